Source: an optimization exercise on an open RTL-to-GDS flow (aim: small area, a short achievable clock period and few clock cycles). Production flows keep margins and buffers that such runs may drop.
At most, simulation tests tie the RTL to the original design; equivalence was not proved.
The runs stand in the order in which they began. Some may have run side by side, so a run need not build on the results above it, and the first need not be the original design.
Some runs may be left out. An edit can pass the tests and still lose a function that they never use.
No functional check of the RTL was part of runs 3 to 8, 10 to 18, 20 to 28, 32, 33, 55 and 57.

===== design/flow/run.sh =====
#!/bin/bash
# synth_recipe.tcl (not shown) runs the flow's synth.tcl, then flattens the netlist and writes it again
# the make line also repeats each setting of config.mk as NAME=value (left out here)
make -C /OpenROAD-flow-scripts/flow DESIGN_CONFIG=/design/flow/config.mk WORK_HOME=/design/flow/orfs CLKGATE_MAP_FILE= SYNTH_SCRIPT=/design/flow/synth_recipe.tcl finish

===== design/flow/config.mk =====
export PLATFORM = sky130hd
export DESIGN_NAME = Top_lvl
export DESIGN_NICKNAME = Top_lvl
export VERILOG_FILES = /design/flow/design.v
export SDC_FILE = /design/flow/constraint.sdc
export NUM_CORES = 4
export LEC_CHECK = 0
export CAP_MARGIN = 20
export CORE_MARGIN = 2
export CORE_UTILIZATION = 40
export SLEW_MARGIN = 20

===== design/flow/constraint.sdc =====
create_clock -name core_clock -period 7.5 [get_ports {clk}]
set_input_delay 1.5000 -clock core_clock [delete_from_list [all_inputs] [get_ports {clk}]]
set_output_delay 1.5000 -clock core_clock [all_outputs]
set_load 0.01 [all_outputs]

===== design/flow/design.v =====
module FSM (clk,start,SNumel,kone,nc0,nc2,nc3,nc4,wg,
            ST_ENTERLOOP,ST_DECREMENTK,ST_GETIX,ST_GETSTACKIX,ST_GETnc,
            ST_GETWEIGHTW,ST_CHILD1,ST_CHILD2,ST_CHILD3,ST_CHILD4,ST_DONESTAGE);
input clk,start,SNumel,kone,nc0,nc2,nc3,nc4,wg;
output ST_ENTERLOOP,ST_DECREMENTK,ST_GETIX,ST_GETSTACKIX,ST_GETnc,
       ST_GETWEIGHTW,ST_CHILD1,ST_CHILD2,ST_CHILD3,ST_CHILD4,ST_DONESTAGE;
parameter START     = 12'b000000000001,
          ENTERLOOP = 12'b000000000010,
          DECREMENTK= 12'b000000000100,
          GETIX     = 12'b000000001000,
          GETSTACKIX= 12'b000000010000,
          GETnc     = 12'b000000100000,
          GETWEIGHTW= 12'b000001000000,
          CHILD1    = 12'b000010000000,
          CHILD2    = 12'b000100000000,
          CHILD3    = 12'b001000000000,
          CHILD4    = 12'b010000000000,
          DONESTAGE = 12'b100000000000;
reg [11:0] state,nstate;
always @(posedge clk)
if(start) state<=ENTERLOOP;
else state<=nstate;
assign ST_ENTERLOOP = (state==ENTERLOOP);
assign ST_DECREMENTK= (state==DECREMENTK);
assign ST_GETIX     = (state==GETIX);
assign ST_GETSTACKIX= (state==GETSTACKIX);
assign ST_GETnc     = (state==GETnc);
assign ST_GETWEIGHTW= (state==GETWEIGHTW);
assign ST_CHILD1    = (state==CHILD1);
assign ST_CHILD2    = (state==CHILD2);
assign ST_CHILD3    = (state==CHILD3);
assign ST_CHILD4    = (state==CHILD4);
assign ST_DONESTAGE = (state==DONESTAGE);
always @(*)
begin
nstate=START;
case(state)
START:      nstate=START;
ENTERLOOP:  if(SNumel) nstate=DECREMENTK; else nstate=GETIX;
DECREMENTK: if(kone) nstate=DONESTAGE; else nstate=ENTERLOOP;
GETIX:      nstate=GETSTACKIX;
GETSTACKIX: nstate=GETnc;
GETnc:      nstate=GETWEIGHTW;
GETWEIGHTW: nstate=CHILD1;
CHILD1:     if(wg || nc0 || !nc2) nstate=ENTERLOOP; else nstate=CHILD2;
CHILD2:     if(nc3) nstate=CHILD3; else nstate=ENTERLOOP;
CHILD3:     if(nc4) nstate=CHILD4; else nstate=ENTERLOOP;
CHILD4:     nstate=ENTERLOOP;
DONESTAGE:  nstate=DONESTAGE;
default:    nstate=START;
endcase
end
endmodule
module Datapath #(parameter C = 4,D=8)(clk,start,data,
            ST_ENTERLOOP,ST_DECREMENTK,ST_GETIX,ST_GETSTACKIX,ST_GETnc,
            ST_GETWEIGHTW,ST_CHILD1,ST_CHILD2,ST_CHILD3,ST_CHILD4,ST_DONESTAGE,
            SNumel,kone,nc0,nc2,nc3,nc4,wg,addres,wpathmin,pathm);
input clk,start;
input [17:0] data;
input ST_ENTERLOOP,ST_DECREMENTK,ST_GETIX,ST_GETSTACKIX,ST_GETnc,
      ST_GETWEIGHTW,ST_CHILD1,ST_CHILD2,ST_CHILD3,ST_CHILD4,ST_DONESTAGE;
output SNumel,kone,nc0,nc2,nc3,nc4,wg;
output reg [17:0] addres;
output reg [14:0] wpathmin;
output [17:0] pathm;
reg [3:0] k;
reg [3:0] nextk;                   
reg [2:0] STACK_IX [1:D];          
reg [2:0] STACK_NUMEL [1:D];       
reg [17:0] STACK_ADRS [0:D*C-1];   
reg [14:0] wpath [1:D];            
reg [17:0] path [1:D];             
reg [17:0] pathmin [1:D];          
reg [3:0] minnodes;                
reg [2:0] nc;
reg [11:0] w;
reg [17:0] adrs;
reg [3:0] outk;                    
integer i;
wire [2:0] ixk = STACK_IX[k];
wire [4:0] rdix = {k[2:0]-3'd1, ixk[1:0]-2'd1};
wire [4:0] wrbase = {k[2:0], 2'b00};    
assign SNumel = (STACK_NUMEL[nextk]==0);
assign kone   = (k==1);
assign nc0    = (nc==0);
assign nc2    = (nc>=2);
assign nc3    = (nc>=3);
assign nc4    = (nc>=4);
assign wg     = (wpath[k]>wpathmin);
assign pathm  = (outk<=minnodes) ? pathmin[outk] : 18'h3FFFF;
always @(posedge clk) begin
if(start) begin
    nextk<=1;
    wpathmin<=15'h7FFF;
    minnodes<=0;
    addres<=0;
    for(i=1;i<=D;i=i+1) begin STACK_IX[i]<=1; STACK_NUMEL[i]<=1; end
    for(i=0;i<D*C;i=i+1) STACK_ADRS[i]<=0;
end
else begin
    if(ST_ENTERLOOP) k<=nextk;
    if(ST_DECREMENTK) begin
        nextk<=k-1;
        outk<=1;
    end
    if(ST_GETIX) begin
        adrs<=STACK_ADRS[rdix];
        addres<=STACK_ADRS[rdix];
        path[k]<=STACK_ADRS[rdix];
        STACK_IX[k]<=STACK_IX[k]+1;
        STACK_NUMEL[k]<=STACK_NUMEL[k]-1;
    end
    if(ST_GETSTACKIX) addres<=adrs+2;
    if(ST_GETnc) begin
        w<=data[11:0];
        addres<=adrs+3;
    end
    if(ST_GETWEIGHTW) begin
        nc<=data[2:0];
        if(k==1) wpath[k]<={3'b000,w};
        else wpath[k]<=wpath[k-1]+{3'b000,w};
        addres<=adrs+4;
    end
    if(ST_CHILD1) begin
        addres<=adrs+5;
        if(!wg) begin
            if(nc==0) begin
                if(wpath[k]<wpathmin) begin
                    wpathmin<=wpath[k];
                    minnodes<=k;
                    for(i=1;i<=D;i=i+1) pathmin[i]<=path[i];
                end
            end
            else begin
                nextk<=k+1;
                STACK_IX[k+1]<=1;
                STACK_NUMEL[k+1]<=nc;
                STACK_ADRS[wrbase]<=data;
            end
        end
    end
    if(ST_CHILD2) begin
        addres<=adrs+6;
        STACK_ADRS[wrbase+1]<=data;
    end
    if(ST_CHILD3) STACK_ADRS[wrbase+2]<=data;
    if(ST_CHILD4) STACK_ADRS[wrbase+3]<=data;
    if(ST_DONESTAGE) if(outk<=D) outk<=outk+1;
end
end
endmodule  
module Top_lvl (clk,start,mem_addr,mem_data,MIN_WEIGHT,MIN_PATH_NODES,donee);
input clk,start;
output [17:0] mem_addr;
input [17:0] mem_data;
output reg [14:0] MIN_WEIGHT;
output reg [17:0] MIN_PATH_NODES;  
output reg donee;
wire ST_ENTERLOOP,ST_DECREMENTK,ST_GETIX,ST_GETSTACKIX,ST_GETnc,
     ST_GETWEIGHTW,ST_CHILD1,ST_CHILD2,ST_CHILD3,ST_CHILD4,ST_DONESTAGE;
wire SNumel,kone,nc0,nc2,nc3,nc4,wg;
wire [17:0] pathm;
wire [14:0] wpathmin;
Datapath d(.clk(clk),.start(start),.data(mem_data),
  .ST_ENTERLOOP(ST_ENTERLOOP),.ST_DECREMENTK(ST_DECREMENTK),.ST_GETIX(ST_GETIX),
  .ST_GETSTACKIX(ST_GETSTACKIX),.ST_GETnc(ST_GETnc),.ST_GETWEIGHTW(ST_GETWEIGHTW),
  .ST_CHILD1(ST_CHILD1),.ST_CHILD2(ST_CHILD2),.ST_CHILD3(ST_CHILD3),.ST_CHILD4(ST_CHILD4),
  .ST_DONESTAGE(ST_DONESTAGE),
  .SNumel(SNumel),.kone(kone),.nc0(nc0),.nc2(nc2),.nc3(nc3),.nc4(nc4),.wg(wg),
  .addres(mem_addr),.wpathmin(wpathmin),.pathm(pathm));
FSM f(.clk(clk),.start(start),.SNumel(SNumel),.kone(kone),.nc0(nc0),.nc2(nc2),.nc3(nc3),.nc4(nc4),.wg(wg),
  .ST_ENTERLOOP(ST_ENTERLOOP),.ST_DECREMENTK(ST_DECREMENTK),.ST_GETIX(ST_GETIX),
  .ST_GETSTACKIX(ST_GETSTACKIX),.ST_GETnc(ST_GETnc),.ST_GETWEIGHTW(ST_GETWEIGHTW),
  .ST_CHILD1(ST_CHILD1),.ST_CHILD2(ST_CHILD2),.ST_CHILD3(ST_CHILD3),.ST_CHILD4(ST_CHILD4),
  .ST_DONESTAGE(ST_DONESTAGE));
always @(posedge clk) begin
if(start) donee<=0;
else begin
  donee<=ST_DONESTAGE;
  if(ST_DONESTAGE) begin
    MIN_PATH_NODES<=pathm;
    MIN_WEIGHT<=wpathmin;
  end
end
end
endmodule  

==> results of run 1 <==
worst max path at each step:
stage | slack [ns] | from | end
floorplan | 0.63 | flip-flop | d.pathmin[1][0]
global placement | 1.60 | flip-flop | d.STACK_NUMEL[7][1]
detailed placement | 1.54 | flip-flop | d.STACK_NUMEL[4][0]
CTS | 1.51 | flip-flop | d.STACK_NUMEL[6][0]
global route | 1.16 | flip-flop | d.STACK_NUMEL[7][1]
finish | 1.48 | flip-flop | d.STACK_NUMEL[6][0]
cells in the final DEF, fill, tap and decap left out, drive strengths merged, types with 23 or more instances in the layout:
cell and instances:
a21oi 157, a22oi 59, a311oi 32, a31oi 42, and2 571, and3 69
buf 137, clkbuf 155, clkdlybuf4s50 69, clkinv 57, dfxtp 58, edfxtp 1138
ha 49, inv 60, mux2 27, mux2i 47, mux4 86, nand2 625
nand3 168, nand4 23, nor2 212, nor3 48, o21ai 109, xnor2 31
xor2 27
registers in the layout (all words and copies together) (netlist names), 18 cells and up, named ones only:
| name | count |
|---|---|
| d.STACK_ADRS | 576 |
| d.path | 144 |
| d.STACK_IX | 32 |
| MIN_PATH_NODES | 18 |
| d.adrs | 18 |
| d.pathmin | 144 |
| d.wpath | 120 |
| d.STACK_NUMEL | 48 |
| d.addres | 18 |
worst register-to-register path, cell delays in order, from the launching register on:
cell and delay (ns):
dfxtp_4 0.75, mux4_2 0.61, mux2_2 0.29, ha_1 0.30, and4_1 0.18, and4_1 0.22, nand3_1 0.10, o21bai_2 0.22
a31oi_2 0.52, or4_2 1.00, o31ai_1 0.17, a222oi_1 0.90, or2_1 0.26, nand2_1 0.17
cells by family after synthesis:
family	Yosys count
flip-flops	1196
AND/OR/NAND/NOR	1799
adder cells (fa/ha/maj)	50
XOR/XNOR	58
multiplexers	160
AO/OA/AOI/OAI	610
buffers and inverters	354
metrics by stage:
step,setup slack (ns),hold WS [ns],cell area [um^2],instances
after floorplan,0.633,0.400,53800,4227
after global placement,1.60,0.400,56700,5894
after detailed placement,1.54,0.405,56700,5895
after CTS,1.51,0.394,60900,6130
after global routing,1.16,0.402,61000,6133
final,1.48,0.395,61000,6134
per-layer routing:
metal	wire (um)	vias up	track usage (%)
li1	-	15616	-
met1	64400	17598	31.2
met2	71000	1623	34.9
met3	13100	295	3.75
met4	5690	0	8.69
met5	0	-	0
area by class of cell:
| type | count | area (um^2) | area share, % |
|---|---|---|---|
| diodes | 1 | 2.50 | 0.00410 |
| clock buffers | 155 | 3380 | 5.54 |
| well taps | 1768 | 2210 | 3.63 |
| multi-input cells | 2677 | 17300 | 28.3 |
| repair buffers | 206 | 1840 | 3.01 |
| inverters | 51 | 193 | 0.316 |
| flip-flops and latches | 1196 | 35300 | 57.9 |
| clock inverters | 80 | 763 | 1.25 |
==> flow_metrics.tcl, run 1 <==
set metrics [dict create \
    area_growth_pct 13.3 \
    timing.final.hold_violations 0 \
    synthSimpleGateAreaFrac_pct 16.6 \
    ant_nets 0 \
    drv_cap 0 \
    synth_fa_ha_area_share_pct 1.18 \
    synth_compound_area_share_pct 7.71 \
    finish.utilization_pct 45.7 \
    place_hpwl_mm 94.3 \
    clkSinkCount 1196 \
    synth_ff_type "edfxtp_1" \
    rsz0062_at_grt "false" \
    post-cts-setup-buffers 0 \
    period_share_pct 80.2 \
    first_global_vias 33906 \
    slew_headroom_pct 21.2 \
    hold_depth 0 \
    routed_wl_mm 154 \
    synth.most_common_cell "edfxtp_1" \
    crit_chain "mux4_2 -> mux2_2 -> ha_1 -> and4_1 -> and4_1 -> nand3_1 -> o21bai_2 -> a31oi_2 -> or4_2 -> o31ai_1 -> a222oi_1 -> or2_1 -> nand2_1" \
    syn_avg_cell_area_um2 12.7 \
    via_per_inst 5.73 \
    synth_top_family_by_area "simple AND/OR/NAND/NOR gates" \
    reg2regPathDepth 13 \
    clock_latency_ns 0.76 \
    muxShareOfSynthArea_pct 5.04 \
    hp-start "d.path[8][6]" \
    ctsLongestPathBuffers 3 \
    synth-seq-cells 1196 \
    synth_top_cell_area_share_pct 63.5 \
    synth_enable_flop_cells 1138 \
    portBuffers 71 \
    die_area_um2 138000 \
    required_ns 7.91 \
    hold_path_class "flip-flop to flip-flop" \
    die_h_um 371 \
    start_util_pct 40.3 \
    gp_congestion 0.915 \
    critPathBufInv 0 \
    setup_tns_ns 0 \
    critical_path.most_common_cell "and4_1" \
    finalClockSkew_ns 0.0280 \
    grt_max_degree 82 \
    synth.distinct_cells 85 \
    seq_area_frac_synth_pct 65.6 \
    fmax_mhz 166 \
    cts_root_buf "clkbuf_16" \
    nets 4332 \
    wire_per_inst_um 25.1 \
    path_clk_slew_ns 0.06 \
    worst_pin_slew_ns 1.18 \
    critPathTopFamily "simple AND/OR/NAND/NOR gates" \
    ios 72 \
    synth_commonest_cells "1138 x edfxtp_1, 625 x nand2_1, 570 x and2_1" \
    slowest_delay_ns 0.99 \
    critical_path_class "flip-flop to flip-flop" \
    vias 35132 \
    synth_xor_area_share_pct 0.944 \
    grt_pass1_wl_mm 227 \
    syn_nets 4297 \
    grt-ovfl-total 0 \
    period_needed_ns 6.02 \
    track_usage_pct 22.4 \
    rows 134 \
    cts_buffers 130 \
    fp.dieW_um 371 \
    crit_path_max_fanout 33 \
    drv_slew 0 \
    htreeDepth 4 \
    synth-async-reset-ratio_pct 0 \
    antenna_found_initial 10 \
    coreArea_um2 133000 \
    cp-end-kind "flip-flop" \
    yosys-top-cells-area "edfxtp_1 63%, and2_1 6.6%, nand2_1 4.4%" \
    postCtsResizedCells 0 \
    drt-pass1-iter-count 6 \
    n_fill_cell 11967 \
    r2r_slack_ns 1.48 \
    critPathArrivalTime_ns 6.42 \
    hold_end "d.pathmin[8][6]" \
    syn_inst 4227 \
    setup_viol 0 \
    yosys.area.top_type "edfxtp_1" \
    yosysWarningCount 22 \
    drt_iter0_markers 4269 \
    reg2reg_to "d.STACK_NUMEL[6][0]" \
    synth_area_um2 53800 \
    final_layout_size_suffix_gt1_share_pct 11.8 \
    critPathLaunchType "flip-flop" \
    status "no timing/DRC/antenna violations" \
    cts_tree "built" \
    worst-path-stages 13 \
    postCtsHoldBufs 0 \
    drc 0 \
    cp_slowest_cell "or4_2" \
]
Testbench counts, summed over its fixed seeds: cycles 40,905.
Power of run 1 is not shown: the default activity estimate is doubtful for this run.
==> run 2: changes to the inputs <==
==> design/flow/design.v (replaced) <==
module Top_lvl (clk,start,mem_addr,mem_data,MIN_WEIGHT,MIN_PATH_NODES,donee);
input clk,start;
output [17:0] mem_addr;
input [17:0] mem_data;
output [14:0] MIN_WEIGHT;
output [17:0] MIN_PATH_NODES;  
output reg donee;
localparam V0=3'd0, V1=3'd1, V2=3'd2, FIN=3'd3, WK=3'd4, WK2=3'd5, DONE=3'd6;
reg [2:0] st;
reg [3:0] d;             
reg [17:0] x;            
reg [14:0] wcur;         
reg [14:0] bud;          
reg [14:0] wx;           
reg [14:0] wmin;         
reg [17:0] best;         
reg [3:0] bd;            
reg [3:0] oc;            
reg [17:0] S [1:7];      
reg [1:0]  R [1:7];      
reg [14:0] W [1:7];      
reg tv;
reg [2:0] T;
integer l;
always @* begin
  tv = 1'b0; T = 3'd1;
  for (l = 1; l <= 7; l = l + 1)
    if (l < d && R[l] != 2'd0) begin tv = 1'b1; T = l; end
end
wire [2:0] bdm1 = bd[2:0] - 3'd1;    
wire [2:0] ridx = (st == DONE) ? oc[2:0] - 3'd1 : T;
wire [17:0] sT = S[ridx];
wire [14:0] WT = W[T];
wire [11:0] w = mem_data[11:0];
wire [2:0] nc = mem_data[2:0];
wire prune = ({3'b000, w} >= bud);
wire [14:0] wsum = wcur + {3'b000, w};
wire leaf1 = !prune && d[3];             
wire end1 = prune || d[3];
wire end2 = (nc == 3'd0);
reg [17:0] addr;
always @* begin
  case (st)
    V0:  addr = mem_data;
    V1:  addr = end1 ? sT : x + 18'd2;
    V2:  addr = end2 ? sT : x + 18'd3;
    FIN: addr = best + 18'd1;
    WK2: addr = x;
    default: addr = sT;
  endcase
end
assign mem_addr = start ? 18'd0 : addr;
assign MIN_WEIGHT = wmin;
assign MIN_PATH_NODES = (oc == 4'd1) ? 18'd0 : (oc > bd) ? 18'h3FFFF : sT;
always @(posedge clk) begin
  if (start) begin
    st <= V1; d <= 4'd1; x <= 18'd0; wcur <= 15'd0;
    bud <= 15'h7FFF; wmin <= 15'h7FFF; donee <= 1'b0;
  end else begin
    case (st)
      V0: begin
        x <= mem_data;
        bud <= wmin - wcur;
        st <= V1;
      end
      V1: begin
        wx <= wsum;
        if (leaf1) begin wmin <= wsum; best <= x; bd <= d; end
        if (!end1) st <= V2;
      end
      V2: begin
        if (end2) begin
          wmin <= wx; best <= x; bd <= d;
        end else begin
          S[d[2:0]] <= x + 18'd4;
          R[d[2:0]] <= nc - 3'd1;
          W[d[2:0]] <= wx;
          wcur <= wx;
          d <= d + 4'd1;
          st <= V0;
        end
      end
      FIN: begin
        if (bd >= 4'd2) S[bdm1] <= best;
        if (bd >= 4'd3) begin d <= bd - 4'd1; st <= WK; end
        else begin st <= DONE; donee <= 1'b1; oc <= 4'd1; end
      end
      WK: begin
        S[d[2:0] - 3'd1] <= mem_data;
        if (d == 4'd2) begin st <= DONE; donee <= 1'b1; oc <= 4'd1; end
        else begin x <= mem_data + 18'd1; d <= d - 4'd1; st <= WK2; end
      end
      WK2: st <= WK;
      default: if (oc <= 4'd8) oc <= oc + 4'd1;
    endcase
    if ((st == V1 && end1) || (st == V2 && end2)) begin
      if (tv) begin
        S[T] <= sT + 18'd1;
        R[T] <= R[T] - 2'd1;
        W[T] <= WT;
        d <= {1'b0, T} + 4'd1;
        wcur <= WT;
        st <= V0;
      end else st <= FIN;
    end
  end
end
endmodule  
==> flow_metrics.tcl, run 2 <==
set metrics [dict create \
    drc 0 \
    critPathBufInv 2 \
    gp_congestion 0.985 \
    clkSinkCount 359 \
    clock_latency_ns 0.57 \
    postCtsHoldBufs 0 \
    synth-seq-cells 359 \
    n_fill_cell 4659 \
    grt_pass1_wl_mm 95.1 \
    synth_ff_type "edfxtp_1" \
    hold_ws_ns 0.479 \
    start_util_pct 40.6 \
    drv_cap 0 \
    slowest_delay_ns 0.62 \
    drt_iter0_markers 1412 \
    synth_commonest_cells "303 x nand2_1, 288 x edfxtp_1, 191 x nor2_1" \
    fin_area_um2 22900 \
    crit_path_max_fanout 15 \
    syn_nets 2120 \
    syn_avg_cell_area_um2 9.80 \
    critPathTopFamily "compound AO/OA/AOI/OAI gates" \
    ctsLongestPathBuffers 3 \
    first_global_vias 15507 \
    cp_slowest_cell "clkdlybuf4s50_1" \
    routed_wl_mm 62.3 \
    die_area_um2 51600 \
    setup_tns_ns 0 \
    num_antenna_cells 0 \
    cts_tree "built" \
    nets 2166 \
    drv_slew 0 \
    finalClockSkew_ns 0.0252 \
    timing.final.hold_violations 0 \
    yosys-top-cells-area "edfxtp_1 43%, dfxtp_1 7.1%, nand2_1 5.7%" \
    via_per_inst 5.84 \
    track_usage_pct 24.3 \
    ant_nets 0 \
    crit_chain "ha_1 -> o32ai_1 -> nand2_1 -> a311oi_1 -> nor2_1 -> buf_4 -> a311oi_1 -> or3_1 -> a221oi_1 -> a221oi_1 -> clkdlybuf4s50_1" \
    cts_root_buf "clkbuf_16" \
    status "no timing/DRC/antenna violations" \
    area_growth_pct 14.6 \
    fmax_mhz 150 \
    critPathLaunchType "flip-flop" \
    postPlaceCellArea_um2 21500 \
    slew_headroom_pct 30.6 \
    largest_register_ffs 126 \
    regMostFlops "S" \
    path_clk_slew_ns 0.06 \
    seq_area_frac_synth_pct 50.5 \
    coreArea_um2 49100 \
    worst_pin_slew_ns 1.03 \
    critPathArrivalTime_ns 5.18 \
    yosys.area.top_type "edfxtp_1" \
    cts_buffers 41 \
    place_hpwl_mm 42.6 \
    grt_max_degree 52 \
    post-cts-setup-buffers 0 \
    fp.dieW_um 227 \
    rsz0062_at_grt "false" \
    syn_inst 2035 \
    hold_path_class "flip-flop to flip-flop" \
    place_ws_ns 0.990 \
    required_ns 6.00 \
    final_layout_size_suffix_gt1_share_pct 9.04 \
    grt-ovfl-total 0 \
    htreeDepth 2 \
    vias 16201 \
    drt-pass1-iter-count 5 \
    synth.most_common_cell "nand2_1" \
    portBuffers 71 \
    critical_path_class "flip-flop to output port" \
    synth-async-reset-ratio_pct 0 \
    setup_viol 0 \
    period_share_pct 89.0 \
    postCtsResizedCells 0 \
    die_h_um 227 \
    yosysWarningCount 1 \
    cp-end-kind "output port" \
    period_needed_ns 6.68 \
    synth.distinct_cells 82 \
    synth_enable_flop_cells 288 \
    antenna_found_initial 0 \
    synth_top_cell_area_share_pct 43.4 \
    ios 72 \
    mostFrequentLayoutCells "303 x nand2_1, 288 x edfxtp_1, 184 x nor2_1" \
    finalWorstSetupSlack_ns 0.822 \
    rows 81 \
    synth_area_um2 19900 \
    final_common_cell "nand2_1" \
    wire_per_inst_um 22.4 \
]
[run 2: cell count changes after synthesis, sizes merged, moves of 79 or more]
cell / delta
edfxtp: -850
and2: -556
nand2: -322
nand3: -87
mux4: -86
buf: -85
clkbuf: -79
[run 2: layer usage]
layer | track usage (%) | vias up | part of all wire [%]
li1 | - | 7579 | -
met1 | 33.0 | 7913 | 43
met4 | 8.81 | 0 | 3.5
met2 | 39.2 | 583 | 46
met3 | 3.82 | 126 | 6.8
met5 | 0 | - | 0
[run 2: worst min-delay path: stages, from the launching register on]
cell and delay [ns]:
dfxtp_1 0.33, a21oi_1 0.06, o31ai_1 0.06
[run 2: metrics by stage]
| stage | util [%] | cells |
|---|---|---|
| after detailed placement | 43.8 | 2701 |
| after floorplan | - | 2035 |
| after global placement | 43.8 | 2701 |
| after CTS | 46.6 | 2775 |
| final | 46.6 | 2776 |
| after global routing | 46.6 | 2776 |
[run 2: final cells by class]
class	instances	area (um^2)	area share, %
flip-flops and latches	359	10100	44.1
multi-input cells	1468	9110	39.9
repair buffers	142	1240	5.41
clock buffers	55	1150	5.03
well taps	664	831	3.64
inverters	69	259	1.13
clock inverters	19	196	0.860
[run 2: path summary, 6_finish.rpt]
| path | from | end | slack, ns | cells after the start |
|---|---|---|---|---|
| worst max register to register | d[0] | S[6][16] | 2.11 | 15 |
| worst min register to register | bud[5] | bud[5] | 0.48 | 2 |
| worst max-delay path | d[0] | mem_addr[2] | 0.82 | 11 |
| worst min-delay path | bud[5] | bud[5] | 0.48 | 2 |
[run 2: cell families after synthesis]
kind of cell    share of synthesized area (%)
mux                                      2.63
simple gates                             16.2
fa+ha+maj                                4.16
flops                                    50.5
xor+xnor                                 4.96
buf+inv                                  4.21
compound gates                           17.3
Testbench counts for the RTL of run 2, summed over its fixed seeds: cycles 14,360.
Power of run 2 is not shown: the default activity estimate is doubtful for this run.
==> run 3: changes to the inputs <==
==> design/flow/design.v (replaced) <==
module Top_lvl (clk,start,mem_addr,mem_data,MIN_WEIGHT,MIN_PATH_NODES,donee);
input clk,start;
output [17:0] mem_addr;
input [17:0] mem_data;
output [14:0] MIN_WEIGHT;
output [17:0] MIN_PATH_NODES;  
output reg donee;
localparam V0=3'd0, V1=3'd1, V2=3'd2, WK=3'd3, DN=3'd4;
reg [2:0] st;
reg [3:0] d;             
reg [17:0] x;            
reg [14:0] wcur;         
reg [14:0] wmin;         
reg [17:0] best;         
reg [3:0] bd;            
reg [3:0] oc;            
reg [17:0] nx;           
reg [2:0] T;             
reg tv;                  
reg [17:0] S [1:7];      
reg [1:0]  R [1:7];      
reg [14:0] W [1:7];      
reg tv2;
reg [2:0] T2;
integer l;
always @* begin
  tv2 = 1'b0; T2 = 3'd1;
  for (l = 1; l <= 7; l = l + 1)
    if (l < T && R[l] != 2'd0) begin tv2 = 1'b1; T2 = l; end
end
wire [2:0] ridx = donee ? oc[2:0] - 3'd1 : T2;
wire [17:0] sr = S[ridx];
wire [1:0] RT = R[T];
wire [11:0] w = mem_data[11:0];
wire [2:0] nc = mem_data[2:0];
wire [14:0] bud = wmin - wcur;
wire prune = ({3'b000, w} >= bud);
wire [14:0] wsum = wcur + {3'b000, w};
wire leaf1 = !prune && d[3];             
wire end1 = prune || d[3];
wire end2 = (nc == 3'd0);
wire fin = (st == V1 && end1) || (st == V2 && end2);    
wire leaf = (st == V1) ? leaf1 : 1'b1;   
wire [17:0] bst = leaf ? x : best;
wire [3:0] bdn = leaf ? d : bd;
reg [17:0] addr;
always @* begin
  case (st)
    V0:  addr = mem_data;
    V1:  addr = end1 ? (tv ? nx : bst + 18'd1) : x + 18'd2;
    V2:  addr = end2 ? (tv ? nx : bst + 18'd1) : x + 18'd3;
    WK:  addr = mem_data + 18'd1;
    default: addr = nx;
  endcase
end
assign mem_addr = start ? 18'd0 : addr;
assign MIN_WEIGHT = wmin;
assign MIN_PATH_NODES = (oc == 4'd1) ? 18'd0 : (oc > bd) ? 18'h3FFFF : sr;
reg sw, rw, ww;
reg [2:0] si;
reg [17:0] sd;
reg [1:0] rd;
always @* begin
  sw = 1'b0; rw = 1'b0; ww = 1'b0; si = d[2:0]; sd = x + 18'd4; rd = nc[1:0] - 2'd1;
  if (st == V2 && !end2) begin sw = 1'b1; rw = 1'b1; ww = 1'b1; end
  if (fin && tv) begin sw = 1'b1; rw = 1'b1; si = T; sd = nx + 18'd1; rd = RT - 2'd1; end
  if (fin && !tv) begin sw = (bdn >= 4'd2); si = bdn[2:0] - 3'd1; sd = bst; end
  if (st == WK) begin sw = 1'b1; si = d[2:0] - 3'd1; sd = mem_data; end
end
always @(posedge clk) begin
  if (sw) S[si] <= sd;
  if (rw) R[si] <= rd;
  if (ww) W[si] <= wcur;
end
always @(posedge clk) begin
  if (start) begin
    st <= V1; d <= 4'd1; x <= 18'd0; wcur <= 15'd0;
    wmin <= 15'h7FFF; donee <= 1'b0; tv <= 1'b0;
  end else begin
    case (st)
      V0: begin
        x <= mem_data;
        st <= V1;
      end
      V1: begin
        wcur <= wsum;
        if (!end1) st <= V2;
      end
      V2: if (!end2) begin
        d <= d + 4'd1;
        st <= V0;
        if (nc[2:1] != 2'b00) begin nx <= x + 18'd4; T <= d[2:0]; tv <= 1'b1; end
      end
      WK: begin
        d <= d - 4'd1;
        if (d == 4'd3) begin donee <= 1'b1; oc <= 4'd1; end
        if (d == 4'd2) begin st <= DN; oc <= 4'd2; end
      end
      default: if (oc <= 4'd8) oc <= oc + 4'd1;
    endcase
    if (fin) begin
      if (leaf) begin wmin <= (st == V1) ? wsum : wcur; best <= x; bd <= d; end
      if (tv) begin
        d <= {1'b0, T} + 4'd1;
        wcur <= W[T];
        st <= V0;
        if (RT == 2'd1) begin nx <= sr; T <= T2; tv <= tv2; end
        else nx <= nx + 18'd1;
      end else begin
        d <= bdn - 4'd1;
        if (bdn >= 4'd3) begin
          st <= WK;
          if (bdn == 4'd3) begin donee <= 1'b1; oc <= 4'd1; end
        end else begin
          st <= DN; donee <= 1'b1; oc <= 4'd1;
        end
      end
    end
  end
end
endmodule  
--- a/design/flow/config.mk
+++ b/design/flow/config.mk
@@ -5,7 +5,9 @@
 export SDC_FILE = /design/flow/constraint.sdc
 export NUM_CORES = 4
 export LEC_CHECK = 0
+export ABC_CLOCK_PERIOD_IN_PS = 4500
 export CAP_MARGIN = 20
 export CORE_MARGIN = 2
 export CORE_UTILIZATION = 40
+export SETUP_SLACK_MARGIN = 2.5
 export SLEW_MARGIN = 20
==> flow_metrics.tcl, run 3 <==
set metrics [dict create \
    hold_depth 1 \
    required_ns 6.00 \
    grt_pass1_wl_mm 106 \
    yosys.area.top_type "edfxtp_1" \
    area_growth_pct 31.2 \
    crit_path_max_fanout 6 \
    fp.dieW_um 228 \
    coreArea_um2 49200 \
    track_usage_pct 26.8 \
    reg2regPathDepth 34 \
    status "no timing/DRC/antenna violations" \
    critical_path_class "flip-flop to output port" \
    mostFrequentLayoutCells "294 x edfxtp_1, 261 x nand2_1, 142 x buf_4" \
    ios 72 \
    setup_viol 0 \
    drt-pass1-iter-count 7 \
    grt-ovfl-total 0 \
    final_layout_size_suffix_gt1_share_pct 25.3 \
    nets 2276 \
    portBuffers 71 \
    reg2reg_to "S[2][8]" \
    postCtsHoldBufs 0 \
    place_hpwl_mm 45.2 \
    n_fill_cell 4225 \
    clock_latency_ns 0.59 \
    critPathLaunchType "flip-flop" \
    r2r-start "wcur[1]" \
    grt_max_degree 50 \
    vias 17593 \
    drt_iter0_markers 1891 \
    drv_cap 0 \
    final_common_cell "edfxtp_1" \
    via_per_inst 6.10 \
    worstSetupEndpoint "mem_addr[10]" \
    slew_headroom_pct 29.6 \
    routed_wl_mm 74.1 \
    ctsLongestPathBuffers 3 \
    cp_slowest_cell "dfxtp_1" \
    synth-seq-cells 354 \
    hold_ws_ns 0.528 \
    cts_buffers 39 \
    period_share_pct 90.3 \
    finalClockSkew_ns 0.0375 \
    worst_pin_slew_ns 1.06 \
    drc 0 \
    synth_area_um2 20000 \
    period_needed_ns 6.77 \
    yosysWarningCount 1 \
    cts_root_buf "clkbuf_16" \
    rsz0062_at_grt "true" \
    syn_avg_cell_area_um2 10.1 \
    synth_commonest_cells "294 x edfxtp_1, 270 x nand2_1, 147 x nor2_1" \
    cp-startpoint "wcur[7]" \
    synth_ff_type "edfxtp_1" \
    synth.most_common_cell "edfxtp_1" \
    path_clk_slew_ns 0.06 \
    gp_congestion 0.958 \
    critical_path.most_common_cell "a21oi_2" \
    seq_area_frac_synth_pct 50.1 \
    antenna_found_initial 2 \
    syn_inst 1987 \
    wire_per_inst_um 25.7 \
    final_cell_count_no_fill 2885 \
    critPathArrivalTime_ns 5.27 \
    dp_cells 2662 \
    clkSinkCount 354 \
    synth-async-reset-ratio_pct 0 \
    cp-end-kind "output port" \
    cts_tree "built" \
    regMostFlops "S" \
    drv_slew 0 \
    synth_top_cell_area_share_pct 44.1 \
    synth.distinct_cells 83 \
    die_area_um2 51900 \
    ant_nets 0 \
    syn_nets 2073 \
    timing.final.hold_violations 0 \
    htreeDepth 2 \
    slowest_delay_ns 0.43 \
    start_util_pct 40.7 \
    largest_register_ffs 126 \
    fmax_mhz 148 \
    setup_tns_ns 0 \
    first_global_vias 16266 \
    yosys-top-cells-area "edfxtp_1 44%, dfxtp_1 6.0%, nand2_1 5.1%" \
    synth_enable_flop_cells 294 \
    r2r_slack_ns 1.61 \
    hold_path_class "flip-flop to flip-flop" \
    die_h_um 228 \
    rows 81 \
]
-- run 3: how the worst min path moves through the flow --
stage / startpoint / to / slack (ns)
2_1_floorplan: wmin[0] / wmin[0] / 0.48
3_3_place_gp: wmin[0] / wmin[0] / 0.46
3_5_place_dp: wmin[0] / wmin[0] / 0.46
4_1_cts: wmin[11] / wmin[11] / 0.53
5_1_grt: wmin[11] / wmin[11] / 0.56
6_report: wmin[11] / wmin[11] / 0.53
-- run 3: worst max-delay path: cells and delay by family (launching register included) --
kind / cells / cell delay, ns
AO/OA/AOI/OAI: 11 / 1.87
buffers and inverters: 3 / 0.39
adder cells (fa/ha/maj): 3 / 0.81
flip-flops: 1 / 0.43
AND/OR/NAND/NOR: 6 / 0.83
XOR/XNOR: 2 / 0.36
-- run 3: cells by family after synthesis --
group	synth area share, %
fa+ha+maj	4.24
simple gates	15.4
mux	5.39
xor+xnor	4.36
compound gates	16.9
flops	50.1
buf+inv	3.67
-- run 3: area by class of cell --
type | count | area, um^2 | share of cell area [%]
inverter | 57 | 220 | 0.838
antenna | 1 | 2.50 | 0.00952
clock buffer | 50 | 1030 | 3.91
clock inverter | 21 | 226 | 0.862
multi-input combinational | 1446 | 10700 | 40.8
timing repair buffer | 292 | 3190 | 12.1
tap | 664 | 831 | 3.16
sequential | 354 | 10000 | 38.2
-- run 3: per-stage QoR --
stage	instance area (um^2)	setup WS (ns)	util [%]
final	26300	0.728	53.5
after global routing	26300	0.504	53.5
after global placement	22100	0.580	45.0
after detailed placement	22100	0.580	45.0
after CTS	25200	0.772	51.2
after floorplan	20500	1.63	-
-- run 3: routing by layer --
metal | share of wire, % | global-route usage [%]
met4 | 3.3 | 8.33
met3 | 10 | 6.96
met5 | 0 | 0
met1 | 42 | 38.1
met2 | 45 | 40.1
-- run 3: what timing repair did --
| item | CTS | global route |
|---|---|---|
| gates resized for setup | 232 | 122 |
| gates cloned | 18 | 7 |
| setup endpoints to repair | 409 | 414 |
| hold endpoints to repair | 0 | 0 |
| pin swaps | 60 | 46 |
| buffers inserted | 74 | 50 |
Power of run 3 is not shown: the default activity estimate is doubtful for this run.
==> run 4: changes to the inputs <==
==> design/flow/config.mk (replaced) <==
export PLATFORM = sky130hd
export DESIGN_NAME = Top_lvl
export DESIGN_NICKNAME = Top_lvl
export VERILOG_FILES = /design/flow/design.v
export SDC_FILE = /design/flow/constraint.sdc
export NUM_CORES = 4
export LEC_CHECK = 0
export CAP_MARGIN = 20
export CORE_MARGIN = 2
export CORE_UTILIZATION = 40
export SLEW_MARGIN = 20
==> flow_metrics.tcl, run 4 <==
set metrics [dict create \
    rsz0062_at_grt "true" \
    required_ns 6.00 \
    clkSinkCount 354 \
    synth.most_common_cell "edfxtp_1" \
    synth_commonest_cells "294 x edfxtp_1, 270 x nand2_1, 147 x nor2_1" \
    yosysWarningCount 1 \
    wl_met3_mm 5.70 \
    slew_headroom_pct 24.6 \
    rows 81 \
    seq_area_frac_synth_pct 50.1 \
    timing.final.hold_violations 0 \
    synth-async-reset-ratio_pct 0 \
    routed_wl_mm 65.5 \
    area_growth_pct 16.2 \
    grt_max_degree 68 \
    period_share_pct 96.4 \
    cts_root_buf "clkbuf_16" \
    drv_slew 0 \
    coreArea_um2 49200 \
    worst_pin_slew_ns 1.13 \
    path_clk_slew_ns 0.06 \
    fin_area_um2 23300 \
    wl_met2_mm 28.7 \
    routed.top_layer "met4" \
    antenna_found_initial 0 \
    status "no timing/DRC/antenna violations" \
    cts_buffers 40 \
    synth.distinct_cells 83 \
    hold_ws_ns 0.490 \
    drt-pass1-iter-count 6 \
    drc 0 \
    via_per_inst 6.02 \
    ant_nets 0 \
    start_util_pct 40.7 \
    clock_latency_ns 0.60 \
    vias 16488 \
    finalClockSkew_ns 0.0447 \
    synth_ff_type "edfxtp_1" \
    cp-end-kind "output port" \
    synth_top_cell_area_share_pct 44.1 \
    regMostFlops "S" \
    die_h_um 228 \
    syn_inst 1987 \
    synth-seq-cells 354 \
    die_area_um2 51900 \
    synth_area_um2 20000 \
    final_common_cell "edfxtp_1" \
    top_usage_layer "met1" \
    use_met2_pct 37.1 \
    hold_depth 1 \
    grt_pass1_wl_mm 98.2 \
    yosys-top-cells-area "edfxtp_1 44%, dfxtp_1 6.0%, nand2_1 5.1%" \
    hold_path_class "flip-flop to flip-flop" \
    setup_viol 0 \
    crit_path_max_fanout 18 \
    mostFrequentLayoutCells "294 x edfxtp_1, 268 x nand2_1, 146 x nor2_1" \
    period_needed_ns 7.23 \
    finish.utilization_pct 47.3 \
    yosys.area.top_type "edfxtp_1" \
    ios 72 \
    postCtsHoldBufs 0 \
    wire_per_inst_um 23.9 \
    ctsLongestPathBuffers 3 \
    wl_met1_mm 30.2 \
    dp_cells 2661 \
    postPlaceCellArea_um2 21700 \
    first_global_vias 15279 \
    num_antenna_cells 0 \
    place_hpwl_mm 44.4 \
    use_met1_pct 37.2 \
    portBuffers 71 \
    nets 2130 \
    track_usage_pct 24.7 \
    htreeDepth 2 \
    cts_tree "built" \
    critical_path_class "flip-flop to output port" \
    largest_register_ffs 126 \
    fmax_mhz 138 \
    critPathArrivalTime_ns 5.73 \
    met3_usage_pct 4.51 \
    reg2regPathDepth 27 \
    drv_cap 0 \
    critPathLaunchType "flip-flop" \
    r2r_slack_ns 0.86 \
    fp.dieW_um 228 \
    synth_enable_flop_cells 294 \
    syn_avg_cell_area_um2 10.1 \
    final_layout_size_suffix_gt1_share_pct 12.7 \
    final_cell_count_no_fill 2739 \
    gp_congestion 0.946 \
    grt-ovfl-total 0 \
    syn_nets 2073 \
    drt_iter0_markers 1710 \
]
run 4: cell counts after synthesis:
No cell type changed its count.
run 4: cell type report:
| class | count | area (um^2) |
|---|---|---|
| well taps | 664 | 831 |
| repair buffers | 152 | 1360 |
| clock buffers | 50 | 1090 |
| fillers | 4582 | 25900 |
| flip-flops and latches | 354 | 10000 |
| clock inverters | 23 | 239 |
| inverters | 57 | 214 |
| multi-input cells | 1439 | 9510 |
run 4: path summary, 6_finish.rpt:
| kind | from | to |
|---|---|---|
| setup / recovery | wcur[0] | mem_addr[4] |
| hold / removal | wmin[0] | wmin[0] |
| setup reg to reg | wcur[0] | S[3][12] |
| hold reg to reg | wmin[0] | wmin[0] |
run 4: worst max-delay path, stage by stage (launching register included):
cell and delay [ns]:
dfxtp_2 0.38, ha_1 0.24, fa_1 0.40, nand2b_1 0.21, a21oi_2 0.21, nor2b_1 0.10, o21bai_1 0.13, a21oi_1 0.09
xor2_1 0.16, ha_1 0.30, a21oi_1 0.06, o21ai_0 0.21, o21ai_0 0.15, a21oi_2 0.24, o22a_2 0.26, buf_4 0.14
nand4_4 0.27, a21oi_4 0.25, buf_6 0.22, o21a_1 0.15, a21oi_1 0.04, o22ai_1 0.33, clkdlybuf4s50_1 0.61
run 4: stage by stage:
step / worst slack [ns] / setup TNS (ns)
final: 0.273 / 0
after global routing: -0.0238 / -0.0443
after CTS: 0.0134 / 0
after detailed placement: 0.157 / 0
after global placement: 0.278 / 0
after floorplan: 0.890 / 0
run 4: logic make-up after synthesis:
group | after synthesis | share of synthesized area [%]
AO/OA/AOI/OAI | 516 | 16.9
multiplexers | 81 | 5.39
flip-flops | 354 | 50.1
adder cells (fa/ha/maj) | 66 | 4.24
XOR/XNOR | 97 | 4.36
buffers and inverters | 194 | 3.67
AND/OR/NAND/NOR | 679 | 15.4
run 4: timing repair:
item                       4_1_cts  5_1_grt
buffers inserted                 0        5
pin swaps                        0        6
gates cloned                     0        0
setup endpoints to repair        5       18
gates resized for setup          8       37
Power of run 4 is not shown: the default activity estimate is doubtful for this run.
==> run 5: changes to the inputs <==
==> design/flow/design.v (replaced) <==
module Top_lvl (clk,start,mem_addr,mem_data,MIN_WEIGHT,MIN_PATH_NODES,donee);
input clk,start;
output [17:0] mem_addr;
input [17:0] mem_data;
output [14:0] MIN_WEIGHT;
output [17:0] MIN_PATH_NODES;  
output reg donee;
localparam V0=3'd0, V1=3'd1, V2=3'd2, WK=3'd3, DN=3'd4, FIN=3'd5;
reg [2:0] st;
reg [3:0] d;             
reg [17:0] x;            
reg [14:0] wcur;         
reg [14:0] bud;          
reg [14:0] wmin;         
reg [17:0] best;         
reg [3:0] bd;            
reg [3:0] oc;            
reg [17:0] nx;           
reg [2:0] T;             
reg tv;                  
reg [17:0] S [1:7];      
reg [1:0]  R [1:7];      
reg [14:0] W [1:7];      
reg tv2;
reg [2:0] T2;
integer l;
always @* begin
  tv2 = 1'b0; T2 = 3'd1;
  for (l = 1; l <= 7; l = l + 1)
    if (l < T && R[l] != 2'd0) begin tv2 = 1'b1; T2 = l; end
end
wire [2:0] bdm1 = bd[2:0] - 3'd1;       
wire [2:0] ridx = donee ? oc[2:0] - 3'd1 : T2;
wire [17:0] sr = S[ridx];
wire [1:0] RT = R[T];
wire [17:0] nx1 = nx + 18'd1;           
wire [17:0] xk = x + {16'd0, 1'b1, st == V2};    
wire [17:0] best1 = best + 18'd1;       
wire [11:0] w = mem_data[11:0];
wire [2:0] nc = mem_data[2:0];
wire prune = (bud[14:12] == 3'd0) && (w >= bud[11:0]);
wire [14:0] wsum = wcur + {3'b000, w};
wire end1 = prune || d[3];              
wire end2 = (nc == 3'd0);
wire v1 = (st == V1), v2 = (st == V2);
wire fin = (v1 && end1) || (v2 && end2);    
wire leaf = fin && !(v1 && prune);          
wire over = (fin && !tv && !leaf) || (st == FIN);    
reg [17:0] addr;
always @* begin
  if (st == V0) addr = mem_data;
  else if (st == WK) addr = mem_data + 18'd1;
  else if (!(v1 || v2) || fin) addr = tv ? nx1 : best1;
  else addr = xk;
end
assign mem_addr = start ? 18'd0 : addr;
assign MIN_WEIGHT = wmin;
assign MIN_PATH_NODES = (oc == 4'd1) ? 18'd0 : (oc > bd) ? 18'h3FFFF : sr;
reg sw, rw, ww;
reg [2:0] si;
reg [17:0] sd;
reg [1:0] rd;
always @* begin
  sw = 1'b0; rw = 1'b0; ww = 1'b0; si = d[2:0]; sd = xk; rd = nc[1:0] - 2'd1;
  if (v2 && !end2) begin sw = 1'b1; rw = 1'b1; ww = 1'b1; end
  if (fin && tv) begin sw = 1'b1; rw = 1'b1; si = T; sd = nx1; rd = RT - 2'd1; end
  if (over) begin sw = (bd >= 4'd2); si = bdm1; sd = best; end
  if (st == WK) begin sw = 1'b1; si = d[2:0] - 3'd1; sd = mem_data; end
end
always @(posedge clk) begin
  if (sw) S[si] <= sd;
  if (rw) R[si] <= rd;
  if (ww) W[si] <= wcur;
end
always @(posedge clk) begin
  if (start) begin
    st <= V1; d <= 4'd1; x <= 18'd0; wcur <= 15'd0;
    bud <= 15'h7FFF; wmin <= 15'h7FFF; donee <= 1'b0; tv <= 1'b0;
  end else begin
    case (st)
      V0: begin
        x <= mem_data;
        bud <= wmin - wcur;
        st <= V1;
      end
      V1: begin
        wcur <= wsum;
        if (!end1) st <= V2;
      end
      V2: if (!end2) begin
        d <= d + 4'd1;
        st <= V0;
        if (nc[2:1] != 2'b00) begin nx <= xk; T <= d[2:0]; tv <= 1'b1; end
      end
      WK: begin
        d <= d - 4'd1;
        if (d == 4'd3) begin donee <= 1'b1; oc <= 4'd1; end
        if (d == 4'd2) begin st <= DN; oc <= 4'd2; end
      end
      DN: if (oc <= 4'd8) oc <= oc + 4'd1;
      default: ;
    endcase
    if (leaf) begin wmin <= v1 ? wsum : wcur; best <= x; bd <= d; end
    if (fin) begin
      if (tv) begin
        d <= {1'b0, T} + 4'd1;
        wcur <= W[T];
        st <= V0;
        if (RT == 2'd1) begin nx <= sr; T <= T2; tv <= tv2; end
        else nx <= nx1;
      end else if (leaf) st <= FIN;
    end
    if (over) begin
      d <= bd - 4'd1;
      if (bd >= 4'd3) begin
        st <= WK;
        if (bd == 4'd3) begin donee <= 1'b1; oc <= 4'd1; end
      end else begin
        st <= DN; donee <= 1'b1; oc <= 4'd1;
      end
    end
  end
end
endmodule  
--- a/design/flow/config.mk
+++ b/design/flow/config.mk
@@ -8,4 +8,5 @@
 export CAP_MARGIN = 20
 export CORE_MARGIN = 2
 export CORE_UTILIZATION = 40
+export SETUP_SLACK_MARGIN = 3.0
 export SLEW_MARGIN = 20
==> flow_metrics.tcl, run 5 <==
set metrics [dict create \
    routed_wl_mm 60.6 \
    hold_ws_ns 0.475 \
    required_ns 6.00 \
    setup_viol 0 \
    synth_area_um2 19400 \
    status "no timing/DRC/antenna violations" \
    drv_slew 0 \
    yosys-top-cells-area "edfxtp_1 46%, dfxtp_1 7.7%, mux4_2 4.3%" \
    syn_inst 1800 \
    synth_enable_flop_cells 294 \
    synth.most_common_cell "edfxtp_1" \
    timing.final.hold_violations 0 \
    period_share_pct 71.5 \
    final_common_cell "edfxtp_1" \
    cts_buffers 40 \
    drt_iter0_markers 1518 \
    grt-ovfl-total 0 \
    coreArea_um2 47800 \
    first_global_vias 14901 \
    nets 2046 \
    path_clk_slew_ns 0.06 \
    finalClockSkew_ns 0.0356 \
    synth_top_cell_area_share_pct 45.5 \
    grt_pass1_wl_mm 91.7 \
    syn_nets 1881 \
    fp.dieW_um 224 \
    area_growth_pct 23.6 \
    worst_pin_slew_ns 1.06 \
    antenna_found_initial 1 \
    ctsLongestPathBuffers 3 \
    ios 72 \
    synth-seq-cells 369 \
    postPlaceCellArea_um2 21100 \
    track_usage_pct 24.0 \
    ant_nets 0 \
    rsz0062_at_grt "true" \
    regMostFlops "S" \
    syn_avg_cell_area_um2 10.8 \
    period_needed_ns 5.36 \
    fin_area_um2 24000 \
    seq_area_frac_synth_pct 53.3 \
    slew_headroom_pct 28.7 \
    critical_path_class "primary input to output port" \
    largest_register_ffs 126 \
    cp-end-kind "output port" \
    synth_commonest_cells "294 x edfxtp_1, 192 x nand2_1, 174 x nor2_1" \
    portBuffers 71 \
    clkSinkCount 369 \
    cts_root_buf "clkbuf_16" \
    synth_ff_type "edfxtp_1" \
    place_hpwl_mm 38.3 \
    num_antenna_cells 0 \
    wire_per_inst_um 23.2 \
    crit_path_max_fanout 3 \
    r2r_slack_ns 3.74 \
    drt-pass1-iter-count 6 \
    vias 15663 \
    clock_latency_ns 0.58 \
    yosysWarningCount 1 \
    rows 80 \
    mostFrequentLayoutCells "294 x edfxtp_1, 184 x nand2_1, 155 x nor2_1" \
    hold_path_class "flip-flop to flip-flop" \
    via_per_inst 6.00 \
    fmax_mhz 187 \
    die_h_um 224 \
    drv_cap 0 \
    yosys.area.top_type "edfxtp_1" \
    start_util_pct 40.5 \
    critPathArrivalTime_ns 3.86 \
    grt_max_degree 65 \
    synth.distinct_cells 79 \
    drc 0 \
    synth-async-reset-ratio_pct 0 \
    htreeDepth 2 \
    gp_congestion 0.929 \
    die_area_um2 50300 \
    cts_tree "built" \
    final_layout_size_suffix_gt1_share_pct 23.5 \
    setup_tns_ns 0 \
    critPathLaunchType "primary input" \
]
run 5: cell count changes in the layout (fill, tap and decap cells not counted), sizes merged, moves of 14 or more:
cell           change
buf              +118
nand2             -78
clkdlybuf4s50     -40
a21oi             -30
nor2              +26
nand3             -25
a211oi            +23
xnor2             -22
a311oi            -20
mux2              -18
mux4              +18
dfxtp             +15
nor3              -14
run 5: cells by family (layout without fill, tap and decap cells):
family / after synthesis / count (layout) / share of synthesized area [%]
AOI/OAI and AO/OA: 468 / 472 / 15.8
xor gates and xnor gates: 73 / 73 / 3.30
and+or+nand+nor: 592 / 593 / 14.0
buffers and inverters: 165 / 357 / 3.52
adders and majority gates: 61 / 61 / 4.01
DFF: 369 / 369 / 53.3
muxes: 72 / 72 / 6.16
run 5: final timing paths:
path	start	endpoint	depth (start not counted)
max reg2reg	bud[2]	S[7][0]	13
max	mem_data[10]	mem_addr[0]	14
min	bud[14]	bud[14]	2
min reg2reg	bud[14]	bud[14]	2
run 5: critical path, cell delays in order:
cell and delay, ns:
buf_6 0.09, buf_6 0.12, ha_4 0.26, and4_4 0.27, a21oi_4 0.07, a21oi_4 0.20, a211oi_4 0.07, buf_6 0.14
a21oi_4 0.23, buf_12 0.14, mux2_4 0.30, a211oi_2 0.20, a211oi_2 0.07, buf_2 0.18
run 5: through the flow:
step                std cells  utilization, %  worst slack, ns
global placement         2425            44.1             1.03
finish                   2612            50.1             2.14
global route             2612            50.1             2.08
floorplan                1800               -             2.52
CTS                      2597            49.6             2.15
detailed placement       2425            44.1            0.977
run 5: final cells by class:
class,count,area (um^2)
clock buffer,52,1060
clock inverter,22,228
fill,4265,23900
inverter,61,231
multi-input combinational,1271,9510
sequential,369,10300
tap,615,769
timing repair buffer,222,1850
run 5: what timing repair did:
item	4_1_cts	5_1_grt
resized for setup	330	31
endpoints found under the setup margin	433	170
setup buffers	93	15
pin swaps	74	32
cloned	5	0
endpoints found under the hold margin	0	0
hold buffers	0	0
run 5: routing by layer:
layer	routed length, um	global-route usage, %
met2	26600	36.1
met1	27000	35.4
met4	1680	7.22
met3	5340	3.93
met5	0	0
Power of run 5 is not shown: the default activity estimate is doubtful for this run.
==> run 6: changes to the inputs <==
--- a/design/flow/config.mk
+++ b/design/flow/config.mk
@@ -8,5 +8,4 @@
 export CAP_MARGIN = 20
 export CORE_MARGIN = 2
 export CORE_UTILIZATION = 40
-export SETUP_SLACK_MARGIN = 3.0
 export SLEW_MARGIN = 20
==> flow_metrics.tcl, run 6 <==
set metrics [dict create \
    reg2regPathDepth 12 \
    timing.final.hold_violations 0 \
    area_growth_pct 15.3 \
    postCtsResizedCells 0 \
    synth_top_cell_area_share_pct 45.5 \
    seq_area_frac_synth_pct 53.3 \
    path_clk_slew_ns 0.06 \
    clock_latency_ns 0.58 \
    ctsLongestPathBuffers 3 \
    cp-startpoint "mem_data[11]" \
    synth.most_common_cell "edfxtp_1" \
    syn_nets 1881 \
    ios 72 \
    drt-pass1-iter-count 5 \
    postPlaceCellArea_um2 20900 \
    r2r_slack_ns 3.20 \
    vias 14925 \
    critical_path_class "primary input to output port" \
    status "no timing/DRC/antenna violations" \
    finalWorstSetupSlack_ns 0.730 \
    start_util_pct 40.5 \
    gp_congestion 0.976 \
    grt-ovfl-total 0 \
    hold_end "bud[13]" \
    yosysWarningCount 1 \
    die_h_um 224 \
    hp-start "bud[13]" \
    critPathLaunchType "primary input" \
    period_share_pct 90.3 \
    yosys.area.top_type "edfxtp_1" \
    largest_register_ffs 126 \
    fmax_mhz 148 \
    final_layout_size_suffix_gt1_share_pct 11.2 \
    via_per_inst 5.95 \
    drt_iter0_markers 1520 \
    mostFrequentLayoutCells "294 x edfxtp_1, 191 x nand2_1, 172 x nor2_1" \
    die_area_um2 50300 \
    finalClockSkew_ns 0.0238 \
    rsz0062_at_grt "false" \
    top_usage_layer "met2" \
    coreArea_um2 47800 \
    slew_headroom_pct 27.8 \
    setup_viol 0 \
    fp.dieW_um 224 \
    regMostFlops "S" \
    grt_max_degree 60 \
    cts_root_buf "clkbuf_16" \
    drc 0 \
    portBuffers 71 \
    r2r-start "st[1]" \
    wire_per_inst_um 22.8 \
    met3_usage_pct 5.78 \
    postCtsHoldBufs 0 \
    synth_ff_type "edfxtp_1" \
    rows 80 \
    reg2reg_to "S[3][14]" \
    first_global_vias 14285 \
    n_fill_cell 4340 \
    track_usage_pct 22.8 \
    post-cts-setup-buffers 0 \
    hold_path_class "flip-flop to flip-flop" \
    worst_pin_slew_ns 1.08 \
    ant_nets 0 \
    antenna_found_initial 3 \
    syn_inst 1800 \
    synth-async-reset-ratio_pct 0 \
    grt_pass1_wl_mm 87.5 \
    clkSinkCount 369 \
    use_met1_pct 33.2 \
    layout.area.seq_um2 10300 \
    fin_area_um2 22400 \
    htreeDepth 2 \
    hold_depth 2 \
    final_common_cell "edfxtp_1" \
    critPathArrivalTime_ns 5.27 \
    use_met2_pct 33.3 \
    multiInputGateArea_um2 8500 \
    cts_buffers 40 \
    nets 1943 \
    period_needed_ns 6.77 \
    synth-seq-cells 369 \
    place_ws_ns 0.773 \
    synth_enable_flop_cells 294 \
    synth_area_um2 19400 \
    cp-end-kind "output port" \
    synth_commonest_cells "294 x edfxtp_1, 192 x nand2_1, 174 x nor2_1" \
    drv_cap 0 \
    crit_path_max_fanout 11 \
    required_ns 6.00 \
    place_hpwl_mm 39.4 \
    drv_slew 0 \
    syn_avg_cell_area_um2 10.8 \
    setup_tns_ns 0 \
    synth.distinct_cells 79 \
    routed_wl_mm 57.3 \
    cts_tree "built" \
    yosys-top-cells-area "edfxtp_1 46%, dfxtp_1 7.7%, mux4_2 4.3%" \
]
## run 6: logic make-up after synthesis
group / Yosys count / share of synthesized area (%)
AO/OA/AOI/OAI: 468 / 15.8
XOR/XNOR: 73 / 3.30
adder cells (fa/ha/maj): 61 / 4.01
buffers and inverters: 165 / 3.52
flip-flops: 369 / 53.3
multiplexers: 72 / 6.16
AND/OR/NAND/NOR: 592 / 14.0
## run 6: worst max-delay path by stage
| stage | endpoint | depth (start not counted) |
|---|---|---|
| finish | mem_addr[8] | 11 |
| global route | mem_addr[0] | 12 |
| CTS | mem_addr[0] | 11 |
| detailed placement | mem_addr[0] | 11 |
| global placement | mem_addr[0] | 11 |
| floorplan | S[5][0] | 10 |
## run 6: worst max-delay path: stages
cell and delay [ns]:
clkdlybuf4s50_1 0.53, ha_1 0.36, and4_1 0.19, a21oi_1 0.19, a21oi_1 0.16, a211oi_2 0.59, a21oi_2 0.36, nor2_1 0.17
o31ai_1 0.09, a211oi_1 0.46, clkdlybuf4s50_1 0.64
## run 6: final cells by class
type                            count  area share, %
Sequential cell                   369           46.2
Multi-Input combinational cell   1266           38.0
Timing Repair Buffer              124           4.94
Clock buffer                       46           4.62
Tap cell                          615           3.44
Clock inverter                     28           1.73
Inverter                           61           1.02
Antenna cell                        1         0.0112
## run 6: metrics by stage
stage | hold WS (ns) | utilization, % | cells
3_5_place_dp | 0.455 | 43.7 | 2435
4_1_cts | 0.467 | 46.7 | 2509
6_report | 0.464 | 46.7 | 2510
5_1_grt | 0.483 | 46.7 | 2509
3_3_place_gp | 0.443 | 43.7 | 2435
2_1_floorplan | 0.406 | - | 1800
## run 6: layer usage
| layer | up-vias | wire length (um) | part of all wire, % |
|---|---|---|---|
| met1 | 7298 | 25500 | 45 |
| li1 | 6891 | - | - |
| met2 | 628 | 24500 | 43 |
| met3 | 106 | 5410 | 9.4 |
| met4 | 2 | 1830 | 3.2 |
| met5 | - | 8 | 0.014 |
Power of run 6 is not shown: the default activity estimate is doubtful for this run.
==> run 7: changes to the inputs <==
--- a/design/flow/design.v
+++ b/design/flow/design.v
@@ -15,7 +15,6 @@
 reg [17:0] best;         
 reg [3:0] bd;            
 reg [3:0] oc;            
-reg [17:0] nx;           
 reg [2:0] T;             
 reg tv;                  
 reg [17:0] S [1:7];      
@@ -30,10 +29,10 @@
     if (l < T && R[l] != 2'd0) begin tv2 = 1'b1; T2 = l; end
 end
 wire [2:0] bdm1 = bd[2:0] - 3'd1;       
-wire [2:0] ridx = donee ? oc[2:0] - 3'd1 : T2;
+wire [2:0] ridx = donee ? oc[2:0] - 3'd1 : T;
 wire [17:0] sr = S[ridx];
 wire [1:0] RT = R[T];
-wire [17:0] nx1 = nx + 18'd1;           
+wire [17:0] nx1 = sr + 18'd1;           
 wire [17:0] xk = x + {16'd0, 1'b1, st == V2};    
 wire [17:0] best1 = best + 18'd1;       
 wire [11:0] w = mem_data[11:0];
@@ -90,7 +89,7 @@
       V2: if (!end2) begin
         d <= d + 4'd1;
         st <= V0;
-        if (nc[2:1] != 2'b00) begin nx <= xk; T <= d[2:0]; tv <= 1'b1; end
+        if (nc[2:1] != 2'b00) begin T <= d[2:0]; tv <= 1'b1; end
       end
       WK: begin
         d <= d - 4'd1;
@@ -106,8 +105,7 @@
         d <= {1'b0, T} + 4'd1;
         wcur <= W[T];
         st <= V0;
-        if (RT == 2'd1) begin nx <= sr; T <= T2; tv <= tv2; end
-        else nx <= nx1;
+        if (RT == 2'd1) begin T <= T2; tv <= tv2; end
       end else if (leaf) st <= FIN;
     end
     if (over) begin
--- a/design/flow/config.mk
+++ b/design/flow/config.mk
@@ -8,4 +8,5 @@
 export CAP_MARGIN = 20
 export CORE_MARGIN = 2
 export CORE_UTILIZATION = 40
+export SETUP_SLACK_MARGIN = 3.0
 export SLEW_MARGIN = 20
==> flow_metrics.tcl, run 7 <==
set metrics [dict create \
    vias 14775 \
    synth.distinct_cells 74 \
    die_area_um2 47200 \
    drc 0 \
    start_util_pct 40.3 \
    slew_headroom_pct 24.6 \
    yosysWarningCount 1 \
    reg2reg_to "S[1][10]" \
    hp-start "bud[4]" \
    worst_pin_slew_ns 1.13 \
    period_share_pct 73.1 \
    status "no timing/DRC/antenna violations" \
    ios 72 \
    wl_met2_mm 25.8 \
    finalWorstSetupSlack_ns 2.02 \
    reg2regPathDepth 8 \
    synth_commonest_cells "276 x edfxtp_1, 174 x nand2_1, 154 x nor2_1" \
    synth_ff_type "edfxtp_1" \
    critPathLaunchType "flip-flop" \
    drv_cap 0 \
    drv_slew 0 \
    mostFrequentLayoutCells "276 x edfxtp_1, 170 x nand2_1, 134 x nor2_1" \
    gp_congestion 0.866 \
    required_ns 6.00 \
    grt_max_degree 50 \
    final_common_cell "edfxtp_1" \
    synth_area_um2 18200 \
    cts_tree "built" \
    cp_slowest_cell "edfxtp_1" \
    synth_top_cell_area_share_pct 45.5 \
    wire_per_inst_um 22.6 \
    drt-pass1-iter-count 6 \
    place_hpwl_mm 35.6 \
    hold_end "bud[4]" \
    area_growth_pct 26.6 \
    cp-startpoint "oc[0]" \
    synth-async-reset-ratio_pct 0 \
    cts_root_buf "clkbuf_16" \
    syn_avg_cell_area_um2 10.5 \
    fp.dieW_um 217 \
    via_per_inst 5.91 \
    setup_tns_ns 0 \
    ctsLongestPathBuffers 3 \
    path_clk_slew_ns 0.06 \
    cp-end-kind "output port" \
    routed.top_layer "met5" \
    antenna_found_initial 2 \
    rows 78 \
    synth-seq-cells 351 \
    cts_buffers 40 \
    synth.most_common_cell "edfxtp_1" \
    worst-path-stages 15 \
    seq_area_frac_synth_pct 53.8 \
    yosys.area.top_type "edfxtp_1" \
    track_usage_pct 23.9 \
    regMostFlops "S" \
    syn_inst 1727 \
    largest_register_ffs 126 \
    nets 1951 \
    final_layout_size_suffix_gt1_share_pct 22.9 \
    critPathArrivalTime_ns 3.98 \
    rsz0062_at_grt "true" \
    portBuffers 71 \
    wl_met1_mm 24.9 \
    grt_pass1_wl_mm 86.6 \
    routed_wl_mm 56.6 \
    clkSinkCount 351 \
    clock_latency_ns 0.57 \
    crit_path_max_fanout 13 \
    yosys-top-cells-area "edfxtp_1 46%, dfxtp_1 8.2%, ha_1 4.1%" \
    hold_depth 2 \
    critical_path_class "flip-flop to output port" \
    num_antenna_cells 0 \
    syn_nets 1808 \
    setup_viol 0 \
    timing.final.hold_violations 0 \
    die_h_um 217 \
    place_ws_ns 0.834 \
    htreeDepth 2 \
    fmax_mhz 182 \
    first_global_vias 14188 \
    grt-ovfl-total 0 \
    drt_iter0_markers 1385 \
    hold_ws_ns 0.468 \
    wl_met3_mm 4.70 \
    finish.utilization_pct 51.0 \
    crit_chain "inv_2 -> ha_4 -> and2_4 -> nor2_4 -> buf_12 -> a311oi_2 -> a31oi_1 -> buf_4 -> or3_4 -> nand4bb_4 -> nor3_4 -> xor2_2 -> a211o_1 -> a31oi_2 -> buf_2" \
    r2r-start "tv" \
    postCtsHoldBufs 0 \
    ant_nets 0 \
    synth_enable_flop_cells 276 \
    slowest_delay_ns 0.42 \
    critPathBufInv 4 \
    r2r_slack_ns 2.92 \
    critPathTopFamily "simple AND/OR/NAND/NOR gates" \
    coreArea_um2 45200 \
    period_needed_ns 5.48 \
    hold_path_class "flip-flop to flip-flop" \
    n_fill_cell 3976 \
    finalClockSkew_ns 0.0274 \
]
run 7: worst max path at each step:
| stage | endpoint | slack (ns) |
|---|---|---|
| finish | mem_addr[17] | 2.02 |
| global route | mem_addr[17] | 1.87 |
| global placement | mem_addr[17] | 0.87 |
| CTS | mem_addr[12] | 2.04 |
| floorplan | mem_addr[17] | 2.71 |
| detailed placement | mem_addr[0] | 0.83 |
run 7: cell type report:
class / instances / area, um^2 / area share (%)
Clock inverter: 26 / 298 / 1.29
Sequential cell: 351 / 9800 / 42.5
Multi-Input combinational cell: 1212 / 8940 / 38.8
Tap cell: 600 / 751 / 3.26
Clock buffer: 48 / 1050 / 4.56
Inverter: 57 / 218 / 0.945
Timing Repair Buffer: 208 / 1990 / 8.64
run 7: metal layers:
layer	global-route usage (%)	vias to the layer above
met2	37.0	633
met3	4.37	98
met4	6.35	4
met1	34.3	7290
li1	-	6750
met5	0	-
run 7: repair_timing:
item / CTS / global route
resized for setup: 287 / 64
endpoints found under the setup margin: 411 / 260
gates cloned: 7 / 0
buffers inserted: 72 / 22
pin swaps: 41 / 24
run 7: kinds of logic (layout without fill, tap and decap cells):
kind of cell	after synthesis	after routing	share of synthesized area [%]
flops	351	351	53.8
simple gates	566	567	14.4
mux	57	57	4.56
fa+ha+maj	61	61	4.28
buf+inv	166	339	3.73
xor+xnor	74	74	3.60
compound gates	452	453	15.7
run 7: per-stage QoR:
step	instance area (um^2)	cells
after floorplan	18500	1727
after global placement	19800	2327
after detailed placement	19800	2327
after CTS	22600	2480
after global routing	23000	2502
final	23000	2502
run 7: worst register-to-register path, delay by kind of cell, from the launching register on:
| kind | cells | cell delay (ns) |
|---|---|---|
| and+or+nand+nor | 4 | 1.28 |
| DFF | 1 | 1.06 |
| buffers and inverters | 2 | 1.00 |
| AOI/OAI and AO/OA | 2 | 0.90 |
Power of run 7 is not shown: the default activity estimate is doubtful for this run.
==> run 8: changes to the inputs <==
--- a/design/flow/config.mk
+++ b/design/flow/config.mk
@@ -5,6 +5,7 @@
 export SDC_FILE = /design/flow/constraint.sdc
 export NUM_CORES = 4
 export LEC_CHECK = 0
+export ABC_CLOCK_PERIOD_IN_PS = 2500
 export CAP_MARGIN = 20
 export CORE_MARGIN = 2
 export CORE_UTILIZATION = 40
==> flow_metrics.tcl, run 8 <==
set metrics [dict create \
    rsz0062_at_grt "true" \
    regMostFlops "S" \
    synth-async-reset-ratio_pct 0 \
    portBuffers 71 \
    place_hpwl_mm 35.6 \
    seq_area_frac_synth_pct 53.8 \
    grt_pass1_wl_mm 86.6 \
    num_antenna_cells 0 \
    fmax_mhz 182 \
    syn_avg_cell_area_um2 10.5 \
    ctsLongestPathBuffers 3 \
    wl_met3_mm 4.70 \
    postCtsHoldBufs 0 \
    drv_slew 0 \
    drt_iter0_markers 1385 \
    die_area_um2 47200 \
    grt-ovfl-total 0 \
    area_growth_pct 26.6 \
    synth_commonest_cells "276 x edfxtp_1, 174 x nand2_1, 154 x nor2_1" \
    required_ns 6.00 \
    critPathLaunchType "flip-flop" \
    critPathArrivalTime_ns 3.98 \
    n_fill_cell 3976 \
    gp_congestion 0.866 \
    use_met2_pct 37.0 \
    period_needed_ns 5.48 \
    ios 72 \
    finalClockSkew_ns 0.0274 \
    first_global_vias 14188 \
    ant_nets 0 \
    antenna_found_initial 2 \
    die_h_um 217 \
    rows 78 \
    wl_met2_mm 25.8 \
    clkSinkCount 351 \
    synth_enable_flop_cells 276 \
    htreeDepth 2 \
    status "no timing/DRC/antenna violations" \
    grt_max_degree 50 \
    cts_root_buf "clkbuf_16" \
    worst_pin_slew_ns 1.13 \
    vias 14775 \
    final_layout_size_suffix_gt1_share_pct 22.9 \
    syn_nets 1808 \
    routed_wl_mm 56.6 \
    slew_headroom_pct 24.6 \
    mostFrequentLayoutCells "276 x edfxtp_1, 170 x nand2_1, 134 x nor2_1" \
    coreArea_um2 45200 \
    yosys.area.top_type "edfxtp_1" \
    nets 1951 \
    routed.top_layer "met5" \
    drc 0 \
    use_met1_pct 34.3 \
    timing.final.hold_violations 0 \
    synth-seq-cells 351 \
    fp.dieW_um 217 \
    cts_tree "built" \
    crit_path_max_fanout 13 \
    top_usage_layer "met2" \
    setup_tns_ns 0 \
    yosysWarningCount 1 \
    wire_per_inst_um 22.6 \
    wl_met1_mm 24.9 \
    cp-end-kind "output port" \
    critical_path_class "flip-flop to output port" \
    yosys-top-cells-area "edfxtp_1 46%, dfxtp_1 8.2%, ha_1 4.1%" \
    cts_buffers 40 \
    path_clk_slew_ns 0.06 \
    hold_path_class "flip-flop to flip-flop" \
    track_usage_pct 23.9 \
    synth_area_um2 18200 \
    syn_inst 1727 \
    met3_usage_pct 4.37 \
    drt-pass1-iter-count 6 \
    start_util_pct 40.3 \
    clock_latency_ns 0.57 \
    setup_viol 0 \
    final_common_cell "edfxtp_1" \
    via_per_inst 5.91 \
    largest_register_ffs 126 \
    period_share_pct 73.1 \
    synth.most_common_cell "edfxtp_1" \
    synth.distinct_cells 74 \
    drv_cap 0 \
    synth_ff_type "edfxtp_1" \
    synth_top_cell_area_share_pct 45.5 \
]
run 8: cell type report:
class,count,area (um^2),share of cell area [%]
Tap cell,600,751,3.26
Clock buffer,48,1050,4.56
Timing Repair Buffer,208,1990,8.64
Inverter,57,218,0.945
Clock inverter,26,298,1.29
Sequential cell,351,9800,42.5
Multi-Input combinational cell,1212,8940,38.8
run 8: metrics by stage:
| step | utilization, % | hold slack, ns | area (um^2) | cells | worst slack, ns |
|---|---|---|---|---|---|
| floorplan | - | 0.435 | 18500 | 1727 | 2.71 |
| global placement | 43.8 | 0.453 | 19800 | 2327 | 0.869 |
| detailed placement | 43.8 | 0.454 | 19800 | 2327 | 0.834 |
| CTS | 49.9 | 0.468 | 22600 | 2480 | 2.04 |
| global route | 51.0 | 0.494 | 23000 | 2502 | 1.87 |
| finish | 51.0 | 0.468 | 23000 | 2502 | 2.02 |
run 8: timing repair:
action,CTS,global route
resized for setup,287,64
setup buffers,72,22
setup endpoints to repair,411,260
pin swaps,41,24
cloned,7,0
run 8: kinds of logic (layout without fill, tap and decap cells):
logic type / after synthesis / in the layout / synth area share [%]
simple gates: 566 / 567 / 14.4
compound gates: 452 / 453 / 15.7
flops: 351 / 351 / 53.8
buf+inv: 166 / 339 / 3.73
xor+xnor: 74 / 74 / 3.60
fa+ha+maj: 61 / 61 / 4.28
mux: 57 / 57 / 4.56
run 8: worst paths after layout:
path	start	to	slack, ns	cells past startpoint
max reg2reg	tv	S[1][10]	2.92	8
max	oc[0]	mem_addr[17]	2.02	15
min reg2reg	bud[4]	bud[4]	0.47	2
min	bud[4]	bud[4]	0.47	2
run 8: worst max-delay path, stage by stage (launching register included):
cell and delay [ns]:
edfxtp_1 0.42, inv_2 0.08, ha_4 0.30, and2_4 0.19
nor2_4 0.06, buf_12 0.16, a311oi_2 0.23, a31oi_1 0.07
buf_4 0.18, or3_4 0.41, nand4bb_4 0.28, nor3_4 0.23
xor2_2 0.12, a211o_1 0.31, a31oi_2 0.20, buf_2 0.16
Power of run 8 is not shown: the default activity estimate is doubtful for this run.
==> run 9: changes to the inputs <==
--- a/design/flow/design.v
+++ b/design/flow/design.v
@@ -14,7 +14,6 @@
 reg [14:0] wmin;         
 reg [17:0] best;         
 reg [3:0] bd;            
-reg [3:0] oc;            
 reg [2:0] T;             
 reg tv;                  
 reg [17:0] S [1:7];      
@@ -29,8 +28,7 @@
     if (l < T && R[l] != 2'd0) begin tv2 = 1'b1; T2 = l; end
 end
 wire [2:0] bdm1 = bd[2:0] - 3'd1;       
-wire [2:0] ridx = donee ? oc[2:0] - 3'd1 : T;
-wire [17:0] sr = S[ridx];
+wire [17:0] sr = S[T];
 wire [1:0] RT = R[T];
 wire [17:0] nx1 = sr + 18'd1;           
 wire [17:0] xk = x + {16'd0, 1'b1, st == V2};    
@@ -54,7 +52,7 @@
 end
 assign mem_addr = start ? 18'd0 : addr;
 assign MIN_WEIGHT = wmin;
-assign MIN_PATH_NODES = (oc == 4'd1) ? 18'd0 : (oc > bd) ? 18'h3FFFF : sr;
+assign MIN_PATH_NODES = (st != DN || d == 4'd1) ? 18'd0 : (d > bd) ? 18'h3FFFF : sr;
 reg sw, rw, ww;
 reg [2:0] si;
 reg [17:0] sd;
@@ -93,10 +91,13 @@
       end
       WK: begin
         d <= d - 4'd1;
-        if (d == 4'd3) begin donee <= 1'b1; oc <= 4'd1; end
-        if (d == 4'd2) begin st <= DN; oc <= 4'd2; end
+        if (d == 4'd3) donee <= 1'b1;
+        if (d == 4'd2) begin st <= DN; d <= 4'd2; T <= 3'd1; end
       end
-      DN: if (oc <= 4'd8) oc <= oc + 4'd1;
+      DN: begin
+        if (d <= 4'd8) d <= d + 4'd1;
+        T <= T + 3'd1;
+      end
       default: ;
     endcase
     if (leaf) begin wmin <= v1 ? wsum : wcur; best <= x; bd <= d; end
@@ -112,9 +113,9 @@
       d <= bd - 4'd1;
       if (bd >= 4'd3) begin
         st <= WK;
-        if (bd == 4'd3) begin donee <= 1'b1; oc <= 4'd1; end
+        if (bd == 4'd3) donee <= 1'b1;
       end else begin
-        st <= DN; donee <= 1'b1; oc <= 4'd1;
+        st <= DN; donee <= 1'b1; d <= 4'd1; T <= 3'd0;
       end
     end
   end
==> design/flow/config.mk (replaced) <==
export PLATFORM = sky130hd
export DESIGN_NAME = Top_lvl
export DESIGN_NICKNAME = Top_lvl
export VERILOG_FILES = /design/flow/design.v
export SDC_FILE = /design/flow/constraint.sdc
export NUM_CORES = 4
export LEC_CHECK = 0
export CAP_MARGIN = 20
export CORE_MARGIN = 2
export CORE_UTILIZATION = 40
export SETUP_SLACK_MARGIN = 4.0
export SLEW_MARGIN = 20
==> flow_metrics.tcl, run 9 <==
set metrics [dict create \
    status "no timing/DRC/antenna violations" \
    nets 1932 \
    rows 77 \
    final_cell_count_no_fill 2476 \
    fin_area_um2 24800 \
    gp_congestion 0.879 \
    yosys.area.top_type "edfxtp_1" \
    slew_headroom_pct 37.7 \
    timing.final.hold_violations 0 \
    synth_ff_type "edfxtp_1" \
    mostFrequentLayoutCells "272 x edfxtp_1, 134 x nand2_1, 104 x nor2_1" \
    n_fill_cell 3603 \
    synth-async-reset-ratio_pct 0 \
    htreeDepth 2 \
    synth_top_cell_area_share_pct 45.1 \
    grt-ovfl-total 0 \
    synth.distinct_cells 88 \
    place_ws_ns 1.06 \
    setup_viol 0 \
    largest_register_ffs 126 \
    hp-start "bud[13]" \
    grt_pass1_wl_mm 89.1 \
    cp-startpoint "mem_data[11]" \
    num_antenna_cells 0 \
    final_common_cell "edfxtp_1" \
    worst_pin_slew_ns 0.934 \
    critPathArrivalTime_ns 3.85 \
    path_clk_slew_ns 0.05 \
    ios 72 \
    fmax_mhz 187 \
    syn_inst 1602 \
    synth_xor_area_share_pct 3.39 \
    syn_avg_cell_area_um2 11.3 \
    dp_cells 2204 \
    ctsLongestPathBuffers 3 \
    finalWorstSetupSlack_ns 2.15 \
    wire_per_inst_um 24.6 \
    crit_path_max_fanout 4 \
    synth_top_family_by_area "compound AO/OA/AOI/OAI gates" \
    drc 0 \
    synth-seq-cells 347 \
    synth_commonest_cells "272 x edfxtp_1, 143 x nand2_1, 123 x nor2_1" \
    synth_fa_ha_area_share_pct 4.16 \
    clkSinkCount 347 \
    postPlaceCellArea_um2 20100 \
    regMostFlops "S" \
    synth_compound_area_share_pct 15.1 \
    via_per_inst 5.95 \
    track_usage_pct 25.2 \
    drt-pass1-iter-count 5 \
    die_area_um2 47000 \
    final_layout_size_suffix_gt1_share_pct 34.1 \
    period_needed_ns 5.35 \
    start_util_pct 40.8 \
    place_hpwl_mm 36.0 \
    area_growth_pct 37.2 \
    r2r-start "st[0]" \
    syn_nets 1681 \
    yosysWarningCount 1 \
    seq_area_frac_synth_pct 53.4 \
    clock_latency_ns 0.57 \
    ant_nets 0 \
    die_h_um 217 \
    drv_cap 0 \
    postCtsHoldBufs 0 \
    finalClockSkew_ns 0.0288 \
    period_share_pct 71.3 \
    critPathLaunchType "primary input" \
    finish.utilization_pct 55.9 \
    antenna_found_initial 2 \
    cts_tree "built" \
    synthSimpleGateAreaFrac_pct 12.4 \
    synth.most_common_cell "edfxtp_1" \
    first_global_vias 14314 \
    synth_area_um2 18100 \
    coreArea_um2 44400 \
    cts_root_buf "clkbuf_16" \
    required_ns 6.00 \
    drt_iter0_markers 1327 \
    muxShareOfSynthArea_pct 8.20 \
    grt_max_degree 69 \
    rsz0062_at_grt "true" \
    synth_enable_flop_cells 272 \
    hold_ws_ns 0.473 \
    cts_buffers 39 \
    critical_path_class "primary input to output port" \
    drv_slew 0 \
    hold_path_class "flip-flop to flip-flop" \
    portBuffers 71 \
    fp.dieW_um 217 \
    yosys-top-cells-area "edfxtp_1 45%, dfxtp_1 8.3%, ha_1 3.9%" \
    setup_tns_ns 0 \
    routed_wl_mm 60.9 \
    vias 14720 \
    cp-end-kind "output port" \
]
==> run 9: cell count changes in the layout (fill, tap and decap cells not counted), moves of 18 or more <==
cell     before  now
buf_6        22   84
nand3_1      94   32
nand2_1     170  134
o21ai_0      78   47
buf_2        18   36
nor2_1      134  104
a21oi_1     121   69
==> run 9: worst max-delay path: stages <==
cell	delay (ns)
buf_6	0.09
buf_6	0.12
ha_4	0.29
nand2_4	0.06
o21ai_4	0.23
o21ai_4	0.10
a21oi_4	0.22
o31a_1	0.21
buf_4	0.14
mux2_4	0.33
a211oi_4	0.24
nor3_4	0.10
buf_2	0.20
==> run 9: area by class of cell <==
type | count | area, um^2 | area share (%)
clock inverter | 20 | 169 | 0.680
clock buffer | 52 | 1070 | 4.29
inverter | 53 | 214 | 0.861
sequential | 347 | 9700 | 39.0
multi-input combinational | 1112 | 9630 | 38.8
tap | 592 | 741 | 2.98
timing repair buffer | 300 | 3320 | 13.4
==> run 9: metal layers <==
layer  track usage (%)  part of all wire, %
met1              32.1                   39
met2              41.2                   47
met3              5.62                  8.4
met4              11.4                  4.7
met5                 0                0.039
==> run 9: cells by family (layout without fill, tap and decap cells) <==
| kind of cell | after synthesis | after routing |
|---|---|---|
| simple gates | 468 | 469 |
| compound gates | 406 | 409 |
| flops | 347 | 347 |
| buf+inv | 147 | 425 |
| mux | 105 | 105 |
| xor+xnor | 70 | 70 |
| fa+ha+maj | 59 | 59 |
==> run 9: worst paths after layout <==
kind         slack, ns          end  cells past startpoint
max               2.15  mem_addr[0]                     13
min               0.47      bud[13]                      2
max reg2reg       3.58      S[1][6]                     12
min reg2reg       0.47      bud[13]                      2
==> run 9: what timing repair did <==
action                                 4_1_cts  5_1_grt
endpoints found under the hold margin        0        0
setup buffers                              143       37
setup endpoints to repair                  492      474
pin swaps                                   80       60
resized for setup                          464      103
gates cloned                                16        4
Testbench counts for the RTL of run 9, summed over its fixed seeds: cycles 13,924.
Power of run 9 is not shown: the default activity estimate is doubtful for this run.
==> run 10: changes to the inputs <==
--- a/design/flow/design.v
+++ b/design/flow/design.v
@@ -9,7 +9,6 @@
 reg [2:0] st;
 reg [3:0] d;             
 reg [17:0] x;            
-reg [14:0] wcur;         
 reg [14:0] bud;          
 reg [14:0] wmin;         
 reg [17:0] best;         
@@ -36,10 +35,12 @@
 wire [11:0] w = mem_data[11:0];
 wire [2:0] nc = mem_data[2:0];
 wire prune = (bud[14:12] == 3'd0) && (w >= bud[11:0]);
-wire [14:0] wsum = wcur + {3'b000, w};
 wire end1 = prune || d[3];              
 wire end2 = (nc == 3'd0);
 wire v1 = (st == V1), v2 = (st == V2);
+wire [14:0] bw = bud - {3'b000, w};     
+wire [2:0] dm1 = d[2:0] - 3'd1;         
+wire [14:0] wp = wmin - ((st == V0) ? W[dm1] : v1 ? bw : bud);
 wire fin = (v1 && end1) || (v2 && end2);    
 wire leaf = fin && !(v1 && prune);          
 wire over = (fin && !tv && !leaf) || (st == FIN);    
@@ -62,26 +63,26 @@
   if (v2 && !end2) begin sw = 1'b1; rw = 1'b1; ww = 1'b1; end
   if (fin && tv) begin sw = 1'b1; rw = 1'b1; si = T; sd = nx1; rd = RT - 2'd1; end
   if (over) begin sw = (bd >= 4'd2); si = bdm1; sd = best; end
-  if (st == WK) begin sw = 1'b1; si = d[2:0] - 3'd1; sd = mem_data; end
+  if (st == WK) begin sw = 1'b1; si = dm1; sd = mem_data; end
 end
 always @(posedge clk) begin
   if (sw) S[si] <= sd;
   if (rw) R[si] <= rd;
-  if (ww) W[si] <= wcur;
+  if (ww) W[si] <= wp;
 end
 always @(posedge clk) begin
   if (start) begin
-    st <= V1; d <= 4'd1; x <= 18'd0; wcur <= 15'd0;
+    st <= V1; d <= 4'd1; x <= 18'd0;
     bud <= 15'h7FFF; wmin <= 15'h7FFF; donee <= 1'b0; tv <= 1'b0;
   end else begin
     case (st)
       V0: begin
         x <= mem_data;
-        bud <= wmin - wcur;
+        bud <= wp;
         st <= V1;
       end
       V1: begin
-        wcur <= wsum;
+        bud <= bw;
         if (!end1) st <= V2;
       end
       V2: if (!end2) begin
@@ -100,11 +101,10 @@
       end
       default: ;
     endcase
-    if (leaf) begin wmin <= v1 ? wsum : wcur; best <= x; bd <= d; end
+    if (leaf) begin wmin <= wp; best <= x; bd <= d; end
     if (fin) begin
       if (tv) begin
         d <= {1'b0, T} + 4'd1;
-        wcur <= W[T];
         st <= V0;
         if (RT == 2'd1) begin T <= T2; tv <= tv2; end
       end else if (leaf) st <= FIN;
--- a/design/flow/config.mk
+++ b/design/flow/config.mk
@@ -8,5 +8,6 @@
 export CAP_MARGIN = 20
 export CORE_MARGIN = 2
 export CORE_UTILIZATION = 40
-export SETUP_SLACK_MARGIN = 4.0
+export CTS_BUF_LIST = sky130_fd_sc_hd__clkbuf_4 sky130_fd_sc_hd__clkbuf_8
+export SETUP_SLACK_MARGIN = 3.0
 export SLEW_MARGIN = 20
==> flow_metrics.tcl, run 10 <==
set metrics [dict create \
    rows 77 \
    synth_compound_area_share_pct 15.0 \
    regMostFlops "S" \
    timing.final.hold_violations 0 \
    syn_nets 1737 \
    synth_xor_area_share_pct 3.45 \
    critPathArrivalTime_ns 3.82 \
    portBuffers 71 \
    yosysWarningCount 1 \
    final_layout_size_suffix_gt1_share_pct 30.6 \
    cts_tree "built" \
    drv_cap 0 \
    synth.most_common_cell "edfxtp_1" \
    synth-seq-cells 332 \
    ios 72 \
    ctsLongestPathBuffers 3 \
    cp-startpoint "mem_data[9]" \
    status "no timing/DRC/antenna violations" \
    synth_enable_flop_cells 272 \
    worstSetupEndpoint "mem_addr[0]" \
    cts_root_buf "clkbuf_8" \
    synth_ff_type "edfxtp_1" \
    yosys.area.top_type "edfxtp_1" \
    synth-async-reset-ratio_pct 0 \
    vias 14540 \
    synth_area_um2 18000 \
    antenna_found_initial 3 \
    period_needed_ns 5.32 \
    setup_tns_ns 0 \
    cp-end-kind "output port" \
    finalClockSkew_ns 0.0466 \
    critical_path_class "primary input to output port" \
    seq_area_frac_synth_pct 52.0 \
    fmax_mhz 188 \
    path_clk_slew_ns 0.06 \
    drv_slew 0 \
    final_common_cell "edfxtp_1" \
    synth_commonest_cells "272 x edfxtp_1, 171 x nand2_1, 148 x a21oi_1" \
    place_hpwl_mm 37.0 \
    use_met2_pct 38.2 \
    met3_usage_pct 6.12 \
    r2r-start "d[1]" \
    clkSinkCount 332 \
    via_per_inst 5.83 \
    reg2reg_to "W[5][14]" \
    hold_path_class "flip-flop to flip-flop" \
    required_ns 6.00 \
    grt-ovfl-total 0 \
    yosys-top-cells-area "edfxtp_1 45%, dfxtp_1 6.7%, mux4_2 4.1%" \
    critPathLaunchType "primary input" \
    use_met1_pct 31.4 \
    muxShareOfSynthArea_pct 9.23 \
    top_usage_layer "met2" \
    gp_congestion 0.953 \
    track_usage_pct 23.8 \
    hold_depth 2 \
    grt_pass1_wl_mm 84.1 \
    nets 1933 \
    start_util_pct 40.6 \
    ant_nets 0 \
    r2r_slack_ns 2.98 \
    wire_per_inst_um 23.1 \
    grt_max_degree 42 \
    crit_path_max_fanout 6 \
    area_growth_pct 30.0 \
    setup_viol 0 \
    coreArea_um2 44300 \
    rsz0062_at_grt "true" \
    synth.distinct_cells 78 \
    reg2regPathDepth 20 \
    postCtsHoldBufs 0 \
    htreeDepth 2 \
    clock_latency_ns 0.66 \
    routed_wl_mm 57.5 \
    drc 0 \
    synth_fa_ha_area_share_pct 4.18 \
    mostFrequentLayoutCells "272 x edfxtp_1, 160 x nand2_1, 118 x a21oi_1" \
    syn_avg_cell_area_um2 10.9 \
    syn_inst 1658 \
    synthSimpleGateAreaFrac_pct 12.5 \
    largest_register_ffs 126 \
    synth_top_cell_area_share_pct 45.4 \
    fp.dieW_um 216 \
    period_share_pct 70.9 \
    slew_headroom_pct 17.4 \
    cts_buffers 56 \
    die_h_um 216 \
    first_global_vias 14001 \
    worst_pin_slew_ns 1.23 \
    num_antenna_cells 0 \
    drt_iter0_markers 1350 \
    drt-pass1-iter-count 7 \
    synth_top_family_by_area "compound AO/OA/AOI/OAI gates" \
    die_area_um2 46700 \
]
## run 10: how the worst min path moves through the flow
| stage | from | to |
|---|---|---|
| 5_1_grt | x[0] | best[0] |
| 3_3_place_gp | x[0] | best[0] |
| 2_1_floorplan | x[0] | best[0] |
| 3_5_place_dp | x[0] | best[0] |
| 4_1_cts | x[0] | best[0] |
| 6_report | x[17] | x[17] |
## run 10: cells by family after synthesis
logic type                 count (synthesis)
and+or+nand+nor                          486
AOI/OAI and AO/OA                        425
DFF                                      332
buffers and inverters                    163
muxes                                    122
xor gates and xnor gates                  71
adders and majority gates                 59
## run 10: critical path, cell delays in order
cell and delay (ns):
buf_12 0.10, inv_12 0.03, ha_4 0.25, nand4_1 0.12
or4_4 0.43, o31a_1 0.35, buf_6 0.15, nand2_8 0.11
mux2_4 0.34, a211oi_4 0.21, a211oi_2 0.06, buf_2 0.16
## run 10: what timing repair did
| item | CTS | global route |
|---|---|---|
| pin swaps | 51 | 65 |
| resized for setup | 303 | 150 |
| cloned | 3 | 2 |
| endpoints found under the setup margin | 536 | 376 |
| setup buffers | 87 | 30 |
## run 10: layout make-up
| class | count | area, um^2 |
|---|---|---|
| Inverter | 66 | 308 |
| Clock inverter | 36 | 299 |
| Tap cell | 592 | 741 |
| Timing Repair Buffer | 232 | 2210 |
| Clock buffer | 70 | 882 |
| Fill cell | 3850 | 20900 |
| Sequential cell | 332 | 9390 |
| Multi-Input combinational cell | 1166 | 9590 |
## run 10: metal layers
layer / wire length [um] / share of wire (%)
met1: 23900 / 42
met2: 26800 / 47
met3: 5130 / 8.9
met4: 1700 / 3.0
met5: 13 / 0.023
## run 10: stage by stage
stage                     area [um^2]  util [%]  setup slack [ns]  std cells  hold WS (ns)
after global routing            23400      52.8              2.10       2494         0.511
final                           23400      52.8              2.18       2494         0.495
after CTS                       22500      50.8              2.21       2462         0.485
after floorplan                 18600         -              2.31       1658         0.437
after global placement          20000      45.0             0.654       2266         0.451
after detailed placement        20000      45.0             0.561       2266         0.468
Power of run 10 is not shown: the default activity estimate is doubtful for this run.
==> run 11: changes to the inputs <==
--- a/design/flow/design.v
+++ b/design/flow/design.v
@@ -1,3 +1,15 @@
+module Next_addr (md, bud, a, b, start, sv0, swk, sv1, sv2, d8, prune, addr);
+input [17:0] md;
+input [14:0] bud;
+input [17:0] a, b;
+input start, sv0, swk, sv1, sv2, d8;
+output prune;
+output [17:0] addr;
+assign prune = (bud[14:12] == 3'd0) && (md[11:0] >= bud[11:0]);
+wire e = (sv1 && (prune || d8)) || (sv2 && md[2:0] == 3'd0) || !(sv1 || sv2);
+wire [17:0] m = sv0 ? md : swk ? md + 18'd1 : e ? a : b;
+assign addr = start ? 18'd0 : m;
+endmodule
 module Top_lvl (clk,start,mem_addr,mem_data,MIN_WEIGHT,MIN_PATH_NODES,donee);
 input clk,start;
 output [17:0] mem_addr;
@@ -34,7 +46,7 @@
 wire [17:0] best1 = best + 18'd1;       
 wire [11:0] w = mem_data[11:0];
 wire [2:0] nc = mem_data[2:0];
-wire prune = (bud[14:12] == 3'd0) && (w >= bud[11:0]);
+wire prune;
 wire end1 = prune || d[3];              
 wire end2 = (nc == 3'd0);
 wire v1 = (st == V1), v2 = (st == V2);
@@ -44,14 +56,8 @@
 wire fin = (v1 && end1) || (v2 && end2);    
 wire leaf = fin && !(v1 && prune);          
 wire over = (fin && !tv && !leaf) || (st == FIN);    
-reg [17:0] addr;
-always @* begin
-  if (st == V0) addr = mem_data;
-  else if (st == WK) addr = mem_data + 18'd1;
-  else if (!(v1 || v2) || fin) addr = tv ? nx1 : best1;
-  else addr = xk;
-end
-assign mem_addr = start ? 18'd0 : addr;
+Next_addr na (.md(mem_data), .bud(bud), .a(tv ? nx1 : best1), .b(xk), .start(start),
+  .sv0(st == V0), .swk(st == WK), .sv1(v1), .sv2(v2), .d8(d[3]), .prune(prune), .addr(mem_addr));
 assign MIN_WEIGHT = wmin;
 assign MIN_PATH_NODES = (st != DN || d == 4'd1) ? 18'd0 : (d > bd) ? 18'h3FFFF : sr;
 reg sw, rw, ww;
--- a/design/flow/config.mk
+++ b/design/flow/config.mk
@@ -8,6 +8,7 @@
 export CAP_MARGIN = 20
 export CORE_MARGIN = 2
 export CORE_UTILIZATION = 40
-export CTS_BUF_LIST = sky130_fd_sc_hd__clkbuf_4 sky130_fd_sc_hd__clkbuf_8
 export SETUP_SLACK_MARGIN = 3.0
 export SLEW_MARGIN = 20
+export SYNTH_HIERARCHICAL = 1
+export SYNTH_MINIMUM_KEEP_SIZE = 0
==> flow_metrics.tcl, run 11 <==
set metrics [dict create \
    status "no timing/DRC/antenna violations" \
    drc 0 \
    largest_register_ffs 126 \
    rows 77 \
    drt_iter0_markers 1497 \
    cts_tree "built" \
    setup_tns_ns 0 \
    finalClockSkew_ns 0.0344 \
    seq_area_frac_synth_pct 51.8 \
    worst_pin_slew_ns 1.10 \
    ios 72 \
    timing.final.hold_violations 0 \
    mostFrequentLayoutCells "272 x edfxtp_1, 159 x nand2_1, 117 x a21oi_1" \
    area_growth_pct 30.4 \
    grt_pass1_wl_mm 82.9 \
    synth.distinct_cells 94 \
    postCtsResizedCells 281 \
    period_needed_ns 5.11 \
    cts_buffers 37 \
    place_hpwl_mm 36.6 \
    fin_area_um2 23600 \
    final_common_cell "edfxtp_1" \
    clkSinkCount 332 \
    synth_enable_flop_cells 272 \
    critical_path_class "primary input to output port" \
    synth_area_um2 18100 \
    ctsLongestPathBuffers 3 \
    postPlaceCellArea_um2 19700 \
    rsz0062_at_grt "true" \
    cp-end-kind "output port" \
    reg2reg_to "W[2][13]" \
    first_global_vias 13575 \
    n_fill_cell 3743 \
    cp-startpoint "mem_data[1]" \
    hold_path_class "flip-flop to flip-flop" \
    drv_slew 0 \
    slowest_delay_ns 0.34 \
    fp.dieW_um 217 \
    antenna_found_initial 0 \
    grt_max_degree 47 \
    nets 1912 \
    cts_root_buf "clkbuf_16" \
    grt-ovfl-total 0 \
    synth-async-reset-ratio_pct 0 \
    synth-seq-cells 332 \
    yosys.area.top_type "edfxtp_1" \
    place_ws_ns 1.06 \
    reg2regPathDepth 18 \
    final_layout_size_suffix_gt1_share_pct 28.0 \
    regMostFlops "S" \
    synth_ff_type "edfxtp_1" \
    clock_latency_ns 0.56 \
    htreeDepth 2 \
    syn_avg_cell_area_um2 11.1 \
    slew_headroom_pct 26.9 \
    post-cts-setup-buffers 71 \
    path_clk_slew_ns 0.06 \
    start_util_pct 40.7 \
    hold_end "best[0]" \
    fmax_mhz 196 \
    synth_top_cell_area_share_pct 45.1 \
    postCtsHoldBufs 0 \
    drv_cap 0 \
    critPathArrivalTime_ns 3.61 \
    die_area_um2 46900 \
    setup_viol 0 \
    synth.most_common_cell "edfxtp_1" \
    period_share_pct 68.1 \
    critPathLaunchType "primary input" \
    cp_slowest_cell "a211o_1" \
    crit_path_max_fanout 5 \
    die_h_um 217 \
    syn_nets 1715 \
    required_ns 6.00 \
    r2r_slack_ns 3.00 \
    drt-pass1-iter-count 6 \
    num_antenna_cells 0 \
    hp-start "x[0]" \
    r2r-start "d[1]" \
    routed_wl_mm 57.3 \
    crit_chain "buf_12 -> inv_2 -> ha_4 -> nor2b_4 -> a211o_1 -> nor3_4 -> a21oi_4 -> buf_12 -> buf_6 -> buf_8 -> and4b_1 -> a211o_1 -> buf_2" \
    yosys-top-cells-area "edfxtp_1 45%, dfxtp_1 6.6%, a21oi_1 4.1%" \
    yosysWarningCount 7 \
    vias 14486 \
    wire_per_inst_um 23.4 \
    hold_depth 0 \
    finalWorstSetupSlack_ns 2.39 \
    portBuffers 71 \
    synth_commonest_cells "272 x edfxtp_1, 164 x nand2_1, 147 x a21oi_1" \
    gp_congestion 0.944 \
    via_per_inst 5.91 \
    coreArea_um2 44400 \
    syn_inst 1635 \
    ant_nets 0 \
    track_usage_pct 23.1 \
]
[run 11: cell count changes after synthesis, moves of 8 or more]
cell	before	now
mux2_2	22	13
mux2i_1	67	50
nor2_1	118	134
or3_1	5	13
nor4_1	16	3
and3_1	17	9
clkbuf_1	65	54
mux4_1	0	11
nor3_1	50	31
o21ai_0	95	76
xor2_1	30	21
[run 11: Yosys stat by module, one instance, submodules excluded]
module     cells inside  flip-flops and latches  times used
Top_lvl            1417                     332           1
Next_addr           218                       0           1
[run 11: metrics by stage]
stage / hold WS, ns / cells / utilization (%)
finish: 0.479 / 2452 / 53.1
global route: 0.495 / 2452 / 53.1
CTS: 0.472 / 2387 / 50.0
detailed placement: 0.455 / 2246 / 44.3
global placement: 0.456 / 2245 / 44.3
floorplan: 0.430 / 1635 / -
[run 11: cell families after synthesis]
kind of cell / after synthesis / share of synthesized area, %
xor gates and xnor gates: 69 / 3.34
muxes: 100 / 8.41
DFF: 332 / 51.8
buffers and inverters: 154 / 3.85
AOI/OAI and AO/OA: 423 / 14.9
and+or+nand+nor: 497 / 13.4
adders and majority gates: 60 / 4.23
[run 11: metal layers]
layer / track usage (%) / part of all wire (%) / vias to the layer above
li1: - / - / 6570
met1: 32.0 / 42 / 7164
met2: 37.8 / 47 / 630
met3: 3.92 / 8.0 / 122
met4: 5.87 / 2.8 / 0
met5: 0 / 0 / -
[run 11: how the worst max path moves through the flow]
stage,end,cells after the start,slack (ns)
2_1_floorplan,W[1][14],16,2.75
3_3_place_gp,mem_addr[13],11,1.09
3_5_place_dp,mem_addr[13],11,1.06
4_1_cts,mem_addr[2],13,2.42
5_1_grt,mem_addr[13],13,2.29
6_report,mem_addr[2],13,2.39
[run 11: final cells by class]
class	instances	area, um^2	share of cell area [%]
inverter	67	274	1.16
multi-input combinational	1150	9510	40.3
tap	592	741	3.14
timing repair buffer	244	2570	10.9
clock buffer	52	1010	4.29
clock inverter	15	109	0.461
sequential	332	9380	39.8
[run 11: critical path, delay by kind of cell]
family / cells / cell delay (ns)
fa+ha+maj: 1 / 0.14
buf+inv: 6 / 0.72
compound gates: 3 / 0.69
simple gates: 3 / 0.55
Power of run 11 is not shown: the default activity estimate is doubtful for this run.
==> run 12: changes to the inputs <==
--- a/design/flow/design.v
+++ b/design/flow/design.v
@@ -1,15 +1,3 @@
-module Next_addr (md, bud, a, b, start, sv0, swk, sv1, sv2, d8, prune, addr);
-input [17:0] md;
-input [14:0] bud;
-input [17:0] a, b;
-input start, sv0, swk, sv1, sv2, d8;
-output prune;
-output [17:0] addr;
-assign prune = (bud[14:12] == 3'd0) && (md[11:0] >= bud[11:0]);
-wire e = (sv1 && (prune || d8)) || (sv2 && md[2:0] == 3'd0) || !(sv1 || sv2);
-wire [17:0] m = sv0 ? md : swk ? md + 18'd1 : e ? a : b;
-assign addr = start ? 18'd0 : m;
-endmodule
 module Top_lvl (clk,start,mem_addr,mem_data,MIN_WEIGHT,MIN_PATH_NODES,donee);
 input clk,start;
 output [17:0] mem_addr;
@@ -17,11 +5,12 @@
 output [14:0] MIN_WEIGHT;
 output [17:0] MIN_PATH_NODES;  
 output reg donee;
-localparam V0=3'd0, V1=3'd1, V2=3'd2, WK=3'd3, DN=3'd4, FIN=3'd5;
+localparam V0=3'd0, V1=3'd1, V2=3'd2, WK=3'd3, DN=3'd4, FIN=3'd5, V1B=3'd6;
 reg [2:0] st;
 reg [3:0] d;             
 reg [17:0] x;            
 reg [14:0] bud;          
+reg pr;                  
 reg [14:0] wmin;         
 reg [17:0] best;         
 reg [3:0] bd;            
@@ -39,25 +28,34 @@
     if (l < T && R[l] != 2'd0) begin tv2 = 1'b1; T2 = l; end
 end
 wire [2:0] bdm1 = bd[2:0] - 3'd1;       
+wire [2:0] dm1 = d[2:0] - 3'd1;         
 wire [17:0] sr = S[T];
 wire [1:0] RT = R[T];
 wire [17:0] nx1 = sr + 18'd1;           
 wire [17:0] xk = x + {16'd0, 1'b1, st == V2};    
 wire [17:0] best1 = best + 18'd1;       
+wire [17:0] na = tv ? nx1 : best1;      
+wire v1 = (st == V1), v2 = (st == V2);
 wire [11:0] w = mem_data[11:0];
 wire [2:0] nc = mem_data[2:0];
-wire prune;
-wire end1 = prune || d[3];              
-wire end2 = (nc == 3'd0);
-wire v1 = (st == V1), v2 = (st == V2);
+wire prune = (bud[14:12] == 3'd0) && (w >= bud[11:0]);
+wire guess = (bud[14:11] == 4'd0);      
+wire d8 = d[3];                         
+wire nc0 = (nc == 3'd0);
 wire [14:0] bw = bud - {3'b000, w};     
-wire [2:0] dm1 = d[2:0] - 3'd1;         
 wire [14:0] wp = wmin - ((st == V0) ? W[dm1] : v1 ? bw : bud);
-wire fin = (v1 && end1) || (v2 && end2);    
-wire leaf = fin && !(v1 && prune);          
+wire fin = (v1 && (d8 || (guess && prune))) || (v2 && (pr || nc0));    
+wire leaf = (v1 && d8 && !prune) || (v2 && !pr && nc0);              
 wire over = (fin && !tv && !leaf) || (st == FIN);    
-Next_addr na (.md(mem_data), .bud(bud), .a(tv ? nx1 : best1), .b(xk), .start(start),
-  .sv0(st == V0), .swk(st == WK), .sv1(v1), .sv2(v2), .d8(d[3]), .prune(prune), .addr(mem_addr));
+wire push = v2 && !pr && !nc0;
+reg [17:0] addr;
+always @* begin
+  if (st == V0) addr = mem_data;
+  else if (st == WK) addr = mem_data + 18'd1;
+  else if (st == V1B || (v1 && !(guess || d8)) || push) addr = xk;
+  else addr = na;
+end
+assign mem_addr = start ? 18'd0 : addr;
 assign MIN_WEIGHT = wmin;
 assign MIN_PATH_NODES = (st != DN || d == 4'd1) ? 18'd0 : (d > bd) ? 18'h3FFFF : sr;
 reg sw, rw, ww;
@@ -66,7 +64,7 @@
 reg [1:0] rd;
 always @* begin
   sw = 1'b0; rw = 1'b0; ww = 1'b0; si = d[2:0]; sd = xk; rd = nc[1:0] - 2'd1;
-  if (v2 && !end2) begin sw = 1'b1; rw = 1'b1; ww = 1'b1; end
+  if (push) begin sw = 1'b1; rw = 1'b1; ww = 1'b1; end
   if (fin && tv) begin sw = 1'b1; rw = 1'b1; si = T; sd = nx1; rd = RT - 2'd1; end
   if (over) begin sw = (bd >= 4'd2); si = bdm1; sd = best; end
   if (st == WK) begin sw = 1'b1; si = dm1; sd = mem_data; end
@@ -89,9 +87,14 @@
       end
       V1: begin
         bud <= bw;
-        if (!end1) st <= V2;
+        pr <= prune;
+        st <= (guess && !prune) ? V1B : V2;
       end
-      V2: if (!end2) begin
+      V1B: begin
+        pr <= 1'b0;
+        st <= V2;
+      end
+      V2: if (push) begin
         d <= d + 4'd1;
         st <= V0;
         if (nc[2:1] != 2'b00) begin T <= d[2:0]; tv <= 1'b1; end
--- a/design/flow/config.mk
+++ b/design/flow/config.mk
@@ -10,5 +10,3 @@
 export CORE_UTILIZATION = 40
 export SETUP_SLACK_MARGIN = 3.0
 export SLEW_MARGIN = 20
-export SYNTH_HIERARCHICAL = 1
-export SYNTH_MINIMUM_KEEP_SIZE = 0
==> flow_metrics.tcl, run 12 <==
set metrics [dict create \
    status "no timing/DRC/antenna violations" \
    cp_slowest_cell "nor4_4" \
    regMostFlops "S" \
    wl_met2_mm 26.9 \
    crit_path_max_fanout 6 \
    synth-seq-cells 333 \
    r2r_slack_ns 2.91 \
    wl_met1_mm 25.4 \
    gp_congestion 0.918 \
    cp-end-kind "output port" \
    hold_ws_ns 0.498 \
    track_usage_pct 24.1 \
    syn_nets 1727 \
    synth-async-reset-ratio_pct 0 \
    yosys-top-cells-area "edfxtp_1 45%, dfxtp_1 6.7%, mux4_2 4.1%" \
    final_layout_size_suffix_gt1_share_pct 30.5 \
    portBuffers 71 \
    required_ns 6.00 \
    synth.most_common_cell "edfxtp_1" \
    finalClockSkew_ns 0.0394 \
    critical_path_class "primary input to output port" \
    setup_tns_ns 0 \
    slew_headroom_pct 29.6 \
    cp-startpoint "mem_data[6]" \
    critPathArrivalTime_ns 3.42 \
    num_antenna_cells 0 \
    r2r-start "d[0]" \
    hold_depth 0 \
    hold_path_class "flip-flop to flip-flop" \
    yosysWarningCount 1 \
    cts_buffers 38 \
    synth_ff_type "edfxtp_1" \
    htreeDepth 2 \
    ant_nets 0 \
    period_share_pct 65.7 \
    slowest_delay_ns 0.34 \
    critPathLaunchType "primary input" \
    wire_per_inst_um 23.8 \
    n_fill_cell 3794 \
    yosys.area.top_type "edfxtp_1" \
    via_per_inst 5.95 \
    grt_max_degree 42 \
    rsz0062_at_grt "true" \
    critPathBufInv 3 \
    drv_slew 0 \
    drc 0 \
    final_cell_count_no_fill 2447 \
    die_area_um2 46900 \
    drv_cap 0 \
    largest_register_ffs 126 \
    synth_enable_flop_cells 273 \
    drt-pass1-iter-count 7 \
    routed.top_layer "met5" \
    cts_tree "built" \
    dp_cells 2248 \
    worst-path-stages 10 \
    period_needed_ns 4.92 \
    setup_viol 0 \
    synth.distinct_cells 84 \
    first_global_vias 14022 \
    rows 77 \
    critPathTopFamily "simple AND/OR/NAND/NOR gates" \
    area_growth_pct 30.5 \
    synth_commonest_cells "273 x edfxtp_1, 152 x nor2_1, 143 x nand2_1" \
    die_h_um 216 \
    mostFrequentLayoutCells "273 x edfxtp_1, 136 x nor2_1, 130 x nand2_1" \
    synth_area_um2 18100 \
    place_hpwl_mm 37.2 \
    final_common_cell "edfxtp_1" \
    clkSinkCount 333 \
    multiInputGateArea_um2 9760 \
    routed_wl_mm 58.3 \
    vias 14570 \
    syn_avg_cell_area_um2 11.0 \
    fmax_mhz 203 \
    wl_met3_mm 4.25 \
    timing.final.hold_violations 0 \
    coreArea_um2 44400 \
    antenna_found_initial 1 \
    drt_iter0_markers 1317 \
    cts_root_buf "clkbuf_16" \
    ctsLongestPathBuffers 3 \
    grt_pass1_wl_mm 86.0 \
    ios 72 \
    worst_pin_slew_ns 1.04 \
    nets 1907 \
    crit_chain "buf_4 -> inv_2 -> nor4_4 -> and4_4 -> and3_4 -> nand3_2 -> a21oi_1 -> nor2_1 -> a2111oi_4 -> buf_2" \
    seq_area_frac_synth_pct 52.1 \
    layout.area.seq_um2 9430 \
    reg2reg_to "bud[14]" \
    grt-ovfl-total 0 \
    path_clk_slew_ns 0.06 \
    fp.dieW_um 216 \
    worstSetupEndpoint "mem_addr[17]" \
    start_util_pct 40.7 \
    syn_inst 1648 \
    reg2regPathDepth 17 \
    synth_top_cell_area_share_pct 45.4 \
    finish.utilization_pct 53.1 \
    clock_latency_ns 0.58 \
]
[run 12: changes by cell type in the layout (fill, tap and decap cells not counted), sizes merged, moves of 9 or more]
cell	before	now
xor2	21	37
clkdlybuf4s50	36	27
xnor2	49	33
o21ai	82	102
nor4	4	17
mux2	13	23
nor2	134	153
a21oi	151	134
nand2	164	143
dlymetal6s2s	1	11
[run 12: layout make-up]
class,instances,area share [%]
clock inverter,13,0.499
multi-input combinational,1160,41.4
tap,592,3.14
sequential,333,40.0
inverter,58,1.01
timing repair buffer,237,9.38
clock buffer,54,4.55
[run 12: how the worst min path moves through the flow]
stage          start       to  slack, ns
2_1_floorplan   d[2]    bd[2]       0.43
3_3_place_gp    x[0]  best[0]       0.45
3_5_place_dp    x[0]  best[0]       0.46
4_1_cts         x[0]  best[0]       0.48
5_1_grt         x[0]  best[0]       0.50
6_report        x[0]  best[0]       0.50
[run 12: kinds of logic (layout without fill, tap and decap cells)]
group / Yosys count / count (layout) / share of synthesized area, %
flip-flops: 333 / 333 / 52.1
AO/OA/AOI/OAI: 427 / 429 / 14.9
adder cells (fa/ha/maj): 59 / 59 / 4.17
XOR/XNOR: 68 / 70 / 3.30
AND/OR/NAND/NOR: 490 / 490 / 13.0
buffers and inverters: 159 / 362 / 3.85
multiplexers: 112 / 112 / 8.65
[run 12: repair_timing]
action / 4_1_cts / 5_1_grt
pin swaps: 84 / 65
hold buffers: 0 / 0
resized for setup: 360 / 103
endpoints found under the hold margin: 0 / 0
buffers inserted: 91 / 34
cloned: 4 / 3
setup endpoints to repair: 536 / 394
[run 12: per-layer routing]
layer / track usage, % / vias up
met5: 0 / -
met4: 7.95 / 2
met3: 4.84 / 104
met2: 37.6 / 563
met1: 33.7 / 7321
li1: - / 6580
[run 12: per-stage QoR]
stage                     setup slack (ns)  area, um^2
after floorplan                       2.54       18600
after global placement                1.03       19800
after detailed placement              1.10       19800
after CTS                             2.60       22800
after global routing                  2.49       23600
final                                 2.58       23600
Power of run 12 is not shown: the default activity estimate is doubtful for this run.
==> run 13: changes to the inputs <==
--- a/design/flow/config.mk
+++ b/design/flow/config.mk
@@ -8,5 +8,7 @@
 export CAP_MARGIN = 20
 export CORE_MARGIN = 2
 export CORE_UTILIZATION = 40
+export CTS_CLUSTER_DIAMETER = 100
+export CTS_CLUSTER_SIZE = 30
 export SETUP_SLACK_MARGIN = 3.0
 export SLEW_MARGIN = 20
==> flow_metrics.tcl, run 13 <==
set metrics [dict create \
    die_h_um 216 \
    critical_path_class "flip-flop to output port" \
    postPlaceCellArea_um2 19800 \
    routed_wl_mm 57.2 \
    yosys.area.top_type "edfxtp_1" \
    ctsLongestPathBuffers 3 \
    reg2reg_to "bud[13]" \
    start_util_pct 40.7 \
    path_clk_slew_ns 0.11 \
    critPathLaunchType "flip-flop" \
    clkSinkCount 333 \
    hp-start "x[0]" \
    synth.most_common_cell "edfxtp_1" \
    fp.dieW_um 216 \
    status "no timing/DRC/antenna violations" \
    synth_commonest_cells "273 x edfxtp_1, 152 x nor2_1, 143 x nand2_1" \
    synth.distinct_cells 84 \
    timing.final.hold_violations 0 \
    cts_tree "built" \
    cp_slowest_cell "mux4_2" \
    syn_avg_cell_area_um2 11.0 \
    syn_inst 1648 \
    setup_viol 0 \
    cp-end-kind "output port" \
    finish.utilization_pct 51.8 \
    synth_top_family_by_area "compound AO/OA/AOI/OAI gates" \
    synth_top_cell_area_share_pct 45.4 \
    ant_nets 0 \
    synth_area_um2 18100 \
    wire_per_inst_um 23.7 \
    crit_chain "buf_8 -> buf_6 -> mux2_4 -> mux4_2 -> o211ai_1 -> buf_4 -> buf_4 -> nor4_1 -> xnor2_1 -> buf_4 -> a21oi_4 -> a41oi_2 -> buf_2" \
    synth_ff_type "edfxtp_1" \
    crit_path_max_fanout 5 \
    area_growth_pct 27.4 \
    drt-pass1-iter-count 7 \
    setup_tns_ns 0 \
    required_ns 6.00 \
    synth_compound_area_share_pct 14.9 \
    drv_slew 0 \
    finalClockSkew_ns 0.0239 \
    grt_max_degree 42 \
    htreeDepth 1 \
    synthSimpleGateAreaFrac_pct 13.0 \
    nets 1891 \
    hold_path_class "flip-flop to flip-flop" \
    reg2regPathDepth 17 \
    num_antenna_cells 0 \
    grt_pass1_wl_mm 84.8 \
    first_global_vias 13729 \
    seq_area_frac_synth_pct 52.1 \
    cts_buffers 16 \
    gp_congestion 0.918 \
    final_common_cell "edfxtp_1" \
    ios 72 \
    r2r_slack_ns 3.08 \
    rsz0062_at_grt "true" \
    slew_headroom_pct 30.2 \
    die_area_um2 46900 \
    hold_depth 2 \
    regMostFlops "S" \
    synth_xor_area_share_pct 3.30 \
    period_share_pct 65.5 \
    coreArea_um2 44400 \
    yosys-top-cells-area "edfxtp_1 45%, dfxtp_1 6.7%, mux4_2 4.1%" \
    critical_path.most_common_cell "buf_4" \
    hold_ws_ns 0.508 \
    fmax_mhz 203 \
    place_hpwl_mm 37.2 \
    worst_pin_slew_ns 1.04 \
    track_usage_pct 23.6 \
    drv_cap 0 \
    via_per_inst 5.94 \
    portBuffers 71 \
    critPathBufInv 6 \
    synth-async-reset-ratio_pct 0 \
    synth_fa_ha_area_share_pct 4.17 \
    clock_latency_ns 0.55 \
    syn_nets 1727 \
    muxShareOfSynthArea_pct 8.65 \
    critPathArrivalTime_ns 3.41 \
    synth_enable_flop_cells 273 \
    rows 77 \
    final_layout_size_suffix_gt1_share_pct 30.0 \
    postCtsHoldBufs 0 \
    drt_iter0_markers 1493 \
    mostFrequentLayoutCells "273 x edfxtp_1, 134 x nor2_1, 131 x nand2_1" \
    fin_area_um2 23000 \
    cts_root_buf "clkbuf_16" \
    slowest_delay_ns 0.53 \
    synth-seq-cells 333 \
    antenna_found_initial 0 \
    yosysWarningCount 1 \
    drc 0 \
    r2r-start "d[0]" \
    vias 14345 \
    grt-ovfl-total 0 \
    hold_end "x[0]" \
    critPathTopFamily "buffers and inverters" \
    period_needed_ns 4.91 \
    largest_register_ffs 126 \
]
-- run 13: cell counts after synthesis --
Identical to the previous run, type by type.
-- run 13: cells by family (layout without fill, tap and decap cells) --
| kind of cell | after synthesis | count (layout) |
|---|---|---|
| muxes | 112 | 112 |
| adders and majority gates | 59 | 59 |
| buffers and inverters | 159 | 330 |
| and+or+nand+nor | 490 | 490 |
| AOI/OAI and AO/OA | 427 | 428 |
| DFF | 333 | 333 |
| xor gates and xnor gates | 68 | 70 |
-- run 13: what timing repair did --
action	4_1_cts	5_1_grt
buffers inserted	93	41
resized for setup	352	126
setup endpoints to repair	537	411
gates cloned	2	2
pin swaps	104	60
-- run 13: through the flow --
step | setup slack (ns) | instances
2_1_floorplan | 2.54 | 1648
3_5_place_dp | 1.10 | 2248
4_1_cts | 2.54 | 2371
3_3_place_gp | 1.03 | 2248
5_1_grt | 2.45 | 2414
6_report | 2.59 | 2414
-- run 13: worst min-delay path, cell delays in order, from the launching register on --
cell	delay (ns)
dfxtp_1	0.35
nand2_1	0.06
a21oi_1	0.06
-- run 13: final cells by class --
type | instances | area [um^2]
timing repair buffer | 244 | 2310
inverter | 58 | 256
multi-input combinational | 1159 | 9740
clock buffer | 23 | 448
tap | 592 | 741
clock inverter | 5 | 68.8
sequential | 333 | 9430
fill | 3873 | 21400
-- run 13: worst max-delay path by stage --
stage / depth (start not counted) / startpoint / to / slack [ns]
global route: 15 / flip-flop / mem_addr[17] / 2.45
finish: 13 / flip-flop / mem_addr[10] / 2.59
global placement: 11 / mem_data[0] / mem_addr[0] / 1.03
CTS: 12 / flip-flop / mem_addr[5] / 2.54
detailed placement: 11 / mem_data[0] / mem_addr[1] / 1.10
floorplan: 11 / mem_data[0] / S[3][0] / 2.54
-- run 13: layer usage --
metal / up-vias / part of all wire, % / GRT usage [%]
li1: 6522 / - / -
met1: 7234 / 45 / 33.9
met2: 518 / 47 / 37.8
met3: 71 / 6.2 / 3.24
met4: 0 / 2.4 / 5.87
met5: - / 0 / 0
Power of run 13 is not shown: the default activity estimate is doubtful for this run.
==> run 14: changes to the inputs <==
--- a/design/flow/design.v
+++ b/design/flow/design.v
@@ -5,7 +5,7 @@
 output [14:0] MIN_WEIGHT;
 output [17:0] MIN_PATH_NODES;  
 output reg donee;
-localparam V0=3'd0, V1=3'd1, V2=3'd2, WK=3'd3, DN=3'd4, FIN=3'd5, V1B=3'd6;
+localparam V0=3'd0, V1=3'd1, V2=3'd2, WK=3'd3, DN=3'd4, FIN=3'd5, V1B=3'd6, WK2=3'd7;
 reg [2:0] st;
 reg [3:0] d;             
 reg [17:0] x;            
@@ -32,7 +32,7 @@
 wire [17:0] sr = S[T];
 wire [1:0] RT = R[T];
 wire [17:0] nx1 = sr + 18'd1;           
-wire [17:0] xk = x + {16'd0, 1'b1, st == V2};    
+wire [17:0] xk = x + {16'd0, st != WK2, st == V2 || st == WK2};    
 wire [17:0] best1 = best + 18'd1;       
 wire [17:0] na = tv ? nx1 : best1;      
 wire v1 = (st == V1), v2 = (st == V2);
@@ -48,13 +48,9 @@
 wire leaf = (v1 && d8 && !prune) || (v2 && !pr && nc0);              
 wire over = (fin && !tv && !leaf) || (st == FIN);    
 wire push = v2 && !pr && !nc0;
-reg [17:0] addr;
-always @* begin
-  if (st == V0) addr = mem_data;
-  else if (st == WK) addr = mem_data + 18'd1;
-  else if (st == V1B || (v1 && !(guess || d8)) || push) addr = xk;
-  else addr = na;
-end
+wire rx = (st == V1B) || (st == WK2) || (v1 && !(guess || d8));
+wire [17:0] ra = rx ? xk : na;
+wire [17:0] addr = (st == V0) ? mem_data : (push ? xk : ra);
 assign mem_addr = start ? 18'd0 : addr;
 assign MIN_WEIGHT = wmin;
 assign MIN_PATH_NODES = (st != DN || d == 4'd1) ? 18'd0 : (d > bd) ? 18'h3FFFF : sr;
@@ -100,9 +96,14 @@
         if (nc[2:1] != 2'b00) begin T <= d[2:0]; tv <= 1'b1; end
       end
       WK: begin
+        x <= mem_data;
         d <= d - 4'd1;
-        if (d == 4'd3) donee <= 1'b1;
+        st <= WK2;
         if (d == 4'd2) begin st <= DN; d <= 4'd2; T <= 3'd1; end
+      end
+      WK2: begin
+        st <= WK;
+        if (d == 4'd2) donee <= 1'b1;
       end
       DN: begin
         if (d <= 4'd8) d <= d + 4'd1;
--- a/design/flow/config.mk
+++ b/design/flow/config.mk
@@ -8,7 +8,5 @@
 export CAP_MARGIN = 20
 export CORE_MARGIN = 2
 export CORE_UTILIZATION = 40
-export CTS_CLUSTER_DIAMETER = 100
-export CTS_CLUSTER_SIZE = 30
 export SETUP_SLACK_MARGIN = 3.0
 export SLEW_MARGIN = 20
==> flow_metrics.tcl, run 14 <==
set metrics [dict create \
    required_ns 7.76 \
    clkSinkCount 333 \
    synth_ff_type "edfxtp_1" \
    critPathBufInv 4 \
    critPathTopFamily "compound AO/OA/AOI/OAI gates" \
    setup_tns_ns 0 \
    cp_slowest_cell "o41a_1" \
    met3_usage_pct 4.16 \
    final_layout_size_suffix_gt1_share_pct 31.3 \
    drt_iter0_markers 1692 \
    die_h_um 213 \
    coreArea_um2 43100 \
    synth_enable_flop_cells 273 \
    status "no timing/DRC/antenna violations" \
    slowest_delay_ns 0.45 \
    wl_met2_mm 26.6 \
    yosys.area.top_type "edfxtp_1" \
    finalClockSkew_ns 0.0340 \
    worst_pin_slew_ns 1.20 \
    timing.final.hold_violations 0 \
    vias 14366 \
    synth-async-reset-ratio_pct 0 \
    ctsLongestPathBuffers 3 \
    use_met2_pct 39.6 \
    fp.dieW_um 213 \
    routed_wl_mm 58.8 \
    setup_viol 0 \
    synth.distinct_cells 76 \
    area_growth_pct 33.9 \
    grt_pass1_wl_mm 85.9 \
    wl_met1_mm 25.1 \
    path_clk_slew_ns 0.06 \
    hold_ws_ns 0.485 \
    cts_buffers 37 \
    final_common_cell "edfxtp_1" \
    critical_path_class "primary input to flip-flop" \
    syn_inst 1571 \
    wl_met3_mm 5.08 \
    first_global_vias 13627 \
    critPathArrivalTime_ns 5.27 \
    regMostFlops "S" \
    yosysWarningCount 1 \
    routed.top_layer "met4" \
    track_usage_pct 25.5 \
    drv_slew 0 \
    hold_path_class "flip-flop to flip-flop" \
    die_area_um2 45400 \
    postCtsHoldBufs 0 \
    drc 0 \
    mostFrequentLayoutCells "273 x edfxtp_1, 140 x nand2_1, 137 x buf_4" \
    yosys-top-cells-area "edfxtp_1 47%, dfxtp_1 6.9%, a21oi_1 4.4%" \
    wire_per_inst_um 24.4 \
    rsz0062_at_grt "true" \
    use_met1_pct 36.6 \
    clock_latency_ns 0.57 \
    syn_nets 1650 \
    period_needed_ns 5.01 \
    synth-seq-cells 333 \
    via_per_inst 5.96 \
    num_antenna_cells 0 \
    synth_top_cell_area_share_pct 46.9 \
    ios 72 \
    rows 76 \
    crit_path_max_fanout 5 \
    cp-end-kind "flip-flop" \
    drt-pass1-iter-count 6 \
    largest_register_ffs 126 \
    period_share_pct 66.8 \
    cts_root_buf "clkbuf_16" \
    drv_cap 0 \
    critPathLaunchType "primary input" \
    slew_headroom_pct 19.7 \
    place_hpwl_mm 36.8 \
    cts_tree "built" \
    portBuffers 71 \
    syn_avg_cell_area_um2 11.1 \
    start_util_pct 40.6 \
    antenna_found_initial 0 \
    synth.most_common_cell "edfxtp_1" \
    ant_nets 0 \
    synth_commonest_cells "273 x edfxtp_1, 153 x a21oi_1, 146 x nand2_1" \
    fmax_mhz 200 \
    crit_chain "buf_12 -> ha_4 -> inv_2 -> fa_2 -> buf_4 -> xnor2_2 -> o22ai_2 -> a21oi_2 -> ha_1 -> nor2b_1 -> o31a_1 -> o41ai_2 -> o21ai_1 -> o41a_1 -> a21o_1 -> a21oi_4 -> buf_6 -> xnor2_2" \
    htreeDepth 2 \
    grt_max_degree 46 \
    synth_area_um2 17500 \
    critical_path.most_common_cell "xnor2_2" \
    grt-ovfl-total 0 \
    top_usage_layer "met2" \
    r2r_slack_ns 2.58 \
    seq_area_frac_synth_pct 53.8 \
    nets 1875 \
    gp_congestion 0.920 \
]
-- run 14: final timing paths --
path | from | to | cells past startpoint
max | mem_data[0] | W[6][14] | 18
min | x[17] | best[17] | 0
max reg2reg | d[1] | W[6][14] | 18
min reg2reg | x[17] | best[17] | 0
-- run 14: what timing repair did --
item / CTS / global route
gates cloned: 6 / 6
setup buffers: 103 / 49
gates resized for setup: 321 / 109
pin swaps: 75 / 79
endpoints found under the setup margin: 511 / 372
-- run 14: logic make-up (layout without fill, tap and decap cells) --
| family | Yosys count | in the layout | synth area share, % |
|---|---|---|---|
| adders and majority gates | 59 | 59 | 4.35 |
| AOI/OAI and AO/OA | 411 | 411 | 14.8 |
| muxes | 87 | 87 | 7.85 |
| DFF | 333 | 333 | 53.8 |
| xor gates and xnor gates | 67 | 69 | 3.36 |
| and+or+nand+nor | 466 | 468 | 12.1 |
| buffers and inverters | 148 | 398 | 3.76 |
-- run 14: cell type report --
type | instances | area, um^2
clock inverters | 16 | 310
repair buffers | 274 | 2620
repair inverters | 1 | 5.00
flip-flops and latches | 333 | 9420
inverters | 55 | 219
multi-input cells | 1094 | 9090
clock buffers | 52 | 1000
well taps | 585 | 732
fillers | 3572 | 19700
-- run 14: through the flow --
| stage | setup slack, ns | instance area [um^2] | instances | util, % |
|---|---|---|---|---|
| after global placement | 1.22 | 19200 | 2177 | 44.5 |
| final | 2.49 | 23400 | 2410 | 54.3 |
| after floorplan | 2.63 | 17900 | 1571 | - |
| after detailed placement | 1.12 | 19200 | 2177 | 44.5 |
| after global routing | 2.36 | 23400 | 2410 | 54.3 |
| after CTS | 2.53 | 22400 | 2354 | 52.1 |
-- run 14: worst reg2reg max path: stages, from the launching register on --
cell and delay (ns):
dfxtp_2 0.37, inv_1 0.23, ha_2 0.28, xor2_2 0.17, buf_8 0.27, mux4_2 0.34, mux2_2 0.33, o211a_1 0.25
a21oi_4 0.17, ha_4 0.23, o21a_1 0.16, o31a_1 0.13, o41ai_2 0.38, o21ai_1 0.17, o41a_1 0.45, a21o_1 0.21
a21oi_4 0.24, buf_6 0.14, xnor2_2 0.09
Power of run 14 is not shown: the default activity estimate is doubtful for this run.
==> run 15: changes to the inputs <==
--- a/design/flow/design.v
+++ b/design/flow/design.v
@@ -16,6 +16,7 @@
 reg [3:0] bd;            
 reg [2:0] T;             
 reg tv;                  
+reg [17:0] na;           
 reg [17:0] S [1:7];      
 reg [1:0]  R [1:7];      
 reg [14:0] W [1:7];      
@@ -32,9 +33,9 @@
 wire [17:0] sr = S[T];
 wire [1:0] RT = R[T];
 wire [17:0] nx1 = sr + 18'd1;           
-wire [17:0] xk = x + {16'd0, st != WK2, st == V2 || st == WK2};    
+wire k1 = (st == WK2) || (st == FIN);
+wire [17:0] xk = x + {16'd0, !k1, (st == V2) || k1};    
 wire [17:0] best1 = best + 18'd1;       
-wire [17:0] na = tv ? nx1 : best1;      
 wire v1 = (st == V1), v2 = (st == V2);
 wire [11:0] w = mem_data[11:0];
 wire [2:0] nc = mem_data[2:0];
@@ -43,12 +44,13 @@
 wire d8 = d[3];                         
 wire nc0 = (nc == 3'd0);
 wire [14:0] bw = bud - {3'b000, w};     
-wire [14:0] wp = wmin - ((st == V0) ? W[dm1] : v1 ? bw : bud);
+wire [14:0] wq = wmin - ((st == V0) ? W[dm1] : bud);
+wire [14:0] wx = wq + {3'b000, w};      
 wire fin = (v1 && (d8 || (guess && prune))) || (v2 && (pr || nc0));    
 wire leaf = (v1 && d8 && !prune) || (v2 && !pr && nc0);              
 wire over = (fin && !tv && !leaf) || (st == FIN);    
 wire push = v2 && !pr && !nc0;
-wire rx = (st == V1B) || (st == WK2) || (v1 && !(guess || d8));
+wire rx = (st == V1B) || k1 || (v1 && !(guess || d8));
 wire [17:0] ra = rx ? xk : na;
 wire [17:0] addr = (st == V0) ? mem_data : (push ? xk : ra);
 assign mem_addr = start ? 18'd0 : addr;
@@ -68,7 +70,7 @@
 always @(posedge clk) begin
   if (sw) S[si] <= sd;
   if (rw) R[si] <= rd;
-  if (ww) W[si] <= wp;
+  if (ww) W[si] <= wq;
 end
 always @(posedge clk) begin
   if (start) begin
@@ -78,7 +80,8 @@
     case (st)
       V0: begin
         x <= mem_data;
-        bud <= wp;
+        na <= tv ? nx1 : best1;
+        bud <= wq;
         st <= V1;
       end
       V1: begin
@@ -111,7 +114,7 @@
       end
       default: ;
     endcase
-    if (leaf) begin wmin <= wp; best <= x; bd <= d; end
+    if (leaf) begin wmin <= v1 ? wx : wq; best <= x; bd <= d; end
     if (fin) begin
       if (tv) begin
         d <= {1'b0, T} + 4'd1;
==> flow_metrics.tcl, run 15 <==
set metrics [dict create \
    largest_register_ffs 126 \
    via_per_inst 5.97 \
    hp-start "x[17]" \
    drt-pass1-iter-count 6 \
    hold_path_class "flip-flop to flip-flop" \
    synth-async-reset-ratio_pct 0 \
    routed_wl_mm 63.2 \
    clkSinkCount 351 \
    timing.final.hold_violations 0 \
    required_ns 6.00 \
    n_fill_cell 3892 \
    drc 0 \
    syn_inst 1688 \
    wire_per_inst_um 24.6 \
    nets 2022 \
    worst_pin_slew_ns 1.08 \
    postCtsResizedCells 332 \
    finalClockSkew_ns 0.0200 \
    fp.dieW_um 221 \
    htreeDepth 2 \
    setup_tns_ns 0 \
    critPathLaunchType "primary input" \
    synth_commonest_cells "291 x edfxtp_1, 175 x nand2_1, 147 x nor2_1" \
    mostFrequentLayoutCells "291 x edfxtp_1, 161 x nand2_1, 134 x nor2_1" \
    final_layout_size_suffix_gt1_share_pct 30.4 \
    synth_ff_type "edfxtp_1" \
    seq_area_frac_synth_pct 52.8 \
    clock_latency_ns 0.58 \
    synth.distinct_cells 86 \
    place_ws_ns 1.23 \
    synth_area_um2 18800 \
    r2r-start "d[0]" \
    num_antenna_cells 0 \
    first_global_vias 14822 \
    vias 15312 \
    die_h_um 221 \
    track_usage_pct 24.9 \
    die_area_um2 48800 \
    period_share_pct 62.4 \
    coreArea_um2 46500 \
    finish.utilization_pct 54.4 \
    drt_iter0_markers 1602 \
    grt_max_degree 48 \
    cts_tree "built" \
    cp-end-kind "output port" \
    post-cts-setup-buffers 130 \
    grt_pass1_wl_mm 92.9 \
    finalWorstSetupSlack_ns 2.82 \
    path_clk_slew_ns 0.06 \
    place_hpwl_mm 39.3 \
    critical_path_class "primary input to output port" \
    status "no timing/DRC/antenna violations" \
    syn_avg_cell_area_um2 11.1 \
    synth.most_common_cell "edfxtp_1" \
    final_common_cell "edfxtp_1" \
    period_needed_ns 4.68 \
    area_growth_pct 34.4 \
    crit_path_max_fanout 6 \
    drv_slew 0 \
    ios 72 \
    ant_nets 0 \
    portBuffers 71 \
    cp-startpoint "mem_data[0]" \
    fmax_mhz 214 \
    cts_root_buf "clkbuf_16" \
    yosysWarningCount 1 \
    drv_cap 0 \
    antenna_found_initial 0 \
    regMostFlops "S" \
    slew_headroom_pct 28.0 \
    ctsLongestPathBuffers 3 \
    synth_enable_flop_cells 291 \
    grt-ovfl-total 0 \
    rows 79 \
    yosys.area.top_type "edfxtp_1" \
    start_util_pct 40.5 \
    rsz0062_at_grt "true" \
    yosys-top-cells-area "edfxtp_1 46%, dfxtp_1 6.4%, ha_1 4.7%" \
    setup_viol 0 \
    synth-seq-cells 351 \
    cts_buffers 40 \
    syn_nets 1782 \
    gp_congestion 0.875 \
    critPathArrivalTime_ns 3.18 \
    postCtsHoldBufs 0 \
    synth_top_cell_area_share_pct 46.4 \
]
[run 15: changes by cell type after synthesis, sizes merged, moves of 10 or more]
cell and delta:
mux2i +22, a211oi +17, a31oi +13, nand2 +30, nand3 -12, ha +14, xor2 +10, o211ai +18
a21oi -18, edfxtp +18
[run 15: final timing paths]
kind / to / slack (ns) / cells past startpoint
min: x[17] / 0.50 / 2
max reg2reg: wmin[9] / 2.92 / 22
min reg2reg: x[17] / 0.50 / 2
max: mem_addr[4] / 2.82 / 14
[run 15: cell type report]
cell class / instances / area, um^2 / share of cell area, %
flip-flops and latches: 351 / 9970 / 39.4
multi-input cells: 1187 / 9860 / 39.0
repair buffers: 297 / 3060 / 12.1
clock buffers: 50 / 1100 / 4.35
well taps: 607 / 759 / 3.00
clock inverters: 23 / 282 / 1.11
inverters: 51 / 258 / 1.02
[run 15: worst max-delay path, stage by stage]
cell      delay [ns]
buf_12          0.11
inv_12          0.05
ha_4            0.11
nor2b_4         0.17
nor2_4          0.05
nand2_2         0.09
o21ai_4         0.10
buf_6           0.16
buf_16          0.13
buf_6           0.11
nand2_2         0.05
o211ai_1        0.17
a21oi_2         0.20
buf_2           0.17
[run 15: kinds of logic (layout without fill, tap and decap cells)]
kind of cell,after synthesis,after routing,synth area share (%)
and+or+nand+nor,512,512,12.8
AOI/OAI and AO/OA,421,421,14.6
DFF,351,351,52.8
buffers and inverters,151,421,3.61
muxes,100,100,7.43
xor gates and xnor gates,79,80,3.68
adders and majority gates,74,74,5.08
[run 15: per-layer routing]
| layer | global-route usage [%] | vias to the layer above | part of all wire, % |
|---|---|---|---|
| met2 | 39.4 | 723 | 46 |
| met1 | 33.7 | 7577 | 41 |
| li1 | - | 6824 | - |
| met3 | 4.40 | 188 | 7.9 |
| met5 | 0 | - | 0 |
| met4 | 10.8 | 0 | 5.0 |
[run 15: stage by stage]
stage	cells	area [um^2]	hold WS [ns]
after floorplan	1688	19500	0.432
after global placement	2313	20800	0.452
after detailed placement	2315	20800	0.462
after CTS	2532	24500	0.502
after global routing	2566	25300	0.530
final	2566	25300	0.502
Power of run 15 is not shown: the default activity estimate is doubtful for this run.
==> run 16: changes to the inputs <==
--- a/design/flow/design.v
+++ b/design/flow/design.v
@@ -16,7 +16,6 @@
 reg [3:0] bd;            
 reg [2:0] T;             
 reg tv;                  
-reg [17:0] na;           
 reg [17:0] S [1:7];      
 reg [1:0]  R [1:7];      
 reg [14:0] W [1:7];      
@@ -33,9 +32,9 @@
 wire [17:0] sr = S[T];
 wire [1:0] RT = R[T];
 wire [17:0] nx1 = sr + 18'd1;           
-wire k1 = (st == WK2) || (st == FIN);
-wire [17:0] xk = x + {16'd0, !k1, (st == V2) || k1};    
+wire [17:0] xk = x + {16'd0, st != WK2, st == V2 || st == WK2};    
 wire [17:0] best1 = best + 18'd1;       
+wire [17:0] na = tv ? nx1 : best1;      
 wire v1 = (st == V1), v2 = (st == V2);
 wire [11:0] w = mem_data[11:0];
 wire [2:0] nc = mem_data[2:0];
@@ -50,7 +49,7 @@
 wire leaf = (v1 && d8 && !prune) || (v2 && !pr && nc0);              
 wire over = (fin && !tv && !leaf) || (st == FIN);    
 wire push = v2 && !pr && !nc0;
-wire rx = (st == V1B) || k1 || (v1 && !(guess || d8));
+wire rx = (st == V1B) || (st == WK2) || (v1 && !(guess || d8));
 wire [17:0] ra = rx ? xk : na;
 wire [17:0] addr = (st == V0) ? mem_data : (push ? xk : ra);
 assign mem_addr = start ? 18'd0 : addr;
@@ -80,7 +79,6 @@
     case (st)
       V0: begin
         x <= mem_data;
-        na <= tv ? nx1 : best1;
         bud <= wq;
         st <= V1;
       end
==> flow_metrics.tcl, run 16 <==
set metrics [dict create \
    drc 0 \
    num_antenna_cells 0 \
    path_clk_slew_ns 0.06 \
    cts_buffers 38 \
    fin_area_um2 24400 \
    seq_area_frac_synth_pct 52.1 \
    fmax_mhz 201 \
    ios 72 \
    synth-seq-cells 333 \
    final_layout_size_suffix_gt1_share_pct 31.8 \
    coreArea_um2 44400 \
    r2r_slack_ns 2.74 \
    synth_enable_flop_cells 273 \
    yosys-top-cells-area "edfxtp_1 45%, dfxtp_1 6.7%, ha_1 4.9%" \
    syn_nets 1744 \
    synth-async-reset-ratio_pct 0 \
    slew_headroom_pct 37.2 \
    antenna_found_initial 0 \
    r2r-start "d[0]" \
    worst_pin_slew_ns 0.935 \
    synth_ff_type "edfxtp_1" \
    critPathBufInv 6 \
    yosysWarningCount 1 \
    cts_root_buf "clkbuf_16" \
    reg2regPathDepth 22 \
    rsz0062_at_grt "true" \
    routed_wl_mm 61.2 \
    gp_congestion 0.916 \
    period_share_pct 66.5 \
    finish.utilization_pct 55.0 \
    cp-startpoint "mem_data[1]" \
    cp-end-kind "output port" \
    track_usage_pct 24.9 \
    grt-ovfl-total 0 \
    portBuffers 71 \
    synth_top_cell_area_share_pct 45.4 \
    hold_path_class "flip-flop to flip-flop" \
    critPathLaunchType "primary input" \
    drv_cap 0 \
    routed.top_layer "met4" \
    cts_tree "built" \
    wl_met2_mm 28.8 \
    regMostFlops "S" \
    die_h_um 216 \
    crit_path_max_fanout 4 \
    synth_area_um2 18000 \
    mostFrequentLayoutCells "273 x edfxtp_1, 154 x nand2_1, 138 x buf_4" \
    timing.final.hold_violations 0 \
    drt-pass1-iter-count 6 \
    area_growth_pct 35.5 \
    vias 15094 \
    critPathTopFamily "compound AO/OA/AOI/OAI gates" \
    cp_slowest_cell "a21boi_4" \
    critical_path.most_common_cell "buf_6" \
    use_met1_pct 32.7 \
    wl_met3_mm 4.87 \
    ant_nets 0 \
    rows 77 \
    setup_tns_ns 0 \
    critPathArrivalTime_ns 3.49 \
    syn_avg_cell_area_um2 10.9 \
    drt_iter0_markers 1587 \
    worst-path-stages 15 \
    drv_slew 0 \
    htreeDepth 2 \
    slowest_delay_ns 0.25 \
    clock_latency_ns 0.58 \
    final_common_cell "edfxtp_1" \
    met3_usage_pct 4.73 \
    nets 1983 \
    critical_path_class "primary input to output port" \
    clkSinkCount 333 \
    start_util_pct 40.6 \
    postPlaceCellArea_um2 19900 \
    yosys.area.top_type "edfxtp_1" \
    synth.most_common_cell "edfxtp_1" \
    use_met2_pct 40.3 \
    grt_max_degree 41 \
    wire_per_inst_um 24.4 \
    syn_inst 1650 \
    ctsLongestPathBuffers 3 \
    wl_met1_mm 24.6 \
    finalClockSkew_ns 0.0367 \
    synth.distinct_cells 83 \
    via_per_inst 6.02 \
    fp.dieW_um 216 \
    largest_register_ffs 126 \
    worstSetupEndpoint "mem_addr[14]" \
    period_needed_ns 4.99 \
    status "no timing/DRC/antenna violations" \
    first_global_vias 14540 \
    synth_commonest_cells "273 x edfxtp_1, 163 x nand2_1, 149 x nor2_1" \
    top_usage_layer "met2" \
    required_ns 6.00 \
    grt_pass1_wl_mm 88.5 \
    crit_chain "buf_6 -> buf_6 -> inv_4 -> ha_4 -> nor2b_4 -> nor3_4 -> o21ai_2 -> buf_6 -> a21boi_4 -> buf_6 -> o211ai_1 -> a21oi_2 -> a221oi_2 -> nor2_2 -> buf_6" \
    place_hpwl_mm 36.9 \
    setup_viol 0 \
    die_area_um2 46800 \
    reg2reg_to "wmin[14]" \
]
run 16: cell count changes after synthesis, moves of 7 or more:
cell,before,now
a21oi_1,134,148
o21ai_0,72,79
nor4_1,15,3
a22oi_1,0,17
a221oi_1,3,12
nor4b_1,7,0
edfxtp_1,291,273
nand2_1,175,163
o211ai_1,37,46
a31oi_1,19,7
run 16: cell type report:
cell class	instances	area, um^2
fillers	3679	20000
multi-input cells	1174	9870
repair buffers	289	2980
inverters	53	230
well taps	592	741
clock buffers	46	1000
flip-flops and latches	333	9420
clock inverters	21	200
run 16: worst min-delay path by stage:
stage	cells past startpoint	to	slack (ns)	startpoint
2_1_floorplan	0	bd[3]	0.43	d[3]
3_3_place_gp	0	best[17]	0.46	x[17]
3_5_place_dp	0	best[0]	0.47	x[0]
4_1_cts	0	best[17]	0.48	x[17]
5_1_grt	0	best[17]	0.49	x[17]
6_report	0	best[17]	0.48	x[17]
run 16: kinds of logic (layout without fill, tap and decap cells):
| logic type | Yosys count | in the layout | share of synthesized area, % |
|---|---|---|---|
| and+or+nand+nor | 471 | 472 | 11.8 |
| AOI/OAI and AO/OA | 442 | 445 | 15.7 |
| DFF | 333 | 333 | 52.1 |
| buffers and inverters | 147 | 409 | 3.45 |
| muxes | 100 | 100 | 7.62 |
| xor gates and xnor gates | 83 | 83 | 4.03 |
| adders and majority gates | 74 | 74 | 5.30 |
run 16: metrics by stage:
step / cells / hold slack, ns / worst slack (ns)
after floorplan: 1650 / 0.432 / 2.72
after global routing: 2508 / 0.493 / 2.48
after detailed placement: 2267 / 0.470 / 1.04
after CTS: 2460 / 0.477 / 2.57
final: 2508 / 0.476 / 2.51
after global placement: 2267 / 0.462 / 1.08
run 16: timing repair:
| action | 4_1_cts | 5_1_grt |
|---|---|---|
| gates cloned | 12 | 6 |
| hold buffers | 0 | 0 |
| pin swaps | 65 | 81 |
| setup endpoints to repair | 497 | 430 |
| resized for setup | 349 | 172 |
| buffers inserted | 114 | 42 |
Power of run 16 is not shown: the default activity estimate is doubtful for this run.
==> run 17: changes to the inputs <==
--- a/design/flow/design.v
+++ b/design/flow/design.v
@@ -1,3 +1,11 @@
+module Next_addr (md, a, b, start, sv0, sv2, sb, addr);
+input [17:0] md, a, b;
+input start, sv0, sv2, sb;
+output [17:0] addr;
+wire useb = sb || (sv2 && md[2:0] != 3'd0);
+wire [17:0] m = sv0 ? md : useb ? b : a;
+assign addr = start ? 18'd0 : m;
+endmodule
 module Top_lvl (clk,start,mem_addr,mem_data,MIN_WEIGHT,MIN_PATH_NODES,donee);
 input clk,start;
 output [17:0] mem_addr;
@@ -16,6 +24,7 @@
 reg [3:0] bd;            
 reg [2:0] T;             
 reg tv;                  
+reg [17:0] na;           
 reg [17:0] S [1:7];      
 reg [1:0]  R [1:7];      
 reg [14:0] W [1:7];      
@@ -32,9 +41,9 @@
 wire [17:0] sr = S[T];
 wire [1:0] RT = R[T];
 wire [17:0] nx1 = sr + 18'd1;           
-wire [17:0] xk = x + {16'd0, st != WK2, st == V2 || st == WK2};    
+wire k1 = (st == WK2) || (st == FIN);
+wire [17:0] xk = x + {16'd0, !k1, (st == V2) || k1};    
 wire [17:0] best1 = best + 18'd1;       
-wire [17:0] na = tv ? nx1 : best1;      
 wire v1 = (st == V1), v2 = (st == V2);
 wire [11:0] w = mem_data[11:0];
 wire [2:0] nc = mem_data[2:0];
@@ -49,10 +58,9 @@
 wire leaf = (v1 && d8 && !prune) || (v2 && !pr && nc0);              
 wire over = (fin && !tv && !leaf) || (st == FIN);    
 wire push = v2 && !pr && !nc0;
-wire rx = (st == V1B) || (st == WK2) || (v1 && !(guess || d8));
-wire [17:0] ra = rx ? xk : na;
-wire [17:0] addr = (st == V0) ? mem_data : (push ? xk : ra);
-assign mem_addr = start ? 18'd0 : addr;
+wire rx = (st == V1B) || k1 || (v1 && !(guess || d8));
+Next_addr nad (.md(mem_data), .a(na), .b(xk), .start(start), .sv0(st == V0),
+  .sv2(v2 && !pr), .sb(rx), .addr(mem_addr));
 assign MIN_WEIGHT = wmin;
 assign MIN_PATH_NODES = (st != DN || d == 4'd1) ? 18'd0 : (d > bd) ? 18'h3FFFF : sr;
 reg sw, rw, ww;
@@ -79,6 +87,7 @@
     case (st)
       V0: begin
         x <= mem_data;
+        na <= tv ? nx1 : best1;
         bud <= wq;
         st <= V1;
       end
--- a/design/flow/config.mk
+++ b/design/flow/config.mk
@@ -8,5 +8,7 @@
 export CAP_MARGIN = 20
 export CORE_MARGIN = 2
 export CORE_UTILIZATION = 40
-export SETUP_SLACK_MARGIN = 3.0
+export SETUP_SLACK_MARGIN = 2.5
 export SLEW_MARGIN = 20
+export SYNTH_HIERARCHICAL = 1
+export SYNTH_MINIMUM_KEEP_SIZE = 0
==> flow_metrics.tcl, run 17 <==
set metrics [dict create \
    worst_pin_slew_ns 1.11 \
    fmax_mhz 200 \
    synth_top_cell_area_share_pct 46.0 \
    synth-async-reset-ratio_pct 0 \
    slew_headroom_pct 25.2 \
    required_ns 7.74 \
    hold_path_class "flip-flop to flip-flop" \
    yosys.area.top_type "edfxtp_1" \
    drt_iter0_markers 1548 \
    critPathLaunchType "primary input" \
    synth-seq-cells 351 \
    htreeDepth 2 \
    finish.utilization_pct 48.8 \
    drv_slew 0 \
    area_growth_pct 20.1 \
    r2r_slack_ns 2.71 \
    final_layout_size_suffix_gt1_share_pct 19.9 \
    portBuffers 71 \
    track_usage_pct 23.3 \
    synth_ff_type "edfxtp_1" \
    critPathArrivalTime_ns 5.24 \
    period_needed_ns 5.00 \
    syn_inst 1682 \
    via_per_inst 5.91 \
    yosys-top-cells-area "edfxtp_1 46%, dfxtp_1 6.3%, ha_1 4.6%" \
    cp-end-kind "flip-flop" \
    clkSinkCount 351 \
    crit_path_max_fanout 7 \
    rsz0062_at_grt "true" \
    hold_ws_ns 0.485 \
    place_hpwl_mm 39.9 \
    ant_nets 0 \
    slowest_delay_ns 0.49 \
    post-cts-setup-buffers 31 \
    gp_congestion 0.937 \
    synth_enable_flop_cells 291 \
    cts_root_buf "clkbuf_16" \
    clock_latency_ns 0.59 \
    setup_tns_ns 0 \
    grt_pass1_wl_mm 87.1 \
    critPathTopFamily "compound AO/OA/AOI/OAI gates" \
    fp.dieW_um 222 \
    synth.distinct_cells 93 \
    period_share_pct 66.7 \
    critPathBufInv 4 \
    drt-pass1-iter-count 9 \
    die_h_um 222 \
    mostFrequentLayoutCells "291 x edfxtp_1, 137 x nor2_1, 120 x nand2_1" \
    postCtsHoldBufs 0 \
    grt-ovfl-total 0 \
    syn_avg_cell_area_um2 11.3 \
    path_clk_slew_ns 0.06 \
    synth_area_um2 19000 \
    nets 1914 \
    drv_cap 0 \
    antenna_found_initial 0 \
    drc 0 \
    final_common_cell "edfxtp_1" \
    finalClockSkew_ns 0.0428 \
    vias 14516 \
    ctsLongestPathBuffers 3 \
    yosysWarningCount 7 \
    routed_wl_mm 58.9 \
    regMostFlops "S" \
    die_area_um2 49200 \
    cts_tree "built" \
    synth_commonest_cells "291 x edfxtp_1, 150 x nor2_1, 129 x nand2_1" \
    start_util_pct 40.6 \
    coreArea_um2 46800 \
    cts_buffers 38 \
    setup_viol 0 \
    timing.final.hold_violations 0 \
    synth.most_common_cell "edfxtp_1" \
    seq_area_frac_synth_pct 52.3 \
    grt_max_degree 52 \
    ios 72 \
    crit_chain "clkdlybuf4s50_1 -> buf_4 -> inv_1 -> ha_1 -> nand2b_1 -> a2111o_1 -> a311oi_4 -> a21o_1 -> o32ai_1 -> o41ai_2 -> nand2_2 -> nor3_4 -> buf_2" \
    first_global_vias 13853 \
    critical_path_class "primary input to flip-flop" \
    status "no timing/DRC/antenna violations" \
    largest_register_ffs 126 \
    cp_slowest_cell "o41ai_2" \
    postCtsResizedCells 99 \
    num_antenna_cells 0 \
    wire_per_inst_um 24.0 \
    syn_nets 1776 \
    rows 79 \
]
run 17: cell types whose count changed in the layout (fill, tap and decap cells not counted), sizes merged, moves of 15 or more:
cell	before	now
a31oi	7	26
o211ai	47	32
a21oi	148	119
o21ai	85	108
nand2	164	130
buf	234	120
clkdlybuf4s50	30	49
edfxtp	273	291
inv	55	86
run 17: metrics by stage:
| step | cells | cell area (um^2) | setup slack, ns |
|---|---|---|---|
| after floorplan | 1682 | 19000 | 2.04 |
| after global placement | 2321 | 20500 | 1.21 |
| after detailed placement | 2321 | 20500 | 1.14 |
| after CTS | 2423 | 22300 | 2.32 |
| after global routing | 2456 | 22800 | 2.41 |
| final | 2456 | 22800 | 2.50 |
run 17: path summary, 6_finish.rpt:
check	from	end	cells after the start
worst max-delay path	mem_data[0]	W[1][12]	13
worst min-delay path	x[17]	best[17]	0
worst min register to register	x[17]	best[17]	0
worst max register to register	d[0]	wmin[14]	23
run 17: cells by family after synthesis:
group	share of synthesized area (%)
AO/OA/AOI/OAI	15.9
flip-flops	52.3
XOR/XNOR	3.69
multiplexers	8.51
buffers and inverters	4.06
AND/OR/NAND/NOR	10.5
adder cells (fa/ha/maj)	5.03
run 17: modules after synthesis, one instance, submodules excluded:
module     cells inside  flip-flops and latches  cell area (um^2)  copies in the design
Next_addr            86                       0               588                     1
Top_lvl            1596                     351             18400                     1
run 17: layout make-up:
| type | instances | area, um^2 |
|---|---|---|
| clock buffer | 46 | 991 |
| timing repair buffer | 189 | 1710 |
| inverter | 88 | 343 |
| timing repair inverter | 1 | 6.26 |
| multi-input combinational | 1151 | 8820 |
| clock inverter | 23 | 210 |
| tap | 607 | 759 |
| fill | 4187 | 23900 |
| sequential | 351 | 9970 |
run 17: per-layer routing:
metal	up-vias	share of wire [%]	track usage, %
met5	-	0	0
met2	666	45	36.3
li1	6600	-	-
met4	0	2.6	6.52
met1	7140	44	33.3
met3	110	8.4	4.39
Power of run 17 is not shown: the default activity estimate is doubtful for this run.
==> run 18: changes to the inputs <==
--- a/design/flow/config.mk
+++ b/design/flow/config.mk
@@ -8,7 +8,7 @@
 export CAP_MARGIN = 20
 export CORE_MARGIN = 2
 export CORE_UTILIZATION = 40
-export SETUP_SLACK_MARGIN = 2.5
+export SETUP_SLACK_MARGIN = 3.0
 export SLEW_MARGIN = 20
 export SYNTH_HIERARCHICAL = 1
 export SYNTH_MINIMUM_KEEP_SIZE = 0
==> flow_metrics.tcl, run 18 <==
set metrics [dict create \
    drc 0 \
    final_common_cell "edfxtp_1" \
    syn_nets 1776 \
    timing.final.hold_violations 0 \
    synth_area_um2 19000 \
    period_share_pct 65.3 \
    synth_xor_area_share_pct 3.69 \
    clock_latency_ns 0.58 \
    routed_wl_mm 61.2 \
    hold_ws_ns 0.521 \
    drv_slew 0 \
    fmax_mhz 204 \
    cts_root_buf "clkbuf_16" \
    cts_buffers 39 \
    regMostFlops "S" \
    place_ws_ns 1.22 \
    track_usage_pct 24.3 \
    synth_enable_flop_cells 291 \
    die_h_um 222 \
    mostFrequentLayoutCells "291 x edfxtp_1, 174 x buf_4, 129 x nor2_1" \
    fp.dieW_um 222 \
    synth-async-reset-ratio_pct 0 \
    gp_congestion 0.918 \
    num_antenna_cells 0 \
    cp-end-kind "output port" \
    critical_path_class "flip-flop to output port" \
    vias 15363 \
    dp_cells 2299 \
    syn_inst 1682 \
    synth.most_common_cell "edfxtp_1" \
    path_clk_slew_ns 0.06 \
    drt_iter0_markers 1749 \
    die_area_um2 49200 \
    ctsLongestPathBuffers 3 \
    rows 79 \
    synth_fa_ha_area_share_pct 5.03 \
    area_growth_pct 29.5 \
    ant_nets 0 \
    muxShareOfSynthArea_pct 8.51 \
    largest_register_ffs 126 \
    htreeDepth 2 \
    setup_viol 0 \
    period_needed_ns 4.90 \
    finalClockSkew_ns 0.0325 \
    postPlaceCellArea_um2 20600 \
    place_hpwl_mm 39.7 \
    yosys.area.top_type "edfxtp_1" \
    nets 2011 \
    coreArea_um2 46800 \
    synth_top_family_by_area "compound AO/OA/AOI/OAI gates" \
    worst_pin_slew_ns 1.03 \
    first_global_vias 14861 \
    finish.utilization_pct 52.6 \
    synth-seq-cells 351 \
    final_layout_size_suffix_gt1_share_pct 29.0 \
    portBuffers 71 \
    synth_top_cell_area_share_pct 46.0 \
    synth_commonest_cells "291 x edfxtp_1, 150 x nor2_1, 129 x nand2_1" \
    start_util_pct 40.6 \
    yosysWarningCount 7 \
    fin_area_um2 24600 \
    finalWorstSetupSlack_ns 2.60 \
    cts_tree "built" \
    clkSinkCount 351 \
    yosys-top-cells-area "edfxtp_1 46%, dfxtp_1 6.3%, ha_1 4.6%" \
    slew_headroom_pct 31.3 \
    synth_compound_area_share_pct 15.9 \
    drt-pass1-iter-count 8 \
    final_cell_count_no_fill 2555 \
    grt_pass1_wl_mm 91.3 \
    synthSimpleGateAreaFrac_pct 10.5 \
    seq_area_frac_synth_pct 52.3 \
    status "no timing/DRC/antenna violations" \
    critPathLaunchType "flip-flop" \
    crit_path_max_fanout 5 \
    grt_max_degree 53 \
    via_per_inst 6.01 \
    grt-ovfl-total 0 \
    critPathArrivalTime_ns 3.40 \
    hold_path_class "flip-flop to flip-flop" \
    rsz0062_at_grt "true" \
    synth_ff_type "edfxtp_1" \
    drv_cap 0 \
    synth.distinct_cells 93 \
    syn_avg_cell_area_um2 11.3 \
    antenna_found_initial 0 \
    required_ns 6.00 \
    wire_per_inst_um 24.0 \
    setup_tns_ns 0 \
    ios 72 \
]
## run 18: cell counts after synthesis
Identical to the previous run, type by type.
## run 18: per-layer routing
layer | part of all wire (%) | vias up | GRT usage (%) | wire length (um)
li1 | - | 6801 | - | -
met3 | 9.6 | 166 | 4.27 | 5910
met4 | 4.1 | 0 | 9.63 | 2510
met1 | 42 | 7566 | 34.3 | 25500
met2 | 45 | 830 | 37.4 | 27300
met5 | 0 | - | 0 | 0
## run 18: cells by family after synthesis
kind of cell | after synthesis
and+or+nand+nor | 437
xor gates and xnor gates | 80
adders and majority gates | 74
AOI/OAI and AO/OA | 447
muxes | 112
buffers and inverters | 181
DFF | 351
## run 18: cell type report
| class | count | area [um^2] |
|---|---|---|
| clock buffer | 49 | 1030 |
| tap | 607 | 759 |
| multi-input combinational | 1151 | 9490 |
| sequential | 351 | 9970 |
| clock inverter | 23 | 367 |
| fill | 3939 | 22200 |
| timing repair buffer | 286 | 2630 |
| inverter | 88 | 352 |
## run 18: modules after synthesis, one instance, submodules excluded
module / cells inside / area, um^2 / copies in the design / flops+latches
Top_lvl: 1596 / 18400 / 1 / 351
Next_addr: 86 / 588 / 1 / 0
## run 18: path summary, 6_finish.rpt
path         slack (ns)           end  depth (start not counted)     from
max                2.60  mem_addr[10]                         12    st[1]
min                0.52       wmin[4]                          1  wmin[4]
max reg2reg        2.63      wmin[14]                         24     d[0]
min reg2reg        0.52       wmin[4]                          1  wmin[4]
## run 18: repair_timing
| item | CTS | global route |
|---|---|---|
| cloned | 4 | 1 |
| pin swaps | 62 | 77 |
| hold buffers | 0 | 0 |
| gates resized for setup | 209 | 137 |
| buffers inserted | 133 | 45 |
| setup endpoints to repair | 455 | 376 |
## run 18: critical path, stage by stage (launching register included)
cell	delay [ns]
dfxtp_4	0.38
or3b_4	0.40
nand2_4	0.08
ha_4	0.14
inv_2	0.04
fa_2	0.38
nor2_4	0.16
nand3_4	0.14
nor3_2	0.15
xor2_1	0.28
o21ai_1	0.16
a221oi_2	0.31
buf_2	0.20
Power of run 18 is not shown: the default activity estimate is doubtful for this run.
==> run 19: changes to the inputs <==
==> design/flow/design.v: back to that of run 9 <==
--- a/design/flow/config.mk
+++ b/design/flow/config.mk
@@ -10,5 +10,3 @@
 export CORE_UTILIZATION = 40
 export SETUP_SLACK_MARGIN = 3.0
 export SLEW_MARGIN = 20
-export SYNTH_HIERARCHICAL = 1
-export SYNTH_MINIMUM_KEEP_SIZE = 0
==> flow_metrics.tcl, run 19 <==
set metrics [dict create \
    place_hpwl_mm 36.4 \
    setup_tns_ns 0 \
    grt-ovfl-total 0 \
    mostFrequentLayoutCells "272 x edfxtp_1, 137 x nand2_1, 112 x nor2_1" \
    yosys-top-cells-area "edfxtp_1 45%, dfxtp_1 8.3%, ha_1 3.9%" \
    track_usage_pct 23.1 \
    period_needed_ns 5.28 \
    drc 0 \
    htreeDepth 2 \
    ctsLongestPathBuffers 3 \
    num_antenna_cells 0 \
    hold_depth 0 \
    die_area_um2 47000 \
    synth.distinct_cells 88 \
    syn_nets 1681 \
    critical_path_class "primary input to output port" \
    grt_max_degree 50 \
    yosys.area.top_type "edfxtp_1" \
    sh_seq_area_pct 43.6 \
    wire_per_inst_um 23.9 \
    reg2regPathDepth 9 \
    cts_root_buf "clkbuf_16" \
    syn_inst 1602 \
    cp-end-kind "output port" \
    synth_top_cell_area_share_pct 45.1 \
    fmax_mhz 189 \
    first_global_vias 13349 \
    hold_ws_ns 0.473 \
    regMostFlops "S" \
    fin_area_um2 22200 \
    drv_slew 0 \
    nets 1796 \
    coreArea_um2 44400 \
    n_all_buffers 164 \
    period_share_pct 70.4 \
    cts_buffers 40 \
    reg2reg_to "S[7][14]" \
    synth_enable_flop_cells 272 \
    setup_viol 0 \
    path_clk_slew_ns 0.06 \
    rows 77 \
    rsz0062_at_grt "true" \
    syn_avg_cell_area_um2 11.3 \
    inverters 53 \
    area_growth_pct 22.8 \
    clkSinkCount 347 \
    ant_nets 0 \
    finalClockSkew_ns 0.0206 \
    hp-start "x[0]" \
    layout.area.seq_um2 9690 \
    drv_cap 0 \
    synth-async-reset-ratio_pct 0 \
    vias 14000 \
    final_common_cell "edfxtp_1" \
    crit_path_max_fanout 4 \
    via_per_inst 5.98 \
    buf_share_pct 6.81 \
    drt_iter0_markers 1366 \
    postCtsHoldBufs 0 \
    final_layout_size_suffix_gt1_share_pct 21.7 \
    largest_register_ffs 126 \
    hold_end "best[0]" \
    multiInputGateArea_um2 8720 \
    cts_tree "built" \
    synth_commonest_cells "272 x edfxtp_1, 143 x nand2_1, 123 x nor2_1" \
    area_dominant_class "registers" \
    ios 72 \
    r2r_slack_ns 3.62 \
    tap_cells 592 \
    num-multi-input-gates 1111 \
    die_h_um 217 \
    drt-pass1-iter-count 7 \
    r2r-start "st[0]" \
    critPathLaunchType "primary input" \
    postPlaceCellArea_um2 19900 \
    yosysWarningCount 1 \
    area_share_clock_buf_inv_pct 6.11 \
    status "no timing/DRC/antenna violations" \
    synth_area_um2 18100 \
    synth.most_common_cell "edfxtp_1" \
    portBuffers 71 \
    multi_input_area_share_pct 39.2 \
    finalWorstSetupSlack_ns 2.22 \
    start_util_pct 40.8 \
    synth_ff_type "edfxtp_1" \
    gp_congestion 0.914 \
    clkbuf_count 51 \
    timing.final.hold_violations 0 \
    place_ws_ns 0.797 \
    seq_area_frac_synth_pct 53.4 \
    antenna_found_initial 5 \
    fp.dieW_um 217 \
    hold_path_class "flip-flop to flip-flop" \
    worst_pin_slew_ns 1.16 \
    grt_pass1_wl_mm 82.1 \
    n_fill_cell 3882 \
    synth-seq-cells 347 \
    clock_latency_ns 0.57 \
    slew_headroom_pct 22.2 \
    required_ns 6.00 \
    seq_cells 347 \
    routed_wl_mm 55.9 \
    critPathArrivalTime_ns 3.78 \
]
run 19: cell types whose count changed after synthesis, moves of 13 or more:
cell / delta
nor2_1: -27
and3_1: +15
a211oi_1: +38
nand2_1: +14
mux2i_1: -18
dfxtp_1: +15
ha_1: -13
o21ai_0: -43
inv_1: -33
edfxtp_1: -19
run 19: cell families (layout without fill, tap and decap cells):
kind of cell               Yosys count  after routing  share of synthesized area [%]
buffers and inverters              147            290                           3.39
adders and majority gates           59             59                           4.16
muxes                              105            105                           8.20
and+or+nand+nor                    468            468                           12.4
DFF                                347            347                           53.4
AOI/OAI and AO/OA                  406            409                           15.1
xor gates and xnor gates            70             70                           3.39
run 19: worst max-delay path by stage:
stage,startpoint,endpoint,slack (ns),cells past startpoint
final,mem_data[11],mem_addr[1],2.22,15
after global routing,mem_data[11],mem_addr[1],2.12,15
after CTS,mem_data[11],mem_addr[0],2.24,12
after detailed placement,mem_data[0],mem_addr[16],0.80,11
after global placement,mem_data[0],mem_addr[16],0.84,11
after floorplan,mem_data[8],W[4][0],2.55,11
run 19: what timing repair did:
| item | CTS | global route |
|---|---|---|
| cloned | 1 | 4 |
| resized for setup | 204 | 66 |
| setup endpoints to repair | 382 | 305 |
| pin swaps | 31 | 23 |
| setup buffers | 22 | 28 |
run 19: through the flow:
stage	cells	util [%]
finish	2340	50.0
global route	2340	50.0
CTS	2308	48.8
detailed placement	2212	44.7
global placement	2212	44.7
floorplan	1602	-
run 19: worst max-delay path, cell delays in order:
cell      delay [ns]
buf_6           0.09
buf_6           0.12
ha_4            0.29
nand2_4         0.05
o21ai_4         0.23
o21ai_4         0.09
a21oi_4         0.20
buf_6           0.13
o31ai_4         0.05
buf_6           0.16
buf_6           0.12
nand2_2         0.06
nand3_2         0.09
a221oi_4        0.38
buf_2           0.20
run 19: layer usage:
metal	GRT usage, %	vias to the layer above	part of all wire (%)
met2	37.3	642	47
met5	0	-	0.091
met4	8.58	8	3.6
met3	4.44	128	8.1
li1	-	6341	-
met1	30.8	6881	42
Testbench counts for the RTL of run 19, summed over its fixed seeds: cycles 13,924.
Power of run 19 is not shown: the default activity estimate is doubtful for this run.
==> run 20: changes to the inputs <==
==> design/flow/design.v (replaced) <==
module Next_addr (md, a, b, start, sv0, sv2, sb, addr);
input [17:0] md, a, b;
input start, sv0, sv2, sb;
output [17:0] addr;
wire useb = sb || (sv2 && md[2:0] != 3'd0);
wire [17:0] m = sv0 ? md : useb ? b : a;
assign addr = start ? 18'd0 : m;
endmodule
module Top_lvl (clk,start,mem_addr,mem_data,MIN_WEIGHT,MIN_PATH_NODES,donee);
input clk,start;
output [17:0] mem_addr;
input [17:0] mem_data;
output [14:0] MIN_WEIGHT;
output [17:0] MIN_PATH_NODES;  
output reg donee;
localparam V0=3'd0, V1=3'd1, V2=3'd2, WK=3'd3, DN=3'd4, FIN=3'd5, V1B=3'd6, WK2=3'd7;
reg [2:0] st;
reg [3:0] d;             
reg [17:0] x;            
reg [14:0] bud;          
reg pr;                  
reg [14:0] wmin;         
reg [17:0] best;         
reg [3:0] bd;            
reg [2:0] T;             
reg tv;                  
reg [17:0] na;           
reg [17:0] S [1:7];      
reg [1:0]  R [1:7];      
reg [14:0] W [1:7];      
reg tv2;
reg [2:0] T2;
integer l;
always @* begin
  tv2 = 1'b0; T2 = 3'd1;
  for (l = 1; l <= 7; l = l + 1)
    if (l < T && R[l] != 2'd0) begin tv2 = 1'b1; T2 = l; end
end
wire [2:0] bdm1 = bd[2:0] - 3'd1;       
wire [2:0] dm1 = d[2:0] - 3'd1;         
wire [17:0] sr = S[T];
wire [1:0] RT = R[T];
wire [17:0] nx1 = sr + 18'd1;           
wire k1 = (st == WK2) || (st == FIN);
wire [17:0] xk = x + {16'd0, !k1, (st == V2) || k1};    
wire [17:0] best1 = best + 18'd1;       
wire v1 = (st == V1), v2 = (st == V2);
wire [11:0] w = mem_data[11:0];
wire [2:0] nc = mem_data[2:0];
wire prune = (bud[14:12] == 3'd0) && (w >= bud[11:0]);
wire guess = (bud[14:11] == 4'd0);      
wire d8 = d[3];                         
wire nc0 = (nc == 3'd0);
wire [14:0] bw = bud - {3'b000, w};     
wire [14:0] wq = wmin - ((st == V0) ? W[dm1] : bud);
wire [14:0] wx = wq + {3'b000, w};      
wire fin = (v1 && (d8 || (guess && prune))) || (v2 && (pr || nc0));    
wire leaf = (v1 && d8 && !prune) || (v2 && !pr && nc0);              
wire over = (fin && !tv && !leaf) || (st == FIN);    
wire push = v2 && !pr && !nc0;
wire rx = (st == V1B) || k1 || (v1 && !(guess || d8));
Next_addr nad (.md(mem_data), .a(na), .b(xk), .start(start), .sv0(st == V0),
  .sv2(v2 && !pr), .sb(rx), .addr(mem_addr));
assign MIN_WEIGHT = wmin;
assign MIN_PATH_NODES = (st != DN || d == 4'd1) ? 18'd0 : (d > bd) ? 18'h3FFFF : sr;
reg sw, rw, ww;
reg [2:0] si;
reg [17:0] sd;
reg [1:0] rd;
always @* begin
  sw = 1'b0; rw = 1'b0; ww = 1'b0; si = d[2:0]; sd = xk; rd = nc[1:0] - 2'd1;
  if (push) begin sw = 1'b1; rw = 1'b1; ww = 1'b1; end
  if (fin && tv) begin sw = 1'b1; rw = 1'b1; si = T; sd = nx1; rd = RT - 2'd1; end
  if (over) begin sw = (bd >= 4'd2); si = bdm1; sd = best; end
  if (st == WK) begin sw = 1'b1; si = dm1; sd = mem_data; end
end
always @(posedge clk) begin
  if (sw) S[si] <= sd;
  if (rw) R[si] <= rd;
  if (ww) W[d[2:0]] <= wq;    
end
always @(posedge clk) begin
  if (start) begin
    st <= V1; d <= 4'd1; x <= 18'd0;
    bud <= 15'h7FFF; wmin <= 15'h7FFF; donee <= 1'b0; tv <= 1'b0;
  end else begin
    case (st)
      V0: begin
        x <= mem_data;
        na <= tv ? nx1 : best1;
        bud <= wq;
        st <= V1;
      end
      V1: begin
        bud <= bw;
        pr <= prune;
        st <= (guess && !prune) ? V1B : V2;
      end
      V1B: begin
        pr <= 1'b0;
        st <= V2;
      end
      V2: if (push) begin
        d <= d + 4'd1;
        st <= V0;
        if (nc[2:1] != 2'b00) begin T <= d[2:0]; tv <= 1'b1; end
      end
      WK: begin
        x <= mem_data;
        d <= d - 4'd1;
        st <= WK2;
        if (d == 4'd2) begin st <= DN; d <= 4'd2; T <= 3'd1; end
      end
      WK2: begin
        st <= WK;
        if (d == 4'd2) donee <= 1'b1;
      end
      DN: begin
        if (d <= 4'd8) d <= d + 4'd1;
        T <= T + 3'd1;
      end
      default: ;
    endcase
    if (leaf) begin wmin <= v1 ? wx : wq; best <= x; bd <= d; end
    if (fin) begin
      if (tv) begin
        d <= {1'b0, T} + 4'd1;
        st <= V0;
        if (RT == 2'd1) begin T <= T2; tv <= tv2; end
      end else if (leaf) st <= FIN;
    end
    if (over) begin
      d <= bd - 4'd1;
      if (bd >= 4'd3) begin
        st <= WK;
        if (bd == 4'd3) donee <= 1'b1;
      end else begin
        st <= DN; donee <= 1'b1; d <= 4'd1; T <= 3'd0;
      end
    end
  end
end
endmodule  
--- a/design/flow/config.mk
+++ b/design/flow/config.mk
@@ -8,5 +8,7 @@
 export CAP_MARGIN = 20
 export CORE_MARGIN = 2
 export CORE_UTILIZATION = 40
-export SETUP_SLACK_MARGIN = 3.0
+export SETUP_SLACK_MARGIN = 2.5
 export SLEW_MARGIN = 20
+export SYNTH_HIERARCHICAL = 1
+export SYNTH_MINIMUM_KEEP_SIZE = 0
==> flow_metrics.tcl, run 20 <==
set metrics [dict create \
    status "no timing/DRC/antenna violations" \
    synthSimpleGateAreaFrac_pct 10.7 \
    coreArea_um2 46400 \
    postPlaceCellArea_um2 20300 \
    cts_tree "built" \
    regMostFlops "S" \
    grt-ovfl-total 0 \
    mostFrequentLayoutCells "291 x edfxtp_1, 160 x nor2_1, 123 x a21oi_1" \
    ios 72 \
    via_per_inst 5.86 \
    antenna_found_initial 0 \
    post-cts-setup-buffers 12 \
    postCtsResizedCells 89 \
    synth.most_common_cell "edfxtp_1" \
    start_util_pct 40.4 \
    hold_ws_ns 0.498 \
    synth_commonest_cells "291 x edfxtp_1, 172 x nor2_1, 131 x a21oi_1" \
    die_h_um 220 \
    syn_avg_cell_area_um2 11.3 \
    synth_compound_area_share_pct 15.2 \
    wire_per_inst_um 23.0 \
    drt_iter0_markers 1292 \
    yosys-top-cells-area "edfxtp_1 47%, dfxtp_1 6.4%, ha_1 4.7%" \
    largest_register_ffs 126 \
    required_ns 6.00 \
    drc 0 \
    period_needed_ns 4.97 \
    die_area_um2 48600 \
    seq_area_frac_synth_pct 53.1 \
    routed_wl_mm 55.0 \
    syn_nets 1755 \
    final_common_cell "edfxtp_1" \
    htreeDepth 2 \
    cts_root_buf "clkbuf_16" \
    synth_xor_area_share_pct 3.88 \
    syn_inst 1660 \
    drv_slew 0 \
    drt-pass1-iter-count 5 \
    synth_top_cell_area_share_pct 46.6 \
    portBuffers 71 \
    drv_cap 0 \
    ctsLongestPathBuffers 3 \
    postCtsHoldBufs 0 \
    critical_path_class "flip-flop to output port" \
    period_share_pct 66.3 \
    hold_path_class "flip-flop to flip-flop" \
    critPathLaunchType "flip-flop" \
    cp_slowest_cell "fa_2" \
    final_cell_count_no_fill 2395 \
    gp_congestion 0.892 \
    synth_enable_flop_cells 291 \
    track_usage_pct 22.8 \
    rows 79 \
    yosysWarningCount 7 \
    cp-end-kind "output port" \
    crit_chain "clkinvlp_4 -> nor2_4 -> inv_1 -> o21ai_1 -> ha_2 -> inv_1 -> fa_2 -> nor4_4 -> buf_4 -> nor2b_4 -> nand2_1 -> xnor2_2 -> o21ai_0 -> a221oi_2 -> clkbuf_2" \
    fin_area_um2 22300 \
    ant_nets 0 \
    first_global_vias 13439 \
    synth_area_um2 18700 \
    finalWorstSetupSlack_ns 2.53 \
    setup_viol 0 \
    synth-async-reset-ratio_pct 0 \
    nets 1851 \
    synth.distinct_cells 80 \
    place_hpwl_mm 37.5 \
    slowest_delay_ns 0.39 \
    finish.utilization_pct 48.0 \
    place_ws_ns 1.29 \
    synth_top_family_by_area "compound AO/OA/AOI/OAI gates" \
    path_clk_slew_ns 0.06 \
    worst_pin_slew_ns 1.10 \
    cts_buffers 40 \
    synth-seq-cells 351 \
    synth_fa_ha_area_share_pct 5.17 \
    fp.dieW_um 220 \
    rsz0062_at_grt "true" \
    grt_pass1_wl_mm 83.0 \
    final_layout_size_suffix_gt1_share_pct 16.9 \
    timing.final.hold_violations 0 \
    slew_headroom_pct 26.0 \
    area_growth_pct 18.8 \
    dp_cells 2296 \
    yosys.area.top_type "edfxtp_1" \
    clkSinkCount 351 \
    critPathArrivalTime_ns 3.47 \
    grt_max_degree 55 \
    clock_latency_ns 0.59 \
    muxShareOfSynthArea_pct 8.19 \
    setup_tns_ns 0 \
    synth_ff_type "edfxtp_1" \
    finalClockSkew_ns 0.0430 \
    vias 14028 \
    crit_path_max_fanout 3 \
    critical_path.most_common_cell "inv_1" \
    fmax_mhz 201 \
]
==> run 20: changes by cell type after synthesis, sizes merged, moves of 16 or more <==
| cell | delta |
|---|---|
| a221oi | +20 |
| a211oi | -36 |
| inv | +17 |
| nand2 | -27 |
| edfxtp | +19 |
| a21oi | +20 |
| nor2 | +47 |
| mux2 | -22 |
| nand3 | -16 |
| o21ai | +45 |
==> run 20: logic make-up after synthesis <==
logic type / Yosys count
AO/OA/AOI/OAI: 442
AND/OR/NAND/NOR: 440
flip-flops: 351
buffers and inverters: 166
multiplexers: 103
XOR/XNOR: 83
adder cells (fa/ha/maj): 75
==> run 20: worst max-delay path: cells and delay by family (launching register included) <==
kind / cells / cell delay (ns)
simple gates: 4 / 0.71
xor+xnor: 1 / 0.16
buf+inv: 5 / 0.58
flops: 1 / 0.35
compound gates: 3 / 0.48
fa+ha+maj: 2 / 0.59
==> run 20: final cells by class <==
| class | count | area (um^2) |
|---|---|---|
| fill | 4157 | 24100 |
| sequential | 351 | 9950 |
| multi-input combinational | 1143 | 8620 |
| timing repair buffer | 148 | 1310 |
| clock buffer | 44 | 1030 |
| tap | 607 | 759 |
| clock inverter | 29 | 304 |
| inverter | 72 | 283 |
| antenna | 1 | 2.50 |
==> run 20: path summary, 6_finish.rpt <==
check | cells past startpoint | slack [ns] | start | endpoint
worst max-delay path | 15 | 2.53 | st[0] | mem_addr[16]
worst min-delay path | 0 | 0.50 | x[0] | best[0]
worst max register to register | 21 | 2.67 | d[0] | wmin[14]
worst min register to register | 0 | 0.50 | x[0] | best[0]
==> run 20: modules after synthesis, one instance, submodules excluded <==
module / flip-flops and latches / area [um^2] / cells inside / times used
Next_addr: 0 / 588 / 86 / 1
Top_lvl: 351 / 18100 / 1574 / 1
==> run 20: routing by layer <==
layer  vias up  GRT usage (%)  wire length (um)  part of all wire [%]
met5         -              0                 0                     0
met4         0           6.17              1270                   2.3
met3        82           3.42              3550                   6.5
met2       507           36.2             25400                    46
met1      6997           32.5             24800                    45
li1       6442              -                 -                     -
Power of run 20 is not shown: the default activity estimate is doubtful for this run.
==> run 21: changes to the inputs <==
==> design/flow/design.v (replaced) <==
module Next_addr (md, a, b, start, sv0, sv2, sb, addr);
input [17:0] md, a, b;
input start, sv0, sv2, sb;
output [17:0] addr;
wire useb = sb || (sv2 && md[2:0] != 3'd0);
wire [17:0] m = sv0 ? md : useb ? b : a;
assign addr = start ? 18'd0 : m;
endmodule
module Stack (clk, sen, ren, wen, sd, rd, wd, si, ri, wi, so, ro, wo, rnz);
input clk;
input [7:1] sen, ren, wen;      
input [17:0] sd;
input [1:0] rd;
input [14:0] wd;
input [2:0] si, ri, wi;         
output reg [17:0] so;
output reg [1:0] ro;
output reg [14:0] wo;
output [7:1] rnz;               
reg [18*7-1:0] S;
reg [2*7-1:0] R;
reg [15*7-1:0] W;
integer l;
always @(posedge clk)
  for (l = 1; l <= 7; l = l + 1) begin
    if (sen[l]) S[18*(l-1) +: 18] <= sd;
    if (ren[l]) R[2*(l-1) +: 2] <= rd;
    if (wen[l]) W[15*(l-1) +: 15] <= wd;
  end
always @* begin
  case (si)
    3'd2: so = S[18*1 +: 18];
    3'd3: so = S[18*2 +: 18];
    3'd4: so = S[18*3 +: 18];
    3'd5: so = S[18*4 +: 18];
    3'd6: so = S[18*5 +: 18];
    3'd7: so = S[18*6 +: 18];
    default: so = S[17:0];
  endcase
  case (ri)
    3'd2: ro = R[2*1 +: 2];
    3'd3: ro = R[2*2 +: 2];
    3'd4: ro = R[2*3 +: 2];
    3'd5: ro = R[2*4 +: 2];
    3'd6: ro = R[2*5 +: 2];
    3'd7: ro = R[2*6 +: 2];
    default: ro = R[1:0];
  endcase
  case (wi)
    3'd2: wo = W[15*1 +: 15];
    3'd3: wo = W[15*2 +: 15];
    3'd4: wo = W[15*3 +: 15];
    3'd5: wo = W[15*4 +: 15];
    3'd6: wo = W[15*5 +: 15];
    3'd7: wo = W[15*6 +: 15];
    default: wo = W[14:0];
  endcase
end
genvar g;
generate for (g = 1; g <= 7; g = g + 1) begin : nz
  assign rnz[g] = (R[2*(g-1) +: 2] != 2'd0);
end endgenerate
endmodule
module Top_lvl (clk,start,mem_addr,mem_data,MIN_WEIGHT,MIN_PATH_NODES,donee);
input clk,start;
output [17:0] mem_addr;
input [17:0] mem_data;
output [14:0] MIN_WEIGHT;
output [17:0] MIN_PATH_NODES;  
output reg donee;
localparam V0=3'd0, V1=3'd1, V2=3'd2, WK=3'd3, DN=3'd4, FIN=3'd5, V1B=3'd6, WK2=3'd7;
reg [2:0] st;
reg [3:0] d;             
reg [17:0] x;            
reg [17:0] xa;           
reg [14:0] bud;          
reg pr;                  
reg [14:0] wmin;         
reg [17:0] best;         
reg [3:0] bd;            
reg [2:0] T;             
reg tv;                  
reg [17:0] na;           
wire v1 = (st == V1), v2 = (st == V2), wk = (st == WK);
wire [11:0] w = mem_data[11:0];
wire [2:0] nc = mem_data[2:0];
wire prune = (bud[14:12] == 3'd0) && (w >= bud[11:0]);
wire guess = (bud[14:11] == 4'd0);      
wire d8 = d[3];                         
wire nc0 = (nc == 3'd0);
wire fin = (v1 && (d8 || (guess && prune))) || (v2 && (pr || nc0));    
wire leaf = (v1 && d8 && !prune) || (v2 && !pr && nc0);              
wire over = (fin && !tv && !leaf) || (st == FIN);    
wire push = v2 && !pr && !nc0;
wire adv = fin && tv;                   
wire [2:0] bdm1 = bd[2:0] - 3'd1;       
wire [2:0] dm1 = d[2:0] - 3'd1;         
wire [17:0] sr;
wire [1:0] RT;
wire [14:0] Wp;
wire [7:1] rnz;
wire [17:0] nx1 = sr + 18'd1;           
wire [14:0] wq = wmin - ((st == V0) ? Wp : bud);    
wire [14:0] wx = wq + {3'b000, w};      
wire [17:0] sd = wk ? mem_data : push ? xa : tv ? nx1 : best;
wire [1:0] rd = push ? nc[1:0] - 2'd1 : RT - 2'd1;
reg [7:1] sen, ren, wen;
integer l;
always @* begin
  for (l = 1; l <= 7; l = l + 1) begin
    wen[l] = push && d[2:0] == l;
    ren[l] = wen[l] || (adv && T == l);
    sen[l] = ren[l] || (over && bd >= 4'd2 && bdm1 == l) || (wk && dm1 == l);
  end
end
Stack stk (.clk(clk), .sen(sen), .ren(ren), .wen(wen), .sd(sd), .rd(rd), .wd(wq),
  .si(T), .ri(T), .wi(dm1), .so(sr), .ro(RT), .wo(Wp), .rnz(rnz));
reg tv2;
reg [2:0] T2;
always @* begin
  tv2 = 1'b0; T2 = 3'd1;
  for (l = 1; l <= 7; l = l + 1)
    if (l < T && rnz[l]) begin tv2 = 1'b1; T2 = l; end
end
wire rx = (st == V1B) || (st == WK2) || (v1 && !(guess || d8));
Next_addr nad (.md(mem_data), .a((st == FIN) ? best + 18'd1 : na), .b(xa), .start(start),
  .sv0(st == V0), .sv2(v2 && !pr), .sb(rx), .addr(mem_addr));
assign MIN_WEIGHT = wmin;
assign MIN_PATH_NODES = (st != DN || d == 4'd1) ? 18'd0 : (d > bd) ? 18'h3FFFF : sr;
always @(posedge clk) begin
  if (start) begin
    st <= V1; d <= 4'd1; x <= 18'd0; xa <= 18'd2;
    bud <= 15'h7FFF; wmin <= 15'h7FFF; donee <= 1'b0; tv <= 1'b0;
  end else begin
    case (st)
      V0: begin
        x <= mem_data;
        na <= tv ? nx1 : best + 18'd1;
        bud <= wq;
        st <= V1;
      end
      V1: begin
        bud <= bud - {3'b000, w};
        pr <= prune;
        st <= (guess && !prune) ? V1B : V2;
      end
      V1B: begin
        pr <= 1'b0;
        st <= V2;
      end
      V2: if (push) begin
        d <= d + 4'd1;
        st <= V0;
        if (nc[2:1] != 2'b00) begin T <= d[2:0]; tv <= 1'b1; end
      end
      WK: begin
        d <= d - 4'd1;
        st <= WK2;
        if (d == 4'd2) begin st <= DN; d <= 4'd2; T <= 3'd1; end
      end
      WK2: begin
        st <= WK;
        if (d == 4'd2) donee <= 1'b1;
      end
      DN: begin
        if (d <= 4'd8) d <= d + 4'd1;
        T <= T + 3'd1;
      end
      default: ;
    endcase
    if (st == V0 || wk) xa <= mem_data + {16'd0, st == V0, wk};
    else if (rx) xa <= xa + 18'd1;
    if (leaf) begin wmin <= v1 ? wx : wq; best <= x; bd <= d; end
    if (fin) begin
      if (tv) begin
        d <= {1'b0, T} + 4'd1;
        st <= V0;
        if (RT == 2'd1) begin T <= T2; tv <= tv2; end
      end else if (leaf) st <= FIN;
    end
    if (over) begin
      d <= bd - 4'd1;
      if (bd >= 4'd3) begin
        st <= WK;
        if (bd == 4'd3) donee <= 1'b1;
      end else begin
        st <= DN; donee <= 1'b1; d <= 4'd1; T <= 3'd0;
      end
    end
  end
end
endmodule  
--- a/design/flow/config.mk
+++ b/design/flow/config.mk
@@ -10,5 +10,3 @@
 export CORE_UTILIZATION = 40
 export SETUP_SLACK_MARGIN = 2.5
 export SLEW_MARGIN = 20
-export SYNTH_HIERARCHICAL = 1
-export SYNTH_MINIMUM_KEEP_SIZE = 0
==> flow_metrics.tcl, run 21 <==
set metrics [dict create \
    required_ns 6.00 \
    synth-async-reset-ratio_pct 0 \
    hold_depth 0 \
    synth_ff_type "edfxtp_1" \
    yosysWarningCount 2 \
    drv_cap 0 \
    final_layout_size_suffix_gt1_share_pct 18.3 \
    setup_tns_ns 0 \
    final_cell_count_no_fill 2611 \
    syn_avg_cell_area_um2 10.7 \
    gp_congestion 0.903 \
    setup_viol 0 \
    finish.utilization_pct 49.0 \
    portBuffers 71 \
    grt_pass1_wl_mm 96.3 \
    cts_buffers 41 \
    drt-pass1-iter-count 9 \
    mostFrequentLayoutCells "289 x edfxtp_1, 144 x nand2_1, 143 x nor2_1" \
    place_ws_ns 0.960 \
    via_per_inst 6.15 \
    htreeDepth 2 \
    drc 0 \
    finalClockSkew_ns 0.0279 \
    cts_tree "built" \
    slowest_delay_ns 0.44 \
    multiInputGateArea_um2 9440 \
    grt-ovfl-total 0 \
    syn_inst 1832 \
    synth-seq-cells 364 \
    layout.area.seq_um2 10200 \
    synth_enable_flop_cells 289 \
    ctsLongestPathBuffers 3 \
    die_area_um2 50600 \
    routed_wl_mm 65.2 \
    cp-end-kind "output port" \
    hold_path_class "flip-flop to flip-flop" \
    crit_chain "buf_6 -> buf_6 -> inv_2 -> buf_6 -> ha_4 -> nor2b_4 -> or4_4 -> nand2b_4 -> buf_12 -> buf_12 -> buf_16 -> a211oi_4 -> a211oi_2 -> buf_2" \
    synth.distinct_cells 78 \
    cp_slowest_cell "or4_4" \
    synth_top_cell_area_share_pct 44.4 \
    synth_commonest_cells "289 x edfxtp_1, 148 x nor2_1, 147 x nand2_1" \
    drt_iter0_markers 1660 \
    first_global_vias 15301 \
    track_usage_pct 25.2 \
    nets 2066 \
    status "no timing/DRC/antenna violations" \
    final_common_cell "edfxtp_1" \
    die_h_um 225 \
    clock_latency_ns 0.59 \
    start_util_pct 40.3 \
    critPathLaunchType "primary input" \
    num_antenna_cells 0 \
    area_growth_pct 21.8 \
    cts_root_buf "clkbuf_16" \
    slew_headroom_pct 24.6 \
    fmax_mhz 199 \
    vias 16055 \
    regMostFlops "stk.S" \
    path_clk_slew_ns 0.06 \
    ant_nets 0 \
    dp_cells 2467 \
    n_fill_cell 4337 \
    fp.dieW_um 225 \
    critical_path.most_common_cell "buf_6" \
    wire_per_inst_um 25.0 \
    period_share_pct 67.0 \
    worst_pin_slew_ns 1.13 \
    critPathArrivalTime_ns 3.53 \
    finalWorstSetupSlack_ns 2.47 \
    crit_path_max_fanout 4 \
    ios 72 \
    clkSinkCount 364 \
    timing.final.hold_violations 0 \
    coreArea_um2 48500 \
    largest_register_ffs 126 \
    drv_slew 0 \
    syn_nets 1941 \
    synth.most_common_cell "edfxtp_1" \
    antenna_found_initial 0 \
    period_needed_ns 5.03 \
    critical_path_class "primary input to output port" \
    synth_area_um2 19500 \
    yosys-top-cells-area "edfxtp_1 44%, dfxtp_1 7.7%, ha_1 5.4%" \
    place_hpwl_mm 42.2 \
    grt_max_degree 61 \
    rows 81 \
    reg2regPathDepth 21 \
    seq_area_frac_synth_pct 52.1 \
    rsz0062_at_grt "true" \
    yosys.area.top_type "edfxtp_1" \
]
run 21: final cells by class:
type	instances	area share (%)
multi-input combinational	1285	39.7
timing repair buffer	194	7.44
inverter	71	1.15
clock buffer	49	4.44
tap	622	3.27
clock inverter	26	1.23
sequential	364	42.8
run 21: logic make-up (layout without fill, tap and decap cells):
| kind of cell | Yosys count | after routing | synth area share, % |
|---|---|---|---|
| xor+xnor | 90 | 90 | 4.03 |
| buf+inv | 183 | 340 | 3.80 |
| compound gates | 577 | 577 | 20.2 |
| simple gates | 495 | 495 | 12.2 |
| mux | 34 | 34 | 1.86 |
| flops | 364 | 364 | 52.1 |
| fa+ha+maj | 89 | 89 | 5.85 |
run 21: stage by stage:
| stage | hold slack (ns) | area, um^2 |
|---|---|---|
| finish | 0.430 | 23800 |
| global route | 0.439 | 23800 |
| CTS | 0.431 | 23400 |
| detailed placement | 0.416 | 21100 |
| global placement | 0.411 | 21100 |
| floorplan | 0.408 | 19700 |
run 21: final timing paths:
kind                             startpoint           end  slack [ns]
worst max-delay path            mem_data[1]  mem_addr[11]        2.47
worst min-delay path                   x[9]       best[9]        0.43
worst max register to register         d[0]      wmin[14]        2.65
worst min register to register         x[9]       best[9]        0.43
run 21: routing by layer:
metal	up-vias	GRT usage, %	wire, um
met2	754	39.9	29700
met4	0	8.22	2150
met1	7946	35.6	28300
met3	140	3.81	5040
li1	7215	-	-
met5	-	0	0
run 21: worst max-delay path: cells and delay by family:
family          cells  cell delay (ns)
fa+ha+maj           1             0.14
simple gates        3             0.69
compound gates      2             0.35
buf+inv             8             0.84
run 21: what timing repair did:
item	in CTS	in global routing
setup buffers	52	10
resized for setup	214	63
hold buffers	0	0
pin swaps	38	37
gates cloned	5	1
endpoints found under the setup margin	276	114
Power of run 21 is not shown: the default activity estimate is doubtful for this run.
==> run 22: changes to the inputs <==
--- a/design/flow/config.mk
+++ b/design/flow/config.mk
@@ -10,3 +10,5 @@
 export CORE_UTILIZATION = 40
 export SETUP_SLACK_MARGIN = 2.5
 export SLEW_MARGIN = 20
+export SYNTH_HIERARCHICAL = 1
+export SYNTH_MINIMUM_KEEP_SIZE = 0
==> flow_metrics.tcl, run 22 <==
set metrics [dict create \
    status "no timing/DRC/antenna violations" \
    syn_avg_cell_area_um2 10.9 \
    hold_path_class "flip-flop to flip-flop" \
    drv_cap 0 \
    clkSinkCount 364 \
    critPathTopFamily "compound AO/OA/AOI/OAI gates" \
    path_clk_slew_ns 0.07 \
    num_antenna_cells 0 \
    largest_register_ffs 126 \
    yosysWarningCount 8 \
    grt_pass1_wl_mm 90.2 \
    period_share_pct 66.4 \
    place_hpwl_mm 40.5 \
    drt_iter0_markers 1458 \
    area_growth_pct 17.9 \
    timing.final.hold_violations 0 \
    critPathLaunchType "flip-flop" \
    slew_headroom_pct 31.8 \
    n_fill_cell 4552 \
    worst_pin_slew_ns 1.02 \
    die_area_um2 52200 \
    clock_latency_ns 0.59 \
    fmax_mhz 201 \
    worstSetupEndpoint "wmin[13]" \
    critical_path_class "flip-flop to flip-flop" \
    worst-path-stages 24 \
    postCtsHoldBufs 0 \
    critPathBufInv 4 \
    r2r-start "d[1]" \
    via_per_inst 5.89 \
    syn_inst 1855 \
    ios 72 \
    crit_path_max_fanout 5 \
    final_cell_count_no_fill 2648 \
    setup_tns_ns 0 \
    coreArea_um2 50000 \
    wl_met2_mm 26.9 \
    rows 82 \
    routed.top_layer "met4" \
    fin_area_um2 23700 \
    postPlaceCellArea_um2 21500 \
    mostFrequentLayoutCells "289 x edfxtp_1, 142 x nand2_1, 129 x a21oi_1" \
    wl_met3_mm 4.80 \
    regMostFlops "stk.S" \
    r2r_slack_ns 2.52 \
    dp_cells 2530 \
    gp_congestion 0.877 \
    drc 0 \
    ant_nets 0 \
    synth_area_um2 20100 \
    slowest_delay_ns 0.37 \
    period_needed_ns 4.98 \
    cp-end-kind "flip-flop" \
    required_ns 7.94 \
    wire_per_inst_um 22.7 \
    fp.dieW_um 228 \
    finalClockSkew_ns 0.0402 \
    syn_nets 1963 \
    drt-pass1-iter-count 5 \
    cts_tree "built" \
    grt-ovfl-total 0 \
    final_layout_size_suffix_gt1_share_pct 14.8 \
    ctsLongestPathBuffers 3 \
    reg2regPathDepth 24 \
    track_usage_pct 22.5 \
    finalWorstSetupSlack_ns 2.52 \
    critPathArrivalTime_ns 5.42 \
    routed_wl_mm 60.2 \
    drv_slew 0 \
    nets 2056 \
    cts_root_buf "clkbuf_16" \
    crit_chain "clkinvlp_4 -> ha_4 -> clkinvlp_4 -> buf_12 -> and2_4 -> a32o_1 -> o32a_1 -> mux2i_1 -> ha_1 -> buf_6 -> o21a_1 -> o31a_1 -> nor2_2 -> nor2_2 -> a21oi_4 -> xnor2_4 -> ha_4 -> and2_4 -> a311oi_4 -> a21oi_2 -> a211o_1 -> nand3_2 -> xor2_1 -> o211ai_1" \
    cp_slowest_cell "dfxtp_4" \
    wl_met1_mm 26.5 \
    vias 15600 \
    reg2reg_to "wmin[13]" \
    cp-startpoint "d[1]" \
    place_ws_ns 1.22 \
    die_h_um 228 \
    htreeDepth 2 \
    grt_max_degree 61 \
    final_common_cell "edfxtp_1" \
    rsz0062_at_grt "true" \
    portBuffers 71 \
    antenna_found_initial 0 \
    first_global_vias 14731 \
    cts_buffers 40 \
    start_util_pct 40.3 \
    setup_viol 0 \
]
## run 22: worst min path at each step
stage	startpoint	to	slack, ns	cells after the start
detailed placement	x[10]	best[10]	0.41	0
floorplan	x[0]	best[0]	0.41	0
finish	x[3]	best[3]	0.43	0
global placement	x[11]	best[11]	0.41	0
CTS	x[4]	best[4]	0.43	0
global route	x[2]	best[2]	0.44	0
## run 22: layer usage
metal / GRT usage, % / up-vias
met2: 34.4 / 650
met1: 32.1 / 7644
met5: 0 / -
met4: 7.99 / 0
li1: - / 7203
met3: 3.83 / 103
## run 22: area by class of cell
cell class                      instances  area [um^2]  area share [%]
Timing Repair Buffer                  159         1450            6.11
Inverter                               81          329            1.39
Multi-Input combinational cell       1302         9620            40.5
Sequential cell                       364        10200            42.9
Clock inverter                         24          290            1.22
Clock buffer                           46         1020            4.31
Tap cell                              672          841            3.54
## run 22: stage by stage
step                hold slack, ns  utilization [%]
floorplan                    0.408                -
global placement             0.413             43.0
detailed placement           0.414             43.0
CTS                          0.428             46.7
global route                 0.440             47.5
finish                       0.426             47.5
## run 22: repair_timing
action                     in CTS  in global routing
pin swaps                      24                 37
setup endpoints to repair     136                142
resized for setup              69                 65
buffers inserted               33                 14
cloned                          1                  0
Power of run 22 is not shown: the default activity estimate is doubtful for this run.
==> run 23: changes to the inputs <==
==> design/flow/design.v: back to that of run 10 <==
--- a/design/flow/config.mk
+++ b/design/flow/config.mk
@@ -10,5 +10,3 @@
 export CORE_UTILIZATION = 40
 export SETUP_SLACK_MARGIN = 2.5
 export SLEW_MARGIN = 20
-export SYNTH_HIERARCHICAL = 1
-export SYNTH_MINIMUM_KEEP_SIZE = 0
==> flow_metrics.tcl, run 23 <==
set metrics [dict create \
    rows 77 \
    synth_ff_type "edfxtp_1" \
    drc 0 \
    antenna_found_initial 1 \
    routed_wl_mm 55.4 \
    grt_max_degree 42 \
    mostFrequentLayoutCells "272 x edfxtp_1, 164 x nand2_1, 130 x a21oi_1" \
    critPathLaunchType "primary input" \
    synth.distinct_cells 78 \
    cp_slowest_cell "or4_4" \
    fin_area_um2 22300 \
    drt-pass1-iter-count 7 \
    critPathArrivalTime_ns 3.80 \
    gp_congestion 0.933 \
    synth_area_um2 18000 \
    synth_commonest_cells "272 x edfxtp_1, 171 x nand2_1, 148 x a21oi_1" \
    hp-start "x[0]" \
    largest_register_ffs 126 \
    setup_tns_ns 0 \
    final_layout_size_suffix_gt1_share_pct 23.5 \
    rsz0062_at_grt "true" \
    period_share_pct 70.7 \
    hold_depth 0 \
    slowest_delay_ns 0.45 \
    path_clk_slew_ns 0.06 \
    via_per_inst 5.86 \
    drv_slew 0 \
    n_fill_cell 3952 \
    cts_root_buf "clkbuf_16" \
    period_needed_ns 5.30 \
    timing.final.hold_violations 0 \
    fmax_mhz 189 \
    syn_avg_cell_area_um2 10.9 \
    synth_fa_ha_area_share_pct 4.18 \
    fp.dieW_um 216 \
    cts_tree "built" \
    crit_chain "buf_12 -> inv_6 -> ha_4 -> nand4_1 -> or4_4 -> o31a_4 -> and2_4 -> buf_6 -> nand2_2 -> nand3_2 -> a221oi_4 -> buf_2" \
    required_ns 6.00 \
    seq_area_frac_synth_pct 52.0 \
    portBuffers 71 \
    wire_per_inst_um 23.1 \
    ctsLongestPathBuffers 3 \
    synth_compound_area_share_pct 15.0 \
    place_hpwl_mm 37.3 \
    drv_cap 0 \
    die_h_um 216 \
    synth_xor_area_share_pct 3.45 \
    synthSimpleGateAreaFrac_pct 12.5 \
    syn_inst 1658 \
    r2r-start "d[1]" \
    yosysWarningCount 1 \
    area_growth_pct 23.7 \
    start_util_pct 40.6 \
    coreArea_um2 44300 \
    slew_headroom_pct 28.8 \
    track_usage_pct 23.5 \
    critical_path_class "primary input to output port" \
    drt_iter0_markers 1353 \
    synth_enable_flop_cells 272 \
    hold_end "best[0]" \
    hold_path_class "flip-flop to flip-flop" \
    clock_latency_ns 0.56 \
    num_antenna_cells 0 \
    crit_path_max_fanout 5 \
    synth-seq-cells 332 \
    grt_pass1_wl_mm 83.3 \
    muxShareOfSynthArea_pct 9.23 \
    regMostFlops "S" \
    setup_viol 0 \
    finalClockSkew_ns 0.0220 \
    grt-ovfl-total 0 \
    synth-async-reset-ratio_pct 0 \
    cts_buffers 38 \
    vias 14086 \
    synth_top_family_by_area "compound AO/OA/AOI/OAI gates" \
    htreeDepth 2 \
    reg2reg_to "W[1][14]" \
    first_global_vias 13520 \
    final_common_cell "edfxtp_1" \
    cp-end-kind "output port" \
    ant_nets 0 \
    reg2regPathDepth 18 \
    die_area_um2 46700 \
    synth.most_common_cell "edfxtp_1" \
    clkSinkCount 332 \
    nets 1861 \
    syn_nets 1737 \
    yosys-top-cells-area "edfxtp_1 45%, dfxtp_1 6.7%, mux4_2 4.1%" \
    worst_pin_slew_ns 1.06 \
    r2r_slack_ns 2.68 \
    yosys.area.top_type "edfxtp_1" \
    status "no timing/DRC/antenna violations" \
    ios 72 \
    dp_cells 2266 \
    synth_top_cell_area_share_pct 45.4 \
    final_cell_count_no_fill 2403 \
    postPlaceCellArea_um2 19900 \
]
[run 23: metrics by stage]
stage	hold slack [ns]	setup slack [ns]	utilization [%]
2_1_floorplan	0.437	2.07	-
3_3_place_gp	0.446	0.672	44.8
3_5_place_dp	0.470	0.564	44.8
4_1_cts	0.472	2.23	49.4
5_1_grt	0.491	2.16	50.3
6_report	0.488	2.20	50.3
[run 23: area by class of cell]
type | count | area, um^2 | area share, %
inverter | 66 | 283 | 1.27
sequential | 332 | 9380 | 42.1
clock inverter | 24 | 164 | 0.736
clock buffer | 45 | 997 | 4.48
multi-input combinational | 1166 | 9150 | 41.0
tap | 592 | 741 | 3.32
timing repair buffer | 178 | 1570 | 7.03
[run 23: worst max-delay path by stage]
stage,depth (start not counted),endpoint,slack [ns],startpoint
finish,12,mem_addr[1],2.20,mem_data[11]
global route,13,mem_addr[1],2.16,mem_data[7]
detailed placement,12,mem_addr[5],0.56,mem_data[7]
floorplan,10,S[2][0],2.07,mem_data[9]
global placement,12,mem_addr[5],0.67,mem_data[7]
CTS,10,mem_addr[13],2.23,flip-flop
[run 23: worst max-delay path: cells and delay by family]
kind / cells / cell delay (ns)
AND/OR/NAND/NOR: 5 / 0.94
AO/OA/AOI/OAI: 2 / 0.66
buffers and inverters: 4 / 0.43
adder cells (fa/ha/maj): 1 / 0.26
[run 23: per-layer routing]
metal / up-vias / track usage [%] / wire [um]
met5: - / 0 / 0
met4: 0 / 6.85 / 1460
met3: 101 / 3.94 / 4180
met2: 548 / 37.2 / 25800
met1: 6961 / 33.1 / 24000
li1: 6476 / - / -
[run 23: kinds of logic (layout without fill, tap and decap cells)]
kind of cell,Yosys count,after routing
AO/OA/AOI/OAI,425,425
XOR/XNOR,71,71
adder cells (fa/ha/maj),59,59
buffers and inverters,163,313
flip-flops,332,332
multiplexers,122,122
AND/OR/NAND/NOR,486,489
[run 23: timing repair]
item | 4_1_cts | 5_1_grt
pin swaps | 44 | 31
hold buffers | 0 | 0
resized for setup | 265 | 53
setup buffers | 51 | 14
setup endpoints to repair | 417 | 139
gates cloned | 2 | 1
Power of run 23 is not shown: the default activity estimate is doubtful for this run.
==> run 24: changes to the inputs <==
--- a/design/flow/config.mk
+++ b/design/flow/config.mk
@@ -8,5 +8,5 @@
 export CAP_MARGIN = 20
 export CORE_MARGIN = 2
 export CORE_UTILIZATION = 40
-export SETUP_SLACK_MARGIN = 2.5
+export SETUP_SLACK_MARGIN = 2.0
 export SLEW_MARGIN = 20
==> flow_metrics.tcl, run 24 <==
set metrics [dict create \
    yosys-top-cells-area "edfxtp_1 45%, dfxtp_1 6.7%, mux4_2 4.1%" \
    yosysWarningCount 1 \
    finalWorstSetupSlack_ns 2.06 \
    path_clk_slew_ns 0.06 \
    via_per_inst 5.90 \
    period_needed_ns 5.44 \
    syn_inst 1658 \
    die_h_um 216 \
    cp-end-kind "output port" \
    yosys.area.top_type "edfxtp_1" \
    synth_area_um2 18000 \
    routed_wl_mm 53.7 \
    final_layout_size_suffix_gt1_share_pct 17.6 \
    place_ws_ns 0.550 \
    worst_pin_slew_ns 1.15 \
    timing.final.hold_violations 0 \
    coreArea_um2 44300 \
    setup_tns_ns 0 \
    seq_area_frac_synth_pct 52.0 \
    portBuffers 71 \
    critPathArrivalTime_ns 3.94 \
    crit_path_max_fanout 7 \
    fin_area_um2 21400 \
    grt_pass1_wl_mm 80.6 \
    drv_cap 0 \
    cp_slowest_cell "o31a_1" \
    setup_viol 0 \
    final_common_cell "edfxtp_1" \
    critical_path_class "primary input to output port" \
    gp_congestion 0.951 \
    rsz0062_at_grt "true" \
    htreeDepth 2 \
    drt_iter0_markers 1402 \
    crit_chain "buf_2 -> inv_1 -> ha_4 -> nand2_1 -> nor3_2 -> a21oi_2 -> o31a_1 -> nand2_4 -> clkbuf_16 -> o21ai_0 -> and3_1 -> nor4_2 -> clkdlybuf4s15_2" \
    die_area_um2 46700 \
    largest_register_ffs 126 \
    rows 77 \
    ctsLongestPathBuffers 3 \
    postCtsHoldBufs 0 \
    syn_avg_cell_area_um2 10.9 \
    syn_nets 1737 \
    cts_buffers 38 \
    synth_top_cell_area_share_pct 45.4 \
    grt_max_degree 51 \
    synth.most_common_cell "edfxtp_1" \
    antenna_found_initial 2 \
    status "no timing/DRC/antenna violations" \
    critPathTopFamily "simple AND/OR/NAND/NOR gates" \
    critPathLaunchType "primary input" \
    first_global_vias 13349 \
    ant_nets 0 \
    clkSinkCount 332 \
    r2r_slack_ns 2.41 \
    postPlaceCellArea_um2 19600 \
    drc 0 \
    required_ns 6.00 \
    synth_ff_type "edfxtp_1" \
    finalClockSkew_ns 0.0186 \
    vias 13941 \
    synth-async-reset-ratio_pct 0 \
    slew_headroom_pct 23.2 \
    slowest_delay_ns 0.35 \
    regMostFlops "S" \
    ios 72 \
    grt-ovfl-total 0 \
    period_share_pct 72.5 \
    fp.dieW_um 216 \
    start_util_pct 40.6 \
    nets 1820 \
    cts_tree "built" \
    clock_latency_ns 0.56 \
    synth.distinct_cells 78 \
    area_growth_pct 18.7 \
    synth_commonest_cells "272 x edfxtp_1, 171 x nand2_1, 148 x a21oi_1" \
    drt-pass1-iter-count 6 \
    fmax_mhz 184 \
    mostFrequentLayoutCells "272 x edfxtp_1, 169 x nand2_1, 144 x a21oi_1" \
    drv_slew 0 \
    wire_per_inst_um 22.7 \
    synth-seq-cells 332 \
    track_usage_pct 22.5 \
    cts_root_buf "clkbuf_16" \
    synth_enable_flop_cells 272 \
    critPathBufInv 4 \
    place_hpwl_mm 36.8 \
    hold_path_class "flip-flop to flip-flop" \
    num_antenna_cells 0 \
]
-- run 24: changes by cell type in the layout (fill, tap and decap cells not counted), moves of 8 or more --
cell / delta
a21oi_1: +14
buf_6: -17
a21oi_2: -11
buf_4: -29
clkbuf_1: +8
nor4_4: -9
nor4_2: +8
clkinv_1: -9
-- run 24: kinds of logic (layout without fill, tap and decap cells) --
kind of cell / after synthesis / count (layout) / share of synthesized area [%]
AND/OR/NAND/NOR: 486 / 486 / 12.5
AO/OA/AOI/OAI: 425 / 425 / 15.0
flip-flops: 332 / 332 / 52.0
buffers and inverters: 163 / 275 / 3.59
multiplexers: 122 / 122 / 9.23
XOR/XNOR: 71 / 71 / 3.45
adder cells (fa/ha/maj): 59 / 59 / 4.18
-- run 24: area by class of cell --
class / instances / area, um^2
multi-input cells: 1163 / 8480
clock inverters: 14 / 209
inverters: 66 / 263
fillers: 4006 / 22900
flip-flops and latches: 332 / 9380
well taps: 592 / 741
clock buffers: 55 / 1050
repair buffers: 140 / 1250
-- run 24: worst paths after layout --
path | startpoint | endpoint | cells after the start
worst max-delay path | mem_data[6] | mem_addr[15] | 13
worst min register to register | x[17] | best[17] | 0
worst min-delay path | x[17] | best[17] | 0
worst max register to register | d[1] | W[4][14] | 19
-- run 24: repair_timing --
item	CTS	global route
pin swaps	18	14
resized for setup	167	55
endpoints found under the setup margin	253	52
cloned	1	1
buffers inserted	15	7
-- run 24: metal layers --
metal | global-route usage (%) | vias up | wire length (um)
met3 | 3.40 | 97 | 3870
met2 | 36.0 | 539 | 24700
met4 | 6.69 | 0 | 1370
li1 | - | 6387 | -
met5 | 0 | - | 0
met1 | 31.7 | 6918 | 23700
-- run 24: per-stage QoR --
stage / hold slack (ns) / utilization (%) / instances
finish: 0.483 / 48.2 / 2362
global route: 0.506 / 48.2 / 2362
CTS: 0.479 / 47.8 / 2354
detailed placement: 0.465 / 44.1 / 2269
global placement: 0.472 / 44.1 / 2269
floorplan: 0.437 / - / 1658
Power of run 24 is not shown: the default activity estimate is doubtful for this run.
==> run 25: changes to the inputs <==
==> design/flow/design.v (replaced) <==
module Next_addr (md, bud, a, b, start, sv0, sv1, sv2, d8, sb, addr);
input [17:0] md, a, b;
input [6:0] bud;                
input start, sv0, sv1, sv2, d8, sb;
output [17:0] addr;
wire gone = (bud[6:4] == 3'd0) && (md[11:8] > bud[3:0]);
wire useb = sb || (sv1 && !gone && !d8) || (sv2 && md[2:0] != 3'd0);
wire [17:0] m = sv0 ? md : useb ? b : a;
assign addr = start ? 18'd0 : m;
endmodule
module Top_lvl (clk,start,mem_addr,mem_data,MIN_WEIGHT,MIN_PATH_NODES,donee);
input clk,start;
output [17:0] mem_addr;
input [17:0] mem_data;
output [14:0] MIN_WEIGHT;
output [17:0] MIN_PATH_NODES;  
output reg donee;
localparam V0=3'd0, V1=3'd1, V2=3'd2, WK=3'd3, DN=3'd4, FIN=3'd5, WK2=3'd7;
reg [2:0] st;
reg [3:0] d;             
reg [17:0] x;            
reg [14:0] bud;          
reg pr;                  
reg [14:0] wmin;         
reg [17:0] best;         
reg [3:0] bd;            
reg [2:0] T;             
reg tv;                  
reg [17:0] na;           
reg [17:0] S [1:7];      
reg [1:0]  R [1:7];      
reg [14:0] W [1:7];      
reg tv2;
reg [2:0] T2;
integer l;
always @* begin
  tv2 = 1'b0; T2 = 3'd1;
  for (l = 1; l <= 7; l = l + 1)
    if (l < T && R[l] != 2'd0) begin tv2 = 1'b1; T2 = l; end
end
wire [2:0] bdm1 = bd[2:0] - 3'd1;       
wire [2:0] dm1 = d[2:0] - 3'd1;         
wire [17:0] sr = S[T];
wire [1:0] RT = R[T];
wire [17:0] nx1 = sr + 18'd1;           
wire k1 = (st == WK2) || (st == FIN);
wire [17:0] xk = x + {16'd0, !k1, (st == V2) || k1};    
wire [17:0] best1 = best + 18'd1;       
wire v1 = (st == V1), v2 = (st == V2);
wire [11:0] w = mem_data[11:0];
wire [2:0] nc = mem_data[2:0];
wire prune = (bud[14:12] == 3'd0) && (w >= bud[11:0]);
wire gone = (bud[14:12] == 3'd0) && (w[11:8] > bud[11:8]);    
wire d8 = d[3];                         
wire nc0 = (nc == 3'd0);
wire [14:0] bw = bud - {3'b000, w};     
wire [14:0] wq = wmin - ((st == V0) ? W[dm1] : bud);
wire [14:0] wx = wq + {3'b000, w};      
wire fin = (v1 && (d8 || gone)) || (v2 && (pr || nc0));    
wire leaf = (v1 && d8 && !prune) || (v2 && !pr && nc0);              
wire over = (fin && !tv && !leaf) || (st == FIN);    
wire push = v2 && !pr && !nc0;
Next_addr nad (.md(mem_data), .bud(bud[14:8]), .a(na), .b(xk), .start(start), .sv0(st == V0),
  .sv1(v1), .sv2(v2 && !pr), .d8(d8), .sb(k1), .addr(mem_addr));
assign MIN_WEIGHT = wmin;
assign MIN_PATH_NODES = (st != DN || d == 4'd1) ? 18'd0 : (d > bd) ? 18'h3FFFF : sr;
reg sw, rw, ww;
reg [2:0] si;
reg [17:0] sd;
reg [1:0] rd;
always @* begin
  sw = 1'b0; rw = 1'b0; ww = 1'b0; si = d[2:0]; sd = xk; rd = nc[1:0] - 2'd1;
  if (push) begin sw = 1'b1; rw = 1'b1; ww = 1'b1; end
  if (fin && tv) begin sw = 1'b1; rw = 1'b1; si = T; sd = nx1; rd = RT - 2'd1; end
  if (over) begin sw = (bd >= 4'd2); si = bdm1; sd = best; end
  if (st == WK) begin sw = 1'b1; si = dm1; sd = mem_data; end
end
always @(posedge clk) begin
  if (sw) S[si] <= sd;
  if (rw) R[si] <= rd;
  if (ww) W[d[2:0]] <= wq;    
end
always @(posedge clk) begin
  if (start) begin
    st <= V1; d <= 4'd1; x <= 18'd0;
    bud <= 15'h7FFF; wmin <= 15'h7FFF; donee <= 1'b0; tv <= 1'b0;
  end else begin
    case (st)
      V0: begin
        x <= mem_data;
        na <= tv ? nx1 : best1;
        bud <= wq;
        st <= V1;
      end
      V1: begin
        bud <= bw;
        pr <= prune;
        st <= V2;
      end
      V2: if (push) begin
        d <= d + 4'd1;
        st <= V0;
        if (nc[2:1] != 2'b00) begin T <= d[2:0]; tv <= 1'b1; end
      end
      WK: begin
        x <= mem_data;
        d <= d - 4'd1;
        st <= WK2;
        if (d == 4'd2) begin st <= DN; d <= 4'd2; T <= 3'd1; end
      end
      WK2: begin
        st <= WK;
        if (d == 4'd2) donee <= 1'b1;
      end
      DN: begin
        if (d <= 4'd8) d <= d + 4'd1;
        T <= T + 3'd1;
      end
      default: ;
    endcase
    if (leaf) begin wmin <= v1 ? wx : wq; best <= x; bd <= d; end
    if (fin) begin
      if (tv) begin
        d <= {1'b0, T} + 4'd1;
        st <= V0;
        if (RT == 2'd1) begin T <= T2; tv <= tv2; end
      end else if (leaf) st <= FIN;
    end
    if (over) begin
      d <= bd - 4'd1;
      if (bd >= 4'd3) begin
        st <= WK;
        if (bd == 4'd3) donee <= 1'b1;
      end else begin
        st <= DN; donee <= 1'b1; d <= 4'd1; T <= 3'd0;
      end
    end
  end
end
endmodule  
--- a/design/flow/config.mk
+++ b/design/flow/config.mk
@@ -10,3 +10,5 @@
 export CORE_UTILIZATION = 40
 export SETUP_SLACK_MARGIN = 2.0
 export SLEW_MARGIN = 20
+export SYNTH_HIERARCHICAL = 1
+export SYNTH_MINIMUM_KEEP_SIZE = 0
==> flow_metrics.tcl, run 25 <==
set metrics [dict create \
    cts_root_buf "clkbuf_16" \
    place_hpwl_mm 41.4 \
    syn_avg_cell_area_um2 11.1 \
    critPathLaunchType "primary input" \
    cp_slowest_cell "clkdlybuf4s50_1" \
    fmax_mhz 183 \
    period_needed_ns 5.48 \
    drt_iter0_markers 1105 \
    cts_tree "built" \
    hold_path_class "flip-flop to flip-flop" \
    synth_ff_type "edfxtp_1" \
    nets 1912 \
    finalClockSkew_ns 0.0202 \
    slew_headroom_pct 24.0 \
    ant_nets 0 \
    critPathArrivalTime_ns 3.98 \
    path_clk_slew_ns 0.06 \
    drv_cap 0 \
    synth-async-reset-ratio_pct 0 \
    first_global_vias 14102 \
    syn_inst 1729 \
    ios 72 \
    grt-ovfl-total 0 \
    antenna_found_initial 0 \
    clkSinkCount 351 \
    synth-seq-cells 351 \
    crit_chain "clkdlybuf4s50_1 -> buf_4 -> o31ai_2 -> nand2b_2 -> buf_4 -> a2111oi_0 -> a211oi_1 -> clkdlybuf4s50_1" \
    die_area_um2 49900 \
    postCtsHoldBufs 0 \
    r2r-start "d[0]" \
    crit_path_max_fanout 18 \
    setup_tns_ns 0 \
    seq_area_frac_synth_pct 51.6 \
    status "no timing/DRC/antenna violations" \
    reg2reg_to "wmin[11]" \
    via_per_inst 5.83 \
    fp.dieW_um 223 \
    cp-startpoint "mem_data[1]" \
    wire_per_inst_um 23.6 \
    mostFrequentLayoutCells "291 x edfxtp_1, 166 x nor2_1, 141 x nand2_1" \
    critPathTopFamily "buffers and inverters" \
    drc 0 \
    start_util_pct 40.4 \
    n_fill_cell 4373 \
    drt-pass1-iter-count 5 \
    worst-path-stages 8 \
    htreeDepth 2 \
    synth_area_um2 19300 \
    setup_viol 0 \
    area_growth_pct 15.8 \
    track_usage_pct 23.0 \
    synth_commonest_cells "291 x edfxtp_1, 168 x nor2_1, 143 x nand2_1" \
    routed_wl_mm 58.0 \
    critical_path_class "primary input to output port" \
    syn_nets 1829 \
    reg2regPathDepth 20 \
    worstSetupEndpoint "mem_addr[0]" \
    gp_congestion 0.898 \
    num_antenna_cells 0 \
    worst_pin_slew_ns 1.13 \
    cp-end-kind "output port" \
    grt_max_degree 56 \
    regMostFlops "S" \
    drv_slew 0 \
    vias 14332 \
    slowest_delay_ns 0.53 \
    rsz0062_at_grt "true" \
    grt_pass1_wl_mm 86.1 \
    largest_register_ffs 126 \
    final_common_cell "edfxtp_1" \
    critPathBufInv 4 \
    timing.final.hold_violations 0 \
    portBuffers 71 \
    final_layout_size_suffix_gt1_share_pct 13.7 \
    synth_enable_flop_cells 291 \
    synth_top_cell_area_share_pct 45.4 \
    r2r_slack_ns 2.23 \
    required_ns 6.00 \
    clock_latency_ns 0.57 \
    synth.most_common_cell "edfxtp_1" \
    coreArea_um2 47600 \
    cts_buffers 39 \
    yosysWarningCount 7 \
    ctsLongestPathBuffers 3 \
    period_share_pct 73.0 \
    die_h_um 223 \
    synth.distinct_cells 91 \
    rows 80 \
    yosys.area.top_type "edfxtp_1" \
    yosys-top-cells-area "edfxtp_1 45%, dfxtp_1 6.2%, ha_1 4.9%" \
]
==> run 25: per-module statistics from Yosys, one instance, submodules excluded <==
module | times used | area [um^2] | flops+latches | cells
Top_lvl | 1 | 18400 | 351 | 1590
Next_addr | 1 | 893 | 0 | 139
==> run 25: through the flow <==
stage | cell area [um^2] | utilization (%) | hold WS [ns] | cells | worst slack (ns)
6_report | 22300 | 46.8 | 0.481 | 2457 | 2.02
3_5_place_dp | 20700 | 43.5 | 0.471 | 2371 | 1.20
4_1_cts | 22100 | 46.4 | 0.474 | 2447 | 2.02
3_3_place_gp | 20700 | 43.5 | 0.451 | 2371 | 1.30
2_1_floorplan | 19300 | - | 0.437 | 1729 | 2.02
5_1_grt | 22300 | 46.8 | 0.478 | 2457 | 1.99
==> run 25: worst min-delay path by stage <==
stage / startpoint / end / depth (start not counted)
after CTS: x[0] / best[0] / 0
final: x[0] / best[0] / 0
after detailed placement: x[0] / best[0] / 0
after global routing: x[0] / best[0] / 0
after floorplan: x[0] / best[0] / 0
after global placement: x[0] / best[0] / 0
==> run 25: timing repair <==
item | in CTS | in global routing
endpoints found under the hold margin | 0 | 0
buffers inserted | 5 | 9
gates resized for setup | 42 | 25
pin swaps | 4 | 8
setup endpoints to repair | 31 | 82
==> run 25: cell type report <==
cell class / count / area [um^2] / share of cell area (%)
Sequential cell: 351 / 9960 / 44.6
Multi-Input combinational cell: 1209 / 8840 / 39.6
Timing Repair Buffer: 135 / 1220 / 5.47
Clock buffer: 48 / 1020 / 4.57
Tap cell: 615 / 769 / 3.45
Inverter: 76 / 290 / 1.30
Clock inverter: 23 / 204 / 0.914
==> run 25: routing by layer <==
metal / wire, um / vias up / track usage [%]
met5: 0 / - / 0
met4: 2160 / 0 / 9.61
met3: 3300 / 106 / 3.87
met2: 27800 / 482 / 38.1
met1: 24700 / 7126 / 29.8
li1: - / 6618 / -
==> run 25: kinds of logic after synthesis <==
group | synth area share (%)
buf+inv | 3.69
mux | 7.95
xor+xnor | 3.91
compound gates | 14.7
fa+ha+maj | 5.35
flops | 51.6
simple gates | 12.9
Power of run 25 is not shown: the default activity estimate is doubtful for this run.
==> run 26: changes to the inputs <==
--- a/design/flow/config.mk
+++ b/design/flow/config.mk
@@ -8,7 +8,7 @@
 export CAP_MARGIN = 20
 export CORE_MARGIN = 2
 export CORE_UTILIZATION = 40
-export SETUP_SLACK_MARGIN = 2.0
+export SETUP_SLACK_MARGIN = 2.5
 export SLEW_MARGIN = 20
 export SYNTH_HIERARCHICAL = 1
 export SYNTH_MINIMUM_KEEP_SIZE = 0
==> flow_metrics.tcl, run 26 <==
set metrics [dict create \
    status "no timing/DRC/antenna violations" \
    nets 1955 \
    postPlaceCellArea_um2 20800 \
    largest_register_ffs 126 \
    setup_tns_ns 0 \
    vias 14697 \
    synth_commonest_cells "291 x edfxtp_1, 168 x nor2_1, 143 x nand2_1" \
    yosys-top-cells-area "edfxtp_1 45%, dfxtp_1 6.2%, ha_1 4.9%" \
    fp.dieW_um 223 \
    antenna_found_initial 1 \
    cts_tree "built" \
    synth_area_um2 19300 \
    rows 80 \
    r2r_slack_ns 2.63 \
    critPathArrivalTime_ns 3.56 \
    postCtsHoldBufs 0 \
    syn_avg_cell_area_um2 11.1 \
    final_layout_size_suffix_gt1_share_pct 20.8 \
    r2r-start "d[0]" \
    hold_end "x[1]" \
    rsz0062_at_grt "true" \
    cp-startpoint "st[2]" \
    period_share_pct 67.4 \
    reg2reg_to "wmin[12]" \
    slew_headroom_pct 25.7 \
    synth.distinct_cells 91 \
    worst_pin_slew_ns 1.11 \
    gp_congestion 0.917 \
    synth_top_cell_area_share_pct 45.4 \
    die_area_um2 49900 \
    via_per_inst 5.88 \
    clkSinkCount 351 \
    critical_path_class "flip-flop to output port" \
    hold_path_class "flip-flop to flip-flop" \
    final_common_cell "edfxtp_1" \
    area_growth_pct 21.0 \
    hp-start "x[1]" \
    cp_slowest_cell "or3b_4" \
    drv_slew 0 \
    portBuffers 71 \
    timing.final.hold_violations 0 \
    grt_max_degree 74 \
    critPathLaunchType "flip-flop" \
    routed_wl_mm 58.4 \
    slowest_delay_ns 0.43 \
    syn_inst 1729 \
    synth.most_common_cell "edfxtp_1" \
    coreArea_um2 47600 \
    required_ns 6.00 \
    worstSetupEndpoint "mem_addr[16]" \
    critical_path.most_common_cell "inv_2" \
    grt_pass1_wl_mm 87.5 \
    drt-pass1-iter-count 7 \
    yosysWarningCount 7 \
    period_needed_ns 5.06 \
    grt-ovfl-total 0 \
    ios 72 \
    fin_area_um2 23300 \
    num_antenna_cells 0 \
    setup_viol 0 \
    clock_latency_ns 0.57 \
    first_global_vias 14355 \
    crit_path_max_fanout 4 \
    finalClockSkew_ns 0.0310 \
    syn_nets 1829 \
    wire_per_inst_um 23.4 \
    synth_ff_type "edfxtp_1" \
    die_h_um 223 \
    mostFrequentLayoutCells "291 x edfxtp_1, 162 x nor2_1, 137 x nand2_1" \
    path_clk_slew_ns 0.06 \
    hold_depth 2 \
    synth-seq-cells 351 \
    cp-end-kind "output port" \
    ctsLongestPathBuffers 3 \
    yosys.area.top_type "edfxtp_1" \
    ant_nets 0 \
    cts_root_buf "clkbuf_16" \
    synth-async-reset-ratio_pct 0 \
    drv_cap 0 \
    track_usage_pct 23.1 \
    cts_buffers 39 \
    start_util_pct 40.4 \
    reg2regPathDepth 20 \
    drc 0 \
    seq_area_frac_synth_pct 51.6 \
    place_hpwl_mm 38.8 \
    fmax_mhz 198 \
    drt_iter0_markers 1388 \
    regMostFlops "S" \
    crit_chain "or3b_4 -> nand2_4 -> ha_4 -> inv_2 -> fa_2 -> nor3b_2 -> nand4_1 -> inv_2 -> and3_4 -> xor2_2 -> nor2_2 -> a211oi_4 -> buf_2" \
    htreeDepth 2 \
    synth_enable_flop_cells 291 \
]
run 26: per-module statistics from Yosys (local to each module, per instance):
module     copies in the design  flops+latches
Next_addr                     1              0
Top_lvl                       1            351
run 26: cell families after synthesis:
| kind of cell | Yosys count | synth area share, % |
|---|---|---|
| buffers and inverters | 169 | 3.69 |
| AO/OA/AOI/OAI | 420 | 14.7 |
| flip-flops | 351 | 51.6 |
| AND/OR/NAND/NOR | 519 | 12.9 |
| XOR/XNOR | 86 | 3.91 |
| multiplexers | 104 | 7.95 |
| adder cells (fa/ha/maj) | 80 | 5.35 |
run 26: worst max-delay path: cells and delay by family, from the launching register on:
| kind | cells | cell delay, ns |
|---|---|---|
| flip-flops | 1 | 0.35 |
| XOR/XNOR | 1 | 0.20 |
| AO/OA/AOI/OAI | 1 | 0.29 |
| adder cells (fa/ha/maj) | 2 | 0.49 |
| AND/OR/NAND/NOR | 6 | 1.23 |
| buffers and inverters | 3 | 0.40 |
run 26: metal layers:
metal / part of all wire [%] / vias up / global-route usage, %
li1: - / 6709 / -
met1: 42 / 7309 / 30.5
met2: 47 / 544 / 37.9
met3: 7.1 / 133 / 4.29
met4: 3.4 / 2 / 8.56
met5: 0.012 / - / 0
run 26: per-stage QoR:
step | hold WS (ns) | setup slack (ns) | utilization, % | cells
finish | 0.485 | 2.44 | 48.9 | 2500
global route | 0.509 | 2.40 | 48.9 | 2500
CTS | 0.488 | 2.33 | 48.0 | 2481
detailed placement | 0.447 | 1.17 | 43.6 | 2371
global placement | 0.448 | 1.29 | 43.6 | 2371
floorplan | 0.437 | 2.03 | - | 1729
run 26: timing repair:
action                                  4_1_cts  5_1_grt
setup buffers                                33       16
gates cloned                                  6        3
endpoints found under the setup margin      281      198
pin swaps                                    28       26
gates resized for setup                     206       84
run 26: final cells by class:
type / instances / area (um^2)
clock buffers: 49 / 1040
clock inverters: 22 / 200
fillers: 4295 / 24300
inverters: 76 / 294
multi-input cells: 1212 / 9480
flip-flops and latches: 351 / 9960
well taps: 615 / 769
repair buffers: 174 / 1550
repair inverters: 1 / 7.51
Power of run 26 is not shown: the default activity estimate is doubtful for this run.
==> run 27: changes to the inputs <==
==> design/flow/design.v: back to that of run 10 <==
--- a/design/flow/config.mk
+++ b/design/flow/config.mk
@@ -8,7 +8,7 @@
 export CAP_MARGIN = 20
 export CORE_MARGIN = 2
 export CORE_UTILIZATION = 40
-export SETUP_SLACK_MARGIN = 2.5
+export CTS_CLUSTER_DIAMETER = 60
+export CTS_CLUSTER_SIZE = 24
+export SETUP_SLACK_MARGIN = 2.0
 export SLEW_MARGIN = 20
-export SYNTH_HIERARCHICAL = 1
-export SYNTH_MINIMUM_KEEP_SIZE = 0
==> flow_metrics.tcl, run 27 <==
set metrics [dict create \
    period_share_pct 72.5 \
    final_layout_size_suffix_gt1_share_pct 17.5 \
    grt_pass1_wl_mm 79.6 \
    drv_cap 0 \
    ios 72 \
    synth-async-reset-ratio_pct 0 \
    crit_path_max_fanout 6 \
    postCtsHoldBufs 0 \
    period_needed_ns 5.43 \
    cts_buffers 28 \
    synth_fa_ha_area_share_pct 4.18 \
    place_ws_ns 0.550 \
    worst_pin_slew_ns 1.16 \
    drc 0 \
    r2r_slack_ns 2.38 \
    yosysWarningCount 1 \
    grt_max_degree 51 \
    track_usage_pct 22.1 \
    synth_top_family_by_area "compound AO/OA/AOI/OAI gates" \
    finalClockSkew_ns 0.0150 \
    die_h_um 216 \
    syn_inst 1658 \
    syn_avg_cell_area_um2 10.9 \
    critPathLaunchType "primary input" \
    synth_top_cell_area_share_pct 45.4 \
    grt-ovfl-total 0 \
    critical_path_class "primary input to output port" \
    setup_tns_ns 0 \
    final_common_cell "edfxtp_1" \
    synthSimpleGateAreaFrac_pct 12.5 \
    finalWorstSetupSlack_ns 2.07 \
    synth_commonest_cells "272 x edfxtp_1, 171 x nand2_1, 148 x a21oi_1" \
    synth.most_common_cell "edfxtp_1" \
    path_clk_slew_ns 0.08 \
    hold_path_class "flip-flop to flip-flop" \
    r2r-start "d[1]" \
    htreeDepth 1 \
    antenna_found_initial 1 \
    synth_enable_flop_cells 272 \
    reg2regPathDepth 19 \
    drv_slew 0 \
    via_per_inst 5.86 \
    fp.dieW_um 216 \
    yosys.area.top_type "edfxtp_1" \
    status "no timing/DRC/antenna violations" \
    clock_latency_ns 0.58 \
    ctsLongestPathBuffers 3 \
    cts_tree "built" \
    ant_nets 0 \
    yosys-top-cells-area "edfxtp_1 45%, dfxtp_1 6.7%, mux4_2 4.1%" \
    largest_register_ffs 126 \
    clkSinkCount 332 \
    seq_area_frac_synth_pct 52.0 \
    synth.distinct_cells 78 \
    drt_iter0_markers 1302 \
    reg2reg_to "W[3][14]" \
    hold_depth 0 \
    place_hpwl_mm 36.8 \
    num_antenna_cells 0 \
    gp_congestion 0.951 \
    hp-start "x[17]" \
    synth_area_um2 18000 \
    rsz0062_at_grt "false" \
    hold_end "best[17]" \
    cts_root_buf "clkbuf_16" \
    critPathArrivalTime_ns 3.93 \
    mostFrequentLayoutCells "272 x edfxtp_1, 169 x nand2_1, 144 x a21oi_1" \
    nets 1811 \
    portBuffers 71 \
    drt-pass1-iter-count 6 \
    synth_ff_type "edfxtp_1" \
    timing.final.hold_violations 0 \
    die_area_um2 46700 \
    slew_headroom_pct 22.6 \
    cp-end-kind "output port" \
    muxShareOfSynthArea_pct 9.23 \
    vias 13739 \
    synth-seq-cells 332 \
    synth_compound_area_share_pct 15.0 \
    rows 77 \
    synth_xor_area_share_pct 3.45 \
    regMostFlops "S" \
    setup_viol 0 \
    coreArea_um2 44300 \
    fmax_mhz 184 \
    required_ns 6.00 \
    wire_per_inst_um 22.6 \
    routed_wl_mm 53.1 \
    syn_nets 1737 \
    area_growth_pct 17.6 \
    first_global_vias 13178 \
    start_util_pct 40.6 \
]
## run 27: cells by family (layout without fill, tap and decap cells)
kind of cell,count (synthesis),count (layout)
and+or+nand+nor,486,486
AOI/OAI and AO/OA,425,425
DFF,332,332
buffers and inverters,163,259
muxes,122,122
xor gates and xnor gates,71,71
adders and majority gates,59,59
## run 27: worst max path at each step
stage	startpoint	to	slack [ns]	cells past startpoint
after global routing	d[1]	W[3][14]	1.98	19
after floorplan	mem_data[2]	S[1][0]	1.45	12
after global placement	mem_data[10]	mem_addr[15]	0.65	12
after CTS	mem_data[1]	mem_addr[14]	1.97	11
after detailed placement	mem_data[10]	mem_addr[15]	0.55	12
final	mem_data[9]	mem_addr[15]	2.07	13
## run 27: metal layers
metal	up-vias	share of wire (%)	global-route usage, %
met2	522	46	35.6
li1	6370	-	-
met3	87	7.5	3.21
met5	-	0	0
met4	0	2.4	5.50
met1	6760	44	31.6
## run 27: final cells by class
type,count,area [um^2]
Clock buffer,28,701
Clock inverter,24,334
Fill cell,4038,23100
Inverter,66,263
Multi-Input combinational cell,1163,8490
Sequential cell,332,9380
Tap cell,592,741
Timing Repair Buffer,141,1270
## run 27: stage by stage
stage / util [%] / hold WS (ns) / instances / instance area, um^2
after floorplan: - / 0.437 / 1658 / 18100
after global placement: 44.1 / 0.472 / 2269 / 19600
after detailed placement: 44.1 / 0.465 / 2269 / 19600
after CTS: 47.3 / 0.486 / 2337 / 21000
after global routing: 47.8 / 0.513 / 2346 / 21200
final: 47.8 / 0.486 / 2346 / 21200
## run 27: what timing repair did
item	CTS	global route
setup buffers	15	6
setup endpoints to repair	249	47
gates resized for setup	171	53
cloned	1	1
pin swaps	19	13
## run 27: critical path: stages
cell	delay, ns
buf_8	0.09
inv_4	0.05
ha_4	0.26
nand4_1	0.15
or4_4	0.46
o31a_1	0.32
nand2_4	0.16
buf_12	0.12
clkbuf_16	0.13
o21ai_0	0.06
and3_1	0.23
nor4_2	0.23
buf_2	0.17
Power of run 27 is not shown: the default activity estimate is doubtful for this run.
==> run 28: changes to the inputs <==
==> design/flow/design.v (replaced) <==
module Next_addr (md, bud, a, b, start, sv0, sv1, sv2, d8, sb, addr);
input [17:0] md, a, b;
input [6:0] bud;                
input start, sv0, sv1, sv2, d8, sb;
output [17:0] addr;
wire gone = (bud[6:4] == 3'd0) && (md[11:8] > bud[3:0]);
wire useb = sb || (sv1 && !gone && !d8) || (sv2 && md[2:0] != 3'd0);
wire [17:0] m = sv0 ? md : useb ? b : a;
assign addr = start ? 18'd0 : m;
endmodule
module Top_lvl (clk,start,mem_addr,mem_data,MIN_WEIGHT,MIN_PATH_NODES,donee);
input clk,start;
output [17:0] mem_addr;
input [17:0] mem_data;
output [14:0] MIN_WEIGHT;
output [17:0] MIN_PATH_NODES;  
output reg donee;
localparam V0=3'd0, V1=3'd1, V2=3'd2, WK=3'd3, DN=3'd4, FIN=3'd5, WK2=3'd7;
reg [2:0] st;
reg [3:0] d;             
reg [17:0] x;            
reg [14:0] bud;          
reg pr;                  
reg [14:0] wmin;         
reg [17:0] best;         
reg [3:0] bd;            
reg [2:0] T;             
reg tv;                  
reg [17:0] na;           
reg [17:0] S [1:7];      
reg [1:0]  R [1:7];      
reg [14:0] W [1:7];      
reg tv2;
reg [2:0] T2;
integer l;
always @* begin
  tv2 = 1'b0; T2 = 3'd1;
  for (l = 1; l <= 7; l = l + 1)
    if (l < T && R[l] != 2'd0) begin tv2 = 1'b1; T2 = l; end
end
wire [2:0] bdm1 = bd[2:0] - 3'd1;       
wire [2:0] dm1 = d[2:0] - 3'd1;         
wire [17:0] sr = S[T];
wire [1:0] RT = R[T];
wire [17:0] nx1 = sr + 18'd1;           
wire [17:0] x1 = x + 18'd1;             
wire [17:0] xk = v2 ? x1 : x;           
wire [17:0] best1 = best + 18'd1;       
wire v1 = (st == V1), v2 = (st == V2);
wire [11:0] w = mem_data[11:0];
wire [2:0] nc = mem_data[2:0];
wire prune = (bud[14:12] == 3'd0) && (w >= bud[11:0]);
wire gone = (bud[14:12] == 3'd0) && (w[11:8] > bud[11:8]);    
wire d8 = d[3];                         
wire nc0 = (nc == 3'd0);
wire [14:0] bw = bud - {3'b000, w};     
wire [14:0] wq = wmin - ((st == V0) ? W[dm1] : bud);
wire [14:0] wx = wq + {3'b000, w};      
wire fin = (v1 && (d8 || gone)) || (v2 && (pr || nc0));    
wire leaf = (v1 && d8 && !prune) || (v2 && !pr && nc0);              
wire over = (fin && !tv && !leaf) || (st == FIN);    
wire push = v2 && !pr && !nc0;
Next_addr nad (.md(mem_data), .bud(bud[14:8]), .a((st == FIN) ? best1 : na), .b(xk), .start(start),
  .sv0(st == V0), .sv1(v1), .sv2(v2 && !pr), .d8(d8), .sb(st == WK2), .addr(mem_addr));
assign MIN_WEIGHT = wmin;
assign MIN_PATH_NODES = (st != DN || d == 4'd1) ? 18'd0 : (d > bd) ? 18'h3FFFF : sr;
reg sw, rw, ww;
reg [2:0] si;
reg [17:0] sd;
reg [1:0] rd;
always @* begin
  sw = 1'b0; rw = 1'b0; ww = 1'b0; si = d[2:0]; sd = xk; rd = nc[1:0] - 2'd1;
  if (push) begin sw = 1'b1; rw = 1'b1; ww = 1'b1; end
  if (fin && tv) begin sw = 1'b1; rw = 1'b1; si = T; sd = nx1; rd = RT - 2'd1; end
  if (over) begin sw = (bd >= 4'd2); si = bdm1; sd = best; end
  if (st == WK) begin sw = 1'b1; si = dm1; sd = mem_data; end
end
always @(posedge clk) begin
  if (sw) S[si] <= sd;
  if (rw) R[si] <= rd;
  if (ww) W[d[2:0]] <= wq;    
end
always @(posedge clk) begin
  if (start) begin
    st <= V1; d <= 4'd1; x <= 18'd2;
    bud <= 15'h7FFF; wmin <= 15'h7FFF; donee <= 1'b0; tv <= 1'b0;
  end else begin
    case (st)
      V0: begin
        x <= mem_data + 18'd2;
        na <= tv ? nx1 : best1;
        bud <= wq;
        st <= V1;
      end
      V1: begin
        bud <= bw;
        pr <= prune;
        st <= V2;
      end
      V2: if (push) begin
        d <= d + 4'd1;
        st <= V0;
        if (nc[2:1] != 2'b00) begin T <= d[2:0]; tv <= 1'b1; end
      end
      WK: begin
        x <= mem_data + 18'd1;
        d <= d - 4'd1;
        st <= WK2;
        if (d == 4'd2) begin st <= DN; d <= 4'd2; T <= 3'd1; end
      end
      WK2: begin
        st <= WK;
        if (d == 4'd2) donee <= 1'b1;
      end
      DN: begin
        if (d <= 4'd8) d <= d + 4'd1;
        T <= T + 3'd1;
      end
      default: ;
    endcase
    if (leaf) begin wmin <= v1 ? wx : wq; best <= x - 18'd2; bd <= d; end
    if (fin) begin
      if (tv) begin
        d <= {1'b0, T} + 4'd1;
        st <= V0;
        if (RT == 2'd1) begin T <= T2; tv <= tv2; end
      end else if (leaf) st <= FIN;
    end
    if (over) begin
      d <= bd - 4'd1;
      if (bd >= 4'd3) begin
        st <= WK;
        if (bd == 4'd3) donee <= 1'b1;
      end else begin
        st <= DN; donee <= 1'b1; d <= 4'd1; T <= 3'd0;
      end
    end
  end
end
endmodule  
--- a/design/flow/config.mk
+++ b/design/flow/config.mk
@@ -8,7 +8,7 @@
 export CAP_MARGIN = 20
 export CORE_MARGIN = 2
 export CORE_UTILIZATION = 40
-export CTS_CLUSTER_DIAMETER = 60
-export CTS_CLUSTER_SIZE = 24
-export SETUP_SLACK_MARGIN = 2.0
+export SETUP_SLACK_MARGIN = 2.5
 export SLEW_MARGIN = 20
+export SYNTH_HIERARCHICAL = 1
+export SYNTH_MINIMUM_KEEP_SIZE = 0
==> flow_metrics.tcl, run 28 <==
set metrics [dict create \
    synth_area_um2 19900 \
    met3_usage_pct 3.74 \
    status "no timing/DRC/antenna violations" \
    rows 81 \
    rsz0062_at_grt "true" \
    gp_congestion 0.938 \
    synth_xor_area_share_pct 4.71 \
    n_fill_cell 4431 \
    top_usage_layer "met2" \
    syn_inst 1824 \
    ios 72 \
    synth_ff_type "edfxtp_1" \
    required_ns 6.00 \
    synthSimpleGateAreaFrac_pct 12.7 \
    synth_top_family_by_area "compound AO/OA/AOI/OAI gates" \
    largest_register_ffs 126 \
    drc 0 \
    drt_iter0_markers 1329 \
    drv_cap 0 \
    grt_pass1_wl_mm 89.5 \
    synth_commonest_cells "291 x edfxtp_1, 195 x nor2_1, 129 x nand2_1" \
    clock_latency_ns 0.58 \
    yosys-top-cells-area "edfxtp_1 44%, dfxtp_1 6.0%, ha_1 5.0%" \
    seq_area_frac_synth_pct 49.9 \
    postCtsHoldBufs 0 \
    muxShareOfSynthArea_pct 7.76 \
    worst_pin_slew_ns 1.02 \
    vias 15302 \
    syn_avg_cell_area_um2 10.9 \
    portBuffers 71 \
    critPathArrivalTime_ns 3.43 \
    grt_max_degree 59 \
    fmax_mhz 203 \
    cts_root_buf "clkbuf_16" \
    use_met1_pct 32.3 \
    ant_nets 0 \
    period_share_pct 65.8 \
    use_met2_pct 36.6 \
    clkSinkCount 351 \
    antenna_found_initial 1 \
    cp-end-kind "output port" \
    mostFrequentLayoutCells "291 x edfxtp_1, 189 x nor2_1, 129 x nand2_1" \
    area_growth_pct 20.8 \
    slew_headroom_pct 32.0 \
    ctsLongestPathBuffers 3 \
    drv_slew 0 \
    final_common_cell "edfxtp_1" \
    yosys.area.top_type "edfxtp_1" \
    start_util_pct 40.6 \
    syn_nets 1927 \
    wl_met3_mm 3.64 \
    critPathLaunchType "primary input" \
    synth-seq-cells 351 \
    setup_tns_ns 0 \
    yosysWarningCount 7 \
    wl_met2_mm 27.7 \
    synth.most_common_cell "edfxtp_1" \
    htreeDepth 2 \
    coreArea_um2 49100 \
    synth_compound_area_share_pct 15.7 \
    cts_buffers 40 \
    period_needed_ns 4.93 \
    cts_tree "built" \
    die_area_um2 51600 \
    nets 2044 \
    final_layout_size_suffix_gt1_share_pct 19.5 \
    fp.dieW_um 227 \
    synth-async-reset-ratio_pct 0 \
    regMostFlops "S" \
    critical_path_class "primary input to output port" \
    routed.top_layer "met4" \
    finalClockSkew_ns 0.0353 \
    drt-pass1-iter-count 8 \
    via_per_inst 5.80 \
    place_hpwl_mm 42.1 \
    timing.final.hold_violations 0 \
    synth_enable_flop_cells 291 \
    synth_fa_ha_area_share_pct 5.33 \
    hold_path_class "flip-flop to flip-flop" \
    crit_path_max_fanout 7 \
    synth_top_cell_area_share_pct 43.9 \
    path_clk_slew_ns 0.06 \
    wl_met1_mm 27.1 \
    die_h_um 227 \
    track_usage_pct 23.0 \
    routed_wl_mm 59.9 \
    first_global_vias 14538 \
    setup_viol 0 \
    wire_per_inst_um 22.7 \
    synth.distinct_cells 88 \
    grt-ovfl-total 0 \
]
[run 28: per-module statistics from Yosys, one instance, submodules excluded]
module / area [um^2] / copies in the design / cells inside
Top_lvl: 19000 / 1 / 1685
Next_addr: 893 / 1 / 139
[run 28: cells by family after synthesis]
group | Yosys count
flip-flops | 351
AO/OA/AOI/OAI | 463
XOR/XNOR | 107
AND/OR/NAND/NOR | 538
multiplexers | 103
buffers and inverters | 179
adder cells (fa/ha/maj) | 83
[run 28: final timing paths]
kind | startpoint | to | slack [ns] | cells past startpoint
worst min-delay path | bud[2] | bud[2] | 0.53 | 2
worst max register to register | d[0] | wmin[13] | 2.68 | 21
worst min register to register | bud[2] | bud[2] | 0.53 | 2
worst max-delay path | mem_data[9] | mem_addr[0] | 2.57 | 9
[run 28: worst max-delay path, stage by stage]
cell,delay [ns]
buf_2,0.17
ha_4,0.28
nor2b_1,0.12
o211ai_1,0.13
buf_6,0.17
a211o_4,0.37
buf_4,0.16
a211oi_4,0.33
buf_2,0.20
[run 28: final cells by class]
type,count,area [um^2],area share (%)
multi-input combinational,1295,10100,42.1
sequential,351,9950,41.4
antenna,1,2.50,0.0104
clock inverter,22,238,0.989
inverter,73,284,1.18
clock buffer,51,1060,4.42
tap,664,831,3.46
timing repair buffer,180,1550,6.43
[run 28: timing repair]
action / 4_1_cts / 5_1_grt
resized for setup: 181 / 69
setup endpoints to repair: 281 / 227
gates cloned: 2 / 2
pin swaps: 10 / 19
setup buffers: 21 / 27
[run 28: per-stage QoR]
| step | hold slack (ns) | setup slack (ns) | instances | utilization (%) | area [um^2] |
|---|---|---|---|---|---|
| after global placement | 0.527 | 1.06 | 2511 | 43.9 | 21600 |
| final | 0.533 | 2.57 | 2637 | 49.0 | 24000 |
| after global routing | 0.552 | 2.43 | 2636 | 49.0 | 24000 |
| after detailed placement | 0.525 | 1.04 | 2511 | 43.9 | 21600 |
| after floorplan | 0.486 | 2.25 | 1824 | - | 20000 |
| after CTS | 0.535 | 2.32 | 2607 | 48.0 | 23600 |
Power of run 28 is not shown: the default activity estimate is doubtful for this run.
==> run 29: changes to the inputs <==
==> design/flow/design.v (replaced) <==
module Top_lvl (clk,start,mem_addr,mem_data,MIN_WEIGHT,MIN_PATH_NODES,donee);
input clk,start;
output [17:0] mem_addr;
input [17:0] mem_data;
output [14:0] MIN_WEIGHT;
output [17:0] MIN_PATH_NODES;  
output reg donee;
localparam V0=3'd0, V1=3'd1, V2=3'd2, WK=3'd3, DN=3'd4, FIN=3'd5;
reg [2:0] st;
reg [3:0] d;             
reg [17:0] x;            
reg [14:0] bud;          
reg pr;                  
reg [14:0] wmin;         
reg [17:0] best;         
reg [3:0] bd;            
reg [2:0] T;             
reg tv;                  
reg [17:0] S [1:7];      
reg [1:0]  R [1:7];      
reg [14:0] W [1:7];      
reg tv2;
reg [2:0] T2;
integer l;
always @* begin
  tv2 = 1'b0; T2 = 3'd1;
  for (l = 1; l <= 7; l = l + 1)
    if (l < T && R[l] != 2'd0) begin tv2 = 1'b1; T2 = l; end
end
wire [2:0] bdm1 = bd[2:0] - 3'd1;       
wire [17:0] sr = S[T];
wire [1:0] RT = R[T];
wire [17:0] nx1 = sr + 18'd1;           
wire [17:0] xk = x + {16'd0, 1'b1, st == V2};    
wire [17:0] best1 = best + 18'd1;       
wire [11:0] w = mem_data[11:0];
wire [2:0] nc = mem_data[2:0];
wire prune = (bud[14:12] == 3'd0) && (w >= bud[11:0]);
wire gone = (bud[14:12] == 3'd0) && (w[11:8] > bud[11:8]);    
wire end1 = gone || d[3];               
wire end2 = pr || (nc == 3'd0);
wire v1 = (st == V1), v2 = (st == V2);
wire [14:0] bw = bud - {3'b000, w};     
wire [2:0] dm1 = d[2:0] - 3'd1;         
wire [14:0] wp = wmin - ((st == V0) ? W[dm1] : v1 ? bw : bud);
wire fin = (v1 && end1) || (v2 && end2);    
wire leaf = fin && !(v1 ? prune : pr);      
wire over = (fin && !tv && !leaf) || (st == FIN);    
reg [17:0] addr;
always @* begin
  if (st == V0) addr = mem_data;
  else if (st == WK) addr = mem_data + 18'd1;
  else if (!(v1 || v2) || fin) addr = tv ? nx1 : best1;
  else addr = xk;
end
assign mem_addr = start ? 18'd0 : addr;
assign MIN_WEIGHT = wmin;
assign MIN_PATH_NODES = (st != DN || d == 4'd1) ? 18'd0 : (d > bd) ? 18'h3FFFF : sr;
reg sw, rw, ww;
reg [2:0] si;
reg [17:0] sd;
reg [1:0] rd;
always @* begin
  sw = 1'b0; rw = 1'b0; ww = 1'b0; si = d[2:0]; sd = xk; rd = nc[1:0] - 2'd1;
  if (v2 && !end2) begin sw = 1'b1; rw = 1'b1; ww = 1'b1; end
  if (fin && tv) begin sw = 1'b1; rw = 1'b1; si = T; sd = nx1; rd = RT - 2'd1; end
  if (over) begin sw = (bd >= 4'd2); si = bdm1; sd = best; end
  if (st == WK) begin sw = 1'b1; si = dm1; sd = mem_data; end
end
always @(posedge clk) begin
  if (sw) S[si] <= sd;
  if (rw) R[si] <= rd;
  if (ww) W[si] <= wp;
end
always @(posedge clk) begin
  if (start) begin
    st <= V1; d <= 4'd1; x <= 18'd0;
    bud <= 15'h7FFF; wmin <= 15'h7FFF; donee <= 1'b0; tv <= 1'b0;
  end else begin
    case (st)
      V0: begin
        x <= mem_data;
        bud <= wp;
        st <= V1;
      end
      V1: begin
        bud <= bw;
        pr <= prune;
        if (!end1) st <= V2;
      end
      V2: if (!end2) begin
        d <= d + 4'd1;
        st <= V0;
        if (nc[2:1] != 2'b00) begin T <= d[2:0]; tv <= 1'b1; end
      end
      WK: begin
        d <= d - 4'd1;
        if (d == 4'd3) donee <= 1'b1;
        if (d == 4'd2) begin st <= DN; d <= 4'd2; T <= 3'd1; end
      end
      DN: begin
        if (d <= 4'd8) d <= d + 4'd1;
        T <= T + 3'd1;
      end
      default: ;
    endcase
    if (leaf) begin wmin <= wp; best <= x; bd <= d; end
    if (fin) begin
      if (tv) begin
        d <= {1'b0, T} + 4'd1;
        st <= V0;
        if (RT == 2'd1) begin T <= T2; tv <= tv2; end
      end else if (leaf) st <= FIN;
    end
    if (over) begin
      d <= bd - 4'd1;
      if (bd >= 4'd3) begin
        st <= WK;
        if (bd == 4'd3) donee <= 1'b1;
      end else begin
        st <= DN; donee <= 1'b1; d <= 4'd1; T <= 3'd0;
      end
    end
  end
end
endmodule  
--- a/design/flow/config.mk
+++ b/design/flow/config.mk
@@ -8,7 +8,7 @@
 export CAP_MARGIN = 20
 export CORE_MARGIN = 2
 export CORE_UTILIZATION = 40
+export CTS_CLUSTER_DIAMETER = 60
+export CTS_CLUSTER_SIZE = 24
 export SETUP_SLACK_MARGIN = 2.5
 export SLEW_MARGIN = 20
-export SYNTH_HIERARCHICAL = 1
-export SYNTH_MINIMUM_KEEP_SIZE = 0
==> flow_metrics.tcl, run 29 <==
set metrics [dict create \
    rows 77 \
    synth_enable_flop_cells 273 \
    coreArea_um2 44200 \
    clkSinkCount 333 \
    timing.final.hold_violations 0 \
    period_share_pct 69.4 \
    path_clk_slew_ns 0.08 \
    ctsLongestPathBuffers 3 \
    final_common_cell "edfxtp_1" \
    first_global_vias 13546 \
    synth_top_cell_area_share_pct 45.8 \
    yosysWarningCount 1 \
    rsz0062_at_grt "true" \
    cp-end-kind "output port" \
    synth_commonest_cells "273 x edfxtp_1, 147 x a21oi_1, 147 x nand2_1" \
    synth_top_family_by_area "compound AO/OA/AOI/OAI gates" \
    status "no timing/DRC/antenna violations" \
    nets 1809 \
    synth_ff_type "edfxtp_1" \
    place_hpwl_mm 35.6 \
    cts_root_buf "clkbuf_16" \
    routed_wl_mm 54.1 \
    hold_path_class "flip-flop to flip-flop" \
    grt_max_degree 48 \
    syn_inst 1599 \
    drt_iter0_markers 1447 \
    track_usage_pct 22.9 \
    syn_nets 1680 \
    synth.distinct_cells 76 \
    clock_latency_ns 0.63 \
    drt-pass1-iter-count 6 \
    synth_area_um2 17900 \
    antenna_found_initial 1 \
    cts_tree "built" \
    setup_tns_ns 0 \
    synth.most_common_cell "edfxtp_1" \
    synth_compound_area_share_pct 15.0 \
    crit_path_max_fanout 12 \
    regMostFlops "S" \
    start_util_pct 40.5 \
    drc 0 \
    synth-seq-cells 333 \
    gp_congestion 0.961 \
    htreeDepth 1 \
    finalClockSkew_ns 0.0500 \
    slew_headroom_pct 17.6 \
    worst_pin_slew_ns 1.23 \
    critPathTopFamily "compound AO/OA/AOI/OAI gates" \
    seq_area_frac_synth_pct 52.5 \
    critPathBufInv 5 \
    num_antenna_cells 0 \
    critPathArrivalTime_ns 3.71 \
    die_area_um2 46400 \
    drv_slew 0 \
    ios 72 \
    yosys-top-cells-area "edfxtp_1 46%, dfxtp_1 6.7%, ha_1 4.1%" \
    fmax_mhz 192 \
    yosys.area.top_type "edfxtp_1" \
    final_layout_size_suffix_gt1_share_pct 23.6 \
    largest_register_ffs 126 \
    period_needed_ns 5.21 \
    area_growth_pct 22.6 \
    fp.dieW_um 216 \
    vias 13882 \
    finish.utilization_pct 49.6 \
    synth-async-reset-ratio_pct 0 \
    cts_buffers 30 \
    wire_per_inst_um 23.1 \
    syn_avg_cell_area_um2 11.2 \
    die_h_um 216 \
    portBuffers 71 \
    via_per_inst 5.92 \
    grt-ovfl-total 0 \
    required_ns 6.00 \
    muxShareOfSynthArea_pct 8.99 \
    cp_slowest_cell "dlygate4sd2_1" \
    crit_chain "buf_12 -> inv_6 -> ha_4 -> nor2b_4 -> o21bai_4 -> a21oi_4 -> nor3_4 -> o21ai_2 -> buf_4 -> buf_6 -> mux2i_1 -> a211oi_1 -> dlygate4sd2_1" \
    critPathLaunchType "primary input" \
    grt_pass1_wl_mm 81.9 \
    slowest_delay_ns 0.30 \
    mostFrequentLayoutCells "273 x edfxtp_1, 143 x nand2_1, 131 x a21oi_1" \
    synth_xor_area_share_pct 3.48 \
    ant_nets 0 \
    setup_viol 0 \
    drv_cap 0 \
    synthSimpleGateAreaFrac_pct 11.5 \
    critical_path_class "primary input to output port" \
    synth_fa_ha_area_share_pct 4.35 \
]
==> run 29: cell types whose count changed in the layout (fill, tap and decap cells not counted), sizes merged, moves of 17 or more <==
cell / before / now
nor3: 35 / 52
a211oi: 62 / 27
nor2: 196 / 123
ha: 80 / 59
xor2: 52 / 33
or2: 22 / 2
buf: 120 / 145
clkbuf: 56 / 34
o211ai: 39 / 16
edfxtp: 291 / 273
nand2: 129 / 147
a21oi: 114 / 147
==> run 29: final cells by class <==
cell class | count | area (um^2)
clock buffers | 31 | 754
clock inverters | 24 | 380
fillers | 3895 | 22300
inverters | 56 | 238
multi-input cells | 1112 | 8660
flip-flops and latches | 333 | 9420
well taps | 592 | 741
repair buffers | 195 | 1760
==> run 29: timing repair <==
item	in CTS	in global routing
gates cloned	2	0
pin swaps	44	39
setup endpoints to repair	346	224
setup buffers	59	24
resized for setup	244	79
hold buffers	0	0
==> run 29: worst paths after layout <==
kind                   to  slack (ns)   startpoint  cells after the start
max          mem_addr[16]        2.29  mem_data[9]                     13
min               best[0]        0.45         x[0]                      0
max reg2reg       W[3][8]        2.75         d[1]                     14
min reg2reg       best[0]        0.45         x[0]                      0
==> run 29: routing by layer <==
layer / GRT usage [%] / up-vias / routed length [um]
li1: - / 6300 / -
met1: 31.7 / 6849 / 22900
met2: 37.3 / 628 / 25200
met3: 3.47 / 103 / 4330
met4: 6.83 / 2 / 1610
met5: 0 / - / 11
==> run 29: through the flow <==
| stage | instances | hold WS (ns) | instance area [um^2] | setup WS, ns |
|---|---|---|---|---|
| 2_1_floorplan | 1599 | 0.435 | 18000 | 2.01 |
| 3_3_place_gp | 2202 | 0.466 | 19300 | 0.927 |
| 3_5_place_dp | 2203 | 0.466 | 19300 | 0.838 |
| 4_1_cts | 2319 | 0.443 | 21500 | 2.24 |
| 5_1_grt | 2343 | 0.471 | 21900 | 2.17 |
| 6_report | 2343 | 0.446 | 21900 | 2.29 |
Testbench counts for the RTL of run 29, summed over its fixed seeds: cycles 14,033.
Power of run 29 is not shown: the default activity estimate is doubtful for this run.
==> run 30: changes to the inputs <==
--- a/design/flow/config.mk
+++ b/design/flow/config.mk
@@ -10,5 +10,5 @@
 export CORE_UTILIZATION = 40
 export CTS_CLUSTER_DIAMETER = 60
 export CTS_CLUSTER_SIZE = 24
-export SETUP_SLACK_MARGIN = 2.5
+export SETUP_SLACK_MARGIN = 3.0
 export SLEW_MARGIN = 20
==> flow_metrics.tcl, run 30 <==
set metrics [dict create \
    via_per_inst 5.90 \
    grt_pass1_wl_mm 81.7 \
    worst_pin_slew_ns 1.04 \
    synth_area_um2 17900 \
    status "no timing/DRC/antenna violations" \
    coreArea_um2 44200 \
    path_clk_slew_ns 0.07 \
    portBuffers 71 \
    critPathLaunchType "primary input" \
    wl_met3_mm 3.78 \
    first_global_vias 13454 \
    syn_inst 1599 \
    synth_top_cell_area_share_pct 45.8 \
    syn_nets 1680 \
    antenna_found_initial 0 \
    required_ns 6.00 \
    setup_viol 0 \
    die_area_um2 46400 \
    gp_congestion 0.936 \
    start_util_pct 40.5 \
    wire_per_inst_um 23.4 \
    hold_path_class "flip-flop to flip-flop" \
    crit_chain "buf_12 -> inv_12 -> ha_4 -> nand2_4 -> o21bai_4 -> a21oi_4 -> nor3_4 -> o21a_2 -> buf_6 -> buf_12 -> a211oi_4 -> a211oi_4 -> a211oi_2 -> a211oi_2 -> buf_2" \
    n_fill_cell 3796 \
    clkSinkCount 333 \
    die_h_um 216 \
    vias 13956 \
    final_layout_size_suffix_gt1_share_pct 27.9 \
    slowest_delay_ns 0.29 \
    fp.dieW_um 216 \
    yosys.area.top_type "edfxtp_1" \
    ios 72 \
    met3_usage_pct 3.10 \
    drt-pass1-iter-count 5 \
    yosysWarningCount 1 \
    drc 0 \
    synth.most_common_cell "edfxtp_1" \
    cp_slowest_cell "ha_4" \
    synth_commonest_cells "273 x edfxtp_1, 147 x a21oi_1, 147 x nand2_1" \
    area_growth_pct 27.4 \
    routed_wl_mm 55.3 \
    final_common_cell "edfxtp_1" \
    use_met2_pct 37.5 \
    crit_path_max_fanout 5 \
    regMostFlops "S" \
    routed.top_layer "met4" \
    drv_slew 0 \
    yosys-top-cells-area "edfxtp_1 46%, dfxtp_1 6.7%, ha_1 4.1%" \
    synth_ff_type "edfxtp_1" \
    setup_tns_ns 0 \
    period_share_pct 69.4 \
    ctsLongestPathBuffers 3 \
    critPathBufInv 5 \
    critPathArrivalTime_ns 3.71 \
    cts_buffers 28 \
    slew_headroom_pct 28.9 \
    cts_tree "built" \
    postCtsHoldBufs 0 \
    grt_max_degree 43 \
    mostFrequentLayoutCells "273 x edfxtp_1, 135 x nand2_1, 123 x a21oi_1" \
    finalClockSkew_ns 0.0393 \
    place_hpwl_mm 35.6 \
    timing.final.hold_violations 0 \
    htreeDepth 1 \
    use_met1_pct 31.7 \
    syn_avg_cell_area_um2 11.2 \
    rsz0062_at_grt "true" \
    wl_met2_mm 26.2 \
    drv_cap 0 \
    num_antenna_cells 0 \
    largest_register_ffs 126 \
    clock_latency_ns 0.60 \
    top_usage_layer "met2" \
    ant_nets 0 \
    grt-ovfl-total 0 \
    wl_met1_mm 23.5 \
    critical_path_class "primary input to output port" \
    rows 77 \
    period_needed_ns 5.21 \
    critPathTopFamily "compound AO/OA/AOI/OAI gates" \
    synth_enable_flop_cells 273 \
    synth.distinct_cells 76 \
    seq_area_frac_synth_pct 52.5 \
    drt_iter0_markers 1270 \
    synth-async-reset-ratio_pct 0 \
    track_usage_pct 22.9 \
    cp-end-kind "output port" \
    synth-seq-cells 333 \
    cts_root_buf "clkbuf_16" \
    nets 1831 \
    fmax_mhz 192 \
]
[run 30: changes by cell type in the layout (fill, tap and decap cells not counted), sizes merged]
| cell | previous run | this run |
|---|---|---|
| dlymetal6s2s | 1 | 17 |
| clkdlybuf4s15 | 2 | 1 |
| bufbuf | 1 | 0 |
| clkdlybuf4s50 | 40 | 23 |
| a41o | 1 | 2 |
| dlygate4sd2 | 3 | 1 |
| clkinvlp | 1 | 2 |
| clkdlybuf4s18 | 0 | 1 |
| buf | 145 | 172 |
| xor2 | 33 | 32 |
| clkinv | 9 | 5 |
| bufinv | 2 | 3 |
[run 30: final timing paths]
check	slack, ns	startpoint	depth (start not counted)	to
hold / removal	0.48	x[0]	0	best[0]
hold reg to reg	0.48	x[0]	0	best[0]
setup reg to reg	2.92	d[1]	18	bud[13]
setup / recovery	2.29	mem_data[11]	15	mem_addr[1]
[run 30: kinds of logic after synthesis]
group	after synthesis	share of synthesized area (%)
adders and majority gates	61	4.35
xor gates and xnor gates	71	3.48
and+or+nand+nor	450	11.5
muxes	108	8.99
DFF	333	52.5
AOI/OAI and AO/OA	421	15.0
buffers and inverters	155	4.07
[run 30: area by class of cell]
| type | instances | area (um^2) | share of cell area [%] |
|---|---|---|---|
| timing repair buffer | 219 | 2100 | 9.23 |
| tap | 592 | 741 | 3.25 |
| inverter | 56 | 270 | 1.19 |
| sequential | 333 | 9410 | 41.3 |
| clock inverter | 22 | 335 | 1.47 |
| clock buffer | 30 | 729 | 3.20 |
| multi-input combinational | 1112 | 9200 | 40.4 |
[run 30: per-stage QoR]
stage               std cells  setup slack (ns)  hold slack (ns)  area (um^2)  util (%)
floorplan                1599              2.74            0.435        18500         -
global placement         2207              1.00            0.469        19700      44.6
detailed placement       2207             0.953            0.465        19700      44.6
CTS                      2334              2.24            0.485        22100      50.1
global route             2364              2.21            0.491        22800      51.5
finish                   2364              2.29            0.485        22800      51.5
[run 30: what timing repair did]
item / CTS / global route
hold endpoints to repair: 0 / 0
pin swaps: 51 / 43
resized for setup: 300 / 115
cloned: 2 / 2
setup buffers: 73 / 28
endpoints found under the setup margin: 509 / 301
Power of run 30 is not shown: the default activity estimate is doubtful for this run.
==> run 31: changes to the inputs <==
==> design/flow/config.mk (replaced) <==
export PLATFORM = sky130hd
export DESIGN_NAME = Top_lvl
export DESIGN_NICKNAME = Top_lvl
export VERILOG_FILES = /design/flow/design.v
export SDC_FILE = /design/flow/constraint.sdc
export NUM_CORES = 4
export LEC_CHECK = 0
export CAP_MARGIN = 0
export CORE_MARGIN = 2
export CORE_UTILIZATION = 40
export CTS_CLUSTER_DIAMETER = 60
export CTS_CLUSTER_SIZE = 24
export SETUP_SLACK_MARGIN = 2.0
export SLEW_MARGIN = 0
==> flow_metrics.tcl, run 31 <==
set metrics [dict create \
    synth_commonest_cells "273 x edfxtp_1, 147 x a21oi_1, 147 x nand2_1" \
    final_common_cell "edfxtp_1" \
    period_share_pct 72.0 \
    reg2regPathDepth 18 \
    wire_per_inst_um 22.8 \
    period_needed_ns 5.40 \
    critPathArrivalTime_ns 3.90 \
    routed.top_layer "met4" \
    num_antenna_cells 0 \
    synth.most_common_cell "edfxtp_1" \
    drt_iter0_markers 1425 \
    yosysWarningCount 1 \
    hold_depth 0 \
    synth_enable_flop_cells 273 \
    grt_pass1_wl_mm 78.0 \
    n_fill_cell 3994 \
    crit_path_max_fanout 7 \
    met3_usage_pct 3.68 \
    drv_cap 0 \
    start_util_pct 40.5 \
    rows 77 \
    path_clk_slew_ns 0.08 \
    postCtsHoldBufs 0 \
    hold_ws_ns 0.478 \
    track_usage_pct 21.9 \
    syn_nets 1680 \
    fmax_mhz 185 \
    critPathLaunchType "primary input" \
    drv_slew 0 \
    slew_headroom_pct 24.2 \
    die_h_um 216 \
    die_area_um2 46400 \
    finalClockSkew_ns 0.0349 \
    seq_area_frac_synth_pct 52.5 \
    use_met2_pct 34.4 \
    htreeDepth 1 \
    nets 1762 \
    rsz0062_at_grt "true" \
    synth-seq-cells 333 \
    synth_top_cell_area_share_pct 45.8 \
    timing.final.hold_violations 0 \
    drc 0 \
    largest_register_ffs 126 \
    cts_tree "built" \
    first_global_vias 12622 \
    clkSinkCount 333 \
    gp_congestion 0.944 \
    hold_path_class "flip-flop to flip-flop" \
    fp.dieW_um 216 \
    yosys-top-cells-area "edfxtp_1 46%, dfxtp_1 6.7%, ha_1 4.1%" \
    status "no timing/DRC/antenna violations" \
    synth-async-reset-ratio_pct 0 \
    portBuffers 71 \
    drt-pass1-iter-count 5 \
    regMostFlops "S" \
    ios 72 \
    mostFrequentLayoutCells "273 x edfxtp_1, 146 x nand2_1, 142 x a21oi_1" \
    via_per_inst 5.85 \
    wl_met2_mm 24.0 \
    wl_met1_mm 23.2 \
    ctsLongestPathBuffers 3 \
    cp-end-kind "output port" \
    synth_ff_type "edfxtp_1" \
    coreArea_um2 44200 \
    finish.utilization_pct 47.6 \
    top_usage_layer "met2" \
    critical_path_class "primary input to output port" \
    yosys.area.top_type "edfxtp_1" \
    cts_buffers 28 \
    vias 13425 \
    final_layout_size_suffix_gt1_share_pct 17.1 \
    grt-ovfl-total 0 \
    synth_area_um2 17900 \
    syn_inst 1599 \
    setup_viol 0 \
    synth.distinct_cells 76 \
    worst_pin_slew_ns 1.13 \
    wl_met3_mm 3.85 \
    antenna_found_initial 0 \
    routed_wl_mm 52.4 \
    place_hpwl_mm 35.6 \
    area_growth_pct 17.7 \
    clock_latency_ns 0.60 \
    setup_tns_ns 0 \
    required_ns 6.00 \
    syn_avg_cell_area_um2 11.2 \
    grt_max_degree 44 \
    use_met1_pct 31.6 \
    ant_nets 0 \
    cts_root_buf "clkbuf_16" \
]
==> run 31: worst paths after layout <==
kind | start | endpoint | slack (ns)
max | mem_data[9] | mem_addr[3] | 2.10
min | x[0] | best[0] | 0.48
max reg2reg | d[1] | W[4][14] | 2.26
min reg2reg | x[0] | best[0] | 0.48
==> run 31: what timing repair did <==
action | CTS | global route
setup endpoints to repair | 53 | 59
buffers inserted | 18 | 19
pin swaps | 9 | 20
cloned | 2 | 1
gates resized for setup | 100 | 51
==> run 31: worst max-delay path, cell delays in order <==
cell	delay, ns
buf_2	0.17
inv_2	0.09
ha_4	0.31
nor2b_1	0.14
o21bai_1	0.09
a21oi_2	0.19
nor3_2	0.07
o21a_2	0.29
a211oi_2	0.24
a21oi_1	0.09
a221oi_2	0.38
dlygate4sd2_1	0.33
==> run 31: through the flow <==
| step | cell area (um^2) | setup slack [ns] | std cells |
|---|---|---|---|
| final | 21100 | 2.10 | 2295 |
| after global routing | 21100 | 1.93 | 2295 |
| after detailed placement | 19200 | 0.879 | 2203 |
| after global placement | 19200 | 0.973 | 2203 |
| after CTS | 20800 | 1.93 | 2275 |
| after floorplan | 17900 | 1.98 | 1599 |
==> run 31: area by class of cell <==
cell class,count,area (um^2),share of cell area (%)
Tap cell,592,741,3.52
Inverter,56,215,1.02
Timing Repair Buffer,150,1350,6.41
Sequential cell,333,9410,44.7
Clock buffer,31,733,3.48
Clock inverter,21,350,1.66
Multi-Input combinational cell,1112,8260,39.2
==> run 31: logic make-up (layout without fill, tap and decap cells) <==
logic type | Yosys count | in the layout | synth area share [%]
buffers and inverters | 155 | 258 | 4.07
adder cells (fa/ha/maj) | 61 | 61 | 4.35
multiplexers | 108 | 108 | 8.99
flip-flops | 333 | 333 | 52.5
AO/OA/AOI/OAI | 421 | 421 | 15.0
XOR/XNOR | 71 | 72 | 3.48
AND/OR/NAND/NOR | 450 | 450 | 11.5
Power of run 31 is not shown: the default activity estimate is doubtful for this run.
==> run 32: changes to the inputs <==
--- a/design/flow/design.v
+++ b/design/flow/design.v
@@ -1,3 +1,15 @@
+module Next_addr #(parameter N = 6) (md, w4, n3, bud, a, b, start, sv0, sv1, sv2, d8, sb, addr);
+input [N-1:0] md, a, b;
+input [3:0] w4;                 
+input [2:0] n3;                 
+input [6:0] bud;                
+input start, sv0, sv1, sv2, d8, sb;
+output [N-1:0] addr;
+wire gone = (bud[6:4] == 3'd0) && (w4 > bud[3:0]);
+wire useb = sb || (sv1 && !gone && !d8) || (sv2 && n3 != 3'd0);
+wire [N-1:0] m = sv0 ? md : useb ? b : a;
+assign addr = start ? {N{1'b0}} : m;
+endmodule
 module Top_lvl (clk,start,mem_addr,mem_data,MIN_WEIGHT,MIN_PATH_NODES,donee);
 input clk,start;
 output [17:0] mem_addr;
@@ -5,7 +17,7 @@
 output [14:0] MIN_WEIGHT;
 output [17:0] MIN_PATH_NODES;  
 output reg donee;
-localparam V0=3'd0, V1=3'd1, V2=3'd2, WK=3'd3, DN=3'd4, FIN=3'd5;
+localparam V0=3'd0, V1=3'd1, V2=3'd2, WK=3'd3, DN=3'd4, FIN=3'd5, WK2=3'd6;
 reg [2:0] st;
 reg [3:0] d;             
 reg [17:0] x;            
@@ -31,7 +43,7 @@
 wire [17:0] sr = S[T];
 wire [1:0] RT = R[T];
 wire [17:0] nx1 = sr + 18'd1;           
-wire [17:0] xk = x + {16'd0, 1'b1, st == V2};    
+wire [17:0] xk = (st == V2) ? x + 18'd1 : x;    
 wire [17:0] best1 = best + 18'd1;       
 wire [11:0] w = mem_data[11:0];
 wire [2:0] nc = mem_data[2:0];
@@ -46,14 +58,13 @@
 wire fin = (v1 && end1) || (v2 && end2);    
 wire leaf = fin && !(v1 ? prune : pr);      
 wire over = (fin && !tv && !leaf) || (st == FIN);    
-reg [17:0] addr;
-always @* begin
-  if (st == V0) addr = mem_data;
-  else if (st == WK) addr = mem_data + 18'd1;
-  else if (!(v1 || v2) || fin) addr = tv ? nx1 : best1;
-  else addr = xk;
-end
-assign mem_addr = start ? 18'd0 : addr;
+wire [17:0] na = tv ? nx1 : best1;      
+genvar g;
+generate for (g = 0; g < 3; g = g + 1) begin : ad
+  Next_addr #(.N(6)) nad (.md(mem_data[6*g +: 6]), .w4(mem_data[11:8]), .n3(mem_data[2:0]),
+    .bud(bud[14:8]), .a(na[6*g +: 6]), .b(xk[6*g +: 6]), .start(start), .sv0(st == V0),
+    .sv1(v1), .sv2(v2 && !pr), .d8(d[3]), .sb(st == WK2), .addr(mem_addr[6*g +: 6]));
+end endgenerate
 assign MIN_WEIGHT = wmin;
 assign MIN_PATH_NODES = (st != DN || d == 4'd1) ? 18'd0 : (d > bd) ? 18'h3FFFF : sr;
 reg sw, rw, ww;
@@ -74,12 +85,12 @@
 end
 always @(posedge clk) begin
   if (start) begin
-    st <= V1; d <= 4'd1; x <= 18'd0;
+    st <= V1; d <= 4'd1; x <= 18'd2;
     bud <= 15'h7FFF; wmin <= 15'h7FFF; donee <= 1'b0; tv <= 1'b0;
   end else begin
     case (st)
       V0: begin
-        x <= mem_data;
+        x <= mem_data + 18'd2;
         bud <= wp;
         st <= V1;
       end
@@ -94,9 +105,14 @@
         if (nc[2:1] != 2'b00) begin T <= d[2:0]; tv <= 1'b1; end
       end
       WK: begin
+        x <= mem_data + 18'd1;
         d <= d - 4'd1;
-        if (d == 4'd3) donee <= 1'b1;
+        st <= WK2;
         if (d == 4'd2) begin st <= DN; d <= 4'd2; T <= 3'd1; end
+      end
+      WK2: begin
+        st <= WK;
+        if (d == 4'd2) donee <= 1'b1;
       end
       DN: begin
         if (d <= 4'd8) d <= d + 4'd1;
@@ -104,7 +120,7 @@
       end
       default: ;
     endcase
-    if (leaf) begin wmin <= wp; best <= x; bd <= d; end
+    if (leaf) begin wmin <= wp; best <= x - 18'd2; bd <= d; end
     if (fin) begin
       if (tv) begin
         d <= {1'b0, T} + 4'd1;
==> design/flow/config.mk (replaced) <==
export PLATFORM = sky130hd
export DESIGN_NAME = Top_lvl
export DESIGN_NICKNAME = Top_lvl
export VERILOG_FILES = /design/flow/design.v
export SDC_FILE = /design/flow/constraint.sdc
export NUM_CORES = 4
export LEC_CHECK = 0
export CAP_MARGIN = 20
export CORE_MARGIN = 2
export CORE_UTILIZATION = 40
export CTS_CLUSTER_DIAMETER = 60
export CTS_CLUSTER_SIZE = 24
export SETUP_SLACK_MARGIN = 2.5
export SLEW_MARGIN = 20
export SYNTH_HIERARCHICAL = 1
export SYNTH_MINIMUM_KEEP_SIZE = 0
==> flow_metrics.tcl, run 32 <==
set metrics [dict create \
    status "no timing/DRC/antenna violations" \
    path_clk_slew_ns 0.09 \
    slew_headroom_pct 37.1 \
    synth_compound_area_share_pct 15.4 \
    num_antenna_cells 0 \
    synth.most_common_cell "edfxtp_1" \
    synth_fa_ha_area_share_pct 5.06 \
    setup_viol 0 \
    nets 1989 \
    synth_commonest_cells "273 x edfxtp_1, 177 x nor2_1, 126 x nand2_1" \
    slowest_delay_ns 0.55 \
    r2r_slack_ns 2.71 \
    hp-start "wmin[2]" \
    top_usage_layer "met2" \
    largest_register_ffs 126 \
    portBuffers 71 \
    regMostFlops "S" \
    yosys-top-cells-area "edfxtp_1 43%, dfxtp_1 6.4%, ha_1 4.8%" \
    drv_cap 0 \
    hold_end "wmin[2]" \
    period_share_pct 69.2 \
    hold_depth 2 \
    final_cell_count_no_fill 2523 \
    required_ns 6.00 \
    cts_tree "built" \
    syn_nets 1856 \
    grt_max_degree 42 \
    fp.dieW_um 221 \
    synthSimpleGateAreaFrac_pct 13.1 \
    ctsLongestPathBuffers 3 \
    n_fill_cell 4089 \
    die_h_um 221 \
    vias 14671 \
    antenna_found_initial 2 \
    routed.top_layer "met4" \
    critPathTopFamily "compound AO/OA/AOI/OAI gates" \
    yosys.area.top_type "edfxtp_1" \
    gp_congestion 1.00 \
    yosysWarningCount 7 \
    reg2regPathDepth 16 \
    drc 0 \
    final_common_cell "edfxtp_1" \
    critical_path_class "flip-flop to output port" \
    wl_met1_mm 24.8 \
    rows 79 \
    mostFrequentLayoutCells "273 x edfxtp_1, 166 x nor2_1, 119 x nand2_1" \
    syn_inst 1761 \
    wl_met2_mm 25.6 \
    crit_chain "buf_6 -> buf_6 -> mux4_2 -> nand2_2 -> o32a_4 -> buf_4 -> nor2_1 -> xnor2_1 -> nand2_1 -> o21ai_0 -> or2_2 -> a2111oi_4 -> a211oi_4 -> dlygate4sd2_1" \
    fmax_mhz 193 \
    met3_usage_pct 3.11 \
    ant_nets 0 \
    use_met1_pct 31.6 \
    dp_cells 2381 \
    first_global_vias 14438 \
    worst_pin_slew_ns 0.938 \
    critPathBufInv 4 \
    start_util_pct 40.5 \
    postCtsHoldBufs 0 \
    r2r-start "d[2]" \
    routed_wl_mm 56.2 \
    clock_latency_ns 0.59 \
    area_growth_pct 23.1 \
    final_layout_size_suffix_gt1_share_pct 23.4 \
    synth.distinct_cells 85 \
    wl_met3_mm 3.88 \
    clkSinkCount 333 \
    drt-pass1-iter-count 6 \
    rsz0062_at_grt "true" \
    muxShareOfSynthArea_pct 7.62 \
    syn_avg_cell_area_um2 10.7 \
    place_hpwl_mm 38.0 \
    cp_slowest_cell "mux4_2" \
    synth_enable_flop_cells 273 \
    htreeDepth 1 \
    ios 72 \
    synth_top_cell_area_share_pct 43.5 \
    drv_slew 0 \
    synth_area_um2 18900 \
    synth_top_family_by_area "compound AO/OA/AOI/OAI gates" \
    grt_pass1_wl_mm 85.9 \
    use_met2_pct 35.4 \
    track_usage_pct 22.4 \
    via_per_inst 5.81 \
    synth-seq-cells 333 \
    setup_tns_ns 0 \
    seq_area_frac_synth_pct 49.8 \
    critPathLaunchType "flip-flop" \
    period_needed_ns 5.19 \
    wire_per_inst_um 22.3 \
    coreArea_um2 46600 \
    cp-end-kind "output port" \
    synth_xor_area_share_pct 4.78 \
    drt_iter0_markers 1468 \
    die_area_um2 48900 \
    crit_path_max_fanout 7 \
    cts_root_buf "clkbuf_16" \
    cts_buffers 28 \
    timing.final.hold_violations 0 \
    finalClockSkew_ns 0.0376 \
    reg2reg_to "wmin[14]" \
    hold_path_class "flip-flop to flip-flop" \
    synth_ff_type "edfxtp_1" \
    synth-async-reset-ratio_pct 0 \
    critical_path.most_common_cell "buf_6" \
    critPathArrivalTime_ns 3.69 \
    grt-ovfl-total 0 \
]
[run 32: changes by cell type after synthesis, sizes merged, moves of 16 or more]
cell     previous run  this run
a2111oi             3        19
a211oi             27        63
a21oi             147       111
clkbuf             80        62
inv                56        92
mux2i              49        67
nand2             147       126
nor2              123       177
or2                 2        25
xnor2              39        56
[run 32: cell type report]
class / count / area (um^2) / area share (%)
Timing Repair Buffer: 196 / 1730 / 7.46
Clock inverter: 24 / 305 / 1.32
Inverter: 94 / 358 / 1.54
Clock buffer: 28 / 701 / 3.02
Multi-Input combinational cell: 1241 / 9940 / 42.8
Tap cell: 607 / 759 / 3.27
Sequential cell: 333 / 9420 / 40.6
[run 32: repair_timing]
action                                  CTS  global route
pin swaps                                57            34
setup buffers                            66            19
cloned                                    3             2
endpoints found under the setup margin  429           388
resized for setup                       289            78
[run 32: stage by stage]
step	utilization (%)	cell area (um^2)	setup WS (ns)	hold WS [ns]
2_1_floorplan	-	18900	2.16	0.435
6_report	49.9	23200	2.31	0.512
3_5_place_dp	43.6	20300	1.24	0.499
4_1_cts	49.0	22800	2.33	0.513
5_1_grt	49.9	23200	2.20	0.549
3_3_place_gp	43.6	20300	1.27	0.482
[run 32: worst max path at each step]
stage | end | cells past startpoint | startpoint | slack [ns]
3_5_place_dp | W[3][13] | 17 | mem_data[2] | 1.24
3_3_place_gp | mem_addr[0] | 7 | mem_data[9] | 1.27
6_report | mem_addr[5] | 14 | flip-flop | 2.31
2_1_floorplan | S[3][0] | 12 | mem_data[9] | 2.16
4_1_cts | mem_addr[10] | 13 | flip-flop | 2.33
5_1_grt | mem_addr[14] | 16 | flip-flop | 2.20
[run 32: logic make-up after synthesis]
family                   after synthesis
flip-flops                           333
XOR/XNOR                             103
AO/OA/AOI/OAI                        430
buffers and inverters                189
multiplexers                         107
adder cells (fa/ha/maj)               75
AND/OR/NAND/NOR                      524
Power of run 32 is not shown: the default activity estimate is doubtful for this run.
==> run 33: changes to the inputs <==
--- a/design/flow/config.mk
+++ b/design/flow/config.mk
@@ -10,7 +10,7 @@
 export CORE_UTILIZATION = 40
 export CTS_CLUSTER_DIAMETER = 60
 export CTS_CLUSTER_SIZE = 24
-export SETUP_SLACK_MARGIN = 2.5
+export SETUP_SLACK_MARGIN = 3.0
 export SLEW_MARGIN = 20
 export SYNTH_HIERARCHICAL = 1
 export SYNTH_MINIMUM_KEEP_SIZE = 0
==> flow_metrics.tcl, run 33 <==
set metrics [dict create \
    critPathLaunchType "flip-flop" \
    hold_ws_ns 0.496 \
    ctsLongestPathBuffers 3 \
    routed_wl_mm 60.8 \
    synth_top_cell_area_share_pct 43.5 \
    ant_nets 0 \
    slowest_delay_ns 0.41 \
    status "no timing/DRC/antenna violations" \
    largest_register_ffs 126 \
    worst-path-stages 14 \
    drc 0 \
    synth-async-reset-ratio_pct 0 \
    critPathBufInv 3 \
    required_ns 6.00 \
    dp_cells 2373 \
    grt-ovfl-total 0 \
    drv_slew 0 \
    synth-seq-cells 333 \
    syn_inst 1761 \
    crit_chain "buf_12 -> buf_4 -> mux2i_4 -> a211oi_4 -> nor2_4 -> nor4_4 -> and3_4 -> xnor2_1 -> nand2_1 -> o21ai_0 -> or2_4 -> a2111oi_4 -> a211oi_2 -> buf_2" \
    cp_slowest_cell "dfxtp_4" \
    postPlaceCellArea_um2 20500 \
    seq_area_frac_synth_pct 49.8 \
    clock_latency_ns 0.60 \
    worst_pin_slew_ns 1.11 \
    die_h_um 221 \
    rsz0062_at_grt "true" \
    start_util_pct 40.5 \
    yosys.area.top_type "edfxtp_1" \
    coreArea_um2 46600 \
    drt-pass1-iter-count 6 \
    cts_buffers 29 \
    synth_enable_flop_cells 273 \
    via_per_inst 5.86 \
    synth.most_common_cell "edfxtp_1" \
    synth.distinct_cells 85 \
    vias 15330 \
    first_global_vias 14661 \
    slew_headroom_pct 25.3 \
    drt_iter0_markers 1585 \
    crit_path_max_fanout 7 \
    cts_tree "built" \
    clkSinkCount 333 \
    hold_depth 2 \
    rows 79 \
    mostFrequentLayoutCells "273 x edfxtp_1, 161 x nor2_1, 142 x buf_4" \
    timing.final.hold_violations 0 \
    area_growth_pct 34.2 \
    regMostFlops "S" \
    fp.dieW_um 221 \
    setup_viol 0 \
    syn_nets 1856 \
    gp_congestion 0.926 \
    synth_ff_type "edfxtp_1" \
    synth_commonest_cells "273 x edfxtp_1, 177 x nor2_1, 126 x nand2_1" \
    fin_area_um2 25300 \
    portBuffers 71 \
    period_needed_ns 5.10 \
    critPathTopFamily "simple AND/OR/NAND/NOR gates" \
    yosys-top-cells-area "edfxtp_1 43%, dfxtp_1 6.4%, ha_1 4.8%" \
    critical_path_class "flip-flop to output port" \
    grt_pass1_wl_mm 89.6 \
    synth_area_um2 18900 \
    path_clk_slew_ns 0.08 \
    final_layout_size_suffix_gt1_share_pct 31.2 \
    reg2regPathDepth 18 \
    fmax_mhz 196 \
    syn_avg_cell_area_um2 10.7 \
    final_common_cell "edfxtp_1" \
    ios 72 \
    grt_max_degree 40 \
    track_usage_pct 23.5 \
    die_area_um2 48900 \
    finalClockSkew_ns 0.0183 \
    critPathArrivalTime_ns 3.60 \
    nets 2082 \
    cts_root_buf "clkbuf_16" \
    htreeDepth 1 \
    hold_path_class "flip-flop to flip-flop" \
    place_hpwl_mm 38.6 \
    cp-end-kind "output port" \
    wire_per_inst_um 23.2 \
    setup_tns_ns 0 \
    period_share_pct 68.1 \
    drv_cap 0 \
    yosysWarningCount 7 \
    final_cell_count_no_fill 2618 \
    antenna_found_initial 3 \
]
==> run 33: cell counts after synthesis <==
No cell type changed its count.
==> run 33: layout make-up <==
class / count / area [um^2]
antenna: 1 / 2.50
tap: 607 / 759
inverter: 94 / 377
multi-input combinational: 1241 / 10800
timing repair buffer: 288 / 2850
clock buffer: 29 / 726
sequential: 333 / 9420
clock inverter: 25 / 380
fill: 3832 / 21200
==> run 33: final timing paths <==
kind              from      endpoint  slack (ns)
max          flip-flop  mem_addr[13]        2.40
min            wmin[5]       wmin[5]        0.50
max reg2reg       d[1]      wmin[14]        2.96
min reg2reg    wmin[5]       wmin[5]        0.50
==> run 33: through the flow <==
step | setup WS, ns | util [%]
6_report | 2.40 | 54.4
5_1_grt | 2.30 | 54.4
4_1_cts | 2.45 | 52.0
3_5_place_dp | 1.07 | 43.9
3_3_place_gp | 1.15 | 43.9
2_1_floorplan | 2.77 | -
==> run 33: repair_timing <==
item,in CTS,in global routing
hold buffers,0,0
pin swaps,137,71
gates cloned,4,1
resized for setup,444,142
endpoints found under the setup margin,547,424
buffers inserted,134,50
==> run 33: cell families (layout without fill, tap and decap cells) <==
| logic type | count (synthesis) | after routing | share of synthesized area [%] |
|---|---|---|---|
| mux | 107 | 107 | 7.62 |
| flops | 333 | 333 | 49.8 |
| buf+inv | 189 | 436 | 4.17 |
| other cells | 0 | 1 | 0 |
| simple gates | 524 | 524 | 13.1 |
| xor+xnor | 103 | 105 | 4.78 |
| fa+ha+maj | 75 | 75 | 5.06 |
| compound gates | 430 | 430 | 15.4 |
==> run 33: worst min-delay path: cells and delay by family (launching register included) <==
kind | cells | cell delay [ns]
simple gates | 2 | 0.12
flops | 1 | 0.33
==> run 33: layer usage <==
metal / vias up / share of wire, % / GRT usage (%)
li1: 7007 / - / -
met2: 654 / 47 / 38.1
met5: - / 0 / 0
met3: 106 / 7.2 / 3.94
met1: 7563 / 43 / 32.5
met4: 0 / 3.0 / 6.99
Power of run 33 is not shown: the default activity estimate is doubtful for this run.
==> run 34: changes to the inputs <==
==> design/flow/design.v: back to that of run 29 <==
--- a/design/flow/config.mk
+++ b/design/flow/config.mk
@@ -10,7 +10,5 @@
 export CORE_UTILIZATION = 40
 export CTS_CLUSTER_DIAMETER = 60
 export CTS_CLUSTER_SIZE = 24
-export SETUP_SLACK_MARGIN = 3.0
+export SETUP_SLACK_MARGIN = 2.0
 export SLEW_MARGIN = 20
-export SYNTH_HIERARCHICAL = 1
-export SYNTH_MINIMUM_KEEP_SIZE = 0
==> flow_metrics.tcl, run 34 <==
set metrics [dict create \
    synth-async-reset-ratio_pct 0 \
    drc 0 \
    portBuffers 71 \
    drt-pass1-iter-count 5 \
    coreArea_um2 44200 \
    synth_ff_type "edfxtp_1" \
    slowest_delay_ns 0.35 \
    crit_chain "clkdlybuf4s15_1 -> inv_1 -> nor3_4 -> nand3_4 -> nor2_2 -> nand3_1 -> xnor2_1 -> a221oi_1 -> nand2_1 -> a41oi_1 -> dlygate4sd2_1" \
    cp-end-kind "output port" \
    clkSinkCount 333 \
    period_share_pct 72.0 \
    syn_nets 1680 \
    setup_tns_ns 0 \
    routed_wl_mm 52.4 \
    period_needed_ns 5.40 \
    synth_fa_ha_area_share_pct 4.35 \
    place_hpwl_mm 35.6 \
    use_met2_pct 34.4 \
    synth_enable_flop_cells 273 \
    final_layout_size_suffix_gt1_share_pct 17.0 \
    wire_per_inst_um 22.8 \
    synth_xor_area_share_pct 3.48 \
    cp_slowest_cell "clkdlybuf4s15_1" \
    syn_avg_cell_area_um2 11.2 \
    cp-startpoint "mem_data[2]" \
    syn_inst 1599 \
    postCtsHoldBufs 0 \
    fp.dieW_um 216 \
    nets 1763 \
    required_ns 6.00 \
    muxShareOfSynthArea_pct 8.99 \
    grt-ovfl-total 0 \
    num_antenna_cells 0 \
    mostFrequentLayoutCells "273 x edfxtp_1, 147 x nand2_1, 142 x a21oi_1" \
    synth_area_um2 17900 \
    slew_headroom_pct 33.1 \
    clock_latency_ns 0.60 \
    cts_root_buf "clkbuf_16" \
    met3_usage_pct 3.68 \
    n_fill_cell 3991 \
    vias 13379 \
    top_usage_layer "met2" \
    status "no timing/DRC/antenna violations" \
    synth_commonest_cells "273 x edfxtp_1, 147 x a21oi_1, 147 x nand2_1" \
    ctsLongestPathBuffers 3 \
    yosys-top-cells-area "edfxtp_1 46%, dfxtp_1 6.7%, ha_1 4.1%" \
    yosys.area.top_type "edfxtp_1" \
    regMostFlops "S" \
    via_per_inst 5.83 \
    hold_path_class "flip-flop to flip-flop" \
    fmax_mhz 185 \
    yosysWarningCount 1 \
    use_met1_pct 31.6 \
    ant_nets 0 \
    grt_pass1_wl_mm 78.0 \
    synth_compound_area_share_pct 15.0 \
    hp-start "x[0]" \
    synth_top_cell_area_share_pct 45.8 \
    r2r-start "d[1]" \
    rows 77 \
    cts_tree "built" \
    synth.distinct_cells 76 \
    timing.final.hold_violations 0 \
    synth-seq-cells 333 \
    gp_congestion 0.944 \
    crit_path_max_fanout 6 \
    finalClockSkew_ns 0.0337 \
    final_common_cell "edfxtp_1" \
    critical_path_class "primary input to output port" \
    area_growth_pct 17.7 \
    htreeDepth 1 \
    setup_viol 0 \
    cts_buffers 28 \
    drv_cap 0 \
    track_usage_pct 21.9 \
    drv_slew 0 \
    synth.most_common_cell "edfxtp_1" \
    critPathLaunchType "primary input" \
    grt_max_degree 44 \
    rsz0062_at_grt "true" \
    worst_pin_slew_ns 0.993 \
    path_clk_slew_ns 0.08 \
    start_util_pct 40.5 \
    ios 72 \
    synthSimpleGateAreaFrac_pct 11.5 \
    drt_iter0_markers 1411 \
    die_h_um 216 \
    antenna_found_initial 0 \
    first_global_vias 12622 \
    synth_top_family_by_area "compound AO/OA/AOI/OAI gates" \
    critPathArrivalTime_ns 3.90 \
    largest_register_ffs 126 \
    seq_area_frac_synth_pct 52.5 \
    die_area_um2 46400 \
]
## run 34: changes by cell type in the layout (fill, tap and decap cells not counted), sizes merged, moves of 14 or more
cell     delta
nor2       -54
buf       -158
or2        -23
a31oi      +15
nand2      +21
a211oi     -36
inv        -41
a21oi      +36
xnor2      -18
xor2       -15
ha         -14
a2111oi    -16
mux2i      -18
## run 34: final timing paths
path | cells past startpoint | slack (ns) | endpoint
setup / recovery | 11 | 2.10 | mem_addr[9]
hold reg to reg | 0 | 0.47 | best[0]
hold / removal | 0 | 0.47 | best[0]
setup reg to reg | 18 | 2.32 | W[1][14]
## run 34: through the flow
step | utilization [%] | instances | hold WS, ns | cell area (um^2) | worst slack (ns)
after floorplan | - | 1599 | 0.435 | 17900 | 1.98
after global placement | 43.5 | 2203 | 0.462 | 19200 | 0.973
after detailed placement | 43.5 | 2203 | 0.462 | 19200 | 0.879
after CTS | 47.0 | 2275 | 0.471 | 20800 | 1.93
after global routing | 47.6 | 2296 | 0.485 | 21100 | 1.93
final | 47.6 | 2296 | 0.473 | 21100 | 2.10
## run 34: area by class of cell
cell class | count | area [um^2] | area share [%]
clock buffer | 31 | 733 | 3.48
timing repair buffer | 151 | 1360 | 6.45
inverter | 56 | 215 | 1.02
sequential | 333 | 9410 | 44.7
tap | 592 | 741 | 3.52
multi-input combinational | 1112 | 8250 | 39.2
clock inverter | 21 | 350 | 1.66
## run 34: routing by layer
layer	wire length, um	share of wire, %	up-vias
li1	-	-	6206
met1	23200	44	6597
met2	24100	46	506
met3	3890	7.4	70
met4	1230	2.3	0
met5	0	0	-
## run 34: timing repair
item | in CTS | in global routing
gates resized for setup | 100 | 48
buffers inserted | 18 | 19
endpoints found under the setup margin | 53 | 52
pin swaps | 9 | 20
cloned | 2 | 1
## run 34: worst max-delay path, delay by kind of cell
| kind | cells | cell delay [ns] |
|---|---|---|
| buffers and inverters | 3 | 0.86 |
| AND/OR/NAND/NOR | 5 | 0.83 |
| AO/OA/AOI/OAI | 2 | 0.56 |
| XOR/XNOR | 1 | 0.13 |
Testbench counts for the RTL of run 34, summed over its fixed seeds: cycles 14,033.
Power of run 34 is not shown: the default activity estimate is doubtful for this run.
==> run 35: changes to the inputs <==
--- a/design/flow/config.mk
+++ b/design/flow/config.mk
@@ -10,5 +10,5 @@
 export CORE_UTILIZATION = 40
 export CTS_CLUSTER_DIAMETER = 60
 export CTS_CLUSTER_SIZE = 24
-export SETUP_SLACK_MARGIN = 2.0
+export SETUP_SLACK_MARGIN = 1.5
 export SLEW_MARGIN = 20
==> flow_metrics.tcl, run 35 <==
set metrics [dict create \
    routed_wl_mm 52.5 \
    num_antenna_cells 0 \
    coreArea_um2 44200 \
    dp_cells 2205 \
    drv_cap 0 \
    portBuffers 71 \
    place_hpwl_mm 35.9 \
    syn_inst 1599 \
    nets 1732 \
    gp_congestion 0.910 \
    synth_enable_flop_cells 273 \
    worst_pin_slew_ns 1.17 \
    regMostFlops "S" \
    required_ns 6.00 \
    largest_register_ffs 126 \
    synth_area_um2 17900 \
    start_util_pct 40.5 \
    synth_commonest_cells "273 x edfxtp_1, 147 x a21oi_1, 147 x nand2_1" \
    drt_iter0_markers 1303 \
    synth_top_cell_area_share_pct 45.8 \
    yosysWarningCount 1 \
    critPathArrivalTime_ns 4.41 \
    htreeDepth 1 \
    fmax_mhz 169 \
    cp-end-kind "output port" \
    postCtsHoldBufs 0 \
    setup_viol 0 \
    ios 72 \
    yosys-top-cells-area "edfxtp_1 46%, dfxtp_1 6.7%, ha_1 4.1%" \
    r2r-start "d[1]" \
    synth-seq-cells 333 \
    status "no timing/DRC/antenna violations" \
    vias 13359 \
    n_fill_cell 4007 \
    reg2regPathDepth 17 \
    finish.utilization_pct 46.4 \
    via_per_inst 5.90 \
    rows 77 \
    crit_chain "dlygate4sd2_1 -> inv_1 -> ha_1 -> nor2b_2 -> o21ai_1 -> buf_4 -> o21ai_2 -> buf_6 -> mux2i_2 -> o21ai_0 -> o21ai_1 -> nor2_1 -> clkdlybuf4s50_1" \
    antenna_found_initial 3 \
    drv_slew 0 \
    ant_nets 0 \
    setup_tns_ns 0 \
    drt-pass1-iter-count 5 \
    slew_headroom_pct 21.5 \
    critPathTopFamily "buffers and inverters" \
    cts_root_buf "clkbuf_16" \
    finalClockSkew_ns 0.0172 \
    cp_slowest_cell "clkdlybuf4s50_1" \
    period_needed_ns 5.91 \
    syn_nets 1680 \
    clkSinkCount 333 \
    period_share_pct 78.8 \
    hold_depth 2 \
    syn_avg_cell_area_um2 11.2 \
    clock_latency_ns 0.58 \
    synth-async-reset-ratio_pct 0 \
    fp.dieW_um 216 \
    area_growth_pct 14.7 \
    grt_max_degree 48 \
    final_common_cell "edfxtp_1" \
    slowest_delay_ns 0.50 \
    rsz0062_at_grt "false" \
    mostFrequentLayoutCells "273 x edfxtp_1, 147 x nand2_1, 145 x a21oi_1" \
    hp-start "x[0]" \
    drc 0 \
    ctsLongestPathBuffers 3 \
    seq_area_frac_synth_pct 52.5 \
    path_clk_slew_ns 0.08 \
    wire_per_inst_um 23.2 \
    grt-ovfl-total 0 \
    yosys.area.top_type "edfxtp_1" \
    final_cell_count_no_fill 2264 \
    final_layout_size_suffix_gt1_share_pct 12.6 \
    cts_tree "built" \
    cp-startpoint "mem_data[1]" \
    track_usage_pct 22.3 \
    timing.final.hold_violations 0 \
    synth_ff_type "edfxtp_1" \
    synth.most_common_cell "edfxtp_1" \
    critPathBufInv 5 \
    critical_path_class "primary input to output port" \
    hold_path_class "flip-flop to flip-flop" \
    first_global_vias 12954 \
    worst-path-stages 13 \
    critPathLaunchType "primary input" \
    cts_buffers 28 \
    critical_path.most_common_cell "o21ai_1" \
    die_area_um2 46400 \
    die_h_um 216 \
    synth.distinct_cells 76 \
    crit_path_max_fanout 15 \
    grt_pass1_wl_mm 80.0 \
]
## run 35: worst min-delay path, cell delays in order (launching register included)
cell and delay, ns:
dfxtp_1 0.34, nand2_1 0.06, a21oi_1 0.05
## run 35: cell type report
cell class                      instances  area, um^2  area share, %
Clock buffer                           31         733           3.57
Clock inverter                         20         322           1.57
Inverter                               56         215           1.05
Multi-Input combinational cell       1111        8010           39.0
Sequential cell                       333        9410           45.8
Tap cell                              592         741           3.61
Timing Repair Buffer                  121        1100           5.35
## run 35: kinds of logic after synthesis
group           share of synthesized area (%)
flops                                    52.5
compound gates                           15.0
mux                                      8.99
simple gates                             11.5
fa+ha+maj                                4.35
xor+xnor                                 3.48
buf+inv                                  4.07
## run 35: final timing paths
path,to,slack [ns]
setup / recovery,mem_addr[0],1.59
hold / removal,x[0],0.50
setup reg to reg,bud[12],1.88
hold reg to reg,x[0],0.50
## run 35: per-layer routing
| metal | vias to the layer above | share of wire, % | GRT usage, % |
|---|---|---|---|
| met5 | - | 0 | 0 |
| met4 | 0 | 2.3 | 5.31 |
| met3 | 77 | 7.5 | 3.11 |
| met2 | 536 | 46 | 35.3 |
| met1 | 6622 | 45 | 32.4 |
| li1 | 6124 | - | - |
## run 35: repair_timing
| action | CTS | global route |
|---|---|---|
| setup endpoints to repair | 18 | 25 |
| gates resized for setup | 38 | 20 |
| setup buffers | 2 | 6 |
| pin swaps | 3 | 3 |
## run 35: stage by stage
| stage | worst slack, ns | hold WS [ns] | area [um^2] |
|---|---|---|---|
| 3_5_place_dp | 0.962 | 0.469 | 19200 |
| 3_3_place_gp | 1.02 | 0.466 | 19200 |
| 6_report | 1.59 | 0.497 | 20500 |
| 5_1_grt | 1.51 | 0.507 | 20500 |
| 4_1_cts | 1.38 | 0.487 | 20400 |
| 2_1_floorplan | 1.70 | 0.435 | 17900 |
Power of run 35 is not shown: the default activity estimate is doubtful for this run.
==> run 36: changes to the inputs <==
--- a/design/flow/config.mk
+++ b/design/flow/config.mk
@@ -9,6 +9,6 @@
 export CORE_MARGIN = 2
 export CORE_UTILIZATION = 40
 export CTS_CLUSTER_DIAMETER = 60
-export CTS_CLUSTER_SIZE = 24
-export SETUP_SLACK_MARGIN = 1.5
+export CTS_CLUSTER_SIZE = 30
+export SETUP_SLACK_MARGIN = 2.25
 export SLEW_MARGIN = 20
==> flow_metrics.tcl, run 36 <==
set metrics [dict create \
    die_h_um 216 \
    routed_wl_mm 53.3 \
    cts_root_buf "clkbuf_16" \
    rows 77 \
    period_needed_ns 5.30 \
    drv_slew 0 \
    synth_area_um2 17900 \
    drt-pass1-iter-count 7 \
    synth.most_common_cell "edfxtp_1" \
    hold_path_class "flip-flop to flip-flop" \
    regMostFlops "S" \
    synth_enable_flop_cells 273 \
    cp-end-kind "output port" \
    wire_per_inst_um 22.9 \
    syn_nets 1680 \
    track_usage_pct 22.5 \
    finish.utilization_pct 49.1 \
    drc 0 \
    critPathArrivalTime_ns 3.80 \
    postPlaceCellArea_um2 19300 \
    finalClockSkew_ns 0.0457 \
    critical_path_class "flip-flop to output port" \
    dp_cells 2202 \
    status "no timing/DRC/antenna violations" \
    setup_tns_ns 0 \
    num_antenna_cells 0 \
    drv_cap 0 \
    yosysWarningCount 1 \
    nets 1797 \
    final_cell_count_no_fill 2330 \
    start_util_pct 40.5 \
    portBuffers 71 \
    first_global_vias 13258 \
    cp_slowest_cell "mux4_2" \
    timing.final.hold_violations 0 \
    critical_path.most_common_cell "buf_4" \
    critPathTopFamily "multiplexers" \
    place_hpwl_mm 35.5 \
    slowest_delay_ns 0.50 \
    setup_viol 0 \
    htreeDepth 1 \
    syn_inst 1599 \
    crit_path_max_fanout 5 \
    area_growth_pct 21.3 \
    ctsLongestPathBuffers 3 \
    postCtsHoldBufs 0 \
    seq_area_frac_synth_pct 52.5 \
    yosys.area.top_type "edfxtp_1" \
    synth-seq-cells 333 \
    synth_commonest_cells "273 x edfxtp_1, 147 x a21oi_1, 147 x nand2_1" \
    synth_ff_type "edfxtp_1" \
    critPathBufInv 5 \
    vias 13754 \
    drt_iter0_markers 1401 \
    worst_pin_slew_ns 1.11 \
    synth_top_cell_area_share_pct 45.8 \
    cts_buffers 28 \
    antenna_found_initial 1 \
    syn_avg_cell_area_um2 11.2 \
    mostFrequentLayoutCells "273 x edfxtp_1, 144 x nand2_1, 132 x a21oi_1" \
    grt_pass1_wl_mm 80.9 \
    crit_chain "buf_6 -> buf_4 -> mux2_2 -> mux4_2 -> buf_4 -> o2111ai_4 -> inv_1 -> nand2_1 -> xor2_2 -> mux2i_1 -> a311oi_2 -> dlygate4sd2_1" \
    rsz0062_at_grt "true" \
    hold_ws_ns 0.486 \
    final_layout_size_suffix_gt1_share_pct 22.0 \
    place_ws_ns 0.703 \
    final_common_cell "edfxtp_1" \
    fmax_mhz 189 \
    slew_headroom_pct 25.4 \
    ios 72 \
    synth.distinct_cells 76 \
    coreArea_um2 44200 \
    grt_max_degree 44 \
    die_area_um2 46400 \
    fp.dieW_um 216 \
    clkSinkCount 333 \
    via_per_inst 5.90 \
    ant_nets 0 \
    synth-async-reset-ratio_pct 0 \
    critPathLaunchType "flip-flop" \
    yosys-top-cells-area "edfxtp_1 46%, dfxtp_1 6.7%, ha_1 4.1%" \
    cts_tree "built" \
    required_ns 6.00 \
    fin_area_um2 21700 \
    clock_latency_ns 0.61 \
    gp_congestion 0.951 \
    period_share_pct 70.6 \
    finalWorstSetupSlack_ns 2.20 \
    largest_register_ffs 126 \
    grt-ovfl-total 0 \
    path_clk_slew_ns 0.09 \
]
==> run 36: what timing repair did <==
item | in CTS | in global routing
setup buffers | 45 | 29
gates cloned | 1 | 1
setup endpoints to repair | 192 | 346
gates resized for setup | 156 | 106
pin swaps | 30 | 30
==> run 36: final timing paths <==
check | slack [ns] | to | depth (start not counted) | start
setup / recovery | 2.20 | mem_addr[10] | 12 | flip-flop
hold / removal | 0.49 | best[0] | 0 | x[0]
setup reg to reg | 2.54 | W[7][14] | 17 | d[1]
hold reg to reg | 0.49 | best[0] | 0 | x[0]
==> run 36: logic make-up (layout without fill, tap and decap cells) <==
| kind of cell | Yosys count | in the layout | share of synthesized area [%] |
|---|---|---|---|
| muxes | 108 | 108 | 8.99 |
| DFF | 333 | 333 | 52.5 |
| and+or+nand+nor | 450 | 450 | 11.5 |
| buffers and inverters | 155 | 293 | 4.07 |
| adders and majority gates | 61 | 61 | 4.35 |
| xor gates and xnor gates | 71 | 72 | 3.48 |
| AOI/OAI and AO/OA | 421 | 421 | 15.0 |
==> run 36: worst register-to-register path, cell delays in order (launching register included) <==
cell and delay, ns:
dfxtp_1 0.54, inv_1 0.16, ha_1 0.52, buf_4 0.40, mux4_2 0.37, nand2_1 0.08, o21ai_0 0.16, a21oi_1 0.21
ha_1 0.28, nor2b_1 0.19, o31a_1 0.28, or3_1 0.36, a21oi_2 0.18, o21ai_1 0.17, a31oi_2 0.26, o21ai_1 0.12
xnor2_1 0.31, inv_2 0.12
==> run 36: metal layers <==
layer / share of wire [%] / vias to the layer above / GRT usage, %
met5: 0.013 / - / 0
met1: 43 / 6811 / 31.6
met2: 46 / 589 / 35.7
li1: - / 6260 / -
met4: 2.7 / 2 / 6.60
met3: 8.0 / 92 / 4.14
==> run 36: layout make-up <==
| cell class | instances | area [um^2] |
|---|---|---|
| clock buffers | 28 | 701 |
| well taps | 592 | 741 |
| flip-flops and latches | 333 | 9410 |
| repair buffers | 185 | 1640 |
| fillers | 3946 | 22500 |
| inverters | 56 | 223 |
| multi-input cells | 1112 | 8560 |
| clock inverters | 24 | 433 |
Power of run 36 is not shown: the default activity estimate is doubtful for this run.
==> run 37: changes to the inputs <==
--- a/design/flow/config.mk
+++ b/design/flow/config.mk
@@ -7,8 +7,8 @@
 export LEC_CHECK = 0
 export CAP_MARGIN = 20
 export CORE_MARGIN = 2
-export CORE_UTILIZATION = 40
+export CORE_UTILIZATION = 55
 export CTS_CLUSTER_DIAMETER = 60
-export CTS_CLUSTER_SIZE = 30
-export SETUP_SLACK_MARGIN = 2.25
+export CTS_CLUSTER_SIZE = 24
+export SETUP_SLACK_MARGIN = 2.0
 export SLEW_MARGIN = 20
==> flow_metrics.tcl, run 37 <==
set metrics [dict create \
    yosys.area.top_type "edfxtp_1" \
    syn_avg_cell_area_um2 11.2 \
    layout.area.seq_um2 9420 \
    fp.dieW_um 184 \
    finalClockSkew_ns 0.0222 \
    required_ns 6.00 \
    place_hpwl_mm 34.8 \
    cp-startpoint "mem_data[11]" \
    syn_nets 1680 \
    multiInputGateArea_um2 8200 \
    period_share_pct 72.4 \
    cp-end-kind "output port" \
    dp_cells 2057 \
    ios 72 \
    place_ws_ns 0.681 \
    drv_cap 0 \
    start_util_pct 55.4 \
    synth_area_um2 17900 \
    hp-start "x[0]" \
    setup_viol 0 \
    yosys-top-cells-area "edfxtp_1 46%, dfxtp_1 6.7%, ha_1 4.1%" \
    rsz0062_at_grt "false" \
    drv_slew 0 \
    num_antenna_cells 0 \
    routed_wl_mm 50.4 \
    drt_iter0_markers 1302 \
    final_cell_count_no_fill 2133 \
    die_h_um 184 \
    gp_congestion 0.934 \
    grt_pass1_wl_mm 77.0 \
    r2r-start "d[0]" \
    period_needed_ns 5.43 \
    setup_tns_ns 0 \
    antenna_found_initial 0 \
    path_clk_slew_ns 0.08 \
    cts_tree "built" \
    syn_inst 1599 \
    nets 1750 \
    worst_pin_slew_ns 1.10 \
    slew_headroom_pct 26.5 \
    synth_commonest_cells "273 x edfxtp_1, 147 x a21oi_1, 147 x nand2_1" \
    synth_top_cell_area_share_pct 45.8 \
    synth.distinct_cells 76 \
    via_per_inst 6.25 \
    synth-async-reset-ratio_pct 0 \
    synth.most_common_cell "edfxtp_1" \
    synth_enable_flop_cells 273 \
    critPathArrivalTime_ns 3.93 \
    portBuffers 71 \
    clkSinkCount 333 \
    critical_path_class "primary input to output port" \
    hold_path_class "flip-flop to flip-flop" \
    final_common_cell "edfxtp_1" \
    synth_ff_type "edfxtp_1" \
    grt_max_degree 39 \
    critPathLaunchType "primary input" \
    grt-ovfl-total 0 \
    ctsLongestPathBuffers 3 \
    ant_nets 0 \
    final_layout_size_suffix_gt1_share_pct 15.9 \
    n_fill_cell 2571 \
    clock_latency_ns 0.59 \
    vias 13341 \
    crit_path_max_fanout 6 \
    die_area_um2 34000 \
    seq_area_frac_synth_pct 52.5 \
    track_usage_pct 30.0 \
    largest_register_ffs 126 \
    htreeDepth 1 \
    yosysWarningCount 1 \
    timing.final.hold_violations 0 \
    cts_root_buf "clkbuf_16" \
    first_global_vias 12805 \
    wire_per_inst_um 23.6 \
    cts_buffers 28 \
    synth-seq-cells 333 \
    rows 66 \
    status "no timing/DRC/antenna violations" \
    drc 0 \
    coreArea_um2 32300 \
    area_growth_pct 15.8 \
    mostFrequentLayoutCells "273 x edfxtp_1, 146 x nand2_1, 143 x a21oi_1" \
    fmax_mhz 184 \
    drt-pass1-iter-count 7 \
    regMostFlops "S" \
    finalWorstSetupSlack_ns 2.07 \
]
[run 37: critical path, cell delays in order]
cell	delay, ns
buf_4	0.13
inv_4	0.06
ha_4	0.29
nand2_2	0.06
o21bai_4	0.18
a21oi_4	0.21
nor3_4	0.06
o21a_1	0.24
buf_4	0.15
buf_4	0.13
a211oi_2	0.24
a211oi_2	0.06
a211oi_2	0.41
buf_2	0.21
[run 37: final timing paths]
kind                      end  slack (ns)  depth (start not counted)
setup / recovery  mem_addr[1]        2.07                         14
hold / removal           x[0]        0.49                          2
setup reg to reg     W[5][14]        2.43                         18
hold reg to reg          x[0]        0.49                          2
[run 37: kinds of logic (layout without fill, tap and decap cells)]
family,Yosys count,count (layout),share of synthesized area (%)
and+or+nand+nor,450,450,11.5
DFF,333,333,52.5
AOI/OAI and AO/OA,421,421,15.0
xor gates and xnor gates,71,71,3.48
adders and majority gates,61,61,4.35
buffers and inverters,155,247,4.07
muxes,108,108,8.99
[run 37: layout make-up]
type | instances | area share [%]
timing repair buffer | 139 | 5.92
tap | 442 | 2.67
sequential | 333 | 45.4
multi-input combinational | 1111 | 39.6
inverter | 56 | 1.06
clock buffer | 29 | 3.50
clock inverter | 23 | 1.85
[run 37: routing by layer]
layer / part of all wire [%] / vias to the layer above / GRT usage (%)
met5: 0 / - / 0
met4: 3.0 / 0 / 9.41
met3: 5.9 / 95 / 3.24
met2: 49 / 514 / 51.3
met1: 42 / 6552 / 40.2
li1: - / 6180 / -
[run 37: timing repair]
action / 4_1_cts / 5_1_grt
hold buffers: 0 / 0
setup buffers: 17 / 7
resized for setup: 93 / 66
endpoints found under the setup margin: 54 / 55
hold endpoints to repair: 0 / 0
pin swaps: 16 / 18
[run 37: per-stage QoR]
step | util (%) | cell area (um^2) | hold slack [ns]
floorplan | - | 17900 | 0.435
global placement | 59.1 | 19100 | 0.456
detailed placement | 59.1 | 19100 | 0.471
CTS | 63.5 | 20500 | 0.486
global route | 64.2 | 20700 | 0.498
finish | 64.2 | 20700 | 0.491
Power of run 37 is not shown: the default activity estimate is doubtful for this run.
==> run 38: changes to the inputs <==
--- a/design/flow/config.mk
+++ b/design/flow/config.mk
@@ -7,8 +7,9 @@
 export LEC_CHECK = 0
 export CAP_MARGIN = 20
 export CORE_MARGIN = 2
-export CORE_UTILIZATION = 55
+export CORE_UTILIZATION = 40
 export CTS_CLUSTER_DIAMETER = 60
 export CTS_CLUSTER_SIZE = 24
+export PLACE_DENSITY = 0.75
 export SETUP_SLACK_MARGIN = 2.0
 export SLEW_MARGIN = 20
==> flow_metrics.tcl, run 38 <==
set metrics [dict create \
    status "no timing/DRC/antenna violations" \
    ios 72 \
    synth_xor_area_share_pct 3.48 \
    synth.most_common_cell "edfxtp_1" \
    cts_root_buf "clkbuf_16" \
    drc 0 \
    start_util_pct 40.5 \
    cts_tree "built" \
    drv_slew 0 \
    postCtsHoldBufs 0 \
    wire_per_inst_um 22.1 \
    rsz0062_at_grt "true" \
    synth-seq-cells 333 \
    mostFrequentLayoutCells "273 x edfxtp_1, 147 x nand2_1, 142 x a21oi_1" \
    final_common_cell "edfxtp_1" \
    timing.final.hold_violations 0 \
    drt-pass1-iter-count 5 \
    regMostFlops "S" \
    yosysWarningCount 1 \
    antenna_found_initial 0 \
    num_antenna_cells 0 \
    area_growth_pct 15.2 \
    syn_avg_cell_area_um2 11.2 \
    grt-ovfl-total 0 \
    cp-startpoint "mem_data[9]" \
    r2r_slack_ns 2.33 \
    hold_ws_ns 0.483 \
    reg2reg_to "W[1][13]" \
    dp_cells 2203 \
    period_needed_ns 5.51 \
    muxShareOfSynthArea_pct 8.99 \
    required_ns 6.00 \
    routed_wl_mm 50.2 \
    worst_pin_slew_ns 0.991 \
    finalClockSkew_ns 0.0206 \
    slew_headroom_pct 33.9 \
    synth_top_cell_area_share_pct 45.8 \
    synth.distinct_cells 76 \
    vias 13643 \
    clkSinkCount 333 \
    rows 77 \
    synth_enable_flop_cells 273 \
    synth_fa_ha_area_share_pct 4.35 \
    synth_commonest_cells "273 x edfxtp_1, 147 x a21oi_1, 147 x nand2_1" \
    track_usage_pct 20.9 \
    gp_congestion 0.955 \
    setup_tns_ns 0 \
    period_share_pct 73.5 \
    n_fill_cell 3920 \
    finish.utilization_pct 46.6 \
    final_cell_count_no_fill 2270 \
    grt_pass1_wl_mm 76.2 \
    postPlaceCellArea_um2 19200 \
    first_global_vias 13046 \
    synthSimpleGateAreaFrac_pct 11.5 \
    drv_cap 0 \
    fin_area_um2 20600 \
    critPathArrivalTime_ns 4.01 \
    worstSetupEndpoint "mem_addr[1]" \
    clock_latency_ns 0.57 \
    die_area_um2 46400 \
    synth_top_family_by_area "compound AO/OA/AOI/OAI gates" \
    coreArea_um2 44200 \
    synth-async-reset-ratio_pct 0 \
    fmax_mhz 182 \
    seq_area_frac_synth_pct 52.5 \
    hold_path_class "flip-flop to flip-flop" \
    place_ws_ns 0.793 \
    drt_iter0_markers 1647 \
    reg2regPathDepth 18 \
    cp-end-kind "output port" \
    portBuffers 71 \
    place_hpwl_mm 34.3 \
    crit_path_max_fanout 7 \
    final_layout_size_suffix_gt1_share_pct 15.3 \
    critPathLaunchType "primary input" \
    cts_buffers 25 \
    synth_ff_type "edfxtp_1" \
    die_h_um 216 \
    synth_area_um2 17900 \
    nets 1740 \
    ctsLongestPathBuffers 3 \
    ant_nets 0 \
    largest_register_ffs 126 \
    fp.dieW_um 216 \
    syn_inst 1599 \
    critical_path_class "primary input to output port" \
    path_clk_slew_ns 0.08 \
    setup_viol 0 \
    grt_max_degree 44 \
    r2r-start "d[1]" \
    syn_nets 1680 \
    htreeDepth 1 \
    synth_compound_area_share_pct 15.0 \
    via_per_inst 6.01 \
    yosys.area.top_type "edfxtp_1" \
    yosys-top-cells-area "edfxtp_1 46%, dfxtp_1 6.7%, ha_1 4.1%" \
    finalWorstSetupSlack_ns 1.99 \
]
run 38: final cells by class:
cell class              count  area, um^2  area share [%]
inverters                  56         215            1.04
clock buffers              27         633            3.07
multi-input cells        1111        8190            39.7
flip-flops and latches    333        9410            45.7
well taps                 592         741            3.59
repair buffers            132        1160            5.61
clock inverters            19         270            1.31
run 38: timing repair:
item	CTS	global route
resized for setup	89	52
setup buffers	9	12
setup endpoints to repair	62	60
pin swaps	12	17
run 38: worst min-delay path by stage:
stage / startpoint / endpoint / slack (ns) / cells after the start
6_report: x[0] / best[0] / 0.48 / 0
3_5_place_dp: x[0] / best[0] / 0.45 / 0
4_1_cts: x[0] / best[0] / 0.48 / 0
5_1_grt: x[0] / best[0] / 0.49 / 0
3_3_place_gp: x[0] / best[0] / 0.45 / 0
2_1_floorplan: d[3] / bd[3] / 0.43 / 0
run 38: kinds of logic (layout without fill, tap and decap cells):
group           count (synthesis)  in the layout
compound gates                421            421
xor+xnor                       71             71
fa+ha+maj                      61             61
buf+inv                       155            234
flops                         333            333
mux                           108            108
simple gates                  450            450
run 38: critical path, cell delays in order:
cell           delay [ns]
clkbuf_4             0.18
inv_2                0.09
ha_4                 0.31
nor2b_1              0.18
o21bai_2             0.11
a21oi_4              0.20
nor3_2               0.07
o21a_1               0.26
a211oi_1             0.26
a211oi_1             0.10
a211oi_1             0.33
a211oi_2             0.10
dlygate4sd2_1        0.31
run 38: metal layers:
| metal | track usage (%) | vias to the layer above | routed length, um | share of wire, % |
|---|---|---|---|---|
| li1 | - | 6130 | - | - |
| met1 | 28.3 | 6687 | 20400 | 41 |
| met2 | 35.0 | 731 | 23800 | 47 |
| met3 | 3.52 | 95 | 4810 | 9.6 |
| met4 | 5.31 | 0 | 1140 | 2.3 |
| met5 | 0 | - | 0 | 0 |
Power of run 38 is not shown: the default activity estimate is doubtful for this run.
==> run 39: changes to the inputs <==
--- a/design/flow/design.v
+++ b/design/flow/design.v
@@ -4,13 +4,14 @@
 input [17:0] mem_data;
 output [14:0] MIN_WEIGHT;
 output [17:0] MIN_PATH_NODES;  
-output reg donee;
+output donee;
 localparam V0=3'd0, V1=3'd1, V2=3'd2, WK=3'd3, DN=3'd4, FIN=3'd5;
 reg [2:0] st;
 reg [3:0] d;             
 reg [17:0] x;            
 reg [14:0] bud;          
 reg pr;                  
+reg dn;                  
 reg [14:0] wmin;         
 reg [17:0] best;         
 reg [3:0] bd;            
@@ -55,6 +56,7 @@
 end
 assign mem_addr = start ? 18'd0 : addr;
 assign MIN_WEIGHT = wmin;
+assign donee = dn || (over && bd <= 4'd2);
 assign MIN_PATH_NODES = (st != DN || d == 4'd1) ? 18'd0 : (d > bd) ? 18'h3FFFF : sr;
 reg sw, rw, ww;
 reg [2:0] si;
@@ -75,7 +77,7 @@
 always @(posedge clk) begin
   if (start) begin
     st <= V1; d <= 4'd1; x <= 18'd0;
-    bud <= 15'h7FFF; wmin <= 15'h7FFF; donee <= 1'b0; tv <= 1'b0;
+    bud <= 15'h7FFF; wmin <= 15'h7FFF; dn <= 1'b0; tv <= 1'b0;
   end else begin
     case (st)
       V0: begin
@@ -95,7 +97,7 @@
       end
       WK: begin
         d <= d - 4'd1;
-        if (d == 4'd3) donee <= 1'b1;
+        if (d == 4'd3) dn <= 1'b1;
         if (d == 4'd2) begin st <= DN; d <= 4'd2; T <= 3'd1; end
       end
       DN: begin
@@ -116,9 +118,9 @@
       d <= bd - 4'd1;
       if (bd >= 4'd3) begin
         st <= WK;
-        if (bd == 4'd3) donee <= 1'b1;
+        if (bd == 4'd3) dn <= 1'b1;
       end else begin
-        st <= DN; donee <= 1'b1; d <= 4'd1; T <= 3'd0;
+        st <= DN; dn <= 1'b1; d <= 4'd2; T <= 3'd1;
       end
     end
   end
--- a/design/flow/config.mk
+++ b/design/flow/config.mk
@@ -7,9 +7,8 @@
 export LEC_CHECK = 0
 export CAP_MARGIN = 20
 export CORE_MARGIN = 2
-export CORE_UTILIZATION = 40
+export CORE_UTILIZATION = 55
 export CTS_CLUSTER_DIAMETER = 60
 export CTS_CLUSTER_SIZE = 24
-export PLACE_DENSITY = 0.75
 export SETUP_SLACK_MARGIN = 2.0
 export SLEW_MARGIN = 20
==> flow_metrics.tcl, run 39 <==
set metrics [dict create \
    finish.utilization_pct 64.6 \
    status "no timing/DRC/antenna violations" \
    cts_root_buf "clkbuf_16" \
    synth-seq-cells 333 \
    drt_iter0_markers 1290 \
    gp_congestion 0.981 \
    track_usage_pct 30.9 \
    drv_slew 0 \
    start_util_pct 55.5 \
    cp-end-kind "output port" \
    place_hpwl_mm 35.9 \
    htreeDepth 1 \
    yosys-top-cells-area "edfxtp_1 46%, dfxtp_1 6.7%, mux4_2 4.3%" \
    routed_wl_mm 52.6 \
    place_ws_ns 0.661 \
    postPlaceCellArea_um2 19300 \
    rsz0062_at_grt "true" \
    ctsLongestPathBuffers 3 \
    vias 13650 \
    rows 66 \
    synth_ff_type "edfxtp_1" \
    path_clk_slew_ns 0.08 \
    crit_path_max_fanout 8 \
    period_share_pct 72.6 \
    portBuffers 71 \
    ios 72 \
    finalWorstSetupSlack_ns 2.06 \
    synth_commonest_cells "273 x edfxtp_1, 150 x nand2_1, 138 x a21oi_1" \
    regMostFlops "S" \
    fmax_mhz 184 \
    synth-async-reset-ratio_pct 0 \
    grt-ovfl-total 0 \
    hold_ws_ns 0.461 \
    setup_viol 0 \
    slowest_delay_ns 0.32 \
    required_ns 6.00 \
    drv_cap 0 \
    hold_depth 0 \
    final_layout_size_suffix_gt1_share_pct 17.3 \
    coreArea_um2 32300 \
    syn_nets 1690 \
    syn_inst 1610 \
    grt_pass1_wl_mm 78.6 \
    seq_area_frac_synth_pct 52.4 \
    clock_latency_ns 0.60 \
    cp_slowest_cell "a222oi_1" \
    mostFrequentLayoutCells "273 x edfxtp_1, 149 x nand2_1, 135 x a21oi_1" \
    area_growth_pct 16.4 \
    drt-pass1-iter-count 7 \
    nets 1768 \
    largest_register_ffs 126 \
    die_area_um2 34100 \
    clkSinkCount 333 \
    worst_pin_slew_ns 1.07 \
    synth_top_cell_area_share_pct 45.7 \
    final_common_cell "edfxtp_1" \
    finalClockSkew_ns 0.0309 \
    critical_path_class "primary input to output port" \
    synth_enable_flop_cells 273 \
    grt_max_degree 60 \
    timing.final.hold_violations 0 \
    via_per_inst 6.35 \
    antenna_found_initial 0 \
    cts_tree "built" \
    dp_cells 2074 \
    drc 0 \
    synth.distinct_cells 85 \
    fp.dieW_um 185 \
    setup_tns_ns 0 \
    synth_area_um2 17900 \
    critPathLaunchType "primary input" \
    yosysWarningCount 1 \
    period_needed_ns 5.44 \
    first_global_vias 13064 \
    die_h_um 185 \
    final_cell_count_no_fill 2151 \
    critPathArrivalTime_ns 3.94 \
    synth.most_common_cell "edfxtp_1" \
    fin_area_um2 20900 \
    syn_avg_cell_area_um2 11.1 \
    crit_chain "buf_2 -> inv_2 -> ha_4 -> nand2_2 -> o21bai_2 -> a21oi_2 -> buf_6 -> o31ai_4 -> buf_6 -> buf_4 -> buf_4 -> a222oi_1 -> a31oi_1 -> buf_2" \
    wire_per_inst_um 24.4 \
    ant_nets 0 \
    cts_buffers 28 \
    slew_headroom_pct 28.5 \
    hold_path_class "flip-flop to flip-flop" \
    yosys.area.top_type "edfxtp_1" \
    num_antenna_cells 0 \
    reg2regPathDepth 15 \
]
==> run 39: cell count changes in the layout (fill, tap and decap cells not counted), moves of 6 or more <==
cell	delta
a211o_1	-7
o211ai_1	+8
nor3_1	-10
o2111ai_1	+6
nor4_2	+6
mux2i_1	+12
buf_4	+7
nor3_2	-7
o22ai_1	+7
a21oi_1	-7
and4_1	+7
mux4_2	+11
mux4_1	-13
==> run 39: worst max-delay path, delay by kind of cell <==
family | cells | cell delay [ns]
AO/OA/AOI/OAI | 5 | 0.96
buffers and inverters | 7 | 1.09
adder cells (fa/ha/maj) | 1 | 0.30
AND/OR/NAND/NOR | 1 | 0.08
==> run 39: cells by family (layout without fill, tap and decap cells) <==
| group | after synthesis | count (layout) | synth area share [%] |
|---|---|---|---|
| xor+xnor | 70 | 70 | 3.42 |
| mux | 118 | 118 | 9.11 |
| compound gates | 412 | 413 | 14.8 |
| fa+ha+maj | 60 | 60 | 4.27 |
| buf+inv | 154 | 252 | 3.54 |
| simple gates | 463 | 463 | 12.5 |
| flops | 333 | 333 | 52.4 |
==> run 39: path summary, 6_finish.rpt <==
check / startpoint / endpoint / slack, ns
setup / recovery: mem_data[10] / mem_addr[11] / 2.06
hold / removal: x[0] / best[0] / 0.46
setup reg to reg: d[1] / bud[12] / 2.17
hold reg to reg: x[0] / best[0] / 0.46
==> run 39: repair_timing <==
action                     CTS  global route
gates resized for setup    125            39
pin swaps                   18            12
setup endpoints to repair   66            74
gates cloned                 1             0
setup buffers               17             8
hold buffers                 0             0
==> run 39: final cells by class <==
cell class / instances / area, um^2
Clock buffer: 30 / 729
Timing Repair Buffer: 141 / 1200
Inverter: 60 / 231
Sequential cell: 333 / 9410
Fill cell: 2508 / 11400
Tap cell: 442 / 553
Clock inverter: 21 / 353
Multi-Input combinational cell: 1124 / 8390
==> run 39: layer usage <==
| layer | global-route usage [%] | vias up | part of all wire (%) |
|---|---|---|---|
| li1 | - | 6248 | - |
| met1 | 39.2 | 6693 | 40 |
| met2 | 52.7 | 569 | 49 |
| met3 | 3.93 | 140 | 6.3 |
| met4 | 14.2 | 0 | 5.1 |
| met5 | 0 | - | 0 |
Testbench counts for the RTL of run 39, summed over its fixed seeds: cycles 13,855.
Power of run 39 is not shown: the default activity estimate is doubtful for this run.
==> run 40: changes to the inputs <==
--- a/design/flow/config.mk
+++ b/design/flow/config.mk
@@ -10,5 +10,6 @@
 export CORE_UTILIZATION = 55
 export CTS_CLUSTER_DIAMETER = 60
 export CTS_CLUSTER_SIZE = 24
-export SETUP_SLACK_MARGIN = 2.0
+export PLACE_DENSITY = 0.7
+export SETUP_SLACK_MARGIN = 2.25
 export SLEW_MARGIN = 20
==> flow_metrics.tcl, run 40 <==
set metrics [dict create \
    cp_slowest_cell "or3_4" \
    htreeDepth 1 \
    r2r-start "d[1]" \
    num_antenna_cells 0 \
    reg2regPathDepth 16 \
    final_layout_size_suffix_gt1_share_pct 21.2 \
    setup_tns_ns 0 \
    first_global_vias 13078 \
    required_ns 6.00 \
    cts_root_buf "clkbuf_16" \
    synth.most_common_cell "edfxtp_1" \
    synth_commonest_cells "273 x edfxtp_1, 150 x nand2_1, 138 x a21oi_1" \
    yosys-top-cells-area "edfxtp_1 46%, dfxtp_1 6.7%, mux4_2 4.3%" \
    gp_congestion 0.972 \
    ios 72 \
    period_share_pct 69.2 \
    critical_path.most_common_cell "buf_6" \
    cp-startpoint "mem_data[0]" \
    fmax_mhz 193 \
    fp.dieW_um 185 \
    reg2reg_to "bud[12]" \
    seq_area_frac_synth_pct 52.4 \
    portBuffers 71 \
    track_usage_pct 30.5 \
    crit_chain "buf_6 -> inv_2 -> ha_1 -> nor2b_2 -> or3_4 -> o31ai_4 -> buf_6 -> buf_4 -> mux2i_2 -> o21ai_0 -> o21ai_1 -> nor2_2 -> buf_2" \
    synth_area_um2 17900 \
    drc 0 \
    vias 14035 \
    critPathArrivalTime_ns 3.69 \
    cts_buffers 27 \
    drt-pass1-iter-count 6 \
    start_util_pct 55.5 \
    worst-path-stages 13 \
    period_needed_ns 5.19 \
    synth_ff_type "edfxtp_1" \
    mostFrequentLayoutCells "273 x edfxtp_1, 149 x nand2_1, 132 x a21oi_1" \
    via_per_inst 6.42 \
    drt_iter0_markers 1761 \
    slowest_delay_ns 0.41 \
    regMostFlops "S" \
    crit_path_max_fanout 8 \
    critPathLaunchType "primary input" \
    critPathBufInv 5 \
    ctsLongestPathBuffers 3 \
    timing.final.hold_violations 0 \
    antenna_found_initial 0 \
    cts_tree "built" \
    drv_slew 0 \
    r2r_slack_ns 2.66 \
    worst_pin_slew_ns 1.18 \
    drv_cap 0 \
    routed_wl_mm 52.6 \
    clock_latency_ns 0.57 \
    grt-ovfl-total 0 \
    path_clk_slew_ns 0.09 \
    yosysWarningCount 1 \
    use_met1_pct 43.6 \
    critical_path_class "primary input to output port" \
    die_h_um 185 \
    grt_pass1_wl_mm 78.8 \
    clkSinkCount 333 \
    syn_inst 1610 \
    met3_usage_pct 5.69 \
    rsz0062_at_grt "true" \
    synth_enable_flop_cells 273 \
    synth-async-reset-ratio_pct 0 \
    use_met2_pct 47.9 \
    yosys.area.top_type "edfxtp_1" \
    area_growth_pct 19.4 \
    critPathTopFamily "buffers and inverters" \
    finalClockSkew_ns 0.0174 \
    syn_avg_cell_area_um2 11.1 \
    status "no timing/DRC/antenna violations" \
    slew_headroom_pct 20.2 \
    cp-end-kind "output port" \
    worstSetupEndpoint "mem_addr[0]" \
    syn_nets 1690 \
    largest_register_ffs 126 \
    synth.distinct_cells 85 \
    wire_per_inst_um 24.0 \
    coreArea_um2 32300 \
    rows 66 \
    ant_nets 0 \
    hold_path_class "flip-flop to flip-flop" \
    final_cell_count_no_fill 2186 \
    setup_viol 0 \
    final_common_cell "edfxtp_1" \
    grt_max_degree 49 \
    nets 1804 \
    synth_top_cell_area_share_pct 45.7 \
    n_fill_cell 2441 \
    top_usage_layer "met2" \
    place_hpwl_mm 35.8 \
    synth-seq-cells 333 \
    die_area_um2 34100 \
    dp_cells 2073 \
]
==> run 40: tightest hold or removal path, stage by stage (launching register included) <==
cell and delay (ns):
dfxtp_1 0.35, nand2_1 0.06, a21oi_1 0.05
==> run 40: kinds of logic (layout without fill, tap and decap cells) <==
family | count (synthesis) | after routing | share of synthesized area, %
xor gates and xnor gates | 70 | 70 | 3.42
muxes | 118 | 118 | 9.11
and+or+nand+nor | 463 | 463 | 12.5
adders and majority gates | 60 | 60 | 4.27
AOI/OAI and AO/OA | 412 | 412 | 14.8
DFF | 333 | 333 | 52.4
buffers and inverters | 154 | 288 | 3.54
==> run 40: stage by stage <==
step | util (%) | hold slack (ns) | setup slack, ns | instance area [um^2]
floorplan | - | 0.435 | 1.66 | 18000
global placement | 59.7 | 0.445 | 0.651 | 19300
detailed placement | 59.7 | 0.458 | 0.533 | 19300
CTS | 64.7 | 0.481 | 2.21 | 20900
global route | 66.3 | 0.507 | 2.20 | 21400
finish | 66.3 | 0.503 | 2.31 | 21400
==> run 40: worst min-delay path by stage <==
| stage | cells past startpoint | start | slack, ns | to |
|---|---|---|---|---|
| after floorplan | 0 | d[2] | 0.43 | bd[2] |
| after CTS | 0 | x[0] | 0.48 | best[0] |
| after global placement | 0 | x[0] | 0.45 | best[0] |
| final | 2 | x[13] | 0.50 | x[13] |
| after detailed placement | 0 | x[0] | 0.46 | best[0] |
| after global routing | 0 | x[17] | 0.51 | best[17] |
==> run 40: area by class of cell <==
cell class                 count  area (um^2)  share of cell area (%)
clock buffer                  28          679                    3.17
clock inverter                21          315                    1.47
inverter                      60          249                    1.16
multi-input combinational   1123         8650                    40.4
sequential                   333         9420                    44.0
tap                          442          553                    2.58
timing repair buffer         179         1540                    7.18
==> run 40: layer usage <==
layer / wire length (um) / share of wire (%)
met1: 21700 / 41
met2: 24000 / 46
met3: 5390 / 10
met4: 1540 / 2.9
met5: 0 / 0
==> run 40: what timing repair did <==
action,in CTS,in global routing
endpoints found under the setup margin,350,40
pin swaps,27,28
hold buffers,0,0
endpoints found under the hold margin,0,0
buffers inserted,35,29
resized for setup,179,73
Power of run 40 is not shown: the default activity estimate is doubtful for this run.
==> run 41: changes to the inputs <==
--- a/design/flow/config.mk
+++ b/design/flow/config.mk
@@ -11,5 +11,5 @@
 export CTS_CLUSTER_DIAMETER = 60
 export CTS_CLUSTER_SIZE = 24
 export PLACE_DENSITY = 0.7
-export SETUP_SLACK_MARGIN = 2.25
+export SETUP_SLACK_MARGIN = 2.5
 export SLEW_MARGIN = 20
==> flow_metrics.tcl, run 41 <==
set metrics [dict create \
    drv_slew 0 \
    synth.most_common_cell "edfxtp_1" \
    grt-ovfl-total 0 \
    die_area_um2 34100 \
    place_hpwl_mm 35.2 \
    period_needed_ns 5.26 \
    timing.final.hold_violations 0 \
    ctsLongestPathBuffers 3 \
    ant_nets 0 \
    finalClockSkew_ns 0.0243 \
    nets 1821 \
    drt-pass1-iter-count 7 \
    cts_buffers 27 \
    rsz0062_at_grt "true" \
    coreArea_um2 32300 \
    hold_ws_ns 0.473 \
    synth_commonest_cells "273 x edfxtp_1, 150 x nand2_1, 138 x a21oi_1" \
    die_h_um 185 \
    gp_congestion 0.947 \
    rows 66 \
    via_per_inst 6.40 \
    vias 14094 \
    synth_enable_flop_cells 273 \
    final_layout_size_suffix_gt1_share_pct 24.2 \
    period_share_pct 70.2 \
    mostFrequentLayoutCells "273 x edfxtp_1, 149 x nand2_1, 124 x a21oi_1" \
    r2r_slack_ns 2.70 \
    clock_latency_ns 0.57 \
    setup_viol 0 \
    worst_pin_slew_ns 1.14 \
    grt_max_degree 45 \
    synth-seq-cells 333 \
    portBuffers 71 \
    clkSinkCount 333 \
    antenna_found_initial 0 \
    synth_area_um2 17900 \
    final_cell_count_no_fill 2203 \
    ios 72 \
    synth.distinct_cells 85 \
    start_util_pct 55.5 \
    critical_path_class "primary input to output port" \
    drt_iter0_markers 1901 \
    required_ns 6.00 \
    status "no timing/DRC/antenna violations" \
    syn_avg_cell_area_um2 11.1 \
    num_antenna_cells 0 \
    syn_nets 1690 \
    setup_tns_ns 0 \
    syn_inst 1610 \
    cp-end-kind "output port" \
    synth_ff_type "edfxtp_1" \
    yosysWarningCount 1 \
    area_growth_pct 21.5 \
    hold_path_class "flip-flop to flip-flop" \
    critPathLaunchType "primary input" \
    crit_path_max_fanout 5 \
    grt_pass1_wl_mm 78.1 \
    dp_cells 2069 \
    htreeDepth 1 \
    drc 0 \
    critPathArrivalTime_ns 3.76 \
    cts_tree "built" \
    first_global_vias 13293 \
    regMostFlops "S" \
    largest_register_ffs 126 \
    drv_cap 0 \
    yosys.area.top_type "edfxtp_1" \
    track_usage_pct 30.4 \
    synth-async-reset-ratio_pct 0 \
    seq_area_frac_synth_pct 52.4 \
    wire_per_inst_um 23.9 \
    fp.dieW_um 185 \
    synth_top_cell_area_share_pct 45.7 \
    path_clk_slew_ns 0.08 \
    fmax_mhz 190 \
    yosys-top-cells-area "edfxtp_1 46%, dfxtp_1 6.7%, mux4_2 4.3%" \
    routed_wl_mm 52.6 \
    slew_headroom_pct 23.0 \
    cts_root_buf "clkbuf_16" \
    final_common_cell "edfxtp_1" \
]
==> run 41: cell counts after synthesis <==
Identical to the previous run, type by type.
==> run 41: final timing paths <==
check / end / from / depth (start not counted)
hold reg to reg: best[0] / x[0] / 0
hold / removal: best[0] / x[0] / 0
setup / recovery: mem_addr[0] / mem_data[11] / 14
setup reg to reg: wmin[13] / d[1] / 19
==> run 41: worst max-delay path, stage by stage <==
cell	delay, ns
buf_12	0.08
clkinvlp_4	0.10
ha_4	0.35
nand4_1	0.16
nand2_1	0.15
a21oi_4	0.06
o31ai_4	0.27
buf_4	0.17
buf_6	0.10
mux2i_1	0.22
o21ai_1	0.10
o21ai_2	0.23
nor2_2	0.09
buf_2	0.18
==> run 41: through the flow <==
stage / utilization, % / setup WS, ns / cell area [um^2]
floorplan: - / 2.22 / 18200
global placement: 60.1 / 0.923 / 19400
detailed placement: 60.1 / 0.831 / 19400
CTS: 66.1 / 2.34 / 21400
global route: 67.5 / 2.16 / 21800
finish: 67.5 / 2.24 / 21800
==> run 41: repair_timing <==
item	4_1_cts	5_1_grt
gates resized for setup	253	73
hold buffers	0	0
setup buffers	60	22
pin swaps	53	34
endpoints found under the setup margin	462	249
gates cloned	1	2
==> run 41: cell type report <==
cell class | count | area [um^2]
well taps | 442 | 553
fillers | 2379 | 10500
clock inverters | 21 | 317
flip-flops and latches | 333 | 9410
repair buffers | 195 | 1680
inverters | 60 | 246
clock buffers | 28 | 679
multi-input cells | 1124 | 8900
==> run 41: cells by family (layout without fill, tap and decap cells) <==
family / Yosys count / in the layout / share of synthesized area [%]
xor+xnor: 70 / 71 / 3.42
compound gates: 412 / 412 / 14.8
simple gates: 463 / 463 / 12.5
fa+ha+maj: 60 / 60 / 4.27
mux: 118 / 118 / 9.11
buf+inv: 154 / 304 / 3.54
flops: 333 / 333 / 52.4
==> run 41: routing by layer <==
layer | vias up | track usage [%] | share of wire (%)
li1 | 6358 | - | -
met2 | 807 | 47.8 | 46
met4 | 0 | 13.2 | 4.8
met3 | 151 | 5.53 | 9.0
met5 | - | 0 | 0
met1 | 6778 | 41.4 | 40
Power of run 41 is not shown: the default activity estimate is doubtful for this run.
==> run 42: changes to the inputs <==
--- a/design/flow/config.mk
+++ b/design/flow/config.mk
@@ -9,7 +9,7 @@
 export CORE_MARGIN = 2
 export CORE_UTILIZATION = 55
 export CTS_CLUSTER_DIAMETER = 60
-export CTS_CLUSTER_SIZE = 24
+export CTS_CLUSTER_SIZE = 32
 export PLACE_DENSITY = 0.7
-export SETUP_SLACK_MARGIN = 2.5
+export SETUP_SLACK_MARGIN = 2.25
 export SLEW_MARGIN = 20
==> flow_metrics.tcl, run 42 <==
set metrics [dict create \
    status "no timing/DRC/antenna violations" \
    nets 1806 \
    n_fill_cell 2438 \
    drv_slew 0 \
    critPathArrivalTime_ns 3.68 \
    yosys.area.top_type "edfxtp_1" \
    place_hpwl_mm 35.8 \
    final_layout_size_suffix_gt1_share_pct 21.2 \
    drt-pass1-iter-count 6 \
    final_cell_count_no_fill 2189 \
    synth.most_common_cell "edfxtp_1" \
    yosys-top-cells-area "edfxtp_1 46%, dfxtp_1 6.7%, mux4_2 4.3%" \
    rsz0062_at_grt "true" \
    critical_path_class "primary input to output port" \
    coreArea_um2 32300 \
    finalWorstSetupSlack_ns 2.32 \
    rows 66 \
    required_ns 6.00 \
    cts_root_buf "clkbuf_16" \
    regMostFlops "S" \
    gp_congestion 0.972 \
    routed_wl_mm 52.6 \
    synth_enable_flop_cells 273 \
    largest_register_ffs 126 \
    worst_pin_slew_ns 1.13 \
    ctsLongestPathBuffers 3 \
    critPathLaunchType "primary input" \
    cts_buffers 27 \
    syn_avg_cell_area_um2 11.1 \
    track_usage_pct 30.6 \
    num_antenna_cells 0 \
    area_growth_pct 19.4 \
    mostFrequentLayoutCells "273 x edfxtp_1, 149 x nand2_1, 132 x a21oi_1" \
    via_per_inst 6.45 \
    cp-end-kind "output port" \
    drc 0 \
    final_common_cell "edfxtp_1" \
    wire_per_inst_um 24.0 \
    synth_top_cell_area_share_pct 45.7 \
    vias 14112 \
    die_h_um 185 \
    grt-ovfl-total 0 \
    setup_viol 0 \
    ant_nets 0 \
    reg2regPathDepth 16 \
    finish.utilization_pct 66.3 \
    synth_area_um2 17900 \
    layout.area.seq_um2 9420 \
    dp_cells 2073 \
    fmax_mhz 193 \
    synth-seq-cells 333 \
    ios 72 \
    first_global_vias 13123 \
    synth_ff_type "edfxtp_1" \
    crit_path_max_fanout 7 \
    drv_cap 0 \
    hold_depth 2 \
    synth_commonest_cells "273 x edfxtp_1, 150 x nand2_1, 138 x a21oi_1" \
    path_clk_slew_ns 0.09 \
    timing.final.hold_violations 0 \
    htreeDepth 1 \
    syn_inst 1610 \
    clock_latency_ns 0.58 \
    die_area_um2 34100 \
    syn_nets 1690 \
    grt_max_degree 49 \
    seq_area_frac_synth_pct 52.4 \
    drt_iter0_markers 1809 \
    period_needed_ns 5.18 \
    clkSinkCount 333 \
    grt_pass1_wl_mm 78.9 \
    hold_path_class "flip-flop to flip-flop" \
    place_ws_ns 0.533 \
    portBuffers 71 \
    multiInputGateArea_um2 8630 \
    start_util_pct 55.5 \
    finalClockSkew_ns 0.0175 \
    period_share_pct 69.0 \
    yosysWarningCount 1 \
    antenna_found_initial 0 \
    cts_tree "built" \
    setup_tns_ns 0 \
    fp.dieW_um 185 \
    synth-async-reset-ratio_pct 0 \
    slew_headroom_pct 23.6 \
    synth.distinct_cells 85 \
]
run 42: cells by family after synthesis:
| family | after synthesis | synth area share (%) |
|---|---|---|
| DFF | 333 | 52.4 |
| AOI/OAI and AO/OA | 412 | 14.8 |
| and+or+nand+nor | 463 | 12.5 |
| buffers and inverters | 154 | 3.54 |
| xor gates and xnor gates | 70 | 3.42 |
| adders and majority gates | 60 | 4.27 |
| muxes | 118 | 9.11 |
run 42: final timing paths:
path                from            to  slack [ns]
max          mem_data[1]  mem_addr[16]        2.32
min                x[13]         x[13]        0.50
max reg2reg         d[1]       bud[10]        2.68
min reg2reg        x[13]         x[13]        0.50
run 42: what timing repair did:
action / 4_1_cts / 5_1_grt
setup buffers: 35 / 31
gates resized for setup: 178 / 69
hold buffers: 0 / 0
pin swaps: 26 / 28
endpoints found under the setup margin: 350 / 46
run 42: area by class of cell:
cell class / instances / area share, %
clock buffers: 28 / 3.17
clock inverters: 22 / 1.54
inverters: 60 / 1.15
multi-input cells: 1123 / 40.3
flip-flops and latches: 333 / 44.0
well taps: 442 / 2.58
repair buffers: 181 / 7.25
run 42: stage by stage:
| stage | area (um^2) | hold WS, ns |
|---|---|---|
| 4_1_cts | 20900 | 0.483 |
| 2_1_floorplan | 18000 | 0.435 |
| 6_report | 21400 | 0.501 |
| 5_1_grt | 21400 | 0.507 |
| 3_5_place_dp | 19300 | 0.458 |
| 3_3_place_gp | 19300 | 0.445 |
run 42: metal layers:
layer  GRT usage, %  share of wire (%)  up-vias
li1               -                  -     6329
met1           43.7                 41     6901
met2           48.0                 46      767
met3           5.45                9.7      115
met4           8.86                2.9        0
met5              0                  0        -
run 42: worst max-delay path, stage by stage:
cell,delay (ns)
buf_4,0.14
ha_4,0.14
and3_4,0.21
and3_1,0.18
and2_4,0.20
and4_4,0.24
and3_1,0.19
o21ai_0,0.11
a221oi_2,0.31
a31oi_1,0.13
dlygate4sd2_1,0.31
Power of run 42 is not shown: the default activity estimate is doubtful for this run.
==> run 43: changes to the inputs <==
--- a/design/flow/design.v
+++ b/design/flow/design.v
@@ -19,7 +19,7 @@
 reg tv;                  
 reg [17:0] S [1:7];      
 reg [1:0]  R [1:7];      
-reg [14:0] W [1:7];      
+reg [14:0] W [1:6];      
 reg tv2;
 reg [2:0] T2;
 integer l;
@@ -43,7 +43,8 @@
 wire v1 = (st == V1), v2 = (st == V2);
 wire [14:0] bw = bud - {3'b000, w};     
 wire [2:0] dm1 = d[2:0] - 3'd1;         
-wire [14:0] wp = wmin - ((st == V0) ? W[dm1] : v1 ? bw : bud);
+wire [2:0] wi = d[3] ? 3'd6 : dm1;      
+wire [14:0] wp = wmin - ((st == V0) ? W[wi] : v1 ? bw : bud);
 wire fin = (v1 && end1) || (v2 && end2);    
 wire leaf = fin && !(v1 ? prune : pr);      
 wire over = (fin && !tv && !leaf) || (st == FIN);    
@@ -72,7 +73,7 @@
 always @(posedge clk) begin
   if (sw) S[si] <= sd;
   if (rw) R[si] <= rd;
-  if (ww) W[si] <= wp;
+  if (ww && !d[3] && d[2:0] != 3'd7) W[si] <= wp;
 end
 always @(posedge clk) begin
   if (start) begin
@@ -82,11 +83,12 @@
     case (st)
       V0: begin
         x <= mem_data;
-        bud <= wp;
+        if (!d[3]) bud <= wp;    
         st <= V1;
       end
       V1: begin
-        bud <= bw;
+        if (!d[3]) bud <= bw;
+        else if (!prune) bud <= {3'b000, w};
         pr <= prune;
         if (!end1) st <= V2;
       end
--- a/design/flow/config.mk
+++ b/design/flow/config.mk
@@ -9,7 +9,7 @@
 export CORE_MARGIN = 2
 export CORE_UTILIZATION = 55
 export CTS_CLUSTER_DIAMETER = 60
-export CTS_CLUSTER_SIZE = 32
+export CTS_CLUSTER_SIZE = 24
 export PLACE_DENSITY = 0.7
 export SETUP_SLACK_MARGIN = 2.25
 export SLEW_MARGIN = 20
==> flow_metrics.tcl, run 43 <==
set metrics [dict create \
    synth.most_common_cell "edfxtp_1" \
    synth_commonest_cells "258 x edfxtp_1, 167 x nand2_1, 167 x nor2_1" \
    drt_iter0_markers 1821 \
    drv_cap 0 \
    path_clk_slew_ns 0.09 \
    muxShareOfSynthArea_pct 6.46 \
    yosysWarningCount 1 \
    synth_compound_area_share_pct 17.5 \
    die_area_um2 33600 \
    rows 65 \
    r2r-start "d[3]" \
    period_needed_ns 5.18 \
    regMostFlops "S" \
    fmax_mhz 193 \
    htreeDepth 1 \
    setup_viol 0 \
    setup_tns_ns 0 \
    synth.distinct_cells 92 \
    hold_path_class "flip-flop to flip-flop" \
    grt_pass1_wl_mm 81.8 \
    clkSinkCount 318 \
    cts_buffers 27 \
    synth_ff_type "edfxtp_1" \
    track_usage_pct 31.9 \
    antenna_found_initial 0 \
    via_per_inst 6.54 \
    synth_area_um2 17700 \
    final_layout_size_suffix_gt1_share_pct 17.8 \
    drv_slew 0 \
    fp.dieW_um 183 \
    final_common_cell "edfxtp_1" \
    place_hpwl_mm 36.6 \
    ant_nets 0 \
    cp-end-kind "output port" \
    crit_path_max_fanout 4 \
    hold_depth 0 \
    synth_top_family_by_area "compound AO/OA/AOI/OAI gates" \
    grt-ovfl-total 0 \
    finish.utilization_pct 65.8 \
    hold_ws_ns 0.473 \
    area_growth_pct 17.7 \
    synth_fa_ha_area_share_pct 4.40 \
    portBuffers 71 \
    first_global_vias 13730 \
    reg2regPathDepth 16 \
    synthSimpleGateAreaFrac_pct 13.5 \
    cts_tree "built" \
    synth_top_cell_area_share_pct 43.8 \
    status "no timing/DRC/antenna violations" \
    cts_root_buf "clkbuf_16" \
    finalClockSkew_ns 0.0291 \
    critPathLaunchType "primary input" \
    worstSetupEndpoint "mem_addr[13]" \
    vias 14546 \
    period_share_pct 69.1 \
    yosys-top-cells-area "edfxtp_1 44%, dfxtp_1 6.8%, ha_1 4.2%" \
    rsz0062_at_grt "true" \
    syn_avg_cell_area_um2 10.4 \
    required_ns 6.00 \
    r2r_slack_ns 2.57 \
    reg2reg_to "bud[13]" \
    postCtsHoldBufs 0 \
    mostFrequentLayoutCells "258 x edfxtp_1, 162 x nand2_1, 147 x nor2_1" \
    clock_latency_ns 0.58 \
    synth-seq-cells 318 \
    ios 72 \
    start_util_pct 55.9 \
    synth_xor_area_share_pct 3.47 \
    yosys.area.top_type "edfxtp_1" \
    synth_enable_flop_cells 258 \
    syn_nets 1779 \
    ctsLongestPathBuffers 3 \
    synth-async-reset-ratio_pct 0 \
    routed_wl_mm 54.1 \
    die_h_um 183 \
    cp-startpoint "mem_data[1]" \
    grt_max_degree 45 \
    critical_path_class "primary input to output port" \
    drc 0 \
    worst_pin_slew_ns 1.14 \
    gp_congestion 0.963 \
    nets 1882 \
    drt-pass1-iter-count 8 \
    timing.final.hold_violations 0 \
    num_antenna_cells 0 \
    seq_area_frac_synth_pct 50.6 \
    syn_inst 1698 \
    coreArea_um2 31600 \
    wire_per_inst_um 24.3 \
    slew_headroom_pct 23.4 \
    largest_register_ffs 126 \
    critPathArrivalTime_ns 3.68 \
]
run 43: critical path: stages:
cell and delay [ns]:
dlygate4sd2_1 0.25, buf_6 0.13, buf_4 0.12, nand4_1 0.24, nor2_2 0.24, nand2_2 0.13, nor2_4 0.18, o21ai_0 0.10
nand2_1 0.09, o221ai_1 0.10, o31a_1 0.29, dlygate4sd2_1 0.30
run 43: per-layer routing:
metal | vias up | wire, um | GRT usage, %
met5 | - | 0 | 0
met4 | 0 | 1660 | 10.2
met3 | 132 | 5750 | 5.80
met2 | 818 | 25100 | 51.4
met1 | 7015 | 21600 | 44.1
li1 | 6581 | - | -
run 43: timing repair:
| action | 4_1_cts | 5_1_grt |
|---|---|---|
| setup endpoints to repair | 101 | 65 |
| resized for setup | 155 | 61 |
| pin swaps | 27 | 14 |
| buffers inserted | 53 | 7 |
| cloned | 1 | 0 |
run 43: how the worst min path moves through the flow:
stage | slack [ns] | start | endpoint
floorplan | 0.43 | d[3] | bd[3]
finish | 0.47 | x[0] | best[0]
global route | 0.49 | x[0] | best[0]
detailed placement | 0.45 | x[0] | best[0]
CTS | 0.46 | x[0] | best[0]
global placement | 0.45 | x[0] | best[0]
run 43: per-stage QoR:
stage	setup slack (ns)	area [um^2]	cells
3_5_place_dp	0.794	18800	2113
4_1_cts	2.25	20600	2217
3_3_place_gp	0.798	18800	2113
6_report	2.32	20800	2224
2_1_floorplan	2.36	17700	1698
5_1_grt	2.17	20800	2224
run 43: cell families (layout without fill, tap and decap cells):
group                      count (synthesis)  in the layout
and+or+nand+nor                          526            526
xor gates and xnor gates                  70             70
DFF                                      318            318
adders and majority gates                 61             61
AOI/OAI and AO/OA                        467            467
buffers and inverters                    163            287
muxes                                     93             93
run 43: final cells by class:
class	count	area (um^2)
fillers	2446	10800
inverters	60	239
clock inverters	23	383
clock buffers	27	676
well taps	402	503
repair buffers	177	1480
multi-input cells	1217	8570
flip-flops and latches	318	8960
Testbench counts for the RTL of run 43, summed over its fixed seeds: cycles 13,855.
Power of run 43 is not shown: the default activity estimate is doubtful for this run.
==> run 44: changes to the inputs <==
--- a/design/flow/design.v
+++ b/design/flow/design.v
@@ -19,7 +19,11 @@
 reg tv;                  
 reg [17:0] S [1:7];      
 reg [1:0]  R [1:7];      
-reg [14:0] W [1:6];      
+reg [11:0] W1;
+reg [12:0] W2;
+reg [13:0] W3;
+reg [14:0] W4, W5, W6;
+reg [14:0] Wr;           
 reg tv2;
 reg [2:0] T2;
 integer l;
@@ -44,7 +48,17 @@
 wire [14:0] bw = bud - {3'b000, w};     
 wire [2:0] dm1 = d[2:0] - 3'd1;         
 wire [2:0] wi = d[3] ? 3'd6 : dm1;      
-wire [14:0] wp = wmin - ((st == V0) ? W[wi] : v1 ? bw : bud);
+always @* begin
+  case (wi)
+    3'd1: Wr = {3'b000, W1};
+    3'd2: Wr = {2'b00, W2};
+    3'd3: Wr = {1'b0, W3};
+    3'd4: Wr = W4;
+    3'd5: Wr = W5;
+    default: Wr = W6;
+  endcase
+end
+wire [14:0] wp = wmin - ((st == V0) ? Wr : v1 ? bw : bud);
 wire fin = (v1 && end1) || (v2 && end2);    
 wire leaf = fin && !(v1 ? prune : pr);      
 wire over = (fin && !tv && !leaf) || (st == FIN);    
@@ -73,7 +87,15 @@
 always @(posedge clk) begin
   if (sw) S[si] <= sd;
   if (rw) R[si] <= rd;
-  if (ww && !d[3] && d[2:0] != 3'd7) W[si] <= wp;
+  if (ww) case (si)
+    3'd1: W1 <= wp[11:0];
+    3'd2: W2 <= wp[12:0];
+    3'd3: W3 <= wp[13:0];
+    3'd4: W4 <= wp;
+    3'd5: W5 <= wp;
+    3'd6: W6 <= wp;
+    default: ;
+  endcase
 end
 always @(posedge clk) begin
   if (start) begin
==> flow_metrics.tcl, run 44 <==
set metrics [dict create \
    status "no timing/DRC/antenna violations" \
    synth.most_common_cell "edfxtp_1" \
    mostFrequentLayoutCells "252 x edfxtp_1, 179 x nand2_1, 138 x a21oi_1" \
    syn_inst 1680 \
    synth_top_cell_area_share_pct 43.6 \
    die_area_um2 33000 \
    synth_compound_area_share_pct 17.2 \
    yosys-top-cells-area "edfxtp_1 44%, dfxtp_1 6.9%, a21oi_1 4.1%" \
    finalClockSkew_ns 0.0192 \
    seq_area_frac_synth_pct 50.5 \
    period_needed_ns 5.25 \
    yosysWarningCount 1 \
    path_clk_slew_ns 0.09 \
    start_util_pct 55.5 \
    clkSinkCount 312 \
    critPathArrivalTime_ns 3.75 \
    setup_viol 0 \
    synth_top_family_by_area "compound AO/OA/AOI/OAI gates" \
    crit_path_max_fanout 5 \
    synth_area_um2 17400 \
    fmax_mhz 190 \
    drv_slew 0 \
    via_per_inst 6.48 \
    coreArea_um2 31300 \
    cp-end-kind "output port" \
    hold_depth 0 \
    htreeDepth 1 \
    portBuffers 71 \
    synth_ff_type "edfxtp_1" \
    slew_headroom_pct 23.0 \
    area_growth_pct 21.3 \
    grt_max_degree 43 \
    synth-async-reset-ratio_pct 0 \
    track_usage_pct 31.5 \
    final_layout_size_suffix_gt1_share_pct 21.1 \
    largest_register_ffs 126 \
    rsz0062_at_grt "true" \
    synth.distinct_cells 75 \
    muxShareOfSynthArea_pct 6.75 \
    critPathLaunchType "primary input" \
    hold_path_class "flip-flop to flip-flop" \
    grt_pass1_wl_mm 80.4 \
    drt-pass1-iter-count 5 \
    nets 1879 \
    ant_nets 0 \
    synth_enable_flop_cells 252 \
    first_global_vias 13592 \
    timing.final.hold_violations 0 \
    place_ws_ns 0.611 \
    ctsLongestPathBuffers 3 \
    vias 14415 \
    rows 65 \
    synth_xor_area_share_pct 3.61 \
    clock_latency_ns 0.57 \
    cts_root_buf "clkbuf_16" \
    die_h_um 182 \
    gp_congestion 0.928 \
    routed_wl_mm 53.6 \
    drv_cap 0 \
    drt_iter0_markers 1471 \
    synth_commonest_cells "252 x edfxtp_1, 183 x nand2_1, 143 x a21oi_1" \
    required_ns 6.00 \
    cts_tree "built" \
    antenna_found_initial 0 \
    regMostFlops "S" \
    critical_path_class "primary input to output port" \
    synth_fa_ha_area_share_pct 4.34 \
    drc 0 \
    finalWorstSetupSlack_ns 2.25 \
    num_antenna_cells 0 \
    period_share_pct 70.0 \
    yosys.area.top_type "edfxtp_1" \
    place_hpwl_mm 36.2 \
    wire_per_inst_um 24.1 \
    layout.area.seq_um2 8780 \
    final_common_cell "edfxtp_1" \
    syn_nets 1759 \
    ios 72 \
    worst_pin_slew_ns 1.14 \
    multiInputGateArea_um2 8880 \
    grt-ovfl-total 0 \
    syn_avg_cell_area_um2 10.3 \
    setup_tns_ns 0 \
    synthSimpleGateAreaFrac_pct 13.8 \
    fp.dieW_um 182 \
    synth-seq-cells 312 \
    reg2regPathDepth 17 \
    cts_buffers 27 \
    n_fill_cell 2359 \
]
[run 44: cell families after synthesis]
family          after synthesis
compound gates              456
xor+xnor                     70
fa+ha+maj                    59
buf+inv                     164
flops                       312
mux                          97
simple gates                522
[run 44: worst paths after layout]
kind                 from  slack [ns]          end
max reg2reg          d[1]        2.44        W4[8]
max          mem_data[11]        2.25  mem_addr[3]
min                  x[0]        0.48      best[0]
min reg2reg          x[0]        0.48      best[0]
[run 44: per-stage QoR]
step                      hold WS [ns]  cell area [um^2]  util [%]  instances
final                            0.483             21100      67.3       2223
after global routing             0.476             21100      67.3       2223
after CTS                        0.473             20400      65.2       2185
after detailed placement         0.467             18600      59.5       2100
after global placement           0.449             18600      59.5       2100
after floorplan                  0.435             17400         -       1680
[run 44: layout make-up]
type / instances / area share [%]
clock buffers: 29 / 3.24
clock inverters: 21 / 1.56
inverters: 61 / 1.20
multi-input cells: 1204 / 42.1
flip-flops and latches: 312 / 41.7
well taps: 402 / 2.39
repair buffers: 194 / 7.80
[run 44: routing by layer]
| metal | part of all wire (%) | wire length, um | track usage (%) |
|---|---|---|---|
| met5 | 0 | 0 | 0 |
| met4 | 3.4 | 1810 | 10.6 |
| met3 | 6.7 | 3590 | 3.15 |
| met2 | 49 | 26500 | 54.1 |
| met1 | 40 | 21700 | 42.1 |
[run 44: worst max-delay path: stages]
cell	delay [ns]
buf_12	0.10
inv_8	0.04
ha_4	0.30
nand2_4	0.06
o21bai_4	0.19
a211o_1	0.35
and3_4	0.20
buf_4	0.14
buf_6	0.11
a211oi_4	0.16
a211oi_2	0.06
nor3_2	0.34
buf_2	0.20
[run 44: timing repair]
action,CTS,global route
gates resized for setup,220,113
pin swaps,41,46
buffers inserted,35,38
hold buffers,0,0
endpoints found under the setup margin,321,76
Testbench counts for the RTL of run 44, summed over its fixed seeds: cycles 13,855.
Power of run 44 is not shown: the default activity estimate is doubtful for this run.
==> run 45: changes to the inputs <==
==> design/flow/flow/run.sh (new file) <==
#!/bin/bash
# The standard layout (standard.sh: ORFS from the standard synthesis to the
# routed layout), with one change: the port buffers that global placement
# inserts are plain buffers (buf_4) instead of the resizer's default pick, a
# delay cell (clkdlybuf4s50_1). make's full output goes to standard.log; ORFS
# keeps each step's own log under orfs/logs/.
set -euo pipefail
export BUFFER_PORTS_ARGS="-buffer_cell sky130_fd_sc_hd__buf_4"
bash standard.sh > standard.log 2>&1
==> design/flow/standard.sh (new file) <==
#!/bin/bash
# synth_recipe.tcl (not shown) runs the flow's synth.tcl, then flattens the netlist and writes it again
# the make line also repeats each setting of config.mk as NAME=value (left out here)
make -C /OpenROAD-flow-scripts/flow DESIGN_CONFIG=/design/flow/config.mk WORK_HOME=/design/flow/orfs CLKGATE_MAP_FILE= SYNTH_SCRIPT=/design/flow/synth_recipe.tcl "${@:-finish}"
--- a/design/flow/config.mk
+++ b/design/flow/config.mk
@@ -11,5 +11,5 @@
 export CTS_CLUSTER_DIAMETER = 60
 export CTS_CLUSTER_SIZE = 24
 export PLACE_DENSITY = 0.7
-export SETUP_SLACK_MARGIN = 2.25
+export SETUP_SLACK_MARGIN = 2.75
 export SLEW_MARGIN = 20
removed: design/flow/run.sh
==> flow_metrics.tcl, run 45 <==
set metrics [dict create \
    status "no timing/DRC/antenna violations" \
    ctsLongestPathBuffers 3 \
    rows 65 \
    vias 14495 \
    synth.most_common_cell "edfxtp_1" \
    synth_fa_ha_area_share_pct 4.34 \
    fp.dieW_um 182 \
    via_per_inst 6.47 \
    crit_path_max_fanout 6 \
    fin_area_um2 21800 \
    path_clk_slew_ns 0.08 \
    critPathArrivalTime_ns 3.71 \
    syn_avg_cell_area_um2 10.3 \
    yosys.area.top_type "edfxtp_1" \
    start_util_pct 55.5 \
    track_usage_pct 32.5 \
    ant_nets 0 \
    die_area_um2 33000 \
    clkSinkCount 312 \
    drc 0 \
    grt_pass1_wl_mm 82.4 \
    finalClockSkew_ns 0.0273 \
    dp_cells 2089 \
    cts_tree "built" \
    htreeDepth 1 \
    seq_area_frac_synth_pct 50.5 \
    layout.area.seq_um2 8780 \
    mostFrequentLayoutCells "252 x edfxtp_1, 175 x nand2_1, 164 x buf_4" \
    area_growth_pct 25.7 \
    routed_wl_mm 54.5 \
    antenna_found_initial 0 \
    muxShareOfSynthArea_pct 6.75 \
    grt_max_degree 56 \
    n_fill_cell 2248 \
    ios 72 \
    timing.final.hold_violations 0 \
    syn_nets 1759 \
    synth_top_cell_area_share_pct 43.6 \
    portBuffers 71 \
    die_h_um 182 \
    drt-pass1-iter-count 7 \
    regMostFlops "S" \
    critPathLaunchType "primary input" \
    synth_area_um2 17400 \
    multiInputGateArea_um2 9290 \
    first_global_vias 14049 \
    drv_slew 0 \
    drt_iter0_markers 1573 \
    place_hpwl_mm 36.4 \
    wire_per_inst_um 24.3 \
    yosys-top-cells-area "edfxtp_1 44%, dfxtp_1 6.9%, a21oi_1 4.1%" \
    syn_inst 1680 \
    nets 1898 \
    drv_cap 0 \
    worst_pin_slew_ns 1.13 \
    period_needed_ns 5.21 \
    largest_register_ffs 126 \
    synth_enable_flop_cells 252 \
    num_antenna_cells 0 \
    cts_root_buf "clkbuf_16" \
    rsz0062_at_grt "true" \
    grt-ovfl-total 0 \
    final_layout_size_suffix_gt1_share_pct 25.8 \
    yosysWarningCount 1 \
    place_ws_ns 1.63 \
    fmax_mhz 192 \
    period_share_pct 69.5 \
    critical_path_class "primary input to output port" \
    finalWorstSetupSlack_ns 2.29 \
    setup_tns_ns 0 \
    setup_viol 0 \
    cts_buffers 26 \
    postPlaceCellArea_um2 18800 \
    synth.distinct_cells 75 \
    synth_top_family_by_area "compound AO/OA/AOI/OAI gates" \
    final_common_cell "edfxtp_1" \
    gp_congestion 0.952 \
    cp-end-kind "output port" \
    final_cell_count_no_fill 2241 \
    coreArea_um2 31300 \
    synthSimpleGateAreaFrac_pct 13.8 \
    synth-seq-cells 312 \
    synth-async-reset-ratio_pct 0 \
    slew_headroom_pct 23.8 \
    synth_ff_type "edfxtp_1" \
    synth_xor_area_share_pct 3.61 \
    clock_latency_ns 0.57 \
    synth_commonest_cells "252 x edfxtp_1, 183 x nand2_1, 143 x a21oi_1" \
    postCtsHoldBufs 0 \
    synth_compound_area_share_pct 17.2 \
    hold_path_class "flip-flop to flip-flop" \
    required_ns 6.00 \
]
[run 45: cell types whose count changed in the layout (fill, tap and decap cells not counted), moves of 7 or more]
| cell | previous run | this run |
|---|---|---|
| buf_4 | 112 | 164 |
| clkdlybuf4s50_1 | 39 | 0 |
| buf_6 | 8 | 21 |
| buf_2 | 12 | 0 |
| buf_12 | 7 | 18 |
| nor3_4 | 5 | 16 |
| nor3_2 | 16 | 7 |
| nor2_4 | 3 | 11 |
| o21ai_0 | 66 | 59 |
[run 45: what timing repair did]
action | CTS | global route
buffers inserted | 72 | 26
pin swaps | 59 | 41
endpoints found under the setup margin | 295 | 196
cloned | 6 | 0
gates resized for setup | 156 | 70
[run 45: kinds of logic after synthesis]
logic type | Yosys count
flops | 312
compound gates | 456
buf+inv | 164
mux | 97
fa+ha+maj | 59
xor+xnor | 70
simple gates | 522
[run 45: critical path: stages]
cell,delay [ns]
buf_12,0.11
inv_6,0.05
ha_4,0.20
buf_6,0.12
and4_4,0.19
a211o_4,0.34
and3_4,0.22
buf_12,0.14
mux2i_4,0.19
o211ai_1,0.18
o21ai_1,0.11
nor2_2,0.20
buf_6,0.14
[run 45: worst paths after layout]
check          startpoint  slack, ns     endpoint  cells after the start
max reg2reg          d[1]       2.83       W6[13]                     19
max          mem_data[10]       2.29  mem_addr[0]                     13
min reg2reg       wmin[4]       0.50      wmin[4]                      2
min               wmin[4]       0.50      wmin[4]                      2
[run 45: layout make-up]
type / count / area share, %
clock buffers: 27 / 3.09
clock inverters: 21 / 1.33
inverters: 61 / 1.21
multi-input cells: 1206 / 42.6
flip-flops and latches: 312 / 40.2
well taps: 402 / 2.30
repair buffers: 212 / 9.29
[run 45: stage by stage]
step                      utilization, %  hold slack (ns)
after floorplan                        -            0.435
after global placement              59.9            0.479
after detailed placement            60.0            0.487
after CTS                           67.8            0.500
after global routing                69.7            0.532
final                               69.7            0.497
[run 45: metal layers]
layer	up-vias	wire length, um	track usage [%]
met4	0	2870	15.3
met1	7079	21500	41.5
met5	-	0	0
met3	144	3840	4.65
li1	6578	-	-
met2	694	26300	55.0
Power of run 45 is not shown: the default activity estimate is doubtful for this run.
==> run 46: changes to the inputs <==
--- a/design/flow/config.mk
+++ b/design/flow/config.mk
@@ -11,5 +11,5 @@
 export CTS_CLUSTER_DIAMETER = 60
 export CTS_CLUSTER_SIZE = 24
 export PLACE_DENSITY = 0.7
-export SETUP_SLACK_MARGIN = 2.75
+export SETUP_SLACK_MARGIN = 2.5
 export SLEW_MARGIN = 20
==> flow_metrics.tcl, run 46 <==
set metrics [dict create \
    status "no timing/DRC/antenna violations" \
    worst_pin_slew_ns 1.21 \
    seq_area_frac_synth_pct 50.5 \
    cp-startpoint "mem_data[11]" \
    rows 65 \
    gp_congestion 0.967 \
    critPathLaunchType "primary input" \
    grt-ovfl-total 0 \
    clock_latency_ns 0.57 \
    largest_register_ffs 126 \
    portBuffers 71 \
    required_ns 6.00 \
    hold_path_class "flip-flop to flip-flop" \
    fmax_mhz 196 \
    timing.final.hold_violations 0 \
    place_hpwl_mm 35.4 \
    syn_nets 1759 \
    drt_iter0_markers 1533 \
    synth.distinct_cells 75 \
    nets 1888 \
    r2r_slack_ns 2.73 \
    ant_nets 0 \
    yosys-top-cells-area "edfxtp_1 44%, dfxtp_1 6.9%, a21oi_1 4.1%" \
    postCtsHoldBufs 0 \
    critPathArrivalTime_ns 3.61 \
    reg2reg_to "wmin[14]" \
    dp_cells 2087 \
    synth_commonest_cells "252 x edfxtp_1, 183 x nand2_1, 143 x a21oi_1" \
    critical_path_class "primary input to output port" \
    r2r-start "st[2]" \
    drv_slew 0 \
    drt-pass1-iter-count 7 \
    antenna_found_initial 0 \
    grt_max_degree 55 \
    drv_cap 0 \
    yosys.area.top_type "edfxtp_1" \
    syn_inst 1680 \
    routed_wl_mm 53.4 \
    hold_end "best[0]" \
    syn_avg_cell_area_um2 10.3 \
    ios 72 \
    mostFrequentLayoutCells "252 x edfxtp_1, 175 x nand2_1, 174 x buf_4" \
    cts_root_buf "clkbuf_16" \
    synth_enable_flop_cells 252 \
    drc 0 \
    slew_headroom_pct 19.3 \
    crit_path_max_fanout 5 \
    die_area_um2 33000 \
    clkSinkCount 312 \
    wire_per_inst_um 23.9 \
    setup_viol 0 \
    synth-seq-cells 312 \
    track_usage_pct 31.3 \
    reg2regPathDepth 16 \
    cts_buffers 27 \
    first_global_vias 13659 \
    final_cell_count_no_fill 2232 \
    fin_area_um2 21400 \
    via_per_inst 6.43 \
    area_growth_pct 23.4 \
    coreArea_um2 31300 \
    finalClockSkew_ns 0.0156 \
    die_h_um 182 \
    synth_top_cell_area_share_pct 43.6 \
    final_common_cell "edfxtp_1" \
    num_antenna_cells 0 \
    start_util_pct 55.5 \
    htreeDepth 1 \
    grt_pass1_wl_mm 79.3 \
    synth.most_common_cell "edfxtp_1" \
    rsz0062_at_grt "true" \
    yosysWarningCount 1 \
    ctsLongestPathBuffers 3 \
    path_clk_slew_ns 0.08 \
    period_share_pct 68.1 \
    setup_tns_ns 0 \
    fp.dieW_um 182 \
    hold_ws_ns 0.487 \
    hp-start "x[0]" \
    synth-async-reset-ratio_pct 0 \
    cts_tree "built" \
    hold_depth 0 \
    period_needed_ns 5.11 \
    synth_area_um2 17400 \
    synth_ff_type "edfxtp_1" \
    cp-end-kind "output port" \
    regMostFlops "S" \
    final_layout_size_suffix_gt1_share_pct 25.6 \
    vias 14352 \
    postPlaceCellArea_um2 18500 \
]
-- run 46: worst max-delay path by stage --
stage | end | slack (ns) | cells past startpoint
2_1_floorplan | W4[0] | 2.12 | 11
3_3_place_gp | mem_addr[10] | 1.41 | 10
3_5_place_dp | mem_addr[9] | 1.31 | 10
4_1_cts | mem_addr[9] | 2.39 | 12
5_1_grt | wmin[14] | 2.31 | 20
6_report | mem_addr[2] | 2.39 | 12
-- run 46: layout make-up --
type,instances,area [um^2]
fill,2308,9880
multi-input combinational,1206,9140
sequential,312,8790
timing repair buffer,201,1750
clock buffer,27,676
tap,402,503
clock inverter,23,315
inverter,61,264
-- run 46: cell families (layout without fill, tap and decap cells) --
family          Yosys count  after routing  share of synthesized area (%)
fa+ha+maj                59             59                           4.34
flops                   312            312                           50.5
xor+xnor                 70             70                           3.61
compound gates          456            456                           17.2
mux                      97             97                           6.75
buf+inv                 164            312                           3.85
simple gates            522            524                           13.8
-- run 46: timing repair --
| action | 4_1_cts | 5_1_grt |
|---|---|---|
| pin swaps | 37 | 53 |
| buffers inserted | 46 | 43 |
| gates cloned | 4 | 1 |
| resized for setup | 138 | 110 |
| endpoints found under the setup margin | 171 | 92 |
-- run 46: critical path, stage by stage --
cell	delay (ns)
buf_12	0.10
inv_8	0.04
ha_4	0.29
nand2_4	0.06
o21bai_4	0.19
a211o_4	0.37
and3_4	0.22
mux2_4	0.32
o22ai_2	0.13
a22oi_2	0.11
nor2_1	0.15
buf_4	0.14
-- run 46: per-stage QoR --
stage	worst slack, ns	utilization, %
after detailed placement	1.31	59.0
after floorplan	2.12	-
after global placement	1.41	59.0
final	2.39	68.4
after CTS	2.39	65.5
after global routing	2.31	68.4
-- run 46: routing by layer --
layer	up-vias	global-route usage [%]	share of wire, %
li1	6555	-	-
met1	6997	40.7	40
met2	662	52.5	48
met3	138	4.45	6.9
met4	0	13.6	4.7
met5	-	0	0
Power of run 46 is not shown: the default activity estimate is doubtful for this run.
==> run 47: changes to the inputs <==
--- a/design/flow/config.mk
+++ b/design/flow/config.mk
@@ -11,5 +11,5 @@
 export CTS_CLUSTER_DIAMETER = 60
 export CTS_CLUSTER_SIZE = 24
 export PLACE_DENSITY = 0.7
-export SETUP_SLACK_MARGIN = 2.5
+export SETUP_SLACK_MARGIN = 2.25
 export SLEW_MARGIN = 20
==> flow_metrics.tcl, run 47 <==
set metrics [dict create \
    ios 72 \
    rsz0062_at_grt "true" \
    layout.area.seq_um2 8780 \
    drc 0 \
    yosysWarningCount 1 \
    r2r_slack_ns 2.48 \
    synth_enable_flop_cells 252 \
    cts_tree "built" \
    synth_top_cell_area_share_pct 43.6 \
    regMostFlops "S" \
    gp_congestion 0.979 \
    wire_per_inst_um 23.8 \
    ant_nets 0 \
    top_usage_layer "met2" \
    critPathBufInv 4 \
    critPathArrivalTime_ns 3.75 \
    vias 13975 \
    synth.most_common_cell "edfxtp_1" \
    nets 1830 \
    cp_slowest_cell "a211o_1" \
    fp.dieW_um 182 \
    setup_viol 0 \
    post-cts-setup-buffers 22 \
    fmax_mhz 190 \
    critical_path_class "primary input to output port" \
    met3_usage_pct 3.33 \
    finalClockSkew_ns 0.0299 \
    synth_top_family_by_area "compound AO/OA/AOI/OAI gates" \
    critPathTopFamily "compound AO/OA/AOI/OAI gates" \
    routed_wl_mm 51.6 \
    rows 65 \
    coreArea_um2 31300 \
    slowest_delay_ns 0.34 \
    syn_nets 1759 \
    yosys.area.top_type "edfxtp_1" \
    via_per_inst 6.44 \
    period_share_pct 70.0 \
    synthSimpleGateAreaFrac_pct 13.8 \
    worst_pin_slew_ns 1.07 \
    synth.distinct_cells 75 \
    period_needed_ns 5.25 \
    grt_pass1_wl_mm 78.3 \
    synth_fa_ha_area_share_pct 4.34 \
    clkSinkCount 312 \
    use_met1_pct 41.1 \
    mostFrequentLayoutCells "252 x edfxtp_1, 180 x nand2_1, 140 x a21oi_1" \
    track_usage_pct 30.8 \
    reg2regPathDepth 20 \
    muxShareOfSynthArea_pct 6.75 \
    drt_iter0_markers 1643 \
    cp-end-kind "output port" \
    multiInputGateArea_um2 8510 \
    path_clk_slew_ns 0.08 \
    syn_inst 1680 \
    place_hpwl_mm 35.4 \
    wl_met3_mm 3.20 \
    area_growth_pct 15.9 \
    portBuffers 71 \
    hold_end "wmin[6]" \
    ctsLongestPathBuffers 3 \
    postCtsHoldBufs 0 \
    die_area_um2 33000 \
    seq_area_frac_synth_pct 50.5 \
    final_common_cell "edfxtp_1" \
    n_fill_cell 2467 \
    use_met2_pct 51.9 \
    critical_path.most_common_cell "a211oi_1" \
    largest_register_ffs 126 \
    required_ns 6.00 \
    reg2reg_to "W6[14]" \
    start_util_pct 55.5 \
    cts_buffers 25 \
    r2r-start "d[1]" \
    num_antenna_cells 0 \
    final_layout_size_suffix_gt1_share_pct 18.3 \
    yosys-top-cells-area "edfxtp_1 44%, dfxtp_1 6.9%, a21oi_1 4.1%" \
    synth-seq-cells 312 \
    cts_root_buf "clkbuf_16" \
    status "no timing/DRC/antenna violations" \
    grt-ovfl-total 0 \
    timing.final.hold_violations 0 \
    antenna_found_initial 0 \
    drv_cap 0 \
    drt-pass1-iter-count 6 \
    synth_area_um2 17400 \
    crit_path_max_fanout 9 \
    synth-async-reset-ratio_pct 0 \
    hold_path_class "flip-flop to flip-flop" \
    die_h_um 182 \
    hold_depth 2 \
    grt_max_degree 56 \
    synth_ff_type "edfxtp_1" \
    synth_commonest_cells "252 x edfxtp_1, 183 x nand2_1, 143 x a21oi_1" \
    synth_compound_area_share_pct 17.2 \
    syn_avg_cell_area_um2 10.3 \
    htreeDepth 1 \
    crit_chain "buf_8 -> inv_2 -> ha_4 -> nand2_2 -> o21bai_4 -> a211o_1 -> buf_6 -> and3_4 -> a211oi_1 -> a211oi_1 -> nor3_2 -> buf_4" \
    synth_xor_area_share_pct 3.61 \
    wl_met1_mm 21.1 \
    clock_latency_ns 0.57 \
    postCtsResizedCells 47 \
    drv_slew 0 \
    critPathLaunchType "primary input" \
    routed.top_layer "met4" \
    wl_met2_mm 25.1 \
    hp-start "wmin[6]" \
    first_global_vias 13233 \
    slew_headroom_pct 28.1 \
    setup_tns_ns 0 \
]
## run 47: cell count changes in the layout (fill, tap and decap cells not counted), sizes merged
cell | previous run | this run
buf | 199 | 144
clkinv | 8 | 7
nand2 | 183 | 184
bufbuf | 1 | 0
clkbuf | 28 | 25
inv | 68 | 70
bufinv | 1 | 2
clkinvlp | 7 | 2
## run 47: final cells by class
cell class	count	share of cell area [%]
multi-input combinational	1207	42.3
sequential	312	43.6
tap	402	2.50
clock inverter	20	1.50
clock buffer	25	3.11
inverter	61	1.20
timing repair buffer	144	5.80
## run 47: worst max path at each step
stage	cells past startpoint	endpoint	from	slack (ns)
floorplan	12	S[1][0]	mem_data[10]	1.92
global placement	10	mem_addr[10]	mem_data[11]	1.47
detailed placement	10	mem_addr[9]	mem_data[11]	1.40
CTS	11	mem_addr[10]	mem_data[9]	2.22
global route	10	donee	mem_data[6]	2.14
finish	12	mem_addr[3]	mem_data[10]	2.25
## run 47: worst register-to-register path, delay by kind of cell, from the launching register on
kind | cells | cell delay [ns]
buffers and inverters | 3 | 0.59
XOR/XNOR | 2 | 0.43
AO/OA/AOI/OAI | 9 | 1.82
adder cells (fa/ha/maj) | 3 | 0.90
AND/OR/NAND/NOR | 3 | 0.48
flip-flops | 1 | 0.53
## run 47: cells by family (layout without fill, tap and decap cells)
group                    after synthesis  count (layout)
XOR/XNOR                              70              70
multiplexers                          97              97
buffers and inverters                164             250
AO/OA/AOI/OAI                        456             456
AND/OR/NAND/NOR                      522             525
flip-flops                           312             312
adder cells (fa/ha/maj)               59              59
## run 47: stage by stage
stage / setup slack (ns) / instances / cell area (um^2) / hold WS, ns / utilization (%)
5_1_grt: 2.14 / 2171 / 20100 / 0.519 / 64.3
2_1_floorplan: 1.92 / 1680 / 17400 / 0.435 / -
3_5_place_dp: 1.40 / 2087 / 18400 / 0.486 / 58.7
4_1_cts: 2.22 / 2157 / 19700 / 0.498 / 62.9
6_report: 2.25 / 2171 / 20100 / 0.499 / 64.3
3_3_place_gp: 1.47 / 2087 / 18400 / 0.453 / 58.6
Power of run 47 is not shown: the default activity estimate is doubtful for this run.
==> run 48: changes to the inputs <==
--- a/design/flow/config.mk
+++ b/design/flow/config.mk
@@ -11,5 +11,5 @@
 export CTS_CLUSTER_DIAMETER = 60
 export CTS_CLUSTER_SIZE = 24
 export PLACE_DENSITY = 0.7
-export SETUP_SLACK_MARGIN = 2.25
+export SETUP_SLACK_MARGIN = 2.0
 export SLEW_MARGIN = 20
==> flow_metrics.tcl, run 48 <==
set metrics [dict create \
    status "no timing/DRC/antenna violations" \
    cp-end-kind "output port" \
    dp_cells 2089 \
    reg2reg_to "bud[6]" \
    reg2regPathDepth 19 \
    slowest_delay_ns 0.40 \
    num_antenna_cells 0 \
    slew_headroom_pct 16.1 \
    wire_per_inst_um 23.7 \
    yosys-top-cells-area "edfxtp_1 44%, dfxtp_1 6.9%, a21oi_1 4.1%" \
    syn_avg_cell_area_um2 10.3 \
    routed_wl_mm 51.0 \
    synth_enable_flop_cells 252 \
    final_cell_count_no_fill 2151 \
    synth_commonest_cells "252 x edfxtp_1, 183 x nand2_1, 143 x a21oi_1" \
    cp-startpoint "mem_data[11]" \
    critPathArrivalTime_ns 3.97 \
    antenna_found_initial 0 \
    drt-pass1-iter-count 7 \
    clock_latency_ns 0.57 \
    mostFrequentLayoutCells "252 x edfxtp_1, 182 x nand2_1, 142 x a21oi_1" \
    synth-seq-cells 312 \
    critical_path_class "primary input to output port" \
    rsz0062_at_grt "true" \
    fmax_mhz 183 \
    critPathLaunchType "primary input" \
    area_growth_pct 12.7 \
    synth_area_um2 17400 \
    die_h_um 182 \
    r2r_slack_ns 2.37 \
    rows 65 \
    yosys.area.top_type "edfxtp_1" \
    hold_end "best[0]" \
    seq_area_frac_synth_pct 50.5 \
    cp_slowest_cell "a211o_1" \
    cts_root_buf "clkbuf_16" \
    htreeDepth 1 \
    vias 13979 \
    setup_viol 0 \
    ctsLongestPathBuffers 3 \
    period_share_pct 73.0 \
    place_hpwl_mm 35.6 \
    critPathBufInv 3 \
    timing.final.hold_violations 0 \
    via_per_inst 6.50 \
    syn_inst 1680 \
    grt_max_degree 56 \
    drc 0 \
    grt_pass1_wl_mm 78.2 \
    hold_depth 0 \
    critPathTopFamily "compound AO/OA/AOI/OAI gates" \
    regMostFlops "S" \
    crit_chain "buf_4 -> inv_1 -> ha_4 -> nand2_1 -> o21bai_2 -> a211o_1 -> and3_2 -> a211oi_1 -> a211oi_1 -> nor3_2 -> buf_4" \
    coreArea_um2 31300 \
    finalClockSkew_ns 0.0354 \
    final_layout_size_suffix_gt1_share_pct 14.6 \
    track_usage_pct 30.5 \
    synth_ff_type "edfxtp_1" \
    synth-async-reset-ratio_pct 0 \
    r2r-start "d[0]" \
    cts_tree "built" \
    grt-ovfl-total 0 \
    path_clk_slew_ns 0.08 \
    ant_nets 0 \
    synth.distinct_cells 75 \
    nets 1808 \
    finalWorstSetupSlack_ns 2.03 \
    yosysWarningCount 1 \
    die_area_um2 33000 \
    clkSinkCount 312 \
    largest_register_ffs 126 \
    place_ws_ns 1.24 \
    synth.most_common_cell "edfxtp_1" \
    hold_path_class "flip-flop to flip-flop" \
    drv_slew 0 \
    worst_pin_slew_ns 1.23 \
    postCtsHoldBufs 0 \
    period_needed_ns 5.47 \
    drt_iter0_markers 1628 \
    synth_top_cell_area_share_pct 43.6 \
    first_global_vias 13370 \
    final_common_cell "edfxtp_1" \
    gp_congestion 0.936 \
    fp.dieW_um 182 \
    setup_tns_ns 0 \
    portBuffers 71 \
    crit_path_max_fanout 8 \
    drv_cap 0 \
    hp-start "x[0]" \
    syn_nets 1759 \
    start_util_pct 55.5 \
    cts_buffers 26 \
    required_ns 6.00 \
    ios 72 \
]
[run 48: kinds of logic (layout without fill, tap and decap cells)]
group / Yosys count / count (layout) / synth area share, %
xor+xnor: 70 / 70 / 3.61
compound gates: 456 / 456 / 17.2
simple gates: 522 / 524 / 13.8
flops: 312 / 312 / 50.5
buf+inv: 164 / 231 / 3.85
mux: 97 / 97 / 6.75
fa+ha+maj: 59 / 59 / 4.34
[run 48: area by class of cell]
| cell class | instances | area (um^2) |
|---|---|---|
| multi-input cells | 1206 | 8210 |
| clock inverters | 20 | 255 |
| inverters | 61 | 229 |
| well taps | 402 | 503 |
| flip-flops and latches | 312 | 8780 |
| fillers | 2485 | 11700 |
| clock buffers | 28 | 679 |
| repair buffers | 122 | 932 |
[run 48: worst max-delay path by stage]
stage | to | slack [ns] | cells after the start
5_1_grt | mem_addr[17] | 1.94 | 11
4_1_cts | W6[14] | 1.86 | 19
3_3_place_gp | W1[9] | 1.35 | 12
3_5_place_dp | W1[11] | 1.24 | 12
2_1_floorplan | S[1][0] | 1.83 | 12
6_report | mem_addr[3] | 2.03 | 11
[run 48: layer usage]
layer | up-vias | global-route usage (%) | wire length (um)
li1 | 6402 | - | -
met1 | 6768 | 40.4 | 20600
met2 | 674 | 50.6 | 24200
met3 | 135 | 4.49 | 3730
met4 | 0 | 12.8 | 2410
met5 | - | 0 | 0
[run 48: repair_timing]
| action | CTS | global route |
|---|---|---|
| gates resized for setup | 18 | 26 |
| setup buffers | 4 | 7 |
| pin swaps | 4 | 5 |
| gates cloned | 1 | 1 |
| endpoints found under the setup margin | 64 | 74 |
[run 48: stage by stage]
stage               utilization, %  cell area, um^2  hold slack (ns)
CTS                           61.9            19400            0.474
global placement              58.5            18300            0.447
finish                        62.5            19600            0.481
global route                  62.5            19600            0.491
floorplan                        -            17400            0.435
detailed placement            58.6            18300            0.458
Power of run 48 is not shown: the default activity estimate is doubtful for this run.
==> run 49: changes to the inputs <==
--- a/design/flow/design.v
+++ b/design/flow/design.v
@@ -5,7 +5,7 @@
 output [14:0] MIN_WEIGHT;
 output [17:0] MIN_PATH_NODES;  
 output donee;
-localparam V0=3'd0, V1=3'd1, V2=3'd2, WK=3'd3, DN=3'd4, FIN=3'd5;
+localparam V0=3'd0, V1=3'd1, V2=3'd2, WK=3'd3, DN=3'd4, FIN=3'd5, WK2=3'd6;
 reg [2:0] st;
 reg [3:0] d;             
 reg [17:0] x;            
@@ -36,7 +36,7 @@
 wire [17:0] sr = S[T];
 wire [1:0] RT = R[T];
 wire [17:0] nx1 = sr + 18'd1;           
-wire [17:0] xk = x + {16'd0, 1'b1, st == V2};    
+wire [17:0] xk = x + {16'd0, st != WK2, st == V2 || st == WK2};    
 wire [17:0] best1 = best + 18'd1;       
 wire [11:0] w = mem_data[11:0];
 wire [2:0] nc = mem_data[2:0];
@@ -65,9 +65,8 @@
 reg [17:0] addr;
 always @* begin
   if (st == V0) addr = mem_data;
-  else if (st == WK) addr = mem_data + 18'd1;
-  else if (!(v1 || v2) || fin) addr = tv ? nx1 : best1;
-  else addr = xk;
+  else if (((v1 || v2) && !fin) || st == WK2) addr = xk;
+  else addr = tv ? nx1 : best1;
 end
 assign mem_addr = start ? 18'd0 : addr;
 assign MIN_WEIGHT = wmin;
@@ -120,9 +119,14 @@
         if (nc[2:1] != 2'b00) begin T <= d[2:0]; tv <= 1'b1; end
       end
       WK: begin
+        x <= mem_data;
         d <= d - 4'd1;
-        if (d == 4'd3) dn <= 1'b1;
+        st <= WK2;
         if (d == 4'd2) begin st <= DN; d <= 4'd2; T <= 3'd1; end
+      end
+      WK2: begin
+        st <= WK;
+        if (d == 4'd2) dn <= 1'b1;
       end
       DN: begin
         if (d <= 4'd8) d <= d + 4'd1;
--- a/design/flow/config.mk
+++ b/design/flow/config.mk
@@ -11,5 +11,5 @@
 export CTS_CLUSTER_DIAMETER = 60
 export CTS_CLUSTER_SIZE = 24
 export PLACE_DENSITY = 0.7
-export SETUP_SLACK_MARGIN = 2.0
+export SETUP_SLACK_MARGIN = 2.25
 export SLEW_MARGIN = 20
==> flow_metrics.tcl, run 49 <==
set metrics [dict create \
    status "no timing/DRC/antenna violations" \
    place_hpwl_mm 33.0 \
    synth_area_um2 16800 \
    finalClockSkew_ns 0.0227 \
    crit_path_max_fanout 11 \
    syn_avg_cell_area_um2 11.0 \
    fp.dieW_um 179 \
    critical_path.most_common_cell "buf_4" \
    clkSinkCount 312 \
    n_fill_cell 2396 \
    portBuffers 71 \
    reg2regPathDepth 19 \
    wire_per_inst_um 23.6 \
    start_util_pct 55.4 \
    clock_latency_ns 0.57 \
    yosysWarningCount 1 \
    hold_path_class "flip-flop to flip-flop" \
    hp-start "x[17]" \
    drt_iter0_markers 1391 \
    yosys-top-cells-area "edfxtp_1 45%, dfxtp_1 7.1%, mux2i_1 4.3%" \
    worst_pin_slew_ns 1.13 \
    synth-async-reset-ratio_pct 0 \
    cp_slowest_cell "mux4_2" \
    r2r-start "d[0]" \
    synth.most_common_cell "edfxtp_1" \
    path_clk_slew_ns 0.08 \
    syn_nets 1605 \
    gp_congestion 0.966 \
    ctsLongestPathBuffers 3 \
    timing.final.hold_violations 0 \
    slowest_delay_ns 0.56 \
    track_usage_pct 29.2 \
    hold_depth 2 \
    setup_viol 0 \
    setup_tns_ns 0 \
    worst-path-stages 11 \
    critPathArrivalTime_ns 3.73 \
    htreeDepth 1 \
    regMostFlops "S" \
    antenna_found_initial 0 \
    synth_enable_flop_cells 252 \
    synth.distinct_cells 85 \
    postCtsHoldBufs 0 \
    first_global_vias 12069 \
    fmax_mhz 191 \
    grt-ovfl-total 0 \
    cts_root_buf "clkbuf_16" \
    die_area_um2 32000 \
    period_needed_ns 5.23 \
    num_antenna_cells 0 \
    synth_ff_type "edfxtp_1" \
    drv_cap 0 \
    die_h_um 179 \
    vias 12947 \
    ant_nets 0 \
    period_share_pct 69.7 \
    routed_wl_mm 47.5 \
    drt-pass1-iter-count 7 \
    critPathTopFamily "simple AND/OR/NAND/NOR gates" \
    via_per_inst 6.43 \
    rsz0062_at_grt "true" \
    grt_max_degree 46 \
    coreArea_um2 30300 \
    rows 64 \
    cts_buffers 26 \
    final_layout_size_suffix_gt1_share_pct 18.2 \
    yosys.area.top_type "edfxtp_1" \
    cp-end-kind "output port" \
    drc 0 \
    ios 72 \
    critPathBufInv 2 \
    crit_chain "buf_4 -> mux2i_1 -> mux4_2 -> or2_1 -> nor3_4 -> nand4_4 -> nor3_2 -> xnor2_1 -> a2111oi_2 -> nor2_1 -> buf_4" \
    required_ns 6.00 \
    synth-seq-cells 312 \
    seq_area_frac_synth_pct 52.2 \
    final_common_cell "edfxtp_1" \
    synth_commonest_cells "252 x edfxtp_1, 144 x nand2_1, 141 x nor2_1" \
    cts_tree "built" \
    critPathLaunchType "flip-flop" \
    area_growth_pct 14.8 \
    grt_pass1_wl_mm 71.0 \
    mostFrequentLayoutCells "252 x edfxtp_1, 142 x nand2_1, 131 x nor2_1" \
    slew_headroom_pct 24.0 \
    syn_inst 1526 \
    synth_top_cell_area_share_pct 45.0 \
    critical_path_class "flip-flop to output port" \
    nets 1676 \
    drv_slew 0 \
    largest_register_ffs 126 \
]
[run 49: cell count changes in the layout (fill, tap and decap cells not counted), sizes merged, moves of 9 or more]
cell	previous run	this run
a21oi	143	128
nand2	183	144
a211oi	23	33
o21ai	78	54
nand3	45	32
o21a	19	10
o211ai	19	29
a2111oi	16	6
a221o	8	17
nor3	60	31
o22ai	23	11
a22oi	16	1
[run 49: layout make-up]
type	instances	area [um^2]	share of cell area (%)
flip-flops and latches	312	8790	45.5
well taps	396	495	2.57
clock inverters	22	315	1.63
repair buffers	130	1030	5.32
inverters	63	240	1.25
clock buffers	26	651	3.37
multi-input cells	1064	7780	40.3
[run 49: cells by family after synthesis]
family,Yosys count,synth area share [%]
and+or+nand+nor,437,12.1
xor gates and xnor gates,73,3.80
AOI/OAI and AO/OA,393,15.9
buffers and inverters,150,3.77
DFF,312,52.2
muxes,102,7.77
adders and majority gates,59,4.53
[run 49: layer usage]
layer	vias to the layer above	GRT usage (%)	routed length, um
met5	-	0	0
met4	0	7.99	1270
met3	87	3.54	3670
met2	563	47.9	22700
met1	6421	41.3	19800
li1	5876	-	-
[run 49: path summary, 6_finish.rpt]
| check | end | slack [ns] |
|---|---|---|
| setup reg to reg | bud[9] | 2.70 |
| hold / removal | x[17] | 0.48 |
| setup / recovery | mem_addr[13] | 2.27 |
| hold reg to reg | x[17] | 0.48 |
[run 49: timing repair]
item,CTS,global route
buffers inserted,11,13
gates cloned,1,0
gates resized for setup,39,51
hold endpoints to repair,0,0
endpoints found under the setup margin,84,68
pin swaps,7,13
[run 49: tightest hold or removal path, delay by kind of cell, from the launching register on]
kind	cells	cell delay, ns
flip-flops	1	0.33
AND/OR/NAND/NOR	1	0.06
AO/OA/AOI/OAI	1	0.05
[run 49: stage by stage]
stage	setup WS (ns)	instances	instance area (um^2)	utilization, %	hold slack [ns]
floorplan	2.16	1526	16800	-	0.435
global placement	1.77	1940	17700	58.4	0.450
detailed placement	1.68	1940	17700	58.4	0.457
CTS	2.22	2000	19000	62.5	0.478
global route	2.14	2013	19300	63.6	0.492
finish	2.27	2013	19300	63.6	0.484
Testbench counts for the RTL of run 49, summed over its fixed seeds: cycles 13,933.
Power of run 49 is not shown: the default activity estimate is doubtful for this run.
==> run 50: changes to the inputs <==
==> design/flow/flow/run.sh (replaced) <==
#!/bin/bash
# The standard layout (standard.sh: ORFS from the standard synthesis to the
# routed layout), with one change: the port buffers that global placement
# inserts are plain buffers (buf_2) instead of the resizer's default pick, a
# delay cell (clkdlybuf4s50_1). make's full output goes to standard.log; ORFS
# keeps each step's own log under orfs/logs/.
set -euo pipefail
export BUFFER_PORTS_ARGS="-buffer_cell sky130_fd_sc_hd__buf_2"
bash standard.sh > standard.log 2>&1
==> flow_metrics.tcl, run 50 <==
set metrics [dict create \
    regMostFlops "S" \
    synth_area_um2 16800 \
    final_layout_size_suffix_gt1_share_pct 19.1 \
    path_clk_slew_ns 0.07 \
    drv_cap 0 \
    coreArea_um2 30300 \
    critical_path_class "primary input to output port" \
    slew_headroom_pct 29.5 \
    worst_pin_slew_ns 1.06 \
    ctsLongestPathBuffers 3 \
    synth_xor_area_share_pct 3.80 \
    hold_end "x[17]" \
    syn_nets 1605 \
    critPathArrivalTime_ns 3.71 \
    mostFrequentLayoutCells "252 x edfxtp_1, 142 x nand2_1, 131 x nor2_1" \
    portBuffers 71 \
    syn_inst 1526 \
    drv_slew 0 \
    place_ws_ns 1.65 \
    r2r_slack_ns 2.60 \
    first_global_vias 12319 \
    r2r-start "d[1]" \
    synth-seq-cells 312 \
    nets 1683 \
    synth_enable_flop_cells 252 \
    clkSinkCount 312 \
    num_antenna_cells 0 \
    finalClockSkew_ns 0.0203 \
    htreeDepth 1 \
    routed_wl_mm 48.3 \
    yosysWarningCount 1 \
    synth_ff_type "edfxtp_1" \
    reg2regPathDepth 20 \
    drc 0 \
    hold_path_class "flip-flop to flip-flop" \
    rsz0062_at_grt "true" \
    grt-ovfl-total 0 \
    grt_max_degree 46 \
    yosys-top-cells-area "edfxtp_1 45%, dfxtp_1 7.1%, mux2i_1 4.3%" \
    crit_path_max_fanout 11 \
    cts_buffers 27 \
    synth_commonest_cells "252 x edfxtp_1, 144 x nand2_1, 141 x nor2_1" \
    cts_root_buf "clkbuf_16" \
    track_usage_pct 29.9 \
    setup_viol 0 \
    start_util_pct 55.4 \
    synth_compound_area_share_pct 15.9 \
    final_common_cell "edfxtp_1" \
    status "no timing/DRC/antenna violations" \
    wl_met3_mm 4.29 \
    cp-end-kind "output port" \
    synth.distinct_cells 85 \
    wire_per_inst_um 23.9 \
    die_h_um 179 \
    via_per_inst 6.46 \
    cts_tree "built" \
    synth_top_family_by_area "compound AO/OA/AOI/OAI gates" \
    postPlaceCellArea_um2 17600 \
    fin_area_um2 19300 \
    finalWorstSetupSlack_ns 2.29 \
    rows 64 \
    synth_fa_ha_area_share_pct 4.53 \
    drt_iter0_markers 1294 \
    synth_top_cell_area_share_pct 45.0 \
    hp-start "x[17]" \
    period_needed_ns 5.21 \
    reg2reg_to "bud[6]" \
    antenna_found_initial 0 \
    seq_area_frac_synth_pct 52.2 \
    synth.most_common_cell "edfxtp_1" \
    fp.dieW_um 179 \
    yosys.area.top_type "edfxtp_1" \
    timing.final.hold_violations 0 \
    routed.top_layer "met4" \
    critPathLaunchType "primary input" \
    fmax_mhz 192 \
    gp_congestion 0.938 \
    setup_tns_ns 0 \
    ios 72 \
    muxShareOfSynthArea_pct 7.77 \
    synth-async-reset-ratio_pct 0 \
    clock_latency_ns 0.59 \
    wl_met1_mm 19.8 \
    drt-pass1-iter-count 6 \
    hold_depth 2 \
    area_growth_pct 15.0 \
    finish.utilization_pct 63.7 \
    place_hpwl_mm 32.6 \
    die_area_um2 32000 \
    postCtsHoldBufs 0 \
    largest_register_ffs 126 \
    required_ns 6.00 \
    ant_nets 0 \
    synthSimpleGateAreaFrac_pct 12.1 \
    vias 13046 \
    period_share_pct 69.4 \
    grt_pass1_wl_mm 72.6 \
    syn_avg_cell_area_um2 11.0 \
    wl_met2_mm 22.9 \
]
## run 50: cell counts after synthesis
No cell type changed its count.
## run 50: worst max-delay path, stage by stage
cell and delay (ns):
buf_2 0.18, inv_2 0.11, ha_1 0.25, nor2b_4 0.15, o211ai_1 0.25, buf_4 0.21
o21a_4 0.22, buf_4 0.15, nor3_1 0.05, a2111oi_2 0.38, nor2_1 0.09, buf_2 0.15
## run 50: timing repair
action                                  CTS  global route
resized for setup                        60            43
pin swaps                                12            13
cloned                                    2             1
endpoints found under the hold margin     0             0
endpoints found under the setup margin   19            62
setup buffers                            12            12
## run 50: metal layers
| layer | vias to the layer above | GRT usage [%] |
|---|---|---|
| li1 | 5905 | - |
| met1 | 6400 | 41.8 |
| met2 | 637 | 48.4 |
| met3 | 104 | 4.77 |
| met4 | 0 | 8.50 |
| met5 | - | 0 |
## run 50: logic make-up after synthesis
| kind of cell | count (synthesis) |
|---|---|
| AOI/OAI and AO/OA | 393 |
| xor gates and xnor gates | 73 |
| and+or+nand+nor | 437 |
| adders and majority gates | 59 |
| muxes | 102 |
| buffers and inverters | 150 |
| DFF | 312 |
## run 50: area by class of cell
cell class                      count  area (um^2)
Clock inverter                     22          377
Multi-Input combinational cell   1064         7840
Clock buffer                       27          676
Sequential cell                   312         8790
Tap cell                          396          495
Timing Repair Buffer              136          920
Fill cell                        2357        11000
Inverter                           63          244
## run 50: metrics by stage
stage	hold WS (ns)	cells
2_1_floorplan	0.435	1526
3_3_place_gp	0.455	1944
3_5_place_dp	0.455	1944
4_1_cts	0.483	2007
5_1_grt	0.500	2020
6_report	0.489	2020
## run 50: worst max-delay path by stage
| stage | startpoint | endpoint | slack, ns | depth (start not counted) |
|---|---|---|---|---|
| final | mem_data[0] | mem_addr[13] | 2.29 | 12 |
| after global routing | mem_data[0] | mem_addr[13] | 2.20 | 12 |
| after CTS | mem_data[1] | mem_addr[2] | 2.24 | 12 |
| after detailed placement | mem_data[0] | donee | 1.65 | 12 |
| after global placement | mem_data[0] | donee | 1.69 | 12 |
| after floorplan | mem_data[5] | donee | 2.16 | 12 |
Power of run 50 is not shown: the default activity estimate is doubtful for this run.
==> run 51: changes to the inputs <==
==> design/flow/flow/run.sh (replaced) <==
#!/bin/bash
# The standard layout (standard.sh: ORFS from the standard synthesis to the
# routed layout), with one change: the port buffers that global placement
# inserts are plain buffers (buf_4) instead of the resizer's default pick, a
# delay cell (clkdlybuf4s50_1). make's full output goes to standard.log; ORFS
# keeps each step's own log under orfs/logs/.
set -euo pipefail
export BUFFER_PORTS_ARGS="-buffer_cell sky130_fd_sc_hd__buf_4"
bash standard.sh > standard.log 2>&1
--- a/design/flow/config.mk
+++ b/design/flow/config.mk
@@ -11,5 +11,5 @@
 export CTS_CLUSTER_DIAMETER = 60
 export CTS_CLUSTER_SIZE = 24
 export PLACE_DENSITY = 0.7
-export SETUP_SLACK_MARGIN = 2.25
+export SETUP_SLACK_MARGIN = 2.5
 export SLEW_MARGIN = 20
==> flow_metrics.tcl, run 51 <==
set metrics [dict create \
    cts_root_buf "clkbuf_16" \
    rsz0062_at_grt "true" \
    critical_path_class "primary input to output port" \
    die_area_um2 32000 \
    finalClockSkew_ns 0.0192 \
    synth.most_common_cell "edfxtp_1" \
    place_hpwl_mm 33.0 \
    first_global_vias 12677 \
    timing.final.hold_violations 0 \
    worst_pin_slew_ns 1.15 \
    area_growth_pct 21.4 \
    ios 72 \
    setup_viol 0 \
    mostFrequentLayoutCells "252 x edfxtp_1, 166 x buf_4, 141 x nand2_1" \
    yosys-top-cells-area "edfxtp_1 45%, dfxtp_1 7.1%, mux2i_1 4.3%" \
    grt_max_degree 49 \
    syn_nets 1605 \
    start_util_pct 55.4 \
    cts_buffers 26 \
    critPathArrivalTime_ns 3.62 \
    synth.distinct_cells 85 \
    ant_nets 0 \
    antenna_found_initial 2 \
    path_clk_slew_ns 0.08 \
    drc 0 \
    portBuffers 71 \
    drt-pass1-iter-count 7 \
    yosys.area.top_type "edfxtp_1" \
    seq_area_frac_synth_pct 52.2 \
    synth_enable_flop_cells 252 \
    required_ns 6.00 \
    clock_latency_ns 0.57 \
    hold_path_class "flip-flop to flip-flop" \
    wire_per_inst_um 24.2 \
    yosysWarningCount 1 \
    synth_commonest_cells "252 x edfxtp_1, 144 x nand2_1, 141 x nor2_1" \
    syn_inst 1526 \
    cts_tree "built" \
    fmax_mhz 195 \
    num_antenna_cells 0 \
    final_layout_size_suffix_gt1_share_pct 25.2 \
    slew_headroom_pct 22.8 \
    synth-async-reset-ratio_pct 0 \
    vias 13436 \
    routed_wl_mm 50.2 \
    ctsLongestPathBuffers 3 \
    drv_slew 0 \
    drt_iter0_markers 1315 \
    drv_cap 0 \
    critPathLaunchType "primary input" \
    synth_ff_type "edfxtp_1" \
    largest_register_ffs 126 \
    nets 1739 \
    final_common_cell "edfxtp_1" \
    period_needed_ns 5.12 \
    syn_avg_cell_area_um2 11.0 \
    clkSinkCount 312 \
    synth_area_um2 16800 \
    die_h_um 179 \
    status "no timing/DRC/antenna violations" \
    htreeDepth 1 \
    grt-ovfl-total 0 \
    postCtsHoldBufs 0 \
    track_usage_pct 30.2 \
    coreArea_um2 30300 \
    grt_pass1_wl_mm 73.7 \
    period_share_pct 68.3 \
    fp.dieW_um 179 \
    rows 64 \
    gp_congestion 0.963 \
    synth_top_cell_area_share_pct 45.0 \
    synth-seq-cells 312 \
    regMostFlops "S" \
    via_per_inst 6.47 \
    setup_tns_ns 0 \
    cp-end-kind "output port" \
    crit_path_max_fanout 6 \
]
run 51: cells by family after synthesis:
group | share of synthesized area [%]
xor+xnor | 3.80
compound gates | 15.9
buf+inv | 3.77
simple gates | 12.1
fa+ha+maj | 4.53
flops | 52.2
mux | 7.77
run 51: metal layers:
layer / global-route usage [%] / vias to the layer above / share of wire (%)
met5: 0 / - / 0.026
met2: 48.0 / 719 / 47
met3: 5.87 / 150 / 9.2
li1: - / 5997 / -
met4: 11.9 / 2 / 4.0
met1: 41.0 / 6568 / 40
run 51: layout make-up:
class	instances	area, um^2
clock buffer	26	651
fill	2240	9930
inverter	63	265
tap	396	495
timing repair buffer	192	1680
multi-input combinational	1065	8210
sequential	312	8790
clock inverter	22	327
run 51: worst paths after layout:
check                end         start  depth (start not counted)  slack (ns)
max          mem_addr[2]  mem_data[10]                         12        2.38
min                x[12]         x[12]                          2        0.52
max reg2reg       W4[14]          d[1]                         21        2.60
min reg2reg        x[12]         x[12]                          2        0.52
run 51: worst max-delay path, cell delays in order:
cell,delay [ns]
buf_12,0.10
inv_4,0.04
ha_4,0.29
nand2_4,0.05
o21bai_4,0.18
a21oi_4,0.21
nor2_4,0.08
o21ai_4,0.27
buf_6,0.20
a211oi_2,0.09
a211oi_2,0.40
buf_4,0.19
run 51: through the flow:
step                      util, %  hold WS, ns  instance area, um^2  std cells  setup slack (ns)
final                        67.3        0.524                20400       2076              2.38
after global routing         67.3        0.540                20400       2076              2.33
after CTS                    64.8        0.505                19700       2031              2.45
after detailed placement     58.9        0.489                17900       1942              1.48
after global placement       58.9        0.480                17900       1942              1.54
after floorplan                 -        0.435                17000       1526              2.47
run 51: timing repair:
item | in CTS | in global routing
pin swaps | 32 | 34
gates resized for setup | 124 | 74
setup buffers | 38 | 42
setup endpoints to repair | 115 | 65
cloned | 3 | 3
Power of run 51 is not shown: the default activity estimate is doubtful for this run.
==> run 52: changes to the inputs <==
--- a/design/flow/design.v
+++ b/design/flow/design.v
@@ -66,7 +66,7 @@
 always @* begin
   if (st == V0) addr = mem_data;
   else if (((v1 || v2) && !fin) || st == WK2) addr = xk;
-  else addr = tv ? nx1 : best1;
+  else addr = tv ? sr : best1;
 end
 assign mem_addr = start ? 18'd0 : addr;
 assign MIN_WEIGHT = wmin;
@@ -77,7 +77,7 @@
 reg [17:0] sd;
 reg [1:0] rd;
 always @* begin
-  sw = 1'b0; rw = 1'b0; ww = 1'b0; si = d[2:0]; sd = xk; rd = nc[1:0] - 2'd1;
+  sw = 1'b0; rw = 1'b0; ww = 1'b0; si = d[2:0]; sd = x + 18'd4; rd = nc[1:0] - 2'd1;
   if (v2 && !end2) begin sw = 1'b1; rw = 1'b1; ww = 1'b1; end
   if (fin && tv) begin sw = 1'b1; rw = 1'b1; si = T; sd = nx1; rd = RT - 2'd1; end
   if (over) begin sw = (bd >= 4'd2); si = bdm1; sd = best; end
--- a/design/flow/config.mk
+++ b/design/flow/config.mk
@@ -11,5 +11,5 @@
 export CTS_CLUSTER_DIAMETER = 60
 export CTS_CLUSTER_SIZE = 24
 export PLACE_DENSITY = 0.7
-export SETUP_SLACK_MARGIN = 2.5
+export SETUP_SLACK_MARGIN = 2.25
 export SLEW_MARGIN = 20
==> flow_metrics.tcl, run 52 <==
set metrics [dict create \
    status "no timing/DRC/antenna violations" \
    yosys-top-cells-area "edfxtp_1 44%, dfxtp_1 7.0%, ha_1 4.2%" \
    die_h_um 180 \
    setup_viol 0 \
    grt_max_degree 54 \
    fmax_mhz 193 \
    place_hpwl_mm 34.2 \
    cts_buffers 28 \
    synth_xor_area_share_pct 4.35 \
    synthSimpleGateAreaFrac_pct 13.1 \
    synth_top_family_by_area "compound AO/OA/AOI/OAI gates" \
    drt-pass1-iter-count 7 \
    critical_path_class "primary input to output port" \
    crit_chain "buf_6 -> inv_1 -> ha_4 -> nand4_1 -> a21oi_2 -> a211oi_4 -> buf_6 -> nor2_4 -> o21ai_4 -> buf_6 -> nor2_4 -> nor3_2 -> a211oi_2 -> buf_4" \
    grt-ovfl-total 0 \
    antenna_found_initial 0 \
    rsz0062_at_grt "false" \
    vias 13506 \
    drc 0 \
    synth.distinct_cells 84 \
    synth_enable_flop_cells 252 \
    cts_tree "built" \
    setup_tns_ns 0 \
    reg2regPathDepth 18 \
    n_fill_cell 2407 \
    regMostFlops "S" \
    multiInputGateArea_um2 8050 \
    hold_depth 2 \
    cp-end-kind "output port" \
    critPathBufInv 5 \
    via_per_inst 6.43 \
    slew_headroom_pct 25.0 \
    period_needed_ns 5.19 \
    synth_commonest_cells "252 x edfxtp_1, 183 x nand2_1, 137 x a21oi_1" \
    hold_path_class "flip-flop to flip-flop" \
    postCtsHoldBufs 0 \
    required_ns 6.00 \
    yosysWarningCount 1 \
    first_global_vias 12938 \
    critPathArrivalTime_ns 3.69 \
    worst_pin_slew_ns 1.11 \
    ios 72 \
    coreArea_um2 30600 \
    layout.area.seq_um2 8780 \
    drv_slew 0 \
    synth-async-reset-ratio_pct 0 \
    cts_root_buf "clkbuf_16" \
    num_antenna_cells 0 \
    wire_per_inst_um 23.6 \
    critPathTopFamily "compound AO/OA/AOI/OAI gates" \
    seq_area_frac_synth_pct 51.4 \
    mostFrequentLayoutCells "252 x edfxtp_1, 182 x nand2_1, 129 x a21oi_1" \
    synth-seq-cells 312 \
    synth_compound_area_share_pct 16.7 \
    portBuffers 71 \
    synth_fa_ha_area_share_pct 4.53 \
    synth.most_common_cell "edfxtp_1" \
    grt_pass1_wl_mm 76.1 \
    largest_register_ffs 126 \
    synth_area_um2 17100 \
    htreeDepth 1 \
    slowest_delay_ns 0.37 \
    syn_inst 1609 \
    cp_slowest_cell "a211oi_2" \
    drv_cap 0 \
    fp.dieW_um 180 \
    path_clk_slew_ns 0.08 \
    ctsLongestPathBuffers 3 \
    syn_nets 1689 \
    start_util_pct 55.8 \
    die_area_um2 32400 \
    clock_latency_ns 0.58 \
    critPathLaunchType "primary input" \
    rows 64 \
    synth_ff_type "edfxtp_1" \
    area_growth_pct 15.3 \
    ant_nets 0 \
    final_layout_size_suffix_gt1_share_pct 18.2 \
    critical_path.most_common_cell "buf_6" \
    finalClockSkew_ns 0.0267 \
    track_usage_pct 29.9 \
    routed_wl_mm 49.5 \
    muxShareOfSynthArea_pct 6.25 \
    timing.final.hold_violations 0 \
    clkSinkCount 312 \
    syn_avg_cell_area_um2 10.6 \
    period_share_pct 69.1 \
    yosys.area.top_type "edfxtp_1" \
    worst-path-stages 14 \
    gp_congestion 0.976 \
    synth_top_cell_area_share_pct 44.3 \
    nets 1761 \
    crit_path_max_fanout 6 \
    drt_iter0_markers 1432 \
    final_common_cell "edfxtp_1" \
]
[run 52: cell types whose count changed in the layout (fill, tap and decap cells not counted), sizes merged, moves of 7 or more]
| cell | previous run | this run |
|---|---|---|
| buf | 189 | 132 |
| mux2i | 72 | 48 |
| a221o | 17 | 2 |
| o221ai | 18 | 5 |
| o211ai | 29 | 38 |
| o21ai | 54 | 86 |
| nor3 | 31 | 38 |
| a21oi | 128 | 137 |
| nand2 | 144 | 183 |
| xnor2 | 38 | 47 |
| a211oi | 33 | 43 |
| a22o | 0 | 9 |
| mux2 | 8 | 20 |
| nor2 | 142 | 128 |
[run 52: area by class of cell]
type,count,area share (%)
clock buffer,29,3.69
clock inverter,23,1.86
timing repair buffer,132,5.23
multi-input combinational,1146,40.9
inverter,61,1.18
sequential,312,44.6
tap,396,2.52
[run 52: final timing paths]
kind / startpoint / endpoint / slack [ns]
max: mem_data[8] / mem_addr[1] / 2.31
min: wmin[6] / wmin[6] / 0.50
max reg2reg: d[1] / wmin[14] / 2.52
min reg2reg: wmin[6] / wmin[6] / 0.50
[run 52: repair_timing]
item,in CTS,in global routing
endpoints found under the setup margin,39,53
setup buffers,11,6
gates cloned,3,0
pin swaps,14,16
resized for setup,47,38
[run 52: layer usage]
layer | global-route usage [%] | wire length, um | vias to the layer above
li1 | - | - | 6154
met1 | 41.3 | 20200 | 6529
met2 | 49.4 | 23500 | 697
met3 | 3.21 | 3710 | 126
met4 | 10.7 | 2060 | 0
met5 | 0 | 0 | -
[run 52: through the flow]
step                hold WS (ns)  instances  utilization, %  instance area, um^2  setup slack, ns
finish                     0.501       2099            64.3                19700             2.31
CTS                        0.502       2093            63.7                19500             2.14
floorplan                  0.406       1609               -                17100             2.25
global route               0.515       2099            64.3                19700             2.23
global placement           0.479       2027            59.0                18100             1.61
detailed placement         0.489       2027            59.0                18100             1.45
Testbench counts for the RTL of run 52, summed over its fixed seeds: cycles 13,933.
Power of run 52 is not shown: the default activity estimate is doubtful for this run.
==> run 53: changes to the inputs <==
--- a/design/flow/config.mk
+++ b/design/flow/config.mk
@@ -11,5 +11,5 @@
 export CTS_CLUSTER_DIAMETER = 60
 export CTS_CLUSTER_SIZE = 24
 export PLACE_DENSITY = 0.7
-export SETUP_SLACK_MARGIN = 2.25
+export SETUP_SLACK_MARGIN = 2.5
 export SLEW_MARGIN = 20
==> flow_metrics.tcl, run 53 <==
set metrics [dict create \
    via_per_inst 6.38 \
    r2r_slack_ns 2.74 \
    synth_commonest_cells "252 x edfxtp_1, 183 x nand2_1, 137 x a21oi_1" \
    ios 72 \
    synth-seq-cells 312 \
    critical_path_class "primary input to output port" \
    crit_path_max_fanout 5 \
    drt-pass1-iter-count 6 \
    synth_ff_type "edfxtp_1" \
    die_area_um2 32400 \
    drt_iter0_markers 1673 \
    slew_headroom_pct 23.0 \
    final_layout_size_suffix_gt1_share_pct 19.7 \
    gp_congestion 0.995 \
    area_growth_pct 16.1 \
    nets 1772 \
    wl_met2_mm 23.2 \
    worst_pin_slew_ns 1.15 \
    ant_nets 0 \
    cts_root_buf "clkbuf_16" \
    rows 64 \
    critPathArrivalTime_ns 3.60 \
    drc 0 \
    cts_tree "built" \
    synth-async-reset-ratio_pct 0 \
    clock_latency_ns 0.58 \
    die_h_um 180 \
    seq_area_frac_synth_pct 51.4 \
    antenna_found_initial 1 \
    grt_pass1_wl_mm 76.3 \
    grt-ovfl-total 0 \
    mostFrequentLayoutCells "252 x edfxtp_1, 183 x nand2_1, 130 x buf_4" \
    status "no timing/DRC/antenna violations" \
    use_met2_pct 48.8 \
    track_usage_pct 30.1 \
    fmax_mhz 196 \
    synth_top_cell_area_share_pct 44.3 \
    drv_slew 0 \
    wire_per_inst_um 23.5 \
    largest_register_ffs 126 \
    ctsLongestPathBuffers 3 \
    top_usage_layer "met2" \
    yosys.area.top_type "edfxtp_1" \
    met3_usage_pct 4.59 \
    syn_nets 1689 \
    final_common_cell "edfxtp_1" \
    wl_met3_mm 3.88 \
    synth.distinct_cells 84 \
    start_util_pct 55.8 \
    setup_tns_ns 0 \
    yosysWarningCount 1 \
    portBuffers 71 \
    wl_met1_mm 19.9 \
    path_clk_slew_ns 0.08 \
    critPathLaunchType "primary input" \
    worstSetupEndpoint "mem_addr[2]" \
    vias 13462 \
    cp-end-kind "output port" \
    routed_wl_mm 49.5 \
    r2r-start "d[1]" \
    synth_area_um2 17100 \
    fp.dieW_um 180 \
    rsz0062_at_grt "true" \
    cts_buffers 26 \
    yosys-top-cells-area "edfxtp_1 44%, dfxtp_1 7.0%, ha_1 4.2%" \
    grt_max_degree 54 \
    htreeDepth 1 \
    hold_depth 2 \
    required_ns 6.00 \
    period_share_pct 68.0 \
    place_hpwl_mm 33.8 \
    clkSinkCount 312 \
    timing.final.hold_violations 0 \
    drv_cap 0 \
    coreArea_um2 30600 \
    reg2regPathDepth 17 \
    hold_ws_ns 0.501 \
    synth.most_common_cell "edfxtp_1" \
    syn_avg_cell_area_um2 10.6 \
    first_global_vias 13077 \
    cp-startpoint "mem_data[10]" \
    use_met1_pct 40.1 \
    finalClockSkew_ns 0.0291 \
    reg2reg_to "wmin[14]" \
    regMostFlops "S" \
    period_needed_ns 5.10 \
    synth_enable_flop_cells 252 \
    setup_viol 0 \
    syn_inst 1609 \
    hold_path_class "flip-flop to flip-flop" \
    routed.top_layer "met4" \
]
-- run 53: changes by cell type in the layout (fill, tap and decap cells not counted), moves of 4 or more --
cell | before | now
a2111oi_2 | 2 | 6
a211oi_1 | 30 | 25
a211oi_2 | 12 | 17
buf_4 | 122 | 130
-- run 53: kinds of logic after synthesis --
| group | after synthesis | share of synthesized area [%] |
|---|---|---|
| mux | 84 | 6.25 |
| simple gates | 483 | 13.1 |
| fa+ha+maj | 60 | 4.53 |
| buf+inv | 151 | 3.66 |
| compound gates | 436 | 16.7 |
| flops | 312 | 51.4 |
| xor+xnor | 83 | 4.35 |
-- run 53: critical path, stage by stage --
cell and delay [ns]:
buf_12 0.09, inv_4 0.04, ha_4 0.28, nand2_1 0.09, o21bai_4 0.20, a211oi_4 0.24
buf_6 0.16, nor3_4 0.05, buf_6 0.15, a211oi_2 0.25, a211oi_2 0.10, a211oi_2 0.27
buf_4 0.19
-- run 53: area by class of cell --
class / instances / area [um^2]
repair buffers: 144 / 1180
clock buffers: 28 / 679
flip-flops and latches: 312 / 8780
well taps: 396 / 495
inverters: 61 / 244
multi-input cells: 1147 / 8140
diodes: 1 / 2.50
clock inverters: 20 / 303
fillers: 2406 / 10800
-- run 53: worst min path at each step --
stage	start	end	slack, ns
global route	wmin[6]	wmin[6]	0.53
finish	wmin[2]	wmin[2]	0.50
global placement	wmin[4]	wmin[4]	0.48
floorplan	x[10]	best[10]	0.41
CTS	x[0]	x[0]	0.50
detailed placement	wmin[2]	wmin[2]	0.49
-- run 53: through the flow --
| stage | worst slack (ns) | area [um^2] | instances | util, % |
|---|---|---|---|---|
| detailed placement | 1.43 | 18100 | 2025 | 59.0 |
| finish | 2.40 | 19800 | 2109 | 64.8 |
| global route | 2.30 | 19800 | 2108 | 64.8 |
| global placement | 1.63 | 18100 | 2025 | 59.0 |
| floorplan | 2.25 | 17100 | 1609 | - |
| CTS | 2.39 | 19700 | 2103 | 64.2 |
-- run 53: timing repair --
action	in CTS	in global routing
setup buffers	27	5
hold buffers	0	0
pin swaps	28	25
cloned	3	0
setup endpoints to repair	70	50
gates resized for setup	87	32
Power of run 53 is not shown: the default activity estimate is doubtful for this run.
==> run 54: changes to the inputs <==
--- a/design/flow/config.mk
+++ b/design/flow/config.mk
@@ -11,5 +11,5 @@
 export CTS_CLUSTER_DIAMETER = 60
 export CTS_CLUSTER_SIZE = 24
 export PLACE_DENSITY = 0.7
-export SETUP_SLACK_MARGIN = 2.5
+export SETUP_SLACK_MARGIN = 2.75
 export SLEW_MARGIN = 20
==> flow_metrics.tcl, run 54 <==
set metrics [dict create \
    timing.final.hold_violations 0 \
    r2r-start "d[0]" \
    num_antenna_cells 0 \
    synth_xor_area_share_pct 4.35 \
    final_common_cell "edfxtp_1" \
    grt-ovfl-total 0 \
    drt-pass1-iter-count 6 \
    track_usage_pct 31.0 \
    cp-startpoint "mem_data[11]" \
    cts_buffers 24 \
    regMostFlops "S" \
    hold_path_class "flip-flop to flip-flop" \
    finalClockSkew_ns 0.0358 \
    critPathBufInv 5 \
    ctsLongestPathBuffers 3 \
    critPathTopFamily "compound AO/OA/AOI/OAI gates" \
    fin_area_um2 20300 \
    slew_headroom_pct 22.2 \
    ios 72 \
    syn_avg_cell_area_um2 10.6 \
    wire_per_inst_um 24.5 \
    fmax_mhz 198 \
    synth-seq-cells 312 \
    finish.utilization_pct 66.3 \
    critPathArrivalTime_ns 3.55 \
    rows 64 \
    critical_path_class "primary input to output port" \
    setup_tns_ns 0 \
    yosys-top-cells-area "edfxtp_1 44%, dfxtp_1 7.0%, ha_1 4.2%" \
    status "no timing/DRC/antenna violations" \
    synth_top_family_by_area "compound AO/OA/AOI/OAI gates" \
    yosysWarningCount 1 \
    grt_max_degree 54 \
    fp.dieW_um 180 \
    coreArea_um2 30600 \
    synth_top_cell_area_share_pct 44.3 \
    crit_path_max_fanout 13 \
    period_needed_ns 5.05 \
    period_share_pct 67.4 \
    n_fill_cell 2332 \
    die_h_um 180 \
    htreeDepth 1 \
    crit_chain "buf_12 -> inv_4 -> ha_4 -> a21oi_4 -> nor2b_4 -> a211oi_4 -> buf_6 -> nor2_4 -> o21ai_4 -> buf_12 -> o211ai_1 -> a311oi_2 -> buf_4" \
    portBuffers 71 \
    nets 1798 \
    synth_commonest_cells "252 x edfxtp_1, 183 x nand2_1, 137 x a21oi_1" \
    drv_cap 0 \
    first_global_vias 12966 \
    cp_slowest_cell "a211oi_4" \
    hp-start "x[1]" \
    area_growth_pct 18.9 \
    synth.most_common_cell "edfxtp_1" \
    place_hpwl_mm 35.9 \
    seq_area_frac_synth_pct 51.4 \
    largest_register_ffs 126 \
    final_layout_size_suffix_gt1_share_pct 23.8 \
    mostFrequentLayoutCells "252 x edfxtp_1, 178 x nand2_1, 153 x buf_4" \
    postPlaceCellArea_um2 18200 \
    gp_congestion 0.974 \
    critPathLaunchType "primary input" \
    synth_area_um2 17100 \
    syn_nets 1689 \
    drv_slew 0 \
    worst_pin_slew_ns 1.15 \
    drc 0 \
    synth_compound_area_share_pct 16.7 \
    slowest_delay_ns 0.37 \
    routed_wl_mm 52.1 \
    start_util_pct 55.8 \
    antenna_found_initial 1 \
    grt_pass1_wl_mm 78.6 \
    synth.distinct_cells 84 \
    critical_path.most_common_cell "buf_12" \
    synthSimpleGateAreaFrac_pct 13.1 \
    setup_viol 0 \
    synth-async-reset-ratio_pct 0 \
    cts_tree "built" \
    rsz0062_at_grt "true" \
    synth_enable_flop_cells 252 \
    die_area_um2 32400 \
    cts_root_buf "clkbuf_16" \
    ant_nets 0 \
    clock_latency_ns 0.57 \
    synth_ff_type "edfxtp_1" \
    drt_iter0_markers 1867 \
    synth_fa_ha_area_share_pct 4.53 \
    vias 13873 \
    path_clk_slew_ns 0.08 \
    yosys.area.top_type "edfxtp_1" \
    via_per_inst 6.51 \
    required_ns 6.00 \
    syn_inst 1609 \
    cp-end-kind "output port" \
    clkSinkCount 312 \
    muxShareOfSynthArea_pct 6.25 \
]
[run 54: cell counts after synthesis]
No cell type changed its count.
[run 54: layout make-up]
type / count / area, um^2 / share of cell area, %
sequential: 312 / 8780 / 43.3
multi-input combinational: 1146 / 8490 / 41.9
timing repair buffer: 173 / 1410 / 6.95
clock buffer: 27 / 612 / 3.02
tap: 396 / 495 / 2.44
inverter: 61 / 260 / 1.28
clock inverter: 15 / 236 / 1.17
[run 54: kinds of logic after synthesis]
logic type / after synthesis
AOI/OAI and AO/OA: 436
xor gates and xnor gates: 83
adders and majority gates: 60
buffers and inverters: 151
DFF: 312
muxes: 84
and+or+nand+nor: 483
[run 54: metrics by stage]
step	hold WS (ns)	cells	worst slack [ns]
after floorplan	0.406	1609	2.42
after global placement	0.482	2014	2.05
after detailed placement	0.489	2016	1.97
after CTS	0.500	2105	2.50
after global routing	0.536	2130	2.39
final	0.516	2130	2.45
[run 54: worst reg2reg max path, stage by stage (launching register included)]
cell	delay, ns
dfxtp_1	0.31
inv_1	0.24
ha_2	0.39
nand2b_1	0.17
nor3_1	0.06
buf_4	0.21
nand2_1	0.09
o21ai_0	0.19
a2111oi_1	0.88
a211oi_1	0.11
a21oi_1	0.19
ha_2	0.32
a21oi_1	0.20
a21oi_2	0.10
a31oi_2	0.22
a21oi_2	0.11
a211o_1	0.29
and3_1	0.16
or3_1	0.30
[run 54: layer usage]
layer  wire length [um]  part of all wire [%]  global-route usage, %
met5                 12                 0.023                      0
met4               1830                   3.5                   8.42
met3               5610                    11                   4.87
met1              21700                    42                   47.2
met2              22900                    44                   46.5
[run 54: timing repair]
action                                 in CTS  in global routing
hold buffers                                0                  0
pin swaps                                  34                 46
endpoints found under the hold margin       0                  0
cloned                                      2                  0
resized for setup                         100                 70
setup buffers                              45                 24
setup endpoints to repair                 226                109
[run 54: path summary, 6_finish.rpt]
path	slack, ns	depth (start not counted)	end
setup reg to reg	2.85	18	wmin[14]
hold / removal	0.52	2	x[1]
setup / recovery	2.45	13	mem_addr[10]
hold reg to reg	0.52	2	x[1]
Power of run 54 is not shown: the default activity estimate is doubtful for this run.
==> run 55: changes to the inputs <==
--- a/design/flow/design.v
+++ b/design/flow/design.v
@@ -62,13 +62,10 @@
 wire fin = (v1 && end1) || (v2 && end2);    
 wire leaf = fin && !(v1 ? prune : pr);      
 wire over = (fin && !tv && !leaf) || (st == FIN);    
-reg [17:0] addr;
-always @* begin
-  if (st == V0) addr = mem_data;
-  else if (((v1 || v2) && !fin) || st == WK2) addr = xk;
-  else addr = tv ? sr : best1;
-end
-assign mem_addr = start ? 18'd0 : addr;
+wire v0 = (st == V0) || start;
+wire [17:0] ra = v0 ? (mem_data & {18{!start}}) : (tv ? sr : best1);    
+wire [17:0] rb = v0 ? (mem_data & {18{!start}}) : xk;                   
+assign mem_addr = ((((v1 || v2) && !fin) || st == WK2) && !v0) ? rb : ra;
 assign MIN_WEIGHT = wmin;
 assign donee = dn || (over && bd <= 4'd2);
 assign MIN_PATH_NODES = (st != DN || d == 4'd1) ? 18'd0 : (d > bd) ? 18'h3FFFF : sr;
--- a/design/flow/config.mk
+++ b/design/flow/config.mk
@@ -11,5 +11,5 @@
 export CTS_CLUSTER_DIAMETER = 60
 export CTS_CLUSTER_SIZE = 24
 export PLACE_DENSITY = 0.7
-export SETUP_SLACK_MARGIN = 2.75
+export SETUP_SLACK_MARGIN = 2.5
 export SLEW_MARGIN = 20
==> flow_metrics.tcl, run 55 <==
set metrics [dict create \
    wire_per_inst_um 24.3 \
    final_cell_count_no_fill 2108 \
    postPlaceCellArea_um2 18200 \
    synth_enable_flop_cells 252 \
    gp_congestion 1.01 \
    ant_nets 0 \
    synth-async-reset-ratio_pct 0 \
    yosys.area.top_type "edfxtp_1" \
    clock_latency_ns 0.55 \
    track_usage_pct 30.8 \
    die_area_um2 32600 \
    routed_wl_mm 51.2 \
    synth_commonest_cells "252 x edfxtp_1, 166 x nand2_1, 140 x a21oi_1" \
    multiInputGateArea_um2 8320 \
    synth_top_cell_area_share_pct 44.1 \
    reg2regPathDepth 18 \
    ctsLongestPathBuffers 3 \
    r2r_slack_ns 2.75 \
    start_util_pct 55.9 \
    critPathLaunchType "primary input" \
    drc 0 \
    setup_viol 0 \
    yosys-top-cells-area "edfxtp_1 44%, dfxtp_1 7.0%, ha_1 4.2%" \
    grt-ovfl-total 0 \
    synth.distinct_cells 81 \
    cts_root_buf "clkbuf_16" \
    layout.area.seq_um2 8770 \
    cp_slowest_cell "a211oi_2" \
    fin_area_um2 20100 \
    num_antenna_cells 0 \
    path_clk_slew_ns 0.07 \
    critical_path.most_common_cell "a211oi_2" \
    finalClockSkew_ns 0.0221 \
    timing.final.hold_violations 0 \
    fp.dieW_um 181 \
    vias 13787 \
    final_common_cell "edfxtp_1" \
    synth_ff_type "edfxtp_1" \
    critPathArrivalTime_ns 3.63 \
    syn_inst 1602 \
    fmax_mhz 195 \
    yosysWarningCount 1 \
    grt_pass1_wl_mm 78.0 \
    clkSinkCount 312 \
    final_layout_size_suffix_gt1_share_pct 19.8 \
    first_global_vias 13115 \
    finish.utilization_pct 65.4 \
    cts_tree "built" \
    finalWorstSetupSlack_ns 2.37 \
    slowest_delay_ns 0.35 \
    crit_path_max_fanout 7 \
    critPathTopFamily "compound AO/OA/AOI/OAI gates" \
    period_needed_ns 5.13 \
    drt-pass1-iter-count 6 \
    coreArea_um2 30700 \
    n_fill_cell 2323 \
    synth-seq-cells 312 \
    die_h_um 181 \
    hold_path_class "flip-flop to flip-flop" \
    required_ns 6.00 \
    dp_cells 2013 \
    area_growth_pct 17.0 \
    grt_max_degree 57 \
    syn_nets 1682 \
    mostFrequentLayoutCells "252 x edfxtp_1, 165 x nand2_1, 145 x buf_4" \
    drt_iter0_markers 1642 \
    portBuffers 71 \
    seq_area_frac_synth_pct 51.1 \
    crit_chain "buf_12 -> inv_6 -> ha_4 -> nand4_1 -> nand2_1 -> a21o_1 -> a21oi_4 -> nor2_4 -> a211oi_2 -> a211oi_2 -> a211oi_2 -> buf_4" \
    worst-path-stages 12 \
    drv_cap 0 \
    cts_buffers 25 \
    ios 72 \
    period_share_pct 68.4 \
    via_per_inst 6.54 \
    hold_ws_ns 0.526 \
    setup_tns_ns 0 \
    regMostFlops "S" \
    status "no timing/DRC/antenna violations" \
    rsz0062_at_grt "true" \
    synth.most_common_cell "edfxtp_1" \
    critPathBufInv 3 \
    place_ws_ns 1.69 \
    worst_pin_slew_ns 1.08 \
    rows 64 \
    largest_register_ffs 126 \
    slew_headroom_pct 27.2 \
    postCtsHoldBufs 0 \
    cp-end-kind "output port" \
    critical_path_class "primary input to output port" \
    drv_slew 0 \
    antenna_found_initial 0 \
    nets 1774 \
    hold_depth 2 \
    syn_avg_cell_area_um2 10.7 \
    htreeDepth 1 \
    place_hpwl_mm 34.8 \
    synth_area_um2 17200 \
]
## run 55: cell types whose count changed in the layout (fill, tap and decap cells not counted), sizes merged, moves of 6 or more
cell and delta:
buf -16, mux2i +16, nor2 -27, a21o +6, a31oi -6, nand2 -17
a211oi -11, nor3 +9, o211ai +10, o21ai -13
## run 55: cell families (layout without fill, tap and decap cells)
kind of cell | after synthesis | in the layout | share of synthesized area [%]
and+or+nand+nor | 442 | 445 | 12.0
AOI/OAI and AO/OA | 441 | 441 | 16.9
DFF | 312 | 312 | 51.1
buffers and inverters | 161 | 268 | 3.74
muxes | 104 | 104 | 7.54
xor gates and xnor gates | 82 | 82 | 4.19
adders and majority gates | 60 | 60 | 4.51
## run 55: cell type report
class | count | area share, %
inverter | 65 | 1.29
clock inverter | 18 | 1.32
timing repair buffer | 158 | 6.48
multi-input combinational | 1132 | 41.5
tap | 396 | 2.47
sequential | 312 | 43.7
clock buffer | 27 | 3.26
## run 55: worst paths after layout
check | from | endpoint
hold / removal | wmin[12] | wmin[12]
hold reg to reg | wmin[12] | wmin[12]
setup / recovery | mem_data[11] | mem_addr[2]
setup reg to reg | d[1] | W5[14]
## run 55: worst register-to-register path: stages, from the launching register on
cell	delay (ns)
dfxtp_2	0.44
inv_1	0.14
ha_2	0.35
or3b_2	0.29
nor2_1	0.06
buf_4	0.20
a22o_1	0.20
a2111oi_2	0.40
a211o_1	0.14
o21ai_0	0.07
ha_1	0.22
fa_1	0.42
nor2b_1	0.19
o31a_1	0.24
o21bai_1	0.10
a211o_1	0.33
o311ai_2	0.36
xnor2_2	0.21
inv_1	0.11
## run 55: timing repair
item,4_1_cts,5_1_grt
pin swaps,24,36
cloned,3,1
resized for setup,75,53
endpoints found under the setup margin,85,286
buffers inserted,20,26
## run 55: metal layers
metal	part of all wire [%]	track usage, %	wire (um)
met1	41	42.9	20900
met2	47	49.4	23900
met3	8.8	4.73	4490
met4	3.6	10.5	1870
met5	0	0	0
Power of run 55 is not shown: the default activity estimate is doubtful for this run.
==> run 56: changes to the inputs <==
--- a/design/flow/design.v
+++ b/design/flow/design.v
@@ -62,10 +62,13 @@
 wire fin = (v1 && end1) || (v2 && end2);    
 wire leaf = fin && !(v1 ? prune : pr);      
 wire over = (fin && !tv && !leaf) || (st == FIN);    
-wire v0 = (st == V0) || start;
-wire [17:0] ra = v0 ? (mem_data & {18{!start}}) : (tv ? sr : best1);    
-wire [17:0] rb = v0 ? (mem_data & {18{!start}}) : xk;                   
-assign mem_addr = ((((v1 || v2) && !fin) || st == WK2) && !v0) ? rb : ra;
+reg [17:0] addr;
+always @* begin
+  if (st == V0) addr = mem_data;
+  else if (((v1 || v2) && !fin) || st == WK2) addr = xk;
+  else addr = tv ? sr : best1;
+end
+assign mem_addr = start ? 18'd0 : addr;
 assign MIN_WEIGHT = wmin;
 assign donee = dn || (over && bd <= 4'd2);
 assign MIN_PATH_NODES = (st != DN || d == 4'd1) ? 18'd0 : (d > bd) ? 18'h3FFFF : sr;
--- a/design/flow/config.mk
+++ b/design/flow/config.mk
@@ -7,9 +7,9 @@
 export LEC_CHECK = 0
 export CAP_MARGIN = 20
 export CORE_MARGIN = 2
-export CORE_UTILIZATION = 55
+export CORE_UTILIZATION = 60
 export CTS_CLUSTER_DIAMETER = 60
 export CTS_CLUSTER_SIZE = 24
-export PLACE_DENSITY = 0.7
+export PLACE_DENSITY = 0.75
 export SETUP_SLACK_MARGIN = 2.5
 export SLEW_MARGIN = 20
==> flow_metrics.tcl, run 56 <==
set metrics [dict create \
    status "no timing/DRC/antenna violations" \
    place_ws_ns 1.47 \
    routed_wl_mm 49.4 \
    clkSinkCount 312 \
    regMostFlops "S" \
    fmax_mhz 193 \
    slowest_delay_ns 0.33 \
    hp-start "wmin[7]" \
    seq_area_frac_synth_pct 51.4 \
    die_h_um 173 \
    coreArea_um2 27900 \
    yosys-top-cells-area "edfxtp_1 44%, dfxtp_1 7.0%, ha_1 4.2%" \
    synth_commonest_cells "252 x edfxtp_1, 183 x nand2_1, 137 x a21oi_1" \
    ios 72 \
    slew_headroom_pct 24.0 \
    multiInputGateArea_um2 8200 \
    required_ns 6.00 \
    first_global_vias 13094 \
    grt_max_degree 54 \
    cts_tree "built" \
    clock_latency_ns 0.56 \
    layout.area.seq_um2 8770 \
    largest_register_ffs 126 \
    rsz0062_at_grt "true" \
    synth-seq-cells 312 \
    crit_path_max_fanout 6 \
    final_layout_size_suffix_gt1_share_pct 19.7 \
    final_common_cell "edfxtp_1" \
    drc 0 \
    timing.final.hold_violations 0 \
    ant_nets 0 \
    antenna_found_initial 0 \
    area_growth_pct 16.3 \
    synth_enable_flop_cells 252 \
    synth.distinct_cells 84 \
    syn_inst 1609 \
    num_antenna_cells 0 \
    synth-async-reset-ratio_pct 0 \
    track_usage_pct 32.1 \
    via_per_inst 6.55 \
    r2r-start "d[1]" \
    worst_pin_slew_ns 1.14 \
    critPathArrivalTime_ns 3.68 \
    gp_congestion 0.925 \
    synth_top_cell_area_share_pct 44.3 \
    cts_root_buf "clkbuf_16" \
    mostFrequentLayoutCells "252 x edfxtp_1, 178 x nand2_1, 141 x buf_4" \
    finalWorstSetupSlack_ns 2.32 \
    cp_slowest_cell "a211oi_4" \
    drv_slew 0 \
    vias 13764 \
    synth_ff_type "edfxtp_1" \
    grt-ovfl-total 0 \
    yosys.area.top_type "edfxtp_1" \
    finalClockSkew_ns 0.0157 \
    yosysWarningCount 1 \
    syn_nets 1689 \
    drt-pass1-iter-count 5 \
    r2r_slack_ns 2.57 \
    critical_path_class "primary input to output port" \
    drt_iter0_markers 1585 \
    cts_buffers 25 \
    critPathBufInv 5 \
    rows 61 \
    nets 1785 \
    portBuffers 71 \
    htreeDepth 1 \
    path_clk_slew_ns 0.06 \
    setup_viol 0 \
    hold_path_class "flip-flop to flip-flop" \
    setup_tns_ns 0 \
    place_hpwl_mm 33.7 \
    fp.dieW_um 173 \
    wire_per_inst_um 23.5 \
    die_area_um2 29800 \
    critPathTopFamily "compound AO/OA/AOI/OAI gates" \
    cp-startpoint "mem_data[11]" \
    drv_cap 0 \
    ctsLongestPathBuffers 3 \
    crit_chain "buf_12 -> inv_8 -> ha_4 -> a21oi_4 -> nor2b_4 -> a211oi_4 -> buf_4 -> nor3_4 -> buf_12 -> a211oi_1 -> a211oi_2 -> a211oi_4 -> buf_4" \
    grt_pass1_wl_mm 74.8 \
    cp-end-kind "output port" \
    synth.most_common_cell "edfxtp_1" \
    start_util_pct 61.2 \
    critPathLaunchType "primary input" \
    syn_avg_cell_area_um2 10.6 \
    synth_area_um2 17100 \
    period_needed_ns 5.18 \
    n_fill_cell 2045 \
    period_share_pct 69.0 \
]
run 56: worst reg2reg max path, cell delays in order (launching register included):
cell	delay (ns)
dfxtp_1	0.56
inv_1	0.19
ha_1	0.42
nand2b_1	0.17
nor3_1	0.06
buf_4	0.21
nand2_1	0.08
o21ai_0	0.16
a2111oi_2	0.53
a211oi_1	0.12
a21oi_1	0.21
ha_1	0.32
and2_1	0.18
o21ai_0	0.24
nand4_1	0.19
a31oi_1	0.25
a21oi_1	0.16
a211o_1	0.31
and3_1	0.17
or3_1	0.29
run 56: path summary, 6_finish.rpt:
kind	end	depth (start not counted)
worst max-delay path	mem_addr[0]	13
worst min-delay path	wmin[7]	2
worst max register to register	wmin[14]	19
worst min register to register	wmin[7]	2
run 56: logic make-up after synthesis:
logic type,count (synthesis),synth area share (%)
buffers and inverters,151,3.66
AND/OR/NAND/NOR,483,13.1
multiplexers,84,6.25
flip-flops,312,51.4
XOR/XNOR,83,4.35
adder cells (fa/ha/maj),60,4.53
AO/OA/AOI/OAI,436,16.7
run 56: final cells by class:
class	count	area share, %
sequential	312	44.2
multi-input combinational	1147	41.4
timing repair buffer	158	6.55
clock buffer	27	3.24
tap	378	2.38
inverter	61	1.24
clock inverter	17	0.997
run 56: timing repair:
item,in CTS,in global routing
pin swaps,29,22
gates resized for setup,97,32
hold buffers,0,0
setup buffers,40,15
gates cloned,1,0
endpoints found under the setup margin,166,101
run 56: through the flow:
stage | instances | hold slack, ns | util (%) | instance area, um^2
detailed placement | 2000 | 0.488 | 64.6 | 18000
floorplan | 1609 | 0.406 | - | 17100
CTS | 2085 | 0.496 | 70.2 | 19600
finish | 2100 | 0.496 | 71.2 | 19800
global placement | 1999 | 0.468 | 64.5 | 18000
global route | 2100 | 0.514 | 71.2 | 19800
run 56: per-layer routing:
layer	share of wire [%]	wire, um	global-route usage (%)	vias to the layer above
met5	0	0	0	-
met4	5.4	2640	15.6	0
met3	8.5	4180	5.26	172
met2	48	23800	54.4	761
met1	38	18700	40.3	6652
li1	-	-	-	6179
Testbench counts for the RTL of run 56, summed over its fixed seeds: cycles 13,933.
Power of run 56 is not shown: the default activity estimate is doubtful for this run.
==> run 57: changes to the inputs <==
--- a/design/flow/design.v
+++ b/design/flow/design.v
@@ -41,7 +41,7 @@
 wire [11:0] w = mem_data[11:0];
 wire [2:0] nc = mem_data[2:0];
 wire prune = (bud[14:12] == 3'd0) && (w >= bud[11:0]);
-wire gone = (bud[14:12] == 3'd0) && (w[11:8] > bud[11:8]);    
+wire gone = (bud[14:12] == 3'd0) && (w[11:9] > bud[11:9]);    
 wire end1 = gone || d[3];               
 wire end2 = pr || (nc == 3'd0);
 wire v1 = (st == V1), v2 = (st == V2);
--- a/design/flow/config.mk
+++ b/design/flow/config.mk
@@ -7,9 +7,9 @@
 export LEC_CHECK = 0
 export CAP_MARGIN = 20
 export CORE_MARGIN = 2
-export CORE_UTILIZATION = 60
+export CORE_UTILIZATION = 55
 export CTS_CLUSTER_DIAMETER = 60
 export CTS_CLUSTER_SIZE = 24
-export PLACE_DENSITY = 0.75
+export PLACE_DENSITY = 0.7
 export SETUP_SLACK_MARGIN = 2.5
 export SLEW_MARGIN = 20
==> flow_metrics.tcl, run 57 <==
set metrics [dict create \
    status "no timing/DRC/antenna violations" \
    period_needed_ns 5.04 \
    synth_area_um2 17700 \
    slowest_delay_ns 0.46 \
    critPathArrivalTime_ns 3.54 \
    grt_max_degree 43 \
    clkSinkCount 312 \
    synth_compound_area_share_pct 16.8 \
    yosys-top-cells-area "edfxtp_1 43%, dfxtp_1 6.8%, mux2i_1 5.1%" \
    clock_latency_ns 0.57 \
    synth_top_family_by_area "compound AO/OA/AOI/OAI gates" \
    drt_iter0_markers 1759 \
    cp-end-kind "output port" \
    area_growth_pct 15.6 \
    grt_pass1_wl_mm 79.6 \
    rows 65 \
    seq_area_frac_synth_pct 49.4 \
    wire_per_inst_um 24.2 \
    fp.dieW_um 184 \
    antenna_found_initial 0 \
    cts_tree "built" \
    regMostFlops "S" \
    worst-path-stages 12 \
    final_common_cell "edfxtp_1" \
    yosysWarningCount 1 \
    place_hpwl_mm 36.3 \
    worstSetupEndpoint "donee" \
    r2r-start "d[1]" \
    hold_path_class "flip-flop to flip-flop" \
    drc 0 \
    drt-pass1-iter-count 6 \
    grt-ovfl-total 0 \
    drv_cap 0 \
    ios 72 \
    crit_path_max_fanout 4 \
    vias 14317 \
    mostFrequentLayoutCells "252 x edfxtp_1, 155 x nand2_1, 125 x buf_4" \
    place_ws_ns 1.46 \
    cp-startpoint "mem_data[10]" \
    routed_wl_mm 52.2 \
    largest_register_ffs 126 \
    via_per_inst 6.63 \
    path_clk_slew_ns 0.07 \
    synth_fa_ha_area_share_pct 4.43 \
    first_global_vias 13654 \
    cp_slowest_cell "a221o_2" \
    reg2regPathDepth 18 \
    drv_slew 0 \
    routed.top_layer "met4" \
    setup_tns_ns 0 \
    synth.distinct_cells 84 \
    gp_congestion 0.980 \
    track_usage_pct 30.7 \
    rsz0062_at_grt "true" \
    ant_nets 0 \
    critPathTopFamily "compound AO/OA/AOI/OAI gates" \
    critical_path.most_common_cell "buf_6" \
    fmax_mhz 198 \
    num_antenna_cells 0 \
    syn_inst 1673 \
    required_ns 6.00 \
    syn_nets 1754 \
    setup_viol 0 \
    cts_root_buf "clkbuf_16" \
    ctsLongestPathBuffers 3 \
    finalClockSkew_ns 0.0220 \
    critical_path_class "primary input to output port" \
    wl_met1_mm 20.7 \
    slew_headroom_pct 27.4 \
    coreArea_um2 31600 \
    synthSimpleGateAreaFrac_pct 13.0 \
    synth-async-reset-ratio_pct 0 \
    worst_pin_slew_ns 1.09 \
    muxShareOfSynthArea_pct 8.76 \
    synth-seq-cells 312 \
    cts_buffers 25 \
    synth_top_cell_area_share_pct 42.6 \
    period_share_pct 67.2 \
    syn_avg_cell_area_um2 10.6 \
    timing.final.hold_violations 0 \
    finalWorstSetupSlack_ns 2.46 \
    nets 1819 \
    htreeDepth 1 \
    die_area_um2 33700 \
    crit_chain "buf_12 -> clkinv_4 -> ha_4 -> buf_6 -> nand4_1 -> nor2_1 -> o2111ai_2 -> a221o_2 -> nand2_8 -> nand3_4 -> o21bai_4 -> buf_6" \
    synth_xor_area_share_pct 3.58 \
    finish.utilization_pct 64.9 \
    wl_met3_mm 4.12 \
    wl_met2_mm 25.1 \
    synth.most_common_cell "edfxtp_1" \
    reg2reg_to "bud[8]" \
    yosys.area.top_type "edfxtp_1" \
    r2r_slack_ns 2.81 \
    die_h_um 184 \
    portBuffers 71 \
    start_util_pct 56.1 \
    critPathBufInv 4 \
    synth_enable_flop_cells 252 \
    synth_ff_type "edfxtp_1" \
    final_layout_size_suffix_gt1_share_pct 18.2 \
    synth_commonest_cells "252 x edfxtp_1, 160 x nand2_1, 125 x a21oi_1" \
    critPathLaunchType "primary input" \
]
==> run 57: cell types whose count changed after synthesis, sizes merged, moves of 11 or more <==
cell / delta
nand2: -23
mux2i: +42
nand3: +23
o22ai: +13
o21ai: -11
o31ai: +11
a211oi: -18
a21oi: -12
nor2: -15
clkbuf: +11
a221o: +11
nor4: +22
==> run 57: what timing repair did <==
action	CTS	global route
pin swaps	24	39
hold buffers	0	0
resized for setup	55	49
setup buffers	20	7
cloned	2	0
setup endpoints to repair	88	83
hold endpoints to repair	0	0
==> run 57: routing by layer <==
metal / vias to the layer above / GRT usage [%]
met3: 138 / 3.88
met5: - / 0
met1: 6950 / 39.9
met4: 0 / 12.6
li1: 6489 / -
met2: 740 / 52.1
==> run 57: area by class of cell <==
| class | instances | area, um^2 |
|---|---|---|
| Inverter | 68 | 263 |
| Clock inverter | 19 | 253 |
| Clock buffer | 27 | 633 |
| Tap cell | 402 | 503 |
| Fill cell | 2467 | 11100 |
| Sequential cell | 312 | 8780 |
| Multi-Input combinational cell | 1191 | 8900 |
| Timing Repair Buffer | 140 | 1190 |
==> run 57: worst min-delay path, cell delays in order, from the launching register on <==
cell and delay (ns):
dfxtp_1 0.33, nand2_1 0.06, nand3_1 0.06
==> run 57: kinds of logic after synthesis <==
family / after synthesis
fa+ha+maj: 61
xor+xnor: 71
compound gates: 446
mux: 127
flops: 312
buf+inv: 171
simple gates: 485
==> run 57: how the worst min path moves through the flow <==
stage,from,end,cells past startpoint
floorplan,x[12],best[12],0
global placement,wmin[7],wmin[7],2
detailed placement,wmin[5],wmin[5],2
CTS,wmin[4],wmin[4],2
global route,x[0],best[0],0
finish,wmin[4],wmin[4],2
==> run 57: stage by stage <==
stage	hold WS (ns)	std cells	instance area, um^2
finish	0.500	2159	20500
detailed placement	0.487	2082	18800
global placement	0.483	2082	18800
CTS	0.502	2150	20200
floorplan	0.406	1673	17800
global route	0.522	2159	20500
Power of run 57 is not shown: the default activity estimate is doubtful for this run.
==> run 58: changes to the inputs <==
--- a/design/flow/design.v
+++ b/design/flow/design.v
@@ -41,7 +41,7 @@
 wire [11:0] w = mem_data[11:0];
 wire [2:0] nc = mem_data[2:0];
 wire prune = (bud[14:12] == 3'd0) && (w >= bud[11:0]);
-wire gone = (bud[14:12] == 3'd0) && (w[11:9] > bud[11:9]);    
+wire gone = (bud[14:12] == 3'd0) && (w[11:8] > bud[11:8]);    
 wire end1 = gone || d[3];               
 wire end2 = pr || (nc == 3'd0);
 wire v1 = (st == V1), v2 = (st == V2);
--- a/design/flow/config.mk
+++ b/design/flow/config.mk
@@ -8,8 +8,8 @@
 export CAP_MARGIN = 20
 export CORE_MARGIN = 2
 export CORE_UTILIZATION = 55
-export CTS_CLUSTER_DIAMETER = 60
-export CTS_CLUSTER_SIZE = 24
+export CTS_CLUSTER_DIAMETER = 50
+export CTS_CLUSTER_SIZE = 32
 export PLACE_DENSITY = 0.7
 export SETUP_SLACK_MARGIN = 2.5
 export SLEW_MARGIN = 20
==> flow_metrics.tcl, run 58 <==
set metrics [dict create \
    final_layout_size_suffix_gt1_share_pct 21.1 \
    synth-seq-cells 312 \
    place_ws_ns 1.43 \
    yosys.area.top_type "edfxtp_1" \
    first_global_vias 13218 \
    crit_path_max_fanout 6 \
    syn_avg_cell_area_um2 10.6 \
    critical_path_class "primary input to output port" \
    via_per_inst 6.39 \
    synth_compound_area_share_pct 16.7 \
    num_antenna_cells 0 \
    largest_register_ffs 126 \
    critPathLaunchType "primary input" \
    rsz0062_at_grt "true" \
    ctsLongestPathBuffers 3 \
    syn_inst 1609 \
    synth_xor_area_share_pct 4.35 \
    slowest_delay_ns 0.32 \
    hold_path_class "flip-flop to flip-flop" \
    postCtsHoldBufs 0 \
    cts_buffers 30 \
    slew_headroom_pct 30.2 \
    setup_tns_ns 0 \
    die_h_um 180 \
    die_area_um2 32400 \
    area_growth_pct 17.9 \
    cts_tree "built" \
    grt-ovfl-total 0 \
    setup_viol 0 \
    regMostFlops "S" \
    r2r_slack_ns 2.76 \
    critPathArrivalTime_ns 3.62 \
    start_util_pct 55.8 \
    synth_top_family_by_area "compound AO/OA/AOI/OAI gates" \
    gp_congestion 0.995 \
    muxShareOfSynthArea_pct 6.25 \
    grt_pass1_wl_mm 77.2 \
    ios 72 \
    drt_iter0_markers 1692 \
    required_ns 6.00 \
    critPathTopFamily "compound AO/OA/AOI/OAI gates" \
    critPathBufInv 5 \
    rows 64 \
    htreeDepth 1 \
    portBuffers 71 \
    postPlaceCellArea_um2 18100 \
    synth.most_common_cell "edfxtp_1" \
    synth_fa_ha_area_share_pct 4.53 \
    cp_slowest_cell "a211oi_2" \
    synth.distinct_cells 84 \
    place_hpwl_mm 33.8 \
    coreArea_um2 30600 \
    synth_area_um2 17100 \
    finalWorstSetupSlack_ns 2.38 \
    yosysWarningCount 1 \
    final_cell_count_no_fill 2129 \
    synth_commonest_cells "252 x edfxtp_1, 183 x nand2_1, 137 x a21oi_1" \
    status "no timing/DRC/antenna violations" \
    clkSinkCount 312 \
    period_needed_ns 5.12 \
    final_common_cell "edfxtp_1" \
    worst_pin_slew_ns 1.04 \
    dp_cells 2025 \
    seq_area_frac_synth_pct 51.4 \
    multiInputGateArea_um2 8190 \
    synth-async-reset-ratio_pct 0 \
    synth_ff_type "edfxtp_1" \
    syn_nets 1689 \
    yosys-top-cells-area "edfxtp_1 44%, dfxtp_1 7.0%, ha_1 4.2%" \
    timing.final.hold_violations 0 \
    nets 1789 \
    routed_wl_mm 50.1 \
    cts_root_buf "clkbuf_16" \
    cp-end-kind "output port" \
    wire_per_inst_um 23.5 \
    drc 0 \
    drv_slew 0 \
    period_share_pct 68.3 \
    n_fill_cell 2350 \
    synth_top_cell_area_share_pct 44.3 \
    drt-pass1-iter-count 7 \
    layout.area.seq_um2 8780 \
    fp.dieW_um 180 \
    ant_nets 0 \
    track_usage_pct 30.3 \
    vias 13614 \
    crit_chain "buf_12 -> inv_4 -> ha_4 -> nand2_1 -> o21bai_4 -> a211oi_4 -> buf_6 -> nor3_4 -> buf_6 -> a211oi_4 -> a211oi_2 -> a211oi_2 -> buf_4" \
    synth_enable_flop_cells 252 \
    finalClockSkew_ns 0.0194 \
    clock_latency_ns 0.58 \
    fmax_mhz 195 \
    path_clk_slew_ns 0.08 \
    mostFrequentLayoutCells "252 x edfxtp_1, 183 x nand2_1, 140 x buf_4" \
    grt_max_degree 54 \
    drv_cap 0 \
    synthSimpleGateAreaFrac_pct 13.1 \
    antenna_found_initial 1 \
    fin_area_um2 20100 \
]
==> run 58: cell count changes in the layout (fill, tap and decap cells not counted), sizes merged, moves of 12 or more <==
cell / delta
nand2: +22
a211oi: +18
nand3: -23
nor2: +15
mux2i: -42
o22ai: -13
buf: +18
o21ai: +12
nor4: -22
a21oi: +12
==> run 58: what timing repair did <==
action / CTS / global route
setup endpoints to repair: 70 / 52
gates cloned: 3 / 0
setup buffers: 30 / 15
resized for setup: 96 / 37
pin swaps: 36 / 22
==> run 58: logic make-up after synthesis <==
group	count (synthesis)
simple gates	483
compound gates	436
flops	312
buf+inv	151
mux	84
xor+xnor	83
fa+ha+maj	60
==> run 58: final timing paths <==
path,start,end,depth (start not counted)
max,mem_data[10],mem_addr[2],13
min,wmin[2],wmin[2],2
max reg2reg,d[1],W5[13],18
min reg2reg,wmin[2],wmin[2],2
==> run 58: worst min-delay path, cell delays in order, from the launching register on <==
cell and delay, ns:
dfxtp_1 0.33, nand2_1 0.06, nand3_1 0.06
==> run 58: layout make-up <==
type | count | share of cell area (%)
Clock buffer | 32 | 3.88
Clock inverter | 24 | 1.65
Inverter | 61 | 1.21
Multi-Input combinational cell | 1147 | 40.7
Sequential cell | 312 | 43.7
Tap cell | 396 | 2.46
Timing Repair Buffer | 157 | 6.41
==> run 58: metal layers <==
layer,up-vias,part of all wire (%),track usage [%]
met5,-,0.026,0
met4,2,4.2,11.5
met3,113,7.4,3.66
met2,648,47,50.6
met1,6653,41,40.8
li1,6198,-,-
==> run 58: stage by stage <==
stage | hold WS (ns) | util (%)
after detailed placement | 0.491 | 59.0
after global placement | 0.478 | 59.0
final | 0.502 | 65.7
after global routing | 0.532 | 65.7
after CTS | 0.503 | 64.9
after floorplan | 0.406 | -
Testbench counts for the RTL of run 58, summed over its fixed seeds: cycles 13,933.
Power of run 58 is not shown: the default activity estimate is doubtful for this run.
==> run 59: changes to the inputs <==
--- a/design/flow/config.mk
+++ b/design/flow/config.mk
@@ -8,8 +8,8 @@
 export CAP_MARGIN = 20
 export CORE_MARGIN = 2
 export CORE_UTILIZATION = 55
-export CTS_CLUSTER_DIAMETER = 50
-export CTS_CLUSTER_SIZE = 32
+export CTS_CLUSTER_DIAMETER = 45
+export CTS_CLUSTER_SIZE = 40
 export PLACE_DENSITY = 0.7
 export SETUP_SLACK_MARGIN = 2.5
 export SLEW_MARGIN = 20
==> flow_metrics.tcl, run 59 <==
set metrics [dict create \
    drc 0 \
    regMostFlops "S" \
    critPathLaunchType "primary input" \
    track_usage_pct 30.5 \
    die_area_um2 32400 \
    hold_path_class "flip-flop to flip-flop" \
    yosysWarningCount 1 \
    fp.dieW_um 180 \
    htreeDepth 2 \
    setup_tns_ns 0 \
    rsz0062_at_grt "true" \
    fmax_mhz 194 \
    final_common_cell "edfxtp_1" \
    synth_enable_flop_cells 252 \
    wire_per_inst_um 23.6 \
    gp_congestion 0.995 \
    slew_headroom_pct 27.0 \
    portBuffers 71 \
    synth_ff_type "edfxtp_1" \
    seq_area_frac_synth_pct 51.4 \
    area_growth_pct 19.2 \
    reg2regPathDepth 18 \
    synth-seq-cells 312 \
    syn_inst 1609 \
    status "no timing/DRC/antenna violations" \
    start_util_pct 55.8 \
    synth-async-reset-ratio_pct 0 \
    syn_nets 1689 \
    synth.most_common_cell "edfxtp_1" \
    fin_area_um2 20300 \
    syn_avg_cell_area_um2 10.6 \
    synth_top_cell_area_share_pct 44.3 \
    finish.utilization_pct 66.5 \
    mostFrequentLayoutCells "252 x edfxtp_1, 181 x nand2_1, 128 x buf_4" \
    postPlaceCellArea_um2 18100 \
    hold_depth 2 \
    synth_commonest_cells "252 x edfxtp_1, 183 x nand2_1, 137 x a21oi_1" \
    drt-pass1-iter-count 5 \
    yosys-top-cells-area "edfxtp_1 44%, dfxtp_1 7.0%, ha_1 4.2%" \
    dp_cells 2025 \
    cts_tree "built" \
    final_cell_count_no_fill 2131 \
    clock_latency_ns 0.55 \
    crit_path_max_fanout 7 \
    ctsLongestPathBuffers 3 \
    timing.final.hold_violations 0 \
    synth.distinct_cells 84 \
    grt-ovfl-total 0 \
    routed_wl_mm 50.3 \
    setup_viol 0 \
    grt_max_degree 54 \
    drv_cap 0 \
    required_ns 6.00 \
    clkSinkCount 312 \
    critPathArrivalTime_ns 3.66 \
    critical_path_class "primary input to output port" \
    coreArea_um2 30600 \
    cts_buffers 39 \
    cp-end-kind "output port" \
    largest_register_ffs 126 \
    die_h_um 180 \
    worst_pin_slew_ns 1.07 \
    final_layout_size_suffix_gt1_share_pct 21.3 \
    ios 72 \
    period_needed_ns 5.16 \
    antenna_found_initial 1 \
    period_share_pct 68.8 \
    grt_pass1_wl_mm 77.2 \
    drt_iter0_markers 1625 \
    nets 1785 \
    cts_root_buf "clkbuf_16" \
    ant_nets 0 \
    synth_area_um2 17100 \
    vias 13571 \
    via_per_inst 6.37 \
    rows 64 \
    drv_slew 0 \
    first_global_vias 13221 \
    yosys.area.top_type "edfxtp_1" \
    num_antenna_cells 0 \
    path_clk_slew_ns 0.06 \
    place_hpwl_mm 33.8 \
    finalClockSkew_ns 0.0265 \
    postCtsHoldBufs 0 \
]
[run 59: layout make-up]
cell class              instances  area [um^2]
repair buffers                144         1200
flip-flops and latches        312         8780
clock buffers                  41         1010
well taps                     396          495
inverters                      61          244
multi-input cells            1147         8220
fillers                      2343        10200
clock inverters                30          394
[run 59: metal layers]
metal | GRT usage [%] | wire [um]
met1 | 40.4 | 20100
met2 | 50.2 | 23700
met3 | 4.89 | 4020
met4 | 12.8 | 2410
met5 | 0 | 13
[run 59: cell families (layout without fill, tap and decap cells)]
family          count (synthesis)  count (layout)  share of synthesized area, %
fa+ha+maj                      60              60                          4.53
xor+xnor                       83              83                          4.35
flops                         312             312                          51.4
simple gates                  483             483                          13.1
compound gates                436             437                          16.7
mux                            84              84                          6.25
buf+inv                       151             276                          3.66
[run 59: timing repair]
item,in CTS,in global routing
pin swaps,32,37
setup buffers,24,7
cloned,3,1
resized for setup,99,45
endpoints found under the setup margin,63,48
[run 59: worst max-delay path, cell delays in order]
cell,delay (ns)
buf_8,0.09
clkinvlp_4,0.11
buf_6,0.13
buf_6,0.12
ha_4,0.15
nor2b_4,0.13
nor2_4,0.14
nor3_4,0.08
buf_6,0.15
nor2_4,0.21
o21ai_4,0.17
nor2_2,0.15
nor3_2,0.05
a211oi_2,0.30
buf_4,0.19
[run 59: through the flow]
stage	hold WS [ns]	setup slack, ns
2_1_floorplan	0.406	2.25
3_3_place_gp	0.478	1.63
3_5_place_dp	0.491	1.43
4_1_cts	0.501	2.36
5_1_grt	0.530	2.30
6_report	0.498	2.34
[run 59: path summary, 6_finish.rpt]
check | startpoint | endpoint | slack [ns]
hold / removal | wmin[2] | wmin[2] | 0.50
setup reg to reg | d[1] | wmin[14] | 2.74
setup / recovery | mem_data[0] | mem_addr[1] | 2.34
hold reg to reg | wmin[2] | wmin[2] | 0.50
Power of run 59 is not shown: the default activity estimate is doubtful for this run.

port drivers added, routing unchanged:
Ports are ideal in the flow. The routed layouts listed here were re-timed in OpenROAD. Step 1 sets driving cells, clkbuf_16 on the clock port and buf_2 on the other inputs (assumed; they add their load-dependent delay and slew). Step 2 also shifts input and output timing later by t, the mid clock arrival at the registers, as if the neighbouring blocks saw the same clock. Three values: ideal ports, drivers, drivers and shift; two values: the first two.
run	t, ns	setup slack, ns	worst slew at a driven data input, ns	pins driven straight from the clock port
run 1	0.816	1.482 / 1.482 / 1.482	0.03	1
run 2	0.621	0.822 / 0.763 / 0.933	0.04	1
run 3	0.627	0.728 / 0.672 / 0.942	0.04	1
run 4	0.631	0.273 / 0.218 / 0.740	0.04	1
run 5	0.615	2.140 / 2.109 / 2.109	0.06	1
run 6	0.625	0.730 / 0.705 / 0.705	0.04	1
run 7	0.619	2.020 / 1.959 / 2.111	0.08	1
run 8	0.619	2.020 / 1.959 / 2.111	0.08	1
run 9	0.619	2.153 / 2.121 / 2.121	0.11	1
run 10	0.688	2.182 / 2.098 / 2.012	0.09	1
run 11	0.597	2.391 / 2.318 / 1.968	0.07	1
run 12	0.615	2.576 / 2.536 / 2.081	0.10	1
run 13	0.598	2.585 / 2.525 / 2.144	0.10	1
run 14	0.611	2.493 / 2.456 / 1.876	0.06	1
run 15	0.633	2.819 / 2.773 / 2.297	0.06	1
run 16	0.619	2.514 / 2.480 / 2.179	0.04	1
run 17	0.623	2.495 / 2.512 / 1.905	0.04	1
run 18	0.621	2.599 / 2.543 / 2.521	0.04	1
run 19	0.615	2.220 / 2.189 / 2.189	0.13	1
run 20	0.624	2.529 / 2.471 / 1.965	0.04	1
run 21	0.635	2.472 / 2.422 / 2.037	0.05	1
run 22	0.631	2.524 / 2.524 / 2.148	0.05	1
run 23	0.608	2.199 / 2.130 / 1.916	0.07	1
run 24	0.611	2.064 / 2.002 / 1.772	0.08	1
run 25	0.617	2.021 / 2.001 / 1.660	0.06	1
run 26	0.615	2.444 / 2.385 / 2.122	0.04	1
run 27	0.631	2.066 / 2.001 / 1.722	0.08	1
run 28	0.618	2.567 / 2.547 / 2.019	0.06	1
run 29	0.659	2.292 / 2.210 / 1.888	0.08	1
run 30	0.637	2.293 / 2.227 / 2.046	0.09	1
run 31	0.634	2.103 / 2.052 / 1.545	0.05	1
run 32	0.636	2.311 / 2.251 / 2.035	0.04	1
run 33	0.652	2.396 / 2.335 / 2.114	0.07	1
run 34	0.633	2.100 / 2.055 / 1.548	0.05	1
run 35	0.631	1.588 / 1.551 / 1.300	0.05	1
run 36	0.643	2.203 / 2.147 / 1.882	0.06	1
run 37	0.637	2.068 / 2.041 / 1.606	0.05	1
run 38	0.607	1.991 / 1.940 / 1.531	0.06	1
run 39	0.632	2.055 / 2.030 / 1.605	0.06	1
run 40	0.613	2.311 / 2.245 / 1.870	0.07	1
run 41	0.609	2.238 / 2.170 / 2.047	0.07	1
run 42	0.619	2.323 / 2.253 / 1.914	0.07	1
run 43	0.623	2.316 / 2.269 / 1.742	0.05	1
run 44	0.612	2.248 / 2.149 / 1.934	0.09	1
run 45	0.610	2.287 / 2.230 / 2.011	0.09	1
run 46	0.613	2.389 / 2.328 / 1.890	0.10	1
run 47	0.607	2.248 / 2.195 / 1.835	0.07	1
run 48	0.609	2.026 / 1.996 / 1.718	0.07	1
run 49	0.618	2.274 / 2.217 / 1.912	0.04	1
run 50	0.633	2.294 / 2.260 / 1.928	0.05	1
run 51	0.611	2.381 / 2.303 / 1.928	0.08	1
run 52	0.620	2.314 / 2.267 / 1.851	0.05	1
run 53	0.613	2.396 / 2.330 / 1.947	0.07	1
run 54	0.601	2.446 / 2.381 / 1.899	0.06	1
run 55	0.597	2.368 / 2.292 / 1.882	0.07	1
run 56	0.610	2.324 / 2.258 / 1.907	0.06	1
run 57	0.610	2.460 / 2.395 / 2.056	0.06	1
run 58	0.622	2.376 / 2.306 / 1.972	0.08	1
run 59	0.587	2.336 / 2.280 / 1.979	0.07	1
After both steps setup and hold are still met in every run listed. For run 14, which loses most, drivers alone change the setup slack by -0.037 ns; drivers and shift together by -0.617 ns.
